From an optimization exercise on the open Yosys and OpenROAD flow, aimed at small area and a short achievable clock period; shortcuts taken in it are not production practice.
Where RTL was checked, it was by simulation tests only, not by an equivalence proof against the original.
Runs are listed by start time; runs that overlapped did not see each other's results, and the first one shown may already differ from the original design.
Some runs may be left out. An edit can pass the tests and still lose a function that they never use.
No functional check of the RTL was part of runs 7 to 11, 17, 21 to 24, 28, 29, 34 and 35.
Power and IR drop assume default switching activity.

==> flow/config.mk <==
export PLATFORM = sky130hd
export DESIGN_NAME = pow_5_pipe
export DESIGN_NICKNAME = pow_5_pipe
export VERILOG_FILES = /design/flow/design.v
export SDC_FILE = /design/flow/constraint.sdc
export NUM_CORES = 4
export LEC_CHECK = 0
export CAP_MARGIN = 20
export CORE_MARGIN = 2
export CORE_UTILIZATION = 40
export SLEW_MARGIN = 20
==> flow/run.sh <==
#!/bin/bash
# synth_recipe.tcl (not shown) runs the flow's synth.tcl, then flattens the netlist and writes it again
# the make line also repeats each setting of config.mk as NAME=value (left out here)
make -C /OpenROAD-flow-scripts/flow DESIGN_CONFIG=/design/flow/config.mk WORK_HOME=/design/flow/orfs CLKGATE_MAP_FILE= SYNTH_SCRIPT=/design/flow/synth_recipe.tcl finish
==> flow/constraint.sdc <==
create_clock -name core_clock -period 6.4 [get_ports {clock}]
set_input_delay 1.2800 -clock core_clock [delete_from_list [all_inputs] [get_ports {clock}]]
set_output_delay 1.2800 -clock core_clock [all_outputs]
set_load 0.01 [all_outputs]
==> flow/design.v <==
module pow_5_pipe
(
    input             clock,
    input      [17:0] n,
    output reg [17:0] n_pow_5
);
    reg [17:0] n_1, n_2, n_3;
    reg [17:0] n_pow_2, n_pow_3, n_pow_4;
    always @(posedge clock)
    begin
        n_1 <= n;
        n_2 <= n_1;
        n_3 <= n_2;
        n_pow_2 <= n * n;
        n_pow_3 <= n_pow_2 * n_1;
        n_pow_4 <= n_pow_3 * n_2;
        n_pow_5 <= n_pow_4 * n_3;
    end
endmodule
==> run notes, run 1 <==
Yosys reg bits=122; HP Class=reg2reg; fin util=44.1%; Fill cells=between 5,000 and 6,000; initial core utilization=40.3%; initial drt markers=605; DIE AREA=54,700 um^2; largest net degree at the start of global routing=29; DRT Wirelength=45,800 um; crit-path max cell delay=0.56 ns; CTS Buf Count=17; met3 usage=2.58%; Antenna diodes=0; global route overflow=0; Yosys cell types=41; area added between synthesis and finish=9.25%; hold buffers post-CTS=0; FF-to-FF Start=n_2[3]; Worst path slowest cell=clkdlybuf4s50_1; cell area after synthesis=21,100 um^2; warnings from Yosys=1; R2R cell count=17; ANT nets after route=0; Max-slew headroom=between 30% and 40%; most used routing layer in global routing=met2; Setup violations, final=0; crit share post-route=95.9%; Vias/cell=4.71; FF/Latch Area=about 2400 um^2; CP Data Arrival Time=6.55 ns; CP Cell Sequence=clkdlybuf4s50_1 > nand2_1 > inv_1 > fa_1 > inv_1 > fa_1 > fa_1 > inv_1 > fa_1 > fa_1 > inv_1 > fa_1 > inv_1 > ha_1 > or3_1 > o21ai_0 > a21oi_1 > a41oi_1 > a21boi_1; nature of the critical path startpoint=primary input; reg2reg setup slack=0.93 ns; post-CTS resize count=0; Root Driver=clkbuf_16; post-CTS setup buffers=0; Sink Count=122; Sum Neg Setup Slack=0 ns; Fin. Hold Viols=0; total core area=between 50,000 and 60,000 um^2; multi-input logic area=around 16,000 um^2; most frequent CP cell=fa_1; antenna violations before repair=0; Final Wtd Congestion=0.809; cell count after synthesis=2,316; vias in the first global route=roughly 16,000; Chip Height=234 um; global-route met1 utilization=22.7%; Req. time, crit path=6.81 ns; worst slew pin tran=0.969 ns; CP startpoint=n[5]; fin. max-slew vios=0; CTS tree=built; DR vias=about 14,000; worst setup path class=in2reg; CTS Buffer Depth=2; first-pass GRT wire length=80,000 um; crit path capture type=flop; Total GRT Usage=18.7%; biggest fanout along the worst timing path=6; met2 global-route usage=34.1%; Ports=37; status=complete, no violations; fmax=0.163 GHz; Wirelength per Cell=15.0 um; syn avg cell area=slightly above 9 um^2; Reg2Reg Capture Point=n_pow_4[13]; Clk Latency, worst-skew pair=0.47 ns; layout cells sized above 1=3.25%; Clock transition at path regs=0.06 ns; Max Cap Violations=0; HPWL Detailed=between 30,000 and 40,000 um; Die W=234 um; Rows=84; RSZ-0062 raised after global routing=no; I/O Buffers=36; Critical Path Sink=n_pow_2[16]; minimum clock period=6.14 ns; Seq/Total Area, Yosys=between 10% and 20%; skew final=~0.012 ns; H-Tree Depth=4; Nets=3,003; DRT Pass-1 Iters=5; DRC errors left=0
worst min path at each step:
| stage | from | endpoint | cells after the start |
|---|---|---|---|
| floorplan | n_1[16] | n_2[16] | 0 |
| global placement | n_1[16] | n_2[16] | 0 |
| detailed placement | n_1[16] | n_2[16] | 0 |
| CTS | n_1[16] | n_2[16] | 0 |
| global route | n_1[16] | n_2[16] | 0 |
| finish | n_1[16] | n_2[16] | 0 |
cell type report:
type | count | area share (%)
clock inverter | 15 | 0.856
timing repair buffer | 74 | 2.96
clock buffer | 17 | 1.84
tap | 688 | 3.73
multi-input combinational | 1516 | 69.9
inverter | 623 | 10.1
sequential | 122 | 10.6
registers in the layout, indices dropped and copies added, names as in the netlist:
register and count:
n_3 18, n_pow_3 18, n_pow_5 18, n_1 17, n_2 17, n_pow_2 17, n_pow_4 17
through the flow:
stage / instances / hold slack (ns) / setup WS [ns] / cell area [um^2]
3_5_place_dp: 3023 / 0.346 / -0.203 / 22500
4_1_cts: 3055 / 0.358 / 0.325 / 23100
5_1_grt: 3055 / 0.366 / 0.0663 / 23100
3_3_place_gp: 3023 / 0.334 / -0.0921 / 22500
6_report: 3055 / 0.358 / 0.260 / 23100
2_1_floorplan: 2324 / 0.324 / 0.447 / 21200
metal layers:
layer | wire length, um | vias to the layer above
li1 | - | 6711
met5 | 0 | -
met3 | 1430 | 78
met1 | 19600 | 7372
met2 | 23800 | 242
met4 | 1060 | 0
critical path, delay by kind of cell:
family / cells / cell delay [ns]
compound gates: 4 / 0.64
fa+ha+maj: 7 / 3.20
buf+inv: 6 / 0.83
simple gates: 2 / 0.59
synthesized netlist by cell type:
master     count  share of area (%)
a2111oi_2      1              0.071
a211oi_1       2              0.071
a21boi_1       3               0.11
a21o_1        17               0.60
a21oi_1       28               0.66
a21oi_2        2              0.083
a311o_1        1              0.047
a311o_2        1              0.053
a31o_1         1              0.041
a31oi_1        2              0.059
a31oi_4        1               0.10
a41oi_1        2              0.083
and2_1       284                8.4
and3_1         2              0.059
buf_2          4              0.095
clkbuf_1      59                1.0
conb_1         2              0.036
dfxtp_1      122                 12
fa_1         412                 39
ha_1         218                 13
inv_1        623                 11
mux2i_1        1              0.047
nand2_1      286                5.1
nand2b_1       5               0.15
nand3_1        1              0.024
nand4_1        1              0.030
nor2_1        22               0.39
nor2b_1        9               0.27
nor3_1         5               0.12
nor4_2         1              0.059
o21a_1        11               0.39
o21ai_0       10               0.24
o21ai_1       10               0.24
o21bai_1       4               0.14
o22a_1         1              0.041
o31a_1         1              0.041
o31ai_1        3               0.11
or2_2          1              0.030
or3_1          1              0.030
xnor2_1      125                5.2
xor2_1        31                1.3
cell families (layout without fill, tap and decap cells):
group | after synthesis | after routing | synth area share, %
mux | 1 | 1 | 0.0473
flops | 122 | 122 | 11.5
other cells | 2 | 10 | 0.0355
buf+inv | 686 | 729 | 12.2
xor+xnor | 156 | 156 | 6.46
fa+ha+maj | 630 | 630 | 51.9
simple gates | 618 | 618 | 14.6
compound gates | 101 | 101 | 3.18
cell usage in the layout, fill, tap and decap left out, types with 3 or more instances in the layout:
master           netlist  final
o31ai_1                3      3
o21bai_1               4      4
buf_12                 0      3
nor3_1                 5      5
fa_1                 412    412
a21oi_1               28     28
nor2_1                22     22
nor2b_1                9      9
clkdlybuf4s50_1        0     36
o21a_1                11     11
buf_4                  0     35
inv_1                623    623
ha_1                 218    218
clkinv_2               0      4
a21boi_1               3      3
nand2b_1               5      5
nand2_1              286    286
clkbuf_16              0     17
xnor2_1              125    125
clkinvlp_4             0      3
a21o_1                17     17
o21ai_1               10     10
and2_1               284    284
conb_1                 2     10
xor2_1                31     31
bufinv_16              0      4
o21ai_0               10     10
dfxtp_1              122    122
Power of run 1 is left out: the tool's default activity adds up to more than one toggle a clock period on the data nets, which glitch-free logic cannot reach.
==> run 2: changes to the inputs <==
==> flow/design.v (replaced) <==
module pow_5_pipe
(
    input             clock,
    input      [17:0] n,
    output reg [17:0] n_pow_5
);
    reg [17:0] n_1;
    always @(posedge clock) n_1 <= n;
    wire [63:0] g_t_dec = 64'd1 << n_1[5:0];
    wire [11:4] g_t;
    assign g_t[4] = |(g_t_dec & 64'h6c6c6c6c6c6c6c6c);
    assign g_t[5] = |(g_t_dec & 64'haa00aa00aa00aa0);
    assign g_t[6] = |(g_t_dec & 64'h466eecc4466eecc4);
    assign g_t[7] = |(g_t_dec & 64'h222a02228880a888);
    assign g_t[8] = |(g_t_dec & 64'h9ed21c589eda3c58);
    assign g_t[9] = |(g_t_dec & 64'haae4e60228664480);
    assign g_t[10] = |(g_t_dec & 64'h103c1e7cf672f8b0);
    assign g_t[11] = |(g_t_dec & 64'hea60e02a4ec2e8e0);
    wire [31:0] k_t_dec = 32'd1 << n_1[4:0];
    wire [4:1] k_t;
    assign k_t[1] = |(k_t_dec & 32'h88888888);
    assign k_t[2] = |(k_t_dec & 32'ha0a0a0a);
    assign k_t[3] = |(k_t_dec & 32'hee44ee44);
    assign k_t[4] = |(k_t_dec & 32'he04a4ae0);
    wire [63:0] f_t_dec = 64'd1 << n_1[5:0];
    wire [17:4] f_t;
    assign f_t[4] = |(f_t_dec & 64'h8282282882822828);
    assign f_t[5] = |(f_t_dec & 64'hc46eec466ec446ec);
    assign f_t[6] = |(f_t_dec & 64'h604ae2e04acae048);
    assign f_t[7] = |(f_t_dec & 64'h468aec2ae6a04688);
    assign f_t[8] = |(f_t_dec & 64'hce440a0864e40880);
    assign f_t[9] = |(f_t_dec & 64'h428ecaac0e42a640);
    assign f_t[10] = |(f_t_dec & 64'h3654f0901094de70);
    assign f_t[11] = |(f_t_dec & 64'h106e786ef40a3060);
    assign f_t[12] = |(f_t_dec & 64'h561646a0b8b4c840);
    assign f_t[13] = |(f_t_dec & 64'h9c3a7c9a28c26a00);
    assign f_t[14] = |(f_t_dec & 64'h8854120cec3c1a80);
    assign f_t[15] = |(f_t_dec & 64'h2988e390f95eb700);
    assign f_t[16] = |(f_t_dec & 64'hf7b0aa4e070ab400);
    assign f_t[17] = |(f_t_dec & 64'he5c2ef3058e09800);
    reg [5:0] a_2; reg [11:0] h_2; reg [11:4] g_2; reg [4:1] k_2;
    reg [17:4] f_2;
    always @(posedge clock) begin
        a_2 <= n_1[5:0]; h_2 <= n_1[17:6]; g_2 <= g_t; k_2 <= k_t;
        f_2 <= f_t;
    end
    wire [31:0] q_2_dec = 32'd1 << h_2[4:0];
    wire [4:2] q_2;
    assign q_2[2] = |(q_2_dec & 32'h44444444);
    assign q_2[3] = |(q_2_dec & 32'h28282828);
    assign q_2[4] = |(q_2_dec & 32'h1ab01ab0);
    wire w1 = g_2[4] & h_2[0];
    wire w2 = g_2[4] & h_2[1];
    wire w3 = g_2[4] & h_2[2];
    wire w4 = g_2[4] & h_2[3];
    wire w5 = g_2[4] & h_2[4];
    wire w6 = g_2[4] & h_2[5];
    wire w7 = g_2[4] & h_2[6];
    wire w8 = g_2[4] & h_2[7];
    wire w9 = g_2[5] & h_2[0];
    wire w10 = g_2[5] & h_2[1];
    wire w11 = g_2[5] & h_2[2];
    wire w12 = g_2[5] & h_2[3];
    wire w13 = g_2[5] & h_2[4];
    wire w14 = g_2[5] & h_2[5];
    wire w15 = g_2[5] & h_2[6];
    wire w16 = g_2[6] & h_2[0];
    wire w17 = g_2[6] & h_2[1];
    wire w18 = g_2[6] & h_2[2];
    wire w19 = g_2[6] & h_2[3];
    wire w20 = g_2[6] & h_2[4];
    wire w21 = g_2[6] & h_2[5];
    wire w22 = g_2[7] & h_2[0];
    wire w23 = g_2[7] & h_2[1];
    wire w24 = g_2[7] & h_2[2];
    wire w25 = g_2[7] & h_2[3];
    wire w26 = g_2[7] & h_2[4];
    wire w27 = g_2[8] & h_2[0];
    wire w28 = g_2[8] & h_2[1];
    wire w29 = g_2[8] & h_2[2];
    wire w30 = g_2[8] & h_2[3];
    wire w31 = g_2[9] & h_2[0];
    wire w32 = g_2[9] & h_2[1];
    wire w33 = g_2[9] & h_2[2];
    wire w34 = g_2[10] & h_2[0];
    wire w35 = g_2[10] & h_2[1];
    wire w36 = g_2[11] & h_2[0];
    wire w37 = a_2[0] & h_2[0];
    wire w38 = a_2[0] & h_2[1];
    wire w39 = a_2[0] & h_2[2];
    wire w40 = a_2[0] & h_2[3];
    wire w41 = a_2[0] & h_2[4];
    wire w42 = a_2[0] & h_2[5];
    wire w43 = a_2[0] & h_2[6];
    wire w44 = a_2[0] & h_2[7];
    wire w45 = a_2[0] & h_2[8];
    wire w46 = a_2[0] & h_2[9];
    wire w47 = a_2[0] & h_2[10];
    wire w48 = a_2[0] & h_2[11];
    wire w49 = a_2[0] & h_2[0];
    wire w50 = a_2[0] & h_2[1];
    wire w51 = a_2[0] & h_2[2];
    wire w52 = a_2[0] & h_2[3];
    wire w53 = a_2[0] & h_2[4];
    wire w54 = a_2[0] & h_2[5];
    wire w55 = a_2[0] & h_2[6];
    wire w56 = a_2[0] & h_2[7];
    wire w57 = a_2[0] & h_2[8];
    wire w58 = a_2[0] & h_2[9];
    wire w59 = k_2[1] & q_2[2];
    wire w60 = k_2[1] & q_2[3];
    wire w61 = k_2[1] & h_2[0];
    wire w62 = k_2[2] & q_2[2];
    wire w63 = k_2[2] & h_2[0];
    wire w64 = k_2[3] & h_2[0];
    wire w65 = k_2[4] & h_2[0];
    wire w66 = a_2[0] & q_2[2];
    wire w67 = a_2[0] & q_2[3];
    wire w68 = a_2[0] & q_2[4];
    wire w69 = a_2[0] & h_2[0];
    wire w70 = f_2[8] ^ w39 ^ w49;
    wire w71 = (f_2[8] & w39) | (f_2[8] & w49) | (w39 & w49);
    wire w72 = f_2[9] ^ w40 ^ w50;
    wire w73 = (f_2[9] & w40) | (f_2[9] & w50) | (w40 & w50);
    wire w74 = f_2[10] ^ w1 ^ w41;
    wire w75 = (f_2[10] & w1) | (f_2[10] & w41) | (w1 & w41);
    wire w76 = w51 ^ w73 ^ w74;
    wire w77 = (w51 & w73) | (w51 & w74) | (w73 & w74);
    wire w78 = f_2[11] ^ w2 ^ w9;
    wire w79 = (f_2[11] & w2) | (f_2[11] & w9) | (w2 & w9);
    wire w80 = w42 ^ w52 ^ w75;
    wire w81 = (w42 & w52) | (w42 & w75) | (w52 & w75);
    wire w82 = w78 ^ w77 ^ w80;
    wire w83 = (w78 & w77) | (w78 & w80) | (w77 & w80);
    wire w84 = f_2[12] ^ w3 ^ w10;
    wire w85 = (f_2[12] & w3) | (f_2[12] & w10) | (w3 & w10);
    wire w86 = w16 ^ w43 ^ w53;
    wire w87 = (w16 & w43) | (w16 & w53) | (w43 & w53);
    wire w88 = w79 ^ w84 ^ w86;
    wire w89 = (w79 & w84) | (w79 & w86) | (w84 & w86);
    wire w90 = f_2[13] ^ w4 ^ w11;
    wire w91 = (f_2[13] & w4) | (f_2[13] & w11) | (w4 & w11);
    wire w92 = w17 ^ w22 ^ w44;
    wire w93 = (w17 & w22) | (w17 & w44) | (w22 & w44);
    wire w94 = w54 ^ w69 ^ w85;
    wire w95 = (w54 & w69) | (w54 & w85) | (w69 & w85);
    wire w96 = w87 ^ w90 ^ w92;
    wire w97 = (w87 & w90) | (w87 & w92) | (w90 & w92);
    wire w98 = w89 ^ w94 ^ w96;
    wire w99 = (w89 & w94) | (w89 & w96) | (w94 & w96);
    wire w100 = f_2[14] ^ w5 ^ w12;
    wire w101 = (f_2[14] & w5) | (f_2[14] & w12) | (w5 & w12);
    wire w102 = w18 ^ w23 ^ w27;
    wire w103 = (w18 & w23) | (w18 & w27) | (w23 & w27);
    wire w104 = w45 ^ w55 ^ w61;
    wire w105 = (w45 & w55) | (w45 & w61) | (w55 & w61);
    wire w106 = w91 ^ w93 ^ w100;
    wire w107 = (w91 & w93) | (w91 & w100) | (w93 & w100);
    wire w108 = w102 ^ w104 ^ w95;
    wire w109 = (w102 & w104) | (w102 & w95) | (w104 & w95);
    wire w110 = f_2[15] ^ w6 ^ w13;
    wire w111 = (f_2[15] & w6) | (f_2[15] & w13) | (w6 & w13);
    wire w112 = w19 ^ w24 ^ w28;
    wire w113 = (w19 & w24) | (w19 & w28) | (w24 & w28);
    wire w114 = w31 ^ w46 ^ w56;
    wire w115 = (w31 & w46) | (w31 & w56) | (w46 & w56);
    wire w116 = w63 ^ w66 ^ w101;
    wire w117 = (w63 & w66) | (w63 & w101) | (w66 & w101);
    wire w118 = w103 ^ w105 ^ w110;
    wire w119 = (w103 & w105) | (w103 & w110) | (w105 & w110);
    wire w120 = w112 ^ w114 ^ w107;
    wire w121 = (w112 & w114) | (w112 & w107) | (w114 & w107);
    wire w122 = f_2[16] ^ w7 ^ w14;
    wire w123 = (f_2[16] & w7) | (f_2[16] & w14) | (w7 & w14);
    wire w124 = w20 ^ w25 ^ w29;
    wire w125 = (w20 & w25) | (w20 & w29) | (w25 & w29);
    wire w126 = w32 ^ w34 ^ w47;
    wire w127 = (w32 & w34) | (w32 & w47) | (w34 & w47);
    wire w128 = w57 ^ w64 ^ w59;
    wire w129 = (w57 & w64) | (w57 & w59) | (w64 & w59);
    wire w130 = w67 ^ w111 ^ w113;
    wire w131 = (w67 & w111) | (w67 & w113) | (w111 & w113);
    wire w132 = w115 ^ w122 ^ w124;
    wire w133 = (w115 & w122) | (w115 & w124) | (w122 & w124);
    wire w134 = w126 ^ w128 ^ w117;
    wire w135 = (w126 & w128) | (w126 & w117) | (w128 & w117);
    wire w136 = w119 ^ w130 ^ w132;
    wire w137 = (w119 & w130) | (w119 & w132) | (w130 & w132);
    wire w138 = f_2[17] ^ w8 ^ w15;
    wire w139 = w21 ^ w26 ^ w30;
    wire w140 = w33 ^ w35 ^ w36;
    wire w141 = w48 ^ w58 ^ w65;
    wire w142 = w60 ^ w62 ^ w68;
    wire w143 = w123 ^ w125 ^ w127;
    wire w144 = w138 ^ w139 ^ w140;
    wire w145 = w141 ^ w129 ^ w142;
    wire w146 = w131 ^ w133 ^ w143;
    reg [34:0] t_3;
    always @(posedge clock) begin
        t_3[0] <= a_2[0];
        t_3[1] <= (a_2[1] & a_2[0]);
        t_3[2] <= (a_2[2] & a_2[0]);
        t_3[3] <= (a_2[3] & a_2[0]);
        t_3[4] <= f_2[4];
        t_3[5] <= f_2[5];
        t_3[6] <= f_2[6];
        t_3[7] <= w37;
        t_3[8] <= f_2[7];
        t_3[9] <= w38;
        t_3[10] <= w70;
        t_3[11] <= w71;
        t_3[12] <= w72;
        t_3[13] <= w76;
        t_3[14] <= w82;
        t_3[15] <= w81;
        t_3[16] <= w88;
        t_3[17] <= w83;
        t_3[18] <= w98;
        t_3[19] <= w97;
        t_3[20] <= w106;
        t_3[21] <= w108;
        t_3[22] <= w99;
        t_3[23] <= w116;
        t_3[24] <= w118;
        t_3[25] <= w109;
        t_3[26] <= w120;
        t_3[27] <= w121;
        t_3[28] <= w134;
        t_3[29] <= w136;
        t_3[30] <= w144;
        t_3[31] <= w145;
        t_3[32] <= w135;
        t_3[33] <= w137;
        t_3[34] <= w146;
    end
    wire w147 = t_3[15] ^ t_3[16] ^ t_3[17];
    wire w148 = (t_3[15] & t_3[16]) | (t_3[15] & t_3[17]) | (t_3[16] & t_3[17]);
    wire w149 = t_3[19] ^ t_3[20] ^ t_3[21];
    wire w150 = (t_3[19] & t_3[20]) | (t_3[19] & t_3[21]) | (t_3[20] & t_3[21]);
    wire w151 = t_3[23] ^ t_3[24] ^ t_3[25];
    wire w152 = (t_3[23] & t_3[24]) | (t_3[23] & t_3[25]) | (t_3[24] & t_3[25]);
    wire w153 = t_3[26] ^ w150 ^ w151;
    wire w154 = (t_3[26] & w150) | (t_3[26] & w151) | (w150 & w151);
    wire w155 = t_3[27] ^ t_3[28] ^ t_3[29];
    wire w156 = (t_3[27] & t_3[28]) | (t_3[27] & t_3[29]) | (t_3[28] & t_3[29]);
    wire w157 = w152 ^ w155 ^ w154;
    wire w158 = (w152 & w155) | (w152 & w154) | (w155 & w154);
    wire w159 = t_3[30] ^ t_3[31] ^ t_3[32];
    wire w160 = t_3[33] ^ t_3[34] ^ w156;
    wire w161 = w159 ^ w160 ^ w158;
    wire [11:0] s0 = {w161, w157, w153, t_3[22], t_3[18], w147, t_3[14], t_3[13], t_3[11], t_3[10], t_3[8], t_3[6]};
    wire [11:0] s1 = {1'b0, 1'b0, 1'b0, w149, w148, 1'b0, 1'b0, 1'b0, t_3[12], 1'b0, t_3[9], t_3[7]};
    always @(posedge clock) n_pow_5 <= {s0 + s1, t_3[5], t_3[4], t_3[3], t_3[2], t_3[1], t_3[0]};
endmodule
==> run 2 against run 1 <==
Net effect:
- fmax up 140%
- synthesized cell count shrank 76%
- area after synthesis fell by 74%
- via count decreased by 72%
- wire length decreased by 74%
- critical path type is now reg2out
- still clean on timing, DRC and antenna
==> run notes, run 2 <==
status=complete, no violations; global route overflow=0; post-CTS setup buffers=0; Power, Total=2.46 mW; Die W=121 um; Root Driver=clkbuf_16; total core area=13,300 um^2; CP Data Arrival Time=1.26 ns; DRT Wirelength=~12,000 um; nature of the critical path startpoint=flop; Finished Cell Area=around 6500 um^2; Sum Neg Setup Slack=0 ns; DR vias=3,998; Seq/Total Area, Yosys=a little over 40%; largest net degree at the start of global routing=55; skew final=0.0124 ns; DRT Pass-1 Iters=4; ANT nets after route=0; first-pass GRT wire length=19,700 um; worst slew pin tran=~0.67 ns; CTS tree=built; minimum clock period=~2.5 ns; reg2reg setup slack=3.89 ns; initial core utilization=41.2%; Sink Count=113; Antenna diodes=0; HPWL Detailed=8340 um; number of synthesized flops with an enable pin=0; initial drt markers=333; DIE AREA=around 15,000 um^2; Rows=42; Top reg by flops=t_3; cell count after synthesis=565; Setup violations, final=0; crit-path max cell delay=roughly 0.54 ns; cell family with most CP delay=buffers and inverters; top cell type's share of synthesized area=41.1%; Ports=37; H-Tree Depth=4; Wirelength per Cell=15.3 um; I/O Buffers=36; share of flip-flops with an asynchronous set or reset=0%; worst setup path class=reg2out; cell area after synthesis=5500 um^2; hold buffers post-CTS=0; CTS Buf Count=17; Post-synth top cells=dfxtp_1 (113), nand2_1 (56), inv_1 (44), fa_1 (41), a21oi_1 (38); area added between synthesis and finish=17.7%; Post-synth top flop=dfxtp_1; Vias/cell=5.15; Clk Latency, worst-skew pair=0.41 ns; CP Cell Sequence=clkdlybuf4s50_1; max FFs per register=35; Hold WS=around 0.32 ns; most common cell after layout, fill and taps aside=dfxtp_1; ranking of synthesized cells by area=dfxtp_1 (41%), fa_1 (15%), xnor2_1 (4.5%); post-CTS resize count=0; Total GRT Usage=17.6%; Pwr per Cell Area=380 nW/um^2; Yosys reg bits=113; layout cells sized above 1=7.67%; warnings from Yosys=1; commonest cells after routing, fill and taps aside=dfxtp_1 (112), nand2_1 (56), inv_1 (44); Fill cells=roughly 1,300; Clock transition at path regs=around 0.050 ns; most common cell in the netlist=dfxtp_1; antenna violations before repair=0; Final Wtd Congestion=between 0.9 and 1; fin. max-slew vios=0; placed cell areas=5890 um^2; Synth area leader=dfxtp_1; biggest fanout along the worst timing path=1; Nets=652; crit path capture type=output pin; vias in the first global route=around 3,900; Max Cap Violations=0; crit share post-route=39.7%; Fin. Hold Viols=0; Max-slew headroom=55.1%; Finished Layout Cells=776; Worst path slowest cell=clkdlybuf4s50_1; syn avg cell area=about 9.7 um^2; HP Class=reg2reg; CTS Buffer Depth=2; fmax=0.394 GHz; RSZ-0062 raised after global routing=no; largest registers=t_3 x35, n_1 x18, n_pow_5 x18; Yosys cell types=60; Chip Height=approximately 120 um; Req. time, crit path=5.12 ns; Leakage Power=2.66 nW; CP bufs+invs=1; DRC errors left=0; VDD IR-drop max=roughly 0.19 mV; dpl cells=744
==> run 2: final timing paths <==
kind | start | to | cells past startpoint
worst max-delay path | n_pow_5[3] | n_pow_5[3] | 1
worst min-delay path | t_3[5] | n_pow_5[5] | 0
worst max register to register | a_2[0] | t_3[18] | 6
worst min register to register | t_3[5] | n_pow_5[5] | 0
==> run 2: report_power, final <==
part / total, mW / switching, mW / internal, mW
sequential: 0.904 / 0.0651 / 0.839
combinational: 0.655 / 0.321 / 0.333
clock: 0.902 / 0.319 / 0.583
total: 2.46 / 0.706 / 1.76
==> run 2: cell type report <==
| cell class | count | area, um^2 | share of cell area, % |
|---|---|---|---|
| Multi-Input combinational cell | 368 | 2840 | 43.8 |
| Clock buffer | 20 | 447 | 6.90 |
| Timing Repair Buffer | 41 | 398 | 6.15 |
| Tap cell | 176 | 220 | 3.40 |
| Clock inverter | 12 | 135 | 2.09 |
| Sequential cell | 113 | 2260 | 35.0 |
| Inverter | 46 | 173 | 2.67 |
==> run 2: layer usage <==
layer  vias to the layer above  wire length, um  GRT usage [%]
li1                       1928                -              -
met5                         -                0              0
met4                         0              244           7.69
met3                        26              672           5.26
met1                      1895             5340           23.2
met2                       149             5570           26.7
==> run 2: metrics by stage <==
step	setup WS, ns	utilization, %
3_3_place_gp	3.92	44.1
3_5_place_dp	3.87	44.1
2_1_floorplan	3.95	-
6_report	3.86	48.5
5_1_grt	3.78	48.5
4_1_cts	3.83	48.5
==> run 2: cell families after synthesis <==
family                     Yosys count  synth area share (%)
AOI/OAI and AO/OA                  131                  15.2
xor gates and xnor gates            41                  6.53
adders and majority gates           46                  16.1
buffers and inverters               84                  7.30
DFF                                113                  41.1
muxes                                2                 0.410
and+or+nand+nor                    148                  13.3
==> run 3: changes to the inputs <==
--- a/flow/config.mk
+++ b/flow/config.mk
@@ -10,2 +10,3 @@
 export CORE_UTILIZATION = 40
+export SETUP_SLACK_MARGIN = 4.3
 export SLEW_MARGIN = 20
==> run 3 against run 2 <==
Net effect:
- final cell count increased by 2.3%
- global-route usage up 0.20 points
- clock skew down 0.0039 ns
- critical path depth rose by 5
- critical path type is now reg2reg
==> run notes, run 3 <==
HP Start=n_1[6]; Leakage Power=2.78 nW; most common cell after layout, fill and taps aside=dfxtp_1; HPWL Detailed=between 8000 and 9000 um; Pwr per Cell Area=383 nW/um^2; Yosys reg bits=around 110; Sum Neg Setup Slack=0 ns; Die W=121 um; skew final=between 0.008 and 0.009 ns; minimum clock period=2.21 ns; crit path capture type=flop; Clk Latency, worst-skew pair=0.41 ns; first-pass GRT wire length=roughly 20,000 um; cell area after synthesis=5500 um^2; most common cell in the netlist=dfxtp_1; Synth area leader=dfxtp_1; reg2reg setup slack=4.19 ns; total core area=13,300 um^2; Fill cells=roughly 1,200; worst slack, placed=approximately 3.9 ns; worst slew pin tran=0.581 ns; Clock transition at path regs=0.05 ns; Combinational Power Share=27.7%; DRT Wirelength=12,300 um; max FFs per register=35; status=complete, no violations; crit share post-route=34.6%; largest registers=t_3 x35, n_1 x18, n_pow_5 x18; syn avg cell area=9.73 um^2; vias in the first global route=roughly 4,000; hold buffers post-CTS=0; initial core utilization=41.2%; FF/Latch Area=2310 um^2; biggest fanout along the worst timing path=6; Final Wtd Congestion=approximately 0.88; fin. max-slew vios=0; Root Driver=clkbuf_16; commonest cells after routing, fill and taps aside=dfxtp_1 (97), nand2_1 (56), a21oi_1 (38); cell count after synthesis=about 570; R2R cell count=6; layout cells sized above 1=20.9%; VDD IR-drop max=~0.16 mV; CTS Buf Count=17; antenna violations before repair=0; fmax=0.452 GHz; Max-slew headroom=61.2%; Max Cap Violations=0; ranking of synthesized cells by area=dfxtp_1 (41%), fa_1 (15%), xnor2_1 (4.5%); number of synthesized flops with an enable pin=0; Seq pwr share=35.3%; global route overflow=0; Chip Height=121 um; Min-Delay Path Depth=0; Total GRT Usage=around 18%; worst hold path endpoint=h_2[0]; CP bufs+invs=2; Req. time, crit path=6.75 ns; placed cell areas=5900 um^2; dpl cells=744; CP Cell Sequence=and2_4 > fa_1 > inv_2 > fa_1 > inv_2 > fa_2; Ports=37; Reg2Reg Capture Point=t_3[29]; nature of the critical path startpoint=flop; DRT Pass-1 Iters=5; Finished Cell Area=~6700 um^2; FF-to-FF Start=h_2[2]; fin util=50.1%; Finished Layout Cells=just under 800; WP depth=6; Fin. Hold Viols=0; Top reg by flops=t_3; Power, Total=2.56 mW; initial drt markers=361; DRC errors left=0; Int Power=~1.8 mW; crit-path max cell delay=0.54 ns; Worst path slowest cell=fa_1; Setup violations, final=0; Yosys cell types=60; Rows=42; largest net degree at the start of global routing=55; Post-synth top cells=dfxtp_1 (113), nand2_1 (56), inv_1 (44), fa_1 (41), a21oi_1 (38); Clock power frac=between 30% and 40%; CP Data Arrival Time=2.56 ns; multi-input logic area=2910 um^2; Post-synth top flop=dfxtp_1; RSZ-0062 raised after global routing=yes; Antenna diodes=0; Sink Count=between 100 and 150; ANT nets after route=0; Hold WS=around 0.32 ns; HP Class=reg2reg; Wirelength per Cell=15.5 um; CTS Buffer Depth=2; warnings from Yosys=1; worst setup path class=reg2reg; area added between synthesis and finish=21.5%; DR vias=slightly above 4,000; Vias/cell=5.12; share of flip-flops with an asynchronous set or reset=0%; DIE AREA=about 15,000 um^2; H-Tree Depth=4; Nets=670; top cell type's share of synthesized area=41.1%; final worst slack=4.19 ns; CTS tree=built; Seq/Total Area, Yosys=~41%; switching power share of the total=28.4%; I/O Buffers=36; cell family with most CP delay=adder cells; net switching power=0.727 mW
run 3: power by group through the flow:
stage	Combinational (mW)	Sequential, mW	Clock, mW
after floorplan	0.485	0.918	0
after global placement	0.656	0.918	0
after detailed placement	0.682	0.922	0
after CTS	0.710	0.904	0.968
after global routing	0.792	0.915	1.00
final	0.709	0.902	0.945
run 3: final cells by class:
cell class,count,share of cell area [%]
Clock buffer,22,7.10
Tap cell,176,3.30
Inverter,46,2.64
Timing Repair Buffer,58,6.89
Multi-Input combinational cell,368,43.5
Sequential cell,113,34.5
Timing Repair inverter,1,0.0749
Clock inverter,10,1.99
run 3: worst register-to-register path: stages (launching register included):
cell and delay (ns):
dfxtp_4 0.36, and2_4 0.14, fa_1 0.54, inv_2 0.04, fa_1 0.51, inv_2 0.04, fa_2 0.52
run 3: routing by layer:
metal / routed length, um / GRT usage, % / vias up
met5: 0 / 0 / -
met1: 5570 / 23.2 / 1960
met4: 285 / 7.83 / 0
met3: 628 / 4.84 / 24
met2: 5810 / 27.6 / 127
li1: - / - / 1953
run 3: timing repair:
action,in CTS,in global routing
gates cloned,1,0
pin swaps,14,11
resized for setup,107,22
endpoints found under the setup margin,44,34
buffers inserted,12,5
run 3: logic make-up (layout without fill, tap and decap cells):
group	after synthesis	after routing	share of synthesized area (%)
muxes	2	2	0.410
DFF	113	113	41.1
xor gates and xnor gates	41	41	6.53
buffers and inverters	84	137	7.30
adders and majority gates	46	46	16.1
and+or+nand+nor	148	148	13.3
AOI/OAI and AO/OA	131	131	15.2
run 3: worst max-delay path by stage:
stage / startpoint / end / slack [ns]
2_1_floorplan: h_2[0] / t_3[18] / 4.15
3_3_place_gp: a_2[0] / t_3[29] / 3.95
3_5_place_dp: a_2[0] / t_3[29] / 3.86
4_1_cts: n_pow_5[3] / n_pow_5[3] / 4.10
5_1_grt: h_2[2] / t_3[29] / 4.12
6_report: h_2[2] / t_3[29] / 4.19
==> run 4: changes to the inputs <==
--- a/flow/config.mk
+++ b/flow/config.mk
@@ -10,2 +10,5 @@
 export CORE_UTILIZATION = 40
+export CTS_BUF_LIST = sky130_fd_sc_hd__clkbuf_4 sky130_fd_sc_hd__clkbuf_8
+export CTS_CLUSTER_DIAMETER = 60
+export CTS_CLUSTER_SIZE = 40
 export SETUP_SLACK_MARGIN = 4.3
==> run 4 against run 3 <==
Net effect:
- final area is 2.8% lower
- hold slack better by 0.0032 ns
- still clean on timing, DRC and antenna
- critical path depth stayed put
- setup slack worse by 0.012 ns
- sequential power hardly changed
- critical path type unchanged
- synthesized cell count stayed put
- utilization is 1.4 points lower
- sequential cell count stayed put
- total power is 9.8% lower
- combinational power hardly changed
- largest cell class unchanged
- global-route usage is 0.11 points higher
==> run notes, run 4 <==
Yosys reg bits=between 100 and 150; vias in the first global route=about 4,000; Antenna diodes=0; number of synthesized flops with an enable pin=0; status=complete, no violations; Final Wtd Congestion=0.882; CTS Buf Count=17; Power, Total=2.31 mW; first-pass GRT wire length=20,300 um; Fin. Hold Viols=0; most common cell after layout, fill and taps aside=dfxtp_1; switching power share of the total=a little under a third; Combinational Power Share=30.7%; ranking of synthesized cells by area=dfxtp_1 (41%), fa_1 (15%), xnor2_1 (4.5%); worst setup path class=reg2reg; VDD IR-drop max=between 0.1 and 0.15 mV; cell count after synthesis=565; nature of the critical path startpoint=flop; crit path capture type=flop; RSZ-0062 raised after global routing=yes; share of flip-flops with an asynchronous set or reset=0%; multi-input logic area=2900 um^2; HPWL Detailed=8330 um; H-Tree Depth=4; Clk Latency, worst-skew pair=0.44 ns; Post-synth top cells=dfxtp_1 (113), nand2_1 (56), inv_1 (44), fa_1 (41), a21oi_1 (38); global route overflow=0; largest registers=t_3 x35, n_1 x18, n_pow_5 x18; DR vias=between 4,000 and 5,000; Clock transition at path regs=0.06 ns; initial drt markers=384; Pwr per Cell Area=355 nW/um^2; biggest fanout along the worst timing path=6; Wirelength per Cell=between 15 and 20 um; area added between synthesis and finish=18.1%; CP Data Arrival Time=between 2 and 3 ns; fmax=0.449 GHz; Ports=37; Sum Neg Setup Slack=0 ns; Vias/cell=5.15; Yosys cell types=60; net switching power=0.695 mW; crit share post-route=34.8%; Seq/Total Area, Yosys=41.1%; worst slew pin tran=just under 0.6 ns; CTS Buffer Depth=2; Post-synth top flop=dfxtp_1; Die W=121 um; FF/Latch Area=2310 um^2; total core area=13,300 um^2; DRT Pass-1 Iters=5; Int Power=1.61 mW; minimum clock period=about 2.2 ns; DRC errors left=0; layout cells sized above 1=21.2%; Req. time, crit path=6.78 ns; Total GRT Usage=17.9%; fin. max-slew vios=0; max FFs per register=35; hold buffers post-CTS=0; Sink Count=between 100 and 150; crit-path max cell delay=0.54 ns; skew final=0.0114 ns; Root Driver=clkbuf_8; commonest cells after routing, fill and taps aside=dfxtp_1 (96), nand2_1 (56), a21oi_1 (38); CP Cell Sequence=and2_4 > fa_1 > inv_2 > fa_1 > inv_2 > fa_2; most common cell in the netlist=dfxtp_1; Top reg by flops=t_3; DIE AREA=between 10,000 and 15,000 um^2; initial core utilization=about two fifths; Fill cells=1,268; DRT Wirelength=12,200 um; Hold WS=0.325 ns; Max Cap Violations=0; syn avg cell area=9.73 um^2; HP Class=reg2reg; CTS tree=built; Synth area leader=dfxtp_1; Chip Height=121 um; I/O Buffers=36; Max-slew headroom=roughly three fifths; ANT nets after route=0; Nets=670; Rows=between 40 and 50; Worst path slowest cell=fa_1; top cell type's share of synthesized area=41.1%; Setup violations, final=0; antenna violations before repair=0; largest net degree at the start of global routing=55; cell area after synthesis=5500 um^2; Seq pwr share=slightly below 40%; cell family with most CP delay=adder cells; CP bufs+invs=2; warnings from Yosys=1; Leakage Power=2.70 nW; Clock power frac=a little under a third
-- run 4: timing repair --
item                       CTS  global route
cloned                       1             0
pin swaps                   14            12
setup buffers               12             5
setup endpoints to repair   44            36
gates resized for setup    108            21
-- run 4: cell type report --
cell class,count,area share [%]
timing repair inverter,1,0.0770
sequential,113,35.5
timing repair buffer,58,7.09
clock buffer,22,4.47
tap,176,3.39
clock inverter,10,2.04
inverter,46,2.72
multi-input combinational,368,44.7
-- run 4: worst paths after layout --
path	endpoint	depth (start not counted)	startpoint	slack [ns]
worst max-delay path	t_3[29]	6	h_2[2]	4.17
worst min-delay path	n_pow_5[3]	0	t_3[3]	0.33
worst max register to register	t_3[29]	6	h_2[2]	4.17
worst min register to register	n_pow_5[3]	0	t_3[3]	0.33
-- run 4: per-layer routing --
metal  up-vias  track usage, %  part of all wire (%)
met5         -               0                     0
met4         0            8.33                   2.3
met3        24            5.03                   5.3
met2       132            27.7                    48
met1      1973            23.2                    45
li1       1958               -                     -
-- run 4: logic make-up (layout without fill, tap and decap cells) --
| kind of cell | count (synthesis) | count (layout) | synth area share, % |
|---|---|---|---|
| adders and majority gates | 46 | 46 | 16.1 |
| AOI/OAI and AO/OA | 131 | 131 | 15.2 |
| xor gates and xnor gates | 41 | 41 | 6.53 |
| and+or+nand+nor | 148 | 148 | 13.3 |
| muxes | 2 | 2 | 0.410 |
| DFF | 113 | 113 | 41.1 |
| buffers and inverters | 84 | 137 | 7.30 |
-- run 4: per-stage QoR --
stage / cells / worst slack (ns) / util [%] / instance area [um^2]
2_1_floorplan: 565 / 4.15 / - / 5560
3_3_place_gp: 744 / 3.95 / 44.2 / 5900
3_5_place_dp: 744 / 3.86 / 44.2 / 5900
4_1_cts: 789 / 4.10 / 48.1 / 6410
5_1_grt: 794 / 4.11 / 48.7 / 6500
6_report: 794 / 4.17 / 48.7 / 6500
-- run 4: power groups by stage --
| stage | logic [mW] | registers [mW] | clock network (mW) |
|---|---|---|---|
| after floorplan | 0.485 | 0.918 | 0 |
| after global placement | 0.656 | 0.918 | 0 |
| after detailed placement | 0.682 | 0.922 | 0 |
| after CTS | 0.710 | 0.903 | 0.720 |
| after global routing | 0.791 | 0.914 | 0.755 |
| final | 0.708 | 0.901 | 0.698 |
-- run 4: worst register-to-register path, delay by kind of cell, from the launching register on --
family | cells | cell delay, ns
adder cells (fa/ha/maj) | 3 | 1.57
AND/OR/NAND/NOR | 1 | 0.14
buffers and inverters | 2 | 0.08
flip-flops | 1 | 0.37
==> run 5: changes to the inputs <==
--- a/flow/config.mk
+++ b/flow/config.mk
@@ -10,5 +10,5 @@
 export CORE_UTILIZATION = 40
-export CTS_BUF_LIST = sky130_fd_sc_hd__clkbuf_4 sky130_fd_sc_hd__clkbuf_8
-export CTS_CLUSTER_DIAMETER = 60
-export CTS_CLUSTER_SIZE = 40
+export CTS_BUF_LIST = sky130_fd_sc_hd__clkbuf_8 sky130_fd_sc_hd__clkbuf_16
+export CTS_CLUSTER_DIAMETER = 300
+export CTS_CLUSTER_SIZE = 100
 export SETUP_SLACK_MARGIN = 4.3
==> run 5 against run 4 <==
Net effect:
- still clean
- count of clock-buffer cells in the layout down 2
- register-to-register slack hardly changed
- final cell count rose by 0.50%
- sequential share of layout area down 1.1 points
- critical path depth did not move
- setup slack gained 0.0043 ns
- critical path type unchanged
==> run notes, run 5 <==
crit-path max cell delay=0.54 ns; antenna violations before repair=0; Total GRT Usage=17.9%; VDD IR-drop max=0.158 mV; Seq/Total Area, Yosys=between 40 and 50%; largest net degree at the start of global routing=55; minimum clock period=2.22 ns; total core area=about 13,000 um^2; biggest fanout along the worst timing path=6; Die W=121 um; Setup violations, final=0; warnings from Yosys=1; Clk Latency, worst-skew pair=0.41 ns; DRT Wirelength=12,400 um; layout cells sized above 1=21.4%; CTS tree=built; top cell type's share of synthesized area=41.1%; crit share post-route=34.7%; Hold WS=0.322 ns; fin. max-slew vios=0; initial core utilization=41.2%; ANT nets after route=0; Power, Total=2.56 mW; DRT Pass-1 Iters=5; worst setup path class=reg2reg; Worst path slowest cell=fa_1; Post-synth top flop=dfxtp_1; H-Tree Depth=4; most common cell after layout, fill and taps aside=dfxtp_1; Yosys cell types=60; DRC errors left=0; Max Cap Violations=0; Root Driver=clkbuf_16; Ports=37; RSZ-0062 raised after global routing=yes; initial drt markers=335; fmax=0.450 GHz; Antenna diodes=0; Pwr per Cell Area=381 nW/um^2; Yosys reg bits=113; max FFs per register=35; status=complete, no violations; Clock transition at path regs=about 0.050 ns; DIE AREA=14,700 um^2; Fin. Hold Viols=0; vias in the first global route=approximately 4,000; Final Wtd Congestion=~0.88; number of synthesized flops with an enable pin=0; Nets=674; worst slew pin tran=0.559 ns; Top reg by flops=t_3; DR vias=slightly above 4,000; Leakage Power=2.81 nW; HP Class=reg2reg; Min-Delay Path Depth=0; Sink Count=113; R2R cell count=6; Chip Height=121 um; first-pass GRT wire length=20,500 um; CP startpoint=h_2[2]; crit path capture type=flop; Reg2Reg Capture Point=t_3[29]; Rows=42; nature of the critical path startpoint=flop; Vias/cell=5.11; global route overflow=0; largest registers=t_3 x35, n_1 x18, n_pow_5 x18; reg2reg setup slack=4.18 ns; CP Cell Sequence=and2_4 > fa_1 > inv_2 > fa_1 > inv_2 > fa_2; Critical Path Sink=t_3[29]; FF-to-FF Start=h_2[2]; cell count after synthesis=between 500 and 600; Synth area leader=dfxtp_1; Req. time, crit path=6.75 ns; CTS Buffer Depth=2; share of flip-flops with an asynchronous set or reset=0%; I/O Buffers=36; CP Data Arrival Time=2.57 ns; area added between synthesis and finish=22.0%; HPWL Detailed=roughly 8300 um; ranking of synthesized cells by area=dfxtp_1 (41%), fa_1 (15%), xnor2_1 (4.5%); final worst slack=between 4 and 5 ns; CTS Buf Count=17; worst slack, placed=3.86 ns; commonest cells after routing, fill and taps aside=dfxtp_1 (97), nand2_1 (56), a21oi_1 (38); Wirelength per Cell=15.5 um; Post-synth top cells=dfxtp_1 (113), nand2_1 (56), inv_1 (44), fa_1 (41), a21oi_1 (38); skew final=0.00789 ns; most common cell in the netlist=dfxtp_1; syn avg cell area=9.73 um^2; Fill cells=1,232; Max-slew headroom=62.7%; Sum Neg Setup Slack=0 ns; cell area after synthesis=~5500 um^2
-- run 5: worst max-delay path, delay by kind of cell (launching register included) --
kind | cells | cell delay, ns
fa+ha+maj | 3 | 1.57
flops | 1 | 0.37
simple gates | 1 | 0.14
buf+inv | 2 | 0.08
-- run 5: where the power goes --
part | internal (mW) | total, mW | switching, mW
Combinational | 0.354 | 0.712 | 0.359
Sequential | 0.839 | 0.901 | 0.0624
Clock | 0.635 | 0.945 | 0.310
Total | 1.83 | 2.56 | 0.731
-- run 5: area by class of cell --
type	count	area, um^2	area share (%)
clock buffers	20	467	6.96
clock inverters	12	140	2.09
inverters	46	176	2.63
multi-input cells	368	2910	43.3
flip-flops and latches	113	2310	34.4
well taps	176	220	3.28
repair buffers	62	488	7.27
repair inverters	1	5.00	0.0746
-- run 5: kinds of logic (layout without fill, tap and decap cells) --
kind of cell    Yosys count  after routing  share of synthesized area [%]
xor+xnor                 41             41                           6.53
flops                   113            113                           41.1
mux                       2              2                          0.410
buf+inv                  84            141                           7.30
compound gates          131            131                           15.2
simple gates            148            148                           13.3
fa+ha+maj                46             46                           16.1
-- run 5: worst min path at each step --
stage / start / endpoint / slack [ns]
floorplan: n_1[8] / h_2[2] / 0.31
global placement: n_1[13] / h_2[7] / 0.31
detailed placement: n_1[17] / h_2[11] / 0.31
CTS: n_1[17] / h_2[11] / 0.32
global route: n_1[9] / h_2[3] / 0.33
finish: n_1[6] / h_2[0] / 0.32
-- run 5: through the flow --
stage,utilization [%],cells,area (um^2)
final,50.3,798,6710
after floorplan,-,565,5560
after global routing,50.3,798,6710
after CTS,49.6,793,6630
after global placement,44.2,744,5900
after detailed placement,44.2,744,5900
-- run 5: layer usage --
metal / vias up / share of wire, % / global-route usage (%) / wire length (um)
met5: - / 0 / 0 / 0
met4: 0 / 2.4 / 7.83 / 293
met3: 27 / 5.8 / 4.84 / 714
met2: 138 / 48 / 27.9 / 5920
met1: 1948 / 44 / 23.4 / 5470
li1: 1965 / - / - / -
-- run 5: timing repair --
action	CTS	global route
cloned	1	0
pin swaps	15	13
endpoints found under the setup margin	44	34
hold buffers	0	0
gates resized for setup	107	22
setup buffers	16	5
==> run 6: changes to the inputs <==
==> flow/config.mk (replaced) <==
export PLATFORM = sky130hd
export DESIGN_NAME = pow_5_pipe
export DESIGN_NICKNAME = pow_5_pipe
export VERILOG_FILES = /design/flow/design.v
export SDC_FILE = /design/flow/constraint.sdc
export NUM_CORES = 4
export LEC_CHECK = 0
export CAP_MARGIN = 20
export CORE_MARGIN = 2
export CORE_UTILIZATION = 60
export CTS_BUF_LIST = sky130_fd_sc_hd__clkbuf_4 sky130_fd_sc_hd__clkbuf_8
export CTS_CLUSTER_DIAMETER = 60
export CTS_CLUSTER_SIZE = 40
export SETUP_SLACK_MARGIN = 4.5
export SLEW_MARGIN = 20
==> run 6 against run 5 <==
Net effect:
- via count grew 5.3%
- critical path depth is the same
- sequential power is essentially flat
- utilization grew 25 points
- setup slack gained 0.0031 ns
- clock power shrank 31%
- final area shrank 1.7%
- sequential share of layout area grew 0.57 points
- largest power group is now registers
==> run notes, run 6 <==
DR vias=4,293; cell count after synthesis=565; CTS Buf Count=17; hold buffers post-CTS=0; CP Data Arrival Time=2.58 ns; largest net degree at the start of global routing=55; ranking of synthesized cells by area=dfxtp_1 (41%), fa_1 (15%), xnor2_1 (4.5%); Pwr per Cell Area=~350 nW/um^2; DRT Wirelength=13,300 um; RSZ-0062 raised after global routing=yes; fin. max-slew vios=0; R2R cell count=6; Post-synth top flop=dfxtp_1; FF-to-FF Start=h_2[4]; fmax=0.451 GHz; share of flip-flops with an asynchronous set or reset=0%; Clk Latency, worst-skew pair=0.42 ns; Fill cells=598; Top reg by flops=t_3; Total GRT Usage=27.6%; FF/Latch Area=2310 um^2; Setup violations, final=0; Vias/cell=approximately 5.8; commonest cells after routing, fill and taps aside=dfxtp_1 (96), nand2_1 (55), a21oi_1 (38); Nets=684; warnings from Yosys=1; Max-slew headroom=70.6%; first-pass GRT wire length=21,000 um; Wirelength per Cell=18.0 um; max FFs per register=35; total core area=8810 um^2; DRT Pass-1 Iters=6; Die W=between 90 and 100 um; initial drt markers=328; top cell type's share of synthesized area=41.1%; Yosys reg bits=roughly 110; Sink Count=~110; most common cell in the netlist=dfxtp_1; Fin. Hold Viols=0; Ports=37; Leakage Power=around 2.8 nW; layout cells sized above 1=about a quarter; biggest fanout along the worst timing path=5; worst hold path endpoint=h_2[2]; HPWL Detailed=8070 um; largest registers=t_3 x35, n_1 x18, n_pow_5 x18; antenna violations before repair=0; Chip Height=99.7 um; crit path capture type=flop; fin util=between 70% and 80%; Post-synth top cells=dfxtp_1 (113), nand2_1 (56), inv_1 (44), fa_1 (41), a21oi_1 (38); DIE AREA=9950 um^2; initial core utilization=between 60% and 70%; Req. time, crit path=6.76 ns; nature of the critical path startpoint=flop; area added between synthesis and finish=20.0%; Rows=34; Max Cap Violations=0; DRC errors left=0; skew final=between 0.008 and 0.009 ns; HP Class=reg2reg; Yosys cell types=60; H-Tree Depth=4; Sum Neg Setup Slack=0 ns; syn avg cell area=9.73 um^2; worst slew pin tran=about 0.44 ns; Root Driver=clkbuf_8; global route overflow=0; status=complete, no violations; minimum clock period=2.22 ns; Min-Delay Path Depth=0; CTS tree=built; I/O Buffers=36; ANT nets after route=0; most common cell after layout, fill and taps aside=dfxtp_1; Final Wtd Congestion=0.923; VDD IR-drop max=0.203 mV; reg2reg setup slack=4.18 ns; HP Start=n_1[8]; multi-input logic area=a little under 3000 um^2; Clock transition at path regs=0.07 ns; Synth area leader=dfxtp_1; Antenna diodes=0; worst setup path class=reg2reg; Reg2Reg Capture Point=t_3[29]; vias in the first global route=4,197; cell area after synthesis=5500 um^2; CTS Buffer Depth=2; Seq/Total Area, Yosys=41.1%; crit share post-route=34.7%; number of synthesized flops with an enable pin=0
-- run 6: timing repair --
item,4_1_cts,5_1_grt
endpoints found under the hold margin,0,0
pin swaps,11,5
endpoints found under the setup margin,54,40
setup buffers,14,17
gates cloned,1,0
resized for setup,121,29
-- run 6: final cells by class --
cell class,count,area share (%)
Clock inverter,13,2.11
Timing Repair inverter,1,0.0759
Multi-Input combinational cell,368,45.0
Sequential cell,113,35.0
Inverter,46,2.85
Tap cell,108,2.05
Clock buffer,18,3.66
Timing Repair Buffer,72,9.35
-- run 6: worst max path at each step --
stage                        from          end  slack, ns  depth (start not counted)
after floorplan            h_2[0]      t_3[18]       4.15                          8
after global placement     h_2[0]      t_3[18]       4.05                          6
after detailed placement   h_2[0]      t_3[18]       4.01                          6
after CTS                 t_3[25]  n_pow_5[17]       4.19                          8
after global routing       g_2[7]      t_3[29]       4.12                          6
final                      h_2[4]      t_3[29]       4.18                          6
-- run 6: power by group --
group          leakage (nW)  total (mW)  switching [mW]  internal [mW]
combinational          1.64       0.753           0.380          0.373
sequential            0.954       0.904          0.0661          0.838
clock                 0.181       0.650           0.302          0.348
-- run 6: critical path: stages (launching register included) --
cell     delay [ns]
dfxtp_2        0.35
and2_4         0.16
fa_1           0.55
inv_2          0.04
fa_1           0.51
inv_2          0.04
fa_2           0.51
-- run 6: kinds of logic after synthesis --
group | share of synthesized area (%)
buffers and inverters | 7.30
adders and majority gates | 16.1
xor gates and xnor gates | 6.53
muxes | 0.410
DFF | 41.1
AOI/OAI and AO/OA | 15.2
and+or+nand+nor | 13.3
-- run 6: layer usage --
metal  GRT usage [%]  wire (um)
met3            5.55       1000
met4            11.2        249
met2            45.0       6610
met5               0          0
met1            36.4       5420
-- run 6: through the flow --
step / hold slack (ns) / power [mW] / worst slack, ns / area (um^2) / cells
2_1_floorplan: 0.310 / 1.41 / 4.15 / 5580 / 565
3_3_place_gp: 0.310 / 1.58 / 4.05 / 5840 / 676
3_5_place_dp: 0.312 / 1.61 / 4.01 / 5840 / 676
4_1_cts: 0.315 / 2.24 / 4.19 / 6350 / 722
5_1_grt: 0.327 / 2.45 / 4.12 / 6600 / 739
6_report: 0.315 / 2.31 / 4.18 / 6600 / 739
==> run 7: changes to the inputs <==
==> flow/design.v (replaced) <==
module pow_5_pipe
(
    input             clock,
    input      [17:0] n,
    output reg [17:0] n_pow_5
);
    reg [17:0] n_1;
    always @(posedge clock) n_1 <= n;
    wire [5:0] a_1 = n_1[5:0];
    wire [11:0] h_1 = n_1[17:6];
    wire [63:0] f_t_dec = 64'd1 << a_1;
    wire f_t_4 = |(f_t_dec & 64'h8282282882822828);
    wire f_t_5 = |(f_t_dec & 64'hc46eec466ec446ec);
    wire f_t_6 = |(f_t_dec & 64'h604ae2e04acae048);
    wire f_t_7 = |(f_t_dec & 64'h468aec2ae6a04688);
    wire f_t_8 = |(f_t_dec & 64'hce440a0864e40880);
    wire f_t_9 = |(f_t_dec & 64'h428ecaac0e42a640);
    wire f_t_10 = |(f_t_dec & 64'h3654f0901094de70);
    wire f_t_11 = |(f_t_dec & 64'h106e786ef40a3060);
    wire f_t_12 = |(f_t_dec & 64'h561646a0b8b4c840);
    wire f_t_13 = |(f_t_dec & 64'h9c3a7c9a28c26a00);
    wire f_t_14 = |(f_t_dec & 64'h8854120cec3c1a80);
    wire f_t_15 = |(f_t_dec & 64'h2988e390f95eb700);
    wire f_t_16 = |(f_t_dec & 64'hf7b0aa4e070ab400);
    wire f_t_17 = |(f_t_dec & 64'he5c2ef3058e09800);
    wire [63:0] a1_t_dec = 64'd1 << a_1;
    wire a1_t_4 = |(a1_t_dec & 64'h6c6c6c6c6c6c6c6c);
    wire a1_t_5 = |(a1_t_dec & 64'haa00aa00aa00aa0);
    wire a1_t_6 = |(a1_t_dec & 64'h466eecc4466eecc4);
    wire a1_t_7 = |(a1_t_dec & 64'h222a02228880a888);
    wire a1_t_8 = |(a1_t_dec & 64'h9ed21c589eda3c58);
    wire a1_t_9 = |(a1_t_dec & 64'haae4e60228664480);
    wire a1_t_10 = |(a1_t_dec & 64'h103c1e7cf672f8b0);
    wire a1_t_11 = |(a1_t_dec & 64'hea60e02a4ec2e8e0);
    wire [63:0] a2_t_dec = 64'd1 << a_1;
    wire a2_t_3 = |(a2_t_dec & 64'hee44ee44ee44ee44);
    wire a2_t_4 = |(a2_t_dec & 64'he04a4ae0e04a4ae0);
    wire [31:0] h2_t_dec = 32'd1 << h_1[4:0];
    wire h2_t_3 = |(h2_t_dec & 32'h28282828);
    wire h2_t_4 = |(h2_t_dec & 32'h1ab01ab0);
    reg [5:0] a_2;
    reg [11:0] h_2;
    reg f_2_4;
    reg f_2_5;
    reg f_2_6;
    reg f_2_7;
    reg f_2_8;
    reg f_2_9;
    reg f_2_10;
    reg f_2_11;
    reg f_2_12;
    reg f_2_13;
    reg f_2_14;
    reg f_2_15;
    reg f_2_16;
    reg f_2_17;
    reg a1_2_4;
    reg a1_2_5;
    reg a1_2_6;
    reg a1_2_7;
    reg a1_2_8;
    reg a1_2_9;
    reg a1_2_10;
    reg a1_2_11;
    reg a2_2_3;
    reg a2_2_4;
    reg h2_2_3;
    reg h2_2_4;
    always @(posedge clock) begin
        a_2 <= a_1;
        h_2 <= h_1;
        f_2_4 <= f_t_4;
        f_2_5 <= f_t_5;
        f_2_6 <= f_t_6;
        f_2_7 <= f_t_7;
        f_2_8 <= f_t_8;
        f_2_9 <= f_t_9;
        f_2_10 <= f_t_10;
        f_2_11 <= f_t_11;
        f_2_12 <= f_t_12;
        f_2_13 <= f_t_13;
        f_2_14 <= f_t_14;
        f_2_15 <= f_t_15;
        f_2_16 <= f_t_16;
        f_2_17 <= f_t_17;
        a1_2_4 <= a1_t_4;
        a1_2_5 <= a1_t_5;
        a1_2_6 <= a1_t_6;
        a1_2_7 <= a1_t_7;
        a1_2_8 <= a1_t_8;
        a1_2_9 <= a1_t_9;
        a1_2_10 <= a1_t_10;
        a1_2_11 <= a1_t_11;
        a2_2_3 <= a2_t_3;
        a2_2_4 <= a2_t_4;
        h2_2_3 <= h2_t_3;
        h2_2_4 <= h2_t_4;
    end
    wire w1 = ((a_2[0] & a_2[1]));
    wire w2 = ((a_2[0] & a_2[2]));
    wire w3 = ((a_2[0] & a_2[3]));
    wire w4 = a_2[0] & h_2[0];
    wire w5 = a_2[0] & h_2[1];
    wire w6 = a_2[0] & h_2[2];
    wire w7 = a_2[0] & h_2[3];
    wire w8 = a_2[0] & h_2[4];
    wire w9 = a_2[0] & h_2[5];
    wire w10 = a_2[0] & h_2[6];
    wire w11 = a_2[0] & h_2[7];
    wire w12 = a_2[0] & h_2[8];
    wire w13 = a_2[0] & h_2[9];
    wire w14 = a_2[0] & h_2[10];
    wire w15 = a_2[0] & h_2[11];
    wire w16 = a_2[0] & h_2[0];
    wire w17 = a_2[0] & h_2[1];
    wire w18 = a_2[0] & h_2[2];
    wire w19 = a_2[0] & h_2[3];
    wire w20 = a_2[0] & h_2[4];
    wire w21 = a_2[0] & h_2[5];
    wire w22 = a_2[0] & h_2[6];
    wire w23 = a_2[0] & h_2[7];
    wire w24 = a_2[0] & h_2[8];
    wire w25 = a_2[0] & h_2[9];
    wire w26 = a1_2_4 & h_2[0];
    wire w27 = a1_2_4 & h_2[1];
    wire w28 = a1_2_4 & h_2[2];
    wire w29 = a1_2_4 & h_2[3];
    wire w30 = a1_2_4 & h_2[4];
    wire w31 = a1_2_4 & h_2[5];
    wire w32 = a1_2_4 & h_2[6];
    wire w33 = a1_2_4 & h_2[7];
    wire w34 = a1_2_5 & h_2[0];
    wire w35 = a1_2_5 & h_2[1];
    wire w36 = a1_2_5 & h_2[2];
    wire w37 = a1_2_5 & h_2[3];
    wire w38 = a1_2_5 & h_2[4];
    wire w39 = a1_2_5 & h_2[5];
    wire w40 = a1_2_5 & h_2[6];
    wire w41 = a1_2_6 & h_2[0];
    wire w42 = a1_2_6 & h_2[1];
    wire w43 = a1_2_6 & h_2[2];
    wire w44 = a1_2_6 & h_2[3];
    wire w45 = a1_2_6 & h_2[4];
    wire w46 = a1_2_6 & h_2[5];
    wire w47 = a1_2_7 & h_2[0];
    wire w48 = a1_2_7 & h_2[1];
    wire w49 = a1_2_7 & h_2[2];
    wire w50 = a1_2_7 & h_2[3];
    wire w51 = a1_2_7 & h_2[4];
    wire w52 = a1_2_8 & h_2[0];
    wire w53 = a1_2_8 & h_2[1];
    wire w54 = a1_2_8 & h_2[2];
    wire w55 = a1_2_8 & h_2[3];
    wire w56 = a1_2_9 & h_2[0];
    wire w57 = a1_2_9 & h_2[1];
    wire w58 = a1_2_9 & h_2[2];
    wire w59 = a1_2_10 & h_2[0];
    wire w60 = a1_2_10 & h_2[1];
    wire w61 = a1_2_11 & h_2[0];
    wire w62 = a_2[0] & h_2[0];
    wire w63 = ((~h_2[0] & h_2[1]));
    wire w64 = a_2[0] & w63;
    wire w65 = a_2[0] & h2_2_3;
    wire w66 = a_2[0] & h2_2_4;
    wire w67 = ((a_2[0] & a_2[1]));
    wire w68 = w67 & h_2[0];
    wire w69 = ((~h_2[0] & h_2[1]));
    wire w70 = w67 & w69;
    wire w71 = w67 & h2_2_3;
    wire w72 = ((a_2[0] & ~a_2[2]));
    wire w73 = w72 & h_2[0];
    wire w74 = ((~h_2[0] & h_2[1]));
    wire w75 = w72 & w74;
    wire w76 = a2_2_3 & h_2[0];
    wire w77 = a2_2_4 & h_2[0];
    wire w78 = f_2_8 ^ w6 ^ w16;
    wire w79 = (f_2_8 & w6) | (f_2_8 & w16) | (w6 & w16);
    wire w80 = f_2_9 ^ w7 ^ w17;
    wire w81 = (f_2_9 & w7) | (f_2_9 & w17) | (w7 & w17);
    wire w82 = f_2_10 ^ w8 ^ w18;
    wire w83 = (f_2_10 & w8) | (f_2_10 & w18) | (w8 & w18);
    wire w84 = w26 ^ w81 ^ w82;
    wire w85 = (w26 & w81) | (w26 & w82) | (w81 & w82);
    wire w86 = f_2_11 ^ w9 ^ w19;
    wire w87 = (f_2_11 & w9) | (f_2_11 & w19) | (w9 & w19);
    wire w88 = w27 ^ w34 ^ w83;
    wire w89 = (w27 & w34) | (w27 & w83) | (w34 & w83);
    wire w90 = w86 ^ w85 ^ w88;
    wire w91 = (w86 & w85) | (w86 & w88) | (w85 & w88);
    wire w92 = f_2_12 ^ w10 ^ w20;
    wire w93 = (f_2_12 & w10) | (f_2_12 & w20) | (w10 & w20);
    wire w94 = w28 ^ w35 ^ w41;
    wire w95 = (w28 & w35) | (w28 & w41) | (w35 & w41);
    wire w96 = w87 ^ w92 ^ w94;
    wire w97 = (w87 & w92) | (w87 & w94) | (w92 & w94);
    wire w98 = f_2_13 ^ w11 ^ w21;
    wire w99 = (f_2_13 & w11) | (f_2_13 & w21) | (w11 & w21);
    wire w100 = w29 ^ w36 ^ w42;
    wire w101 = (w29 & w36) | (w29 & w42) | (w36 & w42);
    wire w102 = w47 ^ w62 ^ w93;
    wire w103 = (w47 & w62) | (w47 & w93) | (w62 & w93);
    wire w104 = w95 ^ w98 ^ w100;
    wire w105 = (w95 & w98) | (w95 & w100) | (w98 & w100);
    wire w106 = f_2_14 ^ w12 ^ w22;
    wire w107 = (f_2_14 & w12) | (f_2_14 & w22) | (w12 & w22);
    wire w108 = w30 ^ w37 ^ w43;
    wire w109 = (w30 & w37) | (w30 & w43) | (w37 & w43);
    wire w110 = w48 ^ w52 ^ w68;
    wire w111 = (w48 & w52) | (w48 & w68) | (w52 & w68);
    wire w112 = w99 ^ w101 ^ w106;
    wire w113 = (w99 & w101) | (w99 & w106) | (w101 & w106);
    wire w114 = w108 ^ w110 ^ w103;
    wire w115 = (w108 & w110) | (w108 & w103) | (w110 & w103);
    wire w116 = f_2_15 ^ w13 ^ w23;
    wire w117 = (f_2_15 & w13) | (f_2_15 & w23) | (w13 & w23);
    wire w118 = w31 ^ w38 ^ w44;
    wire w119 = (w31 & w38) | (w31 & w44) | (w38 & w44);
    wire w120 = w49 ^ w53 ^ w56;
    wire w121 = (w49 & w53) | (w49 & w56) | (w53 & w56);
    wire w122 = w64 ^ w73 ^ w107;
    wire w123 = (w64 & w73) | (w64 & w107) | (w73 & w107);
    wire w124 = w109 ^ w111 ^ w116;
    wire w125 = (w109 & w111) | (w109 & w116) | (w111 & w116);
    wire w126 = w118 ^ w120 ^ w113;
    wire w127 = (w118 & w120) | (w118 & w113) | (w120 & w113);
    wire w128 = f_2_16 ^ w14 ^ w24;
    wire w129 = (f_2_16 & w14) | (f_2_16 & w24) | (w14 & w24);
    wire w130 = w32 ^ w39 ^ w45;
    wire w131 = (w32 & w39) | (w32 & w45) | (w39 & w45);
    wire w132 = w50 ^ w54 ^ w57;
    wire w133 = (w50 & w54) | (w50 & w57) | (w54 & w57);
    wire w134 = w59 ^ w65 ^ w70;
    wire w135 = (w59 & w65) | (w59 & w70) | (w65 & w70);
    wire w136 = w76 ^ w117 ^ w119;
    wire w137 = (w76 & w117) | (w76 & w119) | (w117 & w119);
    wire w138 = w121 ^ w128 ^ w130;
    wire w139 = (w121 & w128) | (w121 & w130) | (w128 & w130);
    wire w140 = w132 ^ w134 ^ w123;
    wire w141 = (w132 & w134) | (w132 & w123) | (w134 & w123);
    wire w142 = f_2_17 ^ w15 ^ w25;
    wire w143 = w33 ^ w40 ^ w46;
    wire w144 = w51 ^ w55 ^ w58;
    wire w145 = w60 ^ w61 ^ w66;
    wire w146 = w71 ^ w75 ^ w77;
    wire w147 = w129 ^ w131 ^ w133;
    wire w148 = w135 ^ w142 ^ w143;
    wire w149 = w144 ^ w145 ^ w146;
    wire w150 = w137 ^ w139 ^ w147;
    reg [36:0] t_3;
    always @(posedge clock) begin
        t_3[0] <= a_2[0];
        t_3[1] <= w1;
        t_3[2] <= w2;
        t_3[3] <= w3;
        t_3[4] <= f_2_4;
        t_3[5] <= f_2_5;
        t_3[6] <= f_2_6;
        t_3[7] <= w4;
        t_3[8] <= f_2_7;
        t_3[9] <= w5;
        t_3[10] <= w78;
        t_3[11] <= w79;
        t_3[12] <= w80;
        t_3[13] <= w84;
        t_3[14] <= w90;
        t_3[15] <= w89;
        t_3[16] <= w96;
        t_3[17] <= w91;
        t_3[18] <= w97;
        t_3[19] <= w102;
        t_3[20] <= w104;
        t_3[21] <= w105;
        t_3[22] <= w112;
        t_3[23] <= w114;
        t_3[24] <= w122;
        t_3[25] <= w124;
        t_3[26] <= w115;
        t_3[27] <= w126;
        t_3[28] <= w125;
        t_3[29] <= w136;
        t_3[30] <= w138;
        t_3[31] <= w127;
        t_3[32] <= w140;
        t_3[33] <= w148;
        t_3[34] <= w149;
        t_3[35] <= w141;
        t_3[36] <= w150;
    end
    wire w151 = t_3[15] ^ t_3[16] ^ t_3[17];
    wire w152 = (t_3[15] & t_3[16]) | (t_3[15] & t_3[17]) | (t_3[16] & t_3[17]);
    wire w153 = t_3[18] ^ t_3[19] ^ t_3[20];
    wire w154 = (t_3[18] & t_3[19]) | (t_3[18] & t_3[20]) | (t_3[19] & t_3[20]);
    wire w155 = t_3[21] ^ t_3[22] ^ t_3[23];
    wire w156 = (t_3[21] & t_3[22]) | (t_3[21] & t_3[23]) | (t_3[22] & t_3[23]);
    wire w157 = t_3[24] ^ t_3[25] ^ t_3[26];
    wire w158 = (t_3[24] & t_3[25]) | (t_3[24] & t_3[26]) | (t_3[25] & t_3[26]);
    wire w159 = t_3[27] ^ w156 ^ w157;
    wire w160 = (t_3[27] & w156) | (t_3[27] & w157) | (w156 & w157);
    wire w161 = t_3[28] ^ t_3[29] ^ t_3[30];
    wire w162 = (t_3[28] & t_3[29]) | (t_3[28] & t_3[30]) | (t_3[29] & t_3[30]);
    wire w163 = t_3[31] ^ t_3[32] ^ w158;
    wire w164 = (t_3[31] & t_3[32]) | (t_3[31] & w158) | (t_3[32] & w158);
    wire w165 = w161 ^ w160 ^ w163;
    wire w166 = (w161 & w160) | (w161 & w163) | (w160 & w163);
    wire w167 = t_3[33] ^ t_3[34] ^ t_3[35];
    wire w168 = t_3[36] ^ w162 ^ w167;
    wire w169 = w164 ^ w168 ^ w166;
    wire [11:0] s0 = {w169, w165, w159, w154, w152, w151, t_3[14], t_3[13], t_3[11], t_3[10], t_3[8], t_3[6]};
    wire [11:0] s1 = {1'b0, 1'b0, 1'b0, w155, w153, 1'b0, 1'b0, 1'b0, t_3[12], 1'b0, t_3[9], t_3[7]};
    always @(posedge clock) n_pow_5 <= {s0 + s1, t_3[5], t_3[4], t_3[3], t_3[2], t_3[1], t_3[0]};
endmodule
--- a/flow/config.mk
+++ b/flow/config.mk
@@ -9,3 +9,3 @@
 export CORE_MARGIN = 2
-export CORE_UTILIZATION = 60
+export CORE_UTILIZATION = 40
 export CTS_BUF_LIST = sky130_fd_sc_hd__clkbuf_4 sky130_fd_sc_hd__clkbuf_8
@@ -13,3 +13,3 @@
 export CTS_CLUSTER_SIZE = 40
-export SETUP_SLACK_MARGIN = 4.5
+export SETUP_SLACK_MARGIN = 4.3
 export SLEW_MARGIN = 20
==> run 7 against run 6 <==
Net effect:
- still clean
- sequential cell count grew 2
- fmax shrank 3.6%
- combinational power shrank 3.9%
- critical path depth grew 2
- hold slack gained 0.0088 ns
- synthesized cell count shrank 0.18%
- total power shrank 3.9%
- wire length shrank 9.4%
- final cell count grew 7.2%
- count of clock-buffer cells in the layout grew 6
- area after synthesis shrank 0.93%
==> run notes, run 7 <==
vias in the first global route=3,837; Hold WS=around 0.32 ns; biggest fanout along the worst timing path=2; status=complete, no violations; CP Cell Sequence=fa_2 > inv_2 > fa_1 > fa_2 > nor2b_2 > nand2_1 > o31ai_2 > xnor2_1; antenna violations before repair=0; Reg2Reg Capture Point=n_pow_5[17]; CP Data Arrival Time=~2.6 ns; Yosys reg bits=115; R2R cell count=8; Root Driver=clkbuf_8; top cell type's share of synthesized area=42.3%; Post-synth top cells=dfxtp_1 (115), nand2_1 (62), a21oi_1 (45), fa_1 (41), inv_1 (41); CTS tree=built; global route overflow=0; hold buffers post-CTS=0; fin util=48.3%; Finished Cell Area=between 6000 and 7000 um^2; I/O Buffers=36; Seq/Total Area, Yosys=42.3%; DRC errors left=0; CTS Buf Count=17; most common cell after layout, fill and taps aside=dfxtp_1; Pwr per Cell Area=345 nW/um^2; DRT Pass-1 Iters=5; fin. max-slew vios=0; fmax=0.435 GHz; DRT Wirelength=12,000 um; crit share post-route=35.9%; Sum Neg Setup Slack=0 ns; ranking of synthesized cells by area=dfxtp_1 (42%), fa_1 (15%), xnor2_1 (5.0%); FF/Latch Area=2320 um^2; FF-to-FF Start=t_3[26]; Req. time, crit path=6.72 ns; layout cells sized above 1=19.0%; Power, Total=around 2.2 mW; Antenna diodes=0; largest net degree at the start of global routing=54; share of flip-flops with an asynchronous set or reset=0%; Sink Count=115; VDD IR-drop max=0.140 mV; worst hold path endpoint=h_2[7]; DR vias=~4,000; H-Tree Depth=4; HP Start=n_1[13]; Min-Delay Path Depth=0; initial drt markers=281; crit path capture type=flop; HPWL Detailed=8110 um; CTS Buffer Depth=2; Max Cap Violations=0; RSZ-0062 raised after global routing=yes; cell count after synthesis=564; minimum clock period=2.30 ns; Clock transition at path regs=around 0.060 ns; Top reg by flops=t_3; most frequent CP cell=fa_2; Total GRT Usage=17.8%; most common cell in the netlist=dfxtp_1; nature of the critical path startpoint=flop; syn avg cell area=9.66 um^2; first-pass GRT wire length=19,600 um; Clk Latency, worst-skew pair=between 0.4 and 0.5 ns; Post-synth top flop=dfxtp_1; multi-input logic area=2910 um^2; Clock power frac=26.2%; Vias/cell=5.14; initial core utilization=41.0%; cell area after synthesis=5450 um^2; Ports=37; max FFs per register=37; DIE AREA=14,600 um^2; Seq pwr share=41.1%; skew final=0.00715 ns; Setup violations, final=0; Rows=42; net switching power=0.677 mW; commonest cells after routing, fill and taps aside=dfxtp_1 (105), nand2_1 (60), a21oi_1 (45); HP Class=reg2reg; Fill cells=between 1,000 and 1,500; Fin. Hold Viols=0; largest registers=t_3 x37, n_1 x18, n_pow_5 x18; Int Power=1.54 mW; Yosys cell types=57; Combinational Power Share=approximately a third; number of synthesized flops with an enable pin=0; Max-slew headroom=64.7%; Leakage Power=2.65 nW; placed cell areas=a little under 6000 um^2; worst slew pin tran=approximately 0.53 ns; warnings from Yosys=1; crit-path max cell delay=0.49 ns; Final Wtd Congestion=between 0.9 and 1; Chip Height=121 um; area added between synthesis and finish=18.0%; total core area=13,300 um^2; switching power share of the total=30.5%; Die W=121 um; Worst path slowest cell=fa_2; Wirelength per Cell=15.2 um; reg2reg setup slack=4.10 ns; Synth area leader=dfxtp_1; ANT nets after route=0; worst setup path class=reg2reg; Nets=671
[run 7: cell types whose count changed after synthesis, moves of 4 or more]
cell     before  now
buf_6         6    0
nor3_1        4    8
nand2_1      56   62
o21ai_1       8    1
nor2_1       26   22
a21oi_1      38   45
[run 7: worst max-delay path by stage]
stage / startpoint / endpoint / slack [ns] / depth (start not counted)
after floorplan: t_3[24] / n_pow_5[17] / 4.10 / 8
after global placement: t_3[24] / n_pow_5[17] / 4.06 / 8
after detailed placement: t_3[24] / n_pow_5[17] / 4.00 / 8
after CTS: t_3[26] / n_pow_5[17] / 4.05 / 8
after global routing: t_3[26] / n_pow_5[17] / 4.00 / 8
final: t_3[26] / n_pow_5[17] / 4.10 / 8
[run 7: power groups by stage]
stage	Clock [mW]	Sequential [mW]	Combinational, mW
floorplan	0	0.932	0.486
global placement	0	0.924	0.670
detailed placement	0	0.928	0.685
CTS	0.603	0.911	0.688
global route	0.644	0.926	0.816
finish	0.582	0.912	0.724
[run 7: layout make-up]
type / count / share of cell area (%)
clock buffers: 24 / 4.94
clock inverters: 5 / 0.428
inverters: 43 / 2.69
multi-input cells: 373 / 45.3
flip-flops and latches: 115 / 36.1
well taps: 176 / 3.43
repair buffers: 56 / 7.20
[run 7: metal layers]
layer / part of all wire, % / vias up / wire (um) / global-route usage, %
met4: 2.2 / 0 / 259 / 7.34
li1: - / 1968 / - / -
met3: 5.1 / 29 / 616 / 5.33
met1: 45 / 1939 / 5380 / 22.9
met5: 0 / - / 0 / 0
met2: 48 / 136 / 5780 / 27.7
[run 7: kinds of logic after synthesis]
| group | share of synthesized area, % |
|---|---|
| DFF | 42.3 |
| adders and majority gates | 16.2 |
| AOI/OAI and AO/OA | 15.3 |
| and+or+nand+nor | 13.4 |
| xor gates and xnor gates | 6.75 |
| buffers and inverters | 5.86 |
| muxes | 0.207 |
[run 7: worst max-delay path: cells and delay by family, from the launching register on]
kind / cells / cell delay, ns
AOI/OAI and AO/OA: 1 / 0.20
and+or+nand+nor: 2 / 0.22
xor gates and xnor gates: 1 / 0.09
DFF: 1 / 0.33
buffers and inverters: 1 / 0.06
adders and majority gates: 3 / 1.29
[run 7: timing repair]
action | CTS | global route
endpoints found under the setup margin | 25 | 31
pin swaps | 15 | 11
setup buffers | 6 | 8
gates resized for setup | 95 | 26
[run 7: per-stage QoR]
step	worst slack, ns	cells
floorplan	4.10	564
global placement	4.06	749
detailed placement	4.00	749
CTS	4.05	784
global route	4.00	792
finish	4.10	792
==> run 8: changes to the inputs <==
==> flow/design.v (replaced) <==
module pow_5_pipe
(
    input             clock,
    input      [17:0] n,
    output reg [17:0] n_pow_5
);
    reg [17:0] n_1;
    always @(posedge clock) n_1 <= n;
    wire [5:0] a_1 = n_1[5:0];
    wire [11:0] h_1 = n_1[17:6];
    wire [63:0] f_t_dec = 64'd1 << a_1;
    wire f_t_4 = |(f_t_dec & 64'h8282282882822828);
    wire f_t_5 = |(f_t_dec & 64'hc46eec466ec446ec);
    wire f_t_6 = |(f_t_dec & 64'h604ae2e04acae048);
    wire f_t_7 = |(f_t_dec & 64'h468aec2ae6a04688);
    wire f_t_8 = |(f_t_dec & 64'hce440a0864e40880);
    wire f_t_9 = |(f_t_dec & 64'h428ecaac0e42a640);
    wire f_t_10 = |(f_t_dec & 64'h3654f0901094de70);
    wire f_t_11 = |(f_t_dec & 64'h106e786ef40a3060);
    wire f_t_12 = |(f_t_dec & 64'h561646a0b8b4c840);
    wire f_t_13 = |(f_t_dec & 64'h9c3a7c9a28c26a00);
    wire f_t_14 = |(f_t_dec & 64'h8854120cec3c1a80);
    wire f_t_15 = |(f_t_dec & 64'h2988e390f95eb700);
    wire f_t_16 = |(f_t_dec & 64'hf7b0aa4e070ab400);
    wire f_t_17 = |(f_t_dec & 64'he5c2ef3058e09800);
    wire [63:0] a1_t_dec = 64'd1 << a_1;
    wire a1_t_4 = |(a1_t_dec & 64'h6c6c6c6c6c6c6c6c);
    wire a1_t_5 = |(a1_t_dec & 64'haa00aa00aa00aa0);
    wire a1_t_6 = |(a1_t_dec & 64'h466eecc4466eecc4);
    wire a1_t_7 = |(a1_t_dec & 64'h222a02228880a888);
    wire a1_t_8 = |(a1_t_dec & 64'h9ed21c589eda3c58);
    wire a1_t_9 = |(a1_t_dec & 64'haae4e60228664480);
    wire a1_t_10 = |(a1_t_dec & 64'h103c1e7cf672f8b0);
    wire a1_t_11 = |(a1_t_dec & 64'hea60e02a4ec2e8e0);
    wire [63:0] a2_t_dec = 64'd1 << a_1;
    wire a2_t_3 = |(a2_t_dec & 64'hee44ee44ee44ee44);
    wire a2_t_4 = |(a2_t_dec & 64'he04a4ae0e04a4ae0);
    wire [31:0] h2_t_dec = 32'd1 << h_1[4:0];
    wire h2_t_3 = |(h2_t_dec & 32'h28282828);
    wire h2_t_4 = |(h2_t_dec & 32'h1ab01ab0);
    reg [5:0] a_2;
    reg [11:0] h_2;
    reg f_2_4;
    reg f_2_5;
    reg f_2_6;
    reg f_2_7;
    reg f_2_8;
    reg f_2_9;
    reg f_2_10;
    reg f_2_11;
    reg f_2_12;
    reg f_2_13;
    reg f_2_14;
    reg f_2_15;
    reg f_2_16;
    reg f_2_17;
    reg a1_2_4;
    reg a1_2_5;
    reg a1_2_6;
    reg a1_2_7;
    reg a1_2_8;
    reg a1_2_9;
    reg a1_2_10;
    reg a1_2_11;
    reg a2_2_3;
    reg a2_2_4;
    reg h2_2_3;
    reg h2_2_4;
    always @(posedge clock) begin
        a_2 <= a_1;
        h_2 <= h_1;
        f_2_4 <= f_t_4;
        f_2_5 <= f_t_5;
        f_2_6 <= f_t_6;
        f_2_7 <= f_t_7;
        f_2_8 <= f_t_8;
        f_2_9 <= f_t_9;
        f_2_10 <= f_t_10;
        f_2_11 <= f_t_11;
        f_2_12 <= f_t_12;
        f_2_13 <= f_t_13;
        f_2_14 <= f_t_14;
        f_2_15 <= f_t_15;
        f_2_16 <= f_t_16;
        f_2_17 <= f_t_17;
        a1_2_4 <= a1_t_4;
        a1_2_5 <= a1_t_5;
        a1_2_6 <= a1_t_6;
        a1_2_7 <= a1_t_7;
        a1_2_8 <= a1_t_8;
        a1_2_9 <= a1_t_9;
        a1_2_10 <= a1_t_10;
        a1_2_11 <= a1_t_11;
        a2_2_3 <= a2_t_3;
        a2_2_4 <= a2_t_4;
        h2_2_3 <= h2_t_3;
        h2_2_4 <= h2_t_4;
    end
    wire w1 = ((a_2[0] & a_2[1]));
    wire w2 = ((a_2[0] & a_2[2]));
    wire w3 = ((a_2[0] & a_2[3]));
    wire w4 = a_2[0] & h_2[0];
    wire w5 = a_2[0] & h_2[1];
    wire w6 = a_2[0] & h_2[2];
    wire w7 = a_2[0] & h_2[3];
    wire w8 = a_2[0] & h_2[4];
    wire w9 = a_2[0] & h_2[5];
    wire w10 = a_2[0] & h_2[6];
    wire w11 = a_2[0] & h_2[7];
    wire w12 = a_2[0] & h_2[8];
    wire w13 = a_2[0] & h_2[9];
    wire w14 = a_2[0] & h_2[10];
    wire w15 = a_2[0] & h_2[11];
    wire w16 = a_2[0] & h_2[0];
    wire w17 = a_2[0] & h_2[1];
    wire w18 = a_2[0] & h_2[2];
    wire w19 = a_2[0] & h_2[3];
    wire w20 = a_2[0] & h_2[4];
    wire w21 = a_2[0] & h_2[5];
    wire w22 = a_2[0] & h_2[6];
    wire w23 = a_2[0] & h_2[7];
    wire w24 = a_2[0] & h_2[8];
    wire w25 = a_2[0] & h_2[9];
    wire w26 = a1_2_4 & h_2[0];
    wire w27 = a1_2_4 & h_2[1];
    wire w28 = a1_2_4 & h_2[2];
    wire w29 = a1_2_4 & h_2[3];
    wire w30 = a1_2_4 & h_2[4];
    wire w31 = a1_2_4 & h_2[5];
    wire w32 = a1_2_4 & h_2[6];
    wire w33 = a1_2_4 & h_2[7];
    wire w34 = a1_2_5 & h_2[0];
    wire w35 = a1_2_5 & h_2[1];
    wire w36 = a1_2_5 & h_2[2];
    wire w37 = a1_2_5 & h_2[3];
    wire w38 = a1_2_5 & h_2[4];
    wire w39 = a1_2_5 & h_2[5];
    wire w40 = a1_2_5 & h_2[6];
    wire w41 = a1_2_6 & h_2[0];
    wire w42 = a1_2_6 & h_2[1];
    wire w43 = a1_2_6 & h_2[2];
    wire w44 = a1_2_6 & h_2[3];
    wire w45 = a1_2_6 & h_2[4];
    wire w46 = a1_2_6 & h_2[5];
    wire w47 = a1_2_7 & h_2[0];
    wire w48 = a1_2_7 & h_2[1];
    wire w49 = a1_2_7 & h_2[2];
    wire w50 = a1_2_7 & h_2[3];
    wire w51 = a1_2_7 & h_2[4];
    wire w52 = a1_2_8 & h_2[0];
    wire w53 = a1_2_8 & h_2[1];
    wire w54 = a1_2_8 & h_2[2];
    wire w55 = a1_2_8 & h_2[3];
    wire w56 = a1_2_9 & h_2[0];
    wire w57 = a1_2_9 & h_2[1];
    wire w58 = a1_2_9 & h_2[2];
    wire w59 = a1_2_10 & h_2[0];
    wire w60 = a1_2_10 & h_2[1];
    wire w61 = a1_2_11 & h_2[0];
    wire w62 = a_2[0] & h_2[0];
    wire w63 = ((~h_2[0] & h_2[1]));
    wire w64 = a_2[0] & w63;
    wire w65 = a_2[0] & h2_2_3;
    wire w66 = a_2[0] & h2_2_4;
    wire w67 = ((a_2[0] & a_2[1]));
    wire w68 = w67 & h_2[0];
    wire w69 = ((~h_2[0] & h_2[1]));
    wire w70 = w67 & w69;
    wire w71 = w67 & h2_2_3;
    wire w72 = ((a_2[0] & ~a_2[2]));
    wire w73 = w72 & h_2[0];
    wire w74 = ((~h_2[0] & h_2[1]));
    wire w75 = w72 & w74;
    wire w76 = a2_2_3 & h_2[0];
    wire w77 = a2_2_4 & h_2[0];
    wire w78 = f_2_6 ^ w4;
    wire w79 = f_2_6 & w4;
    wire w80 = f_2_7 ^ w5 ^ w79;
    wire w81 = (f_2_7 & w5) | (f_2_7 & w79) | (w5 & w79);
    wire w82 = f_2_8 ^ w6 ^ w16;
    wire w83 = (f_2_8 & w6) | (f_2_8 & w16) | (w6 & w16);
    wire w84 = w82 ^ w81;
    wire w85 = w82 & w81;
    wire w86 = f_2_9 ^ w7 ^ w17;
    wire w87 = (f_2_9 & w7) | (f_2_9 & w17) | (w7 & w17);
    wire w88 = w83 ^ w86 ^ w85;
    wire w89 = (w83 & w86) | (w83 & w85) | (w86 & w85);
    wire w90 = f_2_10 ^ w8 ^ w18;
    wire w91 = (f_2_10 & w8) | (f_2_10 & w18) | (w8 & w18);
    wire w92 = w26 ^ w87 ^ w90;
    wire w93 = (w26 & w87) | (w26 & w90) | (w87 & w90);
    wire w94 = f_2_11 ^ w9 ^ w19;
    wire w95 = (f_2_11 & w9) | (f_2_11 & w19) | (w9 & w19);
    wire w96 = w27 ^ w34 ^ w91;
    wire w97 = (w27 & w34) | (w27 & w91) | (w34 & w91);
    wire w98 = w94 ^ w93 ^ w96;
    wire w99 = (w94 & w93) | (w94 & w96) | (w93 & w96);
    wire w100 = f_2_12 ^ w10 ^ w20;
    wire w101 = (f_2_12 & w10) | (f_2_12 & w20) | (w10 & w20);
    wire w102 = w28 ^ w35 ^ w41;
    wire w103 = (w28 & w35) | (w28 & w41) | (w35 & w41);
    wire w104 = w95 ^ w100 ^ w102;
    wire w105 = (w95 & w100) | (w95 & w102) | (w100 & w102);
    wire w106 = f_2_13 ^ w11 ^ w21;
    wire w107 = (f_2_13 & w11) | (f_2_13 & w21) | (w11 & w21);
    wire w108 = w29 ^ w36 ^ w42;
    wire w109 = (w29 & w36) | (w29 & w42) | (w36 & w42);
    wire w110 = w47 ^ w62 ^ w101;
    wire w111 = (w47 & w62) | (w47 & w101) | (w62 & w101);
    wire w112 = w103 ^ w106 ^ w108;
    wire w113 = (w103 & w106) | (w103 & w108) | (w106 & w108);
    wire w114 = f_2_14 ^ w12 ^ w22;
    wire w115 = (f_2_14 & w12) | (f_2_14 & w22) | (w12 & w22);
    wire w116 = w30 ^ w37 ^ w43;
    wire w117 = (w30 & w37) | (w30 & w43) | (w37 & w43);
    wire w118 = w48 ^ w52 ^ w68;
    wire w119 = (w48 & w52) | (w48 & w68) | (w52 & w68);
    wire w120 = w107 ^ w109 ^ w114;
    wire w121 = (w107 & w109) | (w107 & w114) | (w109 & w114);
    wire w122 = w116 ^ w118 ^ w111;
    wire w123 = (w116 & w118) | (w116 & w111) | (w118 & w111);
    wire w124 = f_2_15 ^ w13 ^ w23;
    wire w125 = (f_2_15 & w13) | (f_2_15 & w23) | (w13 & w23);
    wire w126 = w31 ^ w38 ^ w44;
    wire w127 = (w31 & w38) | (w31 & w44) | (w38 & w44);
    wire w128 = w49 ^ w53 ^ w56;
    wire w129 = (w49 & w53) | (w49 & w56) | (w53 & w56);
    wire w130 = w64 ^ w73 ^ w115;
    wire w131 = (w64 & w73) | (w64 & w115) | (w73 & w115);
    wire w132 = w117 ^ w119 ^ w124;
    wire w133 = (w117 & w119) | (w117 & w124) | (w119 & w124);
    wire w134 = w126 ^ w128 ^ w121;
    wire w135 = (w126 & w128) | (w126 & w121) | (w128 & w121);
    wire w136 = f_2_16 ^ w14 ^ w24;
    wire w137 = (f_2_16 & w14) | (f_2_16 & w24) | (w14 & w24);
    wire w138 = w32 ^ w39 ^ w45;
    wire w139 = (w32 & w39) | (w32 & w45) | (w39 & w45);
    wire w140 = w50 ^ w54 ^ w57;
    wire w141 = (w50 & w54) | (w50 & w57) | (w54 & w57);
    wire w142 = w59 ^ w65 ^ w70;
    wire w143 = (w59 & w65) | (w59 & w70) | (w65 & w70);
    wire w144 = w76 ^ w125 ^ w127;
    wire w145 = (w76 & w125) | (w76 & w127) | (w125 & w127);
    wire w146 = w129 ^ w136 ^ w138;
    wire w147 = (w129 & w136) | (w129 & w138) | (w136 & w138);
    wire w148 = w140 ^ w142 ^ w131;
    wire w149 = (w140 & w142) | (w140 & w131) | (w142 & w131);
    wire w150 = f_2_17 ^ w15 ^ w25;
    wire w151 = w33 ^ w40 ^ w46;
    wire w152 = w51 ^ w55 ^ w58;
    wire w153 = w60 ^ w61 ^ w66;
    wire w154 = w71 ^ w75 ^ w77;
    wire w155 = w137 ^ w139 ^ w141;
    wire w156 = w143 ^ w150 ^ w151;
    wire w157 = w152 ^ w153 ^ w154;
    wire w158 = w145 ^ w147 ^ w155;
    reg [34:0] t_3;
    always @(posedge clock) begin
        t_3[0] <= a_2[0];
        t_3[1] <= w1;
        t_3[2] <= w2;
        t_3[3] <= w3;
        t_3[4] <= f_2_4;
        t_3[5] <= f_2_5;
        t_3[6] <= w78;
        t_3[7] <= w80;
        t_3[8] <= w84;
        t_3[9] <= w88;
        t_3[10] <= w92;
        t_3[11] <= w89;
        t_3[12] <= w98;
        t_3[13] <= w97;
        t_3[14] <= w104;
        t_3[15] <= w99;
        t_3[16] <= w105;
        t_3[17] <= w110;
        t_3[18] <= w112;
        t_3[19] <= w113;
        t_3[20] <= w120;
        t_3[21] <= w122;
        t_3[22] <= w130;
        t_3[23] <= w132;
        t_3[24] <= w123;
        t_3[25] <= w134;
        t_3[26] <= w133;
        t_3[27] <= w144;
        t_3[28] <= w146;
        t_3[29] <= w135;
        t_3[30] <= w148;
        t_3[31] <= w156;
        t_3[32] <= w157;
        t_3[33] <= w149;
        t_3[34] <= w158;
    end
    wire w159 = t_3[13] ^ t_3[14] ^ t_3[15];
    wire w160 = (t_3[13] & t_3[14]) | (t_3[13] & t_3[15]) | (t_3[14] & t_3[15]);
    wire w161 = t_3[16] ^ t_3[17] ^ t_3[18];
    wire w162 = (t_3[16] & t_3[17]) | (t_3[16] & t_3[18]) | (t_3[17] & t_3[18]);
    wire w163 = t_3[19] ^ t_3[20] ^ t_3[21];
    wire w164 = (t_3[19] & t_3[20]) | (t_3[19] & t_3[21]) | (t_3[20] & t_3[21]);
    wire w165 = t_3[22] ^ t_3[23] ^ t_3[24];
    wire w166 = (t_3[22] & t_3[23]) | (t_3[22] & t_3[24]) | (t_3[23] & t_3[24]);
    wire w167 = t_3[25] ^ w164 ^ w165;
    wire w168 = (t_3[25] & w164) | (t_3[25] & w165) | (w164 & w165);
    wire w169 = t_3[26] ^ t_3[27] ^ t_3[28];
    wire w170 = (t_3[26] & t_3[27]) | (t_3[26] & t_3[28]) | (t_3[27] & t_3[28]);
    wire w171 = t_3[29] ^ t_3[30] ^ w166;
    wire w172 = (t_3[29] & t_3[30]) | (t_3[29] & w166) | (t_3[30] & w166);
    wire w173 = w169 ^ w168 ^ w171;
    wire w174 = (w169 & w168) | (w169 & w171) | (w168 & w171);
    wire w175 = t_3[31] ^ t_3[32] ^ t_3[33];
    wire w176 = t_3[34] ^ w170 ^ w175;
    wire w177 = w172 ^ w176 ^ w174;
    wire [11:0] s0 = {w177, w173, w167, w162, w160, w159, t_3[12], t_3[10], t_3[9], t_3[8], t_3[7], t_3[6]};
    wire [11:0] s1 = {1'b0, 1'b0, 1'b0, w163, w161, 1'b0, 1'b0, t_3[11], 1'b0, 1'b0, 1'b0, 1'b0};
    always @(posedge clock) n_pow_5 <= {s0 + s1, t_3[5], t_3[4], t_3[3], t_3[2], t_3[1], t_3[0]};
endmodule
==> run 8 against run 7 <==
Net effect:
- critical path type unchanged
- highest routed layer unchanged
- critical endpoint unchanged
- fmax up 4.4%
- still clean
- final area shrank 0.68%
- final cell count decreased by 1.6%
- setup slack improved by 0.098 ns
- combinational power decreased by 11%
- largest power group unchanged
- sequential share of layout area decreased by 0.24 points
==> run notes, run 8 <==
Max-slew headroom=59.5%; Die W=between 100 and 150 um; Yosys reg bits=113; largest registers=t_3 x35, n_1 x18, n_pow_5 x18; Clk Latency, worst-skew pair=0.43 ns; CP Data Arrival Time=2.57 ns; worst slack, placed=3.91 ns; Rows=42; ANT nets after route=0; Leakage Power=around 2.7 nW; DIE AREA=14,500 um^2; syn avg cell area=9.71 um^2; minimum clock period=2.20 ns; final worst slack=between 4 and 5 ns; area added between synthesis and finish=17.8%; DRT Wirelength=12,000 um; commonest cells after routing, fill and taps aside=dfxtp_1 (98), nand2_1 (58), a21oi_1 (42); VDD IR-drop max=0.161 mV; Req. time, crit path=6.76 ns; Vias/cell=5.09; Fin. Hold Viols=0; CTS Buf Count=17; Fill cells=1,246; Wirelength per Cell=15.4 um; Setup violations, final=0; I/O Buffers=36; largest net degree at the start of global routing=66; FF/Latch Area=2290 um^2; warnings from Yosys=1; Max Cap Violations=0; cell count after synthesis=~560; cell family with most CP delay=adder cells; DRC errors left=0; Sink Count=113; HPWL Detailed=slightly above 8000 um; nature of the critical path startpoint=flop; Synth area leader=dfxtp_1; Worst path slowest cell=fa_1; Ports=37; most common cell after layout, fill and taps aside=dfxtp_1; multi-input logic area=2880 um^2; Total GRT Usage=17.6%; crit path capture type=flop; Hold WS=roughly 0.33 ns; Yosys cell types=55; max FFs per register=35; HP Class=reg2reg; Root Driver=clkbuf_8; fmax=0.454 GHz; global route overflow=0; Sum Neg Setup Slack=0 ns; first-pass GRT wire length=19,600 um; Pwr per Cell Area=352 nW/um^2; ranking of synthesized cells by area=dfxtp_1 (42%), fa_1 (16%), xnor2_1 (4.7%); fin. max-slew vios=0; Seq/Total Area, Yosys=41.7%; Post-synth top cells=dfxtp_1 (113), nand2_1 (61), a21oi_1 (42), fa_1 (42), inv_1 (37); vias in the first global route=~3,900; RSZ-0062 raised after global routing=yes; CTS tree=built; Antenna diodes=0; CP Cell Sequence=fa_2 > inv_2 > fa_1 > fa_2 > xnor2_2 > xnor2_1 > xnor2_1 > xnor2_1; Final Wtd Congestion=approximately 0.85; Nets=657; worst slew pin tran=roughly 0.6 ns; biggest fanout along the worst timing path=1; Post-synth top flop=dfxtp_1; Clock transition at path regs=0.07 ns; antenna violations before repair=0; layout cells sized above 1=18.9%; status=complete, no violations; most common cell in the netlist=dfxtp_1; worst setup path class=reg2reg; most frequent CP cell=xnor2_1; Chip Height=120 um; CP bufs+invs=1; crit share post-route=34.4%; CTS Buffer Depth=2; DR vias=3,966; DRT Pass-1 Iters=5; Top reg by flops=t_3; number of synthesized flops with an enable pin=0; top cell type's share of synthesized area=a little over two fifths; cell area after synthesis=5420 um^2; initial drt markers=between 300 and 400; initial core utilization=40.9%; H-Tree Depth=4; skew final=0.0104 ns; total core area=13,200 um^2; share of flip-flops with an asynchronous set or reset=0%; crit-path max cell delay=0.43 ns
[run 8: cell count changes after synthesis, moves of 3 or more]
cell | previous run | this run
a221oi_1 | 4 | 1
a21oi_1 | 45 | 42
buf_2 | 24 | 21
o21ai_0 | 24 | 18
buf_4 | 1 | 6
inv_1 | 41 | 37
o221ai_1 | 3 | 6
o21ai_1 | 1 | 11
nor2_1 | 22 | 26
[run 8: power breakdown]
part | switching [mW] | leakage, nW | internal (mW)
combinational | 0.319 | 1.49 | 0.324
clock | 0.276 | 0.211 | 0.422
sequential | 0.0623 | 0.952 | 0.842
total | 0.658 | 2.66 | 1.59
[run 8: kinds of logic after synthesis]
kind of cell,Yosys count,share of synthesized area [%]
AOI/OAI and AO/OA,125,14.4
xor gates and xnor gates,39,6.44
adders and majority gates,48,16.9
buffers and inverters,76,6.44
DFF,113,41.7
and+or+nand+nor,157,14.1
[run 8: per-stage QoR]
stage | util, % | total power [mW] | cell area [um^2] | cells
after CTS | 47.5 | 2.27 | 6290 | 774
after global placement | 44.4 | 1.57 | 5880 | 739
after floorplan | - | 1.40 | 5480 | 558
final | 48.2 | 2.24 | 6380 | 779
after global routing | 48.2 | 2.39 | 6380 | 779
after detailed placement | 44.4 | 1.59 | 5880 | 739
[run 8: timing repair]
| action | CTS | global route |
|---|---|---|
| pin swaps | 1 | 5 |
| gates cloned | 1 | 0 |
| endpoints found under the setup margin | 32 | 28 |
| gates resized for setup | 98 | 16 |
| hold buffers | 0 | 0 |
| buffers inserted | 2 | 5 |
[run 8: cell type report]
type / instances / share of cell area (%)
multi-input combinational: 369 / 45.0
sequential: 113 / 35.8
timing repair buffer: 49 / 6.64
clock buffer: 22 / 4.55
tap: 176 / 3.45
inverter: 39 / 2.35
clock inverter: 10 / 2.08
timing repair inverter: 1 / 0.0784
[run 8: final timing paths]
path                               from     endpoint  slack [ns]  depth (start not counted)
worst max-delay path            t_3[22]  n_pow_5[17]        4.20                          8
worst min-delay path            n_1[11]       h_2[5]        0.33                          0
worst max register to register  t_3[22]  n_pow_5[17]        4.20                          8
worst min register to register  n_1[11]       h_2[5]        0.33                          0
[run 8: metal layers]
layer	part of all wire (%)	wire length [um]	GRT usage (%)	vias to the layer above
met5	0	0	0	-
met4	2.2	260	7.56	0
met3	5.7	683	4.95	18
met2	46	5540	26.7	135
met1	46	5490	23.4	1902
li1	-	-	-	1911
==> run 9: changes to the inputs <==
--- a/flow/config.mk
+++ b/flow/config.mk
@@ -7,2 +7,3 @@
 export LEC_CHECK = 0
+export ABC_CLOCK_PERIOD_IN_PS = 2200
 export CAP_MARGIN = 20
==> run 9 against run 8 <==
Net effect:
- register-to-register slack barely moved
- wire length stayed put
- first-iteration DRC count unchanged
- global-route usage unchanged
- area after synthesis unchanged
- fmax is the same
- final cell count unchanged
- final area did not move
- synthesized cell count unchanged
- combinational power barely moved
- critical path depth unchanged
- sequential power is essentially flat
- critical path type unchanged
- critical endpoint unchanged
- largest cell class unchanged
==> run notes, run 9 <==
Vias/cell=5.09; Root Driver=clkbuf_8; minimum clock period=2.20 ns; Antenna diodes=0; Max-slew headroom=59.5%; DRC errors left=0; Leakage Power=2.66 nW; DR vias=slightly below 4,000; most frequent CP cell=xnor2_1; Yosys reg bits=113; Ports=37; Seq/Total Area, Yosys=41.7%; nature of the critical path startpoint=flop; CTS Buffer Depth=2; share of flip-flops with an asynchronous set or reset=0%; Synth area leader=dfxtp_1; ANT nets after route=0; Setup violations, final=0; initial core utilization=about 41%; commonest cells after routing, fill and taps aside=dfxtp_1 (98), nand2_1 (58), a21oi_1 (42); Max Cap Violations=0; Pwr per Cell Area=352 nW/um^2; Post-synth top flop=dfxtp_1; crit-path max cell delay=0.43 ns; initial drt markers=between 300 and 400; DRT Pass-1 Iters=5; syn avg cell area=9.71 um^2; DIE AREA=approximately 14,000 um^2; Total GRT Usage=between 10% and 20%; Fill cells=1,246; cell count after synthesis=558; layout cells sized above 1=18.9%; most common cell in the netlist=dfxtp_1; Req. time, crit path=6.76 ns; placed cell areas=slightly below 6000 um^2; top cell type's share of synthesized area=approximately two fifths; skew final=0.0104 ns; Chip Height=120 um; Worst path slowest cell=fa_1; CP Data Arrival Time=about 2.6 ns; crit share post-route=approximately 34%; largest registers=t_3 x35, n_1 x18, n_pow_5 x18; CTS Buf Count=17; Nets=657; Wirelength per Cell=15.4 um; Clock transition at path regs=0.07 ns; crit path capture type=flop; most common cell after layout, fill and taps aside=dfxtp_1; dpl cells=739; DRT Wirelength=12,000 um; HPWL Detailed=8180 um; Sink Count=113; warnings from Yosys=1; H-Tree Depth=4; worst slew pin tran=0.608 ns; worst setup path class=reg2reg; Sum Neg Setup Slack=0 ns; CTS tree=built; total core area=13,200 um^2; Yosys cell types=between 50 and 60; I/O Buffers=36; Die W=roughly 120 um; Finished Cell Area=6380 um^2; HP Class=reg2reg; hold buffers post-CTS=0; largest net degree at the start of global routing=66; fmax=0.454 GHz; area added between synthesis and finish=17.8%; vias in the first global route=3,870; reg2reg setup slack=4.20 ns; ranking of synthesized cells by area=dfxtp_1 (42%), fa_1 (16%), xnor2_1 (4.7%); status=complete, no violations; Clk Latency, worst-skew pair=about 0.43 ns; Post-synth top cells=dfxtp_1 (113), nand2_1 (61), a21oi_1 (42), fa_1 (42), inv_1 (37); Rows=42; max FFs per register=35; first-pass GRT wire length=19,600 um; Final Wtd Congestion=0.853; VDD IR-drop max=0.161 mV; number of synthesized flops with an enable pin=0; fin. max-slew vios=0; Finished Layout Cells=779; antenna violations before repair=0; RSZ-0062 raised after global routing=yes; global route overflow=0; Fin. Hold Viols=0; Top reg by flops=t_3; cell area after synthesis=around 5400 um^2; CP Cell Sequence=fa_2 > inv_2 > fa_1 > fa_2 > xnor2_2 > xnor2_1 > xnor2_1 > xnor2_1; biggest fanout along the worst timing path=1
-- run 9: cell counts after synthesis --
No cell type changed its count.
-- run 9: what timing repair did --
item	in CTS	in global routing
resized for setup	98	16
cloned	1	0
setup buffers	2	5
endpoints found under the setup margin	32	28
pin swaps	1	5
-- run 9: area by class of cell --
class	count	area [um^2]	share of cell area, %
clock buffers	22	290	4.55
clock inverters	10	133	2.08
inverters	39	150	2.35
multi-input cells	369	2880	45.0
flip-flops and latches	113	2290	35.8
well taps	176	220	3.45
repair buffers	49	424	6.64
repair inverters	1	5.00	0.0784
-- run 9: through the flow --
step	util [%]	total power, mW	hold WS [ns]	setup WS, ns
floorplan	-	1.40	0.310	4.23
global placement	44.4	1.57	0.311	4.01
detailed placement	44.4	1.59	0.312	3.91
CTS	47.5	2.27	0.330	4.17
global route	48.2	2.39	0.331	4.05
finish	48.2	2.24	0.327	4.20
-- run 9: power breakdown --
part           leakage [nW]  total, mW  switching [mW]  internal (mW)
registers             0.952      0.904          0.0623          0.842
logic                  1.49      0.643           0.319          0.324
clock network         0.211      0.697           0.276          0.422
total                  2.66       2.24           0.658           1.59
-- run 9: kinds of logic after synthesis --
family	after synthesis	synth area share, %
AO/OA/AOI/OAI	125	14.4
XOR/XNOR	39	6.44
adder cells (fa/ha/maj)	48	16.9
buffers and inverters	76	6.44
flip-flops	113	41.7
AND/OR/NAND/NOR	157	14.1
-- run 9: worst paths after layout --
check                                    to  cells past startpoint     from
worst max register to register  n_pow_5[17]                      8  t_3[22]
worst max-delay path            n_pow_5[17]                      8  t_3[22]
worst min-delay path                 h_2[5]                      0  n_1[11]
worst min register to register       h_2[5]                      0  n_1[11]
-- run 9: critical path: cells and delay by family (launching register included) --
kind | cells | cell delay (ns)
DFF | 1 | 0.33
buffers and inverters | 1 | 0.06
adders and majority gates | 3 | 1.17
xor gates and xnor gates | 4 | 0.58
-- run 9: routing by layer --
layer  track usage [%]  up-vias  routed length (um)
li1                  -     1911                   -
met1              23.4     1902                5490
met2              26.7      135                5540
met3              4.95       18                 683
met4              7.56        0                 260
met5                 0        -                   0
==> run 10: changes to the inputs <==
--- a/flow/design.v
+++ b/flow/design.v
@@ -185,74 +185,79 @@
     wire w87 = (f_2_9 & w7) | (f_2_9 & w17) | (w7 & w17);
-    wire w88 = w83 ^ w86 ^ w85;
-    wire w89 = (w83 & w86) | (w83 & w85) | (w86 & w85);
-    wire w90 = f_2_10 ^ w8 ^ w18;
-    wire w91 = (f_2_10 & w8) | (f_2_10 & w18) | (w8 & w18);
-    wire w92 = w26 ^ w87 ^ w90;
-    wire w93 = (w26 & w87) | (w26 & w90) | (w87 & w90);
-    wire w94 = f_2_11 ^ w9 ^ w19;
-    wire w95 = (f_2_11 & w9) | (f_2_11 & w19) | (w9 & w19);
-    wire w96 = w27 ^ w34 ^ w91;
-    wire w97 = (w27 & w34) | (w27 & w91) | (w34 & w91);
-    wire w98 = w94 ^ w93 ^ w96;
-    wire w99 = (w94 & w93) | (w94 & w96) | (w93 & w96);
-    wire w100 = f_2_12 ^ w10 ^ w20;
-    wire w101 = (f_2_12 & w10) | (f_2_12 & w20) | (w10 & w20);
-    wire w102 = w28 ^ w35 ^ w41;
-    wire w103 = (w28 & w35) | (w28 & w41) | (w35 & w41);
-    wire w104 = w95 ^ w100 ^ w102;
-    wire w105 = (w95 & w100) | (w95 & w102) | (w100 & w102);
-    wire w106 = f_2_13 ^ w11 ^ w21;
-    wire w107 = (f_2_13 & w11) | (f_2_13 & w21) | (w11 & w21);
-    wire w108 = w29 ^ w36 ^ w42;
-    wire w109 = (w29 & w36) | (w29 & w42) | (w36 & w42);
-    wire w110 = w47 ^ w62 ^ w101;
-    wire w111 = (w47 & w62) | (w47 & w101) | (w62 & w101);
-    wire w112 = w103 ^ w106 ^ w108;
-    wire w113 = (w103 & w106) | (w103 & w108) | (w106 & w108);
-    wire w114 = f_2_14 ^ w12 ^ w22;
-    wire w115 = (f_2_14 & w12) | (f_2_14 & w22) | (w12 & w22);
-    wire w116 = w30 ^ w37 ^ w43;
-    wire w117 = (w30 & w37) | (w30 & w43) | (w37 & w43);
-    wire w118 = w48 ^ w52 ^ w68;
-    wire w119 = (w48 & w52) | (w48 & w68) | (w52 & w68);
-    wire w120 = w107 ^ w109 ^ w114;
-    wire w121 = (w107 & w109) | (w107 & w114) | (w109 & w114);
-    wire w122 = w116 ^ w118 ^ w111;
-    wire w123 = (w116 & w118) | (w116 & w111) | (w118 & w111);
-    wire w124 = f_2_15 ^ w13 ^ w23;
-    wire w125 = (f_2_15 & w13) | (f_2_15 & w23) | (w13 & w23);
-    wire w126 = w31 ^ w38 ^ w44;
-    wire w127 = (w31 & w38) | (w31 & w44) | (w38 & w44);
-    wire w128 = w49 ^ w53 ^ w56;
-    wire w129 = (w49 & w53) | (w49 & w56) | (w53 & w56);
-    wire w130 = w64 ^ w73 ^ w115;
-    wire w131 = (w64 & w73) | (w64 & w115) | (w73 & w115);
-    wire w132 = w117 ^ w119 ^ w124;
-    wire w133 = (w117 & w119) | (w117 & w124) | (w119 & w124);
-    wire w134 = w126 ^ w128 ^ w121;
-    wire w135 = (w126 & w128) | (w126 & w121) | (w128 & w121);
-    wire w136 = f_2_16 ^ w14 ^ w24;
-    wire w137 = (f_2_16 & w14) | (f_2_16 & w24) | (w14 & w24);
-    wire w138 = w32 ^ w39 ^ w45;
-    wire w139 = (w32 & w39) | (w32 & w45) | (w39 & w45);
-    wire w140 = w50 ^ w54 ^ w57;
-    wire w141 = (w50 & w54) | (w50 & w57) | (w54 & w57);
-    wire w142 = w59 ^ w65 ^ w70;
-    wire w143 = (w59 & w65) | (w59 & w70) | (w65 & w70);
-    wire w144 = w76 ^ w125 ^ w127;
-    wire w145 = (w76 & w125) | (w76 & w127) | (w125 & w127);
-    wire w146 = w129 ^ w136 ^ w138;
-    wire w147 = (w129 & w136) | (w129 & w138) | (w136 & w138);
-    wire w148 = w140 ^ w142 ^ w131;
-    wire w149 = (w140 & w142) | (w140 & w131) | (w142 & w131);
-    wire w150 = f_2_17 ^ w15 ^ w25;
-    wire w151 = w33 ^ w40 ^ w46;
-    wire w152 = w51 ^ w55 ^ w58;
-    wire w153 = w60 ^ w61 ^ w66;
-    wire w154 = w71 ^ w75 ^ w77;
-    wire w155 = w137 ^ w139 ^ w141;
-    wire w156 = w143 ^ w150 ^ w151;
-    wire w157 = w152 ^ w153 ^ w154;
-    wire w158 = w145 ^ w147 ^ w155;
-    reg [34:0] t_3;
+    wire w88 = f_2_10 ^ w8 ^ w18;
+    wire w89 = (f_2_10 & w8) | (f_2_10 & w18) | (w8 & w18);
+    wire w90 = w26 ^ w87 ^ w88;
+    wire w91 = (w26 & w87) | (w26 & w88) | (w87 & w88);
+    wire w92 = f_2_11 ^ w9 ^ w19;
+    wire w93 = (f_2_11 & w9) | (f_2_11 & w19) | (w9 & w19);
+    wire w94 = w27 ^ w34 ^ w89;
+    wire w95 = (w27 & w34) | (w27 & w89) | (w34 & w89);
+    wire w96 = f_2_12 ^ w10 ^ w20;
+    wire w97 = (f_2_12 & w10) | (f_2_12 & w20) | (w10 & w20);
+    wire w98 = w28 ^ w35 ^ w41;
+    wire w99 = (w28 & w35) | (w28 & w41) | (w35 & w41);
+    wire w100 = w93 ^ w96 ^ w98;
+    wire w101 = (w93 & w96) | (w93 & w98) | (w96 & w98);
+    wire w102 = f_2_13 ^ w11 ^ w21;
+    wire w103 = (f_2_13 & w11) | (f_2_13 & w21) | (w11 & w21);
+    wire w104 = w29 ^ w36 ^ w42;
+    wire w105 = (w29 & w36) | (w29 & w42) | (w36 & w42);
+    wire w106 = w47 ^ w62 ^ w97;
+    wire w107 = (w47 & w62) | (w47 & w97) | (w62 & w97);
+    wire w108 = w99 ^ w102 ^ w104;
+    wire w109 = (w99 & w102) | (w99 & w104) | (w102 & w104);
+    wire w110 = f_2_14 ^ w12 ^ w22;
+    wire w111 = (f_2_14 & w12) | (f_2_14 & w22) | (w12 & w22);
+    wire w112 = w30 ^ w37 ^ w43;
+    wire w113 = (w30 & w37) | (w30 & w43) | (w37 & w43);
+    wire w114 = w48 ^ w52 ^ w68;
+    wire w115 = (w48 & w52) | (w48 & w68) | (w52 & w68);
+    wire w116 = w103 ^ w105 ^ w110;
+    wire w117 = (w103 & w105) | (w103 & w110) | (w105 & w110);
+    wire w118 = w112 ^ w114 ^ w107;
+    wire w119 = (w112 & w114) | (w112 & w107) | (w114 & w107);
+    wire w120 = f_2_15 ^ w13 ^ w23;
+    wire w121 = (f_2_15 & w13) | (f_2_15 & w23) | (w13 & w23);
+    wire w122 = w31 ^ w38 ^ w44;
+    wire w123 = (w31 & w38) | (w31 & w44) | (w38 & w44);
+    wire w124 = w49 ^ w53 ^ w56;
+    wire w125 = (w49 & w53) | (w49 & w56) | (w53 & w56);
+    wire w126 = w64 ^ w73 ^ w111;
+    wire w127 = (w64 & w73) | (w64 & w111) | (w73 & w111);
+    wire w128 = w113 ^ w115 ^ w120;
+    wire w129 = (w113 & w115) | (w113 & w120) | (w115 & w120);
+    wire w130 = f_2_16 ^ w14 ^ w24;
+    wire w131 = (f_2_16 & w14) | (f_2_16 & w24) | (w14 & w24);
+    wire w132 = w32 ^ w39 ^ w45;
+    wire w133 = (w32 & w39) | (w32 & w45) | (w39 & w45);
+    wire w134 = w50 ^ w54 ^ w57;
+    wire w135 = (w50 & w54) | (w50 & w57) | (w54 & w57);
+    wire w136 = w59 ^ w65 ^ w70;
+    wire w137 = (w59 & w65) | (w59 & w70) | (w65 & w70);
+    wire w138 = w76 ^ w121 ^ w123;
+    wire w139 = (w76 & w121) | (w76 & w123) | (w121 & w123);
+    wire w140 = w125 ^ w130 ^ w132;
+    wire w141 = (w125 & w130) | (w125 & w132) | (w130 & w132);
+    wire w142 = w134 ^ w136 ^ w127;
+    wire w143 = (w134 & w136) | (w134 & w127) | (w136 & w127);
+    wire w144 = f_2_17 ^ w15;
+    wire w145 = w25 ^ w33;
+    wire w146 = w40 ^ w46;
+    wire w147 = w51 ^ w55;
+    wire w148 = w58 ^ w60;
+    wire w149 = w61 ^ w66;
+    wire w150 = w71 ^ w75;
+    wire w151 = w77 ^ w144;
+    wire w152 = w145 ^ w146;
+    wire w153 = w147 ^ w148;
+    wire w154 = w149 ^ w150;
+    wire w155 = w151 ^ w152;
+    wire w156 = w153 ^ w154;
+    wire w157 = w131 ^ w133;
+    wire w158 = w135 ^ w137;
+    wire w159 = w155 ^ w156;
+    wire w160 = w157 ^ w158;
+    wire w161 = w159 ^ w160;
+    wire w162 = w139 ^ w141;
+    wire w163 = w161 ^ w162;
+    reg [35:0] t_3;
     always @(posedge clock) begin
@@ -267,50 +272,58 @@
         t_3[8] <= w84;
-        t_3[9] <= w88;
-        t_3[10] <= w92;
-        t_3[11] <= w89;
-        t_3[12] <= w98;
-        t_3[13] <= w97;
-        t_3[14] <= w104;
-        t_3[15] <= w99;
-        t_3[16] <= w105;
-        t_3[17] <= w110;
-        t_3[18] <= w112;
-        t_3[19] <= w113;
-        t_3[20] <= w120;
-        t_3[21] <= w122;
-        t_3[22] <= w130;
-        t_3[23] <= w132;
-        t_3[24] <= w123;
-        t_3[25] <= w134;
-        t_3[26] <= w133;
-        t_3[27] <= w144;
-        t_3[28] <= w146;
-        t_3[29] <= w135;
-        t_3[30] <= w148;
-        t_3[31] <= w156;
-        t_3[32] <= w157;
-        t_3[33] <= w149;
-        t_3[34] <= w158;
+        t_3[9] <= w83;
+        t_3[10] <= w86;
+        t_3[11] <= w85;
+        t_3[12] <= w90;
+        t_3[13] <= w92;
+        t_3[14] <= w91;
+        t_3[15] <= w94;
+        t_3[16] <= w95;
+        t_3[17] <= w100;
+        t_3[18] <= w101;
+        t_3[19] <= w106;
+        t_3[20] <= w108;
+        t_3[21] <= w109;
+        t_3[22] <= w116;
+        t_3[23] <= w118;
+        t_3[24] <= w122;
+        t_3[25] <= w124;
+        t_3[26] <= w117;
+        t_3[27] <= w126;
+        t_3[28] <= w128;
+        t_3[29] <= w119;
+        t_3[30] <= w129;
+        t_3[31] <= w138;
+        t_3[32] <= w140;
+        t_3[33] <= w142;
+        t_3[34] <= w143;
+        t_3[35] <= w163;
     end
-    wire w159 = t_3[13] ^ t_3[14] ^ t_3[15];
-    wire w160 = (t_3[13] & t_3[14]) | (t_3[13] & t_3[15]) | (t_3[14] & t_3[15]);
-    wire w161 = t_3[16] ^ t_3[17] ^ t_3[18];
-    wire w162 = (t_3[16] & t_3[17]) | (t_3[16] & t_3[18]) | (t_3[17] & t_3[18]);
-    wire w163 = t_3[19] ^ t_3[20] ^ t_3[21];
-    wire w164 = (t_3[19] & t_3[20]) | (t_3[19] & t_3[21]) | (t_3[20] & t_3[21]);
-    wire w165 = t_3[22] ^ t_3[23] ^ t_3[24];
-    wire w166 = (t_3[22] & t_3[23]) | (t_3[22] & t_3[24]) | (t_3[23] & t_3[24]);
-    wire w167 = t_3[25] ^ w164 ^ w165;
-    wire w168 = (t_3[25] & w164) | (t_3[25] & w165) | (w164 & w165);
-    wire w169 = t_3[26] ^ t_3[27] ^ t_3[28];
-    wire w170 = (t_3[26] & t_3[27]) | (t_3[26] & t_3[28]) | (t_3[27] & t_3[28]);
-    wire w171 = t_3[29] ^ t_3[30] ^ w166;
-    wire w172 = (t_3[29] & t_3[30]) | (t_3[29] & w166) | (t_3[30] & w166);
-    wire w173 = w169 ^ w168 ^ w171;
-    wire w174 = (w169 & w168) | (w169 & w171) | (w168 & w171);
-    wire w175 = t_3[31] ^ t_3[32] ^ t_3[33];
-    wire w176 = t_3[34] ^ w170 ^ w175;
-    wire w177 = w172 ^ w176 ^ w174;
-    wire [11:0] s0 = {w177, w173, w167, w162, w160, w159, t_3[12], t_3[10], t_3[9], t_3[8], t_3[7], t_3[6]};
-    wire [11:0] s1 = {1'b0, 1'b0, 1'b0, w163, w161, 1'b0, 1'b0, t_3[11], 1'b0, 1'b0, 1'b0, 1'b0};
+    wire w164 = t_3[9] ^ t_3[10] ^ t_3[11];
+    wire w165 = (t_3[9] & t_3[10]) | (t_3[9] & t_3[11]) | (t_3[10] & t_3[11]);
+    wire w166 = t_3[13] ^ t_3[14] ^ t_3[15];
+    wire w167 = (t_3[13] & t_3[14]) | (t_3[13] & t_3[15]) | (t_3[14] & t_3[15]);
+    wire w168 = t_3[16] ^ t_3[17] ^ w167;
+    wire w169 = (t_3[16] & t_3[17]) | (t_3[16] & w167) | (t_3[17] & w167);
+    wire w170 = t_3[18] ^ t_3[19] ^ t_3[20];
+    wire w171 = (t_3[18] & t_3[19]) | (t_3[18] & t_3[20]) | (t_3[19] & t_3[20]);
+    wire w172 = t_3[21] ^ t_3[22] ^ t_3[23];
+    wire w173 = (t_3[21] & t_3[22]) | (t_3[21] & t_3[23]) | (t_3[22] & t_3[23]);
+    wire w174 = t_3[24] ^ t_3[25] ^ t_3[26];
+    wire w175 = (t_3[24] & t_3[25]) | (t_3[24] & t_3[26]) | (t_3[25] & t_3[26]);
+    wire w176 = t_3[27] ^ t_3[28] ^ t_3[29];
+    wire w177 = (t_3[27] & t_3[28]) | (t_3[27] & t_3[29]) | (t_3[28] & t_3[29]);
+    wire w178 = w173 ^ w174 ^ w176;
+    wire w179 = (w173 & w174) | (w173 & w176) | (w174 & w176);
+    wire w180 = t_3[30] ^ t_3[31] ^ t_3[32];
+    wire w181 = (t_3[30] & t_3[31]) | (t_3[30] & t_3[32]) | (t_3[31] & t_3[32]);
+    wire w182 = t_3[33] ^ w175 ^ w177;
+    wire w183 = (t_3[33] & w175) | (t_3[33] & w177) | (w175 & w177);
+    wire w184 = w180 ^ w179 ^ w182;
+    wire w185 = (w180 & w179) | (w180 & w182) | (w179 & w182);
+    wire w186 = t_3[34] ^ t_3[35];
+    wire w187 = w186 ^ w181;
+    wire w188 = w187 ^ w183;
+    wire w189 = w188 ^ w185;
+    wire [11:0] s0 = {w189, w184, w178, w171, w170, w168, w166, t_3[12], w164, t_3[8], t_3[7], t_3[6]};
+    wire [11:0] s1 = {1'b0, 1'b0, 1'b0, w172, w169, 1'b0, 1'b0, w165, 1'b0, 1'b0, 1'b0, 1'b0};
     always @(posedge clock) n_pow_5 <= {s0 + s1, t_3[5], t_3[4], t_3[3], t_3[2], t_3[1], t_3[0]};
--- a/flow/config.mk
+++ b/flow/config.mk
@@ -7,3 +7,2 @@
 export LEC_CHECK = 0
-export ABC_CLOCK_PERIOD_IN_PS = 2200
 export CAP_MARGIN = 20
==> run 10 against run 9 <==
Net effect:
- still clean
- combinational power up 11%
- final cell count up 0.90%
- final area rose by 2.2%
- hold slack worse by 0.0029 ns
- non-clock buffer count increased by 10
- clock power is 9.0% higher
- sequential power down 1%
- critical path type unchanged
- critical endpoint is now t_3[35]
==> run notes, run 10 <==
HP Class=reg2reg; Sink Count=114; Wirelength per Cell=~16 um; fin util=49.2%; Antenna diodes=0; Finished Layout Cells=786; largest registers=t_3 x36, n_1 x18, n_pow_5 x18; ANT nets after route=0; worst slew pin tran=0.543 ns; largest net degree at the start of global routing=52; Chip Height=about 120 um; worst setup path class=reg2reg; Min-Delay Path Depth=0; I/O Buffers=36; Total GRT Usage=18.0%; nature of the critical path startpoint=flop; Post-synth top flop=dfxtp_1; total core area=13,200 um^2; cell count after synthesis=552; HPWL Detailed=8470 um; Fin. Hold Viols=0; fmax=0.456 GHz; fin. max-slew vios=0; Setup violations, final=0; CP bufs+invs=0; CP Cell Sequence=and2_4 > fa_2 > fa_2 > xnor2_2 > xnor2_2 > xnor2_1 > xnor3_1 > xnor2_1; Ports=37; status=complete, no violations; placed cell areas=5910 um^2; crit-path max cell delay=between 0.3 and 0.4 ns; Seq/Total Area, Yosys=42.2%; worst slack, placed=approximately 3.8 ns; Post-synth top cells=dfxtp_1 (114), nand2_1 (55), inv_1 (49), fa_1 (42); share of flip-flops with an asynchronous set or reset=0%; DRC errors left=0; CP Data Arrival Time=2.51 ns; Pwr per Cell Area=about 360 nW/um^2; final worst slack=4.21 ns; VDD IR-drop max=about 0.16 mV; biggest fanout along the worst timing path=8; Root Driver=clkbuf_8; Vias/cell=between 5 and 6; R2R cell count=8; crit share post-route=34.2%; Power, Total=2.37 mW; skew final=0.0106 ns; initial drt markers=383; DRT Wirelength=approximately 12,000 um; syn avg cell area=9.79 um^2; Top reg by flops=t_3; Final Wtd Congestion=roughly 0.94; H-Tree Depth=4; Worst path slowest cell=dfxtp_4; Req. time, crit path=6.72 ns; layout cells sized above 1=20.7%; global route overflow=0; Sum Neg Setup Slack=0 ns; Hold WS=0.325 ns; cell area after synthesis=5410 um^2; Max Cap Violations=0; Yosys reg bits=~110; commonest cells after routing, fill and taps aside=dfxtp_1 (101), nand2_1 (53), inv_1 (43); area added between synthesis and finish=20.6%; vias in the first global route=4,033; Rows=42; Clk Latency, worst-skew pair=~0.43 ns; Yosys cell types=52; ranking of synthesized cells by area=dfxtp_1 (42%), fa_1 (16%), nand2_1 (3.8%); RSZ-0062 raised after global routing=yes; most common cell in the netlist=dfxtp_1; DR vias=between 4,000 and 5,000; CTS tree=built; number of synthesized flops with an enable pin=0; Synth area leader=dfxtp_1; top cell type's share of synthesized area=between 40 and 50%; CTS Buffer Depth=2; Nets=664; most common cell after layout, fill and taps aside=dfxtp_1; antenna violations before repair=0; cell family with most CP delay=XOR/XNOR gates; initial core utilization=40.8%; DRT Pass-1 Iters=6; DIE AREA=14,500 um^2; Leakage Power=2.77 nW; dpl cells=737; warnings from Yosys=1; CTS Buf Count=17; Finished Cell Area=roughly 6500 um^2; crit path capture type=flop; minimum clock period=2.19 ns; Max-slew headroom=63.7%; Clock transition at path regs=0.07 ns; Die W=120 um; WP depth=8; max FFs per register=36; first-pass GRT wire length=between 15,000 and 20,000 um
## run 10: worst paths after layout
| path | start | endpoint | slack (ns) |
|---|---|---|---|
| setup / recovery | a_2[0] | t_3[35] | 4.21 |
| hold / removal | t_3[4] | n_pow_5[4] | 0.32 |
| setup reg to reg | a_2[0] | t_3[35] | 4.21 |
| hold reg to reg | t_3[4] | n_pow_5[4] | 0.32 |
## run 10: per-layer routing
metal  share of wire [%]  track usage [%]  up-vias
li1                    -                -     1906
met1                  42             21.9     1991
met2                  49             29.7      159
met3                 5.9             4.76       32
met4                 2.6             8.50        0
met5                   0                0        -
## run 10: cells by family (layout without fill, tap and decap cells)
family / count (synthesis) / count (layout) / synth area share [%]
and+or+nand+nor: 151 / 151 / 13.6
adders and majority gates: 48 / 48 / 16.9
DFF: 114 / 114 / 42.2
xor gates and xnor gates: 38 / 38 / 6.41
buffers and inverters: 84 / 142 / 6.50
AOI/OAI and AO/OA: 116 / 116 / 14.1
muxes: 1 / 1 / 0.185
## run 10: layout make-up
cell class,instances,area [um^2]
Multi-Input combinational cell,354,2880
Inverter,51,199
Clock buffer,18,241
Sequential cell,114,2310
Tap cell,176,220
Fill cell,1232,6720
Clock inverter,14,211
Timing Repair Buffer,59,467
## run 10: what timing repair did
action,CTS,global route
pin swaps,14,11
setup endpoints to repair,30,29
resized for setup,98,15
setup buffers,6,11
hold buffers,0,0
## run 10: power breakdown
part	total (mW)	internal [mW]	switching (mW)
sequential	0.891	0.838	0.0527
clock	0.760	0.467	0.293
combinational	0.716	0.364	0.352
==> run 11: changes to the inputs <==
--- a/flow/design.v
+++ b/flow/design.v
@@ -185,79 +185,85 @@
     wire w87 = (f_2_9 & w7) | (f_2_9 & w17) | (w7 & w17);
-    wire w88 = f_2_10 ^ w8 ^ w18;
-    wire w89 = (f_2_10 & w8) | (f_2_10 & w18) | (w8 & w18);
-    wire w90 = w26 ^ w87 ^ w88;
-    wire w91 = (w26 & w87) | (w26 & w88) | (w87 & w88);
-    wire w92 = f_2_11 ^ w9 ^ w19;
-    wire w93 = (f_2_11 & w9) | (f_2_11 & w19) | (w9 & w19);
-    wire w94 = w27 ^ w34 ^ w89;
-    wire w95 = (w27 & w34) | (w27 & w89) | (w34 & w89);
-    wire w96 = f_2_12 ^ w10 ^ w20;
-    wire w97 = (f_2_12 & w10) | (f_2_12 & w20) | (w10 & w20);
-    wire w98 = w28 ^ w35 ^ w41;
-    wire w99 = (w28 & w35) | (w28 & w41) | (w35 & w41);
-    wire w100 = w93 ^ w96 ^ w98;
-    wire w101 = (w93 & w96) | (w93 & w98) | (w96 & w98);
-    wire w102 = f_2_13 ^ w11 ^ w21;
-    wire w103 = (f_2_13 & w11) | (f_2_13 & w21) | (w11 & w21);
-    wire w104 = w29 ^ w36 ^ w42;
-    wire w105 = (w29 & w36) | (w29 & w42) | (w36 & w42);
-    wire w106 = w47 ^ w62 ^ w97;
-    wire w107 = (w47 & w62) | (w47 & w97) | (w62 & w97);
-    wire w108 = w99 ^ w102 ^ w104;
-    wire w109 = (w99 & w102) | (w99 & w104) | (w102 & w104);
-    wire w110 = f_2_14 ^ w12 ^ w22;
-    wire w111 = (f_2_14 & w12) | (f_2_14 & w22) | (w12 & w22);
-    wire w112 = w30 ^ w37 ^ w43;
-    wire w113 = (w30 & w37) | (w30 & w43) | (w37 & w43);
-    wire w114 = w48 ^ w52 ^ w68;
-    wire w115 = (w48 & w52) | (w48 & w68) | (w52 & w68);
-    wire w116 = w103 ^ w105 ^ w110;
-    wire w117 = (w103 & w105) | (w103 & w110) | (w105 & w110);
-    wire w118 = w112 ^ w114 ^ w107;
-    wire w119 = (w112 & w114) | (w112 & w107) | (w114 & w107);
-    wire w120 = f_2_15 ^ w13 ^ w23;
-    wire w121 = (f_2_15 & w13) | (f_2_15 & w23) | (w13 & w23);
-    wire w122 = w31 ^ w38 ^ w44;
-    wire w123 = (w31 & w38) | (w31 & w44) | (w38 & w44);
-    wire w124 = w49 ^ w53 ^ w56;
-    wire w125 = (w49 & w53) | (w49 & w56) | (w53 & w56);
-    wire w126 = w64 ^ w73 ^ w111;
-    wire w127 = (w64 & w73) | (w64 & w111) | (w73 & w111);
-    wire w128 = w113 ^ w115 ^ w120;
-    wire w129 = (w113 & w115) | (w113 & w120) | (w115 & w120);
-    wire w130 = f_2_16 ^ w14 ^ w24;
-    wire w131 = (f_2_16 & w14) | (f_2_16 & w24) | (w14 & w24);
-    wire w132 = w32 ^ w39 ^ w45;
-    wire w133 = (w32 & w39) | (w32 & w45) | (w39 & w45);
-    wire w134 = w50 ^ w54 ^ w57;
-    wire w135 = (w50 & w54) | (w50 & w57) | (w54 & w57);
-    wire w136 = w59 ^ w65 ^ w70;
-    wire w137 = (w59 & w65) | (w59 & w70) | (w65 & w70);
-    wire w138 = w76 ^ w121 ^ w123;
-    wire w139 = (w76 & w121) | (w76 & w123) | (w121 & w123);
-    wire w140 = w125 ^ w130 ^ w132;
-    wire w141 = (w125 & w130) | (w125 & w132) | (w130 & w132);
-    wire w142 = w134 ^ w136 ^ w127;
-    wire w143 = (w134 & w136) | (w134 & w127) | (w136 & w127);
-    wire w144 = f_2_17 ^ w15;
-    wire w145 = w25 ^ w33;
-    wire w146 = w40 ^ w46;
-    wire w147 = w51 ^ w55;
-    wire w148 = w58 ^ w60;
-    wire w149 = w61 ^ w66;
-    wire w150 = w71 ^ w75;
-    wire w151 = w77 ^ w144;
-    wire w152 = w145 ^ w146;
-    wire w153 = w147 ^ w148;
-    wire w154 = w149 ^ w150;
-    wire w155 = w151 ^ w152;
-    wire w156 = w153 ^ w154;
-    wire w157 = w131 ^ w133;
-    wire w158 = w135 ^ w137;
-    wire w159 = w155 ^ w156;
-    wire w160 = w157 ^ w158;
-    wire w161 = w159 ^ w160;
-    wire w162 = w139 ^ w141;
-    wire w163 = w161 ^ w162;
-    reg [35:0] t_3;
+    wire w88 = w83 ^ w86 ^ w85;
+    wire w89 = (w83 & w86) | (w83 & w85) | (w86 & w85);
+    wire w90 = f_2_10 ^ w8 ^ w18;
+    wire w91 = (f_2_10 & w8) | (f_2_10 & w18) | (w8 & w18);
+    wire w92 = w26 ^ w87 ^ w90;
+    wire w93 = (w26 & w87) | (w26 & w90) | (w87 & w90);
+    wire w94 = f_2_11 ^ w9 ^ w19;
+    wire w95 = (f_2_11 & w9) | (f_2_11 & w19) | (w9 & w19);
+    wire w96 = w27 ^ w34 ^ w91;
+    wire w97 = (w27 & w34) | (w27 & w91) | (w34 & w91);
+    wire w98 = w94 ^ w93 ^ w96;
+    wire w99 = (w94 & w93) | (w94 & w96) | (w93 & w96);
+    wire w100 = f_2_12 ^ w10 ^ w20;
+    wire w101 = (f_2_12 & w10) | (f_2_12 & w20) | (w10 & w20);
+    wire w102 = w28 ^ w35 ^ w41;
+    wire w103 = (w28 & w35) | (w28 & w41) | (w35 & w41);
+    wire w104 = w95 ^ w100 ^ w102;
+    wire w105 = (w95 & w100) | (w95 & w102) | (w100 & w102);
+    wire w106 = f_2_13 ^ w11 ^ w21;
+    wire w107 = (f_2_13 & w11) | (f_2_13 & w21) | (w11 & w21);
+    wire w108 = w29 ^ w36 ^ w42;
+    wire w109 = (w29 & w36) | (w29 & w42) | (w36 & w42);
+    wire w110 = w47 ^ w62 ^ w101;
+    wire w111 = (w47 & w62) | (w47 & w101) | (w62 & w101);
+    wire w112 = w103 ^ w106 ^ w108;
+    wire w113 = (w103 & w106) | (w103 & w108) | (w106 & w108);
+    wire w114 = f_2_14 ^ w12 ^ w22;
+    wire w115 = (f_2_14 & w12) | (f_2_14 & w22) | (w12 & w22);
+    wire w116 = w30 ^ w37 ^ w43;
+    wire w117 = (w30 & w37) | (w30 & w43) | (w37 & w43);
+    wire w118 = w48 ^ w52 ^ w68;
+    wire w119 = (w48 & w52) | (w48 & w68) | (w52 & w68);
+    wire w120 = w107 ^ w109 ^ w114;
+    wire w121 = (w107 & w109) | (w107 & w114) | (w109 & w114);
+    wire w122 = w116 ^ w118 ^ w111;
+    wire w123 = (w116 & w118) | (w116 & w111) | (w118 & w111);
+    wire w124 = f_2_15 ^ w13 ^ w23;
+    wire w125 = (f_2_15 & w13) | (f_2_15 & w23) | (w13 & w23);
+    wire w126 = w31 ^ w38 ^ w44;
+    wire w127 = (w31 & w38) | (w31 & w44) | (w38 & w44);
+    wire w128 = w49 ^ w53 ^ w56;
+    wire w129 = (w49 & w53) | (w49 & w56) | (w53 & w56);
+    wire w130 = w64 ^ w73 ^ w115;
+    wire w131 = (w64 & w73) | (w64 & w115) | (w73 & w115);
+    wire w132 = w117 ^ w119 ^ w124;
+    wire w133 = (w117 & w119) | (w117 & w124) | (w119 & w124);
+    wire w134 = w126 ^ w128 ^ w121;
+    wire w135 = (w126 & w128) | (w126 & w121) | (w128 & w121);
+    wire w136 = f_2_16 ^ w14 ^ w24;
+    wire w137 = (f_2_16 & w14) | (f_2_16 & w24) | (w14 & w24);
+    wire w138 = w32 ^ w39 ^ w45;
+    wire w139 = (w32 & w39) | (w32 & w45) | (w39 & w45);
+    wire w140 = w50 ^ w54 ^ w57;
+    wire w141 = (w50 & w54) | (w50 & w57) | (w54 & w57);
+    wire w142 = w59 ^ w65 ^ w70;
+    wire w143 = (w59 & w65) | (w59 & w70) | (w65 & w70);
+    wire w144 = w76 ^ w125 ^ w127;
+    wire w145 = (w76 & w125) | (w76 & w127) | (w125 & w127);
+    wire w146 = w129 ^ w136 ^ w138;
+    wire w147 = (w129 & w136) | (w129 & w138) | (w136 & w138);
+    wire w148 = w140 ^ w142 ^ w131;
+    wire w149 = (w140 & w142) | (w140 & w131) | (w142 & w131);
+    wire w150 = f_2_17 ^ w15;
+    wire w151 = w25 ^ w33;
+    wire w152 = w40 ^ w46;
+    wire w153 = w51 ^ w55;
+    wire w154 = w58 ^ w60;
+    wire w155 = w61 ^ w66;
+    wire w156 = w71 ^ w75;
+    wire w157 = w77 ^ w150;
+    wire w158 = w151 ^ w152;
+    wire w159 = w153 ^ w154;
+    wire w160 = w155 ^ w156;
+    wire w161 = w157 ^ w158;
+    wire w162 = w159 ^ w160;
+    wire w163 = w137 ^ w139;
+    wire w164 = w141 ^ w143;
+    wire w165 = w161 ^ w162;
+    wire w166 = w163 ^ w164;
+    wire w167 = w165 ^ w166;
+    wire w168 = w145 ^ w147;
+    wire w169 = w167 ^ w168;
+    reg [32:0] t_3;
     always @(posedge clock) begin
@@ -272,53 +278,44 @@
         t_3[8] <= w84;
-        t_3[9] <= w83;
-        t_3[10] <= w86;
-        t_3[11] <= w85;
-        t_3[12] <= w90;
-        t_3[13] <= w92;
-        t_3[14] <= w91;
-        t_3[15] <= w94;
-        t_3[16] <= w95;
-        t_3[17] <= w100;
-        t_3[18] <= w101;
-        t_3[19] <= w106;
-        t_3[20] <= w108;
-        t_3[21] <= w109;
-        t_3[22] <= w116;
-        t_3[23] <= w118;
-        t_3[24] <= w122;
-        t_3[25] <= w124;
-        t_3[26] <= w117;
-        t_3[27] <= w126;
-        t_3[28] <= w128;
-        t_3[29] <= w119;
-        t_3[30] <= w129;
-        t_3[31] <= w138;
-        t_3[32] <= w140;
-        t_3[33] <= w142;
-        t_3[34] <= w143;
-        t_3[35] <= w163;
+        t_3[9] <= w88;
+        t_3[10] <= w92;
+        t_3[11] <= w89;
+        t_3[12] <= w98;
+        t_3[13] <= w97;
+        t_3[14] <= w104;
+        t_3[15] <= w99;
+        t_3[16] <= w105;
+        t_3[17] <= w110;
+        t_3[18] <= w112;
+        t_3[19] <= w113;
+        t_3[20] <= w120;
+        t_3[21] <= w122;
+        t_3[22] <= w130;
+        t_3[23] <= w132;
+        t_3[24] <= w123;
+        t_3[25] <= w134;
+        t_3[26] <= w133;
+        t_3[27] <= w144;
+        t_3[28] <= w146;
+        t_3[29] <= w135;
+        t_3[30] <= w148;
+        t_3[31] <= w149;
+        t_3[32] <= w169;
     end
-    wire w164 = t_3[9] ^ t_3[10] ^ t_3[11];
-    wire w165 = (t_3[9] & t_3[10]) | (t_3[9] & t_3[11]) | (t_3[10] & t_3[11]);
-    wire w166 = t_3[13] ^ t_3[14] ^ t_3[15];
-    wire w167 = (t_3[13] & t_3[14]) | (t_3[13] & t_3[15]) | (t_3[14] & t_3[15]);
-    wire w168 = t_3[16] ^ t_3[17] ^ w167;
-    wire w169 = (t_3[16] & t_3[17]) | (t_3[16] & w167) | (t_3[17] & w167);
-    wire w170 = t_3[18] ^ t_3[19] ^ t_3[20];
-    wire w171 = (t_3[18] & t_3[19]) | (t_3[18] & t_3[20]) | (t_3[19] & t_3[20]);
-    wire w172 = t_3[21] ^ t_3[22] ^ t_3[23];
-    wire w173 = (t_3[21] & t_3[22]) | (t_3[21] & t_3[23]) | (t_3[22] & t_3[23]);
-    wire w174 = t_3[24] ^ t_3[25] ^ t_3[26];
-    wire w175 = (t_3[24] & t_3[25]) | (t_3[24] & t_3[26]) | (t_3[25] & t_3[26]);
-    wire w176 = t_3[27] ^ t_3[28] ^ t_3[29];
-    wire w177 = (t_3[27] & t_3[28]) | (t_3[27] & t_3[29]) | (t_3[28] & t_3[29]);
-    wire w178 = w173 ^ w174 ^ w176;
-    wire w179 = (w173 & w174) | (w173 & w176) | (w174 & w176);
-    wire w180 = t_3[30] ^ t_3[31] ^ t_3[32];
-    wire w181 = (t_3[30] & t_3[31]) | (t_3[30] & t_3[32]) | (t_3[31] & t_3[32]);
-    wire w182 = t_3[33] ^ w175 ^ w177;
-    wire w183 = (t_3[33] & w175) | (t_3[33] & w177) | (w175 & w177);
+    wire w170 = t_3[13] ^ t_3[14] ^ t_3[15];
+    wire w171 = (t_3[13] & t_3[14]) | (t_3[13] & t_3[15]) | (t_3[14] & t_3[15]);
+    wire w172 = t_3[16] ^ t_3[17] ^ t_3[18];
+    wire w173 = (t_3[16] & t_3[17]) | (t_3[16] & t_3[18]) | (t_3[17] & t_3[18]);
+    wire w174 = t_3[19] ^ t_3[20] ^ t_3[21];
+    wire w175 = (t_3[19] & t_3[20]) | (t_3[19] & t_3[21]) | (t_3[20] & t_3[21]);
+    wire w176 = t_3[22] ^ t_3[23] ^ t_3[24];
+    wire w177 = (t_3[22] & t_3[23]) | (t_3[22] & t_3[24]) | (t_3[23] & t_3[24]);
+    wire w178 = t_3[25] ^ w175 ^ w176;
+    wire w179 = (t_3[25] & w175) | (t_3[25] & w176) | (w175 & w176);
+    wire w180 = t_3[26] ^ t_3[27] ^ t_3[28];
+    wire w181 = (t_3[26] & t_3[27]) | (t_3[26] & t_3[28]) | (t_3[27] & t_3[28]);
+    wire w182 = t_3[29] ^ t_3[30] ^ w177;
+    wire w183 = (t_3[29] & t_3[30]) | (t_3[29] & w177) | (t_3[30] & w177);
     wire w184 = w180 ^ w179 ^ w182;
     wire w185 = (w180 & w179) | (w180 & w182) | (w179 & w182);
-    wire w186 = t_3[34] ^ t_3[35];
+    wire w186 = t_3[31] ^ t_3[32];
     wire w187 = w186 ^ w181;
@@ -326,4 +323,4 @@
     wire w189 = w188 ^ w185;
-    wire [11:0] s0 = {w189, w184, w178, w171, w170, w168, w166, t_3[12], w164, t_3[8], t_3[7], t_3[6]};
-    wire [11:0] s1 = {1'b0, 1'b0, 1'b0, w172, w169, 1'b0, 1'b0, w165, 1'b0, 1'b0, 1'b0, 1'b0};
+    wire [11:0] s0 = {w189, w184, w178, w173, w171, w170, t_3[12], t_3[10], t_3[9], t_3[8], t_3[7], t_3[6]};
+    wire [11:0] s1 = {1'b0, 1'b0, 1'b0, w174, w172, 1'b0, 1'b0, t_3[11], 1'b0, 1'b0, 1'b0, 1'b0};
     always @(posedge clock) n_pow_5 <= {s0 + s1, t_3[5], t_3[4], t_3[3], t_3[2], t_3[1], t_3[0]};
==> run 11 against run 10 <==
Net effect:
- critical path depth unchanged
- utilization fell by 1.9 points
- critical endpoint is now t_3[32]
- sequential cell count down 3
- highest routed layer unchanged
- critical path type unchanged
- area after synthesis is 1.9% lower
- global-route usage decreased by 0.17 points
- sequential share of layout area up 0.78 points
- synthesized cell count is 2.5% lower
- still clean
- final area fell by 5.0%
- register-to-register slack got worse by 0.08 ns
- largest cell class unchanged
==> run notes, run 11 <==
warnings from Yosys=1; Pwr per Cell Area=roughly 310 nW/um^2; Post-synth top flop=dfxtp_1; fmax=approximately 0.44 GHz; Root Driver=clkbuf_8; max FFs per register=33; skew final=0.0120 ns; first-pass GRT wire length=19,600 um; HP Start=n_1[10]; Fill cells=1,245; DRC errors left=0; Sum Neg Setup Slack=0 ns; CTS tree=built; Seq/Total Area, Yosys=41.9%; largest net degree at the start of global routing=52; status=complete, no violations; Finished Layout Cells=752; cell count after synthesis=538; final worst slack=4.13 ns; largest registers=t_3 x33, n_1 x18, n_pow_5 x18; DIE AREA=14,200 um^2; layout cells sized above 1=between 10% and 20%; DRT Pass-1 Iters=5; area added between synthesis and finish=16.8%; Antenna diodes=0; Ports=37; Top reg by flops=t_3; biggest fanout along the worst timing path=6; Yosys cell types=53; fin. max-slew vios=0; I/O Buffers=36; DRT Wirelength=12,000 um; syn avg cell area=between 9 and 10 um^2; Clock transition at path regs=0.10 ns; Vias/cell=5.04; most frequent CP cell=xnor2_1; initial drt markers=290; Max-slew headroom=62.3%; crit-path max cell delay=0.38 ns; most common cell in the netlist=dfxtp_1; commonest cells after routing, fill and taps aside=dfxtp_1 (101), nand2_1 (52), a21oi_1 (30); crit path capture type=flop; antenna violations before repair=0; Die W=around 120 um; Post-synth top cells=dfxtp_1 (111), nand2_1 (54), fa_1 (42), inv_1 (38); ANT nets after route=0; Fin. Hold Viols=0; HPWL Detailed=8490 um; number of synthesized flops with an enable pin=0; nature of the critical path startpoint=flop; Wirelength per Cell=between 15 and 20 um; top cell type's share of synthesized area=between 40% and 50%; share of flip-flops with an asynchronous set or reset=0%; R2R cell count=8; Worst path slowest cell=dfxtp_4; most common cell after layout, fill and taps aside=dfxtp_1; RSZ-0062 raised after global routing=yes; total core area=13,100 um^2; dpl cells=723; CTS Buf Count=9; CTS Buffer Depth=2; Chip Height=119 um; Yosys reg bits=111; Synth area leader=dfxtp_1; reg2reg setup slack=slightly above 4 ns; worst hold path endpoint=h_2[4]; Setup violations, final=0; CP Cell Sequence=and2_1 > fa_2 > fa_2 > xnor2_2 > xnor2_1 > xnor2_1 > xnor3_1 > xnor2_1; global route overflow=0; worst slew pin tran=approximately 0.56 ns; fin util=47.4%; Reg2Reg Capture Point=t_3[32]; FF-to-FF Start=a_2[0]; Nets=639; worst setup path class=reg2reg; cell area after synthesis=5310 um^2; Sink Count=111; worst slack, placed=3.57 ns; ranking of synthesized cells by area=dfxtp_1 (42%), fa_1 (16%), xnor2_1 (4.0%); vias in the first global route=3,735; crit share post-route=35.5%; minimum clock period=roughly 2.3 ns; HP Class=reg2reg; Clk Latency, worst-skew pair=0.39 ns; CP Data Arrival Time=2.55 ns; VDD IR-drop max=0.110 mV; Leakage Power=2.53 nW; H-Tree Depth=3; Rows=42; CP bufs+invs=0; Final Wtd Congestion=0.905; Max Cap Violations=0; Min-Delay Path Depth=0; DR vias=3,793; initial core utilization=40.5%; cell family with most CP delay=XOR/XNOR gates; Total GRT Usage=17.8%; Req. time, crit path=6.68 ns; WP depth=8
-- run 11: kinds of logic (layout without fill, tap and decap cells) --
logic type | count (synthesis) | in the layout | synth area share, %
AND/OR/NAND/NOR | 151 | 151 | 14.0
buffers and inverters | 73 | 111 | 5.78
multiplexers | 1 | 1 | 0.189
adder cells (fa/ha/maj) | 48 | 48 | 17.3
flip-flops | 111 | 111 | 41.9
XOR/XNOR | 38 | 38 | 6.53
AO/OA/AOI/OAI | 116 | 116 | 14.4
-- run 11: per-layer routing --
| layer | part of all wire (%) | wire length (um) | track usage [%] |
|---|---|---|---|
| met1 | 44 | 5270 | 23.1 |
| met2 | 48 | 5730 | 28.6 |
| met3 | 5.4 | 644 | 3.26 |
| met4 | 2.6 | 314 | 8.71 |
| met5 | 0 | 0 | 0 |
-- run 11: worst max path at each step --
stage / start / slack, ns / to
2_1_floorplan: a_2[0] / 4.10 / t_3[32]
3_3_place_gp: a_2[0] / 3.74 / t_3[32]
3_5_place_dp: a_2[0] / 3.57 / t_3[32]
4_1_cts: a_2[0] / 4.11 / t_3[32]
5_1_grt: a1_2_4 / 4.00 / t_3[32]
6_report: a_2[0] / 4.13 / t_3[32]
-- run 11: worst register-to-register path, delay by kind of cell (launching register included) --
| kind | cells | cell delay, ns |
|---|---|---|
| adder cells (fa/ha/maj) | 2 | 0.73 |
| flip-flops | 1 | 0.38 |
| XOR/XNOR | 5 | 0.89 |
| AND/OR/NAND/NOR | 1 | 0.16 |
-- run 11: metrics by stage --
step | power, mW | hold slack, ns | cell area, um^2
finish | 1.93 | 0.333 | 6200
global route | 2.08 | 0.338 | 6200
CTS | 1.96 | 0.335 | 6090
detailed placement | 1.54 | 0.312 | 5810
global placement | 1.52 | 0.313 | 5810
floorplan | 1.35 | 0.310 | 5360
-- run 11: timing repair --
item,in CTS,in global routing
gates resized for setup,120,16
setup endpoints to repair,32,32
hold buffers,0,0
pin swaps,21,11
buffers inserted,9,5
endpoints found under the hold margin,0,0
-- run 11: area by class of cell --
| cell class | count | area, um^2 | share of cell area, % |
|---|---|---|---|
| Multi-Input combinational cell | 354 | 2910 | 47.0 |
| Sequential cell | 111 | 2240 | 36.1 |
| Timing Repair Buffer | 56 | 455 | 7.35 |
| Tap cell | 176 | 220 | 3.55 |
| Clock buffer | 9 | 124 | 2.00 |
| Clock inverter | 6 | 78.8 | 1.27 |
| Inverter | 40 | 166 | 2.69 |
-- run 11: report_power, final --
| group | switching (mW) | internal (mW) |
|---|---|---|
| Sequential | 0.0567 | 0.822 |
| Combinational | 0.318 | 0.310 |
| Clock | 0.241 | 0.187 |
==> run 12: changes to the inputs <==
--- a/flow/design.v
+++ b/flow/design.v
@@ -211,58 +211,51 @@
     wire w113 = (w103 & w106) | (w103 & w108) | (w106 & w108);
-    wire w114 = f_2_14 ^ w12 ^ w22;
-    wire w115 = (f_2_14 & w12) | (f_2_14 & w22) | (w12 & w22);
-    wire w116 = w30 ^ w37 ^ w43;
-    wire w117 = (w30 & w37) | (w30 & w43) | (w37 & w43);
-    wire w118 = w48 ^ w52 ^ w68;
-    wire w119 = (w48 & w52) | (w48 & w68) | (w52 & w68);
-    wire w120 = w107 ^ w109 ^ w114;
-    wire w121 = (w107 & w109) | (w107 & w114) | (w109 & w114);
-    wire w122 = w116 ^ w118 ^ w111;
-    wire w123 = (w116 & w118) | (w116 & w111) | (w118 & w111);
-    wire w124 = f_2_15 ^ w13 ^ w23;
-    wire w125 = (f_2_15 & w13) | (f_2_15 & w23) | (w13 & w23);
-    wire w126 = w31 ^ w38 ^ w44;
-    wire w127 = (w31 & w38) | (w31 & w44) | (w38 & w44);
-    wire w128 = w49 ^ w53 ^ w56;
-    wire w129 = (w49 & w53) | (w49 & w56) | (w53 & w56);
-    wire w130 = w64 ^ w73 ^ w115;
-    wire w131 = (w64 & w73) | (w64 & w115) | (w73 & w115);
-    wire w132 = w117 ^ w119 ^ w124;
-    wire w133 = (w117 & w119) | (w117 & w124) | (w119 & w124);
-    wire w134 = w126 ^ w128 ^ w121;
-    wire w135 = (w126 & w128) | (w126 & w121) | (w128 & w121);
-    wire w136 = f_2_16 ^ w14 ^ w24;
-    wire w137 = (f_2_16 & w14) | (f_2_16 & w24) | (w14 & w24);
-    wire w138 = w32 ^ w39 ^ w45;
-    wire w139 = (w32 & w39) | (w32 & w45) | (w39 & w45);
-    wire w140 = w50 ^ w54 ^ w57;
-    wire w141 = (w50 & w54) | (w50 & w57) | (w54 & w57);
-    wire w142 = w59 ^ w65 ^ w70;
-    wire w143 = (w59 & w65) | (w59 & w70) | (w65 & w70);
-    wire w144 = w76 ^ w125 ^ w127;
-    wire w145 = (w76 & w125) | (w76 & w127) | (w125 & w127);
-    wire w146 = w129 ^ w136 ^ w138;
-    wire w147 = (w129 & w136) | (w129 & w138) | (w136 & w138);
-    wire w148 = w140 ^ w142 ^ w131;
-    wire w149 = (w140 & w142) | (w140 & w131) | (w142 & w131);
-    wire w150 = f_2_17 ^ w15;
-    wire w151 = w25 ^ w33;
-    wire w152 = w40 ^ w46;
-    wire w153 = w51 ^ w55;
-    wire w154 = w58 ^ w60;
-    wire w155 = w61 ^ w66;
-    wire w156 = w71 ^ w75;
-    wire w157 = w77 ^ w150;
-    wire w158 = w151 ^ w152;
-    wire w159 = w153 ^ w154;
-    wire w160 = w155 ^ w156;
-    wire w161 = w157 ^ w158;
-    wire w162 = w159 ^ w160;
-    wire w163 = w137 ^ w139;
-    wire w164 = w141 ^ w143;
-    wire w165 = w161 ^ w162;
-    wire w166 = w163 ^ w164;
-    wire w167 = w165 ^ w166;
-    wire w168 = w145 ^ w147;
-    wire w169 = w167 ^ w168;
+    wire w114 = w105 ^ w110 ^ w112;
+    wire w115 = (w105 & w110) | (w105 & w112) | (w110 & w112);
+    wire w116 = f_2_14 ^ w12 ^ w22;
+    wire w117 = (f_2_14 & w12) | (f_2_14 & w22) | (w12 & w22);
+    wire w118 = w30 ^ w37 ^ w43;
+    wire w119 = (w30 & w37) | (w30 & w43) | (w37 & w43);
+    wire w120 = w48 ^ w52 ^ w68;
+    wire w121 = (w48 & w52) | (w48 & w68) | (w52 & w68);
+    wire w122 = w107 ^ w109 ^ w116;
+    wire w123 = (w107 & w109) | (w107 & w116) | (w109 & w116);
+    wire w124 = w118 ^ w120 ^ w111;
+    wire w125 = (w118 & w120) | (w118 & w111) | (w120 & w111);
+    wire w126 = f_2_15 ^ w13 ^ w23;
+    wire w127 = (f_2_15 & w13) | (f_2_15 & w23) | (w13 & w23);
+    wire w128 = w31 ^ w38 ^ w44;
+    wire w129 = (w31 & w38) | (w31 & w44) | (w38 & w44);
+    wire w130 = w49 ^ w53 ^ w56;
+    wire w131 = (w49 & w53) | (w49 & w56) | (w53 & w56);
+    wire w132 = w64 ^ w73 ^ w117;
+    wire w133 = (w64 & w73) | (w64 & w117) | (w73 & w117);
+    wire w134 = w119 ^ w121 ^ w126;
+    wire w135 = (w119 & w121) | (w119 & w126) | (w121 & w126);
+    wire w136 = w128 ^ w130 ^ w123;
+    wire w137 = (w128 & w130) | (w128 & w123) | (w130 & w123);
+    wire w138 = f_2_16 ^ w14 ^ w24;
+    wire w139 = (f_2_16 & w14) | (f_2_16 & w24) | (w14 & w24);
+    wire w140 = w32 ^ w39 ^ w45;
+    wire w141 = (w32 & w39) | (w32 & w45) | (w39 & w45);
+    wire w142 = w50 ^ w54 ^ w57;
+    wire w143 = (w50 & w54) | (w50 & w57) | (w54 & w57);
+    wire w144 = w59 ^ w65 ^ w70;
+    wire w145 = (w59 & w65) | (w59 & w70) | (w65 & w70);
+    wire w146 = w76 ^ w127 ^ w129;
+    wire w147 = (w76 & w127) | (w76 & w129) | (w127 & w129);
+    wire w148 = w131 ^ w138 ^ w140;
+    wire w149 = (w131 & w138) | (w131 & w140) | (w138 & w140);
+    wire w150 = w142 ^ w144 ^ w133;
+    wire w151 = (w142 & w144) | (w142 & w133) | (w144 & w133);
+    wire w152 = w135 ^ w146 ^ w148;
+    wire w153 = (w135 & w146) | (w135 & w148) | (w146 & w148);
+    wire w154 = f_2_17 ^ w15 ^ w25;
+    wire w155 = w33 ^ w40 ^ w46;
+    wire w156 = w51 ^ w55 ^ w58;
+    wire w157 = w60 ^ w61 ^ w66;
+    wire w158 = w71 ^ w75 ^ w77;
+    wire w159 = w139 ^ w141 ^ w143;
+    wire w160 = w145 ^ w154 ^ w155;
+    wire w161 = w156 ^ w157 ^ w158;
+    wire w162 = w147 ^ w149 ^ w159;
     reg [32:0] t_3;
@@ -285,42 +278,37 @@
         t_3[15] <= w99;
-        t_3[16] <= w105;
-        t_3[17] <= w110;
-        t_3[18] <= w112;
-        t_3[19] <= w113;
-        t_3[20] <= w120;
-        t_3[21] <= w122;
-        t_3[22] <= w130;
-        t_3[23] <= w132;
-        t_3[24] <= w123;
-        t_3[25] <= w134;
-        t_3[26] <= w133;
-        t_3[27] <= w144;
-        t_3[28] <= w146;
-        t_3[29] <= w135;
-        t_3[30] <= w148;
-        t_3[31] <= w149;
-        t_3[32] <= w169;
+        t_3[16] <= w114;
+        t_3[17] <= w113;
+        t_3[18] <= w122;
+        t_3[19] <= w124;
+        t_3[20] <= w115;
+        t_3[21] <= w132;
+        t_3[22] <= w134;
+        t_3[23] <= w125;
+        t_3[24] <= w136;
+        t_3[25] <= w137;
+        t_3[26] <= w150;
+        t_3[27] <= w152;
+        t_3[28] <= w160;
+        t_3[29] <= w161;
+        t_3[30] <= w151;
+        t_3[31] <= w153;
+        t_3[32] <= w162;
     end
-    wire w170 = t_3[13] ^ t_3[14] ^ t_3[15];
-    wire w171 = (t_3[13] & t_3[14]) | (t_3[13] & t_3[15]) | (t_3[14] & t_3[15]);
-    wire w172 = t_3[16] ^ t_3[17] ^ t_3[18];
-    wire w173 = (t_3[16] & t_3[17]) | (t_3[16] & t_3[18]) | (t_3[17] & t_3[18]);
-    wire w174 = t_3[19] ^ t_3[20] ^ t_3[21];
-    wire w175 = (t_3[19] & t_3[20]) | (t_3[19] & t_3[21]) | (t_3[20] & t_3[21]);
-    wire w176 = t_3[22] ^ t_3[23] ^ t_3[24];
-    wire w177 = (t_3[22] & t_3[23]) | (t_3[22] & t_3[24]) | (t_3[23] & t_3[24]);
-    wire w178 = t_3[25] ^ w175 ^ w176;
-    wire w179 = (t_3[25] & w175) | (t_3[25] & w176) | (w175 & w176);
-    wire w180 = t_3[26] ^ t_3[27] ^ t_3[28];
-    wire w181 = (t_3[26] & t_3[27]) | (t_3[26] & t_3[28]) | (t_3[27] & t_3[28]);
-    wire w182 = t_3[29] ^ t_3[30] ^ w177;
-    wire w183 = (t_3[29] & t_3[30]) | (t_3[29] & w177) | (t_3[30] & w177);
-    wire w184 = w180 ^ w179 ^ w182;
-    wire w185 = (w180 & w179) | (w180 & w182) | (w179 & w182);
-    wire w186 = t_3[31] ^ t_3[32];
-    wire w187 = w186 ^ w181;
-    wire w188 = w187 ^ w183;
-    wire w189 = w188 ^ w185;
-    wire [11:0] s0 = {w189, w184, w178, w173, w171, w170, t_3[12], t_3[10], t_3[9], t_3[8], t_3[7], t_3[6]};
-    wire [11:0] s1 = {1'b0, 1'b0, 1'b0, w174, w172, 1'b0, 1'b0, t_3[11], 1'b0, 1'b0, 1'b0, 1'b0};
+    wire w163 = t_3[13] ^ t_3[14] ^ t_3[15];
+    wire w164 = (t_3[13] & t_3[14]) | (t_3[13] & t_3[15]) | (t_3[14] & t_3[15]);
+    wire w165 = t_3[17] ^ t_3[18] ^ t_3[19];
+    wire w166 = (t_3[17] & t_3[18]) | (t_3[17] & t_3[19]) | (t_3[18] & t_3[19]);
+    wire w167 = t_3[21] ^ t_3[22] ^ t_3[23];
+    wire w168 = (t_3[21] & t_3[22]) | (t_3[21] & t_3[23]) | (t_3[22] & t_3[23]);
+    wire w169 = t_3[24] ^ w166 ^ w167;
+    wire w170 = (t_3[24] & w166) | (t_3[24] & w167) | (w166 & w167);
+    wire w171 = t_3[25] ^ t_3[26] ^ t_3[27];
+    wire w172 = (t_3[25] & t_3[26]) | (t_3[25] & t_3[27]) | (t_3[26] & t_3[27]);
+    wire w173 = w168 ^ w171 ^ w170;
+    wire w174 = (w168 & w171) | (w168 & w170) | (w171 & w170);
+    wire w175 = t_3[28] ^ t_3[29] ^ t_3[30];
+    wire w176 = t_3[31] ^ t_3[32] ^ w172;
+    wire w177 = w175 ^ w176 ^ w174;
+    wire [11:0] s0 = {w177, w173, w169, t_3[20], t_3[16], w163, t_3[12], t_3[10], t_3[9], t_3[8], t_3[7], t_3[6]};
+    wire [11:0] s1 = {1'b0, 1'b0, 1'b0, w165, w164, 1'b0, 1'b0, t_3[11], 1'b0, 1'b0, 1'b0, 1'b0};
     always @(posedge clock) n_pow_5 <= {s0 + s1, t_3[5], t_3[4], t_3[3], t_3[2], t_3[1], t_3[0]};
==> run 12 against run 11 <==
Net effect:
- non-clock buffer count did not move
- combinational power rose by 4.6%
- clock skew rose by 0.0091 ns
- global-route usage rose by 0.56 points
==> run notes, run 12 <==
Post-Synth XOR/XNOR Area=6.35%; initial drt markers=353; Max Cap Violations=0; DIE AREA=~14,000 um^2; Antenna diodes=0; antenna violations before repair=0; vias in the first global route=3,887; Top reg by flops=t_3; minimum clock period=between 2 and 2.5 ns; largest net degree at the start of global routing=66; cell count after synthesis=around 560; RSZ-0062 raised after global routing=yes; Finished Layout Cells=777; biggest fanout along the worst timing path=7; Total GRT Usage=around 18%; Nets=663; Chip Height=120 um; global route overflow=0; first-pass GRT wire length=between 20,000 and 25,000 um; CTS Buf Count=9; VDD IR-drop max=~0.14 mV; initial core utilization=about two fifths; I/O Buffers=36; crit path capture type=flop; ANT nets after route=0; Power, Total=1.96 mW; Post-Synth Adder-Cell Area=17.0%; dpl cells=around 750; commonest cells after routing, fill and taps aside=dfxtp_1 (94), nand2_1 (65), a21oi_1 (42); Post-synth top cells=dfxtp_1 (111), nand2_1 (70), inv_1 (45), a21oi_1 (42), fa_1 (42); warnings from Yosys=1; Sum Neg Setup Slack=0 ns; ranking of synthesized cells by area=dfxtp_1 (41%), fa_1 (16%), nand2_1 (4.9%); Synth area leader=dfxtp_1; DR vias=3,991; H-Tree Depth=3; largest registers=t_3 x33, n_1 x18, n_pow_5 x18; fin util=47.5%; layout cells sized above 1=20.1%; Synth Area in Compound Gates=14.4%; Wirelength per Cell=16.0 um; mux contribution to synthesized area=0%; Yosys reg bits=111; fmax=around 0.45 GHz; fin. max-slew vios=0; Fin. Hold Viols=0; Post-synth top flop=dfxtp_1; DRT Wirelength=12,500 um; top cell type's share of synthesized area=41.3%; Pwr per Cell Area=313 nW/um^2; CTS tree=built; Max-slew headroom=61.6%; worst setup path class=reg2reg; Rows=42; most common cell after layout, fill and taps aside=dfxtp_1; Sink Count=between 100 and 150; largest family of logic cells by synthesized area=adder cells; multi-input logic area=2910 um^2; worst slew pin tran=0.571 ns; area added between synthesis and finish=16.4%; HP Class=reg2reg; max FFs per register=33; Req. time, crit path=just under 7 ns; Clk Latency, worst-skew pair=0.40 ns; Die W=120 um; share of flip-flops with an asynchronous set or reset=0%; nature of the critical path startpoint=flop; Final Wtd Congestion=0.884; CTS Buffer Depth=2; simple-gate share of the synthesized area=14.0%; skew final=0.0211 ns; syn avg cell area=9.53 um^2; Setup violations, final=0; Ports=37; cell area after synthesis=5380 um^2; crit share post-route=34.9%; number of synthesized flops with an enable pin=0; DRC errors left=0; CP Data Arrival Time=roughly 2.6 ns; total core area=around 13,000 um^2; Hold WS=about 0.33 ns; status=complete, no violations; Clock transition at path regs=0.12 ns; Root Driver=clkbuf_8; most common cell in the netlist=dfxtp_1; Fill cells=1,275; Yosys cell types=53; Seq/Total Area, Yosys=41.3%; Leakage Power=between 2 and 3 nW; HPWL Detailed=roughly 8300 um; Vias/cell=5.14; DRT Pass-1 Iters=5; FF/Latch Area=around 2300 um^2
## run 12: logic make-up after synthesis
kind of cell	Yosys count
flops	111
fa+ha+maj	48
compound gates	124
xor+xnor	39
simple gates	159
buf+inv	83
## run 12: layer usage
metal  GRT usage, %  routed length (um)
met1           24.9                5760
met2           28.1                5770
met3           4.13                 581
met4           7.87                 359
met5              0                   0
## run 12: path summary, 6_finish.rpt
kind,start,endpoint,slack [ns],cells after the start
setup / recovery,a_2[0],t_3[27],4.17,6
hold / removal,n_1[11],h_2[5],0.33,0
setup reg to reg,a_2[0],t_3[27],4.17,6
hold reg to reg,n_1[11],h_2[5],0.33,0
## run 12: repair_timing
item,4_1_cts,5_1_grt
setup buffers,11,3
pin swaps,11,14
endpoints found under the setup margin,36,36
gates cloned,1,0
resized for setup,108,35
hold buffers,0,0
## run 12: area by class of cell
cell class,instances,area share [%]
Clock inverter,6,0.959
Sequential cell,111,36.2
Inverter,47,2.88
Multi-Input combinational cell,370,46.5
Timing Repair Buffer,56,7.69
Tap cell,176,3.52
Clock buffer,10,2.20
Timing Repair inverter,1,0.0799
## run 12: worst max-delay path, cell delays in order (launching register included)
cell and delay [ns]:
dfxtp_4 0.41, and2_4 0.15, fa_1 0.49, inv_1 0.05
fa_2 0.52, inv_2 0.04, fa_2 0.53
## run 12: stage by stage
stage	setup slack (ns)	area [um^2]
3_3_place_gp	4.12	5830
2_1_floorplan	4.15	5430
4_1_cts	4.20	6110
6_report	4.17	6260
5_1_grt	4.11	6260
3_5_place_dp	4.03	5830
## run 12: power breakdown
part	internal, mW	total, mW	switching [mW]	leakage, nW
registers	0.828	0.888	0.0605	0.937
logic	0.329	0.657	0.328	1.54
clock network	0.162	0.416	0.254	0.102
==> run 13: changes to the inputs <==
--- a/flow/config.mk
+++ b/flow/config.mk
@@ -10,6 +10,4 @@
 export CORE_UTILIZATION = 40
-export CTS_BUF_LIST = sky130_fd_sc_hd__clkbuf_4 sky130_fd_sc_hd__clkbuf_8
-export CTS_CLUSTER_DIAMETER = 60
-export CTS_CLUSTER_SIZE = 40
-export SETUP_SLACK_MARGIN = 4.3
+export CTS_BUF_LIST = sky130_fd_sc_hd__clkbuf_16
+export SETUP_SLACK_MARGIN = 4.4
 export SLEW_MARGIN = 20
==> run 13 against run 12 <==
Net effect:
- total power increased by 6.9%
- wire length increased by 0.50%
- synthesized cell count unchanged
- critical path type unchanged
- highest routed layer unchanged
- first-iteration DRC count decreased by 6.5%
- largest cell class unchanged
- largest power group unchanged
==> run notes, run 13 <==
Post-synth top cells=dfxtp_1 (111), nand2_1 (70), inv_1 (45), a21oi_1 (42), fa_1 (42); first-pass GRT wire length=approximately 20,000 um; Clk Latency, worst-skew pair=about 0.36 ns; HP Class=reg2reg; largest net degree at the start of global routing=66; Setup violations, final=0; CP startpoint=a_2[0]; mux contribution to synthesized area=0%; CP Data Arrival Time=2.52 ns; Sink Count=111; most frequent CP cell=fa_1; warnings from Yosys=1; Vias/cell=between 5 and 6; biggest fanout along the worst timing path=8; Seq/Total Area, Yosys=41.3%; I/O Buffers=36; area added between synthesis and finish=19.8%; RSZ-0062 raised after global routing=yes; DRT Wirelength=12,500 um; CTS tree=built; CP Cell Sequence=buf_4 > and2_1 > fa_1 > fa_1 > fa_2; Max Cap Violations=0; antenna violations before repair=0; Clock transition at path regs=0.07 ns; DR vias=4,014; Post-Synth XOR/XNOR Area=6.35%; cell area after synthesis=5380 um^2; Antenna diodes=0; crit path capture type=flop; reg2reg setup slack=4.19 ns; worst slack, placed=4.04 ns; ranking of synthesized cells by area=dfxtp_1 (41%), fa_1 (16%), nand2_1 (4.9%); HPWL Detailed=8310 um; Leakage Power=2.68 nW; ANT nets after route=0; crit share post-route=34.6%; cell count after synthesis=564; Critical Path Sink=t_3[27]; Req. time, crit path=6.70 ns; Top reg by flops=t_3; skew final=0.00856 ns; final worst slack=4.19 ns; nature of the critical path startpoint=flop; worst slew pin tran=roughly 0.62 ns; VDD IR-drop max=0.148 mV; Post-synth top flop=dfxtp_1; Ports=37; minimum clock period=roughly 2.2 ns; simple-gate share of the synthesized area=14.0%; dpl cells=745; Root Driver=clkbuf_16; Total GRT Usage=18.4%; crit-path max cell delay=0.54 ns; most common cell after layout, fill and taps aside=dfxtp_1; total core area=13,200 um^2; cell family with most CP delay=adder cells; number of synthesized flops with an enable pin=0; H-Tree Depth=3; hold buffers post-CTS=0; top cell type's share of synthesized area=between 40% and 50%; Post-Synth Adder-Cell Area=17.0%; DRC errors left=0; syn avg cell area=9.53 um^2; Max-slew headroom=58.5%; Fill cells=1,251; Hold WS=roughly 0.33 ns; status=complete, no violations; fmax=0.452 GHz; HP Start=n_1[10]; Worst path slowest cell=fa_2; Pwr per Cell Area=326 nW/um^2; fin util=between 40% and 50%; fin. max-slew vios=0; Synth area leader=dfxtp_1; Reg2Reg Capture Point=t_3[27]; Nets=roughly 670; FF-to-FF Start=a_2[0]; WP depth=5; worst setup path class=reg2reg; DIE AREA=14,400 um^2; Synth Area in Compound Gates=14.4%; CTS Buf Count=9; initial drt markers=330; Wirelength per Cell=15.9 um; vias in the first global route=3,904; layout cells sized above 1=22.6%; largest registers=t_3 x33, n_1 x18, n_pow_5 x18; DRT Pass-1 Iters=5; commonest cells after routing, fill and taps aside=dfxtp_1 (95), nand2_1 (66), a21oi_1 (42); share of flip-flops with an asynchronous set or reset=0%; Yosys reg bits=111; most common cell in the netlist=dfxtp_1; Die W=120 um; largest family of logic cells by synthesized area=adder cells; Fin. Hold Viols=0; FF/Latch Area=2260 um^2; max FFs per register=33; CP bufs+invs=1; Sum Neg Setup Slack=0 ns; Finished Layout Cells=787; Rows=42; global route overflow=0; initial core utilization=about 40%; multi-input logic area=2930 um^2; Chip Height=120 um; Final Wtd Congestion=about 0.90; CTS Buffer Depth=2; R2R cell count=5; Yosys cell types=53
## run 13: worst register-to-register path: cells and delay by family (launching register included)
kind	cells	cell delay, ns
adder cells (fa/ha/maj)	3	1.48
buffers and inverters	1	0.15
flip-flops	1	0.39
AND/OR/NAND/NOR	1	0.15
## run 13: per-layer routing
metal  global-route usage (%)  vias to the layer above  routed length [um]
li1                         -                     1939                   -
met3                     3.42                       19                 685
met5                        0                        -                   0
met2                     28.3                      140                5840
met1                     25.5                     1916                5680
met4                     7.43                        0                 331
## run 13: stage by stage
stage	instance area, um^2	total power, mW
after floorplan	5440	1.38
after global placement	5840	1.55
after detailed placement	5840	1.57
after CTS	6290	2.10
after global routing	6440	2.24
final	6440	2.10
## run 13: logic make-up (layout without fill, tap and decap cells)
family                     after synthesis  in the layout
AOI/OAI and AO/OA                      124            124
DFF                                    111            111
buffers and inverters                   83            130
adders and majority gates               48             48
and+or+nand+nor                        159            159
xor gates and xnor gates                39             39
## run 13: worst min-delay path by stage
| stage | to | slack [ns] | depth (start not counted) |
|---|---|---|---|
| 3_3_place_gp | n_pow_5[5] | 0.31 | 0 |
| 4_1_cts | h_2[4] | 0.33 | 0 |
| 6_report | h_2[4] | 0.33 | 0 |
| 5_1_grt | h_2[4] | 0.33 | 0 |
| 3_5_place_dp | t_3[4] | 0.31 | 0 |
| 2_1_floorplan | h_2[10] | 0.31 | 0 |
## run 13: area by class of cell
type                    instances  share of cell area [%]
multi-input cells             370                    45.5
flip-flops and latches        111                    35.2
repair buffers                 66                    8.55
clock buffers                   9                    3.50
well taps                     176                    3.42
inverters                      47                    2.85
clock inverters                 7                   0.971
repair inverters                1                  0.0777
## run 13: repair_timing
| item | in CTS | in global routing |
|---|---|---|
| pin swaps | 11 | 10 |
| cloned | 1 | 0 |
| setup buffers | 18 | 7 |
| setup endpoints to repair | 38 | 39 |
| gates resized for setup | 122 | 32 |
## run 13: report_power, final
part | switching [mW] | internal (mW)
Sequential | 0.0634 | 0.827
Combinational | 0.331 | 0.334
Clock | 0.268 | 0.274
==> run 14: changes to the inputs <==
--- a/flow/config.mk
+++ b/flow/config.mk
@@ -10,4 +10,7 @@
 export CORE_UTILIZATION = 40
-export CTS_BUF_LIST = sky130_fd_sc_hd__clkbuf_16
-export SETUP_SLACK_MARGIN = 4.4
+export CTS_BUF_LIST = sky130_fd_sc_hd__clkbuf_4 sky130_fd_sc_hd__clkbuf_8
+export CTS_CLUSTER_DIAMETER = 60
+export CTS_CLUSTER_SIZE = 40
+export PLACE_DENSITY = 0.75
+export SETUP_SLACK_MARGIN = 4.3
 export SLEW_MARGIN = 20
==> run 14 against run 13 <==
Net effect:
- still clean
- count of clock-buffer cells in the layout increased by 2
- sequential cell count unchanged
- first-iteration DRC count decreased by 3.0%
- setup slack worse by 0.0097 ns
- non-clock buffer count decreased by 13
- highest routed layer unchanged
==> run notes, run 14 <==
status=complete, no violations; crit share post-route=34.7%; Final Wtd Congestion=0.939; initial core utilization=40.8%; worst setup path class=reg2reg; most frequent CP cell=fa_2; ANT nets after route=0; Setup violations, final=0; fin. max-slew vios=0; Seq/Total Area, Yosys=41.3%; Yosys cell types=53; Max Cap Violations=0; commonest cells after routing, fill and taps aside=dfxtp_1 (95), nand2_1 (65), a21oi_1 (42); nature of the critical path startpoint=flop; Fill cells=roughly 1,200; CTS tree=built; FF-to-FF Start=a_2[0]; Max-slew headroom=between 50 and 60%; Ports=37; RSZ-0062 raised after global routing=yes; DRT Pass-1 Iters=4; Leakage Power=2.57 nW; Top reg by flops=t_3; Chip Height=around 120 um; Yosys reg bits=111; number of synthesized flops with an enable pin=0; Sink Count=111; Total GRT Usage=17.6%; most common cell after layout, fill and taps aside=dfxtp_1; DRT Wirelength=12,000 um; CP Cell Sequence=and2_4 > fa_1 > inv_1 > fa_2 > inv_2 > fa_2; Die W=approximately 120 um; Wirelength per Cell=15.5 um; largest registers=t_3 x33, n_1 x18, n_pow_5 x18; Synth area leader=dfxtp_1; first-pass GRT wire length=slightly below 20,000 um; Clk Latency, worst-skew pair=0.38 ns; I/O Buffers=36; warnings from Yosys=1; Sum Neg Setup Slack=0 ns; Antenna diodes=0; DIE AREA=roughly 14,000 um^2; antenna violations before repair=0; share of flip-flops with an asynchronous set or reset=0%; H-Tree Depth=3; fmax=approximately 0.45 GHz; DR vias=approximately 4,000; vias in the first global route=3,950; total core area=13,200 um^2; crit-path max cell delay=0.52 ns; hold buffers post-CTS=0; placed cell areas=5830 um^2; CP startpoint=a_2[0]; HP Class=reg2reg; DRC errors left=0; VDD IR-drop max=between 0.1 and 0.15 mV; ranking of synthesized cells by area=dfxtp_1 (41%), fa_1 (16%), nand2_1 (4.9%); syn avg cell area=9.53 um^2; max FFs per register=33; cell count after synthesis=about 560; Fin. Hold Viols=0; biggest fanout along the worst timing path=5; global route overflow=0; Root Driver=clkbuf_8; Nets=660; Vias/cell=5.12; Req. time, crit path=just under 7 ns; minimum clock period=2.22 ns; Post-synth top flop=dfxtp_1; Finished Cell Area=6200 um^2; Post-synth top cells=dfxtp_1 (111), nand2_1 (70), inv_1 (45), a21oi_1 (42), fa_1 (42); worst slew pin tran=0.623 ns; Clock transition at path regs=0.10 ns; cell family with most CP delay=adder cells; CTS Buffer Depth=2; crit path capture type=flop; skew final=~0.013 ns; Rows=42; HPWL Detailed=8210 um; CP bufs+invs=2; CP Data Arrival Time=2.55 ns; Worst path slowest cell=fa_2; top cell type's share of synthesized area=41.3%; Finished Layout Cells=774; CTS Buf Count=9; initial drt markers=between 300 and 400; Pwr per Cell Area=311 nW/um^2; largest net degree at the start of global routing=66; HP Start=n_1[10]; dpl cells=745; cell area after synthesis=5380 um^2; most common cell in the netlist=dfxtp_1; layout cells sized above 1=20.1%; area added between synthesis and finish=15.3%
-- run 14: cell counts after synthesis --
Identical to the previous run, type by type.
-- run 14: where the power goes --
group          switching, mW  leakage, nW  internal, mW
registers             0.0627        0.938         0.827
clock network          0.228       0.0991         0.162
logic                  0.327         1.53         0.324
-- run 14: cell families after synthesis --
logic type                 Yosys count  share of synthesized area (%)
xor gates and xnor gates            39                           6.35
adders and majority gates           48                           17.0
and+or+nand+nor                    159                           14.0
DFF                                111                           41.3
AOI/OAI and AO/OA                  124                           14.4
buffers and inverters               83                           6.93
-- run 14: area by class of cell --
type,instances,area (um^2),area share (%)
clock buffers,11,151,2.44
clock inverters,5,32.5,0.525
repair buffers,53,428,6.90
multi-input cells,370,2920,47.1
flip-flops and latches,111,2260,36.5
repair inverters,1,5.00,0.0807
well taps,176,220,3.55
inverters,47,180,2.90
-- run 14: metal layers --
layer / global-route usage (%) / wire length, um / vias to the layer above
met5: 0 / 0 / -
met4: 6.76 / 331 / 0
met3: 4.52 / 720 / 22
met2: 28.3 / 5780 / 141
met1: 22.9 / 5180 / 1893
li1: - / - / 1907
-- run 14: repair_timing --
action	CTS	global route
endpoints found under the setup margin	36	33
gates cloned	1	0
resized for setup	110	32
setup buffers	7	5
pin swaps	14	13
-- run 14: path summary, 6_finish.rpt --
kind	end	depth (start not counted)	slack, ns
hold / removal	h_2[4]	0	0.33
hold reg to reg	h_2[4]	0	0.33
setup reg to reg	t_3[27]	6	4.18
setup / recovery	t_3[27]	6	4.18
-- run 14: per-stage QoR --
stage	power [mW]	hold WS, ns	worst slack (ns)	utilization (%)
floorplan	1.38	0.310	4.15	-
global placement	1.54	0.311	4.12	44.2
detailed placement	1.57	0.312	4.05	44.2
CTS	1.94	0.333	4.22	46.0
global route	2.07	0.340	4.13	47.0
finish	1.93	0.330	4.18	47.0
==> run 15: changes to the inputs <==
--- a/flow/config.mk
+++ b/flow/config.mk
@@ -13,3 +13,3 @@
 export CTS_CLUSTER_SIZE = 40
-export PLACE_DENSITY = 0.75
+export PLACE_DENSITY = 0.85
 export SETUP_SLACK_MARGIN = 4.3
==> run 15 against run 14 <==
Net effect:
- non-clock buffer count rose by 1
- final area shrank 0.32%
- count of clock-buffer cells in the layout shrank 2
- fmax fell by 1.4%
- clock skew about the same
- first-iteration DRC count increased by 12%
- hold slack improved by 0.00069 ns
- critical path type unchanged
- largest cell class unchanged
==> run notes, run 15 <==
worst setup path class=reg2reg; ranking of synthesized cells by area=dfxtp_1 (41%), fa_1 (16%), nand2_1 (4.9%); total core area=13,200 um^2; CP bufs+invs=2; first-pass GRT wire length=about 19,000 um; CTS Buffer Depth=2; nature of the critical path startpoint=flop; Antenna diodes=0; crit path capture type=flop; fin. max-slew vios=0; fin util=46.9%; share of flip-flops with an asynchronous set or reset=0%; biggest fanout along the worst timing path=6; Post-synth top cells=dfxtp_1 (111), nand2_1 (70), inv_1 (45), a21oi_1 (42), fa_1 (42); Leakage Power=about 2.5 nW; DRC errors left=0; most common cell in the netlist=dfxtp_1; largest family of logic cells by synthesized area=adder cells; Post-synth top flop=dfxtp_1; DRT Wirelength=11,500 um; largest registers=t_3 x33, n_1 x18, n_pow_5 x18; global route overflow=0; warnings from Yosys=1; crit-path max cell delay=approximately 0.54 ns; VDD IR-drop max=0.140 mV; final worst slack=4.14 ns; Finished Cell Area=6180 um^2; Sink Count=between 100 and 150; skew final=0.0130 ns; HP Class=reg2reg; cell family with most CP delay=adder cells; ANT nets after route=0; cell count after synthesis=564; status=complete, no violations; cell area after synthesis=about 5400 um^2; Max Cap Violations=0; Post-Synth Adder-Cell Area=between 15 and 20%; Vias/cell=5.13; Sum Neg Setup Slack=0 ns; DR vias=3,969; RSZ-0062 raised after global routing=yes; vias in the first global route=3,906; initial core utilization=40.8%; Yosys cell types=53; Finished Layout Cells=774; simple-gate share of the synthesized area=between 10% and 20%; Clk Latency, worst-skew pair=0.38 ns; number of synthesized flops with an enable pin=0; Yosys reg bits=111; top cell type's share of synthesized area=just over 40%; Chip Height=120 um; layout cells sized above 1=20.6%; commonest cells after routing, fill and taps aside=dfxtp_1 (91), nand2_1 (66), a21oi_1 (42); Req. time, crit path=6.73 ns; Pwr per Cell Area=between 300 and 400 nW/um^2; Rows=42; HP Start=t_3[5]; dpl cells=~750; Max-slew headroom=58.7%; CTS Buf Count=9; Power, Total=1.92 mW; H-Tree Depth=3; most frequent CP cell=fa_2; Min-Delay Path Depth=0; worst hold path endpoint=n_pow_5[5]; Ports=37; initial drt markers=359; Hold WS=0.331 ns; Fin. Hold Viols=0; reg2reg setup slack=4.14 ns; Synth area leader=dfxtp_1; CP Cell Sequence=and2_4 > fa_1 > inv_2 > fa_2 > inv_1 > fa_2; worst slew pin tran=approximately 0.62 ns; Worst path slowest cell=fa_1; FF-to-FF Start=a_2[0]; Total GRT Usage=between 15 and 20%; worst slack, placed=4.04 ns; antenna violations before repair=0; syn avg cell area=9.53 um^2; DIE AREA=14,400 um^2; I/O Buffers=36; Setup violations, final=0; Post-Synth XOR/XNOR Area=under 10%; Wirelength per Cell=14.9 um; placed cell areas=5830 um^2; Nets=661; Top reg by flops=t_3; fmax=0.443 GHz; CTS tree=built; Seq/Total Area, Yosys=41.3%; Reg2Reg Capture Point=t_3[27]; minimum clock period=around 2.3 ns; R2R cell count=6; Root Driver=clkbuf_8; max FFs per register=33; DRT Pass-1 Iters=7; Synth Area in Compound Gates=about 14%; most common cell after layout, fill and taps aside=dfxtp_1; area added between synthesis and finish=15.0%; Final Wtd Congestion=approximately 0.93; crit share post-route=around a third; CP Data Arrival Time=about 2.6 ns; Clock transition at path regs=0.10 ns; Die W=120 um; mux contribution to synthesized area=0%; largest net degree at the start of global routing=66; HPWL Detailed=7840 um
-- run 15: cells by family (layout without fill, tap and decap cells) --
group,count (synthesis),in the layout
AO/OA/AOI/OAI,124,124
adder cells (fa/ha/maj),48,48
flip-flops,111,111
XOR/XNOR,39,39
buffers and inverters,83,117
AND/OR/NAND/NOR,159,159
-- run 15: layout make-up --
type,count,area (um^2)
well taps,176,220
repair inverters,1,5.00
fillers,1191,7010
clock inverters,6,43.8
inverters,47,180
multi-input cells,370,2890
flip-flops and latches,111,2260
repair buffers,54,457
clock buffers,9,124
-- run 15: where the power goes --
group,internal (mW),switching (mW)
Clock,0.142,0.231
Combinational,0.328,0.326
Sequential,0.828,0.0635
-- run 15: what timing repair did --
action	CTS	global route
endpoints found under the setup margin	35	33
pin swaps	12	15
setup buffers	9	4
gates resized for setup	112	32
cloned	0	1
hold buffers	0	0
-- run 15: worst max path at each step --
stage,end,depth (start not counted),from
after floorplan,t_3[27],7,a_2[0]
after global placement,t_3[27],6,a_2[0]
after detailed placement,t_3[27],5,h_2[0]
after CTS,t_3[16],6,a1_2_6
after global routing,n_pow_5[17],9,t_3[21]
final,t_3[27],6,a_2[0]
-- run 15: per-layer routing --
| layer | GRT usage (%) | routed length (um) |
|---|---|---|
| met5 | 0 | 0 |
| met4 | 6.91 | 291 |
| met3 | 4.33 | 803 |
| met2 | 27.6 | 5750 |
| met1 | 21.0 | 4700 |
-- run 15: worst reg2reg max path: stages, from the launching register on --
cell and delay (ns):
dfxtp_4 0.39, and2_4 0.15, fa_1 0.54, inv_2 0.05
fa_2 0.52, inv_1 0.05, fa_2 0.52
==> run 16: changes to the inputs <==
--- a/flow/config.mk
+++ b/flow/config.mk
@@ -13,4 +13,4 @@
 export CTS_CLUSTER_SIZE = 40
-export PLACE_DENSITY = 0.85
-export SETUP_SLACK_MARGIN = 4.3
+export PLACE_DENSITY = 0.75
+export SETUP_SLACK_MARGIN = 4.15
 export SLEW_MARGIN = 20
==> run 16 against run 15 <==
Net effect:
- count of clock-buffer cells in the layout is 1 higher
- combinational power is 0.8% lower
- wire length is 7.6% higher
- sequential share of layout area is 0.45 points higher
- die area stayed put
- clock skew is 0.0068 ns higher
==> run notes, run 16 <==
minimum clock period=2.29 ns; largest net degree at the start of global routing=between 60 and 70; nature of the critical path startpoint=flop; max FFs per register=33; top cell type's share of synthesized area=about two fifths; initial drt markers=307; antenna violations before repair=0; largest registers=t_3 x33, n_1 x18, n_pow_5 x18; Seq pwr share=44.9%; Rows=42; net switching power=0.637 mW; Setup violations, final=0; Yosys reg bits=between 100 and 150; Nets=about 660; switching power share of the total=32.2%; area added between synthesis and finish=13.0%; DRT Pass-1 Iters=5; Clk Latency, worst-skew pair=between 0.3 and 0.4 ns; Chip Height=approximately 120 um; Fin. Hold Viols=0; HP Class=reg2reg; HPWL Detailed=8620 um; Ports=37; Max-slew headroom=60.1%; hold buffers post-CTS=0; ranking of synthesized cells by area=dfxtp_1 (41%), fa_1 (16%), nand2_1 (4.9%); Die W=roughly 120 um; Sum Neg Setup Slack=0 ns; Top reg by flops=t_3; Yosys cell types=53; H-Tree Depth=3; Total GRT Usage=18.3%; Clock transition at path regs=0.11 ns; RSZ-0062 raised after global routing=yes; DRC errors left=0; Hold WS=about 0.33 ns; DIE AREA=14,400 um^2; Post-synth top flop=dfxtp_1; total core area=~13,000 um^2; cell count after synthesis=564; DRT Wirelength=about 12,000 um; crit share post-route=35.8%; Vias/cell=5.15; biggest fanout along the worst timing path=12; Post-synth top cells=dfxtp_1 (111), nand2_1 (70), inv_1 (45), a21oi_1 (42), fa_1 (42); commonest cells after routing, fill and taps aside=dfxtp_1 (98), nand2_1 (70), a21oi_1 (42); Seq/Total Area, Yosys=41.3%; first-pass GRT wire length=20,500 um; cell area after synthesis=~5400 um^2; Pwr per Cell Area=325 nW/um^2; CTS Buffer Depth=2; layout cells sized above 1=12.5%; Clock power frac=22.3%; DR vias=3,960; initial core utilization=40.8%; Combinational Power Share=about a third; fin util=46.1%; skew final=0.0198 ns; Leakage Power=around 2.5 nW; warnings from Yosys=1; Int Power=roughly 1.3 mW; most common cell after layout, fill and taps aside=dfxtp_1; fmax=0.436 GHz; share of flip-flops with an asynchronous set or reset=0%; Root Driver=clkbuf_8; vias in the first global route=3,959; CP Data Arrival Time=2.55 ns; placed cell areas=5810 um^2; Sink Count=111; CTS tree=built; I/O Buffers=36; number of synthesized flops with an enable pin=0; Max Cap Violations=0; syn avg cell area=between 9 and 10 um^2; crit path capture type=flop; fin. max-slew vios=0; Wirelength per Cell=16.2 um; Final Wtd Congestion=0.916; worst setup path class=reg2reg; ANT nets after route=0; Req. time, crit path=6.66 ns; Antenna diodes=0; CTS Buf Count=9; status=complete, no violations; Finished Cell Area=6080 um^2; VDD IR-drop max=0.161 mV; most common cell in the netlist=dfxtp_1; Synth area leader=dfxtp_1; worst slew pin tran=0.598 ns; global route overflow=0
==> run 16: final cells by class <==
cell class / instances / area, um^2
fill: 1259 / 7110
multi-input combinational: 370 / 2820
sequential: 111 / 2250
timing repair buffer: 48 / 399
tap: 176 / 220
inverter: 47 / 180
clock buffer: 10 / 131
clock inverter: 6 / 76.3
timing repair inverter: 1 / 5.00
==> run 16: worst paths after layout <==
path              to  depth (start not counted)     from  slack [ns]
max reg2reg  t_3[27]                          6   a_2[0]        4.11
min           h_2[8]                          0  n_1[14]        0.33
max          t_3[27]                          6   a_2[0]        4.11
min reg2reg   h_2[8]                          0  n_1[14]        0.33
==> run 16: worst max-delay path, cell delays in order (launching register included) <==
cell and delay [ns]:
dfxtp_4 0.40, and2_1 0.16, fa_1 0.51, inv_1 0.06
fa_1 0.51, inv_1 0.06, fa_1 0.49
==> run 16: metal layers <==
layer	track usage (%)	routed length (um)
met2	28.8	5810
met3	3.90	626
met1	24.6	5620
met4	7.21	364
met5	0	0
==> run 16: timing repair <==
item | 4_1_cts | 5_1_grt
gates resized for setup | 43 | 31
buffers inserted | 3 | 3
pin swaps | 4 | 7
cloned | 0 | 1
endpoints found under the setup margin | 28 | 23
==> run 16: kinds of logic (layout without fill, tap and decap cells) <==
family / Yosys count / count (layout) / synth area share [%]
AO/OA/AOI/OAI: 124 / 124 / 14.4
XOR/XNOR: 39 / 39 / 6.35
flip-flops: 111 / 111 / 41.3
adder cells (fa/ha/maj): 48 / 48 / 17.0
AND/OR/NAND/NOR: 159 / 159 / 14.0
buffers and inverters: 83 / 112 / 6.93
==> run 16: power groups by stage <==
stage / Combinational (mW) / Sequential, mW / Clock, mW
5_1_grt: 0.734 / 0.900 / 0.480
2_1_floorplan: 0.456 / 0.903 / 0
6_report: 0.648 / 0.887 / 0.442
4_1_cts: 0.640 / 0.887 / 0.456
3_3_place_gp: 0.619 / 0.900 / 0
3_5_place_dp: 0.652 / 0.903 / 0
==> run 16: stage by stage <==
step / cells / power [mW] / worst slack (ns)
after floorplan: 564 / 1.36 / 4.15
after global placement: 746 / 1.52 / 4.12
after detailed placement: 746 / 1.56 / 4.05
after CTS: 765 / 1.98 / 4.11
after global routing: 769 / 2.11 / 4.07
final: 769 / 1.98 / 4.11
==> run 17: changes to the inputs <==
--- a/flow/design.v
+++ b/flow/design.v
@@ -211,52 +211,48 @@
     wire w113 = (w103 & w106) | (w103 & w108) | (w106 & w108);
-    wire w114 = w105 ^ w110 ^ w112;
-    wire w115 = (w105 & w110) | (w105 & w112) | (w110 & w112);
-    wire w116 = f_2_14 ^ w12 ^ w22;
-    wire w117 = (f_2_14 & w12) | (f_2_14 & w22) | (w12 & w22);
-    wire w118 = w30 ^ w37 ^ w43;
-    wire w119 = (w30 & w37) | (w30 & w43) | (w37 & w43);
-    wire w120 = w48 ^ w52 ^ w68;
-    wire w121 = (w48 & w52) | (w48 & w68) | (w52 & w68);
-    wire w122 = w107 ^ w109 ^ w116;
-    wire w123 = (w107 & w109) | (w107 & w116) | (w109 & w116);
-    wire w124 = w118 ^ w120 ^ w111;
-    wire w125 = (w118 & w120) | (w118 & w111) | (w120 & w111);
-    wire w126 = f_2_15 ^ w13 ^ w23;
-    wire w127 = (f_2_15 & w13) | (f_2_15 & w23) | (w13 & w23);
-    wire w128 = w31 ^ w38 ^ w44;
-    wire w129 = (w31 & w38) | (w31 & w44) | (w38 & w44);
-    wire w130 = w49 ^ w53 ^ w56;
-    wire w131 = (w49 & w53) | (w49 & w56) | (w53 & w56);
-    wire w132 = w64 ^ w73 ^ w117;
-    wire w133 = (w64 & w73) | (w64 & w117) | (w73 & w117);
-    wire w134 = w119 ^ w121 ^ w126;
-    wire w135 = (w119 & w121) | (w119 & w126) | (w121 & w126);
-    wire w136 = w128 ^ w130 ^ w123;
-    wire w137 = (w128 & w130) | (w128 & w123) | (w130 & w123);
-    wire w138 = f_2_16 ^ w14 ^ w24;
-    wire w139 = (f_2_16 & w14) | (f_2_16 & w24) | (w14 & w24);
-    wire w140 = w32 ^ w39 ^ w45;
-    wire w141 = (w32 & w39) | (w32 & w45) | (w39 & w45);
-    wire w142 = w50 ^ w54 ^ w57;
-    wire w143 = (w50 & w54) | (w50 & w57) | (w54 & w57);
-    wire w144 = w59 ^ w65 ^ w70;
-    wire w145 = (w59 & w65) | (w59 & w70) | (w65 & w70);
-    wire w146 = w76 ^ w127 ^ w129;
-    wire w147 = (w76 & w127) | (w76 & w129) | (w127 & w129);
-    wire w148 = w131 ^ w138 ^ w140;
-    wire w149 = (w131 & w138) | (w131 & w140) | (w138 & w140);
-    wire w150 = w142 ^ w144 ^ w133;
-    wire w151 = (w142 & w144) | (w142 & w133) | (w144 & w133);
-    wire w152 = w135 ^ w146 ^ w148;
-    wire w153 = (w135 & w146) | (w135 & w148) | (w146 & w148);
-    wire w154 = f_2_17 ^ w15 ^ w25;
-    wire w155 = w33 ^ w40 ^ w46;
-    wire w156 = w51 ^ w55 ^ w58;
-    wire w157 = w60 ^ w61 ^ w66;
-    wire w158 = w71 ^ w75 ^ w77;
-    wire w159 = w139 ^ w141 ^ w143;
-    wire w160 = w145 ^ w154 ^ w155;
-    wire w161 = w156 ^ w157 ^ w158;
-    wire w162 = w147 ^ w149 ^ w159;
-    reg [32:0] t_3;
+    wire w114 = f_2_14 ^ w12 ^ w22;
+    wire w115 = (f_2_14 & w12) | (f_2_14 & w22) | (w12 & w22);
+    wire w116 = w30 ^ w37 ^ w43;
+    wire w117 = (w30 & w37) | (w30 & w43) | (w37 & w43);
+    wire w118 = w48 ^ w52 ^ w68;
+    wire w119 = (w48 & w52) | (w48 & w68) | (w52 & w68);
+    wire w120 = w107 ^ w109 ^ w114;
+    wire w121 = (w107 & w109) | (w107 & w114) | (w109 & w114);
+    wire w122 = w116 ^ w118 ^ w111;
+    wire w123 = (w116 & w118) | (w116 & w111) | (w118 & w111);
+    wire w124 = f_2_15 ^ w13 ^ w23;
+    wire w125 = (f_2_15 & w13) | (f_2_15 & w23) | (w13 & w23);
+    wire w126 = w31 ^ w38 ^ w44;
+    wire w127 = (w31 & w38) | (w31 & w44) | (w38 & w44);
+    wire w128 = w49 ^ w53 ^ w56;
+    wire w129 = (w49 & w53) | (w49 & w56) | (w53 & w56);
+    wire w130 = w64 ^ w73 ^ w115;
+    wire w131 = (w64 & w73) | (w64 & w115) | (w73 & w115);
+    wire w132 = w117 ^ w119 ^ w124;
+    wire w133 = (w117 & w119) | (w117 & w124) | (w119 & w124);
+    wire w134 = w126 ^ w128 ^ w121;
+    wire w135 = (w126 & w128) | (w126 & w121) | (w128 & w121);
+    wire w136 = f_2_16 ^ w14 ^ w24;
+    wire w137 = (f_2_16 & w14) | (f_2_16 & w24) | (w14 & w24);
+    wire w138 = w32 ^ w39 ^ w45;
+    wire w139 = (w32 & w39) | (w32 & w45) | (w39 & w45);
+    wire w140 = w50 ^ w54 ^ w57;
+    wire w141 = (w50 & w54) | (w50 & w57) | (w54 & w57);
+    wire w142 = w59 ^ w65 ^ w70;
+    wire w143 = (w59 & w65) | (w59 & w70) | (w65 & w70);
+    wire w144 = w76 ^ w125 ^ w127;
+    wire w145 = (w76 & w125) | (w76 & w127) | (w125 & w127);
+    wire w146 = w129 ^ w136 ^ w138;
+    wire w147 = (w129 & w136) | (w129 & w138) | (w136 & w138);
+    wire w148 = w140 ^ w142 ^ w131;
+    wire w149 = (w140 & w142) | (w140 & w131) | (w142 & w131);
+    wire w150 = f_2_17 ^ w15 ^ w25;
+    wire w151 = w33 ^ w40 ^ w46;
+    wire w152 = w51 ^ w55 ^ w58;
+    wire w153 = w60 ^ w61 ^ w66;
+    wire w154 = w71 ^ w75 ^ w77;
+    wire w155 = w137 ^ w139 ^ w141;
+    wire w156 = w143 ^ w150 ^ w151;
+    wire w157 = w152 ^ w153 ^ w154;
+    wire w158 = w145 ^ w147 ^ w155;
+    reg [34:0] t_3;
     always @(posedge clock) begin
@@ -278,38 +274,48 @@
         t_3[15] <= w99;
-        t_3[16] <= w114;
-        t_3[17] <= w113;
-        t_3[18] <= w122;
-        t_3[19] <= w124;
-        t_3[20] <= w115;
-        t_3[21] <= w132;
-        t_3[22] <= w134;
-        t_3[23] <= w125;
-        t_3[24] <= w136;
-        t_3[25] <= w137;
-        t_3[26] <= w150;
-        t_3[27] <= w152;
-        t_3[28] <= w160;
-        t_3[29] <= w161;
-        t_3[30] <= w151;
-        t_3[31] <= w153;
-        t_3[32] <= w162;
+        t_3[16] <= w105;
+        t_3[17] <= w110;
+        t_3[18] <= w112;
+        t_3[19] <= w113;
+        t_3[20] <= w120;
+        t_3[21] <= w122;
+        t_3[22] <= w130;
+        t_3[23] <= w132;
+        t_3[24] <= w123;
+        t_3[25] <= w134;
+        t_3[26] <= w133;
+        t_3[27] <= w144;
+        t_3[28] <= w146;
+        t_3[29] <= w135;
+        t_3[30] <= w148;
+        t_3[31] <= w156;
+        t_3[32] <= w157;
+        t_3[33] <= w149;
+        t_3[34] <= w158;
     end
-    wire w163 = t_3[13] ^ t_3[14] ^ t_3[15];
-    wire w164 = (t_3[13] & t_3[14]) | (t_3[13] & t_3[15]) | (t_3[14] & t_3[15]);
-    wire w165 = t_3[17] ^ t_3[18] ^ t_3[19];
-    wire w166 = (t_3[17] & t_3[18]) | (t_3[17] & t_3[19]) | (t_3[18] & t_3[19]);
-    wire w167 = t_3[21] ^ t_3[22] ^ t_3[23];
-    wire w168 = (t_3[21] & t_3[22]) | (t_3[21] & t_3[23]) | (t_3[22] & t_3[23]);
-    wire w169 = t_3[24] ^ w166 ^ w167;
-    wire w170 = (t_3[24] & w166) | (t_3[24] & w167) | (w166 & w167);
-    wire w171 = t_3[25] ^ t_3[26] ^ t_3[27];
-    wire w172 = (t_3[25] & t_3[26]) | (t_3[25] & t_3[27]) | (t_3[26] & t_3[27]);
-    wire w173 = w168 ^ w171 ^ w170;
-    wire w174 = (w168 & w171) | (w168 & w170) | (w171 & w170);
-    wire w175 = t_3[28] ^ t_3[29] ^ t_3[30];
-    wire w176 = t_3[31] ^ t_3[32] ^ w172;
-    wire w177 = w175 ^ w176 ^ w174;
-    wire [11:0] s0 = {w177, w173, w169, t_3[20], t_3[16], w163, t_3[12], t_3[10], t_3[9], t_3[8], t_3[7], t_3[6]};
-    wire [11:0] s1 = {1'b0, 1'b0, 1'b0, w165, w164, 1'b0, 1'b0, t_3[11], 1'b0, 1'b0, 1'b0, 1'b0};
-    always @(posedge clock) n_pow_5 <= {s0 + s1, t_3[5], t_3[4], t_3[3], t_3[2], t_3[1], t_3[0]};
+    wire w159 = t_3[13] ^ t_3[14] ^ t_3[15];
+    wire w160 = (t_3[13] & t_3[14]) | (t_3[13] & t_3[15]) | (t_3[14] & t_3[15]);
+    wire w161 = t_3[16] ^ t_3[17] ^ t_3[18];
+    wire w162 = (t_3[16] & t_3[17]) | (t_3[16] & t_3[18]) | (t_3[17] & t_3[18]);
+    wire w163 = t_3[19] ^ t_3[20] ^ t_3[21];
+    wire w164 = (t_3[19] & t_3[20]) | (t_3[19] & t_3[21]) | (t_3[20] & t_3[21]);
+    wire w165 = t_3[22] ^ t_3[23] ^ t_3[24];
+    wire w166 = (t_3[22] & t_3[23]) | (t_3[22] & t_3[24]) | (t_3[23] & t_3[24]);
+    wire w167 = t_3[25] ^ w164 ^ w165;
+    wire w168 = (t_3[25] & w164) | (t_3[25] & w165) | (w164 & w165);
+    wire w169 = t_3[26] ^ t_3[27] ^ t_3[28];
+    wire w170 = (t_3[26] & t_3[27]) | (t_3[26] & t_3[28]) | (t_3[27] & t_3[28]);
+    wire w171 = t_3[29] ^ t_3[30] ^ w166;
+    wire w172 = (t_3[29] & t_3[30]) | (t_3[29] & w166) | (t_3[30] & w166);
+    wire w173 = w169 ^ w168 ^ w171;
+    wire w174 = (w169 & w168) | (w169 & w171) | (w168 & w171);
+    wire w175 = t_3[31] ^ t_3[32];
+    wire w176 = t_3[33] ^ t_3[34];
+    wire w177 = w175 ^ w176;
+    wire w178 = w177 ^ w170;
+    wire w179 = w178 ^ w172;
+    wire w180 = w179 ^ w174;
+    wire [11:0] s0 = {1'b0, w173, w167, w162, w160, w159, t_3[12], t_3[10], t_3[9], t_3[8], t_3[7], t_3[6]};
+    wire [11:0] s1 = {1'b0, 1'b0, 1'b0, w163, w161, 1'b0, 1'b0, t_3[11], 1'b0, 1'b0, 1'b0, 1'b0};
+    wire [11:0] sum = s0 + s1;
+    always @(posedge clock) n_pow_5 <= {sum[11] ^ w180, sum[10:0], t_3[5], t_3[4], t_3[3], t_3[2], t_3[1], t_3[0]};
 endmodule
--- a/flow/config.mk
+++ b/flow/config.mk
@@ -14,3 +14,3 @@
 export PLACE_DENSITY = 0.75
-export SETUP_SLACK_MARGIN = 4.15
+export SETUP_SLACK_MARGIN = 4.3
 export SLEW_MARGIN = 20
==> run 17 against run 16 <==
Net effect:
- fmax up 3.0%
- sequential cell count up 2
- sequential power up 2%
- sequential share of layout area down 1.0 points
- non-clock buffer count down 3
- wire length down 2.7%
- via count up 2.5%
- count of clock-buffer cells in the layout up 12
- largest power group unchanged
- still clean
==> run notes, run 17 <==
status=complete, no violations; I/O Buffers=36; dpl cells=around 750; RSZ-0062 raised after global routing=yes; Fin. Hold Viols=0; Clock transition at path regs=0.07 ns; Setup violations, final=0; number of synthesized flops with an enable pin=0; CTS Buf Count=17; cell count after synthesis=566; top cell type's share of synthesized area=~41%; crit path capture type=flop; Root Driver=clkbuf_8; CTS Buffer Depth=2; Final Wtd Congestion=a little under 0.9; antenna violations before repair=0; Finished Cell Area=6350 um^2; warnings from Yosys=1; Leakage Power=2.62 nW; Die W=~120 um; DRT Pass-1 Iters=5; Post-Synth XOR/XNOR Area=5.59%; largest net degree at the start of global routing=58; Req. time, crit path=6.76 ns; ANT nets after route=0; Post-synth top flop=dfxtp_1; Synth area leader=dfxtp_1; FF-to-FF Start=t_3[22]; CP startpoint=t_3[22]; mux contribution to synthesized area=0.550%; Critical Path Sink=n_pow_5[17]; R2R cell count=8; Power, Total=2.16 mW; CP Data Arrival Time=2.59 ns; Min-Delay Path Depth=0; Chip Height=121 um; Max Cap Violations=0; HPWL Detailed=slightly above 8000 um; largest registers=t_3 x35, n_1 x18, n_pow_5 x18; Sum Neg Setup Slack=0 ns; crit-path max cell delay=0.44 ns; Yosys reg bits=around 110; HP Class=reg2reg; Worst path slowest cell=fa_1; nature of the critical path startpoint=flop; Max-slew headroom=63.5%; max FFs per register=35; Reg2Reg Capture Point=n_pow_5[17]; biggest fanout along the worst timing path=1; syn avg cell area=around 9.6 um^2; DRT Wirelength=12,100 um; Wirelength per Cell=15.5 um; commonest cells after routing, fill and taps aside=dfxtp_1 (100), nand2_1 (61), a21oi_1 (43); most common cell in the netlist=dfxtp_1; most frequent CP cell=xnor2_1; Top reg by flops=t_3; fin. max-slew vios=0; Antenna diodes=0; Synth Area in Compound Gates=15.4%; Post-synth top cells=dfxtp_1 (113), nand2_1 (62), a21oi_1 (43), fa_1 (42), o21ai_0 (41); most common cell after layout, fill and taps aside=dfxtp_1; CP Cell Sequence=fa_2 > inv_2 > fa_1 > fa_2 > xnor2_2 > xnor2_1 > xnor2_1 > xnor2_1; initial core utilization=41.1%; Sink Count=113; Yosys cell types=just under 60; simple-gate share of the synthesized area=14.6%; share of flip-flops with an asynchronous set or reset=0%; ranking of synthesized cells by area=dfxtp_1 (41%), fa_1 (15%), nand2_1 (4.3%); Pwr per Cell Area=340 nW/um^2; skew final=a little under 0.01 ns; CTS tree=built; VDD IR-drop max=0.147 mV; Finished Layout Cells=around 800; DIE AREA=14,600 um^2; cell area after synthesis=5460 um^2; minimum clock period=2.23 ns; vias in the first global route=between 3,000 and 4,000; area added between synthesis and finish=16.2%; Ports=37; DR vias=4,059; crit share post-route=34.8%; worst slew pin tran=approximately 0.55 ns; largest family of logic cells by synthesized area=adder cells; Total GRT Usage=17.4%; initial drt markers=364; fmax=around 0.45 GHz; Post-Synth Adder-Cell Area=between 10% and 20%; Clk Latency, worst-skew pair=0.43 ns; Hold WS=0.325 ns; layout cells sized above 1=18.4%; Vias/cell=5.20; Seq/Total Area, Yosys=41.4%; first-pass GRT wire length=~20,000 um; reg2reg setup slack=4.17 ns; worst setup path class=reg2reg; DRC errors left=0; total core area=13,300 um^2; Nets=~660; Rows=42; global route overflow=0; H-Tree Depth=4; hold buffers post-CTS=0; placed cell areas=5930 um^2
==> run 17: cell types whose count changed in the layout (fill, tap and decap cells not counted), sizes merged, moves of 3 or more <==
cell / previous run / this run
clkdlybuf4s15: 8 / 0
o22ai: 14 / 7
mux2i: 0 / 3
nand3: 6 / 3
xnor2: 29 / 26
and2: 19 / 27
nand2: 70 / 65
inv: 49 / 31
a31oi: 3 / 6
buf: 12 / 27
clkinv: 0 / 7
o21ai: 28 / 41
==> run 17: worst max-delay path: cells and delay by family (launching register included) <==
kind	cells	cell delay (ns)
buffers and inverters	1	0.07
flip-flops	1	0.32
adder cells (fa/ha/maj)	3	1.18
XOR/XNOR	4	0.59
==> run 17: repair_timing <==
item / 4_1_cts / 5_1_grt
buffers inserted: 1 / 2
endpoints found under the setup margin: 27 / 32
gates resized for setup: 78 / 36
cloned: 0 / 0
pin swaps: 1 / 7
==> run 17: cells by family after synthesis <==
kind of cell    after synthesis
buf+inv                      71
simple gates                161
compound gates              136
flops                       113
mux                           3
fa+ha+maj                    48
xor+xnor                     34
==> run 17: where the power goes <==
| group | switching, mW | internal, mW | leakage (nW) |
|---|---|---|---|
| Clock | 0.278 | 0.342 | 0.195 |
| Sequential | 0.0616 | 0.840 | 0.952 |
| Combinational | 0.320 | 0.318 | 1.47 |
| Total | 0.659 | 1.50 | 2.62 |
==> run 17: metal layers <==
metal,share of wire [%],GRT usage (%),wire [um],vias up
met3,6.7,4.65,813,25
met2,51,28.8,6120,168
met4,2.0,8.36,242,0
li1,-,-,-,1940
met5,0,0,0,-
met1,41,20.8,4910,1926
==> run 17: how the worst min path moves through the flow <==
stage | startpoint | endpoint | slack (ns)
2_1_floorplan | n_1[16] | h_2[10] | 0.31
3_3_place_gp | n_1[15] | h_2[9] | 0.31
3_5_place_dp | t_3[7] | n_pow_5[7] | 0.31
4_1_cts | n_1[15] | h_2[9] | 0.33
5_1_grt | n_1[14] | h_2[8] | 0.33
6_report | n_1[14] | h_2[8] | 0.32
==> run 17: cell type report <==
class,instances,area (um^2)
Tap cell,176,220
Clock inverter,9,83.8
Fill cell,1236,6950
Timing Repair Buffer,45,377
Clock buffer,22,290
Sequential cell,113,2280
Multi-Input combinational cell,382,2960
Inverter,33,131
==> run 17: stage by stage <==
| stage | util (%) | worst slack [ns] |
|---|---|---|
| 4_1_cts | 46.9 | 4.15 |
| 3_5_place_dp | 44.6 | 4.09 |
| 3_3_place_gp | 44.6 | 4.16 |
| 5_1_grt | 47.8 | 4.07 |
| 2_1_floorplan | - | 4.24 |
| 6_report | 47.8 | 4.17 |
==> run 18: changes to the inputs <==
--- a/flow/design.v
+++ b/flow/design.v
@@ -211,48 +211,52 @@
     wire w113 = (w103 & w106) | (w103 & w108) | (w106 & w108);
-    wire w114 = f_2_14 ^ w12 ^ w22;
-    wire w115 = (f_2_14 & w12) | (f_2_14 & w22) | (w12 & w22);
-    wire w116 = w30 ^ w37 ^ w43;
-    wire w117 = (w30 & w37) | (w30 & w43) | (w37 & w43);
-    wire w118 = w48 ^ w52 ^ w68;
-    wire w119 = (w48 & w52) | (w48 & w68) | (w52 & w68);
-    wire w120 = w107 ^ w109 ^ w114;
-    wire w121 = (w107 & w109) | (w107 & w114) | (w109 & w114);
-    wire w122 = w116 ^ w118 ^ w111;
-    wire w123 = (w116 & w118) | (w116 & w111) | (w118 & w111);
-    wire w124 = f_2_15 ^ w13 ^ w23;
-    wire w125 = (f_2_15 & w13) | (f_2_15 & w23) | (w13 & w23);
-    wire w126 = w31 ^ w38 ^ w44;
-    wire w127 = (w31 & w38) | (w31 & w44) | (w38 & w44);
-    wire w128 = w49 ^ w53 ^ w56;
-    wire w129 = (w49 & w53) | (w49 & w56) | (w53 & w56);
-    wire w130 = w64 ^ w73 ^ w115;
-    wire w131 = (w64 & w73) | (w64 & w115) | (w73 & w115);
-    wire w132 = w117 ^ w119 ^ w124;
-    wire w133 = (w117 & w119) | (w117 & w124) | (w119 & w124);
-    wire w134 = w126 ^ w128 ^ w121;
-    wire w135 = (w126 & w128) | (w126 & w121) | (w128 & w121);
-    wire w136 = f_2_16 ^ w14 ^ w24;
-    wire w137 = (f_2_16 & w14) | (f_2_16 & w24) | (w14 & w24);
-    wire w138 = w32 ^ w39 ^ w45;
-    wire w139 = (w32 & w39) | (w32 & w45) | (w39 & w45);
-    wire w140 = w50 ^ w54 ^ w57;
-    wire w141 = (w50 & w54) | (w50 & w57) | (w54 & w57);
-    wire w142 = w59 ^ w65 ^ w70;
-    wire w143 = (w59 & w65) | (w59 & w70) | (w65 & w70);
-    wire w144 = w76 ^ w125 ^ w127;
-    wire w145 = (w76 & w125) | (w76 & w127) | (w125 & w127);
-    wire w146 = w129 ^ w136 ^ w138;
-    wire w147 = (w129 & w136) | (w129 & w138) | (w136 & w138);
-    wire w148 = w140 ^ w142 ^ w131;
-    wire w149 = (w140 & w142) | (w140 & w131) | (w142 & w131);
-    wire w150 = f_2_17 ^ w15 ^ w25;
-    wire w151 = w33 ^ w40 ^ w46;
-    wire w152 = w51 ^ w55 ^ w58;
-    wire w153 = w60 ^ w61 ^ w66;
-    wire w154 = w71 ^ w75 ^ w77;
-    wire w155 = w137 ^ w139 ^ w141;
-    wire w156 = w143 ^ w150 ^ w151;
-    wire w157 = w152 ^ w153 ^ w154;
-    wire w158 = w145 ^ w147 ^ w155;
-    reg [34:0] t_3;
+    wire w114 = w105 ^ w110 ^ w112;
+    wire w115 = (w105 & w110) | (w105 & w112) | (w110 & w112);
+    wire w116 = f_2_14 ^ w12 ^ w22;
+    wire w117 = (f_2_14 & w12) | (f_2_14 & w22) | (w12 & w22);
+    wire w118 = w30 ^ w37 ^ w43;
+    wire w119 = (w30 & w37) | (w30 & w43) | (w37 & w43);
+    wire w120 = w48 ^ w52 ^ w68;
+    wire w121 = (w48 & w52) | (w48 & w68) | (w52 & w68);
+    wire w122 = w107 ^ w109 ^ w116;
+    wire w123 = (w107 & w109) | (w107 & w116) | (w109 & w116);
+    wire w124 = w118 ^ w120 ^ w111;
+    wire w125 = (w118 & w120) | (w118 & w111) | (w120 & w111);
+    wire w126 = f_2_15 ^ w13 ^ w23;
+    wire w127 = (f_2_15 & w13) | (f_2_15 & w23) | (w13 & w23);
+    wire w128 = w31 ^ w38 ^ w44;
+    wire w129 = (w31 & w38) | (w31 & w44) | (w38 & w44);
+    wire w130 = w49 ^ w53 ^ w56;
+    wire w131 = (w49 & w53) | (w49 & w56) | (w53 & w56);
+    wire w132 = w64 ^ w73 ^ w117;
+    wire w133 = (w64 & w73) | (w64 & w117) | (w73 & w117);
+    wire w134 = w119 ^ w121 ^ w126;
+    wire w135 = (w119 & w121) | (w119 & w126) | (w121 & w126);
+    wire w136 = w128 ^ w130 ^ w123;
+    wire w137 = (w128 & w130) | (w128 & w123) | (w130 & w123);
+    wire w138 = f_2_16 ^ w14 ^ w24;
+    wire w139 = (f_2_16 & w14) | (f_2_16 & w24) | (w14 & w24);
+    wire w140 = w32 ^ w39 ^ w45;
+    wire w141 = (w32 & w39) | (w32 & w45) | (w39 & w45);
+    wire w142 = w50 ^ w54 ^ w57;
+    wire w143 = (w50 & w54) | (w50 & w57) | (w54 & w57);
+    wire w144 = w59 ^ w65 ^ w70;
+    wire w145 = (w59 & w65) | (w59 & w70) | (w65 & w70);
+    wire w146 = w76 ^ w127 ^ w129;
+    wire w147 = (w76 & w127) | (w76 & w129) | (w127 & w129);
+    wire w148 = w131 ^ w138 ^ w140;
+    wire w149 = (w131 & w138) | (w131 & w140) | (w138 & w140);
+    wire w150 = w142 ^ w144 ^ w133;
+    wire w151 = (w142 & w144) | (w142 & w133) | (w144 & w133);
+    wire w152 = w135 ^ w146 ^ w148;
+    wire w153 = (w135 & w146) | (w135 & w148) | (w146 & w148);
+    wire w154 = f_2_17 ^ w15 ^ w25;
+    wire w155 = w33 ^ w40 ^ w46;
+    wire w156 = w51 ^ w55 ^ w58;
+    wire w157 = w60 ^ w61 ^ w66;
+    wire w158 = w71 ^ w75 ^ w77;
+    wire w159 = w139 ^ w141 ^ w143;
+    wire w160 = w145 ^ w154 ^ w155;
+    wire w161 = w156 ^ w157 ^ w158;
+    wire w162 = w147 ^ w149 ^ w159;
+    reg [32:0] t_3;
     always @(posedge clock) begin
@@ -274,46 +278,40 @@
         t_3[15] <= w99;
-        t_3[16] <= w105;
-        t_3[17] <= w110;
-        t_3[18] <= w112;
-        t_3[19] <= w113;
-        t_3[20] <= w120;
-        t_3[21] <= w122;
-        t_3[22] <= w130;
-        t_3[23] <= w132;
-        t_3[24] <= w123;
-        t_3[25] <= w134;
-        t_3[26] <= w133;
-        t_3[27] <= w144;
-        t_3[28] <= w146;
-        t_3[29] <= w135;
-        t_3[30] <= w148;
-        t_3[31] <= w156;
-        t_3[32] <= w157;
-        t_3[33] <= w149;
-        t_3[34] <= w158;
+        t_3[16] <= w114;
+        t_3[17] <= w113;
+        t_3[18] <= w122;
+        t_3[19] <= w124;
+        t_3[20] <= w115;
+        t_3[21] <= w132;
+        t_3[22] <= w134;
+        t_3[23] <= w125;
+        t_3[24] <= w136;
+        t_3[25] <= w137;
+        t_3[26] <= w150;
+        t_3[27] <= w152;
+        t_3[28] <= w160;
+        t_3[29] <= w161;
+        t_3[30] <= w151;
+        t_3[31] <= w153;
+        t_3[32] <= w162;
     end
-    wire w159 = t_3[13] ^ t_3[14] ^ t_3[15];
-    wire w160 = (t_3[13] & t_3[14]) | (t_3[13] & t_3[15]) | (t_3[14] & t_3[15]);
-    wire w161 = t_3[16] ^ t_3[17] ^ t_3[18];
-    wire w162 = (t_3[16] & t_3[17]) | (t_3[16] & t_3[18]) | (t_3[17] & t_3[18]);
-    wire w163 = t_3[19] ^ t_3[20] ^ t_3[21];
-    wire w164 = (t_3[19] & t_3[20]) | (t_3[19] & t_3[21]) | (t_3[20] & t_3[21]);
-    wire w165 = t_3[22] ^ t_3[23] ^ t_3[24];
-    wire w166 = (t_3[22] & t_3[23]) | (t_3[22] & t_3[24]) | (t_3[23] & t_3[24]);
-    wire w167 = t_3[25] ^ w164 ^ w165;
-    wire w168 = (t_3[25] & w164) | (t_3[25] & w165) | (w164 & w165);
-    wire w169 = t_3[26] ^ t_3[27] ^ t_3[28];
-    wire w170 = (t_3[26] & t_3[27]) | (t_3[26] & t_3[28]) | (t_3[27] & t_3[28]);
-    wire w171 = t_3[29] ^ t_3[30] ^ w166;
-    wire w172 = (t_3[29] & t_3[30]) | (t_3[29] & w166) | (t_3[30] & w166);
-    wire w173 = w169 ^ w168 ^ w171;
-    wire w174 = (w169 & w168) | (w169 & w171) | (w168 & w171);
-    wire w175 = t_3[31] ^ t_3[32];
-    wire w176 = t_3[33] ^ t_3[34];
-    wire w177 = w175 ^ w176;
-    wire w178 = w177 ^ w170;
-    wire w179 = w178 ^ w172;
+    wire w163 = t_3[13] ^ t_3[14] ^ t_3[15];
+    wire w164 = (t_3[13] & t_3[14]) | (t_3[13] & t_3[15]) | (t_3[14] & t_3[15]);
+    wire w165 = t_3[17] ^ t_3[18] ^ t_3[19];
+    wire w166 = (t_3[17] & t_3[18]) | (t_3[17] & t_3[19]) | (t_3[18] & t_3[19]);
+    wire w167 = t_3[21] ^ t_3[22] ^ t_3[23];
+    wire w168 = (t_3[21] & t_3[22]) | (t_3[21] & t_3[23]) | (t_3[22] & t_3[23]);
+    wire w169 = t_3[24] ^ w166 ^ w167;
+    wire w170 = (t_3[24] & w166) | (t_3[24] & w167) | (w166 & w167);
+    wire w171 = t_3[25] ^ t_3[26] ^ t_3[27];
+    wire w172 = (t_3[25] & t_3[26]) | (t_3[25] & t_3[27]) | (t_3[26] & t_3[27]);
+    wire w173 = w168 ^ w171 ^ w170;
+    wire w174 = (w168 & w171) | (w168 & w170) | (w171 & w170);
+    wire w175 = t_3[28] ^ t_3[29];
+    wire w176 = t_3[30] ^ t_3[31];
+    wire w177 = t_3[32] ^ w175;
+    wire w178 = w176 ^ w177;
+    wire w179 = w172 ^ w178;
     wire w180 = w179 ^ w174;
-    wire [11:0] s0 = {1'b0, w173, w167, w162, w160, w159, t_3[12], t_3[10], t_3[9], t_3[8], t_3[7], t_3[6]};
-    wire [11:0] s1 = {1'b0, 1'b0, 1'b0, w163, w161, 1'b0, 1'b0, t_3[11], 1'b0, 1'b0, 1'b0, 1'b0};
+    wire [11:0] s0 = {1'b0, w173, w169, t_3[20], t_3[16], w163, t_3[12], t_3[10], t_3[9], t_3[8], t_3[7], t_3[6]};
+    wire [11:0] s1 = {1'b0, 1'b0, 1'b0, w165, w164, 1'b0, 1'b0, t_3[11], 1'b0, 1'b0, 1'b0, 1'b0};
     wire [11:0] sum = s0 + s1;
==> run 18 against run 17 <==
Net effect:
- synthesized cell count down 3.4%
- sequential power down 2%
- setup slack worse by 0.037 ns
- highest routed layer unchanged
==> run notes, run 18 <==
Max-slew headroom=65.9%; Leakage Power=2.52 nW; crit share post-route=35.4%; top cell type's share of synthesized area=41.3%; status=complete, no violations; Synth area leader=dfxtp_1; most common cell in the netlist=dfxtp_1; biggest fanout along the worst timing path=6; crit path capture type=flop; H-Tree Depth=3; Total GRT Usage=17.0%; DRC errors left=0; hold buffers post-CTS=0; Post-synth top flop=dfxtp_1; Seq pwr share=46.9%; fin util=45.7%; Wirelength per Cell=roughly 15 um; HPWL Detailed=8020 um; worst slew pin tran=0.507 ns; Root Driver=clkbuf_8; Nets=641; DRT Wirelength=11,500 um; CTS tree=built; Clock power frac=20.4%; total core area=13,200 um^2; Yosys reg bits=111; cell area after synthesis=around 5400 um^2; number of synthesized flops with an enable pin=0; CTS Buffer Depth=2; Combinational Power Share=32.7%; global route overflow=0; Sum Neg Setup Slack=0 ns; Pwr per Cell Area=314 nW/um^2; nature of the critical path startpoint=flop; first-pass GRT wire length=19,200 um; Post-synth top cells=dfxtp_1 (111), nand2_1 (68), fa_1 (42), a21oi_1 (41), inv_1 (35); Req. time, crit path=6.67 ns; largest registers=t_3 x33, n_1 x18, n_pow_5 x18; initial drt markers=349; Max Cap Violations=0; largest net degree at the start of global routing=52; Ports=37; HP Class=reg2reg; most common cell after layout, fill and taps aside=dfxtp_1; initial core utilization=about two fifths; DRT Pass-1 Iters=4; Fill cells=between 1,000 and 1,500; Clk Latency, worst-skew pair=0.38 ns; commonest cells after routing, fill and taps aside=dfxtp_1 (98), nand2_1 (66), a21oi_1 (41); ranking of synthesized cells by area=dfxtp_1 (41%), fa_1 (16%), nand2_1 (4.7%); syn avg cell area=9.83 um^2; Rows=42; CP Data Arrival Time=between 2 and 3 ns; antenna violations before repair=0; net switching power=approximately 0.6 mW; layout cells sized above 1=16.4%; area added between synthesis and finish=12.1%; skew final=around 0.015 ns; vias in the first global route=3,828; Fin. Hold Viols=0; Seq/Total Area, Yosys=41.3%; Int Power=between 1 and 1.5 mW; Clock transition at path regs=0.10 ns; cell count after synthesis=547; warnings from Yosys=1; minimum clock period=2.26 ns; Top reg by flops=t_3; Die W=~120 um; worst setup path class=reg2reg; Vias/cell=5.15; share of flip-flops with an asynchronous set or reset=0%; Yosys cell types=53; max FFs per register=33; Chip Height=120 um; Antenna diodes=0; switching power share of the total=a little under a third; DR vias=3,887; CTS Buf Count=9; ANT nets after route=0; DIE AREA=14,400 um^2; Final Wtd Congestion=around 0.94; fin. max-slew vios=0; Setup violations, final=0; RSZ-0062 raised after global routing=yes; fmax=0.442 GHz; I/O Buffers=36; Sink Count=111; VDD IR-drop max=0.245 mV
[run 18: cell count changes after synthesis, sizes merged, moves of 3 or more]
cell    change
inv        +10
and2        -8
nand2       +6
o21ai       -6
clkbuf      -5
nand2b      -5
o22ai       +4
and2b       +3
nor2        -3
nor2b       -3
xnor2       +3
[run 18: cell type report]
| class | instances | area, um^2 | area share [%] |
|---|---|---|---|
| multi-input combinational | 361 | 2810 | 46.6 |
| sequential | 111 | 2250 | 37.3 |
| timing repair buffer | 50 | 407 | 6.75 |
| tap | 176 | 220 | 3.65 |
| inverter | 41 | 154 | 2.55 |
| clock buffer | 11 | 145 | 2.41 |
| clock inverter | 5 | 41.3 | 0.685 |
[run 18: cells by family (layout without fill, tap and decap cells)]
family / after synthesis / count (layout) / share of synthesized area [%]
compound gates: 128 / 128 / 14.8
buf+inv: 75 / 107 / 7.28
xor+xnor: 38 / 38 / 6.33
mux: 2 / 2 / 0.372
fa+ha+maj: 48 / 48 / 17.0
simple gates: 145 / 145 / 12.8
flops: 111 / 111 / 41.3
[run 18: critical path, cell delays in order (launching register included)]
cell and delay (ns):
dfxtp_4 0.39, and2_4 0.17, fa_1 0.55, inv_2 0.05
fa_1 0.53, inv_2 0.04, fa_1 0.42
[run 18: per-layer routing]
metal	up-vias	global-route usage [%]	part of all wire, %
li1	1861	-	-
met1	1877	22.4	44
met2	137	26.5	47
met3	12	4.52	6.7
met4	0	7.28	2.3
met5	-	0	0
[run 18: path summary, 6_finish.rpt]
check,start,end,slack (ns),cells after the start
setup / recovery,h_2[3],t_3[16],4.14,6
hold / removal,t_3[1],n_pow_5[1],0.33,0
setup reg to reg,h_2[3],t_3[16],4.14,6
hold reg to reg,t_3[1],n_pow_5[1],0.33,0
[run 18: what timing repair did]
item	CTS	global route
pin swaps	1	3
setup endpoints to repair	38	33
hold endpoints to repair	0	0
setup buffers	5	3
resized for setup	86	18
[run 18: metrics by stage]
stage / power, mW / area, um^2 / setup WS (ns) / std cells / hold slack [ns]
global route: 2.03 / 6030 / 4.07 / 755 / 0.335
finish: 1.89 / 6030 / 4.14 / 755 / 0.329
detailed placement: 1.55 / 5790 / 4.00 / 731 / 0.312
global placement: 1.52 / 5790 / 4.13 / 731 / 0.313
floorplan: 1.37 / 5410 / 4.15 / 547 / 0.310
CTS: 1.91 / 5960 / 4.16 / 752 / 0.332
[run 18: power groups by stage]
stage / combinational (mW) / clock (mW) / sequential (mW)
after CTS: 0.618 / 0.402 / 0.886
final: 0.618 / 0.386 / 0.887
after detailed placement: 0.642 / 0 / 0.906
after floorplan: 0.458 / 0 / 0.908
after global routing: 0.702 / 0.429 / 0.900
after global placement: 0.621 / 0 / 0.903
==> run 19: changes to the inputs <==
--- a/flow/config.mk
+++ b/flow/config.mk
@@ -14,3 +14,3 @@
 export PLACE_DENSITY = 0.75
-export SETUP_SLACK_MARGIN = 4.3
+export SETUP_SLACK_MARGIN = 4.4
 export SLEW_MARGIN = 20
==> run 19 against run 18 <==
Net effect:
- still clean
- wire length grew 2.8%
- non-clock buffer count is 6 higher
- clock skew is 0.0018 ns higher
- critical path depth stayed put
- final cell count grew 0.79%
- synthesized cell count is the same
- fmax increased by 3.0%
- critical path type unchanged
- largest power group unchanged
- highest routed layer unchanged
==> run notes, run 19 <==
status=complete, no violations; first-pass GRT wire length=a little under 20,000 um; Clock transition at path regs=about 0.10 ns; Pwr per Cell Area=roughly 320 nW/um^2; most common cell after layout, fill and taps aside=dfxtp_1; DR vias=between 3,000 and 4,000; cell family with most CP delay=adder cells; syn avg cell area=9.83 um^2; Final Wtd Congestion=0.932; CP Data Arrival Time=2.46 ns; Antenna diodes=0; FF/Latch Area=2260 um^2; global route overflow=0; vias in the first global route=~3,800; DRT Wirelength=11,800 um; HPWL Detailed=8100 um; I/O Buffers=36; Max Cap Violations=0; cell area after synthesis=5380 um^2; multi-input logic area=just under 3000 um^2; Clk Latency, worst-skew pair=0.38 ns; crit share post-route=34.3%; Chip Height=~120 um; reg2reg setup slack=4.20 ns; skew final=0.0171 ns; fmax=approximately 0.46 GHz; largest net degree at the start of global routing=46; max FFs per register=33; most common cell in the netlist=dfxtp_1; Total GRT Usage=about 17%; Top reg by flops=t_3; Wirelength per Cell=15.5 um; Worst path slowest cell=fa_1; Seq/Total Area, Yosys=about two fifths; initial core utilization=40.8%; DIE AREA=between 10,000 and 15,000 um^2; Sum Neg Setup Slack=0 ns; RSZ-0062 raised after global routing=yes; biggest fanout along the worst timing path=6; Rows=42; Root Driver=clkbuf_8; most frequent CP cell=fa_1; Vias/cell=between 5 and 6; layout cells sized above 1=21.4%; DRT Pass-1 Iters=5; minimum clock period=roughly 2.2 ns; Leakage Power=2.61 nW; Setup violations, final=0; Post-synth top flop=dfxtp_1; Post-synth top cells=dfxtp_1 (111), nand2_1 (68), fa_1 (42), a21oi_1 (41), inv_1 (35); DRC errors left=0; worst slew pin tran=around 0.48 ns; Fill cells=1,193; initial drt markers=343; Synth area leader=dfxtp_1; CP bufs+invs=2; VDD IR-drop max=0.257 mV; cell count after synthesis=547; fin. max-slew vios=0; Max-slew headroom=67.9%; Ports=37; Sink Count=111; CTS tree=built; total core area=between 10,000 and 15,000 um^2; worst setup path class=reg2reg; share of flip-flops with an asynchronous set or reset=0%; Die W=approximately 120 um; ANT nets after route=0; antenna violations before repair=0; Fin. Hold Viols=0; Nets=647; commonest cells after routing, fill and taps aside=dfxtp_1 (97), nand2_1 (62), a21oi_1 (41); Req. time, crit path=6.67 ns; top cell type's share of synthesized area=41.3%; H-Tree Depth=3; nature of the critical path startpoint=flop; crit-path max cell delay=0.53 ns; HP Class=reg2reg; largest registers=t_3 x33, n_1 x18, n_pow_5 x18; ranking of synthesized cells by area=dfxtp_1 (41%), fa_1 (16%), nand2_1 (4.7%); CTS Buffer Depth=2; area added between synthesis and finish=16.8%; hold buffers post-CTS=0; CP Cell Sequence=buf_12 > nand2_1 > fa_1 > fa_1 > inv_2 > fa_1; Yosys cell types=53; number of synthesized flops with an enable pin=0; crit path capture type=flop; fin util=around 48%; Yosys reg bits=approximately 110; CTS Buf Count=9; warnings from Yosys=1
run 19: cell counts after synthesis:
Identical to the previous run, type by type.
run 19: final timing paths:
check / startpoint / to / depth (start not counted)
worst min-delay path: n_1[10] / h_2[4] / 0
worst min register to register: n_1[10] / h_2[4] / 0
worst max register to register: a_2[0] / t_3[16] / 6
worst max-delay path: a_2[0] / t_3[16] / 6
run 19: what timing repair did:
item | in CTS | in global routing
resized for setup | 112 | 27
endpoints found under the hold margin | 0 | 0
setup endpoints to repair | 51 | 43
setup buffers | 10 | 4
pin swaps | 26 | 9
run 19: report_power, final:
part	leakage, nW	internal, mW	switching, mW
Combinational	1.54	0.318	0.322
Sequential	0.937	0.827	0.0650
Clock	0.130	0.281	0.222
run 19: cell type report:
class                      count  share of cell area [%]
inverter                      41                    2.45
clock buffer                  11                    2.41
timing repair buffer          56                    7.57
sequential                   111                    36.0
multi-input combinational    361                    46.4
clock inverter                 5                    1.65
tap                          176                    3.51
run 19: logic make-up (layout without fill, tap and decap cells):
kind of cell	count (synthesis)	in the layout	share of synthesized area [%]
AOI/OAI and AO/OA	128	128	14.8
xor gates and xnor gates	38	38	6.33
adders and majority gates	48	48	17.0
buffers and inverters	75	113	7.28
DFF	111	111	41.3
muxes	2	2	0.372
and+or+nand+nor	145	145	12.8
run 19: routing by layer:
layer	wire (um)	vias to the layer above	global-route usage (%)
li1	-	1868	-
met1	5180	1898	23.2
met5	0	-	0
met3	744	23	4.56
met2	5560	149	26.5
met4	340	0	7.43
run 19: worst register-to-register path, delay by kind of cell, from the launching register on:
| family | cells | cell delay [ns] |
|---|---|---|
| adders and majority gates | 3 | 1.45 |
| DFF | 1 | 0.41 |
| buffers and inverters | 2 | 0.16 |
| and+or+nand+nor | 1 | 0.08 |
run 19: per-stage QoR:
stage / setup WS (ns) / total power [mW] / cell area, um^2 / std cells / hold slack (ns)
2_1_floorplan: 4.15 / 1.37 / 5420 / 547 / 0.310
3_3_place_gp: 4.14 / 1.52 / 5800 / 731 / 0.313
3_5_place_dp: 4.08 / 1.55 / 5800 / 731 / 0.314
4_1_cts: 4.17 / 2.04 / 6160 / 757 / 0.332
5_1_grt: 4.14 / 2.17 / 6280 / 761 / 0.335
6_report: 4.20 / 2.04 / 6280 / 761 / 0.329
==> run 20: changes to the inputs <==
--- a/flow/config.mk
+++ b/flow/config.mk
@@ -14,3 +14,3 @@
 export PLACE_DENSITY = 0.75
-export SETUP_SLACK_MARGIN = 4.4
+export SETUP_SLACK_MARGIN = 4.2
 export SLEW_MARGIN = 20
==> run 20 against run 19 <==
Net effect:
- clock skew hardly changed
- hold slack better by 0.0044 ns
- register-to-register slack hardly changed
- total power is 4.8% lower
- clock power is 14% lower
- fmax is 0.44% lower
- wire length is 1.7% lower
==> run notes, run 20 <==
status=complete, no violations; Sum Neg Setup Slack=0 ns; warnings from Yosys=1; minimum clock period=2.21 ns; most common cell after layout, fill and taps aside=dfxtp_1; first-pass GRT wire length=a little under 20,000 um; Fin. Hold Viols=0; biggest fanout along the worst timing path=7; vias in the first global route=3,798; I/O Buffers=36; largest registers=t_3 x33, n_1 x18, n_pow_5 x18; reg2reg setup slack=4.19 ns; Rows=42; Vias/cell=5.06; Top reg by flops=t_3; H-Tree Depth=3; CP Data Arrival Time=around 2.5 ns; cell area after synthesis=5380 um^2; crit share post-route=34.5%; Post-synth top cells=dfxtp_1 (111), nand2_1 (68), fa_1 (42), a21oi_1 (41), inv_1 (35); Fill cells=around 1,200; DR vias=3,834; initial drt markers=369; fin. max-slew vios=0; Yosys reg bits=111; Seq/Total Area, Yosys=41.3%; Clock power frac=between 20 and 25%; most common cell in the netlist=dfxtp_1; ANT nets after route=0; Root Driver=clkbuf_8; CTS Buf Count=9; VDD IR-drop max=0.141 mV; crit path capture type=flop; total core area=13,200 um^2; CTS Buffer Depth=2; switching power share of the total=31.6%; Sink Count=between 100 and 150; DRT Wirelength=roughly 12,000 um; fmax=0.453 GHz; Total GRT Usage=around 17%; global route overflow=0; nature of the critical path startpoint=flop; worst slew pin tran=0.504 ns; Die W=120 um; ranking of synthesized cells by area=dfxtp_1 (41%), fa_1 (16%), nand2_1 (4.7%); layout cells sized above 1=~17%; HP Class=reg2reg; Seq pwr share=45.6%; largest net degree at the start of global routing=52; top cell type's share of synthesized area=approximately two fifths; Max Cap Violations=0; hold buffers post-CTS=0; Hold WS=0.333 ns; CTS tree=built; cell count after synthesis=547; Clk Latency, worst-skew pair=0.39 ns; Nets=roughly 650; Combinational Power Share=32.1%; max FFs per register=33; HPWL Detailed=7960 um; Synth area leader=dfxtp_1; DRT Pass-1 Iters=5; Setup violations, final=0; net switching power=between 0.6 and 0.7 mW; Post-synth top flop=dfxtp_1; Wirelength per Cell=15.3 um; DRC errors left=0; Antenna diodes=0; Min-Delay Path Depth=0; share of flip-flops with an asynchronous set or reset=0%; Ports=37; initial core utilization=between 40 and 50%; RSZ-0062 raised after global routing=yes; Leakage Power=2.54 nW; Pwr per Cell Area=320 nW/um^2; number of synthesized flops with an enable pin=0; R2R cell count=6; skew final=0.0176 ns; DIE AREA=14,400 um^2; Max-slew headroom=66.4%; worst setup path class=reg2reg; Req. time, crit path=6.72 ns; syn avg cell area=9.83 um^2; Yosys cell types=53; Int Power=1.32 mW; Clock transition at path regs=roughly 0.10 ns; area added between synthesis and finish=12.7%; Final Wtd Congestion=0.922; Chip Height=120 um; antenna violations before repair=0; commonest cells after routing, fill and taps aside=dfxtp_1 (98), nand2_1 (64), a21oi_1 (41)
[run 20: cell types whose count changed in the layout (fill, tap and decap cells not counted), sizes merged]
cell and change:
bufinv -2, buf -2, clkbuf -1, inv +2
[run 20: final timing paths]
kind	to	startpoint
worst max-delay path	t_3[27]	a_2[0]
worst min-delay path	n_pow_5[8]	t_3[8]
worst max register to register	t_3[27]	a_2[0]
worst min register to register	n_pow_5[8]	t_3[8]
[run 20: stage by stage]
| step | setup WS [ns] | cells | power, mW | util, % | cell area, um^2 |
|---|---|---|---|---|---|
| final | 4.19 | 758 | 1.94 | 45.9 | 6060 |
| after global routing | 4.14 | 758 | 2.07 | 45.9 | 6060 |
| after detailed placement | 4.07 | 731 | 1.54 | 43.7 | 5770 |
| after global placement | 4.10 | 731 | 1.51 | 43.7 | 5770 |
| after CTS | 4.17 | 755 | 1.96 | 45.8 | 6040 |
| after floorplan | 4.15 | 547 | 1.35 | - | 5390 |
[run 20: timing repair]
action / 4_1_cts / 5_1_grt
setup buffers: 9 / 3
setup endpoints to repair: 31 / 18
gates resized for setup: 103 / 14
pin swaps: 15 / 6
[run 20: final cells by class]
cell class / instances / area [um^2] / share of cell area (%)
multi-input combinational: 361 / 2810 / 46.4
sequential: 111 / 2260 / 37.3
timing repair buffer: 54 / 413 / 6.81
tap: 176 / 220 / 3.63
inverter: 41 / 154 / 2.54
clock buffer: 10 / 138 / 2.27
clock inverter: 5 / 65.1 / 1.07
[run 20: cell families after synthesis]
kind of cell	share of synthesized area, %
DFF	41.3
xor gates and xnor gates	6.33
buffers and inverters	7.28
AOI/OAI and AO/OA	14.8
and+or+nand+nor	12.8
muxes	0.372
adders and majority gates	17.0
[run 20: power groups by stage]
stage | combinational [mW] | sequential [mW] | clock [mW]
global placement | 0.610 | 0.903 | 0
floorplan | 0.446 | 0.908 | 0
finish | 0.622 | 0.883 | 0.432
CTS | 0.632 | 0.886 | 0.444
detailed placement | 0.634 | 0.905 | 0
global route | 0.697 | 0.897 | 0.473
[run 20: worst max-delay path, cell delays in order, from the launching register on]
cell and delay (ns):
dfxtp_4 0.39, and2_4 0.15, fa_1 0.50, inv_1 0.05, fa_1 0.49, inv_2 0.04, fa_1 0.52
[run 20: per-layer routing]
metal	vias up	GRT usage [%]	wire, um
met4	0	5.96	223
li1	1865	-	-
met5	-	0	0
met1	1805	23.6	5320
met3	20	4.42	840
met2	144	26.2	5240
==> run 21: changes to the inputs <==
==> flow/design.v (replaced) <==
module pow_5_pipe
(
    input             clock,
    input      [17:0] n,
    output reg [17:0] n_pow_5
);
    reg [17:0] n_1;
    always @(posedge clock) n_1 <= n;
    wire [5:0] a_1 = n_1[5:0];
    wire [11:0] ho_1 = n_1[17:6];
    wire [11:0] h_1 = ho_1 + {ho_1[9:0], 2'b00};
    wire [63:0] f_t_dec = 64'd1 << a_1;
    wire f_t_4 = |(f_t_dec & 64'h8282282882822828);
    wire f_t_5 = |(f_t_dec & 64'hc46eec466ec446ec);
    wire f_t_6 = |(f_t_dec & 64'h604ae2e04acae048);
    wire f_t_7 = |(f_t_dec & 64'h468aec2ae6a04688);
    wire f_t_8 = |(f_t_dec & 64'hce440a0864e40880);
    wire f_t_9 = |(f_t_dec & 64'h428ecaac0e42a640);
    wire f_t_10 = |(f_t_dec & 64'h3654f0901094de70);
    wire f_t_11 = |(f_t_dec & 64'h106e786ef40a3060);
    wire f_t_12 = |(f_t_dec & 64'h561646a0b8b4c840);
    wire f_t_13 = |(f_t_dec & 64'h9c3a7c9a28c26a00);
    wire f_t_14 = |(f_t_dec & 64'h8854120cec3c1a80);
    wire f_t_15 = |(f_t_dec & 64'h2988e390f95eb700);
    wire f_t_16 = |(f_t_dec & 64'hf7b0aa4e070ab400);
    wire f_t_17 = |(f_t_dec & 64'he5c2ef3058e09800);
    wire [63:0] a1_t_dec = 64'd1 << a_1;
    wire a1_t_4 = |(a1_t_dec & 64'h6c6c6c6c6c6c6c6c);
    wire a1_t_5 = |(a1_t_dec & 64'haa00aa00aa00aa0);
    wire a1_t_6 = |(a1_t_dec & 64'h2a0280a82a0280a8);
    wire a1_t_7 = |(a1_t_dec & 64'h8a08aaaa20a200);
    wire a1_t_8 = |(a1_t_dec & 64'hbc5094589ef8bed0);
    wire a1_t_9 = |(a1_t_dec & 64'h826e6e00a8666420);
    wire a1_t_10 = |(a1_t_dec & 64'hac66828cc2aae440);
    wire a1_t_11 = |(a1_t_dec & 64'hc44c0ea26c0c2a80);
    wire [63:0] a2_t_dec = 64'd1 << a_1;
    wire a2_t_3 = |(a2_t_dec & 64'hee44ee44ee44ee44);
    wire a2_t_4 = |(a2_t_dec & 64'he04a4ae0e04a4ae0);
    wire [31:0] h2_t_dec = 32'd1 << ho_1[4:0];
    wire h2_t_3 = |(h2_t_dec & 32'h28282828);
    wire h2_t_4 = |(h2_t_dec & 32'h1ab01ab0);
    reg [5:0] a_2;
    reg [11:0] h_2;
    reg f_2_4;
    reg f_2_5;
    reg f_2_6;
    reg f_2_7;
    reg f_2_8;
    reg f_2_9;
    reg f_2_10;
    reg f_2_11;
    reg f_2_12;
    reg f_2_13;
    reg f_2_14;
    reg f_2_15;
    reg f_2_16;
    reg f_2_17;
    reg a1_2_4;
    reg a1_2_5;
    reg a1_2_6;
    reg a1_2_7;
    reg a1_2_8;
    reg a1_2_9;
    reg a1_2_10;
    reg a1_2_11;
    reg a2_2_3;
    reg a2_2_4;
    reg h2_2_3;
    reg h2_2_4;
    always @(posedge clock) begin
        a_2 <= a_1;
        h_2 <= h_1;
        f_2_4 <= f_t_4;
        f_2_5 <= f_t_5;
        f_2_6 <= f_t_6;
        f_2_7 <= f_t_7;
        f_2_8 <= f_t_8;
        f_2_9 <= f_t_9;
        f_2_10 <= f_t_10;
        f_2_11 <= f_t_11;
        f_2_12 <= f_t_12;
        f_2_13 <= f_t_13;
        f_2_14 <= f_t_14;
        f_2_15 <= f_t_15;
        f_2_16 <= f_t_16;
        f_2_17 <= f_t_17;
        a1_2_4 <= a1_t_4;
        a1_2_5 <= a1_t_5;
        a1_2_6 <= a1_t_6;
        a1_2_7 <= a1_t_7;
        a1_2_8 <= a1_t_8;
        a1_2_9 <= a1_t_9;
        a1_2_10 <= a1_t_10;
        a1_2_11 <= a1_t_11;
        a2_2_3 <= a2_t_3;
        a2_2_4 <= a2_t_4;
        h2_2_3 <= h2_t_3;
        h2_2_4 <= h2_t_4;
    end
    wire w1 = ((a_2[0] & a_2[1]));
    wire w2 = ((a_2[0] & a_2[2]));
    wire w3 = ((a_2[0] & a_2[3]));
    wire w4 = a_2[0] & h_2[0];
    wire w5 = a_2[0] & h_2[1];
    wire w6 = a_2[0] & h_2[2];
    wire w7 = a_2[0] & h_2[3];
    wire w8 = a_2[0] & h_2[4];
    wire w9 = a_2[0] & h_2[5];
    wire w10 = a_2[0] & h_2[6];
    wire w11 = a_2[0] & h_2[7];
    wire w12 = a_2[0] & h_2[8];
    wire w13 = a_2[0] & h_2[9];
    wire w14 = a_2[0] & h_2[10];
    wire w15 = a_2[0] & h_2[11];
    wire w16 = a1_2_4 & h_2[0];
    wire w17 = a1_2_4 & h_2[1];
    wire w18 = a1_2_4 & h_2[2];
    wire w19 = a1_2_4 & h_2[3];
    wire w20 = a1_2_4 & h_2[4];
    wire w21 = a1_2_4 & h_2[5];
    wire w22 = a1_2_4 & h_2[6];
    wire w23 = a1_2_4 & h_2[7];
    wire w24 = a1_2_5 & h_2[0];
    wire w25 = a1_2_5 & h_2[1];
    wire w26 = a1_2_5 & h_2[2];
    wire w27 = a1_2_5 & h_2[3];
    wire w28 = a1_2_5 & h_2[4];
    wire w29 = a1_2_5 & h_2[5];
    wire w30 = a1_2_5 & h_2[6];
    wire w31 = a1_2_6 & h_2[0];
    wire w32 = a1_2_6 & h_2[1];
    wire w33 = a1_2_6 & h_2[2];
    wire w34 = a1_2_6 & h_2[3];
    wire w35 = a1_2_6 & h_2[4];
    wire w36 = a1_2_6 & h_2[5];
    wire w37 = a1_2_7 & h_2[0];
    wire w38 = a1_2_7 & h_2[1];
    wire w39 = a1_2_7 & h_2[2];
    wire w40 = a1_2_7 & h_2[3];
    wire w41 = a1_2_7 & h_2[4];
    wire w42 = a1_2_8 & h_2[0];
    wire w43 = a1_2_8 & h_2[1];
    wire w44 = a1_2_8 & h_2[2];
    wire w45 = a1_2_8 & h_2[3];
    wire w46 = a1_2_9 & h_2[0];
    wire w47 = a1_2_9 & h_2[1];
    wire w48 = a1_2_9 & h_2[2];
    wire w49 = a1_2_10 & h_2[0];
    wire w50 = a1_2_10 & h_2[1];
    wire w51 = a1_2_11 & h_2[0];
    wire w52 = a_2[0] & h_2[0];
    wire w53 = ((~h_2[0] & h_2[1]));
    wire w54 = a_2[0] & w53;
    wire w55 = a_2[0] & h2_2_3;
    wire w56 = a_2[0] & h2_2_4;
    wire w57 = ((a_2[0] & a_2[1]));
    wire w58 = w57 & h_2[0];
    wire w59 = ((~h_2[0] & h_2[1]));
    wire w60 = w57 & w59;
    wire w61 = w57 & h2_2_3;
    wire w62 = ((a_2[0] & ~a_2[2]));
    wire w63 = w62 & h_2[0];
    wire w64 = ((~h_2[0] & h_2[1]));
    wire w65 = w62 & w64;
    wire w66 = a2_2_3 & h_2[0];
    wire w67 = a2_2_4 & h_2[0];
    wire w68 = f_2_6 ^ w4;
    wire w69 = f_2_6 & w4;
    wire w70 = f_2_7 ^ w5 ^ w69;
    wire w71 = (f_2_7 & w5) | (f_2_7 & w69) | (w5 & w69);
    wire w72 = f_2_8 ^ w6 ^ w71;
    wire w73 = (f_2_8 & w6) | (f_2_8 & w71) | (w6 & w71);
    wire w74 = f_2_10 ^ w8 ^ w16;
    wire w75 = (f_2_10 & w8) | (f_2_10 & w16) | (w8 & w16);
    wire w76 = f_2_11 ^ w9 ^ w17;
    wire w77 = (f_2_11 & w9) | (f_2_11 & w17) | (w9 & w17);
    wire w78 = w24 ^ w75 ^ w76;
    wire w79 = (w24 & w75) | (w24 & w76) | (w75 & w76);
    wire w80 = f_2_12 ^ w10 ^ w18;
    wire w81 = (f_2_12 & w10) | (f_2_12 & w18) | (w10 & w18);
    wire w82 = w25 ^ w31 ^ w77;
    wire w83 = (w25 & w31) | (w25 & w77) | (w31 & w77);
    wire w84 = w80 ^ w79 ^ w82;
    wire w85 = (w80 & w79) | (w80 & w82) | (w79 & w82);
    wire w86 = f_2_13 ^ w11 ^ w19;
    wire w87 = (f_2_13 & w11) | (f_2_13 & w19) | (w11 & w19);
    wire w88 = w26 ^ w32 ^ w37;
    wire w89 = (w26 & w32) | (w26 & w37) | (w32 & w37);
    wire w90 = w52 ^ w81 ^ w86;
    wire w91 = (w52 & w81) | (w52 & w86) | (w81 & w86);
    wire w92 = w88 ^ w83 ^ w90;
    wire w93 = (w88 & w83) | (w88 & w90) | (w83 & w90);
    wire w94 = f_2_14 ^ w12 ^ w20;
    wire w95 = (f_2_14 & w12) | (f_2_14 & w20) | (w12 & w20);
    wire w96 = w27 ^ w33 ^ w38;
    wire w97 = (w27 & w33) | (w27 & w38) | (w33 & w38);
    wire w98 = w42 ^ w58 ^ w87;
    wire w99 = (w42 & w58) | (w42 & w87) | (w58 & w87);
    wire w100 = w89 ^ w94 ^ w96;
    wire w101 = (w89 & w94) | (w89 & w96) | (w94 & w96);
    wire w102 = w91 ^ w98 ^ w100;
    wire w103 = (w91 & w98) | (w91 & w100) | (w98 & w100);
    wire w104 = f_2_15 ^ w13 ^ w21;
    wire w105 = (f_2_15 & w13) | (f_2_15 & w21) | (w13 & w21);
    wire w106 = w28 ^ w34 ^ w39;
    wire w107 = (w28 & w34) | (w28 & w39) | (w34 & w39);
    wire w108 = w43 ^ w46 ^ w54;
    wire w109 = (w43 & w46) | (w43 & w54) | (w46 & w54);
    wire w110 = w63 ^ w95 ^ w97;
    wire w111 = (w63 & w95) | (w63 & w97) | (w95 & w97);
    wire w112 = w104 ^ w106 ^ w108;
    wire w113 = (w104 & w106) | (w104 & w108) | (w106 & w108);
    wire w114 = w99 ^ w101 ^ w110;
    wire w115 = (w99 & w101) | (w99 & w110) | (w101 & w110);
    wire w116 = f_2_16 ^ w14 ^ w22;
    wire w117 = (f_2_16 & w14) | (f_2_16 & w22) | (w14 & w22);
    wire w118 = w29 ^ w35 ^ w40;
    wire w119 = (w29 & w35) | (w29 & w40) | (w35 & w40);
    wire w120 = w44 ^ w47 ^ w49;
    wire w121 = (w44 & w47) | (w44 & w49) | (w47 & w49);
    wire w122 = w55 ^ w60 ^ w66;
    wire w123 = (w55 & w60) | (w55 & w66) | (w60 & w66);
    wire w124 = w105 ^ w107 ^ w109;
    wire w125 = (w105 & w107) | (w105 & w109) | (w107 & w109);
    wire w126 = w116 ^ w118 ^ w120;
    wire w127 = (w116 & w118) | (w116 & w120) | (w118 & w120);
    wire w128 = w122 ^ w111 ^ w113;
    wire w129 = (w122 & w111) | (w122 & w113) | (w111 & w113);
    wire w130 = f_2_17 ^ w15 ^ w23;
    wire w131 = w30 ^ w36 ^ w41;
    wire w132 = w45 ^ w48 ^ w50;
    wire w133 = w51 ^ w56 ^ w61;
    wire w134 = w65 ^ w67 ^ w117;
    wire w135 = w119 ^ w121 ^ w123;
    wire w136 = w130 ^ w131 ^ w132;
    wire w137 = w133 ^ w125 ^ w127;
    wire w138 = w134 ^ w135 ^ w136;
    reg [28:0] t_3;
    always @(posedge clock) begin
        t_3[0] <= a_2[0];
        t_3[1] <= w1;
        t_3[2] <= w2;
        t_3[3] <= w3;
        t_3[4] <= f_2_4;
        t_3[5] <= f_2_5;
        t_3[6] <= w68;
        t_3[7] <= w70;
        t_3[8] <= w72;
        t_3[9] <= f_2_9;
        t_3[10] <= w7;
        t_3[11] <= w73;
        t_3[12] <= w74;
        t_3[13] <= w78;
        t_3[14] <= w84;
        t_3[15] <= w85;
        t_3[16] <= w92;
        t_3[17] <= w93;
        t_3[18] <= w102;
        t_3[19] <= w112;
        t_3[20] <= w103;
        t_3[21] <= w114;
        t_3[22] <= w124;
        t_3[23] <= w126;
        t_3[24] <= w115;
        t_3[25] <= w128;
        t_3[26] <= w129;
        t_3[27] <= w137;
        t_3[28] <= w138;
    end
    wire w139 = t_3[9] ^ t_3[10] ^ t_3[11];
    wire w140 = (t_3[9] & t_3[10]) | (t_3[9] & t_3[11]) | (t_3[10] & t_3[11]);
    wire w141 = t_3[19] ^ t_3[20] ^ t_3[21];
    wire w142 = (t_3[19] & t_3[20]) | (t_3[19] & t_3[21]) | (t_3[20] & t_3[21]);
    wire w143 = t_3[22] ^ t_3[23] ^ t_3[24];
    wire w144 = (t_3[22] & t_3[23]) | (t_3[22] & t_3[24]) | (t_3[23] & t_3[24]);
    wire w145 = t_3[25] ^ w142 ^ w143;
    wire w146 = (t_3[25] & w142) | (t_3[25] & w143) | (w142 & w143);
    wire w147 = t_3[26] ^ t_3[27];
    wire w148 = t_3[28] ^ w147;
    wire w149 = w148 ^ w144;
    wire w150 = w149 ^ w146;
    wire [11:0] s0 = {1'b0, w145, w141, t_3[17], t_3[15], t_3[14], t_3[13], t_3[12], w139, t_3[8], t_3[7], t_3[6]};
    wire [11:0] s1 = {1'b0, 1'b0, 1'b0, t_3[18], t_3[16], 1'b0, 1'b0, w140, 1'b0, 1'b0, 1'b0, 1'b0};
    wire [11:0] sum = s0 + s1;
    always @(posedge clock) n_pow_5 <= {sum[11] ^ w150, sum[10:0], t_3[5], t_3[4], t_3[3], t_3[2], t_3[1], t_3[0]};
endmodule
==> run 21 against run 20 <==
Net effect:
- hold slack got worse by 0.0023 ns
- wire length increased by 5.5%
- die area grew 0.56%
- count of clock-buffer cells in the layout grew 2
- first-iteration DRC count is 4.9% lower
- clock skew up 0.0026 ns
- sequential power fell by 1%
- fmax barely moved
- register-to-register slack barely moved
- combinational power down 2%
- non-clock buffer count fell by 5
- critical path type unchanged
- largest power group unchanged
- highest routed layer unchanged
==> run notes, run 21 <==
first-pass GRT wire length=19,900 um; Finished Layout Cells=800; Hold WS=0.331 ns; nature of the critical path startpoint=flop; DRT Wirelength=12,300 um; Seq/Total Area, Yosys=39.6%; Die W=120 um; hold buffers post-CTS=0; Clk Latency, worst-skew pair=around 0.39 ns; mux contribution to synthesized area=0.370%; Ports=37; warnings from Yosys=1; Clock transition at path regs=~0.10 ns; RSZ-0062 raised after global routing=yes; DR vias=4,143; Fin. Hold Viols=0; placed cell areas=5880 um^2; global-route met1 utilization=21.3%; CTS tree=built; largest registers=t_3 x29, n_1 x18, n_pow_5 x18; cell area after synthesis=5410 um^2; Top reg by flops=t_3; Chip Height=120 um; worst setup path class=reg2reg; most common cell in the netlist=dfxtp_1; largest family of logic cells by synthesized area=adder cells; I/O Buffers=36; antenna violations before repair=0; DIE AREA=14,500 um^2; area added between synthesis and finish=12.8%; crit share post-route=34.5%; Sum Neg Setup Slack=0 ns; initial core utilization=~41%; cell count after synthesis=594; CTS Buf Count=9; Setup violations, final=0; Finished Cell Area=6100 um^2; worst slew pin tran=0.603 ns; Post-synth top cells=dfxtp_1 (107), nand2_1 (78), inv_1 (46), o21ai_0 (44); fin. max-slew vios=0; skew final=0.0202 ns; most used routing layer in global routing=met2; CP Data Arrival Time=2.54 ns; syn avg cell area=a little over 9 um^2; minimum clock period=approximately 2.2 ns; Synth Area in Compound Gates=16.1%; Pwr per Cell Area=307 nW/um^2; most common cell after layout, fill and taps aside=dfxtp_1; Leakage Power=about 2.6 nW; Root Driver=clkbuf_8; status=complete, no violations; largest net degree at the start of global routing=71; fmax=0.453 GHz; Final Wtd Congestion=between 0.9 and 1; global route overflow=0; share of flip-flops with an asynchronous set or reset=0%; top cell type's share of synthesized area=between 30% and 40%; simple-gate share of the synthesized area=14.1%; commonest cells after routing, fill and taps aside=dfxtp_1 (94), nand2_1 (75), inv_1 (44), o21ai_0 (44), a21oi_1 (35); VDD IR-drop max=0.113 mV; Yosys cell types=49; initial drt markers=around 350; Rows=42; Wirelength per Cell=15.3 um; Req. time, crit path=6.73 ns; dpl cells=around 780; Vias/cell=roughly 5.2; H-Tree Depth=3; HP Class=reg2reg; Post-synth top flop=dfxtp_1; layout cells sized above 1=roughly an eighth; met3 usage=3.40%; ANT nets after route=0; ranking of synthesized cells by area=dfxtp_1 (40%), fa_1 (13%), xnor2_1 (5.5%); Yosys reg bits=~110; max FFs per register=29; Total GRT Usage=17.6%; Post-Synth Adder-Cell Area=16.2%; HPWL Detailed=roughly 8600 um; total core area=13,200 um^2; Max-slew headroom=roughly 60%; DRT Pass-1 Iters=5; biggest fanout along the worst timing path=5; number of synthesized flops with an enable pin=0; Post-Synth XOR/XNOR Area=7.29%; met2 global-route usage=29.8%; crit path capture type=flop; fin util=46.1%; vias in the first global route=4,097; Max Cap Violations=0; Synth area leader=dfxtp_1; DRC errors left=0; Nets=roughly 700; Antenna diodes=0; CTS Buffer Depth=2; Sink Count=107
-- run 21: where the power goes --
group          internal (mW)  switching [mW]
combinational          0.292           0.316
sequential             0.804          0.0660
clock                  0.164           0.231
total                   1.26           0.613
-- run 21: critical path: stages, from the launching register on --
cell	delay, ns
dfxtp_1	0.46
nand2_1	0.12
fa_1	0.49
fa_1	0.51
inv_1	0.06
fa_1	0.52
-- run 21: final cells by class --
cell class                      instances  area [um^2]
Tap cell                              176          220
Fill cell                            1263         7140
Multi-Input combinational cell        404         2970
Timing Repair Buffer                   49          370
Inverter                               48          185
Clock inverter                          4         33.8
Sequential cell                       107         2170
Clock buffer                           12          153
-- run 21: layer usage --
layer / share of wire [%] / vias up
met1: 43 / 1956
met2: 49 / 132
met3: 4.9 / 31
met4: 3.4 / 0
met5: 0 / -
li1: - / 2024
-- run 21: cell families (layout without fill, tap and decap cells) --
group                      count (synthesis)  count (layout)
and+or+nand+nor                          169             169
DFF                                      107             107
xor gates and xnor gates                  45              45
AOI/OAI and AO/OA                        139             139
buffers and inverters                     83             113
adders and majority gates                 49              49
muxes                                      2               2
-- run 21: repair_timing --
| action | in CTS | in global routing |
|---|---|---|
| endpoints found under the setup margin | 32 | 17 |
| buffers inserted | 5 | 2 |
| pin swaps | 4 | 8 |
| resized for setup | 91 | 12 |
-- run 21: final timing paths --
| kind | from | end | slack (ns) | depth (start not counted) |
|---|---|---|---|---|
| min reg2reg | t_3[6] | n_pow_5[6] | 0.33 | 0 |
| max reg2reg | h_2[4] | t_3[18] | 4.19 | 5 |
| min | t_3[6] | n_pow_5[6] | 0.33 | 0 |
| max | h_2[4] | t_3[18] | 4.19 | 5 |
-- run 21: through the flow --
stage	setup slack [ns]	power, mW
floorplan	4.20	1.33
global placement	4.06	1.49
detailed placement	3.99	1.52
CTS	4.20	1.89
global route	4.12	2.01
finish	4.19	1.87
==> run 22: changes to the inputs <==
--- a/flow/design.v
+++ b/flow/design.v
@@ -190,50 +190,45 @@
     wire w91 = (w52 & w81) | (w52 & w86) | (w81 & w86);
-    wire w92 = w88 ^ w83 ^ w90;
-    wire w93 = (w88 & w83) | (w88 & w90) | (w83 & w90);
-    wire w94 = f_2_14 ^ w12 ^ w20;
-    wire w95 = (f_2_14 & w12) | (f_2_14 & w20) | (w12 & w20);
-    wire w96 = w27 ^ w33 ^ w38;
-    wire w97 = (w27 & w33) | (w27 & w38) | (w33 & w38);
-    wire w98 = w42 ^ w58 ^ w87;
-    wire w99 = (w42 & w58) | (w42 & w87) | (w58 & w87);
-    wire w100 = w89 ^ w94 ^ w96;
-    wire w101 = (w89 & w94) | (w89 & w96) | (w94 & w96);
-    wire w102 = w91 ^ w98 ^ w100;
-    wire w103 = (w91 & w98) | (w91 & w100) | (w98 & w100);
-    wire w104 = f_2_15 ^ w13 ^ w21;
-    wire w105 = (f_2_15 & w13) | (f_2_15 & w21) | (w13 & w21);
-    wire w106 = w28 ^ w34 ^ w39;
-    wire w107 = (w28 & w34) | (w28 & w39) | (w34 & w39);
-    wire w108 = w43 ^ w46 ^ w54;
-    wire w109 = (w43 & w46) | (w43 & w54) | (w46 & w54);
-    wire w110 = w63 ^ w95 ^ w97;
-    wire w111 = (w63 & w95) | (w63 & w97) | (w95 & w97);
-    wire w112 = w104 ^ w106 ^ w108;
-    wire w113 = (w104 & w106) | (w104 & w108) | (w106 & w108);
-    wire w114 = w99 ^ w101 ^ w110;
-    wire w115 = (w99 & w101) | (w99 & w110) | (w101 & w110);
-    wire w116 = f_2_16 ^ w14 ^ w22;
-    wire w117 = (f_2_16 & w14) | (f_2_16 & w22) | (w14 & w22);
-    wire w118 = w29 ^ w35 ^ w40;
-    wire w119 = (w29 & w35) | (w29 & w40) | (w35 & w40);
-    wire w120 = w44 ^ w47 ^ w49;
-    wire w121 = (w44 & w47) | (w44 & w49) | (w47 & w49);
-    wire w122 = w55 ^ w60 ^ w66;
-    wire w123 = (w55 & w60) | (w55 & w66) | (w60 & w66);
-    wire w124 = w105 ^ w107 ^ w109;
-    wire w125 = (w105 & w107) | (w105 & w109) | (w107 & w109);
-    wire w126 = w116 ^ w118 ^ w120;
-    wire w127 = (w116 & w118) | (w116 & w120) | (w118 & w120);
-    wire w128 = w122 ^ w111 ^ w113;
-    wire w129 = (w122 & w111) | (w122 & w113) | (w111 & w113);
-    wire w130 = f_2_17 ^ w15 ^ w23;
-    wire w131 = w30 ^ w36 ^ w41;
-    wire w132 = w45 ^ w48 ^ w50;
-    wire w133 = w51 ^ w56 ^ w61;
-    wire w134 = w65 ^ w67 ^ w117;
-    wire w135 = w119 ^ w121 ^ w123;
-    wire w136 = w130 ^ w131 ^ w132;
-    wire w137 = w133 ^ w125 ^ w127;
-    wire w138 = w134 ^ w135 ^ w136;
-    reg [28:0] t_3;
+    wire w92 = f_2_14 ^ w12 ^ w20;
+    wire w93 = (f_2_14 & w12) | (f_2_14 & w20) | (w12 & w20);
+    wire w94 = w27 ^ w33 ^ w38;
+    wire w95 = (w27 & w33) | (w27 & w38) | (w33 & w38);
+    wire w96 = w42 ^ w58 ^ w87;
+    wire w97 = (w42 & w58) | (w42 & w87) | (w58 & w87);
+    wire w98 = w89 ^ w92 ^ w94;
+    wire w99 = (w89 & w92) | (w89 & w94) | (w92 & w94);
+    wire w100 = f_2_15 ^ w13 ^ w21;
+    wire w101 = (f_2_15 & w13) | (f_2_15 & w21) | (w13 & w21);
+    wire w102 = w28 ^ w34 ^ w39;
+    wire w103 = (w28 & w34) | (w28 & w39) | (w34 & w39);
+    wire w104 = w43 ^ w46 ^ w54;
+    wire w105 = (w43 & w46) | (w43 & w54) | (w46 & w54);
+    wire w106 = w63 ^ w93 ^ w95;
+    wire w107 = (w63 & w93) | (w63 & w95) | (w93 & w95);
+    wire w108 = w100 ^ w102 ^ w104;
+    wire w109 = (w100 & w102) | (w100 & w104) | (w102 & w104);
+    wire w110 = w97 ^ w99 ^ w106;
+    wire w111 = (w97 & w99) | (w97 & w106) | (w99 & w106);
+    wire w112 = f_2_16 ^ w14 ^ w22;
+    wire w113 = (f_2_16 & w14) | (f_2_16 & w22) | (w14 & w22);
+    wire w114 = w29 ^ w35 ^ w40;
+    wire w115 = (w29 & w35) | (w29 & w40) | (w35 & w40);
+    wire w116 = w44 ^ w47 ^ w49;
+    wire w117 = (w44 & w47) | (w44 & w49) | (w47 & w49);
+    wire w118 = w55 ^ w60 ^ w66;
+    wire w119 = (w55 & w60) | (w55 & w66) | (w60 & w66);
+    wire w120 = w101 ^ w103 ^ w105;
+    wire w121 = (w101 & w103) | (w101 & w105) | (w103 & w105);
+    wire w122 = w112 ^ w114 ^ w116;
+    wire w123 = (w112 & w114) | (w112 & w116) | (w114 & w116);
+    wire w124 = w118 ^ w107 ^ w109;
+    wire w125 = (w118 & w107) | (w118 & w109) | (w107 & w109);
+    wire w126 = f_2_17 ^ w15 ^ w23;
+    wire w127 = w30 ^ w36 ^ w41;
+    wire w128 = w45 ^ w48 ^ w50;
+    wire w129 = w51 ^ w56 ^ w61;
+    wire w130 = w65 ^ w67 ^ w113;
+    wire w131 = w115 ^ w117 ^ w119;
+    wire w132 = w126 ^ w127 ^ w128;
+    wire w133 = w129 ^ w121 ^ w123;
+    reg [32:0] t_3;
     always @(posedge clock) begin
@@ -254,33 +249,43 @@
         t_3[14] <= w84;
-        t_3[15] <= w85;
-        t_3[16] <= w92;
-        t_3[17] <= w93;
-        t_3[18] <= w102;
-        t_3[19] <= w112;
-        t_3[20] <= w103;
-        t_3[21] <= w114;
-        t_3[22] <= w124;
-        t_3[23] <= w126;
-        t_3[24] <= w115;
-        t_3[25] <= w128;
-        t_3[26] <= w129;
-        t_3[27] <= w137;
-        t_3[28] <= w138;
+        t_3[15] <= w88;
+        t_3[16] <= w83;
+        t_3[17] <= w90;
+        t_3[18] <= w85;
+        t_3[19] <= w91;
+        t_3[20] <= w96;
+        t_3[21] <= w98;
+        t_3[22] <= w108;
+        t_3[23] <= w110;
+        t_3[24] <= w120;
+        t_3[25] <= w122;
+        t_3[26] <= w111;
+        t_3[27] <= w124;
+        t_3[28] <= w130;
+        t_3[29] <= w131;
+        t_3[30] <= w132;
+        t_3[31] <= w125;
+        t_3[32] <= w133;
     end
-    wire w139 = t_3[9] ^ t_3[10] ^ t_3[11];
-    wire w140 = (t_3[9] & t_3[10]) | (t_3[9] & t_3[11]) | (t_3[10] & t_3[11]);
-    wire w141 = t_3[19] ^ t_3[20] ^ t_3[21];
-    wire w142 = (t_3[19] & t_3[20]) | (t_3[19] & t_3[21]) | (t_3[20] & t_3[21]);
-    wire w143 = t_3[22] ^ t_3[23] ^ t_3[24];
-    wire w144 = (t_3[22] & t_3[23]) | (t_3[22] & t_3[24]) | (t_3[23] & t_3[24]);
-    wire w145 = t_3[25] ^ w142 ^ w143;
-    wire w146 = (t_3[25] & w142) | (t_3[25] & w143) | (w142 & w143);
-    wire w147 = t_3[26] ^ t_3[27];
-    wire w148 = t_3[28] ^ w147;
-    wire w149 = w148 ^ w144;
-    wire w150 = w149 ^ w146;
-    wire [11:0] s0 = {1'b0, w145, w141, t_3[17], t_3[15], t_3[14], t_3[13], t_3[12], w139, t_3[8], t_3[7], t_3[6]};
-    wire [11:0] s1 = {1'b0, 1'b0, 1'b0, t_3[18], t_3[16], 1'b0, 1'b0, w140, 1'b0, 1'b0, 1'b0, 1'b0};
+    wire w134 = t_3[9] ^ t_3[10] ^ t_3[11];
+    wire w135 = (t_3[9] & t_3[10]) | (t_3[9] & t_3[11]) | (t_3[10] & t_3[11]);
+    wire w136 = t_3[15] ^ t_3[16] ^ t_3[17];
+    wire w137 = (t_3[15] & t_3[16]) | (t_3[15] & t_3[17]) | (t_3[16] & t_3[17]);
+    wire w138 = t_3[19] ^ t_3[20] ^ t_3[21];
+    wire w139 = (t_3[19] & t_3[20]) | (t_3[19] & t_3[21]) | (t_3[20] & t_3[21]);
+    wire w140 = t_3[22] ^ t_3[23] ^ w139;
+    wire w141 = (t_3[22] & t_3[23]) | (t_3[22] & w139) | (t_3[23] & w139);
+    wire w142 = t_3[24] ^ t_3[25] ^ t_3[26];
+    wire w143 = (t_3[24] & t_3[25]) | (t_3[24] & t_3[26]) | (t_3[25] & t_3[26]);
+    wire w144 = t_3[27] ^ w142 ^ w141;
+    wire w145 = (t_3[27] & w142) | (t_3[27] & w141) | (w142 & w141);
+    wire w146 = t_3[28] ^ t_3[29];
+    wire w147 = t_3[30] ^ t_3[31];
+    wire w148 = t_3[32] ^ w146;
+    wire w149 = w147 ^ w148;
+    wire w150 = w143 ^ w149;
+    wire w151 = w150 ^ w145;
+    wire [11:0] s0 = {1'b0, w144, w140, w137, t_3[18], t_3[14], t_3[13], t_3[12], w134, t_3[8], t_3[7], t_3[6]};
+    wire [11:0] s1 = {1'b0, 1'b0, 1'b0, w138, w136, 1'b0, 1'b0, w135, 1'b0, 1'b0, 1'b0, 1'b0};
     wire [11:0] sum = s0 + s1;
-    always @(posedge clock) n_pow_5 <= {sum[11] ^ w150, sum[10:0], t_3[5], t_3[4], t_3[3], t_3[2], t_3[1], t_3[0]};
+    always @(posedge clock) n_pow_5 <= {sum[11] ^ w151, sum[10:0], t_3[5], t_3[4], t_3[3], t_3[2], t_3[1], t_3[0]};
 endmodule
==> run 22 against run 21 <==
Net effect:
- still clean
- setup slack gained 0.065 ns
- critical path depth rose by 1
- combinational power is essentially flat
- global-route usage is 0.29 points higher
- area after synthesis up 3.5%
- sequential cell count increased by 4
- largest cell class unchanged
- highest routed layer unchanged
==> run notes, run 22 <==
antenna violations before repair=0; initial core utilization=40.6%; global route overflow=0; H-Tree Depth=3; Vias/cell=approximately 5.2; DRC errors left=0; met3 usage=roughly 3.3%; Die W=around 120 um; share of flip-flops with an asynchronous set or reset=0%; HPWL Detailed=between 8000 and 9000 um; Sum Neg Setup Slack=0 ns; cell area after synthesis=5600 um^2; minimum clock period=2.14 ns; hold buffers post-CTS=0; RSZ-0062 raised after global routing=yes; CP startpoint=h_2[1]; number of synthesized flops with an enable pin=0; syn avg cell area=~9.3 um^2; Req. time, crit path=6.67 ns; Reg2Reg Capture Point=t_3[23]; crit path capture type=flop; Chip Height=122 um; Nets=692; worst slew pin tran=0.634 ns; largest registers=t_3 x33, n_1 x18, n_pow_5 x18; Max-slew headroom=57.7%; CTS Buf Count=9; most common cell after layout, fill and taps aside=dfxtp_1; top cell type's share of synthesized area=39.7%; Clk Latency, worst-skew pair=~0.38 ns; HP Class=reg2reg; CTS tree=built; Critical Path Sink=t_3[23]; fin. max-slew vios=0; most used routing layer in global routing=met2; FF-to-FF Start=h_2[1]; initial drt markers=426; crit share post-route=33.4%; Post-synth top flop=dfxtp_1; biggest fanout along the worst timing path=5; Fin. Hold Viols=0; Antenna diodes=0; DIE AREA=~15,000 um^2; Yosys reg bits=111; global-route met1 utilization=approximately a quarter; Clock transition at path regs=around 0.10 ns; Post-synth top cells=dfxtp_1 (111), nand2_1 (63), inv_1 (47), a21oi_1 (38), fa_1 (35); Pwr per Cell Area=310 nW/um^2; nature of the critical path startpoint=flop; DR vias=about 4,200; reg2reg setup slack=4.26 ns; Yosys cell types=54; Synth area leader=dfxtp_1; Wirelength per Cell=15.7 um; fmax=0.467 GHz; worst setup path class=reg2reg; ranking of synthesized cells by area=dfxtp_1 (40%), fa_1 (13%), xnor2_1 (4.7%); met2 global-route usage=28.2%; CTS Buffer Depth=2; Setup violations, final=0; total core area=13,800 um^2; Total GRT Usage=17.9%; Max Cap Violations=0; Rows=43; most common cell in the netlist=dfxtp_1; first-pass GRT wire length=between 20,000 and 25,000 um; cell count after synthesis=600; I/O Buffers=36; skew final=0.0105 ns; largest net degree at the start of global routing=66; layout cells sized above 1=11.8%; Seq/Total Area, Yosys=39.7%; CP Data Arrival Time=2.41 ns; Root Driver=clkbuf_8; Leakage Power=2.61 nW; Hold WS=roughly 0.33 ns; vias in the first global route=4,091; R2R cell count=6; area added between synthesis and finish=11.6%; VDD IR-drop max=0.127 mV; Top reg by flops=t_3; commonest cells after routing, fill and taps aside=dfxtp_1 (101), nand2_1 (62), inv_1 (43); max FFs per register=33; Ports=37; ANT nets after route=0; status=complete, no violations; DRT Wirelength=between 10,000 and 15,000 um; DRT Pass-1 Iters=5; warnings from Yosys=1; Final Wtd Congestion=0.936; Sink Count=111
==> run 22: changes by cell type in the layout (fill, tap and decap cells not counted), moves of 4 or more <==
cell and delta:
a211oi_1 +5, dfxtp_1 +7, nand2_1 -13, nand3_1 -5, nor3_1 +8, nor3b_1 +4
o21ai_0 -12, o22ai_1 +5, xnor2_1 -4
==> run 22: metal layers <==
metal / share of wire (%) / vias to the layer above
met5: 0 / -
met4: 2.6 / 0
met3: 6.9 / 27
met2: 46 / 167
met1: 44 / 1998
li1: - / 2051
==> run 22: where the power goes <==
group / internal [mW] / switching (mW) / total, mW
sequential: 0.831 / 0.0767 / 0.907
clock: 0.186 / 0.234 / 0.420
combinational: 0.296 / 0.310 / 0.607
==> run 22: worst min path at each step <==
stage | end | from | depth (start not counted) | slack (ns)
5_1_grt | n_pow_5[1] | t_3[1] | 0 | 0.34
3_5_place_dp | n_pow_5[2] | t_3[2] | 0 | 0.31
3_3_place_gp | n_pow_5[2] | t_3[2] | 0 | 0.31
2_1_floorplan | n_pow_5[0] | t_3[0] | 0 | 0.31
6_report | n_pow_5[1] | t_3[1] | 0 | 0.33
4_1_cts | n_pow_5[2] | t_3[2] | 0 | 0.34
==> run 22: cells by family after synthesis <==
family	after synthesis	synth area share, %
buffers and inverters	83	6.75
AO/OA/AOI/OAI	142	16.2
flip-flops	111	39.7
AND/OR/NAND/NOR	169	14.4
multiplexers	2	0.358
adder cells (fa/ha/maj)	49	15.6
XOR/XNOR	44	6.88
==> run 22: timing repair <==
item / in CTS / in global routing
gates resized for setup: 77 / 19
gates cloned: 0 / 1
endpoints found under the setup margin: 27 / 15
buffers inserted: 1 / 6
pin swaps: 0 / 6
==> run 22: per-stage QoR <==
step	instance area, um^2	cells	worst slack, ns	total power, mW	utilization (%)
floorplan	5620	600	4.20	1.37	-
global placement	6020	785	3.86	1.53	43.7
detailed placement	6020	785	3.81	1.56	43.7
CTS	6150	802	4.17	1.95	44.6
global route	6250	809	4.15	2.07	45.4
finish	6250	809	4.26	1.93	45.4
==> run 22: worst max-delay path, cell delays in order, from the launching register on <==
cell and delay, ns:
dfxtp_4 0.38, buf_4 0.13, nand2_1 0.08, fa_1 0.51
fa_1 0.43, inv_1 0.08, fa_1 0.41
==> run 22: final cells by class <==
| cell class | count | area [um^2] |
|---|---|---|
| inverter | 48 | 188 |
| multi-input combinational | 406 | 3030 |
| sequential | 111 | 2240 |
| clock buffer | 13 | 179 |
| timing repair buffer | 47 | 350 |
| timing repair inverter | 1 | 5.00 |
| tap | 180 | 225 |
| clock inverter | 3 | 23.8 |
| fill | 1377 | 7530 |
==> run 23: changes to the inputs <==
--- a/flow/design.v
+++ b/flow/design.v
@@ -172,63 +172,70 @@
     wire w73 = (f_2_8 & w6) | (f_2_8 & w71) | (w6 & w71);
-    wire w74 = f_2_10 ^ w8 ^ w16;
-    wire w75 = (f_2_10 & w8) | (f_2_10 & w16) | (w8 & w16);
-    wire w76 = f_2_11 ^ w9 ^ w17;
-    wire w77 = (f_2_11 & w9) | (f_2_11 & w17) | (w9 & w17);
-    wire w78 = w24 ^ w75 ^ w76;
-    wire w79 = (w24 & w75) | (w24 & w76) | (w75 & w76);
-    wire w80 = f_2_12 ^ w10 ^ w18;
-    wire w81 = (f_2_12 & w10) | (f_2_12 & w18) | (w10 & w18);
-    wire w82 = w25 ^ w31 ^ w77;
-    wire w83 = (w25 & w31) | (w25 & w77) | (w31 & w77);
-    wire w84 = w80 ^ w79 ^ w82;
-    wire w85 = (w80 & w79) | (w80 & w82) | (w79 & w82);
-    wire w86 = f_2_13 ^ w11 ^ w19;
-    wire w87 = (f_2_13 & w11) | (f_2_13 & w19) | (w11 & w19);
-    wire w88 = w26 ^ w32 ^ w37;
-    wire w89 = (w26 & w32) | (w26 & w37) | (w32 & w37);
-    wire w90 = w52 ^ w81 ^ w86;
-    wire w91 = (w52 & w81) | (w52 & w86) | (w81 & w86);
-    wire w92 = f_2_14 ^ w12 ^ w20;
-    wire w93 = (f_2_14 & w12) | (f_2_14 & w20) | (w12 & w20);
-    wire w94 = w27 ^ w33 ^ w38;
-    wire w95 = (w27 & w33) | (w27 & w38) | (w33 & w38);
-    wire w96 = w42 ^ w58 ^ w87;
-    wire w97 = (w42 & w58) | (w42 & w87) | (w58 & w87);
-    wire w98 = w89 ^ w92 ^ w94;
-    wire w99 = (w89 & w92) | (w89 & w94) | (w92 & w94);
-    wire w100 = f_2_15 ^ w13 ^ w21;
-    wire w101 = (f_2_15 & w13) | (f_2_15 & w21) | (w13 & w21);
-    wire w102 = w28 ^ w34 ^ w39;
-    wire w103 = (w28 & w34) | (w28 & w39) | (w34 & w39);
-    wire w104 = w43 ^ w46 ^ w54;
-    wire w105 = (w43 & w46) | (w43 & w54) | (w46 & w54);
-    wire w106 = w63 ^ w93 ^ w95;
-    wire w107 = (w63 & w93) | (w63 & w95) | (w93 & w95);
-    wire w108 = w100 ^ w102 ^ w104;
-    wire w109 = (w100 & w102) | (w100 & w104) | (w102 & w104);
-    wire w110 = w97 ^ w99 ^ w106;
-    wire w111 = (w97 & w99) | (w97 & w106) | (w99 & w106);
-    wire w112 = f_2_16 ^ w14 ^ w22;
-    wire w113 = (f_2_16 & w14) | (f_2_16 & w22) | (w14 & w22);
-    wire w114 = w29 ^ w35 ^ w40;
-    wire w115 = (w29 & w35) | (w29 & w40) | (w35 & w40);
-    wire w116 = w44 ^ w47 ^ w49;
-    wire w117 = (w44 & w47) | (w44 & w49) | (w47 & w49);
-    wire w118 = w55 ^ w60 ^ w66;
-    wire w119 = (w55 & w60) | (w55 & w66) | (w60 & w66);
-    wire w120 = w101 ^ w103 ^ w105;
-    wire w121 = (w101 & w103) | (w101 & w105) | (w103 & w105);
-    wire w122 = w112 ^ w114 ^ w116;
-    wire w123 = (w112 & w114) | (w112 & w116) | (w114 & w116);
-    wire w124 = w118 ^ w107 ^ w109;
-    wire w125 = (w118 & w107) | (w118 & w109) | (w107 & w109);
-    wire w126 = f_2_17 ^ w15 ^ w23;
-    wire w127 = w30 ^ w36 ^ w41;
-    wire w128 = w45 ^ w48 ^ w50;
-    wire w129 = w51 ^ w56 ^ w61;
-    wire w130 = w65 ^ w67 ^ w113;
-    wire w131 = w115 ^ w117 ^ w119;
-    wire w132 = w126 ^ w127 ^ w128;
-    wire w133 = w129 ^ w121 ^ w123;
-    reg [32:0] t_3;
+    wire w74 = f_2_9 ^ w7 ^ w73;
+    wire w75 = (f_2_9 & w7) | (f_2_9 & w73) | (w7 & w73);
+    wire w76 = f_2_10 ^ w8 ^ w16;
+    wire w77 = (f_2_10 & w8) | (f_2_10 & w16) | (w8 & w16);
+    wire w78 = f_2_11 ^ w9 ^ w17;
+    wire w79 = (f_2_11 & w9) | (f_2_11 & w17) | (w9 & w17);
+    wire w80 = w24 ^ w77 ^ w78;
+    wire w81 = (w24 & w77) | (w24 & w78) | (w77 & w78);
+    wire w82 = f_2_12 ^ w10 ^ w18;
+    wire w83 = (f_2_12 & w10) | (f_2_12 & w18) | (w10 & w18);
+    wire w84 = w25 ^ w31 ^ w79;
+    wire w85 = (w25 & w31) | (w25 & w79) | (w31 & w79);
+    wire w86 = w82 ^ w81 ^ w84;
+    wire w87 = (w82 & w81) | (w82 & w84) | (w81 & w84);
+    wire w88 = f_2_13 ^ w11 ^ w19;
+    wire w89 = (f_2_13 & w11) | (f_2_13 & w19) | (w11 & w19);
+    wire w90 = w26 ^ w32 ^ w37;
+    wire w91 = (w26 & w32) | (w26 & w37) | (w32 & w37);
+    wire w92 = w52 ^ w83 ^ w88;
+    wire w93 = (w52 & w83) | (w52 & w88) | (w83 & w88);
+    wire w94 = w90 ^ w85 ^ w92;
+    wire w95 = (w90 & w85) | (w90 & w92) | (w85 & w92);
+    wire w96 = f_2_14 ^ w12 ^ w20;
+    wire w97 = (f_2_14 & w12) | (f_2_14 & w20) | (w12 & w20);
+    wire w98 = w27 ^ w33 ^ w38;
+    wire w99 = (w27 & w33) | (w27 & w38) | (w33 & w38);
+    wire w100 = w42 ^ w58 ^ w89;
+    wire w101 = (w42 & w58) | (w42 & w89) | (w58 & w89);
+    wire w102 = w91 ^ w96 ^ w98;
+    wire w103 = (w91 & w96) | (w91 & w98) | (w96 & w98);
+    wire w104 = w93 ^ w100 ^ w102;
+    wire w105 = (w93 & w100) | (w93 & w102) | (w100 & w102);
+    wire w106 = f_2_15 ^ w13 ^ w21;
+    wire w107 = (f_2_15 & w13) | (f_2_15 & w21) | (w13 & w21);
+    wire w108 = w28 ^ w34 ^ w39;
+    wire w109 = (w28 & w34) | (w28 & w39) | (w34 & w39);
+    wire w110 = w43 ^ w46 ^ w54;
+    wire w111 = (w43 & w46) | (w43 & w54) | (w46 & w54);
+    wire w112 = w63 ^ w97 ^ w99;
+    wire w113 = (w63 & w97) | (w63 & w99) | (w97 & w99);
+    wire w114 = w106 ^ w108 ^ w110;
+    wire w115 = (w106 & w108) | (w106 & w110) | (w108 & w110);
+    wire w116 = w101 ^ w103 ^ w112;
+    wire w117 = (w101 & w103) | (w101 & w112) | (w103 & w112);
+    wire w118 = f_2_16 ^ w14 ^ w22;
+    wire w119 = (f_2_16 & w14) | (f_2_16 & w22) | (w14 & w22);
+    wire w120 = w29 ^ w35 ^ w40;
+    wire w121 = (w29 & w35) | (w29 & w40) | (w35 & w40);
+    wire w122 = w44 ^ w47 ^ w49;
+    wire w123 = (w44 & w47) | (w44 & w49) | (w47 & w49);
+    wire w124 = w55 ^ w60 ^ w66;
+    wire w125 = (w55 & w60) | (w55 & w66) | (w60 & w66);
+    wire w126 = w107 ^ w109 ^ w111;
+    wire w127 = (w107 & w109) | (w107 & w111) | (w109 & w111);
+    wire w128 = w118 ^ w120 ^ w122;
+    wire w129 = (w118 & w120) | (w118 & w122) | (w120 & w122);
+    wire w130 = w124 ^ w113 ^ w115;
+    wire w131 = (w124 & w113) | (w124 & w115) | (w113 & w115);
+    wire w132 = f_2_17 ^ w15 ^ w23;
+    wire w133 = w30 ^ w36 ^ w41;
+    wire w134 = w45 ^ w48 ^ w50;
+    wire w135 = w51 ^ w56 ^ w61;
+    wire w136 = w65 ^ w67 ^ w119;
+    wire w137 = w121 ^ w123 ^ w125;
+    wire w138 = w132 ^ w133 ^ w134;
+    wire w139 = w135 ^ w127 ^ w129;
+    wire w140 = w136 ^ w137 ^ w138;
+    reg [27:0] t_3;
     always @(posedge clock) begin
@@ -243,49 +250,36 @@
         t_3[8] <= w72;
-        t_3[9] <= f_2_9;
-        t_3[10] <= w7;
-        t_3[11] <= w73;
-        t_3[12] <= w74;
-        t_3[13] <= w78;
-        t_3[14] <= w84;
-        t_3[15] <= w88;
-        t_3[16] <= w83;
-        t_3[17] <= w90;
-        t_3[18] <= w85;
-        t_3[19] <= w91;
-        t_3[20] <= w96;
-        t_3[21] <= w98;
-        t_3[22] <= w108;
-        t_3[23] <= w110;
-        t_3[24] <= w120;
-        t_3[25] <= w122;
-        t_3[26] <= w111;
-        t_3[27] <= w124;
-        t_3[28] <= w130;
-        t_3[29] <= w131;
-        t_3[30] <= w132;
-        t_3[31] <= w125;
-        t_3[32] <= w133;
+        t_3[9] <= w74;
+        t_3[10] <= w76;
+        t_3[11] <= w75;
+        t_3[12] <= w80;
+        t_3[13] <= w86;
+        t_3[14] <= w87;
+        t_3[15] <= w94;
+        t_3[16] <= w95;
+        t_3[17] <= w104;
+        t_3[18] <= w114;
+        t_3[19] <= w105;
+        t_3[20] <= w116;
+        t_3[21] <= w126;
+        t_3[22] <= w128;
+        t_3[23] <= w117;
+        t_3[24] <= w130;
+        t_3[25] <= w131;
+        t_3[26] <= w139;
+        t_3[27] <= w140;
     end
-    wire w134 = t_3[9] ^ t_3[10] ^ t_3[11];
-    wire w135 = (t_3[9] & t_3[10]) | (t_3[9] & t_3[11]) | (t_3[10] & t_3[11]);
-    wire w136 = t_3[15] ^ t_3[16] ^ t_3[17];
-    wire w137 = (t_3[15] & t_3[16]) | (t_3[15] & t_3[17]) | (t_3[16] & t_3[17]);
-    wire w138 = t_3[19] ^ t_3[20] ^ t_3[21];
-    wire w139 = (t_3[19] & t_3[20]) | (t_3[19] & t_3[21]) | (t_3[20] & t_3[21]);
-    wire w140 = t_3[22] ^ t_3[23] ^ w139;
-    wire w141 = (t_3[22] & t_3[23]) | (t_3[22] & w139) | (t_3[23] & w139);
-    wire w142 = t_3[24] ^ t_3[25] ^ t_3[26];
-    wire w143 = (t_3[24] & t_3[25]) | (t_3[24] & t_3[26]) | (t_3[25] & t_3[26]);
-    wire w144 = t_3[27] ^ w142 ^ w141;
-    wire w145 = (t_3[27] & w142) | (t_3[27] & w141) | (w142 & w141);
-    wire w146 = t_3[28] ^ t_3[29];
-    wire w147 = t_3[30] ^ t_3[31];
-    wire w148 = t_3[32] ^ w146;
-    wire w149 = w147 ^ w148;
-    wire w150 = w143 ^ w149;
-    wire w151 = w150 ^ w145;
-    wire [11:0] s0 = {1'b0, w144, w140, w137, t_3[18], t_3[14], t_3[13], t_3[12], w134, t_3[8], t_3[7], t_3[6]};
-    wire [11:0] s1 = {1'b0, 1'b0, 1'b0, w138, w136, 1'b0, 1'b0, w135, 1'b0, 1'b0, 1'b0, 1'b0};
+    wire w141 = t_3[18] ^ t_3[19] ^ t_3[20];
+    wire w142 = (t_3[18] & t_3[19]) | (t_3[18] & t_3[20]) | (t_3[19] & t_3[20]);
+    wire w143 = t_3[21] ^ t_3[22] ^ t_3[23];
+    wire w144 = (t_3[21] & t_3[22]) | (t_3[21] & t_3[23]) | (t_3[22] & t_3[23]);
+    wire w145 = t_3[24] ^ w142 ^ w143;
+    wire w146 = (t_3[24] & w142) | (t_3[24] & w143) | (w142 & w143);
+    wire w147 = t_3[25] ^ t_3[26];
+    wire w148 = t_3[27] ^ w147;
+    wire w149 = w144 ^ w148;
+    wire w150 = w149 ^ w146;
+    wire [11:0] s0 = {1'b0, w145, w141, t_3[16], t_3[14], t_3[13], t_3[12], t_3[10], t_3[9], t_3[8], t_3[7], t_3[6]};
+    wire [11:0] s1 = {1'b0, 1'b0, 1'b0, t_3[17], t_3[15], 1'b0, 1'b0, t_3[11], 1'b0, 1'b0, 1'b0, 1'b0};
     wire [11:0] sum = s0 + s1;
-    always @(posedge clock) n_pow_5 <= {sum[11] ^ w151, sum[10:0], t_3[5], t_3[4], t_3[3], t_3[2], t_3[1], t_3[0]};
+    always @(posedge clock) n_pow_5 <= {sum[11] ^ w150, sum[10:0], t_3[5], t_3[4], t_3[3], t_3[2], t_3[1], t_3[0]};
 endmodule
==> run 23 against run 22 <==
Net effect:
- global-route usage fell by 0.64 points
- final cell count fell by 2.5%
- combinational power fell by 3.8%
- via count fell by 1.3%
- clock power rose by 3%
- clock skew rose by 0.0037 ns
- register-to-register slack got worse by 0.08 ns
- fmax fell by 3.8%
- utilization rose by 0.48 points
- critical path type unchanged
- largest cell class unchanged
- largest power group unchanged
==> run notes, run 23 <==
status=complete, no violations; max FFs per register=28; DRC errors left=0; biggest fanout along the worst timing path=11; nature of the critical path startpoint=flop; Synth area leader=dfxtp_1; Antenna diodes=0; total core area=13,300 um^2; warnings from Yosys=1; Sink Count=106; top cell type's share of synthesized area=about two fifths; initial drt markers=approximately 440; Total GRT Usage=17.3%; Final Wtd Congestion=~0.93; most common cell after layout, fill and taps aside=dfxtp_1; cell count after synthesis=585; global route overflow=0; vias in the first global route=approximately 3,900; DIE AREA=14,600 um^2; Power, Total=1.89 mW; DRT Pass-1 Iters=5; Top reg by flops=t_3; VDD IR-drop max=0.145 mV; Fill cells=1,255; worst setup path class=reg2reg; Clk Latency, worst-skew pair=~0.39 ns; Nets=676; RSZ-0062 raised after global routing=yes; largest net degree at the start of global routing=66; CTS Buf Count=9; Yosys cell types=between 50 and 60; Clock transition at path regs=about 0.090 ns; CTS tree=built; Ports=37; HP Class=reg2reg; Max-slew headroom=57.5%; largest registers=t_3 x28, n_1 x18, n_pow_5 x18; crit share post-route=34.8%; Rows=42; HPWL Detailed=8350 um; Root Driver=clkbuf_8; fin. max-slew vios=0; Yosys reg bits=106; DRT Wirelength=around 12,000 um; Wirelength per Cell=15.2 um; Seq/Total Area, Yosys=38.9%; crit-path max cell delay=0.53 ns; first-pass GRT wire length=19,700 um; I/O Buffers=36; Post-synth top cells=dfxtp_1 (106), nand2_1 (66), inv_1 (37), a21oi_1 (36), fa_1 (35); WP depth=7; CP Cell Sequence=nand2_1 > nor2_1 > inv_1 > fa_1 > inv_1 > fa_2 > fa_1; syn avg cell area=roughly 9.3 um^2; initial core utilization=roughly two fifths; antenna violations before repair=0; layout cells sized above 1=11.6%; CP Data Arrival Time=2.56 ns; most common cell in the netlist=dfxtp_1; H-Tree Depth=3; ANT nets after route=0; Chip Height=between 100 and 150 um; cell family with most CP delay=adder cells; Pwr per Cell Area=311 nW/um^2; CP bufs+invs=2; commonest cells after routing, fill and taps aside=dfxtp_1 (91), nand2_1 (66), a21oi_1 (36); final worst slack=4.18 ns; cell area after synthesis=5450 um^2; Max Cap Violations=0; Post-synth top flop=dfxtp_1; Worst path slowest cell=fa_1; Setup violations, final=0; share of flip-flops with an asynchronous set or reset=0%; Min-Delay Path Depth=0; crit path capture type=flop; area added between synthesis and finish=11.8%; hold buffers post-CTS=0; number of synthesized flops with an enable pin=0; fmax=0.450 GHz; Leakage Power=roughly 2.5 nW; CTS Buffer Depth=2; skew final=around 0.014 ns; Req. time, crit path=6.73 ns; worst slew pin tran=0.637 ns; minimum clock period=approximately 2.2 ns; Sum Neg Setup Slack=0 ns; DR vias=around 4,200; worst slack, placed=3.82 ns; Vias/cell=5.31; ranking of synthesized cells by area=dfxtp_1 (39%), fa_1 (13%), xnor2_1 (4.8%); Fin. Hold Viols=0; R2R cell count=7; Die W=roughly 120 um
-- run 23: layout make-up --
| type | count | area [um^2] | share of cell area, % |
|---|---|---|---|
| Inverter | 38 | 154 | 2.53 |
| Multi-Input combinational cell | 405 | 2990 | 49.0 |
| Timing Repair inverter | 1 | 5.00 | 0.0821 |
| Sequential cell | 106 | 2160 | 35.5 |
| Tap cell | 176 | 220 | 3.61 |
| Timing Repair Buffer | 47 | 350 | 5.75 |
| Clock buffer | 13 | 166 | 2.73 |
| Clock inverter | 3 | 46.3 | 0.760 |
-- run 23: kinds of logic after synthesis --
family / Yosys count / synth area share [%]
compound gates: 139 / 16.4
xor+xnor: 44 / 7.07
fa+ha+maj: 49 / 16.1
buf+inv: 74 / 6.33
flops: 106 / 38.9
mux: 2 / 0.367
simple gates: 171 / 14.8
-- run 23: power by group --
| part | internal [mW] | leakage (nW) | switching, mW |
|---|---|---|---|
| clock network | 0.213 | 0.107 | 0.220 |
| registers | 0.800 | 0.895 | 0.0778 |
| logic | 0.287 | 1.53 | 0.296 |
| total | 1.30 | 2.53 | 0.594 |
-- run 23: timing repair --
| item | in CTS | in global routing |
|---|---|---|
| resized for setup | 88 | 9 |
| buffers inserted | 2 | 5 |
| gates cloned | 1 | 0 |
| endpoints found under the setup margin | 35 | 16 |
-- run 23: metal layers --
layer  wire, um  vias up  share of wire [%]  track usage, %
met4        291        0                2.4            7.05
li1           -     2014                  -               -
met1       5200     1997                 44            23.0
met5          0        -                  0               0
met2       5650      152                 47            26.8
met3        816       24                6.8            4.20
-- run 23: path summary, 6_finish.rpt --
check / startpoint / slack (ns) / to
setup / recovery: a_2[0] / 4.18 / t_3[24]
setup reg to reg: a_2[0] / 4.18 / t_3[24]
hold reg to reg: t_3[1] / 0.33 / n_pow_5[1]
hold / removal: t_3[1] / 0.33 / n_pow_5[1]
-- run 23: stage by stage --
stage	cells	cell area (um^2)	hold WS [ns]	utilization, %
4_1_cts	784	6040	0.333	45.4
2_1_floorplan	585	5470	0.310	-
3_5_place_dp	765	5860	0.312	44.1
6_report	789	6090	0.334	45.8
5_1_grt	789	6090	0.342	45.8
3_3_place_gp	765	5860	0.313	44.1
-- run 23: worst reg2reg max path, delay by kind of cell (launching register included) --
kind	cells	cell delay (ns)
adders and majority gates	3	1.40
buffers and inverters	2	0.14
DFF	1	0.41
and+or+nand+nor	2	0.22
==> run 24: changes to the inputs <==
==> flow/design.v: back to that of run 22 <==
--- a/flow/config.mk
+++ b/flow/config.mk
@@ -13,4 +13,4 @@
 export CTS_CLUSTER_SIZE = 40
-export PLACE_DENSITY = 0.75
-export SETUP_SLACK_MARGIN = 4.2
+export PLACE_DENSITY = 0.7
+export SETUP_SLACK_MARGIN = 4.25
 export SLEW_MARGIN = 20
==> run 24 against run 23 <==
Net effect:
- critical endpoint is now n_pow_5[0]
- count of clock-buffer cells in the layout fell by 3
- highest routed layer unchanged
- setup slack improved by 0.12 ns
- area after synthesis rose by 2.7%
- first-iteration DRC count fell by 0.69%
- largest cell class unchanged
- utilization rose by 0.054 points
- hold slack got worse by 0.0080 ns
- via count rose by 1.7%
- clock power rose by 6.5%
- register-to-register slack improved by 0.12 ns
==> run notes, run 24 <==
status=complete, no violations; CP Data Arrival Time=0.83 ns; largest net degree at the start of global routing=between 60 and 70; net switching power=about 0.62 mW; share of flip-flops with an asynchronous set or reset=0%; Synth Area in Compound Gates=16.2%; ANT nets after route=0; Fin. Hold Viols=0; cell area after synthesis=5600 um^2; Combinational Power Share=31.2%; worst setup path class=reg2out; Sum Neg Setup Slack=0 ns; Post-synth top cells=dfxtp_1 (111), nand2_1 (63), inv_1 (47), a21oi_1 (38), fa_1 (35); Yosys cell types=54; dpl cells=a little under 800; Seq pwr share=45.6%; Max-slew headroom=a little under three fifths; Root Driver=clkbuf_8; initial core utilization=40.6%; Rows=43; layout cells sized above 1=12.9%; most common cell after layout, fill and taps aside=dfxtp_1; nature of the critical path startpoint=flop; Clk Latency, worst-skew pair=0.39 ns; Ports=37; Post-Synth Adder-Cell Area=roughly 16%; FF-to-FF Start=n_1[1]; CTS Buf Count=9; DRT Wirelength=around 12,000 um; Sink Count=around 110; worst slack, placed=3.73 ns; switching power share of the total=31.3%; Post-Synth XOR/XNOR Area=6.88%; Power, Total=1.98 mW; Finished Layout Cells=814; Finished Cell Area=6320 um^2; Leakage Power=2.65 nW; antenna violations before repair=0; HP Class=reg2reg; fin. max-slew vios=0; I/O Buffers=36; Die W=122 um; area added between synthesis and finish=12.9%; Reg2Reg Capture Point=f_2_11; DRC errors left=0; most common cell in the netlist=dfxtp_1; commonest cells after routing, fill and taps aside=dfxtp_1 (97), nand2_1 (62), inv_1 (44); Vias/cell=5.23; Pwr per Cell Area=~310 nW/um^2; Post-synth top flop=dfxtp_1; crit-path max cell delay=0.32 ns; warnings from Yosys=1; VDD IR-drop max=0.134 mV; Hold WS=0.326 ns; top cell type's share of synthesized area=39.7%; vias in the first global route=4,134; H-Tree Depth=3; skew final=~0.019 ns; ranking of synthesized cells by area=dfxtp_1 (40%), fa_1 (13%), xnor2_1 (4.7%); Clock transition at path regs=around 0.11 ns; fin util=45.9%; placed cell areas=6030 um^2; Int Power=1.36 mW; syn avg cell area=9.33 um^2; simple-gate share of the synthesized area=~14%; DR vias=4,258; RSZ-0062 raised after global routing=no; Synth area leader=dfxtp_1; Antenna diodes=0; final worst slack=4.29 ns; R2R cell count=6; Top reg by flops=t_3; cell family with most CP delay=flip-flops; hold buffers post-CTS=0; biggest fanout along the worst timing path=1; largest registers=t_3 x33, n_1 x18, n_pow_5 x18; largest family of logic cells by synthesized area=compound AO/OA/AOI/OAI gates; Wirelength per Cell=15.3 um; fmax=about 0.47 GHz; global route overflow=0; Req. time, crit path=~5.1 ns; mux contribution to synthesized area=0.358%; max FFs per register=33; Min-Delay Path Depth=0; Total GRT Usage=17.5%; crit share post-route=32.9%; Setup violations, final=0; Clock power frac=a little under a quarter; CTS tree=built; number of synthesized flops with an enable pin=0; Max Cap Violations=0; Seq/Total Area, Yosys=39.7%; initial drt markers=434; worst slew pin tran=0.647 ns; minimum clock period=2.11 ns; Chip Height=122 um; CTS Buffer Depth=2; CP bufs+invs=1; HP Start=f_2_4; total core area=about 14,000 um^2; crit path capture type=output pin; DRT Pass-1 Iters=5; HPWL Detailed=~8600 um; CP Cell Sequence=buf_2; worst hold path endpoint=t_3[4]; reg2reg setup slack=4.30 ns; Nets=698; DIE AREA=approximately 15,000 um^2; Final Wtd Congestion=0.864; first-pass GRT wire length=20,200 um; cell count after synthesis=600; Yosys reg bits=111; Worst path slowest cell=dfxtp_1
[run 24: cell count changes after synthesis, sizes merged, moves of 2 or more]
cell / previous run / this run
and2: 21 / 18
nand2: 68 / 65
nor3b: 2 / 4
and4: 0 / 2
nor2: 32 / 35
a21oi: 36 / 38
inv: 37 / 47
dfxtp: 106 / 111
[run 24: how the worst max path moves through the flow]
stage	depth (start not counted)	from	slack, ns	to
3_3_place_gp	7	a_2[0]	3.81	t_3[27]
5_1_grt	7	n_1[1]	4.22	a1_2_11
4_1_cts	7	h_2[1]	4.22	t_3[27]
2_1_floorplan	8	a_2[0]	4.21	t_3[27]
6_report	1	n_pow_5[0]	4.29	n_pow_5[0]
3_5_place_dp	7	a_2[0]	3.73	t_3[27]
[run 24: per-layer routing]
layer	GRT usage (%)	vias up	share of wire, %
li1	-	2070	-
met1	22.7	2014	43
met4	8.26	0	3.0
met3	4.09	23	6.3
met5	0	-	0
met2	27.4	151	48
[run 24: final cells by class]
type                            instances  area, um^2
Sequential cell                       111        2250
Multi-Input combinational cell        406        3020
Inverter                               48         188
Timing Repair inverter                  1        5.00
Clock buffer                           10         138
Timing Repair Buffer                   53         412
Fill cell                            1347        7450
Clock inverter                          5        81.3
Tap cell                              180         225
[run 24: what timing repair did]
action                     CTS  global route
gates resized for setup     85            13
cloned                       1             0
pin swaps                    2             5
setup buffers                3             9
setup endpoints to repair   28            11
[run 24: power groups by stage]
| stage | registers (mW) | clock network, mW | logic [mW] |
|---|---|---|---|
| after floorplan | 0.914 | 0 | 0.455 |
| after global placement | 0.921 | 0 | 0.614 |
| after detailed placement | 0.924 | 0 | 0.637 |
| after CTS | 0.905 | 0.474 | 0.615 |
| after global routing | 0.918 | 0.498 | 0.698 |
| final | 0.903 | 0.460 | 0.619 |
[run 24: kinds of logic after synthesis]
kind of cell               Yosys count
AOI/OAI and AO/OA                  142
and+or+nand+nor                    169
muxes                                2
adders and majority gates           49
DFF                                111
buffers and inverters               83
xor gates and xnor gates            44
==> run 25: changes to the inputs <==
==> flow/design.v: back to that of run 18 <==
==> flow/flow/run.sh (new file) <==
#!/bin/bash
set -o pipefail
export BUFFER_PORTS_ARGS="-buffer_cell sky130_fd_sc_hd__buf_1"
export CTS_ARGS="-sink_clustering_enable -repair_clock_nets -dont_use_dummy_load -sink_clustering_size 40 -sink_clustering_max_diameter 60 -buf_list {sky130_fd_sc_hd__clkbuf_4 sky130_fd_sc_hd__clkbuf_8}"
bash standard.sh finish > standard.log 2>&1
==> flow/standard.sh (new file) <==
#!/bin/bash
# synth_recipe.tcl (not shown) runs the flow's synth.tcl, then flattens the netlist and writes it again
# the make line also repeats each setting of config.mk as NAME=value (left out here)
make -C /OpenROAD-flow-scripts/flow DESIGN_CONFIG=/design/flow/config.mk WORK_HOME=/design/flow/orfs CLKGATE_MAP_FILE= SYNTH_SCRIPT=/design/flow/synth_recipe.tcl "${@:-finish}"
--- a/flow/config.mk
+++ b/flow/config.mk
@@ -13,4 +13,4 @@
 export CTS_CLUSTER_SIZE = 40
-export PLACE_DENSITY = 0.7
-export SETUP_SLACK_MARGIN = 4.25
+export PLACE_DENSITY = 0.75
+export SETUP_SLACK_MARGIN = 4.2
 export SLEW_MARGIN = 20
removed: flow/run.sh
==> run 25 against run 24 <==
Net effect:
- wire length fell by 8.2%
- register-to-register slack got worse by 0.12 ns
- hold slack lost 0.015 ns
- area after synthesis is 4.0% lower
- critical path type is now reg2reg
- critical endpoint is now t_3[27]
- largest cell class unchanged
- largest power group unchanged
==> run notes, run 25 <==
status=complete, no violations; dpl cells=731; top cell type's share of synthesized area=41.3%; Reg2Reg Capture Point=t_3[27]; Top reg by flops=t_3; final worst slack=4.18 ns; CP bufs+invs=2; Root Driver=clkbuf_8; DIE AREA=14,400 um^2; simple-gate share of the synthesized area=12.8%; fin. max-slew vios=0; worst setup path class=reg2reg; Vias/cell=5.16; share of flip-flops with an asynchronous set or reset=0%; antenna violations before repair=0; skew final=0.0199 ns; most common cell in the netlist=dfxtp_1; initial core utilization=between 40% and 50%; net switching power=0.581 mW; Synth Area in Compound Gates=14.8%; Critical Path Sink=t_3[27]; Seq pwr share=approximately half; Post-synth top flop=dfxtp_1; Sink Count=about 110; total core area=13,200 um^2; largest net degree at the start of global routing=52; warnings from Yosys=1; DRT Wirelength=11,500 um; crit-path max cell delay=0.51 ns; Post-synth top cells=dfxtp_1 (111), nand2_1 (68), fa_1 (42), a21oi_1 (41), inv_1 (35); initial drt markers=405; Post-Synth Adder-Cell Area=17.0%; worst slew pin tran=0.513 ns; Setup violations, final=0; crit share post-route=34.7%; largest registers=t_3 x33, n_1 x18, n_pow_5 x18; global route overflow=0; most common cell after layout, fill and taps aside=dfxtp_1; Yosys cell types=53; vias in the first global route=between 3,000 and 4,000; Clk Latency, worst-skew pair=0.38 ns; RSZ-0062 raised after global routing=yes; R2R cell count=6; worst slack, placed=slightly above 4 ns; Clock transition at path regs=0.09 ns; ranking of synthesized cells by area=dfxtp_1 (41%), fa_1 (16%), nand2_1 (4.7%); largest family of logic cells by synthesized area=adder cells; Max-slew headroom=65.8%; crit path capture type=flop; Leakage Power=between 2 and 2.5 nW; Yosys reg bits=111; layout cells sized above 1=12.4%; Die W=between 100 and 150 um; Rows=42; Clock power frac=approximately 18%; Final Wtd Congestion=approximately 0.93; Ports=37; Finished Cell Area=5810 um^2; max FFs per register=33; CTS tree=built; switching power share of the total=31.8%; DRT Pass-1 Iters=5; Req. time, crit path=between 6 and 7 ns; Synth area leader=dfxtp_1; CP Data Arrival Time=2.48 ns; DRC errors left=0; I/O Buffers=36; CP Cell Sequence=and2_4 > fa_1 > inv_1 > fa_1 > inv_1 > fa_1; H-Tree Depth=3; Worst path slowest cell=fa_1; fmax=0.451 GHz; Wirelength per Cell=15.3 um; HPWL Detailed=7890 um; Int Power=1.25 mW; mux contribution to synthesized area=0.372%; reg2reg setup slack=between 4 and 5 ns; Seq/Total Area, Yosys=between 40% and 50%; Max Cap Violations=0; Chip Height=between 100 and 150 um; first-pass GRT wire length=19,200 um; Pwr per Cell Area=314 nW/um^2; most frequent CP cell=fa_1; Finished Layout Cells=747; area added between synthesis and finish=8.15%; VDD IR-drop max=0.190 mV; Fin. Hold Viols=0; CP startpoint=a_2[0]; Nets=640; fin util=44.1%; HP Class=reg2reg; syn avg cell area=9.83 um^2; CTS Buffer Depth=2; commonest cells after routing, fill and taps aside=dfxtp_1 (99), nand2_1 (65), a21oi_1 (41); CTS Buf Count=9; Post-Synth XOR/XNOR Area=roughly 6.3%; placed cell areas=5540 um^2; Total GRT Usage=between 10% and 20%; minimum clock period=~2.2 ns; nature of the critical path startpoint=flop; cell area after synthesis=5380 um^2; WP depth=6; cell family with most CP delay=adder cells; biggest fanout along the worst timing path=7; DR vias=3,858; FF-to-FF Start=a_2[0]; ANT nets after route=0; Antenna diodes=0; number of synthesized flops with an enable pin=0; Sum Neg Setup Slack=0 ns; Combinational Power Share=33.7%; cell count after synthesis=~550
[run 25: per-layer routing]
metal | track usage [%] | up-vias | part of all wire, %
met1 | 23.0 | 1829 | 44
met3 | 3.90 | 17 | 6.8
met2 | 26.5 | 164 | 47
met4 | 6.84 | 0 | 2.0
met5 | 0 | - | 0
li1 | - | 1848 | -
[run 25: logic make-up after synthesis]
| group | Yosys count |
|---|---|
| mux | 2 |
| buf+inv | 75 |
| simple gates | 145 |
| fa+ha+maj | 48 |
| xor+xnor | 38 |
| compound gates | 128 |
| flops | 111 |
[run 25: worst min-delay path by stage]
| stage | depth (start not counted) | slack [ns] | startpoint | to |
|---|---|---|---|---|
| 5_1_grt | 0 | 0.32 | n_1[11] | h_2[5] |
| 6_report | 0 | 0.31 | n_1[11] | h_2[5] |
| 4_1_cts | 0 | 0.31 | n_1[11] | h_2[5] |
| 2_1_floorplan | 0 | 0.31 | n_1[16] | h_2[10] |
| 3_5_place_dp | 0 | 0.31 | n_1[17] | h_2[11] |
| 3_3_place_gp | 0 | 0.31 | n_1[12] | h_2[6] |
[run 25: power groups by stage]
stage	clock network, mW	logic [mW]	registers, mW
final	0.322	0.615	0.890
after detailed placement	0	0.582	0.908
after floorplan	0	0.446	0.908
after global placement	0	0.559	0.901
after global routing	0.356	0.703	0.904
after CTS	0.336	0.608	0.890
[run 25: per-stage QoR]
step | power, mW | hold WS [ns]
finish | 1.83 | 0.311
detailed placement | 1.49 | 0.312
global placement | 1.46 | 0.312
global route | 1.96 | 0.316
CTS | 1.83 | 0.312
floorplan | 1.35 | 0.310
[run 25: area by class of cell]
type / instances / area, um^2
fill: 1221 / 7380
timing repair buffer: 49 / 236
multi-input combinational: 361 / 2830
clock buffer: 9 / 124
tap: 176 / 220
sequential: 111 / 2250
inverter: 41 / 154
[run 25: worst register-to-register path, cell delays in order, from the launching register on]
cell	delay [ns]
dfxtp_4	0.39
and2_4	0.15
fa_1	0.51
inv_1	0.06
fa_1	0.48
inv_1	0.05
fa_1	0.45
[run 25: timing repair]
action                                 in CTS  in global routing
resized for setup                          28                 13
endpoints found under the hold margin       0                  0
pin swaps                                  11                  8
hold buffers                                0                  0
setup buffers                               7                  0
setup endpoints to repair                  14                 16
==> run 26: changes to the inputs <==
--- a/flow/flow/run.sh
+++ b/flow/flow/run.sh
@@ -3,2 +3,3 @@
 export BUFFER_PORTS_ARGS="-buffer_cell sky130_fd_sc_hd__buf_1"
+export RECOVER_POWER=100
 export CTS_ARGS="-sink_clustering_enable -repair_clock_nets -dont_use_dummy_load -sink_clustering_size 40 -sink_clustering_max_diameter 60 -buf_list {sky130_fd_sc_hd__clkbuf_4 sky130_fd_sc_hd__clkbuf_8}"
==> run 26 against run 25 <==
Net effect:
- now fails the layout checks on max-capacitance violations, max-slew violations
- non-clock buffer count unchanged
- via count about the same
- final cell count unchanged
- global-route usage unchanged
- fmax decreased by 38%
- critical path depth did not move
- sequential power barely moved
- combinational power fell by 2%
- area after synthesis unchanged
- total power decreased by 0.91%
==> run notes, run 26 <==
most common cell in the netlist=dfxtp_1; DIE AREA=around 14,000 um^2; Die W=120 um; hold buffers post-CTS=0; met2 global-route usage=roughly a quarter; largest registers=t_3 x33, n_1 x18, n_pow_5 x18; Max-slew headroom=-44.5%; DR vias=3,861; top cell type's share of synthesized area=41.3%; antenna violations before repair=0; max FFs per register=33; total core area=13,200 um^2; first-pass GRT wire length=19,200 um; Min-Delay Path Depth=0; Sum Neg Setup Slack=0 ns; skew final=0.0195 ns; HP Class=reg2reg; Wirelength per Cell=around 15 um; Chip Height=120 um; Sink Count=111; worst hold path endpoint=h_2[5]; CP Data Arrival Time=3.84 ns; ANT nets after route=0; met3 usage=3.90%; Max Cap Violations=4; worst setup path class=reg2reg; worst slew pin tran=2.17 ns; Finished Layout Cells=747; DRT Pass-1 Iters=5; R2R cell count=6; Finished Cell Area=5740 um^2; most used routing layer in global routing=met2; Clock transition at path regs=0.09 ns; Reg2Reg Capture Point=f_2_11; VDD IR-drop max=around 0.19 mV; crit share post-route=55.9%; fmax=0.280 GHz; largest net degree at the start of global routing=52; RSZ-0062 raised after global routing=yes; nature of the critical path startpoint=flop; warnings from Yosys=1; most common cell after layout, fill and taps aside=dfxtp_1; fin util=43.5%; Nets=640; commonest cells after routing, fill and taps aside=dfxtp_1 (100), nand2_1 (69), a21oi_1 (41); Total GRT Usage=17.0%; Power, Total=about 1.8 mW; Rows=42; Post-synth top cells=dfxtp_1 (111), nand2_1 (68), fa_1 (42), a21oi_1 (41), inv_1 (35); Antenna diodes=0; placed cell areas=~5500 um^2; initial core utilization=around 40%; status=failed layout checks; DRT Wirelength=11,500 um; CTS tree=built; Yosys reg bits=111; Leakage Power=2.34 nW; ranking of synthesized cells by area=dfxtp_1 (41%), fa_1 (16%), nand2_1 (4.7%); minimum clock period=about 3.6 ns; H-Tree Depth=3; cell area after synthesis=5380 um^2; share of flip-flops with an asynchronous set or reset=0%; layout cells sized above 1=under 10%; FF-to-FF Start=n_1[0]; Seq/Total Area, Yosys=41.3%; CTS Buf Count=9; global route overflow=0; Top reg by flops=t_3; global-route met1 utilization=23.0%; crit path capture type=flop; reg2reg setup slack=2.82 ns; Yosys cell types=between 50 and 60; Vias/cell=between 5 and 6; HP Start=n_1[11]; Setup violations, final=0; Pwr per Cell Area=316 nW/um^2; SO Viols=max-capacitance violations, max-slew violations; Ports=37; Post-synth top flop=dfxtp_1; syn avg cell area=9.83 um^2; number of synthesized flops with an enable pin=0; Clk Latency, worst-skew pair=0.38 ns; CTS Buffer Depth=2; Final Wtd Congestion=0.930; Fin. Hold Viols=0; Root Driver=clkbuf_8; HPWL Detailed=7890 um; biggest fanout along the worst timing path=43; vias in the first global route=roughly 3,800; cell count after synthesis=approximately 550; DRC errors left=0; I/O Buffers=36; Req. time, crit path=6.66 ns; area added between synthesis and finish=6.68%; fin. max-slew vios=178; Synth area leader=dfxtp_1; dpl cells=731; initial drt markers=445
[run 26: cells by family after synthesis]
logic type               count (synthesis)  share of synthesized area (%)
flip-flops                             111                           41.3
AO/OA/AOI/OAI                          128                           14.8
XOR/XNOR                                38                           6.33
multiplexers                             2                          0.372
buffers and inverters                   75                           7.28
adder cells (fa/ha/maj)                 48                           17.0
AND/OR/NAND/NOR                        145                           12.8
[run 26: where the power goes]
group | switching [mW] | internal (mW) | leakage (nW)
clock | 0.195 | 0.126 | 0.0647
sequential | 0.0604 | 0.828 | 0.936
combinational | 0.319 | 0.281 | 1.34
total | 0.575 | 1.24 | 2.34
[run 26: final cells by class]
type / count / area (um^2)
inverter: 41 / 154
clock buffer: 9 / 124
timing repair buffer: 49 / 206
sequential: 111 / 2250
multi-input combinational: 361 / 2780
fill: 1238 / 7450
tap: 176 / 220
[run 26: per-layer routing]
metal / up-vias / part of all wire, %
met5: - / 0
met4: 0 / 2.0
met3: 16 / 6.7
met2: 158 / 47
met1: 1842 / 45
li1: 1845 / -
[run 26: critical path: stages, from the launching register on]
cell	delay (ns)
dfxtp_1	0.31
clkbuf_1	1.23
inv_1	0.81
nand2_1	0.46
a21oi_1	0.14
a21o_1	0.19
a221o_1	0.32
[run 26: worst max-delay path by stage]
stage	start	endpoint	slack (ns)
after floorplan	a_2[0]	t_3[27]	4.15
after global placement	h_2[1]	t_3[16]	4.11
after detailed placement	a_2[0]	t_3[24]	4.06
after CTS	a1_2_5	t_3[16]	4.19
after global routing	n_1[0]	f_2_11	2.57
final	n_1[0]	f_2_11	2.82
[run 26: through the flow]
step                worst slack [ns]  hold slack (ns)
detailed placement              4.06            0.312
global route                    2.57            0.316
floorplan                       4.15            0.310
global placement                4.11            0.312
CTS                             4.19            0.312
finish                          2.82            0.311
[run 26: repair_timing]
action                                 in CTS  in global routing
setup endpoints to repair                  14                 16
gates cloned                                0                  0
gates resized for setup                    28                 13
buffers inserted                            7                  0
pin swaps                                  11                  8
endpoints found under the hold margin       0                  0
==> run 27: changes to the inputs <==
==> flow/flow/run.sh (replaced) <==
#!/bin/bash
set -o pipefail
export BUFFER_PORTS_ARGS="-buffer_cell sky130_fd_sc_hd__buf_1"
export CTS_ARGS="-sink_clustering_enable -repair_clock_nets -dont_use_dummy_load -sink_clustering_size 40 -sink_clustering_max_diameter 60 -buf_list {sky130_fd_sc_hd__clkbuf_4 sky130_fd_sc_hd__clkbuf_8}"
bash standard.sh finish > standard.log 2>&1
==> run 27 against run 26 <==
Net effect:
- now clean on timing, DRC and antenna
- count of clock-buffer cells in the layout is the same
- setup slack gained 1.4 ns
- clock skew is essentially flat
- sequential power is essentially flat
- hold slack lost 0.00052 ns
- combinational power grew 3%
- synthesized cell count is the same
- final area grew 1.4%
- sequential share of layout area shrank 0.47 points
- sequential cell count is the same
- area after synthesis is the same
- non-clock buffer count is the same
==> run notes, run 27 <==
Hold WS=between 0.3 and 0.4 ns; largest net degree at the start of global routing=52; nature of the critical path startpoint=flop; Leakage Power=between 2 and 2.5 nW; worst slack, placed=slightly above 4 ns; share of flip-flops with an asynchronous set or reset=0%; Ports=37; status=complete, no violations; cell count after synthesis=547; Final Wtd Congestion=0.930; commonest cells after routing, fill and taps aside=dfxtp_1 (99), nand2_1 (65), a21oi_1 (41); Setup violations, final=0; Sink Count=111; Fill cells=1,221; crit path capture type=flop; simple-gate share of the synthesized area=12.8%; Root Driver=clkbuf_8; minimum clock period=2.22 ns; skew final=just under 0.02 ns; worst slew pin tran=roughly 0.5 ns; RSZ-0062 raised after global routing=yes; Die W=120 um; Wirelength per Cell=15.3 um; crit share post-route=34.7%; worst setup path class=reg2reg; mux contribution to synthesized area=0.372%; Max-slew headroom=65.8%; Sum Neg Setup Slack=0 ns; Top reg by flops=t_3; Power, Total=1.83 mW; Req. time, crit path=between 6 and 7 ns; HPWL Detailed=7890 um; biggest fanout along the worst timing path=7; Nets=between 600 and 700; VDD IR-drop max=0.190 mV; DR vias=3,858; area added between synthesis and finish=8.15%; DRT Pass-1 Iters=5; initial core utilization=approximately two fifths; layout cells sized above 1=12.4%; Vias/cell=5.16; max FFs per register=33; DIE AREA=14,400 um^2; most common cell in the netlist=dfxtp_1; Seq/Total Area, Yosys=41.3%; H-Tree Depth=3; Post-Synth Adder-Cell Area=between 10% and 20%; largest registers=t_3 x33, n_1 x18, n_pow_5 x18; fin. max-slew vios=0; Rows=42; DRC errors left=0; I/O Buffers=36; fmax=approximately 0.45 GHz; hold buffers post-CTS=0; cell area after synthesis=roughly 5400 um^2; Post-synth top cells=dfxtp_1 (111), nand2_1 (68), fa_1 (42), a21oi_1 (41), inv_1 (35); total core area=~13,000 um^2; most common cell after layout, fill and taps aside=dfxtp_1; Yosys cell types=53; CTS Buffer Depth=2; warnings from Yosys=1; CTS tree=built; first-pass GRT wire length=between 15,000 and 20,000 um; Antenna diodes=0; Clk Latency, worst-skew pair=0.38 ns; Chip Height=120 um; Post-synth top flop=dfxtp_1; Total GRT Usage=17.0%; ranking of synthesized cells by area=dfxtp_1 (41%), fa_1 (16%), nand2_1 (4.7%); syn avg cell area=9.83 um^2; Fin. Hold Viols=0; vias in the first global route=3,785; Synth Area in Compound Gates=14.8%; HP Class=reg2reg; CTS Buf Count=9; Max Cap Violations=0; Synth area leader=dfxtp_1; number of synthesized flops with an enable pin=0; DRT Wirelength=11,500 um; Pwr per Cell Area=314 nW/um^2; top cell type's share of synthesized area=41.3%; CP Data Arrival Time=2.48 ns; fin util=44.1%; ANT nets after route=0; final worst slack=4.18 ns; initial drt markers=405; antenna violations before repair=0; Post-Synth XOR/XNOR Area=6.33%; largest family of logic cells by synthesized area=adder cells; Yosys reg bits=111; Clock transition at path regs=0.09 ns; global route overflow=0
## run 27: cell count changes in the layout (fill, tap and decap cells not counted), sizes merged
cell | previous run | this run
buf | 42 | 49
clkbuf | 16 | 9
## run 27: final cells by class
class                           count  area [um^2]  share of cell area (%)
Multi-Input combinational cell    361         2830                    48.6
Sequential cell                   111         2250                    38.7
Timing Repair Buffer               49          236                    4.07
Tap cell                          176          220                    3.79
Inverter                           41          154                    2.65
Clock buffer                        9          124                    2.13
## run 27: worst paths after layout
check / cells past startpoint / slack [ns] / start / endpoint
max: 6 / 4.18 / a_2[0] / t_3[27]
min: 0 / 0.31 / n_1[11] / h_2[5]
max reg2reg: 6 / 4.18 / a_2[0] / t_3[27]
min reg2reg: 0 / 0.31 / n_1[11] / h_2[5]
## run 27: cell families (layout without fill, tap and decap cells)
| logic type | count (synthesis) | in the layout |
|---|---|---|
| AOI/OAI and AO/OA | 128 | 128 |
| xor gates and xnor gates | 38 | 38 |
| adders and majority gates | 48 | 48 |
| buffers and inverters | 75 | 99 |
| DFF | 111 | 111 |
| muxes | 2 | 2 |
| and+or+nand+nor | 145 | 145 |
## run 27: per-stage QoR
| stage | instances | cell area [um^2] |
|---|---|---|
| after floorplan | 547 | 5390 |
| after global placement | 731 | 5540 |
| after detailed placement | 731 | 5540 |
| after CTS | 747 | 5780 |
| after global routing | 747 | 5810 |
| final | 747 | 5810 |
## run 27: metal layers
layer | routed length [um] | GRT usage (%)
met3 | 784 | 3.90
met5 | 0 | 0
met2 | 5390 | 26.5
met4 | 227 | 6.84
met1 | 5050 | 23.0
## run 27: critical path, stage by stage (launching register included)
cell and delay [ns]:
dfxtp_4 0.39, and2_4 0.15, fa_1 0.51, inv_1 0.06
fa_1 0.48, inv_1 0.05, fa_1 0.45
## run 27: what timing repair did
item	in CTS	in global routing
setup endpoints to repair	14	16
pin swaps	11	8
gates resized for setup	28	13
setup buffers	7	0
hold endpoints to repair	0	0
## run 27: power by group
part           internal (mW)  total (mW)  switching (mW)
Sequential             0.828       0.890          0.0620
Combinational          0.292       0.615           0.324
Clock                  0.126       0.322           0.195
Total                   1.25        1.83           0.581
==> run 28: changes to the inputs <==
==> flow/design.v: back to that of run 21 <==
==> run 28 against run 27 <==
Net effect:
- sequential share of layout area decreased by 2.2 points
- non-clock buffer count rose by 4
- still clean on timing, DRC and antenna
- highest routed layer unchanged
- fmax up 0.56%
- critical path type unchanged
- largest power group unchanged
==> run notes, run 28 <==
DRT Pass-1 Iters=5; Top reg by flops=t_3; Seq pwr share=48.9%; top cell type's share of synthesized area=39.6%; cell area after synthesis=approximately 5400 um^2; warnings from Yosys=1; number of synthesized flops with an enable pin=0; antenna violations before repair=0; Fill cells=between 1,000 and 1,500; Rows=42; fmax=0.453 GHz; DR vias=3,989; ranking of synthesized cells by area=dfxtp_1 (40%), fa_1 (13%), xnor2_1 (5.5%); Root Driver=clkbuf_8; HP Class=reg2reg; Clock power frac=18.1%; max FFs per register=29; DIE AREA=14,500 um^2; CP Data Arrival Time=2.44 ns; layout cells sized above 1=9.66%; ANT nets after route=0; initial drt markers=between 300 and 400; Combinational Power Share=33.1%; Synth area leader=dfxtp_1; crit share post-route=roughly 34%; Max Cap Violations=0; worst setup path class=reg2reg; most common cell in the netlist=dfxtp_1; most common cell after layout, fill and taps aside=dfxtp_1; Fin. Hold Viols=0; Setup violations, final=0; DRT Wirelength=10,900 um; Req. time, crit path=6.63 ns; Yosys cell types=49; Vias/cell=5.01; Max-slew headroom=59.1%; Total GRT Usage=15.9%; total core area=13,200 um^2; global route overflow=0; commonest cells after routing, fill and taps aside=dfxtp_1 (94), nand2_1 (75), inv_1 (44); biggest fanout along the worst timing path=7; Ports=37; Die W=120 um; Finished Cell Area=5960 um^2; Chip Height=120 um; RSZ-0062 raised after global routing=yes; Final Wtd Congestion=0.877; CTS Buffer Depth=2; I/O Buffers=36; Sum Neg Setup Slack=0 ns; Yosys reg bits=107; Clock transition at path regs=around 0.1 ns; Worst path slowest cell=fa_1; placed cell areas=5660 um^2; largest registers=t_3 x29, n_1 x18, n_pow_5 x18; switching power share of the total=about a third; fin. max-slew vios=0; Leakage Power=2.48 nW; CP Cell Sequence=buf_6 > nand2_2 > fa_1 > fa_1 > inv_2 > fa_1; Seq/Total Area, Yosys=39.6%; Int Power=1.21 mW; Wirelength per Cell=13.6 um; hold buffers post-CTS=0; share of flip-flops with an asynchronous set or reset=0%; Sink Count=107; minimum clock period=2.21 ns; Antenna diodes=0; CTS tree=built; H-Tree Depth=3; crit-path max cell delay=0.56 ns; crit path capture type=flop; worst slew pin tran=~0.61 ns; largest net degree at the start of global routing=71; HPWL Detailed=7550 um; syn avg cell area=9.10 um^2; Post-synth top flop=dfxtp_1; DRC errors left=0; first-pass GRT wire length=~18,000 um; cell count after synthesis=594; status=complete, no violations; CTS Buf Count=9; skew final=0.0339 ns; vias in the first global route=3,800; initial core utilization=between 40% and 50%; net switching power=approximately 0.57 mW; area added between synthesis and finish=10.1%; fin util=between 40% and 50%; Post-synth top cells=dfxtp_1 (107), nand2_1 (78), inv_1 (46), o21ai_0 (44); Clk Latency, worst-skew pair=about 0.37 ns; most frequent CP cell=fa_1; Nets=roughly 700; Pwr per Cell Area=299 nW/um^2; nature of the critical path startpoint=flop; VDD IR-drop max=roughly 0.095 mV
run 28: cell types whose count changed in the layout (fill, tap and decap cells not counted), sizes merged, moves of 5 or more:
cell	before	now
a21oi	41	35
inv	41	46
fa	42	35
nor3	8	3
nand3	4	11
nand2	71	78
ha	6	14
xnor2	29	34
nor2	24	34
o21ai	35	45
run 28: power groups by stage:
stage	Clock (mW)	Sequential [mW]	Combinational (mW)
after floorplan	0	0.885	0.443
after global placement	0	0.884	0.552
after detailed placement	0	0.888	0.575
after CTS	0.337	0.873	0.581
after global routing	0.367	0.886	0.672
final	0.322	0.871	0.589
run 28: layout make-up:
cell class                      count  area [um^2]  area share (%)
Multi-Input combinational cell    404         2980            50.0
Sequential cell                   107         2180            36.6
Timing Repair Buffer               53          270            4.54
Tap cell                          176          220            3.70
Inverter                           48          188            3.15
Clock buffer                        9          124            2.08
run 28: kinds of logic (layout without fill, tap and decap cells):
kind of cell / after synthesis / in the layout / share of synthesized area [%]
AOI/OAI and AO/OA: 139 / 139 / 16.1
adders and majority gates: 49 / 49 / 16.2
and+or+nand+nor: 169 / 169 / 14.1
xor gates and xnor gates: 45 / 45 / 7.29
buffers and inverters: 83 / 110 / 6.29
DFF: 107 / 107 / 39.6
muxes: 2 / 2 / 0.370
run 28: metrics by stage:
step | total power [mW] | setup slack [ns] | instances | hold slack [ns]
2_1_floorplan | 1.33 | 4.20 | 594 | 0.310
6_report | 1.78 | 4.19 | 797 | 0.334
3_5_place_dp | 1.46 | 4.00 | 777 | 0.312
4_1_cts | 1.79 | 4.20 | 792 | 0.335
3_3_place_gp | 1.44 | 4.05 | 777 | 0.311
5_1_grt | 1.93 | 4.12 | 797 | 0.338
run 28: critical path, delay by kind of cell, from the launching register on:
| family | cells | cell delay [ns] |
|---|---|---|
| adder cells (fa/ha/maj) | 3 | 1.46 |
| flip-flops | 1 | 0.41 |
| buffers and inverters | 2 | 0.15 |
| AND/OR/NAND/NOR | 1 | 0.04 |
run 28: worst paths after layout:
kind,slack (ns),to,depth (start not counted),from
worst min register to register,0.33,n_pow_5[1],0,t_3[1]
worst max register to register,4.19,t_3[18],6,a_2[0]
worst max-delay path,4.19,t_3[18],6,a_2[0]
worst min-delay path,0.33,n_pow_5[1],0,t_3[1]
run 28: per-layer routing:
layer	vias to the layer above	track usage, %	wire length, um
met4	0	6.10	222
li1	2018	-	-
met5	-	0	0
met1	1835	20.8	4890
met2	120	25.8	5230
met3	16	3.40	530
run 28: repair_timing:
item,4_1_cts,5_1_grt
gates resized for setup,11,27
pin swaps,3,12
setup endpoints to repair,10,21
setup buffers,6,5
==> run 29: changes to the inputs <==
==> flow/design.v: back to that of run 22 <==
==> run 29 against run 28 <==
Net effect:
- still clean
- combinational power is essentially flat
- hold slack better by 0.00059 ns
- sequential share of layout area up 0.58 points
- wire length increased by 4.5%
- setup slack better by 0.051 ns
- utilization decreased by 1.2 points
- total power is 1.9% higher
- register-to-register slack better by 0.05 ns
- critical endpoint is now t_3[27]
- largest cell class unchanged
==> run notes, run 29 <==
dpl cells=786; largest registers=t_3 x33, n_1 x18, n_pow_5 x18; Rows=43; vias in the first global route=3,787; H-Tree Depth=3; layout cells sized above 1=8.01%; antenna violations before repair=0; crit share post-route=33.7%; CTS Buf Count=9; minimum clock period=2.16 ns; Seq/Total Area, Yosys=39.7%; final worst slack=4.24 ns; worst slew pin tran=~0.6 ns; Req. time, crit path=approximately 6.7 ns; Clk Latency, worst-skew pair=0.39 ns; initial core utilization=40.6%; DR top layer=met4; CP Data Arrival Time=2.42 ns; Fin. Hold Viols=0; Max-slew headroom=58.8%; most common cell in the netlist=dfxtp_1; Final Wtd Congestion=0.914; Sink Count=between 100 and 150; Ports=37; Finished Layout Cells=804; I/O Buffers=36; worst setup path class=reg2reg; Chip Height=122 um; area added between synthesis and finish=7.80%; commonest cells after routing, fill and taps aside=dfxtp_1 (101), nand2_1 (63), inv_1 (45); WL met1=5050 um; cell area after synthesis=about 5600 um^2; Post-synth top flop=dfxtp_1; status=complete, no violations; Power, Total=1.82 mW; CTS tree=built; DRC errors left=0; Hold WS=0.334 ns; biggest fanout along the worst timing path=4; Max Cap Violations=0; Nets=roughly 690; Vias/cell=slightly above 5; DRT Pass-1 Iters=5; initial drt markers=roughly 480; DRT Wirelength=between 10,000 and 15,000 um; skew final=0.0245 ns; most common cell after layout, fill and taps aside=dfxtp_1; syn avg cell area=9.33 um^2; Leakage Power=around 2.5 nW; DR vias=4,162; HPWL Detailed=between 7000 and 8000 um; ANT nets after route=0; CTS Buffer Depth=2; number of synthesized flops with an enable pin=0; Root Driver=clkbuf_8; Synth area leader=dfxtp_1; met2 wire length=5140 um; routed length on met3=835 um; HP Class=reg2reg; worst slack, placed=3.81 ns; VDD IR-drop max=0.138 mV; cell count after synthesis=600; global route overflow=0; max FFs per register=33; Yosys reg bits=111; Clock transition at path regs=0.09 ns; crit path capture type=flop; reg2reg setup slack=4.24 ns; Setup violations, final=0; Sum Neg Setup Slack=0 ns; top cell type's share of synthesized area=39.7%; Total GRT Usage=around 16%; fin. max-slew vios=0; ranking of synthesized cells by area=dfxtp_1 (40%), fa_1 (13%), xnor2_1 (4.7%); warnings from Yosys=1; Top reg by flops=t_3; DIE AREA=15,000 um^2; Wirelength per Cell=14.1 um; Antenna diodes=0; Die W=122 um; RSZ-0062 raised after global routing=yes; nature of the critical path startpoint=flop; Pwr per Cell Area=301 nW/um^2; first-pass GRT wire length=18,800 um; total core area=~14,000 um^2; Yosys cell types=54; fmax=between 0.4 and 0.5 GHz; largest net degree at the start of global routing=between 60 and 70; share of flip-flops with an asynchronous set or reset=0%; Post-synth top cells=dfxtp_1 (111), nand2_1 (63), inv_1 (47), a21oi_1 (38), fa_1 (35)
run 29: changes by cell type in the layout (fill, tap and decap cells not counted), moves of 4 or more:
cell	change
nor3_1	+8
dfxtp_4	-5
dfxtp_1	+7
o21ai_0	-11
a211oi_1	+5
nor3b_1	+4
nand2_1	-12
o22ai_1	+5
nand3_1	-5
run 29: per-layer routing:
| layer | track usage (%) | vias up |
|---|---|---|
| met5 | 0 | - |
| met1 | 21.7 | 1896 |
| met3 | 3.95 | 24 |
| met2 | 24.5 | 193 |
| li1 | - | 2049 |
| met4 | 7.54 | 0 |
run 29: path summary, 6_finish.rpt:
check / from / end / cells after the start
worst max-delay path: h_2[1] / t_3[27] / 7
worst min-delay path: t_3[1] / n_pow_5[1] / 0
worst max register to register: h_2[1] / t_3[27] / 7
worst min register to register: t_3[1] / n_pow_5[1] / 0
run 29: cell type report:
type | instances | area (um^2)
fillers | 1364 | 7740
multi-input cells | 406 | 3020
flip-flops and latches | 111 | 2240
repair buffers | 49 | 235
well taps | 180 | 225
inverters | 48 | 188
clock buffers | 9 | 124
repair inverters | 1 | 5.00
run 29: worst max-delay path, stage by stage (launching register included):
cell and delay [ns]:
dfxtp_4 0.37, nand2_1 0.09, nor2_2 0.11, inv_1 0.07
fa_1 0.54, inv_1 0.06, fa_2 0.35, fa_1 0.48
run 29: timing repair:
| action | in CTS | in global routing |
|---|---|---|
| resized for setup | 7 | 14 |
| buffers inserted | 4 | 4 |
| pin swaps | 1 | 2 |
| setup endpoints to repair | 8 | 14 |
| gates cloned | 0 | 1 |
| hold buffers | 0 | 0 |
run 29: power by group:
part,switching [mW],total (mW),internal [mW]
registers,0.0732,0.905,0.832
logic,0.306,0.586,0.281
clock network,0.198,0.324,0.126
run 29: per-stage QoR:
step           util (%)  instance area [um^2]
2_1_floorplan         -                  5620
3_5_place_dp       42.1                  5800
3_3_place_gp       42.1                  5800
5_1_grt            43.8                  6030
6_report           43.8                  6030
4_1_cts            43.3                  5960
run 29: kinds of logic (layout without fill, tap and decap cells):
family	after synthesis	after routing	share of synthesized area, %
adder cells (fa/ha/maj)	49	49	15.6
AO/OA/AOI/OAI	142	142	16.2
AND/OR/NAND/NOR	169	169	14.4
flip-flops	111	111	39.7
XOR/XNOR	44	44	6.88
multiplexers	2	2	0.358
buffers and inverters	83	107	6.75
==> run 30: changes to the inputs <==
==> flow/design.v: back to that of run 18 <==
--- a/flow/config.mk
+++ b/flow/config.mk
@@ -13,3 +13,3 @@
 export CTS_CLUSTER_SIZE = 40
-export PLACE_DENSITY = 0.75
+export PLACE_DENSITY = 0.8
 export SETUP_SLACK_MARGIN = 4.2
==> run 30 against run 29 <==
Net effect:
- wire length shrank 1.2%
- sequential cell count stayed put
- synthesized cell count shrank 8.8%
- global-route usage decreased by 0.32 points
- critical path type unchanged
- largest cell class unchanged
- largest power group unchanged
- highest routed layer unchanged
==> run notes, run 30 <==
Yosys reg bits=111; Synth area leader=dfxtp_1; Vias/cell=5.06; cell area after synthesis=around 5400 um^2; cell family with most CP delay=adder cells; ranking of synthesized cells by area=dfxtp_1 (41%), fa_1 (16%), nand2_1 (4.7%); Post-synth top flop=dfxtp_1; RSZ-0062 raised after global routing=yes; Sink Count=111; Fin. Hold Viols=0; WP depth=7; Sum Neg Setup Slack=0 ns; hold buffers post-CTS=0; syn avg cell area=between 9 and 10 um^2; DRT Pass-1 Iters=5; Min-Delay Path Depth=0; I/O Buffers=36; status=complete, no violations; Finished Cell Area=slightly below 6000 um^2; Nets=650; biggest fanout along the worst timing path=3; net switching power=0.585 mW; fmax=0.458 GHz; Leakage Power=about 2.4 nW; Combinational Power Share=34.7%; largest registers=t_3 x33, n_1 x18, n_pow_5 x18; nature of the critical path startpoint=flop; Worst path slowest cell=fa_1; DRC errors left=0; HPWL Detailed=7500 um; Req. time, crit path=6.71 ns; crit share post-route=34.1%; Clock transition at path regs=0.09 ns; Pwr per Cell Area=313 nW/um^2; worst slew pin tran=0.494 ns; number of synthesized flops with an enable pin=0; Int Power=between 1 and 1.5 mW; commonest cells after routing, fill and taps aside=dfxtp_1 (98), nand2_1 (65), a21oi_1 (41); most common cell in the netlist=dfxtp_1; Clk Latency, worst-skew pair=0.38 ns; Rows=42; Wirelength per Cell=14.8 um; crit path capture type=flop; Fill cells=1,207; Post-synth top cells=dfxtp_1 (111), nand2_1 (68), fa_1 (42), a21oi_1 (41), inv_1 (35); Seq pwr share=a little under half; Max-slew headroom=67.1%; DIE AREA=14,400 um^2; worst setup path class=reg2reg; vias in the first global route=3,602; HP Class=reg2reg; VDD IR-drop max=0.104 mV; share of flip-flops with an asynchronous set or reset=0%; most common cell after layout, fill and taps aside=dfxtp_1; CP Cell Sequence=buf_4 > buf_4 > nand2_1 > inv_1 > fa_2 > fa_2 > fa_1; CP bufs+invs=3; Max Cap Violations=0; CTS Buffer Depth=2; warnings from Yosys=1; Total GRT Usage=15.8%; switching power share of the total=between 30% and 40%; max FFs per register=33; CTS Buf Count=9; global route overflow=0; area added between synthesis and finish=9.87%; DRT Wirelength=11,200 um; skew final=0.0296 ns; DR vias=3,833; top cell type's share of synthesized area=41.3%; cell count after synthesis=about 550; ANT nets after route=0; minimum clock period=2.18 ns; CP Data Arrival Time=2.49 ns; Ports=37; Chip Height=120 um; antenna violations before repair=0; Top reg by flops=t_3; Seq/Total Area, Yosys=41.3%; R2R cell count=7; Antenna diodes=0; crit-path max cell delay=0.53 ns; layout cells sized above 1=between 10% and 20%; Die W=120 um; CTS tree=built; Final Wtd Congestion=0.951; Root Driver=clkbuf_8; H-Tree Depth=3; first-pass GRT wire length=17,900 um; Setup violations, final=0; fin. max-slew vios=0; initial drt markers=496; initial core utilization=40.8%; largest net degree at the start of global routing=52; placed cell areas=5540 um^2; Yosys cell types=53; Clock power frac=17.3%; total core area=between 10,000 and 15,000 um^2
-- run 30: cell count changes after synthesis, sizes merged, moves of 4 or more --
| cell | change |
|---|---|
| a21o | -6 |
| o211ai | -4 |
| nand2b | -4 |
| fa | +7 |
| nor2 | -11 |
| a211oi | -5 |
| inv | -6 |
| nand2 | +6 |
| ha | -8 |
| xor2 | -5 |
-- run 30: final timing paths --
kind,startpoint,endpoint,slack [ns]
max reg2reg,h_2[3],t_3[16],4.22
max,h_2[3],t_3[16],4.22
min,t_3[0],n_pow_5[0],0.31
min reg2reg,t_3[0],n_pow_5[0],0.31
-- run 30: logic make-up (layout without fill, tap and decap cells) --
logic type / count (synthesis) / in the layout / synth area share (%)
AND/OR/NAND/NOR: 145 / 145 / 12.8
XOR/XNOR: 38 / 38 / 6.33
buffers and inverters: 75 / 109 / 7.28
flip-flops: 111 / 111 / 41.3
multiplexers: 2 / 2 / 0.372
adder cells (fa/ha/maj): 48 / 48 / 17.0
AO/OA/AOI/OAI: 128 / 128 / 14.8
-- run 30: timing repair --
item / CTS / global route
pin swaps: 12 / 9
setup buffers: 14 / 3
setup endpoints to repair: 11 / 13
hold endpoints to repair: 0 / 0
resized for setup: 29 / 23
-- run 30: layout make-up --
| class | count | area [um^2] | share of cell area [%] |
|---|---|---|---|
| Multi-Input combinational cell | 361 | 2840 | 48.1 |
| Sequential cell | 111 | 2250 | 38.1 |
| Timing Repair Buffer | 59 | 315 | 5.34 |
| Tap cell | 176 | 220 | 3.73 |
| Inverter | 41 | 154 | 2.61 |
| Clock buffer | 9 | 124 | 2.10 |
-- run 30: metal layers --
layer / up-vias / GRT usage (%) / part of all wire [%]
met1: 1768 / 20.9 / 42
met4: 0 / 6.69 / 2.6
met5: - / 0 / 0
met3: 20 / 3.56 / 7.4
met2: 178 / 25.0 / 48
li1: 1867 / - / -
-- run 30: power groups by stage --
stage,Sequential [mW],Clock (mW),Combinational [mW]
floorplan,0.908,0,0.446
global placement,0.902,0,0.561
detailed placement,0.904,0,0.582
CTS,0.886,0.332,0.605
global route,0.900,0.355,0.718
finish,0.887,0.320,0.640
-- run 30: metrics by stage --
step	hold slack (ns)	std cells	setup WS (ns)	total power, mW	utilization (%)
finish	0.307	757	4.22	1.85	44.8
global route	0.314	757	4.14	1.97	44.8
CTS	0.311	754	4.19	1.82	44.2
detailed placement	0.312	731	4.03	1.49	42.0
global placement	0.312	731	4.10	1.46	42.0
floorplan	0.310	547	4.15	1.35	-
==> run 31: changes to the inputs <==
--- a/flow/config.mk
+++ b/flow/config.mk
@@ -13,4 +13,4 @@
 export CTS_CLUSTER_SIZE = 40
-export PLACE_DENSITY = 0.8
-export SETUP_SLACK_MARGIN = 4.2
+export PLACE_DENSITY = 0.75
+export SETUP_SLACK_MARGIN = 4.25
 export SLEW_MARGIN = 20
==> run 31 against run 30 <==
Net effect:
- sequential power hardly changed
- wire length is 3.4% higher
- critical path depth is 1 lower
- sequential share of layout area hardly changed
- largest power group unchanged
- setup slack better by 0.0052 ns
- combinational power is 3.4% lower
- die area stayed put
- largest cell class unchanged
- global-route usage is 1.1 points higher
- register-to-register slack hardly changed
- non-clock buffer count is 4 lower
- highest routed layer unchanged
- count of clock-buffer cells in the layout stayed put
- first-iteration DRC count is 7.9% lower
==> run notes, run 31 <==
Min-Delay Path Depth=0; CTS Buffer Depth=2; Sink Count=~110; worst slew pin tran=a little over 0.5 ns; HP Start=n_1[10]; VDD IR-drop max=0.160 mV; DRC errors left=0; Wirelength per Cell=around 15 um; crit path capture type=flop; DR vias=3,888; Yosys reg bits=approximately 110; HP Class=reg2reg; Post-synth top flop=dfxtp_1; I/O Buffers=36; Combinational Power Share=around a third; Sum Neg Setup Slack=0 ns; Hold WS=0.305 ns; final worst slack=4.22 ns; placed cell areas=5550 um^2; Root Driver=clkbuf_8; net switching power=0.574 mW; largest net degree at the start of global routing=52; warnings from Yosys=1; status=complete, no violations; Int Power=1.25 mW; antenna violations before repair=0; DRT Pass-1 Iters=4; fin. max-slew vios=0; cell count after synthesis=between 500 and 600; skew final=around 0.025 ns; Ports=37; worst slack, placed=4.09 ns; CP Data Arrival Time=~2.4 ns; FF-to-FF Start=h_2[1]; minimum clock period=between 2 and 2.5 ns; biggest fanout along the worst timing path=2; Reg2Reg Capture Point=t_3[16]; commonest cells after routing, fill and taps aside=dfxtp_1 (99), nand2_1 (64), a21oi_1 (41); Vias/cell=5.16; Setup violations, final=0; HPWL Detailed=8080 um; most common cell in the netlist=dfxtp_1; worst setup path class=reg2reg; first-pass GRT wire length=between 15,000 and 20,000 um; Max-slew headroom=65.6%; Final Wtd Congestion=0.962; DRT Wirelength=11,600 um; DIE AREA=14,400 um^2; reg2reg setup slack=4.22 ns; max FFs per register=33; Yosys cell types=53; Leakage Power=between 2 and 2.5 nW; initial drt markers=roughly 460; Top reg by flops=t_3; initial core utilization=40.8%; largest registers=t_3 x33, n_1 x18, n_pow_5 x18; worst hold path endpoint=h_2[4]; vias in the first global route=between 3,000 and 4,000; hold buffers post-CTS=0; cell area after synthesis=between 5000 and 6000 um^2; nature of the critical path startpoint=flop; Total GRT Usage=16.9%; fin util=44.7%; most common cell after layout, fill and taps aside=dfxtp_1; area added between synthesis and finish=9.73%; H-Tree Depth=3; ANT nets after route=0; Antenna diodes=0; share of flip-flops with an asynchronous set or reset=0%; Fill cells=1,205; layout cells sized above 1=17.0%; switching power share of the total=31.4%; global route overflow=0; Pwr per Cell Area=between 300 and 400 nW/um^2; CTS tree=built; Chip Height=120 um; total core area=around 13,000 um^2; Clock power frac=about 18%; Seq/Total Area, Yosys=41.3%; Die W=120 um; RSZ-0062 raised after global routing=yes; Max Cap Violations=0; fmax=0.459 GHz; Fin. Hold Viols=0; top cell type's share of synthesized area=41.3%; Req. time, crit path=between 6 and 7 ns; Clock transition at path regs=around 0.09 ns; number of synthesized flops with an enable pin=0; Seq pwr share=around 49%; Rows=42; Nets=~650; ranking of synthesized cells by area=dfxtp_1 (41%), fa_1 (16%), nand2_1 (4.7%); syn avg cell area=9.83 um^2; Clk Latency, worst-skew pair=around 0.38 ns; Post-synth top cells=dfxtp_1 (111), nand2_1 (68), fa_1 (42), a21oi_1 (41), inv_1 (35); CTS Buf Count=9; crit share post-route=34.0%; Synth area leader=dfxtp_1; Finished Cell Area=about 5900 um^2; R2R cell count=6
## run 31: worst max-delay path by stage
| stage | startpoint | end | slack, ns | depth (start not counted) |
|---|---|---|---|---|
| CTS | a_2[0] | t_3[16] | 4.19 | 6 |
| global route | t_3[21] | n_pow_5[17] | 4.17 | 8 |
| finish | h_2[1] | t_3[16] | 4.22 | 6 |
| floorplan | a_2[0] | t_3[27] | 4.15 | 7 |
| global placement | a_2[0] | t_3[27] | 4.13 | 6 |
| detailed placement | h_2[0] | t_3[27] | 4.09 | 5 |
## run 31: critical path, stage by stage, from the launching register on
cell and delay [ns]:
dfxtp_4 0.36, and2_4 0.16, fa_1 0.55, inv_2 0.04
fa_1 0.49, inv_1 0.05, fa_1 0.42
## run 31: stage by stage
step	power, mW	std cells
after floorplan	1.35	547
after global placement	1.46	731
after detailed placement	1.49	731
after CTS	1.84	750
after global routing	1.95	753
final	1.83	753
## run 31: kinds of logic (layout without fill, tap and decap cells)
logic type,count (synthesis),after routing,synth area share (%)
muxes,2,2,0.372
buffers and inverters,75,105,7.28
adders and majority gates,48,48,17.0
AOI/OAI and AO/OA,128,128,14.8
xor gates and xnor gates,38,38,6.33
DFF,111,111,41.3
and+or+nand+nor,145,145,12.8
## run 31: power by group through the flow
stage	registers, mW	logic [mW]	clock network (mW)
after floorplan	0.908	0.447	0
after global placement	0.903	0.561	0
after detailed placement	0.906	0.585	0
after CTS	0.888	0.614	0.337
after global routing	0.898	0.697	0.358
final	0.886	0.618	0.322
## run 31: repair_timing
| action | CTS | global route |
|---|---|---|
| gates resized for setup | 34 | 29 |
| endpoints found under the setup margin | 21 | 21 |
| setup buffers | 10 | 3 |
| pin swaps | 17 | 14 |
## run 31: layout make-up
cell class                 instances  area (um^2)  share of cell area (%)
tap                              176          220                    3.73
inverter                          41          154                    2.61
multi-input combinational        361         2850                    48.3
sequential                       111         2250                    38.2
timing repair buffer              55          299                    5.07
clock buffer                       9          124                    2.10
## run 31: per-layer routing
metal  vias up  track usage (%)  share of wire [%]
li1       1859                -                  -
met1      1856             22.3                 45
met2       155             26.7                 47
met3        18             4.90                6.6
met4         0             5.59                1.8
met5         -                0                  0
==> run 32: changes to the inputs <==
==> flow/flow/run.sh (replaced) <==
#!/bin/bash
# The standard layout, with these changes to how the layout is made:
#  - synthesis skips Yosys's early "abc -fast" pass (synth -noabc), so that extract_fa
#    finds the carry-save adder tree as the RTL writes it; everything else in the
#    synthesis script is the standard flow's (including -nofsm -noshare, flatten and renaming)
#  - port buffers use sky130_fd_sc_hd__buf_1 (every input and output still gets its own buffer)
#  - clock tree synthesis does not add dummy load cells
set -o pipefail
export BUFFER_PORTS_ARGS="-buffer_cell sky130_fd_sc_hd__buf_1"
export CTS_ARGS="-sink_clustering_enable -repair_clock_nets -dont_use_dummy_load -sink_clustering_size 40 -sink_clustering_max_diameter 60 -buf_list {sky130_fd_sc_hd__clkbuf_4 sky130_fd_sc_hd__clkbuf_8}"
sed '1s/yosys synth -nofsm -noshare /yosys synth -nofsm -noshare -noabc /' synth_recipe.tcl > flow_synth.tcl
sed "s#SYNTH_SCRIPT=[^ ]*synth_recipe.tcl#SYNTH_SCRIPT=$PWD/flow_synth.tcl#" standard.sh > flow_standard.sh
grep -q -- "-noabc" flow_synth.tcl && grep -q "flow_synth.tcl" flow_standard.sh || { echo "could not set up synthesis script" > standard.log; exit 1; }
bash flow_standard.sh finish > standard.log 2>&1
==> run 32 against run 31 <==
Net effect:
- still clean on timing, DRC and antenna
- clock power barely moved
- critical path depth rose by 1
- clock skew down 0.0071 ns
- sequential power up 0.5%
- hold slack improved by 0.018 ns
- final area decreased by 2.1%
- sequential share of layout area increased by 0.68 points
==> run notes, run 32 <==
dpl cells=695; RSZ-0062 raised after global routing=yes; Finished Layout Cells=708; HP Class=reg2reg; Nets=605; minimum clock period=2.23 ns; DR vias=3,712; skew final=~0.018 ns; Rows=41; commonest cells after routing, fill and taps aside=dfxtp_1 (98), nand2_1 (40), and2_1 (39); nature of the critical path startpoint=flop; share of flip-flops with an asynchronous set or reset=0%; Pwr per Cell Area=~330 nW/um^2; layout cells sized above 1=15.5%; Final Wtd Congestion=roughly 0.93; worst slew pin tran=about 0.54 ns; max FFs per register=33; Vias/cell=roughly 5.2; DRC errors left=0; initial drt markers=502; Sink Count=between 100 and 150; Seq/Total Area, Yosys=42.3%; Post-synth top flop=dfxtp_1; first-pass GRT wire length=18,200 um; H-Tree Depth=3; Hold WS=between 0.3 and 0.4 ns; Root Driver=clkbuf_8; Antenna diodes=0; Yosys reg bits=111; Top reg by flops=t_3; most frequent CP cell=xnor2_2; top cell type's share of synthesized area=42.3%; Chip Height=119 um; VDD IR-drop max=0.112 mV; Total GRT Usage=between 10% and 20%; antenna violations before repair=0; DIE AREA=14,100 um^2; worst setup path class=reg2reg; Max Cap Violations=0; CP Cell Sequence=fa_1 > fa_2 > fa_2 > xnor2_2 > xnor2_2 > xnor2_2 > xnor2_1; Die W=119 um; CP bufs+invs=0; CTS Buf Count=9; HPWL Detailed=7870 um; Wirelength per Cell=approximately 16 um; status=complete, no violations; Sum Neg Setup Slack=0 ns; Fin. Hold Viols=0; fin util=45.4%; vias in the first global route=3,582; DRT Wirelength=11,300 um; placed cell areas=5480 um^2; Setup violations, final=0; fmax=approximately 0.45 GHz; number of synthesized flops with an enable pin=0; biggest fanout along the worst timing path=1; crit-path max cell delay=about 0.49 ns; area added between synthesis and finish=9.99%; Post-synth top cells=dfxtp_1 (111), and2_1 (47), fa_1 (42), nand2_1 (41), o21ai_0 (36); Clk Latency, worst-skew pair=0.38 ns; ranking of synthesized cells by area=dfxtp_1 (42%), fa_1 (16%), and2_1 (5.6%); largest registers=t_3 x33, n_1 x18, n_pow_5 x18; largest net degree at the start of global routing=57; Yosys cell types=48; CTS Buffer Depth=2; global route overflow=0; ANT nets after route=0; Max-slew headroom=between 60% and 70%; warnings from Yosys=1; Leakage Power=2.29 nW; crit share post-route=about a third; Req. time, crit path=6.67 ns; Clock transition at path regs=0.09 ns; I/O Buffers=36; CTS tree=built; CP Data Arrival Time=2.50 ns; total core area=~13,000 um^2; most common cell after layout, fill and taps aside=dfxtp_1; Worst path slowest cell=fa_1; cell family with most CP delay=adder cells; crit path capture type=flop; most common cell in the netlist=dfxtp_1; Finished Cell Area=5770 um^2; cell count after synthesis=517; Synth area leader=dfxtp_1; initial core utilization=41.3%; cell area after synthesis=between 5000 and 6000 um^2; fin. max-slew vios=0; Ports=37; syn avg cell area=10.2 um^2; DRT Pass-1 Iters=5
[run 32: cell types whose count changed after synthesis, sizes merged, moves of 5 or more]
cell	before	now
inv	41	5
nand2	71	41
and2	19	47
a21oi	41	32
nor2	24	32
nand2b	3	9
nand3	4	9
[run 32: layout make-up]
type | instances | area (um^2)
clock buffers | 9 | 124
fillers | 1263 | 6950
inverters | 5 | 18.8
multi-input cells | 365 | 2940
flip-flops and latches | 111 | 2240
well taps | 172 | 215
repair buffers | 46 | 235
[run 32: worst paths after layout]
kind / from / end / slack, ns / cells past startpoint
worst min-delay path: t_3[1] / n_pow_5[1] / 0.32 / 0
worst max register to register: t_3[23] / n_pow_5[17] / 4.17 / 7
worst min register to register: t_3[1] / n_pow_5[1] / 0.32 / 0
worst max-delay path: t_3[23] / n_pow_5[17] / 4.17 / 7
[run 32: metal layers]
| layer | global-route usage (%) | routed length (um) | vias to the layer above |
|---|---|---|---|
| met5 | 0 | 0 | - |
| li1 | - | - | 1779 |
| met1 | 21.9 | 5000 | 1742 |
| met4 | 6.62 | 263 | 0 |
| met3 | 4.49 | 721 | 18 |
| met2 | 24.9 | 5310 | 173 |
[run 32: through the flow]
step           total power, mW  worst slack (ns)
6_report                  1.88              4.17
3_3_place_gp              1.49              4.19
3_5_place_dp              1.52              4.11
5_1_grt                   2.02              4.08
2_1_floorplan             1.38              4.24
4_1_cts                   1.85              4.10
[run 32: repair_timing]
| action | CTS | global route |
|---|---|---|
| buffers inserted | 2 | 2 |
| hold buffers | 0 | 0 |
| endpoints found under the setup margin | 11 | 23 |
| pin swaps | 6 | 10 |
| gates resized for setup | 15 | 45 |
[run 32: report_power, final]
| part | internal, mW | switching (mW) |
|---|---|---|
| clock network | 0.127 | 0.198 |
| logic | 0.342 | 0.326 |
| registers | 0.830 | 0.0599 |
| total | 1.30 | 0.584 |
[run 32: cell families (layout without fill, tap and decap cells)]
kind of cell / Yosys count / after routing / share of synthesized area [%]
AOI/OAI and AO/OA: 119 / 119 / 14.4
xor gates and xnor gates: 38 / 38 / 6.34
adders and majority gates: 48 / 48 / 17.4
buffers and inverters: 41 / 60 / 3.91
DFF: 111 / 111 / 42.3
muxes: 1 / 1 / 0.191
and+or+nand+nor: 159 / 159 / 15.4
==> run 33: changes to the inputs <==
--- a/flow/config.mk
+++ b/flow/config.mk
@@ -14,3 +14,3 @@
 export PLACE_DENSITY = 0.75
-export SETUP_SLACK_MARGIN = 4.25
+export SETUP_SLACK_MARGIN = 4.2
 export SLEW_MARGIN = 20
==> run 33 against run 32 <==
Net effect:
- still clean
- global-route usage increased by 0.75 points
- final cell count decreased by 0.42%
- first-iteration DRC count decreased by 7.4%
- clock skew rose by 0.011 ns
- utilization is 1.1 points lower
- hold slack got worse by 0.011 ns
- register-to-register slack is essentially flat
- combinational power decreased by 6.4%
- die area is the same
- critical endpoint unchanged
- largest cell class unchanged
- largest power group unchanged
==> run notes, run 33 <==
status=complete, no violations; Req. time, crit path=6.73 ns; CTS Buf Count=9; Worst path slowest cell=fa_1; cell family with most CP delay=adder cells; Nets=602; H-Tree Depth=3; Top reg by flops=t_3; crit path capture type=flop; Sum Neg Setup Slack=0 ns; Post-Synth Adder-Cell Area=17.4%; CP Cell Sequence=fa_1 > fa_2 > fa_2 > xnor2_2 > xnor2_2 > xnor2_1 > xnor2_1; Seq/Total Area, Yosys=42.3%; most common cell after layout, fill and taps aside=dfxtp_1; fin. max-slew vios=0; RSZ-0062 raised after global routing=yes; initial drt markers=~470; crit-path max cell delay=0.51 ns; most common cell in the netlist=dfxtp_1; HP Class=reg2reg; Chip Height=approximately 120 um; cell count after synthesis=517; cell area after synthesis=5250 um^2; Yosys cell types=48; worst slew pin tran=0.520 ns; Fin. Hold Viols=0; fmax=0.450 GHz; antenna violations before repair=0; worst setup path class=reg2reg; biggest fanout along the worst timing path=1; commonest cells after routing, fill and taps aside=dfxtp_1 (102), and2_1 (44), nand2_1 (41); CP startpoint=t_3[23]; Max-slew headroom=between 60 and 70%; Final Wtd Congestion=0.918; DIE AREA=between 10,000 and 15,000 um^2; FF/Latch Area=approximately 2200 um^2; Max Cap Violations=0; largest registers=t_3 x33, n_1 x18, n_pow_5 x18; initial core utilization=41.3%; Sink Count=between 100 and 150; Die W=119 um; max FFs per register=33; multi-input logic area=2850 um^2; global route overflow=0; largest family of logic cells by synthesized area=adder cells; Total GRT Usage=17.1%; DRT Pass-1 Iters=6; crit share post-route=34.7%; FF-to-FF Start=t_3[23]; minimum clock period=about 2.2 ns; I/O Buffers=36; Synth area leader=dfxtp_1; HP Start=t_3[1]; Clk Latency, worst-skew pair=0.39 ns; Pwr per Cell Area=328 nW/um^2; share of flip-flops with an asynchronous set or reset=0%; DRT Wirelength=11,400 um; Yosys reg bits=111; total core area=12,700 um^2; DRC errors left=0; Hold WS=0.312 ns; Ports=37; Leakage Power=2.24 nW; nature of the critical path startpoint=flop; Synth Area in Compound Gates=14.4%; Wirelength per Cell=between 15 and 20 um; Post-Synth XOR/XNOR Area=6.34%; Root Driver=clkbuf_8; Post-synth top flop=dfxtp_1; Clock transition at path regs=0.11 ns; placed cell areas=between 5000 and 6000 um^2; ANT nets after route=0; VDD IR-drop max=0.147 mV; Rows=41; top cell type's share of synthesized area=42.3%; warnings from Yosys=1; area added between synthesis and finish=7.44%; skew final=0.0290 ns; Setup violations, final=0; CP Data Arrival Time=2.55 ns; CTS Buffer Depth=2; mux contribution to synthesized area=0.191%; layout cells sized above 1=7.88%; vias in the first global route=roughly 3,700; Finished Cell Area=5640 um^2; largest net degree at the start of global routing=57; Antenna diodes=0; Fill cells=1,271; CTS tree=built; first-pass GRT wire length=18,900 um; HPWL Detailed=just over 8000 um; DR vias=3,746; ranking of synthesized cells by area=dfxtp_1 (42%), fa_1 (16%), and2_1 (5.6%); Vias/cell=5.31; simple-gate share of the synthesized area=~15%; CP bufs+invs=0; syn avg cell area=10.2 um^2; Post-synth top cells=dfxtp_1 (111), and2_1 (47), fa_1 (42), nand2_1 (41), o21ai_0 (36); number of synthesized flops with an enable pin=0
-- run 33: kinds of logic (layout without fill, tap and decap cells) --
kind of cell	after synthesis	after routing
AOI/OAI and AO/OA	119	119
xor gates and xnor gates	38	38
adders and majority gates	48	48
buffers and inverters	41	57
DFF	111	111
muxes	1	1
and+or+nand+nor	159	159
-- run 33: layout make-up --
cell class,count,area share (%)
multi-input cells,365,50.6
flip-flops and latches,111,39.6
well taps,172,3.82
repair buffers,43,3.39
clock buffers,9,2.20
inverters,5,0.333
-- run 33: per-stage QoR --
step                power (mW)  std cells  setup WS (ns)  util [%]
floorplan                 1.37        517           4.20         -
global placement          1.49        695           4.16      43.0
detailed placement        1.52        695           4.09      43.0
CTS                       1.86        704           4.14      44.0
global route              1.99        705           4.09      44.3
finish                    1.85        705           4.18      44.3
-- run 33: what timing repair did --
| action | 4_1_cts | 5_1_grt |
|---|---|---|
| setup endpoints to repair | 4 | 12 |
| pin swaps | 6 | 2 |
| hold endpoints to repair | 0 | 0 |
| setup buffers | 0 | 1 |
| hold buffers | 0 | 0 |
| gates resized for setup | 4 | 14 |
-- run 33: worst paths after layout --
check,endpoint,cells after the start,slack [ns]
setup / recovery,n_pow_5[17],7,4.18
hold / removal,n_pow_5[1],0,0.31
setup reg to reg,n_pow_5[17],7,4.18
hold reg to reg,n_pow_5[1],0,0.31
-- run 33: report_power, final --
part           switching, mW  total, mW  internal [mW]
sequential            0.0603      0.890          0.830
combinational          0.314      0.625          0.312
clock                  0.207      0.333          0.127
total                  0.581       1.85           1.27
-- run 33: per-layer routing --
metal | global-route usage, % | wire [um] | up-vias
li1 | - | - | 1776
met4 | 6.70 | 277 | 0
met5 | 0 | 0 | -
met2 | 27.2 | 5460 | 147
met3 | 5.02 | 735 | 25
met1 | 21.8 | 4970 | 1798
==> run 34: changes to the inputs <==
==> flow/design.v (replaced) <==
module pow_5_pipe
(
    input             clock,
    input      [17:0] n,
    output reg [17:0] n_pow_5
);
    reg [17:0] n_1;
    always @(posedge clock) n_1 <= n;
    wire [5:0] a_1 = n_1[5:0];
    wire [11:0] h_1 = n_1[17:6];
    wire [63:0] f_t_dec = 64'd1 << a_1;
    wire f_t_4 = |(f_t_dec & 64'h8282282882822828);
    wire f_t_5 = |(f_t_dec & 64'hc46eec466ec446ec);
    wire f_t_6 = |(f_t_dec & 64'h604ae2e04acae048);
    wire f_t_7 = |(f_t_dec & 64'h468aec2ae6a04688);
    wire f_t_8 = |(f_t_dec & 64'hce440a0864e40880);
    wire f_t_9 = |(f_t_dec & 64'h428ecaac0e42a640);
    wire f_t_10 = |(f_t_dec & 64'h3654f0901094de70);
    wire f_t_11 = |(f_t_dec & 64'h106e786ef40a3060);
    wire f_t_12 = |(f_t_dec & 64'h561646a0b8b4c840);
    wire f_t_13 = |(f_t_dec & 64'h9c3a7c9a28c26a00);
    wire f_t_14 = |(f_t_dec & 64'h8854120cec3c1a80);
    wire f_t_15 = |(f_t_dec & 64'h2988e390f95eb700);
    wire f_t_16 = |(f_t_dec & 64'hf7b0aa4e070ab400);
    wire f_t_17 = |(f_t_dec & 64'he5c2ef3058e09800);
    wire [5:0] a_0 = n[5:0];
    wire [11:0] h_0 = n[17:6];
    wire [31:0] k_t_dec = 32'd1 << a_0[4:0];
    wire k_t_3 = |(k_t_dec & 32'hee44ee44);
    wire k_t_4 = |(k_t_dec & 32'he04a4ae0);
    wire [31:0] q_t_dec = 32'd1 << h_0[4:0];
    wire q_t_3 = |(q_t_dec & 32'h28282828);
    wire q_t_4 = |(q_t_dec & 32'h1ab01ab0);
    reg [4:0] k_1r, q_1r;
    always @(posedge clock) begin
        k_1r[3] <= k_t_3;
        k_1r[4] <= k_t_4;
        q_1r[3] <= q_t_3;
        q_1r[4] <= q_t_4;
    end
    wire [4:0] k_1 = {k_1r[4], k_1r[3], ((a_1[0] & ~a_1[2])), ((a_1[0] & a_1[1])), a_1[0]};
    wire [4:0] q_1 = {q_1r[4], q_1r[3], ((~h_1[0] & h_1[1])), 1'b0, h_1[0]};
    wire w1 = (k_1[0] & q_1[2]) ^ (k_1[1] & q_1[1]) ^ (k_1[2] & q_1[0]);
    wire w2 = ((k_1[0] & q_1[2]) & (k_1[1] & q_1[1])) | ((k_1[0] & q_1[2]) & (k_1[2] & q_1[0])) | ((k_1[1] & q_1[1]) & (k_1[2] & q_1[0]));
    wire w3 = (k_1[0] & q_1[3]) ^ (k_1[1] & q_1[2]) ^ (k_1[2] & q_1[1]);
    wire w4 = ((k_1[0] & q_1[3]) & (k_1[1] & q_1[2])) | ((k_1[0] & q_1[3]) & (k_1[2] & q_1[1])) | ((k_1[1] & q_1[2]) & (k_1[2] & q_1[1]));
    wire w5 = (k_1[3] & q_1[0]) ^ w2 ^ w3;
    wire w6 = ((k_1[3] & q_1[0]) & w2) | ((k_1[3] & q_1[0]) & w3) | (w2 & w3);
    wire w7 = (k_1[0] & q_1[4]) ^ (k_1[1] & q_1[3]) ^ (k_1[2] & q_1[2]);
    wire w8 = (k_1[3] & q_1[1]) ^ (k_1[4] & q_1[0]) ^ w4;
    wire w9 = w6 ^ w7 ^ w8;
    wire [4:0] kq_t = {w9, w5, w1, (k_1[0] & q_1[1]), (k_1[0] & q_1[0])} + {1'b0, 1'b0, 1'b0, (k_1[1] & q_1[0]), 1'b0};
    wire [63:0] a1_t_dec = 64'd1 << a_1;
    wire a1_t_4 = |(a1_t_dec & 64'h6c6c6c6c6c6c6c6c);
    wire a1_t_5 = |(a1_t_dec & 64'haa00aa00aa00aa0);
    wire a1_t_6 = |(a1_t_dec & 64'h466eecc4466eecc4);
    wire a1_t_7 = |(a1_t_dec & 64'h222a02228880a888);
    wire a1_t_8 = |(a1_t_dec & 64'h9ed21c589eda3c58);
    wire a1_t_9 = |(a1_t_dec & 64'haae4e60228664480);
    wire a1_t_10 = |(a1_t_dec & 64'h103c1e7cf672f8b0);
    wire a1_t_11 = |(a1_t_dec & 64'hea60e02a4ec2e8e0);
    reg [4:0] kq_2;
    reg [5:0] a_2;
    reg [11:0] h_2;
    reg f_2_4;
    reg f_2_5;
    reg f_2_6;
    reg f_2_7;
    reg f_2_8;
    reg f_2_9;
    reg f_2_10;
    reg f_2_11;
    reg f_2_12;
    reg f_2_13;
    reg f_2_14;
    reg f_2_15;
    reg f_2_16;
    reg f_2_17;
    reg a1_2_4;
    reg a1_2_5;
    reg a1_2_6;
    reg a1_2_7;
    reg a1_2_8;
    reg a1_2_9;
    reg a1_2_10;
    reg a1_2_11;
    always @(posedge clock) begin
        a_2 <= a_1;
        h_2 <= h_1;
        f_2_4 <= f_t_4;
        f_2_5 <= f_t_5;
        f_2_6 <= f_t_6;
        f_2_7 <= f_t_7;
        f_2_8 <= f_t_8;
        f_2_9 <= f_t_9;
        f_2_10 <= f_t_10;
        f_2_11 <= f_t_11;
        f_2_12 <= f_t_12;
        f_2_13 <= f_t_13;
        f_2_14 <= f_t_14;
        f_2_15 <= f_t_15;
        f_2_16 <= f_t_16;
        f_2_17 <= f_t_17;
        a1_2_4 <= a1_t_4;
        a1_2_5 <= a1_t_5;
        a1_2_6 <= a1_t_6;
        a1_2_7 <= a1_t_7;
        a1_2_8 <= a1_t_8;
        a1_2_9 <= a1_t_9;
        a1_2_10 <= a1_t_10;
        a1_2_11 <= a1_t_11;
        kq_2 <= kq_t;
    end
    wire w10 = ((a_2[0] & a_2[1]));
    wire w11 = ((a_2[0] & a_2[2]));
    wire w12 = ((a_2[0] & a_2[3]));
    wire w13 = a_2[0] & h_2[0];
    wire w14 = a_2[0] & h_2[1];
    wire w15 = a_2[0] & h_2[2];
    wire w16 = a_2[0] & h_2[3];
    wire w17 = a_2[0] & h_2[4];
    wire w18 = a_2[0] & h_2[5];
    wire w19 = a_2[0] & h_2[6];
    wire w20 = a_2[0] & h_2[7];
    wire w21 = a_2[0] & h_2[8];
    wire w22 = a_2[0] & h_2[9];
    wire w23 = a_2[0] & h_2[10];
    wire w24 = a_2[0] & h_2[11];
    wire w25 = a_2[0] & h_2[0];
    wire w26 = a_2[0] & h_2[1];
    wire w27 = a_2[0] & h_2[2];
    wire w28 = a_2[0] & h_2[3];
    wire w29 = a_2[0] & h_2[4];
    wire w30 = a_2[0] & h_2[5];
    wire w31 = a_2[0] & h_2[6];
    wire w32 = a_2[0] & h_2[7];
    wire w33 = a_2[0] & h_2[8];
    wire w34 = a_2[0] & h_2[9];
    wire w35 = a1_2_4 & h_2[0];
    wire w36 = a1_2_4 & h_2[1];
    wire w37 = a1_2_4 & h_2[2];
    wire w38 = a1_2_4 & h_2[3];
    wire w39 = a1_2_4 & h_2[4];
    wire w40 = a1_2_4 & h_2[5];
    wire w41 = a1_2_4 & h_2[6];
    wire w42 = a1_2_4 & h_2[7];
    wire w43 = a1_2_5 & h_2[0];
    wire w44 = a1_2_5 & h_2[1];
    wire w45 = a1_2_5 & h_2[2];
    wire w46 = a1_2_5 & h_2[3];
    wire w47 = a1_2_5 & h_2[4];
    wire w48 = a1_2_5 & h_2[5];
    wire w49 = a1_2_5 & h_2[6];
    wire w50 = a1_2_6 & h_2[0];
    wire w51 = a1_2_6 & h_2[1];
    wire w52 = a1_2_6 & h_2[2];
    wire w53 = a1_2_6 & h_2[3];
    wire w54 = a1_2_6 & h_2[4];
    wire w55 = a1_2_6 & h_2[5];
    wire w56 = a1_2_7 & h_2[0];
    wire w57 = a1_2_7 & h_2[1];
    wire w58 = a1_2_7 & h_2[2];
    wire w59 = a1_2_7 & h_2[3];
    wire w60 = a1_2_7 & h_2[4];
    wire w61 = a1_2_8 & h_2[0];
    wire w62 = a1_2_8 & h_2[1];
    wire w63 = a1_2_8 & h_2[2];
    wire w64 = a1_2_8 & h_2[3];
    wire w65 = a1_2_9 & h_2[0];
    wire w66 = a1_2_9 & h_2[1];
    wire w67 = a1_2_9 & h_2[2];
    wire w68 = a1_2_10 & h_2[0];
    wire w69 = a1_2_10 & h_2[1];
    wire w70 = a1_2_11 & h_2[0];
    wire w71 = f_2_6 ^ w13;
    wire w72 = f_2_6 & w13;
    wire w73 = f_2_7 ^ w14 ^ w72;
    wire w74 = (f_2_7 & w14) | (f_2_7 & w72) | (w14 & w72);
    wire w75 = f_2_8 ^ w15 ^ w25;
    wire w76 = (f_2_8 & w15) | (f_2_8 & w25) | (w15 & w25);
    wire w77 = w75 ^ w74;
    wire w78 = w75 & w74;
    wire w79 = f_2_9 ^ w16 ^ w26;
    wire w80 = (f_2_9 & w16) | (f_2_9 & w26) | (w16 & w26);
    wire w81 = w76 ^ w79 ^ w78;
    wire w82 = (w76 & w79) | (w76 & w78) | (w79 & w78);
    wire w83 = f_2_10 ^ w17 ^ w27;
    wire w84 = (f_2_10 & w17) | (f_2_10 & w27) | (w17 & w27);
    wire w85 = w35 ^ w80 ^ w83;
    wire w86 = (w35 & w80) | (w35 & w83) | (w80 & w83);
    wire w87 = f_2_11 ^ w18 ^ w28;
    wire w88 = (f_2_11 & w18) | (f_2_11 & w28) | (w18 & w28);
    wire w89 = w36 ^ w43 ^ w84;
    wire w90 = (w36 & w43) | (w36 & w84) | (w43 & w84);
    wire w91 = w87 ^ w86 ^ w89;
    wire w92 = (w87 & w86) | (w87 & w89) | (w86 & w89);
    wire w93 = f_2_12 ^ w19 ^ w29;
    wire w94 = (f_2_12 & w19) | (f_2_12 & w29) | (w19 & w29);
    wire w95 = w37 ^ w44 ^ w50;
    wire w96 = (w37 & w44) | (w37 & w50) | (w44 & w50);
    wire w97 = w88 ^ w93 ^ w95;
    wire w98 = (w88 & w93) | (w88 & w95) | (w93 & w95);
    wire w99 = f_2_13 ^ kq_2[0] ^ w20;
    wire w100 = (f_2_13 & kq_2[0]) | (f_2_13 & w20) | (kq_2[0] & w20);
    wire w101 = w30 ^ w38 ^ w45;
    wire w102 = (w30 & w38) | (w30 & w45) | (w38 & w45);
    wire w103 = w51 ^ w56 ^ w94;
    wire w104 = (w51 & w56) | (w51 & w94) | (w56 & w94);
    wire w105 = w96 ^ w99 ^ w101;
    wire w106 = (w96 & w99) | (w96 & w101) | (w99 & w101);
    wire w107 = w98 ^ w103 ^ w105;
    wire w108 = (w98 & w103) | (w98 & w105) | (w103 & w105);
    wire w109 = f_2_14 ^ kq_2[1] ^ w21;
    wire w110 = (f_2_14 & kq_2[1]) | (f_2_14 & w21) | (kq_2[1] & w21);
    wire w111 = w31 ^ w39 ^ w46;
    wire w112 = (w31 & w39) | (w31 & w46) | (w39 & w46);
    wire w113 = w52 ^ w57 ^ w61;
    wire w114 = (w52 & w57) | (w52 & w61) | (w57 & w61);
    wire w115 = w100 ^ w102 ^ w109;
    wire w116 = (w100 & w102) | (w100 & w109) | (w102 & w109);
    wire w117 = w111 ^ w113 ^ w104;
    wire w118 = (w111 & w113) | (w111 & w104) | (w113 & w104);
    wire w119 = f_2_15 ^ kq_2[2] ^ w22;
    wire w120 = (f_2_15 & kq_2[2]) | (f_2_15 & w22) | (kq_2[2] & w22);
    wire w121 = w32 ^ w40 ^ w47;
    wire w122 = (w32 & w40) | (w32 & w47) | (w40 & w47);
    wire w123 = w53 ^ w58 ^ w62;
    wire w124 = (w53 & w58) | (w53 & w62) | (w58 & w62);
    wire w125 = w65 ^ w110 ^ w112;
    wire w126 = (w65 & w110) | (w65 & w112) | (w110 & w112);
    wire w127 = w114 ^ w119 ^ w121;
    wire w128 = (w114 & w119) | (w114 & w121) | (w119 & w121);
    wire w129 = w123 ^ w116 ^ w125;
    wire w130 = (w123 & w116) | (w123 & w125) | (w116 & w125);
    wire w131 = f_2_16 ^ kq_2[3] ^ w23;
    wire w132 = (f_2_16 & kq_2[3]) | (f_2_16 & w23) | (kq_2[3] & w23);
    wire w133 = w33 ^ w41 ^ w48;
    wire w134 = (w33 & w41) | (w33 & w48) | (w41 & w48);
    wire w135 = w54 ^ w59 ^ w63;
    wire w136 = (w54 & w59) | (w54 & w63) | (w59 & w63);
    wire w137 = w66 ^ w68 ^ w120;
    wire w138 = (w66 & w68) | (w66 & w120) | (w68 & w120);
    wire w139 = w122 ^ w124 ^ w131;
    wire w140 = (w122 & w124) | (w122 & w131) | (w124 & w131);
    wire w141 = w133 ^ w135 ^ w126;
    wire w142 = (w133 & w135) | (w133 & w126) | (w135 & w126);
    wire w143 = w128 ^ w137 ^ w139;
    wire w144 = (w128 & w137) | (w128 & w139) | (w137 & w139);
    wire w145 = f_2_17 ^ kq_2[4] ^ w24;
    wire w146 = w34 ^ w42 ^ w49;
    wire w147 = w55 ^ w60 ^ w64;
    wire w148 = w67 ^ w69 ^ w70;
    wire w149 = w132 ^ w134 ^ w136;
    wire w150 = w145 ^ w146 ^ w147;
    wire w151 = w148 ^ w138 ^ w140;
    reg [31:0] t_3;
    always @(posedge clock) begin
        t_3[0] <= a_2[0];
        t_3[1] <= w10;
        t_3[2] <= w11;
        t_3[3] <= w12;
        t_3[4] <= f_2_4;
        t_3[5] <= f_2_5;
        t_3[6] <= w71;
        t_3[7] <= w73;
        t_3[8] <= w77;
        t_3[9] <= w81;
        t_3[10] <= w85;
        t_3[11] <= w82;
        t_3[12] <= w91;
        t_3[13] <= w90;
        t_3[14] <= w97;
        t_3[15] <= w92;
        t_3[16] <= w107;
        t_3[17] <= w106;
        t_3[18] <= w115;
        t_3[19] <= w117;
        t_3[20] <= w108;
        t_3[21] <= w127;
        t_3[22] <= w118;
        t_3[23] <= w129;
        t_3[24] <= w130;
        t_3[25] <= w141;
        t_3[26] <= w143;
        t_3[27] <= w149;
        t_3[28] <= w150;
        t_3[29] <= w142;
        t_3[30] <= w144;
        t_3[31] <= w151;
    end
    wire w152 = t_3[13] ^ t_3[14] ^ t_3[15];
    wire w153 = (t_3[13] & t_3[14]) | (t_3[13] & t_3[15]) | (t_3[14] & t_3[15]);
    wire w154 = t_3[17] ^ t_3[18] ^ t_3[19];
    wire w155 = (t_3[17] & t_3[18]) | (t_3[17] & t_3[19]) | (t_3[18] & t_3[19]);
    wire w156 = t_3[21] ^ t_3[22] ^ t_3[23];
    wire w157 = (t_3[21] & t_3[22]) | (t_3[21] & t_3[23]) | (t_3[22] & t_3[23]);
    wire w158 = t_3[24] ^ t_3[25] ^ t_3[26];
    wire w159 = (t_3[24] & t_3[25]) | (t_3[24] & t_3[26]) | (t_3[25] & t_3[26]);
    wire w160 = t_3[27] ^ t_3[28];
    wire w161 = t_3[29] ^ t_3[30];
    wire w162 = t_3[31] ^ w160;
    wire w163 = w161 ^ w162;
    wire w164 = w159 ^ w163;
    wire [11:0] s0 = {1'b0, w157, w155, t_3[20], t_3[16], w152, t_3[12], t_3[10], t_3[9], t_3[8], t_3[7], t_3[6]};
    wire [11:0] s1 = {1'b0, w158, w156, w154, w153, 1'b0, 1'b0, t_3[11], 1'b0, 1'b0, 1'b0, 1'b0};
    wire [11:0] sum = s0 + s1;
    always @(posedge clock) n_pow_5 <= {sum[11] ^ w164, sum[10:0], t_3[5], t_3[4], t_3[3], t_3[2], t_3[1], t_3[0]};
endmodule
==> run 34 against run 33 <==
Net effect:
- critical path type is now reg2out
- first-iteration DRC count decreased by 20%
- die area increased by 3.1%
- largest power group unchanged
- count of clock-buffer cells in the layout increased by 8
- total power increased by 6.0%
- sequential power increased by 3.8%
==> run notes, run 34 <==
skew final=0.0242 ns; warnings from Yosys=1; Leakage Power=2.36 nW; Fin. Hold Viols=0; Max-slew headroom=61.0%; Final Wtd Congestion=0.893; number of synthesized flops with an enable pin=0; reg2reg setup slack=roughly 4.3 ns; Rows=between 40 and 50; cell count after synthesis=roughly 530; crit-path max cell delay=~0.31 ns; Pwr per Cell Area=331 nW/um^2; most common cell after layout, fill and taps aside=dfxtp_1; Finished Layout Cells=733; Fill cells=~1,300; WP depth=1; Hold WS=0.299 ns; fin. max-slew vios=0; Clock transition at path regs=0.07 ns; initial drt markers=370; syn avg cell area=10.3 um^2; commonest cells after routing, fill and taps aside=dfxtp_1 (110), nand2_1 (43), and2_1 (43); R2R cell count=4; biggest fanout along the worst timing path=1; Vias/cell=5.24; crit path capture type=output pin; VDD IR-drop max=between 0.1 and 0.15 mV; CP Cell Sequence=buf_1; share of flip-flops with an asynchronous set or reset=0%; DR vias=roughly 3,800; Seq/Total Area, Yosys=42.5%; total core area=~13,000 um^2; fmax=0.466 GHz; Root Driver=clkbuf_8; DIE AREA=14,500 um^2; max FFs per register=32; Sink Count=115; Yosys reg bits=115; most common cell in the netlist=dfxtp_1; nature of the critical path startpoint=flop; Synth area leader=dfxtp_1; CP bufs+invs=1; fin util=44.7%; CTS Buf Count=17; status=complete, no violations; cell family with most CP delay=flip-flops; CP Data Arrival Time=0.87 ns; FF-to-FF Start=h_2[1]; Max Cap Violations=0; cell area after synthesis=5420 um^2; layout cells sized above 1=10.1%; Die W=120 um; CTS Buffer Depth=2; Setup violations, final=0; Power, Total=between 1.5 and 2 mW; Yosys cell types=a little over 50; HP Class=reg2reg; DRT Pass-1 Iters=5; Antenna diodes=0; multi-input logic area=2900 um^2; HPWL Detailed=8460 um; largest registers=t_3 x32, n_1 x18, n_pow_5 x18; hold buffers post-CTS=0; antenna violations before repair=0; Critical Path Sink=n_pow_5[3]; I/O Buffers=36; Req. time, crit path=5.12 ns; H-Tree Depth=4; CTS tree=built; Sum Neg Setup Slack=0 ns; DRC errors left=0; Post-synth top flop=dfxtp_1; worst setup path class=reg2out; Clk Latency, worst-skew pair=0.42 ns; Post-synth top cells=dfxtp_1 (115), and2_1 (48), nand2_1 (43), fa_1 (40), o21ai_0 (36); crit share post-route=33.6%; first-pass GRT wire length=19,800 um; FF/Latch Area=2310 um^2; Reg2Reg Capture Point=t_3[16]; ranking of synthesized cells by area=dfxtp_1 (42%), fa_1 (15%), and2_1 (5.5%); worst slew pin tran=0.584 ns; area added between synthesis and finish=9.31%; Chip Height=roughly 120 um; Ports=37; global route overflow=0; Nets=628; largest net degree at the start of global routing=47; Wirelength per Cell=16.5 um; RSZ-0062 raised after global routing=yes; vias in the first global route=about 3,900; top cell type's share of synthesized area=42.5%; Total GRT Usage=17.5%; dpl cells=712; DRT Wirelength=12,100 um; initial core utilization=40.9%; Worst path slowest cell=dfxtp_1; CP startpoint=n_pow_5[3]; ANT nets after route=0; minimum clock period=about 2.1 ns; Top reg by flops=t_3
==> run 34: worst min path at each step <==
stage / start / end / cells past startpoint
final: n_1[8] / h_2[2] / 0
after global routing: n_1[9] / h_2[3] / 0
after CTS: n_1[8] / h_2[2] / 0
after detailed placement: n_1[8] / h_2[2] / 0
after global placement: n_1[12] / h_2[6] / 0
after floorplan: n_1[16] / h_2[10] / 0
==> run 34: power by group <==
group,switching [mW],internal [mW],leakage [nW]
combinational,0.302,0.274,1.27
clock,0.228,0.232,0.122
sequential,0.0651,0.859,0.968
total,0.594,1.37,2.36
==> run 34: cell families (layout without fill, tap and decap cells) <==
family	Yosys count	count (layout)	synth area share, %
and+or+nand+nor	153	153	14.0
AOI/OAI and AO/OA	126	126	15.2
DFF	115	115	42.5
adders and majority gates	50	50	17.1
buffers and inverters	40	71	4.36
xor gates and xnor gates	39	39	6.30
muxes	3	3	0.624
==> run 34: stage by stage <==
step	setup WS, ns	instance area [um^2]
after floorplan	4.18	5450
after global placement	3.98	5620
after detailed placement	3.93	5620
after CTS	4.14	5870
after global routing	4.19	5920
final	4.25	5920
==> run 34: timing repair <==
action                     CTS  global route
gates resized for setup      6            10
setup buffers                0             4
setup endpoints to repair   15             6
==> run 34: final cells by class <==
cell class              count  share of cell area [%]
multi-input cells         371                    49.0
clock buffers              17                    3.95
repair buffers             45                    3.72
flip-flops and latches    115                    39.1
inverters                   9                   0.570
well taps                 176                    3.72
==> run 34: routing by layer <==
metal / global-route usage, % / up-vias / wire (um)
li1: - / 1849 / -
met1: 22.8 / 1838 / 5380
met2: 27.9 / 135 / 5870
met3: 3.73 / 22 / 657
met4: 8.07 / 0 / 218
met5: 0 / - / 0
==> run 35: changes to the inputs <==
==> flow/design.v: back to that of run 17 <==
==> run 35 against run 34 <==
Net effect:
- die area down 0.67%
- wire length down 4.7%
- fmax shrank 3.0%
- combinational power is 9.6% higher
- critical path depth rose by 6
- clock skew shrank 0.0032 ns
- count of clock-buffer cells in the layout is the same
- first-iteration DRC count increased by 38%
- register-to-register slack got worse by 0.08 ns
- setup slack worse by 0.067 ns
- sequential share of layout area is 0.39 points lower
- critical endpoint is now n_pow_5[17]
- highest routed layer unchanged
==> run notes, run 35 <==
CTS tree=built; Chip Height=roughly 120 um; DRT Wirelength=11,600 um; Post-Synth Adder-Cell Area=17.2%; Post-synth top flop=dfxtp_1; most common cell after layout, fill and taps aside=dfxtp_1; CP startpoint=t_3[24]; share of flip-flops with an asynchronous set or reset=0%; Max Cap Violations=0; crit path capture type=flop; worst slack, placed=3.99 ns; Yosys cell types=56; Rows=42; DRC errors left=0; number of synthesized flops with an enable pin=0; Yosys reg bits=about 110; initial drt markers=510; Clk Latency, worst-skew pair=0.44 ns; commonest cells after routing, fill and taps aside=dfxtp_1 (107), and2_1 (43), fa_1 (38); HPWL Detailed=8250 um; Die W=about 120 um; mux contribution to synthesized area=0.186%; layout cells sized above 1=10.9%; Wirelength per Cell=15.9 um; Post-synth top cells=dfxtp_1 (113), and2_1 (47), fa_1 (42), a21oi_1 (36), nor2_1 (35); CTS Buffer Depth=2; area added between synthesis and finish=9.21%; minimum clock period=around 2.2 ns; Sink Count=113; biggest fanout along the worst timing path=1; met2 global-route usage=around 28%; crit share post-route=~35%; Leakage Power=2.36 nW; antenna violations before repair=0; worst setup path class=reg2reg; most common cell in the netlist=dfxtp_1; worst slew pin tran=0.717 ns; Finished Layout Cells=around 730; Synth area leader=dfxtp_1; first-pass GRT wire length=19,200 um; met3 usage=5.28%; Root Driver=clkbuf_8; VDD IR-drop max=~0.13 mV; Req. time, crit path=6.77 ns; HP Start=t_3[5]; Pwr per Cell Area=340 nW/um^2; Total GRT Usage=17.4%; simple-gate share of the synthesized area=approximately 15%; DRT Pass-1 Iters=6; Antenna diodes=0; DR vias=3,844; cell area after synthesis=around 5400 um^2; I/O Buffers=36; fmax=0.451 GHz; global-route met1 utilization=22.3%; Max-slew headroom=52.1%; Seq/Total Area, Yosys=42.0%; most used routing layer in global routing=met2; CTS Buf Count=17; Vias/cell=5.28; ranking of synthesized cells by area=dfxtp_1 (42%), fa_1 (16%), and2_1 (5.5%); status=complete, no violations; HP Class=reg2reg; warnings from Yosys=1; Post-Synth XOR/XNOR Area=between 6 and 7%; largest family of logic cells by synthesized area=adder cells; DIE AREA=~14,000 um^2; final worst slack=4.18 ns; fin. max-slew vios=0; ANT nets after route=0; Top reg by flops=t_3; Final Wtd Congestion=0.905; Synth Area in Compound Gates=around 15%; top cell type's share of synthesized area=42.0%; Ports=37; Fin. Hold Viols=0; global route overflow=0; CP Data Arrival Time=2.59 ns; skew final=0.0210 ns; FF-to-FF Start=t_3[24]; Nets=621; cell count after synthesis=about 530; max FFs per register=35; nature of the critical path startpoint=flop; largest registers=t_3 x35, n_1 x18, n_pow_5 x18; H-Tree Depth=4; Fill cells=1,260; Sum Neg Setup Slack=0 ns; total core area=13,200 um^2; Clock transition at path regs=about 0.070 ns; dpl cells=711; vias in the first global route=3,816; Setup violations, final=0; RSZ-0062 raised after global routing=yes; syn avg cell area=10.2 um^2; largest net degree at the start of global routing=59; initial core utilization=between 40% and 50%
## run 35: cells by family (layout without fill, tap and decap cells)
family / count (synthesis) / after routing
AOI/OAI and AO/OA: 127 / 127
and+or+nand+nor: 158 / 158
buffers and inverters: 41 / 67
xor gates and xnor gates: 37 / 37
adders and majority gates: 49 / 49
DFF: 113 / 113
muxes: 1 / 1
## run 35: layout make-up
cell class                 instances  area [um^2]  share of cell area, %
clock buffer                      17          234                   3.98
inverter                           8         30.0                  0.511
sequential                       113         2270                   38.7
tap                              176          220                   3.75
timing repair buffer              42          203                   3.45
multi-input combinational        372         2920                   49.6
## run 35: critical path, stage by stage (launching register included)
cell     delay (ns)
dfxtp_2        0.32
fa_2           0.46
fa_2           0.36
fa_2           0.41
xnor2_2        0.14
xnor2_1        0.13
xnor2_1        0.19
xnor2_1        0.13
## run 35: per-stage QoR
stage	power, mW	utilization (%)	hold WS (ns)	instance area, um^2
floorplan	1.38	-	0.310	5380
global placement	1.49	42.3	0.312	5580
global route	2.13	44.5	0.331	5880
CTS	2.01	44.3	0.321	5840
detailed placement	1.53	42.3	0.314	5580
finish	2.00	44.5	0.318	5880
## run 35: what timing repair did
action                                  4_1_cts  5_1_grt
gates resized for setup                       9       22
pin swaps                                     7        6
hold buffers                                  0        0
cloned                                        0        0
endpoints found under the setup margin       11       18
buffers inserted                              0        0
## run 35: per-layer routing
layer  vias up  share of wire [%]  routed length (um)
li1       1827                  -                   -
met1      1854                 43                5000
met2       148                 48                5540
met3        15                7.1                 815
met4         0                1.7                 201
met5         -                  0                   0
## run 35: path summary, 6_finish.rpt
path	to	slack, ns	cells past startpoint
worst max-delay path	n_pow_5[17]	4.18	7
worst min-delay path	n_pow_5[5]	0.32	0
worst max register to register	n_pow_5[17]	4.18	7
worst min register to register	n_pow_5[5]	0.32	0
## run 35: power by group
| group | total [mW] | switching (mW) | internal (mW) |
|---|---|---|---|
| sequential | 0.909 | 0.0656 | 0.843 |
| clock | 0.459 | 0.227 | 0.231 |
| combinational | 0.630 | 0.313 | 0.317 |
==> run 36: changes to the inputs <==
==> flow/design.v: back to that of run 12 <==
==> run 36 against run 35 <==
Net effect:
- still clean
- sequential share of layout area increased by 0.78 points
- combinational power decreased by 5.7%
- synthesized cell count decreased by 2.9%
- hold slack got worse by 0.012 ns
- fmax increased by 0.43%
- register-to-register slack about the same
- via count decreased by 4.7%
- critical path type unchanged
- highest routed layer unchanged
==> run notes, run 36 <==
area added between synthesis and finish=7.13%; worst setup path class=reg2reg; commonest cells after routing, fill and taps aside=dfxtp_1 (104), nand2_1 (46), and2_1 (40); cell count after synthesis=just over 500; hold buffers post-CTS=0; largest net degree at the start of global routing=51; Reg2Reg Capture Point=n_pow_5[17]; Max Cap Violations=0; ANT nets after route=0; Yosys reg bits=111; HP Class=reg2reg; first-pass GRT wire length=18,500 um; Worst path slowest cell=fa_1; fin. max-slew vios=0; switching power share of the total=31.1%; Total GRT Usage=16.9%; Final Wtd Congestion=0.948; net switching power=0.566 mW; I/O Buffers=36; vias in the first global route=3,574; skew final=roughly 0.032 ns; Wirelength per Cell=16.3 um; Ports=37; initial core utilization=41.4%; Root Driver=clkbuf_8; max FFs per register=33; DRT Pass-1 Iters=7; top cell type's share of synthesized area=42.1%; Hold WS=0.306 ns; ranking of synthesized cells by area=dfxtp_1 (42%), fa_1 (16%), and2_1 (5.3%); Fin. Hold Viols=0; Clock power frac=18.3%; CP Data Arrival Time=2.53 ns; Fill cells=1,209; Setup violations, final=0; WP depth=7; largest registers=t_3 x33, n_1 x18, n_pow_5 x18; CTS tree=built; HPWL Detailed=8240 um; Yosys cell types=59; CP startpoint=t_3[21]; antenna violations before repair=0; cell area after synthesis=5280 um^2; Max-slew headroom=61.0%; worst slew pin tran=~0.6 ns; DRC errors left=0; Seq pwr share=roughly half; Die W=119 um; Post-synth top cells=dfxtp_1 (111), nand2_1 (46), and2_1 (45), fa_1 (42), a21oi_1 (31); CTS Buf Count=9; FF-to-FF Start=t_3[21]; total core area=12,800 um^2; Rows=41; fmax=0.453 GHz; RSZ-0062 raised after global routing=yes; DRT Wirelength=11,500 um; syn avg cell area=10.3 um^2; Sink Count=111; DIE AREA=14,100 um^2; cell family with most CP delay=adder cells; Critical Path Sink=n_pow_5[17]; Sum Neg Setup Slack=0 ns; CTS Buffer Depth=2; minimum clock period=2.21 ns; most frequent CP cell=xnor2_1; Chip Height=about 120 um; biggest fanout along the worst timing path=1; warnings from Yosys=1; CP Cell Sequence=fa_1 > fa_2 > fa_2 > xnor2_2 > xnor2_1 > xnor2_1 > xnor2_1; Vias/cell=5.20; DR vias=3,664; share of flip-flops with an asynchronous set or reset=0%; layout cells sized above 1=9.01%; Int Power=1.25 mW; crit share post-route=approximately a third; Combinational Power Share=32.6%; nature of the critical path startpoint=flop; status=complete, no violations; Clk Latency, worst-skew pair=0.39 ns; Req. time, crit path=6.73 ns; H-Tree Depth=3; Clock transition at path regs=0.10 ns; number of synthesized flops with an enable pin=0; VDD IR-drop max=0.133 mV; Nets=602; Antenna diodes=0; Synth area leader=dfxtp_1; crit path capture type=flop; most common cell after layout, fill and taps aside=dfxtp_1; Seq/Total Area, Yosys=42.1%; initial drt markers=between 300 and 400; most common cell in the netlist=dfxtp_1; CP bufs+invs=0; Top reg by flops=t_3; Post-synth top flop=dfxtp_1; Leakage Power=2.22 nW; Pwr per Cell Area=321 nW/um^2; global route overflow=0; crit-path max cell delay=0.50 ns; reg2reg setup slack=4.19 ns; R2R cell count=7
-- run 36: changes by cell type after synthesis, sizes merged, moves of 3 or more --
cell / before / now
a21o: 2 / 5
nand2: 35 / 46
o21a: 4 / 1
a21oi: 36 / 32
o21ai: 31 / 34
nor2: 35 / 26
o22ai: 14 / 7
nand2b: 16 / 6
-- run 36: cell type report --
type / count / area (um^2) / share of cell area (%)
inverter: 7 / 26.3 / 0.464
tap: 172 / 215 / 3.80
sequential: 111 / 2230 / 39.5
multi-input combinational: 361 / 2860 / 50.5
timing repair buffer: 45 / 203 / 3.58
clock buffer: 9 / 124 / 2.19
-- run 36: worst min-delay path by stage --
stage / start / endpoint / slack, ns / cells past startpoint
2_1_floorplan: n_1[16] / h_2[10] / 0.31 / 0
4_1_cts: n_1[15] / h_2[9] / 0.31 / 0
3_3_place_gp: n_1[12] / h_2[6] / 0.31 / 0
6_report: n_1[15] / h_2[9] / 0.31 / 0
3_5_place_dp: t_3[4] / n_pow_5[4] / 0.31 / 0
5_1_grt: n_1[15] / h_2[9] / 0.32 / 0
-- run 36: kinds of logic after synthesis --
kind of cell,count (synthesis),share of synthesized area [%]
mux,1,0.213
simple gates,150,14.4
buf+inv,39,4.40
fa+ha+maj,49,17.5
xor+xnor,36,5.97
flops,111,42.1
compound gates,125,15.4
-- run 36: power groups by stage --
stage,combinational (mW),clock (mW),sequential [mW]
floorplan,0.460,0,0.909
global placement,0.572,0,0.903
detailed placement,0.596,0,0.910
CTS,0.598,0.348,0.894
global route,0.672,0.370,0.906
finish,0.594,0.334,0.891
-- run 36: timing repair --
item	in CTS	in global routing
setup buffers	1	3
endpoints found under the hold margin	0	0
gates resized for setup	7	7
pin swaps	6	0
endpoints found under the setup margin	14	7
-- run 36: worst register-to-register path, cell delays in order (launching register included) --
cell and delay (ns):
dfxtp_2 0.34, fa_1 0.50, fa_2 0.36, fa_2 0.36
xnor2_2 0.14, xnor2_1 0.13, xnor2_1 0.19, xnor2_1 0.13
-- run 36: layer usage --
layer | track usage [%] | vias up | wire length [um]
met5 | 0 | - | 0
met4 | 9.75 | 0 | 458
met3 | 4.12 | 33 | 676
met2 | 25.6 | 122 | 5200
met1 | 22.0 | 1734 | 5160
li1 | - | 1775 | -
-- run 36: per-stage QoR --
stage | area (um^2) | total power, mW | cells | worst slack, ns | utilization (%)
2_1_floorplan | 5300 | 1.37 | 511 | 4.20 | -
3_3_place_gp | 5480 | 1.47 | 692 | 4.14 | 42.9
3_5_place_dp | 5480 | 1.51 | 692 | 4.07 | 42.9
4_1_cts | 5630 | 1.84 | 702 | 4.18 | 44.0
5_1_grt | 5660 | 1.95 | 705 | 4.08 | 44.3
6_report | 5660 | 1.82 | 705 | 4.19 | 44.3

==> static timing again, ports no longer ideal <==
In the flow no input, the clock included, has a driving cell. The finished layouts below were timed again as built, in two steps. Step 1: set_driving_cell puts a clkbuf_16 on clock and a buf_2 on each other input, an assumption about the parent block. Step 2 times the ports against the registers' clock, not the clock port: input delays grow and output delays shrink by t, the midpoint of the rising clock arrivals with the driver on. Three values: no drivers, after step 1, after step 2; two values: the first two.
run | t (ns) | setup WS [ns] | worst setup path after step 2 | latest minus earliest clock arrival (ns) | pins driven straight from the clock port
run 1 | 0.518 | 0.260 / 0.288 / -0.231 | input to register | 0.013 / 0.013 | 1
run 2 | 0.445 | 3.862 / 3.821 / 3.894 | register to register | 0.015 / 0.016 | 1
run 3 | 0.442 | 4.187 / 4.187 / 4.187 | register to register | 0.008 / 0.008 | 1
run 4 | 0.467 | 4.175 / 4.175 / 4.175 | register to register | 0.011 / 0.011 | 1
run 5 | 0.445 | 4.179 / 4.179 / 4.179 | register to register | 0.010 / 0.009 | 1
run 6 | 0.454 | 4.182 / 4.182 / 4.182 | register to register | 0.010 / 0.010 | 1
run 7 | 0.460 | 4.099 / 4.099 / 4.099 | register to register | 0.009 / 0.010 | 1
run 8 | 0.457 | 4.197 / 4.197 / 4.197 | register to register | 0.011 / 0.011 | 1
run 9 | 0.457 | 4.197 / 4.197 / 4.197 | register to register | 0.011 / 0.011 | 1
run 10 | 0.463 | 4.209 / 4.209 / 4.209 | register to register | 0.013 / 0.013 | 1
run 11 | 0.418 | 4.129 / 4.129 / 4.129 | register to register | 0.013 / 0.012 | 1
run 12 | 0.425 | 4.169 / 4.169 / 4.169 | register to register | 0.022 / 0.022 | 1
run 13 | 0.395 | 4.186 / 4.186 / 4.186 | register to register | 0.010 / 0.010 | 1
run 14 | 0.410 | 4.176 / 4.176 / 4.176 | register to register | 0.016 / 0.016 | 1
run 15 | 0.408 | 4.144 / 4.144 / 4.144 | register to register | 0.014 / 0.014 | 1
run 16 | 0.410 | 4.108 / 4.108 / 4.108 | register to register | 0.021 / 0.021 | 1
run 17 | 0.457 | 4.174 / 4.174 / 4.174 | register to register | 0.009 / 0.010 | 1
run 18 | 0.406 | 4.137 / 4.137 / 4.137 | register to register | 0.016 / 0.015 | 1
run 19 | 0.404 | 4.204 / 4.204 / 4.204 | register to register | 0.017 / 0.017 | 1
run 20 | 0.415 | 4.194 / 4.194 / 4.194 | register to register | 0.018 / 0.017 | 1
run 21 | 0.419 | 4.195 / 4.195 / 4.195 | register to register | 0.021 / 0.021 | 1
run 22 | 0.413 | 4.260 / 4.251 / 4.260 | register to register | 0.015 / 0.015 | 1
run 23 | 0.413 | 4.176 / 4.176 / 4.176 | register to register | 0.016 / 0.016 | 1
run 24 | 0.414 | 4.293 / 4.256 / 4.297 | register to register | 0.019 / 0.019 | 1
run 25 | 0.409 | 4.181 / 4.181 / 4.181 | register to register | 0.020 / 0.021 | 1
run 26 | 0.409 | 2.824 / 2.824 / 2.824 | register to register | 0.021 / 0.020 | 1
run 27 | 0.409 | 4.181 / 4.181 / 4.181 | register to register | 0.020 / 0.021 | 1
run 28 | 0.394 | 4.193 / 4.193 / 4.193 | register to register | 0.045 / 0.044 | 1
run 29 | 0.407 | 4.245 / 4.226 / 4.245 | register to register | 0.031 / 0.031 | 1
run 30 | 0.395 | 4.216 / 4.216 / 4.216 | register to register | 0.030 / 0.030 | 1
run 31 | 0.404 | 4.222 / 4.222 / 4.222 | register to register | 0.026 / 0.026 | 1
run 32 | 0.400 | 4.173 / 4.173 / 4.173 | register to register | 0.019 / 0.019 | 1
run 33 | 0.413 | 4.180 / 4.180 / 4.180 | register to register | 0.029 / 0.029 | 1
run 34 | 0.436 | 4.252 / 4.217 / 4.261 | register to register | 0.027 / 0.027 | 1
run 35 | 0.462 | 4.185 / 4.185 / 4.185 | register to register | 0.025 / 0.025 | 1
run 36 | 0.408 | 4.194 / 4.194 / 4.194 | register to register | 0.032 / 0.032 | 1
Met with ideal ports but missed after step 2: setup timing in run 1. For run 1, which loses most, drivers alone change the setup slack by +0.028 ns; drivers and shift together by -0.491 ns.
